Source: an optimization exercise on an open RTL-to-GDS flow (aim: small area, a short achievable clock period and few clock cycles per item). Production flows keep margins and buffers that such runs may drop. RTL that was checked went through simulation tests only; none was proved equivalent to the original. Order is by start time. A run may have started before the one above it ended, and the first run may already hold edits. Not every run is shown, and edits may drop behaviour that the tests do not exercise. Only the layout flow was run in runs 3 to 10, 21, 22 and 25 to 28; the RTL was not checked for function there.

==> flow/design.v <==
module cordic_final (
    input  wire        clk,
    input  wire        rst_n,
    input  wire        start,
    input  wire [31:0] x_in,
    input  wire        func_select,
    output wire        busy,
    output reg         done,
    output wire [32:0] result
);
    assign busy = 1'b0;
    reg [15:0] xr; reg fs0;
    always @(posedge clk) begin xr <= x_in[15:0]; fs0 <= func_select; end
    wire signed [15:0] z0 = fs0 ? xr : {xr[15], xr[15:1]};
    wire d0 = ~z0[15];
    reg d1;
    always @(*) begin
        case ({d0})
            1'd0: d1 = (z0 >= -16'sd9000);
            1'd1: d1 = (z0 >= 16'sd9000);
        endcase
    end
    reg d2;
    always @(*) begin
        case ({d0,d1})
            2'd0: d2 = (z0 >= -16'sd13185);
            2'd1: d2 = (z0 >= -16'sd4815);
            2'd2: d2 = (z0 >= 16'sd4815);
            2'd3: d2 = (z0 >= 16'sd13185);
        endcase
    end
    reg d3;
    always @(*) begin
        case ({d0,d1,d2})
            3'd0: d3 = (z0 >= -16'sd15244);
            3'd1: d3 = (z0 >= -16'sd11126);
            3'd2: d3 = (z0 >= -16'sd6874);
            3'd3: d3 = (z0 >= -16'sd2756);
            3'd4: d3 = (z0 >= 16'sd2756);
            3'd5: d3 = (z0 >= 16'sd6874);
            3'd6: d3 = (z0 >= 16'sd11126);
            3'd7: d3 = (z0 >= 16'sd15244);
        endcase
    end
    reg signed [16:0] t4;
    always @(*) begin
        case ({d0,d1,d2,d3})
            4'd0: t4 = 17'sd16269;
            4'd1: t4 = 17'sd14219;
            4'd2: t4 = 17'sd12151;
            4'd3: t4 = 17'sd10101;
            4'd4: t4 = 17'sd7899;
            4'd5: t4 = 17'sd5849;
            4'd6: t4 = 17'sd3781;
            4'd7: t4 = 17'sd1731;
            4'd8: t4 = -17'sd1731;
            4'd9: t4 = -17'sd3781;
            4'd10: t4 = -17'sd5849;
            4'd11: t4 = -17'sd7899;
            4'd12: t4 = -17'sd10101;
            4'd13: t4 = -17'sd12151;
            4'd14: t4 = -17'sd14219;
            4'd15: t4 = -17'sd16269;
        endcase
    end
    wire signed [16:0] z4 = z0 + t4;
    reg signed [16:0] z4r; reg [3:0] da; reg signed [15:0] z0r; reg fs1;
    always @(posedge clk) begin z4r <= z4; da <= {d0,d1,d2,d3}; z0r <= z0; fs1 <= fs0; end
    wire d4 = ~z4r[16];
    wire signed [16:0] W = z4r + (d4 ? -17'sd1 : 17'sd2049);
    wire wneg = W[16];
    wire wbig = ~W[16] & (|W[15:11]);
    reg [2:0] dl;
    always @(*) begin
        case (W[2:0])
            3'd0: dl = 3'b001;
            3'd1: dl = 3'b001;
            3'd2: dl = 3'b010;
            3'd3: dl = 3'b010;
            3'd4: dl = 3'b101;
            3'd5: dl = 3'b101;
            3'd6: dl = 3'b110;
            3'd7: dl = 3'b110;
        endcase
    end
    wire [10:0] dr = wneg ? 11'd0 : wbig ? 11'h7ff : {W[10:3], dl};    
    wire [15:0] dall = {da, d4, dr};   
    reg [14:0] xt; reg signed [15:0] yt;
    always @(*) begin
        case (dall[15:11])
            5'd0: begin xt = 15'd26410; yt = -16'sd20702; end
            5'd1: begin xt = 15'd24018; yt = -16'sd17552; end
            5'd2: begin xt = 15'd24018; yt = -16'sd17551; end
            5'd3: begin xt = 15'd22002; yt = -16'sd14675; end
            5'd4: begin xt = 15'd21990; yt = -16'sd14653; end
            5'd5: begin xt = 15'd20322; yt = -16'sd12009; end
            5'd6: begin xt = 15'd20322; yt = -16'sd12009; end
            5'd7: begin xt = 15'd18974; yt = -16'sd9553; end
            5'd8: begin xt = 15'd18890; yt = -16'sd9377; end
            5'd9: begin xt = 15'd17860; yt = -16'sd7081; end
            5'd10: begin xt = 15'd17860; yt = -16'sd7081; end
            5'd11: begin xt = 15'd17110; yt = -16'sd4897; end
            5'd12: begin xt = 15'd17106; yt = -16'sd4880; end
            5'd13: begin xt = 15'd16626; yt = -16'sd2772; end
            5'd14: begin xt = 15'd16627; yt = -16'sd2772; end
            5'd15: begin xt = 15'd16409; yt = -16'sd708; end
            5'd16: begin xt = 15'd16412; yt = 16'sd708; end
            5'd17: begin xt = 15'd16628; yt = 16'sd2772; end
            5'd18: begin xt = 15'd16627; yt = 16'sd2772; end
            5'd19: begin xt = 15'd17105; yt = 16'sd4880; end
            5'd20: begin xt = 15'd17111; yt = 16'sd4897; end
            5'd21: begin xt = 15'd17859; yt = 16'sd7081; end
            5'd22: begin xt = 15'd17859; yt = 16'sd7081; end
            5'd23: begin xt = 15'd18887; yt = 16'sd9377; end
            5'd24: begin xt = 15'd18977; yt = 16'sd9553; end
            5'd25: begin xt = 15'd20323; yt = 16'sd12009; end
            5'd26: begin xt = 15'd20323; yt = 16'sd12009; end
            5'd27: begin xt = 15'd21989; yt = 16'sd14653; end
            5'd28: begin xt = 15'd22003; yt = 16'sd14676; end
            5'd29: begin xt = 15'd24017; yt = 16'sd17552; end
            5'd30: begin xt = 15'd24017; yt = 16'sd17551; end
            5'd31: begin xt = 15'd26407; yt = 16'sd20701; end
        endcase
    end
    wire signed [31:0] S = z0r * z0r;
    reg [30:0] Sr;
    always @(posedge clk) Sr <= S[30:0];
    wire [45:0] Sc = Sr * 15'd23900;
    wire signed [15:0] om = 16'sd16384 - $signed({1'b0, Sc[44:30]});
    wire [14:0] x6; wire signed [15:0] y6;
    assign x6 = dall[10] ? $signed({1'b0, xt}) + (yt >>> 5) : $signed({1'b0, xt}) - (yt >>> 5);
    assign y6 = dall[10] ? yt + $signed({1'b0, xt >> 5}) : yt - $signed({1'b0, xt >> 5});
    reg [14:0] xs3; reg signed [15:0] ys3; reg [15:0] dq3; reg fs3;
    always @(posedge clk) begin xs3 <= x6; ys3 <= y6; dq3 <= dall; fs3 <= fs1; end
    wire [14:0] x7; wire signed [15:0] y7;
    assign x7 = dq3[9] ? $signed({1'b0, xs3}) + (ys3 >>> 6) : $signed({1'b0, xs3}) - (ys3 >>> 6);
    assign y7 = dq3[9] ? ys3 + $signed({1'b0, xs3 >> 6}) : ys3 - $signed({1'b0, xs3 >> 6});
    wire [14:0] x8; wire signed [15:0] y8;
    assign x8 = dq3[8] ? $signed({1'b0, x7}) + (y7 >>> 7) : $signed({1'b0, x7}) - (y7 >>> 7);
    assign y8 = dq3[8] ? y7 + $signed({1'b0, x7 >> 7}) : y7 - $signed({1'b0, x7 >> 7});
    reg [14:0] xs4; reg signed [15:0] ys4; reg [15:0] dq4; reg fs4;
    always @(posedge clk) begin xs4 <= x8; ys4 <= y8; dq4 <= dq3; fs4 <= fs3; end
    reg signed [15:0] omr4;
    always @(posedge clk) omr4 <= om;
    wire [14:0] x9; wire signed [15:0] y9;
    assign x9 = dq4[7] ? $signed({1'b0, xs4}) + (ys4 >>> 8) : $signed({1'b0, xs4}) - (ys4 >>> 8);
    assign y9 = dq4[7] ? ys4 + $signed({1'b0, xs4 >> 8}) : ys4 - $signed({1'b0, xs4 >> 8});
    wire [14:0] x10; wire signed [15:0] y10;
    assign x10 = dq4[6] ? $signed({1'b0, x9}) + (y9 >>> 9) : $signed({1'b0, x9}) - (y9 >>> 9);
    assign y10 = dq4[6] ? y9 + $signed({1'b0, x9 >> 9}) : y9 - $signed({1'b0, x9 >> 9});
    reg [14:0] xs5; reg signed [15:0] ys5; reg [15:0] dq5; reg fs5;
    always @(posedge clk) begin xs5 <= x10; ys5 <= y10; dq5 <= dq4; fs5 <= fs4; end
    reg signed [15:0] omr5;
    always @(posedge clk) omr5 <= omr4;
    wire [14:0] x11; wire signed [15:0] y11;
    assign x11 = dq5[5] ? $signed({1'b0, xs5}) + (ys5 >>> 10) : $signed({1'b0, xs5}) - (ys5 >>> 10);
    assign y11 = dq5[5] ? ys5 + $signed({1'b0, xs5 >> 10}) : ys5 - $signed({1'b0, xs5 >> 10});
    wire [14:0] x12; wire signed [15:0] y12;
    assign x12 = dq5[4] ? $signed({1'b0, x11}) + (y11 >>> 11) : $signed({1'b0, x11}) - (y11 >>> 11);
    assign y12 = dq5[4] ? y11 + $signed({1'b0, x11 >> 11}) : y11 - $signed({1'b0, x11 >> 11});
    reg [14:0] xs6; reg signed [15:0] ys6; reg [15:0] dq6; reg fs6;
    always @(posedge clk) begin xs6 <= x12; ys6 <= y12; dq6 <= dq5; fs6 <= fs5; end
    reg signed [15:0] omr6;
    always @(posedge clk) omr6 <= omr5;
    wire [14:0] x13; wire signed [15:0] y13;
    assign x13 = dq6[3] ? $signed({1'b0, xs6}) + (ys6 >>> 12) : $signed({1'b0, xs6}) - (ys6 >>> 12);
    assign y13 = dq6[3] ? ys6 + $signed({1'b0, xs6 >> 12}) : ys6 - $signed({1'b0, xs6 >> 12});
    wire [14:0] x14; wire signed [15:0] y14;
    assign x14 = dq6[2] ? $signed({1'b0, x13}) + (y13 >>> 13) : $signed({1'b0, x13}) - (y13 >>> 13);
    assign y14 = dq6[2] ? y13 + $signed({1'b0, x13 >> 13}) : y13 - $signed({1'b0, x13 >> 13});
    reg [14:0] xs7; reg signed [15:0] ys7; reg [15:0] dq7; reg fs7;
    always @(posedge clk) begin xs7 <= x14; ys7 <= y14; dq7 <= dq6; fs7 <= fs6; end
    reg signed [15:0] omr7;
    always @(posedge clk) omr7 <= omr6;
    wire [14:0] x15; wire signed [15:0] y15;
    assign x15 = dq7[1] ? $signed({1'b0, xs7}) + (ys7 >>> 13) : $signed({1'b0, xs7}) - (ys7 >>> 13);
    assign y15 = dq7[1] ? ys7 + $signed({1'b0, xs7 >> 13}) : ys7 - $signed({1'b0, xs7 >> 13});
    wire [14:0] x16; wire signed [15:0] y16;
    assign x16 = dq7[0] ? $signed({1'b0, x15}) + (y15 >>> 14) : $signed({1'b0, x15}) - (y15 >>> 14);
    assign y16 = dq7[0] ? y15 + $signed({1'b0, x15 >> 14}) : y15 - $signed({1'b0, x15 >> 14});
    reg [14:0] xs8; reg signed [15:0] ys8; reg [15:0] dq8; reg fs8;
    always @(posedge clk) begin xs8 <= x16; ys8 <= y16; dq8 <= dq7; fs8 <= fs7; end
    reg signed [15:0] omr8;
    always @(posedge clk) omr8 <= omr7;
    wire signed [31:0] fp = ys8 * omr8 + (fs8 ? 32'sd0 : 32'sd268435456);
    wire [14:0] rr = fs8 ? fp[28:14] : fp[29:15];
    reg [14:0] res;
    always @(posedge clk) res <= rr;
    assign result = {{18{res[14]}}, res};
    reg [7:0] vq;
    always @(posedge clk or negedge rst_n) begin
        if (!rst_n) begin vq <= 0; done <= 1'b0; end
        else begin vq <= {vq[6:0], start}; done <= vq[7]; end
    end
endmodule
==> flow/run.sh <==
#!/bin/bash
# synth_recipe.tcl (not shown) runs the flow's synth.tcl, then flattens the netlist and writes it again
# the make line also repeats each setting of config.mk as NAME=value (left out here)
make -C /OpenROAD-flow-scripts/flow DESIGN_CONFIG=/design/flow/config.mk WORK_HOME=/design/flow/orfs CLKGATE_MAP_FILE= SYNTH_SCRIPT=/design/flow/synth_recipe.tcl finish
==> flow/config.mk <==
export PLATFORM = sky130hd
export DESIGN_NAME = cordic_final
export DESIGN_NICKNAME = cordic_final
export VERILOG_FILES = /design/flow/design.v
export SDC_FILE = /design/flow/constraint.sdc
export NUM_CORES = 4
export LEC_CHECK = 0
export CAP_MARGIN = 20
export CORE_MARGIN = 2
export CORE_UTILIZATION = 40
export SLEW_MARGIN = 20
==> flow/constraint.sdc <==
create_clock -name core_clock -period 12.0 [get_ports {clk}]
set_input_delay 2.4000 -clock core_clock [delete_from_list [all_inputs] [get_ports {clk}]]
set_output_delay 2.4000 -clock core_clock [all_outputs]
set_load 0.01 [all_outputs]
==> results_dict.tcl, run 1 <==
set metrics [dict create \
    path_clk_slew_ns 0.06 \
    cp_slowest_stage_delay_ns 0.82 \
    first_global_vias 39400 \
    syn_avg_cell_area_um2 8.87 \
    crit_fanout 17 \
    hp-class "reg2reg" \
    rsz0062_at_grt "false" \
    n_antenna_cell 0 \
    cts_resized 0 \
    clock_sinks 396 \
    worst_ep_arrival_time_ns 8.60 \
    first_pass_iters 5 \
    grt_pass1_wl_um 190000 \
    drt_iter0_markers 1611 \
    yosysSeqAreaShare_pct 15.1 \
    cts_tree "yes" \
    fp-row-count 133 \
    synth_warnings 1 \
    worst-setup-path-type "reg2reg" \
    setup_viol 0 \
    fin_area_mm2 0.0567 \
    fillCellCount 13000 \
    yosys.cell_count.top_type "inv_1" \
    die_y_um 367 \
    wirelength_um 111000 \
    vias 38000 \
    hpwl_um 93200 \
    final_cells 7725 \
    drc 0 \
    layout-drive-gt1-share_pct 3.08 \
    outcome "timing/DRC/antenna clean" \
    layout.nets 7353 \
    antenna_found_initial 1 \
    postCtsHoldBufs 0 \
    skew_ns 0.0484 \
    synth_top_area_share_pct 26.2 \
    grt_max_degree 54 \
    routed_via_density 4.92 \
    finalHoldViolCount 0 \
    ys_types 90 \
    die_x_um 367 \
    htreeDepth 2 \
    die-area_mm2 0.135 \
    synthCells 5947 \
    root_buffer "clkbuf_16" \
    clk-insertion-delay-late_ns 0.66 \
    post-route-period-util_pct 67.3 \
    yosysTopAreaCell "fa_1" \
    period_needed_ns 8.08 \
    relSlewSlack_pct 37.1 \
    syn2layout_area_growth_pct 7.55 \
    wl_per_cell_um 14.4 \
    synth_ff_type "dfxtp_1" \
    gr-usage-all-layers_pct 16.8 \
    start_util_pct 40.2 \
    cts-buffers-inserted 48 \
    async_reset_ff_share_pct 2.27 \
    tns_ns 0 \
    ios 71 \
    synth_edf_count 0 \
    dp_cells 7638 \
    ys_ff_latch 396 \
    post-cts-setup-buffers 0 \
    drv_slew 0 \
    detail-route-antenna-nets 0 \
    max-cap-violations 0 \
    clockBufferDepth 3 \
    io_buffers 53 \
    dpl_cell_area_mm2 0.0550 \
    core_area_mm2 0.131 \
    netlist_top_cells_count "1151 x inv_1, 693 x ha_1, 691 x fa_1, 417 x nand2_1, 387 x dfxtp_1" \
    cp_num_buf_inv 3 \
    fmax_mhz 124 \
    slowest_stage "dfxtp_1" \
    crit_path_end_kind "flip-flop" \
    tightest_slew_ns 0.941 \
    grt.overflow.total 0 \
    gp_congestion 0.880 \
    setup.worst_path.start_class "flip-flop" \
    cp.required_ns 12.52 \
    cp_common_cell "o21ai_0" \
    crit_family "compound AO/OA/AOI/OAI gates" \
    synth_area_leaders "fa_1 26%, ha_1 16%, dfxtp_1 15%" \
    synth.cell_area_mm2 0.0527 \
]
cell families (layout without fill, tap and decap cells):
group                      count (synthesis)  in the layout  synth area share, %
adders and majority gates               1384           1384                 42.7
other                                      2              4               0.0142
muxes                                     51             51                 1.04
AOI/OAI and AO/OA                        994            994                 11.9
and+or+nand+nor                         1401           1401                 12.8
DFF                                      396            396                 15.1
xor gates and xnor gates                 426            426                 7.10
buffers and inverters                   1293           1314                 9.34
registers in the layout, indices dropped and copies added, names as in the netlist, 16 cells and up:
| signal | flops |
|---|---|
| ys4 | 16 |
| Sr | 30 |
| ys5 | 16 |
| ys3 | 16 |
| omr8 | 16 |
| z0r | 16 |
| omr4 | 16 |
| z4r | 17 |
| ys7 | 16 |
| xr | 16 |
| ys8 | 16 |
| omr6 | 16 |
| omr7 | 16 |
| ys6 | 16 |
| omr5 | 16 |
cells in the final DEF, fill, tap and decap left out, types with 48 or more instances in the layout:
cell type | synthesis | layout
dfxtp_1 | 387 | 387
and2_1 | 161 | 161
xor2_1 | 111 | 111
nand2b_1 | 60 | 60
fa_1 | 691 | 691
o21ai_0 | 205 | 205
clkdlybuf4s50_1 | 0 | 53
clkbuf_16 | 0 | 48
inv_1 | 1151 | 1151
nor2b_1 | 63 | 63
nor3_1 | 121 | 121
ha_1 | 693 | 693
nor2_1 | 338 | 337
a21oi_1 | 327 | 327
xnor2_1 | 314 | 314
nand3_1 | 63 | 63
a21o_1 | 82 | 82
a31oi_1 | 50 | 50
nand2_1 | 417 | 417
path summary, 6_finish.rpt:
check | from | end | slack (ns) | cells after the start
setup / recovery | fs0$_DFF_P_ | z4r[16]$_DFF_P_ | 3.92 | 31
min in group asynchronous | rst_n | vq[1]$_DFF_PN0_ | 2.07 | 1
max in group asynchronous | rst_n | done$_DFF_PN0_ | 9.65 | 1
hold reg to reg | dq4[2]$_DFF_P_ | dq5[2]$_DFF_P_ | 0.31 | 0
setup reg to reg | fs0$_DFF_P_ | z4r[16]$_DFF_P_ | 3.92 | 31
hold / removal | dq4[2]$_DFF_P_ | dq5[2]$_DFF_P_ | 0.31 | 0
worst reg2reg max path: cells and delay by family (launching register included):
kind / cells / cell delay [ns]
AO/OA/AOI/OAI: 17 / 3.16
multiplexers: 1 / 0.64
flip-flops: 1 / 0.82
buffers and inverters: 3 / 0.68
adder cells (fa/ha/maj): 3 / 1.02
AND/OR/NAND/NOR: 6 / 1.43
XOR/XNOR: 1 / 0.23
routing by layer:
metal / part of all wire, % / global-route usage (%)
met3: 3.3 / 2.06
met1: 47 / 22.0
met2: 47 / 29.0
met4: 2.3 / 4.48
met5: 0 / 0
final cells by class:
class	instances	area (um2)	share of cell area, %
Clock buffer	62	1320	2.33
Clock inverter	25	364	0.642
Inverter	1156	4340	7.65
Multi-Input combinational cell	4260	39800	70.3
Sequential cell	396	7970	14.1
Tap cell	1755	2200	3.87
Timing Repair Buffer	71	666	1.17
stage by stage:
stage / hold slack, ns / worst slack, ns / util (%)
6_report: 0.315 / 3.92 / 43.2
5_1_grt: 0.325 / 3.10 / 43.2
4_1_cts: 0.310 / 4.04 / 43.2
3_5_place_dp: 0.312 / 4.08 / 42.0
3_3_place_gp: 0.310 / 4.19 / 42.0
2_1_floorplan: 0.310 / 5.38 / -
Testbench counts, summed over its fixed seeds: cycles 2,120, items 2,048.
Power of run 1 is left out: the tool's default activity adds up to more than one toggle a clock period on the data nets, which glitch-free logic cannot reach.
==> run 2, diff against run 1 <==
--- a/flow/config.mk
+++ b/flow/config.mk
@@ -10,2 +10,3 @@
 export CORE_UTILIZATION = 40
+export SETUP_SLACK_MARGIN = 5
 export SLEW_MARGIN = 20
==> results_dict.tcl, run 2 <==
set metrics [dict create \
    clockBufferDepth 3 \
    yosysSeqAreaShare_pct 15.1 \
    synth_warnings 1 \
    synthCells 5947 \
    synth_area_leaders "fa_1 26%, ha_1 16%, dfxtp_1 15%" \
    start_util_pct 40.2 \
    netlist_top_cells_count "1151 x inv_1, 693 x ha_1, 691 x fa_1, 417 x nand2_1, 387 x dfxtp_1" \
    wirelength_um 111000 \
    drc 0 \
    grt_pass1_wl_um 190000 \
    routed_via_density 4.92 \
    yosysTopAreaCell "fa_1" \
    ys_ff_latch 396 \
    crit_path_end_kind "flip-flop" \
    crit_chain "and2_1, fa_1, fa_1, fa_1, fa_1, fa_1, fa_1, ha_1, a21o_1, a21o_1, a21o_1, a21o_1, a21oi_1, o21ai_0, a2111oi_0, buf_4, nor2_1, or3_1, a21oi_1, nor4_1" \
    synth_ff_type "dfxtp_1" \
    post-route-period-util_pct 56.2 \
    largest_reg_flops 30 \
    drt_iter0_markers 1551 \
    worst-setup-path-type "reg2reg" \
    cp_slowest_stage_delay_ns 0.72 \
    hpwl_um 93200 \
    crit_family "adder cells" \
    final_common_cell "inv_1" \
    setup_viol 0 \
    relSlewSlack_pct 37.0 \
    mostFrequentLayoutCells "1148 x inv_1, 693 x ha_1, 689 x fa_1, 416 x nand2_1, 347 x dfxtp_1" \
    finalHoldViolCount 0 \
    clock_sinks 396 \
    layout.nets 7366 \
    synth.cell_area_mm2 0.0527 \
    detail-route-antenna-nets 0 \
    postCtsHoldBufs 0 \
    top_layer_used "met4" \
    cts-buffers-inserted 48 \
    hp-class "reg2reg" \
    core_area_mm2 0.131 \
    skew_ns 0.0495 \
    drv_slew 0 \
    max-cap-violations 0 \
    slowest_stage "dfxtp_1" \
    grt.overflow.total 0 \
    antenna_found_initial 1 \
    async_reset_ff_share_pct 2.27 \
    n_antenna_cell 0 \
    first_pass_iters 6 \
    grt_max_degree 54 \
    fmax_mhz 148 \
    gp_congestion 0.880 \
    vias 38100 \
    wl_met1_um 52000 \
    tightest_slew_ns 0.938 \
    die_y_um 367 \
    root_buffer "clkbuf_16" \
    worst_ep_arrival_time_ns 7.24 \
    tns_ns 0 \
    ys_types 90 \
    yosys.cell_count.top_type "inv_1" \
    first_global_vias 39400 \
    largest_register "Sr" \
    clk-insertion-delay-late_ns 0.66 \
    synth_top_area_share_pct 26.2 \
    ios 71 \
    htreeDepth 2 \
    syn2layout_area_growth_pct 8.38 \
    cp.required_ns 12.50 \
    layout-drive-gt1-share_pct 4.71 \
    rsz0062_at_grt "true" \
    path_clk_slew_ns 0.06 \
    dr_wl_met3_um 3950 \
    die-area_mm2 0.135 \
    syn_avg_cell_area_um2 8.87 \
    wl_per_cell_um 14.4 \
    die_x_um 367 \
    fp-row-count 133 \
    cts_tree "yes" \
    cp_common_cell "fa_1" \
    synth_edf_count 0 \
    crit_fanout 16 \
    dr_wl_met2_um 52900 \
    outcome "timing/DRC/antenna clean" \
    reg.largest.list "Sr x30, z4r x17" \
    setup.worst_path.start_class "flip-flop" \
    io_buffers 53 \
    gr-usage-all-layers_pct 16.8 \
    cp_num_buf_inv 1 \
    period_needed_ns 6.74 \
]
==> run 2: cell count changes in the layout (fill, tap and decap cells not counted), moves of 7 or more <==
cell / delta
a21boi_0: -7
buf_4: +11
dfxtp_4: +8
o21ai_1: +8
a21boi_1: +7
dfxtp_1: -40
dfxtp_2: +32
o21ai_0: -8
==> run 2: per-stage QoR <==
stage                     worst slack [ns]  cell area [um2]  utilization (%)  cells  hold WS (ns)
after global placement                4.19            55000             42.0   7638         0.310
after detailed placement              4.08            55000             42.0   7638         0.312
after CTS                             5.01            56800             43.3   7725         0.310
final                                 5.26            57100             43.6   7738         0.315
after global routing                  4.90            57100             43.6   7738         0.325
after floorplan                       5.38            52700                -   5949         0.310
==> run 2: per-layer routing <==
layer / vias to the layer above / global-route usage [%]
li1: 19200 / -
met3: 151 / 2.06
met2: 567 / 29.0
met1: 18200 / 22.0
met4: 0 / 4.48
met5: - / 0
==> run 2: repair_timing <==
action                     CTS  global route
resized for setup           18           105
setup endpoints to repair   20            49
buffers inserted             0            13
pin swaps                    0            13
==> run 2: final cells by class <==
| type | instances | area [um2] |
|---|---|---|
| clock buffer | 62 | 1320 |
| fill | 13000 | 74000 |
| inverter | 1156 | 4350 |
| clock inverter | 25 | 364 |
| multi-input combinational | 4260 | 40100 |
| tap | 1755 | 2200 |
| timing repair buffer | 84 | 773 |
| sequential | 396 | 8040 |
==> run 2: cells by family after synthesis <==
logic type / synth area share, %
adder cells (fa/ha/maj): 42.7
XOR/XNOR: 7.10
flip-flops: 15.1
AO/OA/AOI/OAI: 11.9
buffers and inverters: 9.34
other: 0.0142
AND/OR/NAND/NOR: 12.8
multiplexers: 1.04
==> run 2: worst reg2reg max path: cells and delay by family (launching register included) <==
| family | cells | cell delay (ns) |
|---|---|---|
| adder cells (fa/ha/maj) | 7 | 3.43 |
| AND/OR/NAND/NOR | 4 | 0.70 |
| flip-flops | 1 | 0.72 |
| buffers and inverters | 1 | 0.21 |
| AO/OA/AOI/OAI | 8 | 1.56 |
==> run 2: final timing paths <==
kind	from	to	slack, ns	cells past startpoint
max	omr8[11]$_DFF_P_	res[13]$_DFF_P_	5.26	20
min	dq4[2]$_DFF_P_	dq5[2]$_DFF_P_	0.32	0
max reg2reg	omr8[11]$_DFF_P_	res[13]$_DFF_P_	5.26	20
min reg2reg	dq4[2]$_DFF_P_	dq5[2]$_DFF_P_	0.32	0
max in group asynchronous	rst_n	done$_DFF_PN0_	9.65	1
min in group asynchronous	rst_n	vq[1]$_DFF_PN0_	2.07	1
Power of run 2 is left out for the same reason.
==> run 3, diff against run 2 <==
==> flow/design.v (replaced) <==
module cordic_final (
    input  wire        clk,
    input  wire        rst_n,
    input  wire        start,
    input  wire [31:0] x_in,
    input  wire        func_select,
    output wire        busy,
    output reg         done,
    output wire [32:0] result
);
    assign busy = 1'b0;
    reg [15:0] xr; reg fs0;
    always @(posedge clk) begin xr <= x_in[15:0]; fs0 <= func_select; end
    wire signed [15:0] z0 = fs0 ? xr : {xr[15], xr[15:1]};
    wire d0 = ~z0[15];
    reg d1;
    always @(*) begin
        case ({d0})
            1'd0: d1 = (z0 >= -16'sd9000);
            1'd1: d1 = (z0 >= 16'sd9000);
        endcase
    end
    reg d2;
    always @(*) begin
        case ({d0,d1})
            2'd0: d2 = (z0 >= -16'sd13185);
            2'd1: d2 = (z0 >= -16'sd4815);
            2'd2: d2 = (z0 >= 16'sd4815);
            2'd3: d2 = (z0 >= 16'sd13185);
        endcase
    end
    reg d3;
    always @(*) begin
        case ({d0,d1,d2})
            3'd0: d3 = (z0 >= -16'sd15244);
            3'd1: d3 = (z0 >= -16'sd11126);
            3'd2: d3 = (z0 >= -16'sd6874);
            3'd3: d3 = (z0 >= -16'sd2756);
            3'd4: d3 = (z0 >= 16'sd2756);
            3'd5: d3 = (z0 >= 16'sd6874);
            3'd6: d3 = (z0 >= 16'sd11126);
            3'd7: d3 = (z0 >= 16'sd15244);
        endcase
    end
    reg signed [16:0] t4;
    always @(*) begin
        case ({d0,d1,d2,d3})
            4'd0: t4 = 17'sd16269;
            4'd1: t4 = 17'sd14219;
            4'd2: t4 = 17'sd12151;
            4'd3: t4 = 17'sd10101;
            4'd4: t4 = 17'sd7899;
            4'd5: t4 = 17'sd5849;
            4'd6: t4 = 17'sd3781;
            4'd7: t4 = 17'sd1731;
            4'd8: t4 = -17'sd1731;
            4'd9: t4 = -17'sd3781;
            4'd10: t4 = -17'sd5849;
            4'd11: t4 = -17'sd7899;
            4'd12: t4 = -17'sd10101;
            4'd13: t4 = -17'sd12151;
            4'd14: t4 = -17'sd14219;
            4'd15: t4 = -17'sd16269;
        endcase
    end
    wire signed [16:0] z4 = z0 + t4;    
    wire zs = z0[15];
    wire [14:0] zv = z0[14:0] ^ {15{zs}};
    reg signed [16:0] z4r; reg [3:0] da; reg [14:0] vr; reg sr; reg fs1;
    always @(posedge clk) begin z4r <= z4; da <= {d0,d1,d2,d3}; vr <= zv; sr <= zs; fs1 <= fs0; end
    wire d4 = ~z4r[16];
    wire signed [16:0] W = z4r + (d4 ? -17'sd1 : 17'sd2049);
    wire wneg = W[16];
    wire wbig = ~W[16] & (|W[15:11]);
    reg [2:0] dl;
    always @(*) begin
        case (W[2:0])
            3'd0: dl = 3'b001;
            3'd1: dl = 3'b001;
            3'd2: dl = 3'b010;
            3'd3: dl = 3'b010;
            3'd4: dl = 3'b101;
            3'd5: dl = 3'b101;
            3'd6: dl = 3'b110;
            3'd7: dl = 3'b110;
        endcase
    end
    wire [10:0] dr = wneg ? 11'd0 : wbig ? 11'h7ff : {W[10:3], dl};
    wire [15:0] dall = {da, d4, dr};   
    reg [14:0] xt; reg signed [15:0] yt;
    always @(*) begin
        case (dall[15:11])
            5'd0: begin xt = 15'd26410; yt = -16'sd20702; end
            5'd1: begin xt = 15'd24018; yt = -16'sd17552; end
            5'd2: begin xt = 15'd24018; yt = -16'sd17551; end
            5'd3: begin xt = 15'd22002; yt = -16'sd14675; end
            5'd4: begin xt = 15'd21990; yt = -16'sd14653; end
            5'd5: begin xt = 15'd20322; yt = -16'sd12009; end
            5'd6: begin xt = 15'd20322; yt = -16'sd12009; end
            5'd7: begin xt = 15'd18974; yt = -16'sd9553; end
            5'd8: begin xt = 15'd18890; yt = -16'sd9377; end
            5'd9: begin xt = 15'd17860; yt = -16'sd7081; end
            5'd10: begin xt = 15'd17860; yt = -16'sd7081; end
            5'd11: begin xt = 15'd17110; yt = -16'sd4897; end
            5'd12: begin xt = 15'd17106; yt = -16'sd4880; end
            5'd13: begin xt = 15'd16626; yt = -16'sd2772; end
            5'd14: begin xt = 15'd16627; yt = -16'sd2772; end
            5'd15: begin xt = 15'd16409; yt = -16'sd708; end
            5'd16: begin xt = 15'd16412; yt = 16'sd708; end
            5'd17: begin xt = 15'd16628; yt = 16'sd2772; end
            5'd18: begin xt = 15'd16627; yt = 16'sd2772; end
            5'd19: begin xt = 15'd17105; yt = 16'sd4880; end
            5'd20: begin xt = 15'd17111; yt = 16'sd4897; end
            5'd21: begin xt = 15'd17859; yt = 16'sd7081; end
            5'd22: begin xt = 15'd17859; yt = 16'sd7081; end
            5'd23: begin xt = 15'd18887; yt = 16'sd9377; end
            5'd24: begin xt = 15'd18977; yt = 16'sd9553; end
            5'd25: begin xt = 15'd20323; yt = 16'sd12009; end
            5'd26: begin xt = 15'd20323; yt = 16'sd12009; end
            5'd27: begin xt = 15'd21989; yt = 16'sd14653; end
            5'd28: begin xt = 15'd22003; yt = 16'sd14676; end
            5'd29: begin xt = 15'd24017; yt = 16'sd17552; end
            5'd30: begin xt = 15'd24017; yt = 16'sd17551; end
            5'd31: begin xt = 15'd26407; yt = 16'sd20701; end
        endcase
    end
    wire sq_1 = vr[0] & vr[1];
    wire sq_2 = vr[0] & vr[2];
    wire sq_3 = vr[0] & vr[3];
    wire sq_4 = vr[0] & vr[4];
    wire sq_5 = vr[0] & vr[5];
    wire sq_6 = vr[0] & vr[6];
    wire sq_7 = vr[0] & vr[7];
    wire sq_8 = vr[0] & vr[8];
    wire sq_9 = vr[0] & vr[9];
    wire sq_10 = vr[0] & vr[10];
    wire sq_11 = vr[0] & vr[11];
    wire sq_12 = vr[0] & vr[12];
    wire sq_13 = vr[0] & vr[13];
    wire sq_14 = vr[0] & vr[14];
    wire sq_15 = sr & vr[0];
    wire sq_16 = vr[1] & vr[2];
    wire sq_17 = vr[1] & vr[3];
    wire sq_18 = vr[1] & vr[4];
    wire sq_19 = vr[1] & vr[5];
    wire sq_20 = vr[1] & vr[6];
    wire sq_21 = vr[1] & vr[7];
    wire sq_22 = vr[1] & vr[8];
    wire sq_23 = vr[1] & vr[9];
    wire sq_24 = vr[1] & vr[10];
    wire sq_25 = vr[1] & vr[11];
    wire sq_26 = vr[1] & vr[12];
    wire sq_27 = vr[1] & vr[13];
    wire sq_28 = vr[1] & vr[14];
    wire sq_29 = sr & vr[1];
    wire sq_30 = vr[2] & vr[3];
    wire sq_31 = vr[2] & vr[4];
    wire sq_32 = vr[2] & vr[5];
    wire sq_33 = vr[2] & vr[6];
    wire sq_34 = vr[2] & vr[7];
    wire sq_35 = vr[2] & vr[8];
    wire sq_36 = vr[2] & vr[9];
    wire sq_37 = vr[2] & vr[10];
    wire sq_38 = vr[2] & vr[11];
    wire sq_39 = vr[2] & vr[12];
    wire sq_40 = vr[2] & vr[13];
    wire sq_41 = vr[2] & vr[14];
    wire sq_42 = sr & vr[2];
    wire sq_43 = vr[3] & vr[4];
    wire sq_44 = vr[3] & vr[5];
    wire sq_45 = vr[3] & vr[6];
    wire sq_46 = vr[3] & vr[7];
    wire sq_47 = vr[3] & vr[8];
    wire sq_48 = vr[3] & vr[9];
    wire sq_49 = vr[3] & vr[10];
    wire sq_50 = vr[3] & vr[11];
    wire sq_51 = vr[3] & vr[12];
    wire sq_52 = vr[3] & vr[13];
    wire sq_53 = vr[3] & vr[14];
    wire sq_54 = sr & vr[3];
    wire sq_55 = vr[4] & vr[5];
    wire sq_56 = vr[4] & vr[6];
    wire sq_57 = vr[4] & vr[7];
    wire sq_58 = vr[4] & vr[8];
    wire sq_59 = vr[4] & vr[9];
    wire sq_60 = vr[4] & vr[10];
    wire sq_61 = vr[4] & vr[11];
    wire sq_62 = vr[4] & vr[12];
    wire sq_63 = vr[4] & vr[13];
    wire sq_64 = vr[4] & vr[14];
    wire sq_65 = sr & vr[4];
    wire sq_66 = vr[5] & vr[6];
    wire sq_67 = vr[5] & vr[7];
    wire sq_68 = vr[5] & vr[8];
    wire sq_69 = vr[5] & vr[9];
    wire sq_70 = vr[5] & vr[10];
    wire sq_71 = vr[5] & vr[11];
    wire sq_72 = vr[5] & vr[12];
    wire sq_73 = vr[5] & vr[13];
    wire sq_74 = vr[5] & vr[14];
    wire sq_75 = sr & vr[5];
    wire sq_76 = vr[6] & vr[7];
    wire sq_77 = vr[6] & vr[8];
    wire sq_78 = vr[6] & vr[9];
    wire sq_79 = vr[6] & vr[10];
    wire sq_80 = vr[6] & vr[11];
    wire sq_81 = vr[6] & vr[12];
    wire sq_82 = vr[6] & vr[13];
    wire sq_83 = vr[6] & vr[14];
    wire sq_84 = sr & vr[6];
    wire sq_85 = vr[7] & vr[8];
    wire sq_86 = vr[7] & vr[9];
    wire sq_87 = vr[7] & vr[10];
    wire sq_88 = vr[7] & vr[11];
    wire sq_89 = vr[7] & vr[12];
    wire sq_90 = vr[7] & vr[13];
    wire sq_91 = vr[7] & vr[14];
    wire sq_92 = sr & vr[7];
    wire sq_93 = vr[8] & vr[9];
    wire sq_94 = vr[8] & vr[10];
    wire sq_95 = vr[8] & vr[11];
    wire sq_96 = vr[8] & vr[12];
    wire sq_97 = vr[8] & vr[13];
    wire sq_98 = vr[8] & vr[14];
    wire sq_99 = sr & vr[8];
    wire sq_100 = vr[9] & vr[10];
    wire sq_101 = vr[9] & vr[11];
    wire sq_102 = vr[9] & vr[12];
    wire sq_103 = vr[9] & vr[13];
    wire sq_104 = vr[9] & vr[14];
    wire sq_105 = sr & vr[9];
    wire sq_106 = vr[10] & vr[11];
    wire sq_107 = vr[10] & vr[12];
    wire sq_108 = vr[10] & vr[13];
    wire sq_109 = vr[10] & vr[14];
    wire sq_110 = sr & vr[10];
    wire sq_111 = vr[11] & vr[12];
    wire sq_112 = vr[11] & vr[13];
    wire sq_113 = vr[11] & vr[14];
    wire sq_114 = sr & vr[11];
    wire sq_115 = vr[12] & vr[13];
    wire sq_116 = vr[12] & vr[14];
    wire sq_117 = sr & vr[12];
    wire sq_118 = vr[13] & vr[14];
    wire sq_119 = sr & vr[13];
    wire sq_120 = sr & vr[14];
    wire sq_121 = sq_9 ^ sq_22;
    wire sq_122 = sq_9 & sq_22;
    wire sq_123 = sq_10 ^ sq_23;
    wire sq_124 = sq_10 & sq_23;
    wire sq_125s, sq_125c;
    cf_fa u_sq_125 (.a(sq_11), .b(sq_24), .c(sq_36), .s(sq_125s), .co(sq_125c));
    wire sq_126 = sq_47 ^ sq_57;
    wire sq_127 = sq_47 & sq_57;
    wire sq_128s, sq_128c;
    cf_fa u_sq_128 (.a(sq_12), .b(sq_25), .c(sq_37), .s(sq_128s), .co(sq_128c));
    wire sq_129 = sq_48 ^ sq_58;
    wire sq_130 = sq_48 & sq_58;
    wire sq_131s, sq_131c;
    cf_fa u_sq_131 (.a(sq_13), .b(sq_26), .c(sq_38), .s(sq_131s), .co(sq_131c));
    wire sq_132s, sq_132c;
    cf_fa u_sq_132 (.a(sq_49), .b(sq_59), .c(sq_68), .s(sq_132s), .co(sq_132c));
    wire sq_133 = sq_76 ^ vr[7];
    wire sq_134 = sq_76 & vr[7];
    wire sq_135s, sq_135c;
    cf_fa u_sq_135 (.a(sq_14), .b(sq_27), .c(sq_39), .s(sq_135s), .co(sq_135c));
    wire sq_136s, sq_136c;
    cf_fa u_sq_136 (.a(sq_50), .b(sq_60), .c(sq_69), .s(sq_136s), .co(sq_136c));
    wire sq_137 = sq_77 ^ sq_120;
    wire sq_138 = sq_77 & sq_120;
    wire sq_139s, sq_139c;
    cf_fa u_sq_139 (.a(sq_28), .b(sq_40), .c(sq_51), .s(sq_139s), .co(sq_139c));
    wire sq_140s, sq_140c;
    cf_fa u_sq_140 (.a(sq_61), .b(sq_70), .c(sq_78), .s(sq_140s), .co(sq_140c));
    wire sq_141 = sq_85 ^ vr[8];
    wire sq_142 = sq_85 & vr[8];
    wire sq_143s, sq_143c;
    cf_fa u_sq_143 (.a(sq_41), .b(sq_52), .c(sq_62), .s(sq_143s), .co(sq_143c));
    wire sq_144 = sq_71 ^ sq_79;
    wire sq_145 = sq_71 & sq_79;
    wire sq_146s, sq_146c;
    cf_fa u_sq_146 (.a(sq_53), .b(sq_63), .c(sq_72), .s(sq_146s), .co(sq_146c));
    wire sq_147 = sq_80 ^ sq_87;
    wire sq_148 = sq_80 & sq_87;
    wire sq_149 = sq_64 ^ sq_73;
    wire sq_150 = sq_64 & sq_73;
    wire sq_151 = sq_74 ^ sq_82;
    wire sq_152 = sq_74 & sq_82;
    wire sq_153 = sq_5 ^ sq_18;
    wire sq_154 = sq_5 & sq_18;
    wire sq_155 = sq_6 ^ sq_19;
    wire sq_156 = sq_6 & sq_19;
    wire sq_157s, sq_157c;
    cf_fa u_sq_157 (.a(sq_7), .b(sq_20), .c(sq_32), .s(sq_157s), .co(sq_157c));
    wire sq_158 = sq_43 ^ vr[4];
    wire sq_159 = sq_43 & vr[4];
    wire sq_160s, sq_160c;
    cf_fa u_sq_160 (.a(sq_8), .b(sq_21), .c(sq_33), .s(sq_160s), .co(sq_160c));
    wire sq_161 = sq_44 ^ sq_99;
    wire sq_162 = sq_44 & sq_99;
    wire sq_163s, sq_163c;
    cf_fa u_sq_163 (.a(sq_121), .b(sq_34), .c(sq_45), .s(sq_163s), .co(sq_163c));
    wire sq_164s, sq_164c;
    cf_fa u_sq_164 (.a(sq_55), .b(vr[5]), .c(sq_105), .s(sq_164s), .co(sq_164c));
    wire sq_165s, sq_165c;
    cf_fa u_sq_165 (.a(sq_122), .b(sq_123), .c(sq_35), .s(sq_165s), .co(sq_165c));
    wire sq_166s, sq_166c;
    cf_fa u_sq_166 (.a(sq_46), .b(sq_56), .c(sq_110), .s(sq_166s), .co(sq_166c));
    wire sq_167s, sq_167c;
    cf_fa u_sq_167 (.a(sq_124), .b(sq_125s), .c(sq_126), .s(sq_167s), .co(sq_167c));
    wire sq_168s, sq_168c;
    cf_fa u_sq_168 (.a(sq_66), .b(vr[6]), .c(sq_114), .s(sq_168s), .co(sq_168c));
    wire sq_169s, sq_169c;
    cf_fa u_sq_169 (.a(sq_125c), .b(sq_127), .c(sq_128s), .s(sq_169s), .co(sq_169c));
    wire sq_170s, sq_170c;
    cf_fa u_sq_170 (.a(sq_129), .b(sq_67), .c(sq_117), .s(sq_170s), .co(sq_170c));
    wire sq_171s, sq_171c;
    cf_fa u_sq_171 (.a(sq_128c), .b(sq_130), .c(sq_131s), .s(sq_171s), .co(sq_171c));
    wire sq_172s, sq_172c;
    cf_fa u_sq_172 (.a(sq_132s), .b(sq_133), .c(sq_119), .s(sq_172s), .co(sq_172c));
    wire sq_173s, sq_173c;
    cf_fa u_sq_173 (.a(sq_131c), .b(sq_132c), .c(sq_134), .s(sq_173s), .co(sq_173c));
    wire sq_174s, sq_174c;
    cf_fa u_sq_174 (.a(sq_135s), .b(sq_136s), .c(sq_137), .s(sq_174s), .co(sq_174c));
    wire sq_175s, sq_175c;
    cf_fa u_sq_175 (.a(sq_135c), .b(sq_136c), .c(sq_138), .s(sq_175s), .co(sq_175c));
    wire sq_176s, sq_176c;
    cf_fa u_sq_176 (.a(sq_139s), .b(sq_140s), .c(sq_141), .s(sq_176s), .co(sq_176c));
    wire sq_177s, sq_177c;
    cf_fa u_sq_177 (.a(sq_139c), .b(sq_140c), .c(sq_142), .s(sq_177s), .co(sq_177c));
    wire sq_178s, sq_178c;
    cf_fa u_sq_178 (.a(sq_143s), .b(sq_144), .c(sq_86), .s(sq_178s), .co(sq_178c));
    wire sq_179s, sq_179c;
    cf_fa u_sq_179 (.a(sq_143c), .b(sq_145), .c(sq_146s), .s(sq_179s), .co(sq_179c));
    wire sq_180s, sq_180c;
    cf_fa u_sq_180 (.a(sq_147), .b(sq_93), .c(vr[9]), .s(sq_180s), .co(sq_180c));
    wire sq_181s, sq_181c;
    cf_fa u_sq_181 (.a(sq_146c), .b(sq_148), .c(sq_149), .s(sq_181s), .co(sq_181c));
    wire sq_182s, sq_182c;
    cf_fa u_sq_182 (.a(sq_81), .b(sq_88), .c(sq_94), .s(sq_182s), .co(sq_182c));
    wire sq_183s, sq_183c;
    cf_fa u_sq_183 (.a(sq_150), .b(sq_151), .c(sq_89), .s(sq_183s), .co(sq_183c));
    wire sq_184s, sq_184c;
    cf_fa u_sq_184 (.a(sq_95), .b(sq_100), .c(vr[10]), .s(sq_184s), .co(sq_184c));
    wire sq_185s, sq_185c;
    cf_fa u_sq_185 (.a(sq_152), .b(sq_83), .c(sq_90), .s(sq_185s), .co(sq_185c));
    wire sq_186 = sq_96 ^ sq_101;
    wire sq_187 = sq_96 & sq_101;
    wire sq_188s, sq_188c;
    cf_fa u_sq_188 (.a(sq_91), .b(sq_97), .c(sq_102), .s(sq_188s), .co(sq_188c));
    wire sq_189 = sq_106 ^ vr[11];
    wire sq_190 = sq_106 & vr[11];
    wire sq_191 = sq_98 ^ sq_103;
    wire sq_192 = sq_98 & sq_103;
    wire sq_193 = sq_104 ^ sq_108;
    wire sq_194 = sq_104 & sq_108;
    wire sq_195 = sq_3 ^ sq_16;
    wire sq_196 = sq_3 & sq_16;
    wire sq_197 = sq_4 ^ sq_17;
    wire sq_198 = sq_4 & sq_17;
    wire sq_199s, sq_199c;
    cf_fa u_sq_199 (.a(sq_153), .b(sq_30), .c(vr[3]), .s(sq_199s), .co(sq_199c));
    wire sq_200s, sq_200c;
    cf_fa u_sq_200 (.a(sq_154), .b(sq_155), .c(sq_31), .s(sq_200s), .co(sq_200c));
    wire sq_201s, sq_201c;
    cf_fa u_sq_201 (.a(sq_156), .b(sq_157s), .c(sq_158), .s(sq_201s), .co(sq_201c));
    wire sq_202s, sq_202c;
    cf_fa u_sq_202 (.a(sq_157c), .b(sq_159), .c(sq_160s), .s(sq_202s), .co(sq_202c));
    wire sq_203s, sq_203c;
    cf_fa u_sq_203 (.a(sq_160c), .b(sq_162), .c(sq_163s), .s(sq_203s), .co(sq_203c));
    wire sq_204s, sq_204c;
    cf_fa u_sq_204 (.a(sq_163c), .b(sq_164c), .c(sq_165s), .s(sq_204s), .co(sq_204c));
    wire sq_205s, sq_205c;
    cf_fa u_sq_205 (.a(sq_165c), .b(sq_166c), .c(sq_167s), .s(sq_205s), .co(sq_205c));
    wire sq_206s, sq_206c;
    cf_fa u_sq_206 (.a(sq_167c), .b(sq_168c), .c(sq_169s), .s(sq_206s), .co(sq_206c));
    wire sq_207s, sq_207c;
    cf_fa u_sq_207 (.a(sq_169c), .b(sq_170c), .c(sq_171s), .s(sq_207s), .co(sq_207c));
    wire sq_208s, sq_208c;
    cf_fa u_sq_208 (.a(sq_171c), .b(sq_172c), .c(sq_173s), .s(sq_208s), .co(sq_208c));
    wire sq_209s, sq_209c;
    cf_fa u_sq_209 (.a(sq_173c), .b(sq_174c), .c(sq_175s), .s(sq_209s), .co(sq_209c));
    wire sq_210s, sq_210c;
    cf_fa u_sq_210 (.a(sq_175c), .b(sq_176c), .c(sq_177s), .s(sq_210s), .co(sq_210c));
    wire sq_211s, sq_211c;
    cf_fa u_sq_211 (.a(sq_177c), .b(sq_178c), .c(sq_179s), .s(sq_211s), .co(sq_211c));
    wire sq_212s, sq_212c;
    cf_fa u_sq_212 (.a(sq_179c), .b(sq_180c), .c(sq_181s), .s(sq_212s), .co(sq_212c));
    wire sq_213s, sq_213c;
    cf_fa u_sq_213 (.a(sq_181c), .b(sq_182c), .c(sq_183s), .s(sq_213s), .co(sq_213c));
    wire sq_214s, sq_214c;
    cf_fa u_sq_214 (.a(sq_183c), .b(sq_184c), .c(sq_185s), .s(sq_214s), .co(sq_214c));
    wire sq_215s, sq_215c;
    cf_fa u_sq_215 (.a(sq_185c), .b(sq_187), .c(sq_188s), .s(sq_215s), .co(sq_215c));
    wire sq_216s, sq_216c;
    cf_fa u_sq_216 (.a(sq_188c), .b(sq_190), .c(sq_191), .s(sq_216s), .co(sq_216c));
    wire sq_217s, sq_217c;
    cf_fa u_sq_217 (.a(sq_192), .b(sq_193), .c(sq_111), .s(sq_217s), .co(sq_217c));
    wire sq_218 = sq_194 ^ sq_109;
    wire sq_219 = sq_194 & sq_109;
    wire sq_220 = sq_113 ^ sq_115;
    wire sq_221 = sq_113 & sq_115;
    wire sq_222 = sq_1 ^ vr[1];
    wire sq_223 = sq_1 & vr[1];
    wire sq_224 = sq_2 ^ sq_42;
    wire sq_225 = sq_2 & sq_42;
    wire sq_226s, sq_226c;
    cf_fa u_sq_226 (.a(sq_195), .b(vr[2]), .c(sq_54), .s(sq_226s), .co(sq_226c));
    wire sq_227s, sq_227c;
    cf_fa u_sq_227 (.a(sq_196), .b(sq_197), .c(sq_65), .s(sq_227s), .co(sq_227c));
    wire sq_228s, sq_228c;
    cf_fa u_sq_228 (.a(sq_198), .b(sq_199s), .c(sq_75), .s(sq_228s), .co(sq_228c));
    wire sq_229s, sq_229c;
    cf_fa u_sq_229 (.a(sq_199c), .b(sq_200s), .c(sq_84), .s(sq_229s), .co(sq_229c));
    wire sq_230s, sq_230c;
    cf_fa u_sq_230 (.a(sq_200c), .b(sq_201s), .c(sq_92), .s(sq_230s), .co(sq_230c));
    wire sq_231s, sq_231c;
    cf_fa u_sq_231 (.a(sq_201c), .b(sq_202s), .c(sq_161), .s(sq_231s), .co(sq_231c));
    wire sq_232s, sq_232c;
    cf_fa u_sq_232 (.a(sq_202c), .b(sq_203s), .c(sq_164s), .s(sq_232s), .co(sq_232c));
    wire sq_233s, sq_233c;
    cf_fa u_sq_233 (.a(sq_203c), .b(sq_204s), .c(sq_166s), .s(sq_233s), .co(sq_233c));
    wire sq_234s, sq_234c;
    cf_fa u_sq_234 (.a(sq_204c), .b(sq_205s), .c(sq_168s), .s(sq_234s), .co(sq_234c));
    wire sq_235s, sq_235c;
    cf_fa u_sq_235 (.a(sq_205c), .b(sq_206s), .c(sq_170s), .s(sq_235s), .co(sq_235c));
    wire sq_236s, sq_236c;
    cf_fa u_sq_236 (.a(sq_206c), .b(sq_207s), .c(sq_172s), .s(sq_236s), .co(sq_236c));
    wire sq_237s, sq_237c;
    cf_fa u_sq_237 (.a(sq_207c), .b(sq_208s), .c(sq_174s), .s(sq_237s), .co(sq_237c));
    wire sq_238s, sq_238c;
    cf_fa u_sq_238 (.a(sq_208c), .b(sq_209s), .c(sq_176s), .s(sq_238s), .co(sq_238c));
    wire sq_239s, sq_239c;
    cf_fa u_sq_239 (.a(sq_209c), .b(sq_210s), .c(sq_178s), .s(sq_239s), .co(sq_239c));
    wire sq_240s, sq_240c;
    cf_fa u_sq_240 (.a(sq_210c), .b(sq_211s), .c(sq_180s), .s(sq_240s), .co(sq_240c));
    wire sq_241s, sq_241c;
    cf_fa u_sq_241 (.a(sq_211c), .b(sq_212s), .c(sq_182s), .s(sq_241s), .co(sq_241c));
    wire sq_242s, sq_242c;
    cf_fa u_sq_242 (.a(sq_212c), .b(sq_213s), .c(sq_184s), .s(sq_242s), .co(sq_242c));
    wire sq_243s, sq_243c;
    cf_fa u_sq_243 (.a(sq_213c), .b(sq_214s), .c(sq_186), .s(sq_243s), .co(sq_243c));
    wire sq_244s, sq_244c;
    cf_fa u_sq_244 (.a(sq_214c), .b(sq_215s), .c(sq_189), .s(sq_244s), .co(sq_244c));
    wire sq_245s, sq_245c;
    cf_fa u_sq_245 (.a(sq_215c), .b(sq_216s), .c(sq_107), .s(sq_245s), .co(sq_245c));
    wire sq_246s, sq_246c;
    cf_fa u_sq_246 (.a(sq_216c), .b(sq_217s), .c(vr[12]), .s(sq_246s), .co(sq_246c));
    wire sq_247s, sq_247c;
    cf_fa u_sq_247 (.a(sq_217c), .b(sq_218), .c(sq_112), .s(sq_247s), .co(sq_247c));
    wire sq_248s, sq_248c;
    cf_fa u_sq_248 (.a(sq_219), .b(sq_220), .c(vr[13]), .s(sq_248s), .co(sq_248c));
    wire sq_249 = sq_221 ^ sq_116;
    wire sq_250 = sq_221 & sq_116;
    wire sq_251 = sq_118 ^ vr[14];
    wire sq_252 = sq_118 & vr[14];
    wire [30:0] S = {1'b0, sq_252, sq_250, sq_248c, sq_247c, sq_246c, sq_245c, sq_244c, sq_243c, sq_242c, sq_241c, sq_240c, sq_239c, sq_238c, sq_237c, sq_236c, sq_235c, sq_234c, sq_233c, sq_232c, sq_231c, sq_230c, sq_229c, sq_228c, sq_227c, sq_226c, sq_225, sq_223, sq_222, sq_15, vr[0]} + {1'b0, 1'b0, sq_251, sq_249, sq_248s, sq_247s, sq_246s, sq_245s, sq_244s, sq_243s, sq_242s, sq_241s, sq_240s, sq_239s, sq_238s, sq_237s, sq_236s, sq_235s, sq_234s, sq_233s, sq_232s, sq_231s, sq_230s, sq_229s, sq_228s, sq_227s, sq_226s, sq_224, sq_29, 1'b0, sr};
    reg [30:0] Sr;
    always @(posedge clk) Sr <= S;
    wire cm_1 = ~Sr[0];
    wire cm_2 = ~Sr[1];
    wire cm_3 = ~Sr[2];
    wire cm_4 = ~Sr[3];
    wire cm_5 = ~Sr[4];
    wire cm_6 = ~Sr[5];
    wire cm_7 = ~Sr[6];
    wire cm_8 = ~Sr[7];
    wire cm_9 = ~Sr[8];
    wire cm_10 = ~Sr[9];
    wire cm_11 = ~Sr[10];
    wire cm_12 = ~Sr[11];
    wire cm_13 = ~Sr[12];
    wire cm_14 = ~Sr[13];
    wire cm_15 = ~Sr[14];
    wire cm_16 = ~Sr[15];
    wire cm_17 = ~Sr[16];
    wire cm_18 = ~Sr[17];
    wire cm_19 = ~Sr[18];
    wire cm_20 = ~Sr[19];
    wire cm_21 = ~Sr[20];
    wire cm_22 = ~Sr[21];
    wire cm_23 = ~Sr[22];
    wire cm_24 = ~Sr[23];
    wire cm_25 = ~Sr[24];
    wire cm_26 = ~Sr[25];
    wire cm_27 = ~Sr[26];
    wire cm_28 = ~Sr[27];
    wire cm_29 = ~Sr[28];
    wire cm_30 = ~Sr[29];
    wire cm_31 = ~Sr[30];
    wire cm_32 = ~Sr[8];
    wire cm_33 = ~Sr[9];
    wire cm_34 = ~Sr[10];
    wire cm_35 = ~Sr[11];
    wire cm_36 = ~Sr[12];
    wire cm_37 = ~Sr[13];
    wire cm_38 = ~Sr[14];
    wire cm_39 = ~Sr[15];
    wire cm_40 = ~Sr[16];
    wire cm_41 = ~Sr[17];
    wire cm_42 = ~Sr[18];
    wire cm_43 = ~Sr[19];
    wire cm_44 = ~Sr[20];
    wire cm_45 = ~Sr[21];
    wire cm_46 = ~Sr[22];
    wire cm_47 = ~Sr[23];
    wire cm_48 = ~Sr[24];
    wire cm_49 = ~Sr[25];
    wire cm_50 = ~Sr[26];
    wire cm_51 = ~Sr[27];
    wire cm_52 = ~Sr[28];
    wire cm_53 = ~Sr[29];
    wire cm_54 = ~Sr[30];
    wire cm_55 = Sr[0] ^ Sr[1];
    wire cm_56 = Sr[0] & Sr[1];
    wire cm_57s, cm_57c;
    cf_fa u_cm_57 (.a(Sr[1]), .b(Sr[2]), .c(cm_6), .s(cm_57s), .co(cm_57c));
    wire cm_58s, cm_58c;
    cf_fa u_cm_58 (.a(Sr[2]), .b(Sr[3]), .c(cm_7), .s(cm_58s), .co(cm_58c));
    wire cm_59s, cm_59c;
    cf_fa u_cm_59 (.a(Sr[3]), .b(Sr[4]), .c(cm_8), .s(cm_59s), .co(cm_59c));
    wire cm_60s, cm_60c;
    cf_fa u_cm_60 (.a(Sr[4]), .b(Sr[5]), .c(cm_9), .s(cm_60s), .co(cm_60c));
    wire cm_61s, cm_61c;
    cf_fa u_cm_61 (.a(Sr[5]), .b(Sr[6]), .c(cm_10), .s(cm_61s), .co(cm_61c));
    wire cm_62s, cm_62c;
    cf_fa u_cm_62 (.a(Sr[6]), .b(Sr[7]), .c(cm_11), .s(cm_62s), .co(cm_62c));
    wire cm_63s, cm_63c;
    cf_fa u_cm_63 (.a(Sr[7]), .b(Sr[8]), .c(cm_12), .s(cm_63s), .co(cm_63c));
    wire cm_64s, cm_64c;
    cf_fa u_cm_64 (.a(Sr[8]), .b(Sr[9]), .c(cm_13), .s(cm_64s), .co(cm_64c));
    wire cm_65s, cm_65c;
    cf_fa u_cm_65 (.a(Sr[9]), .b(Sr[10]), .c(cm_14), .s(cm_65s), .co(cm_65c));
    wire cm_66s, cm_66c;
    cf_fa u_cm_66 (.a(Sr[10]), .b(Sr[11]), .c(cm_15), .s(cm_66s), .co(cm_66c));
    wire cm_67s, cm_67c;
    cf_fa u_cm_67 (.a(Sr[11]), .b(Sr[12]), .c(cm_16), .s(cm_67s), .co(cm_67c));
    wire cm_68s, cm_68c;
    cf_fa u_cm_68 (.a(Sr[12]), .b(Sr[13]), .c(cm_17), .s(cm_68s), .co(cm_68c));
    wire cm_69s, cm_69c;
    cf_fa u_cm_69 (.a(Sr[13]), .b(Sr[14]), .c(cm_18), .s(cm_69s), .co(cm_69c));
    wire cm_70s, cm_70c;
    cf_fa u_cm_70 (.a(Sr[14]), .b(Sr[15]), .c(cm_19), .s(cm_70s), .co(cm_70c));
    wire cm_71s, cm_71c;
    cf_fa u_cm_71 (.a(Sr[15]), .b(Sr[16]), .c(cm_20), .s(cm_71s), .co(cm_71c));
    wire cm_72s, cm_72c;
    cf_fa u_cm_72 (.a(Sr[16]), .b(Sr[17]), .c(cm_21), .s(cm_72s), .co(cm_72c));
    wire cm_73s, cm_73c;
    cf_fa u_cm_73 (.a(Sr[17]), .b(Sr[18]), .c(cm_22), .s(cm_73s), .co(cm_73c));
    wire cm_74s, cm_74c;
    cf_fa u_cm_74 (.a(Sr[18]), .b(Sr[19]), .c(cm_23), .s(cm_74s), .co(cm_74c));
    wire cm_75s, cm_75c;
    cf_fa u_cm_75 (.a(Sr[19]), .b(Sr[20]), .c(cm_24), .s(cm_75s), .co(cm_75c));
    wire cm_76s, cm_76c;
    cf_fa u_cm_76 (.a(Sr[20]), .b(Sr[21]), .c(cm_25), .s(cm_76s), .co(cm_76c));
    wire cm_77s, cm_77c;
    cf_fa u_cm_77 (.a(Sr[21]), .b(Sr[22]), .c(cm_26), .s(cm_77s), .co(cm_77c));
    wire cm_78 = Sr[22] ^ Sr[23];
    wire cm_79 = Sr[22] & Sr[23];
    wire cm_80s, cm_80c;
    cf_fa u_cm_80 (.a(cm_1), .b(Sr[2]), .c(Sr[4]), .s(cm_80s), .co(cm_80c));
    wire cm_81s, cm_81c;
    cf_fa u_cm_81 (.a(cm_2), .b(Sr[3]), .c(Sr[5]), .s(cm_81s), .co(cm_81c));
    wire cm_82s, cm_82c;
    cf_fa u_cm_82 (.a(cm_3), .b(Sr[4]), .c(Sr[6]), .s(cm_82s), .co(cm_82c));
    wire cm_83 = Sr[7] ^ cm_34;
    wire cm_84 = Sr[7] & cm_34;
    wire cm_85s, cm_85c;
    cf_fa u_cm_85 (.a(Sr[0]), .b(cm_4), .c(Sr[5]), .s(cm_85s), .co(cm_85c));
    wire cm_86s, cm_86c;
    cf_fa u_cm_86 (.a(Sr[7]), .b(Sr[8]), .c(cm_35), .s(cm_86s), .co(cm_86c));
    wire cm_87s, cm_87c;
    cf_fa u_cm_87 (.a(cm_55), .b(cm_5), .c(Sr[6]), .s(cm_87s), .co(cm_87c));
    wire cm_88s, cm_88c;
    cf_fa u_cm_88 (.a(Sr[8]), .b(Sr[9]), .c(cm_36), .s(cm_88s), .co(cm_88c));
    wire cm_89s, cm_89c;
    cf_fa u_cm_89 (.a(cm_56), .b(cm_57s), .c(Sr[7]), .s(cm_89s), .co(cm_89c));
    wire cm_90s, cm_90c;
    cf_fa u_cm_90 (.a(Sr[9]), .b(Sr[10]), .c(cm_37), .s(cm_90s), .co(cm_90c));
    wire cm_91s, cm_91c;
    cf_fa u_cm_91 (.a(cm_57c), .b(cm_58s), .c(Sr[8]), .s(cm_91s), .co(cm_91c));
    wire cm_92s, cm_92c;
    cf_fa u_cm_92 (.a(Sr[10]), .b(Sr[11]), .c(cm_38), .s(cm_92s), .co(cm_92c));
    wire cm_93s, cm_93c;
    cf_fa u_cm_93 (.a(cm_58c), .b(cm_59s), .c(Sr[9]), .s(cm_93s), .co(cm_93c));
    wire cm_94s, cm_94c;
    cf_fa u_cm_94 (.a(Sr[11]), .b(Sr[12]), .c(cm_39), .s(cm_94s), .co(cm_94c));
    wire cm_95s, cm_95c;
    cf_fa u_cm_95 (.a(cm_59c), .b(cm_60s), .c(Sr[10]), .s(cm_95s), .co(cm_95c));
    wire cm_96s, cm_96c;
    cf_fa u_cm_96 (.a(Sr[12]), .b(Sr[13]), .c(cm_40), .s(cm_96s), .co(cm_96c));
    wire cm_97s, cm_97c;
    cf_fa u_cm_97 (.a(cm_60c), .b(cm_61s), .c(Sr[11]), .s(cm_97s), .co(cm_97c));
    wire cm_98s, cm_98c;
    cf_fa u_cm_98 (.a(Sr[13]), .b(Sr[14]), .c(cm_41), .s(cm_98s), .co(cm_98c));
    wire cm_99s, cm_99c;
    cf_fa u_cm_99 (.a(cm_61c), .b(cm_62s), .c(Sr[12]), .s(cm_99s), .co(cm_99c));
    wire cm_100s, cm_100c;
    cf_fa u_cm_100 (.a(Sr[14]), .b(Sr[15]), .c(cm_42), .s(cm_100s), .co(cm_100c));
    wire cm_101s, cm_101c;
    cf_fa u_cm_101 (.a(cm_62c), .b(cm_63s), .c(Sr[13]), .s(cm_101s), .co(cm_101c));
    wire cm_102s, cm_102c;
    cf_fa u_cm_102 (.a(Sr[15]), .b(Sr[16]), .c(cm_43), .s(cm_102s), .co(cm_102c));
    wire cm_103s, cm_103c;
    cf_fa u_cm_103 (.a(cm_63c), .b(cm_64s), .c(Sr[14]), .s(cm_103s), .co(cm_103c));
    wire cm_104s, cm_104c;
    cf_fa u_cm_104 (.a(Sr[16]), .b(Sr[17]), .c(cm_44), .s(cm_104s), .co(cm_104c));
    wire cm_105s, cm_105c;
    cf_fa u_cm_105 (.a(cm_64c), .b(cm_65s), .c(Sr[15]), .s(cm_105s), .co(cm_105c));
    wire cm_106s, cm_106c;
    cf_fa u_cm_106 (.a(Sr[17]), .b(Sr[18]), .c(cm_45), .s(cm_106s), .co(cm_106c));
    wire cm_107s, cm_107c;
    cf_fa u_cm_107 (.a(cm_65c), .b(cm_66s), .c(Sr[16]), .s(cm_107s), .co(cm_107c));
    wire cm_108s, cm_108c;
    cf_fa u_cm_108 (.a(Sr[18]), .b(Sr[19]), .c(cm_46), .s(cm_108s), .co(cm_108c));
    wire cm_109s, cm_109c;
    cf_fa u_cm_109 (.a(cm_66c), .b(cm_67s), .c(Sr[17]), .s(cm_109s), .co(cm_109c));
    wire cm_110s, cm_110c;
    cf_fa u_cm_110 (.a(Sr[19]), .b(Sr[20]), .c(cm_47), .s(cm_110s), .co(cm_110c));
    wire cm_111s, cm_111c;
    cf_fa u_cm_111 (.a(cm_67c), .b(cm_68s), .c(Sr[18]), .s(cm_111s), .co(cm_111c));
    wire cm_112s, cm_112c;
    cf_fa u_cm_112 (.a(Sr[20]), .b(Sr[21]), .c(cm_48), .s(cm_112s), .co(cm_112c));
    wire cm_113s, cm_113c;
    cf_fa u_cm_113 (.a(cm_68c), .b(cm_69s), .c(Sr[19]), .s(cm_113s), .co(cm_113c));
    wire cm_114s, cm_114c;
    cf_fa u_cm_114 (.a(Sr[21]), .b(Sr[22]), .c(cm_49), .s(cm_114s), .co(cm_114c));
    wire cm_115s, cm_115c;
    cf_fa u_cm_115 (.a(cm_69c), .b(cm_70s), .c(Sr[20]), .s(cm_115s), .co(cm_115c));
    wire cm_116s, cm_116c;
    cf_fa u_cm_116 (.a(Sr[22]), .b(Sr[23]), .c(cm_50), .s(cm_116s), .co(cm_116c));
    wire cm_117s, cm_117c;
    cf_fa u_cm_117 (.a(cm_70c), .b(cm_71s), .c(Sr[21]), .s(cm_117s), .co(cm_117c));
    wire cm_118s, cm_118c;
    cf_fa u_cm_118 (.a(Sr[23]), .b(Sr[24]), .c(cm_51), .s(cm_118s), .co(cm_118c));
    wire cm_119s, cm_119c;
    cf_fa u_cm_119 (.a(cm_71c), .b(cm_72s), .c(Sr[22]), .s(cm_119s), .co(cm_119c));
    wire cm_120s, cm_120c;
    cf_fa u_cm_120 (.a(Sr[24]), .b(Sr[25]), .c(cm_52), .s(cm_120s), .co(cm_120c));
    wire cm_121s, cm_121c;
    cf_fa u_cm_121 (.a(cm_72c), .b(cm_73s), .c(Sr[23]), .s(cm_121s), .co(cm_121c));
    wire cm_122s, cm_122c;
    cf_fa u_cm_122 (.a(Sr[25]), .b(Sr[26]), .c(cm_53), .s(cm_122s), .co(cm_122c));
    wire cm_123s, cm_123c;
    cf_fa u_cm_123 (.a(cm_73c), .b(cm_74s), .c(Sr[24]), .s(cm_123s), .co(cm_123c));
    wire cm_124s, cm_124c;
    cf_fa u_cm_124 (.a(Sr[26]), .b(Sr[27]), .c(cm_54), .s(cm_124s), .co(cm_124c));
    wire cm_125s, cm_125c;
    cf_fa u_cm_125 (.a(cm_74c), .b(cm_75s), .c(Sr[25]), .s(cm_125s), .co(cm_125c));
    wire cm_126 = ~(Sr[27] ^ Sr[28]);
    wire cm_127 = Sr[27] | Sr[28];
    wire cm_128s, cm_128c;
    cf_fa u_cm_128 (.a(cm_75c), .b(cm_76s), .c(Sr[26]), .s(cm_128s), .co(cm_128c));
    wire cm_129 = ~(Sr[28] ^ Sr[29]);
    wire cm_130 = Sr[28] | Sr[29];
    wire cm_131s, cm_131c;
    cf_fa u_cm_131 (.a(cm_76c), .b(cm_77s), .c(Sr[27]), .s(cm_131s), .co(cm_131c));
    wire cm_132 = ~(Sr[29] ^ Sr[30]);
    wire cm_133 = Sr[29] | Sr[30];
    wire cm_134s, cm_134c;
    cf_fa u_cm_134 (.a(cm_77c), .b(cm_78), .c(cm_27), .s(cm_134s), .co(cm_134c));
    wire cm_135 = ~(Sr[28] ^ Sr[30]);
    wire cm_136 = Sr[28] | Sr[30];
    wire cm_137s, cm_137c;
    cf_fa u_cm_137 (.a(cm_79), .b(Sr[23]), .c(Sr[24]), .s(cm_137s), .co(cm_137c));
    wire cm_138 = ~(cm_28 ^ Sr[29]);
    wire cm_139 = cm_28 | Sr[29];
    wire cm_140s, cm_140c;
    cf_fa u_cm_140 (.a(Sr[24]), .b(Sr[25]), .c(cm_29), .s(cm_140s), .co(cm_140c));
    wire cm_141 = Sr[30] ^ 1'b1;
    wire cm_142 = Sr[30] & 1'b1;
    wire cm_143s, cm_143c;
    cf_fa u_cm_143 (.a(Sr[25]), .b(Sr[26]), .c(cm_30), .s(cm_143s), .co(cm_143c));
    wire cm_144 = Sr[26] ^ Sr[27];
    wire cm_145 = Sr[26] & Sr[27];
    wire cm_146 = cm_80s ^ Sr[5];
    wire cm_147 = cm_80s & Sr[5];
    wire cm_148s, cm_148c;
    cf_fa u_cm_148 (.a(cm_80c), .b(cm_81s), .c(Sr[6]), .s(cm_148s), .co(cm_148c));
    wire cm_149s, cm_149c;
    cf_fa u_cm_149 (.a(cm_81c), .b(cm_82s), .c(cm_83), .s(cm_149s), .co(cm_149c));
    wire cm_150s, cm_150c;
    cf_fa u_cm_150 (.a(cm_82c), .b(cm_84), .c(cm_85s), .s(cm_150s), .co(cm_150c));
    wire cm_151s, cm_151c;
    cf_fa u_cm_151 (.a(cm_85c), .b(cm_86c), .c(cm_87s), .s(cm_151s), .co(cm_151c));
    wire cm_152s, cm_152c;
    cf_fa u_cm_152 (.a(cm_87c), .b(cm_88c), .c(cm_89s), .s(cm_152s), .co(cm_152c));
    wire cm_153s, cm_153c;
    cf_fa u_cm_153 (.a(cm_89c), .b(cm_90c), .c(cm_91s), .s(cm_153s), .co(cm_153c));
    wire cm_154s, cm_154c;
    cf_fa u_cm_154 (.a(cm_91c), .b(cm_92c), .c(cm_93s), .s(cm_154s), .co(cm_154c));
    wire cm_155s, cm_155c;
    cf_fa u_cm_155 (.a(cm_93c), .b(cm_94c), .c(cm_95s), .s(cm_155s), .co(cm_155c));
    wire cm_156s, cm_156c;
    cf_fa u_cm_156 (.a(cm_95c), .b(cm_96c), .c(cm_97s), .s(cm_156s), .co(cm_156c));
    wire cm_157s, cm_157c;
    cf_fa u_cm_157 (.a(cm_97c), .b(cm_98c), .c(cm_99s), .s(cm_157s), .co(cm_157c));
    wire cm_158s, cm_158c;
    cf_fa u_cm_158 (.a(cm_99c), .b(cm_100c), .c(cm_101s), .s(cm_158s), .co(cm_158c));
    wire cm_159s, cm_159c;
    cf_fa u_cm_159 (.a(cm_101c), .b(cm_102c), .c(cm_103s), .s(cm_159s), .co(cm_159c));
    wire cm_160s, cm_160c;
    cf_fa u_cm_160 (.a(cm_103c), .b(cm_104c), .c(cm_105s), .s(cm_160s), .co(cm_160c));
    wire cm_161s, cm_161c;
    cf_fa u_cm_161 (.a(cm_105c), .b(cm_106c), .c(cm_107s), .s(cm_161s), .co(cm_161c));
    wire cm_162s, cm_162c;
    cf_fa u_cm_162 (.a(cm_107c), .b(cm_108c), .c(cm_109s), .s(cm_162s), .co(cm_162c));
    wire cm_163s, cm_163c;
    cf_fa u_cm_163 (.a(cm_109c), .b(cm_110c), .c(cm_111s), .s(cm_163s), .co(cm_163c));
    wire cm_164s, cm_164c;
    cf_fa u_cm_164 (.a(cm_111c), .b(cm_112c), .c(cm_113s), .s(cm_164s), .co(cm_164c));
    wire cm_165s, cm_165c;
    cf_fa u_cm_165 (.a(cm_113c), .b(cm_114c), .c(cm_115s), .s(cm_165s), .co(cm_165c));
    wire cm_166s, cm_166c;
    cf_fa u_cm_166 (.a(cm_115c), .b(cm_116c), .c(cm_117s), .s(cm_166s), .co(cm_166c));
    wire cm_167s, cm_167c;
    cf_fa u_cm_167 (.a(cm_117c), .b(cm_118c), .c(cm_119s), .s(cm_167s), .co(cm_167c));
    wire cm_168s, cm_168c;
    cf_fa u_cm_168 (.a(cm_119c), .b(cm_120c), .c(cm_121s), .s(cm_168s), .co(cm_168c));
    wire cm_169s, cm_169c;
    cf_fa u_cm_169 (.a(cm_121c), .b(cm_122c), .c(cm_123s), .s(cm_169s), .co(cm_169c));
    wire cm_170s, cm_170c;
    cf_fa u_cm_170 (.a(cm_123c), .b(cm_124c), .c(cm_125s), .s(cm_170s), .co(cm_170c));
    wire cm_171s, cm_171c;
    cf_fa u_cm_171 (.a(cm_125c), .b(cm_127), .c(cm_128s), .s(cm_171s), .co(cm_171c));
    wire cm_172s, cm_172c;
    cf_fa u_cm_172 (.a(cm_128c), .b(cm_130), .c(cm_131s), .s(cm_172s), .co(cm_172c));
    wire cm_173s, cm_173c;
    cf_fa u_cm_173 (.a(cm_131c), .b(cm_133), .c(cm_134s), .s(cm_173s), .co(cm_173c));
    wire cm_174s, cm_174c;
    cf_fa u_cm_174 (.a(cm_134c), .b(cm_136), .c(cm_137s), .s(cm_174s), .co(cm_174c));
    wire cm_175s, cm_175c;
    cf_fa u_cm_175 (.a(cm_137c), .b(cm_139), .c(cm_140s), .s(cm_175s), .co(cm_175c));
    wire cm_176s, cm_176c;
    cf_fa u_cm_176 (.a(cm_140c), .b(cm_142), .c(cm_143s), .s(cm_176s), .co(cm_176c));
    wire cm_177s, cm_177c;
    cf_fa u_cm_177 (.a(cm_143c), .b(cm_144), .c(cm_31), .s(cm_177s), .co(cm_177c));
    wire cm_178 = cm_145 ^ Sr[27];
    wire cm_179 = cm_145 & Sr[27];
    wire cm_180 = Sr[28] ^ Sr[29];
    wire cm_181 = Sr[28] & Sr[29];
    wire cm_182 = Sr[29] ^ Sr[30];
    wire cm_183 = Sr[29] & Sr[30];
    wire cm_184 = cm_146 ^ cm_32;
    wire cm_185 = cm_146 & cm_32;
    wire cm_186s, cm_186c;
    cf_fa u_cm_186 (.a(cm_147), .b(cm_148s), .c(cm_33), .s(cm_186s), .co(cm_186c));
    wire cm_187 = ~(cm_148c ^ cm_149s);
    wire cm_188 = cm_148c | cm_149s;
    wire cm_189s, cm_189c;
    cf_fa u_cm_189 (.a(cm_149c), .b(cm_150s), .c(cm_86s), .s(cm_189s), .co(cm_189c));
    wire cm_190s, cm_190c;
    cf_fa u_cm_190 (.a(cm_150c), .b(cm_151s), .c(cm_88s), .s(cm_190s), .co(cm_190c));
    wire cm_191s, cm_191c;
    cf_fa u_cm_191 (.a(cm_151c), .b(cm_152s), .c(cm_90s), .s(cm_191s), .co(cm_191c));
    wire cm_192s, cm_192c;
    cf_fa u_cm_192 (.a(cm_152c), .b(cm_153s), .c(cm_92s), .s(cm_192s), .co(cm_192c));
    wire cm_193s, cm_193c;
    cf_fa u_cm_193 (.a(cm_153c), .b(cm_154s), .c(cm_94s), .s(cm_193s), .co(cm_193c));
    wire cm_194s, cm_194c;
    cf_fa u_cm_194 (.a(cm_154c), .b(cm_155s), .c(cm_96s), .s(cm_194s), .co(cm_194c));
    wire cm_195s, cm_195c;
    cf_fa u_cm_195 (.a(cm_155c), .b(cm_156s), .c(cm_98s), .s(cm_195s), .co(cm_195c));
    wire cm_196s, cm_196c;
    cf_fa u_cm_196 (.a(cm_156c), .b(cm_157s), .c(cm_100s), .s(cm_196s), .co(cm_196c));
    wire cm_197s, cm_197c;
    cf_fa u_cm_197 (.a(cm_157c), .b(cm_158s), .c(cm_102s), .s(cm_197s), .co(cm_197c));
    wire cm_198s, cm_198c;
    cf_fa u_cm_198 (.a(cm_158c), .b(cm_159s), .c(cm_104s), .s(cm_198s), .co(cm_198c));
    wire cm_199s, cm_199c;
    cf_fa u_cm_199 (.a(cm_159c), .b(cm_160s), .c(cm_106s), .s(cm_199s), .co(cm_199c));
    wire cm_200s, cm_200c;
    cf_fa u_cm_200 (.a(cm_160c), .b(cm_161s), .c(cm_108s), .s(cm_200s), .co(cm_200c));
    wire cm_201s, cm_201c;
    cf_fa u_cm_201 (.a(cm_161c), .b(cm_162s), .c(cm_110s), .s(cm_201s), .co(cm_201c));
    wire cm_202s, cm_202c;
    cf_fa u_cm_202 (.a(cm_162c), .b(cm_163s), .c(cm_112s), .s(cm_202s), .co(cm_202c));
    wire cm_203s, cm_203c;
    cf_fa u_cm_203 (.a(cm_163c), .b(cm_164s), .c(cm_114s), .s(cm_203s), .co(cm_203c));
    wire cm_204s, cm_204c;
    cf_fa u_cm_204 (.a(cm_164c), .b(cm_165s), .c(cm_116s), .s(cm_204s), .co(cm_204c));
    wire cm_205s, cm_205c;
    cf_fa u_cm_205 (.a(cm_165c), .b(cm_166s), .c(cm_118s), .s(cm_205s), .co(cm_205c));
    wire cm_206s, cm_206c;
    cf_fa u_cm_206 (.a(cm_166c), .b(cm_167s), .c(cm_120s), .s(cm_206s), .co(cm_206c));
    wire cm_207s, cm_207c;
    cf_fa u_cm_207 (.a(cm_167c), .b(cm_168s), .c(cm_122s), .s(cm_207s), .co(cm_207c));
    wire cm_208s, cm_208c;
    cf_fa u_cm_208 (.a(cm_168c), .b(cm_169s), .c(cm_124s), .s(cm_208s), .co(cm_208c));
    wire cm_209s, cm_209c;
    cf_fa u_cm_209 (.a(cm_169c), .b(cm_170s), .c(cm_126), .s(cm_209s), .co(cm_209c));
    wire cm_210s, cm_210c;
    cf_fa u_cm_210 (.a(cm_170c), .b(cm_171s), .c(cm_129), .s(cm_210s), .co(cm_210c));
    wire cm_211s, cm_211c;
    cf_fa u_cm_211 (.a(cm_171c), .b(cm_172s), .c(cm_132), .s(cm_211s), .co(cm_211c));
    wire cm_212s, cm_212c;
    cf_fa u_cm_212 (.a(cm_172c), .b(cm_173s), .c(cm_135), .s(cm_212s), .co(cm_212c));
    wire cm_213s, cm_213c;
    cf_fa u_cm_213 (.a(cm_173c), .b(cm_174s), .c(cm_138), .s(cm_213s), .co(cm_213c));
    wire cm_214s, cm_214c;
    cf_fa u_cm_214 (.a(cm_174c), .b(cm_175s), .c(cm_141), .s(cm_214s), .co(cm_214c));
    wire cm_215 = ~(cm_175c ^ cm_176s);
    wire cm_216 = cm_175c | cm_176s;
    wire cm_217 = ~(cm_176c ^ cm_177s);
    wire cm_218 = cm_176c | cm_177s;
    wire cm_219s, cm_219c;
    cf_fa u_cm_219 (.a(cm_177c), .b(cm_178), .c(Sr[28]), .s(cm_219s), .co(cm_219c));
    wire cm_220 = ~(cm_179 ^ cm_180);
    wire cm_221 = cm_179 | cm_180;
    wire cm_222 = ~(cm_181 ^ cm_182);
    wire cm_223 = cm_181 | cm_182;
    wire cm_224 = ~(cm_183 ^ Sr[30]);
    wire cm_225 = cm_183 | Sr[30];
    wire [42:0] V = {cm_223, cm_221, cm_219c, cm_218, cm_216, cm_214c, cm_213c, cm_212c, cm_211c, cm_210c, cm_209c, cm_208c, cm_207c, cm_206c, cm_205c, cm_204c, cm_203c, cm_202c, cm_201c, cm_200c, cm_199c, cm_198c, cm_197c, cm_196c, cm_195c, cm_194c, cm_193c, cm_192c, cm_191c, cm_190c, cm_189c, cm_188, cm_186c, cm_185, cm_184, 1'b0, 1'b0, 1'b0, 1'b0, 1'b0, 1'b0, 1'b0, 1'b0} + {cm_224, cm_222, cm_220, cm_219s, cm_217, cm_215, cm_214s, cm_213s, cm_212s, cm_211s, cm_210s, cm_209s, cm_208s, cm_207s, cm_206s, cm_205s, cm_204s, cm_203s, cm_202s, cm_201s, cm_200s, cm_199s, cm_198s, cm_197s, cm_196s, cm_195s, cm_194s, cm_193s, cm_192s, cm_191s, cm_190s, cm_189s, cm_187, cm_186s, 1'b1, 1'b0, 1'b0, 1'b0, 1'b0, 1'b0, 1'b0, 1'b0, 1'b0};
    wire [14:0] coeff = V[42:28];
    wire signed [15:0] ysh5 = $signed(yt) >>> 5;
    wire [15:0] xsh5 = {1'b0, xt} >> 5;
    wire [15:0] xn6 = {1'b0, xt} + (ysh5 ^ {16{~dall[10]}}) + {15'd0, ~dall[10]};
    wire [15:0] yn6 = yt + (xsh5 ^ {16{~dall[10]}}) + {15'd0, ~dall[10]};
    reg [14:0] xs3; reg [15:0] ys3; reg [15:0] dq3; reg fs3;
    always @(posedge clk) begin xs3 <= xn6[14:0]; ys3 <= yn6; dq3 <= dall; fs3 <= fs1; end
    wire signed [15:0] ysh6 = $signed(ys3) >>> 6;
    wire [15:0] xsh6 = {1'b0, xs3} >> 6;
    wire [15:0] xn7 = {1'b0, xs3} + (ysh6 ^ {16{~dq3[9]}}) + {15'd0, ~dq3[9]};
    wire [15:0] yn7 = ys3 + (xsh6 ^ {16{~dq3[9]}}) + {15'd0, ~dq3[9]};
    wire signed [15:0] ysh7 = $signed(yn7) >>> 7;
    wire [15:0] xsh7 = {1'b0, xn7[14:0]} >> 7;
    wire [15:0] xn8 = {1'b0, xn7[14:0]} + (ysh7 ^ {16{~dq3[8]}}) + {15'd0, ~dq3[8]};
    wire [15:0] yn8 = yn7 + (xsh7 ^ {16{~dq3[8]}}) + {15'd0, ~dq3[8]};
    reg [14:0] xs4; reg [15:0] ys4; reg [15:0] dq4; reg fs4;
    always @(posedge clk) begin xs4 <= xn8[14:0]; ys4 <= yn8; dq4 <= dq3; fs4 <= fs3; end
    reg [14:0] cf4;
    always @(posedge clk) cf4 <= coeff;
    wire signed [15:0] ysh8 = $signed(ys4) >>> 8;
    wire [15:0] xsh8 = {1'b0, xs4} >> 8;
    wire [15:0] xn9 = {1'b0, xs4} + (ysh8 ^ {16{~dq4[7]}}) + {15'd0, ~dq4[7]};
    wire [15:0] yn9 = ys4 + (xsh8 ^ {16{~dq4[7]}}) + {15'd0, ~dq4[7]};
    wire signed [15:0] ysh9 = $signed(yn9) >>> 9;
    wire [15:0] xsh9 = {1'b0, xn9[14:0]} >> 9;
    wire [15:0] xn10 = {1'b0, xn9[14:0]} + (ysh9 ^ {16{~dq4[6]}}) + {15'd0, ~dq4[6]};
    wire [15:0] yn10 = yn9 + (xsh9 ^ {16{~dq4[6]}}) + {15'd0, ~dq4[6]};
    reg [14:0] xs5; reg [15:0] ys5; reg [15:0] dq5; reg fs5;
    always @(posedge clk) begin xs5 <= xn10[14:0]; ys5 <= yn10; dq5 <= dq4; fs5 <= fs4; end
    reg [14:0] cf5;
    always @(posedge clk) cf5 <= cf4;
    wire signed [15:0] ysh10 = $signed(ys5) >>> 10;
    wire [15:0] xsh10 = {1'b0, xs5} >> 10;
    wire [15:0] xn11 = {1'b0, xs5} + (ysh10 ^ {16{~dq5[5]}}) + {15'd0, ~dq5[5]};
    wire [15:0] yn11 = ys5 + (xsh10 ^ {16{~dq5[5]}}) + {15'd0, ~dq5[5]};
    wire signed [15:0] ysh11 = $signed(yn11) >>> 11;
    wire [15:0] xsh11 = {1'b0, xn11[14:0]} >> 11;
    wire [15:0] xn12 = {1'b0, xn11[14:0]} + (ysh11 ^ {16{~dq5[4]}}) + {15'd0, ~dq5[4]};
    wire [15:0] yn12 = yn11 + (xsh11 ^ {16{~dq5[4]}}) + {15'd0, ~dq5[4]};
    reg [14:0] xs6; reg [15:0] ys6; reg [15:0] dq6; reg fs6;
    always @(posedge clk) begin xs6 <= xn12[14:0]; ys6 <= yn12; dq6 <= dq5; fs6 <= fs5; end
    reg [14:0] cf6;
    always @(posedge clk) cf6 <= cf5;
    wire signed [15:0] ysh12 = $signed(ys6) >>> 12;
    wire [15:0] xsh12 = {1'b0, xs6} >> 12;
    wire [15:0] xn13 = {1'b0, xs6} + (ysh12 ^ {16{~dq6[3]}}) + {15'd0, ~dq6[3]};
    wire [15:0] yn13 = ys6 + (xsh12 ^ {16{~dq6[3]}}) + {15'd0, ~dq6[3]};
    wire signed [15:0] ysh13 = $signed(yn13) >>> 13;
    wire [15:0] xsh13 = {1'b0, xn13[14:0]} >> 13;
    wire [15:0] xn14 = {1'b0, xn13[14:0]} + (ysh13 ^ {16{~dq6[2]}}) + {15'd0, ~dq6[2]};
    wire [15:0] yn14 = yn13 + (xsh13 ^ {16{~dq6[2]}}) + {15'd0, ~dq6[2]};
    reg [14:0] xs7; reg [15:0] ys7; reg [15:0] dq7; reg fs7;
    always @(posedge clk) begin xs7 <= xn14[14:0]; ys7 <= yn14; dq7 <= dq6; fs7 <= fs6; end
    reg [14:0] cf7;
    always @(posedge clk) cf7 <= cf6;
    wire signed [15:0] ysh14 = $signed(ys7) >>> 13;
    wire [15:0] xsh14 = {1'b0, xs7} >> 13;
    wire [15:0] xn15 = {1'b0, xs7} + (ysh14 ^ {16{~dq7[1]}}) + {15'd0, ~dq7[1]};
    wire [15:0] yn15 = ys7 + (xsh14 ^ {16{~dq7[1]}}) + {15'd0, ~dq7[1]};
    wire signed [15:0] ysh15 = $signed(yn15) >>> 14;
    wire [15:0] xsh15 = {1'b0, xn15[14:0]} >> 14;
    wire [15:0] xn16 = {1'b0, xn15[14:0]} + (ysh15 ^ {16{~dq7[0]}}) + {15'd0, ~dq7[0]};
    wire [15:0] yn16 = yn15 + (xsh15 ^ {16{~dq7[0]}}) + {15'd0, ~dq7[0]};
    reg [14:0] xs8; reg [15:0] ys8; reg [15:0] dq8; reg fs8;
    always @(posedge clk) begin xs8 <= xn16[14:0]; ys8 <= yn16; dq8 <= dq7; fs8 <= fs7; end
    reg [14:0] cf8;
    always @(posedge clk) cf8 <= cf7;
    wire mu_1 = cf8[0] ^ 1'b0;
    wire mu_2 = (cf8[1] & ~cf8[0] & ~1'b0) | (~cf8[1] & cf8[0] & 1'b0);
    wire mu_3 = ~cf8[1];
    wire mu_4 = (((mu_1 & ys8[0]) | (mu_2 & 1'b0)) ^ mu_3);
    wire mu_5 = (((mu_1 & ys8[1]) | (mu_2 & ys8[0])) ^ mu_3);
    wire mu_6 = (((mu_1 & ys8[2]) | (mu_2 & ys8[1])) ^ mu_3);
    wire mu_7 = (((mu_1 & ys8[3]) | (mu_2 & ys8[2])) ^ mu_3);
    wire mu_8 = (((mu_1 & ys8[4]) | (mu_2 & ys8[3])) ^ mu_3);
    wire mu_9 = (((mu_1 & ys8[5]) | (mu_2 & ys8[4])) ^ mu_3);
    wire mu_10 = (((mu_1 & ys8[6]) | (mu_2 & ys8[5])) ^ mu_3);
    wire mu_11 = (((mu_1 & ys8[7]) | (mu_2 & ys8[6])) ^ mu_3);
    wire mu_12 = (((mu_1 & ys8[8]) | (mu_2 & ys8[7])) ^ mu_3);
    wire mu_13 = (((mu_1 & ys8[9]) | (mu_2 & ys8[8])) ^ mu_3);
    wire mu_14 = (((mu_1 & ys8[10]) | (mu_2 & ys8[9])) ^ mu_3);
    wire mu_15 = (((mu_1 & ys8[11]) | (mu_2 & ys8[10])) ^ mu_3);
    wire mu_16 = (((mu_1 & ys8[12]) | (mu_2 & ys8[11])) ^ mu_3);
    wire mu_17 = (((mu_1 & ys8[13]) | (mu_2 & ys8[12])) ^ mu_3);
    wire mu_18 = (((mu_1 & ys8[14]) | (mu_2 & ys8[13])) ^ mu_3);
    wire mu_19 = (((mu_1 & ys8[15]) | (mu_2 & ys8[14])) ^ mu_3);
    wire mu_20 = (((mu_1 & ys8[15]) | (mu_2 & ys8[15])) ^ mu_3);
    wire mu_21 = ~mu_20;
    wire mu_22 = cf8[2] ^ cf8[1];
    wire mu_23 = (cf8[3] & ~cf8[2] & ~cf8[1]) | (~cf8[3] & cf8[2] & cf8[1]);
    wire mu_24 = ~cf8[3];
    wire mu_25 = (((mu_22 & ys8[0]) | (mu_23 & 1'b0)) ^ mu_24);
    wire mu_26 = (((mu_22 & ys8[1]) | (mu_23 & ys8[0])) ^ mu_24);
    wire mu_27 = (((mu_22 & ys8[2]) | (mu_23 & ys8[1])) ^ mu_24);
    wire mu_28 = (((mu_22 & ys8[3]) | (mu_23 & ys8[2])) ^ mu_24);
    wire mu_29 = (((mu_22 & ys8[4]) | (mu_23 & ys8[3])) ^ mu_24);
    wire mu_30 = (((mu_22 & ys8[5]) | (mu_23 & ys8[4])) ^ mu_24);
    wire mu_31 = (((mu_22 & ys8[6]) | (mu_23 & ys8[5])) ^ mu_24);
    wire mu_32 = (((mu_22 & ys8[7]) | (mu_23 & ys8[6])) ^ mu_24);
    wire mu_33 = (((mu_22 & ys8[8]) | (mu_23 & ys8[7])) ^ mu_24);
    wire mu_34 = (((mu_22 & ys8[9]) | (mu_23 & ys8[8])) ^ mu_24);
    wire mu_35 = (((mu_22 & ys8[10]) | (mu_23 & ys8[9])) ^ mu_24);
    wire mu_36 = (((mu_22 & ys8[11]) | (mu_23 & ys8[10])) ^ mu_24);
    wire mu_37 = (((mu_22 & ys8[12]) | (mu_23 & ys8[11])) ^ mu_24);
    wire mu_38 = (((mu_22 & ys8[13]) | (mu_23 & ys8[12])) ^ mu_24);
    wire mu_39 = (((mu_22 & ys8[14]) | (mu_23 & ys8[13])) ^ mu_24);
    wire mu_40 = (((mu_22 & ys8[15]) | (mu_23 & ys8[14])) ^ mu_24);
    wire mu_41 = (((mu_22 & ys8[15]) | (mu_23 & ys8[15])) ^ mu_24);
    wire mu_42 = ~mu_41;
    wire mu_43 = cf8[4] ^ cf8[3];
    wire mu_44 = (cf8[5] & ~cf8[4] & ~cf8[3]) | (~cf8[5] & cf8[4] & cf8[3]);
    wire mu_45 = ~cf8[5];
    wire mu_46 = (((mu_43 & ys8[0]) | (mu_44 & 1'b0)) ^ mu_45);
    wire mu_47 = (((mu_43 & ys8[1]) | (mu_44 & ys8[0])) ^ mu_45);
    wire mu_48 = (((mu_43 & ys8[2]) | (mu_44 & ys8[1])) ^ mu_45);
    wire mu_49 = (((mu_43 & ys8[3]) | (mu_44 & ys8[2])) ^ mu_45);
    wire mu_50 = (((mu_43 & ys8[4]) | (mu_44 & ys8[3])) ^ mu_45);
    wire mu_51 = (((mu_43 & ys8[5]) | (mu_44 & ys8[4])) ^ mu_45);
    wire mu_52 = (((mu_43 & ys8[6]) | (mu_44 & ys8[5])) ^ mu_45);
    wire mu_53 = (((mu_43 & ys8[7]) | (mu_44 & ys8[6])) ^ mu_45);
    wire mu_54 = (((mu_43 & ys8[8]) | (mu_44 & ys8[7])) ^ mu_45);
    wire mu_55 = (((mu_43 & ys8[9]) | (mu_44 & ys8[8])) ^ mu_45);
    wire mu_56 = (((mu_43 & ys8[10]) | (mu_44 & ys8[9])) ^ mu_45);
    wire mu_57 = (((mu_43 & ys8[11]) | (mu_44 & ys8[10])) ^ mu_45);
    wire mu_58 = (((mu_43 & ys8[12]) | (mu_44 & ys8[11])) ^ mu_45);
    wire mu_59 = (((mu_43 & ys8[13]) | (mu_44 & ys8[12])) ^ mu_45);
    wire mu_60 = (((mu_43 & ys8[14]) | (mu_44 & ys8[13])) ^ mu_45);
    wire mu_61 = (((mu_43 & ys8[15]) | (mu_44 & ys8[14])) ^ mu_45);
    wire mu_62 = (((mu_43 & ys8[15]) | (mu_44 & ys8[15])) ^ mu_45);
    wire mu_63 = ~mu_62;
    wire mu_64 = cf8[6] ^ cf8[5];
    wire mu_65 = (cf8[7] & ~cf8[6] & ~cf8[5]) | (~cf8[7] & cf8[6] & cf8[5]);
    wire mu_66 = ~cf8[7];
    wire mu_67 = (((mu_64 & ys8[0]) | (mu_65 & 1'b0)) ^ mu_66);
    wire mu_68 = (((mu_64 & ys8[1]) | (mu_65 & ys8[0])) ^ mu_66);
    wire mu_69 = (((mu_64 & ys8[2]) | (mu_65 & ys8[1])) ^ mu_66);
    wire mu_70 = (((mu_64 & ys8[3]) | (mu_65 & ys8[2])) ^ mu_66);
    wire mu_71 = (((mu_64 & ys8[4]) | (mu_65 & ys8[3])) ^ mu_66);
    wire mu_72 = (((mu_64 & ys8[5]) | (mu_65 & ys8[4])) ^ mu_66);
    wire mu_73 = (((mu_64 & ys8[6]) | (mu_65 & ys8[5])) ^ mu_66);
    wire mu_74 = (((mu_64 & ys8[7]) | (mu_65 & ys8[6])) ^ mu_66);
    wire mu_75 = (((mu_64 & ys8[8]) | (mu_65 & ys8[7])) ^ mu_66);
    wire mu_76 = (((mu_64 & ys8[9]) | (mu_65 & ys8[8])) ^ mu_66);
    wire mu_77 = (((mu_64 & ys8[10]) | (mu_65 & ys8[9])) ^ mu_66);
    wire mu_78 = (((mu_64 & ys8[11]) | (mu_65 & ys8[10])) ^ mu_66);
    wire mu_79 = (((mu_64 & ys8[12]) | (mu_65 & ys8[11])) ^ mu_66);
    wire mu_80 = (((mu_64 & ys8[13]) | (mu_65 & ys8[12])) ^ mu_66);
    wire mu_81 = (((mu_64 & ys8[14]) | (mu_65 & ys8[13])) ^ mu_66);
    wire mu_82 = (((mu_64 & ys8[15]) | (mu_65 & ys8[14])) ^ mu_66);
    wire mu_83 = (((mu_64 & ys8[15]) | (mu_65 & ys8[15])) ^ mu_66);
    wire mu_84 = ~mu_83;
    wire mu_85 = cf8[8] ^ cf8[7];
    wire mu_86 = (cf8[9] & ~cf8[8] & ~cf8[7]) | (~cf8[9] & cf8[8] & cf8[7]);
    wire mu_87 = ~cf8[9];
    wire mu_88 = (((mu_85 & ys8[0]) | (mu_86 & 1'b0)) ^ mu_87);
    wire mu_89 = (((mu_85 & ys8[1]) | (mu_86 & ys8[0])) ^ mu_87);
    wire mu_90 = (((mu_85 & ys8[2]) | (mu_86 & ys8[1])) ^ mu_87);
    wire mu_91 = (((mu_85 & ys8[3]) | (mu_86 & ys8[2])) ^ mu_87);
    wire mu_92 = (((mu_85 & ys8[4]) | (mu_86 & ys8[3])) ^ mu_87);
    wire mu_93 = (((mu_85 & ys8[5]) | (mu_86 & ys8[4])) ^ mu_87);
    wire mu_94 = (((mu_85 & ys8[6]) | (mu_86 & ys8[5])) ^ mu_87);
    wire mu_95 = (((mu_85 & ys8[7]) | (mu_86 & ys8[6])) ^ mu_87);
    wire mu_96 = (((mu_85 & ys8[8]) | (mu_86 & ys8[7])) ^ mu_87);
    wire mu_97 = (((mu_85 & ys8[9]) | (mu_86 & ys8[8])) ^ mu_87);
    wire mu_98 = (((mu_85 & ys8[10]) | (mu_86 & ys8[9])) ^ mu_87);
    wire mu_99 = (((mu_85 & ys8[11]) | (mu_86 & ys8[10])) ^ mu_87);
    wire mu_100 = (((mu_85 & ys8[12]) | (mu_86 & ys8[11])) ^ mu_87);
    wire mu_101 = (((mu_85 & ys8[13]) | (mu_86 & ys8[12])) ^ mu_87);
    wire mu_102 = (((mu_85 & ys8[14]) | (mu_86 & ys8[13])) ^ mu_87);
    wire mu_103 = (((mu_85 & ys8[15]) | (mu_86 & ys8[14])) ^ mu_87);
    wire mu_104 = (((mu_85 & ys8[15]) | (mu_86 & ys8[15])) ^ mu_87);
    wire mu_105 = ~mu_104;
    wire mu_106 = cf8[10] ^ cf8[9];
    wire mu_107 = (cf8[11] & ~cf8[10] & ~cf8[9]) | (~cf8[11] & cf8[10] & cf8[9]);
    wire mu_108 = ~cf8[11];
    wire mu_109 = (((mu_106 & ys8[0]) | (mu_107 & 1'b0)) ^ mu_108);
    wire mu_110 = (((mu_106 & ys8[1]) | (mu_107 & ys8[0])) ^ mu_108);
    wire mu_111 = (((mu_106 & ys8[2]) | (mu_107 & ys8[1])) ^ mu_108);
    wire mu_112 = (((mu_106 & ys8[3]) | (mu_107 & ys8[2])) ^ mu_108);
    wire mu_113 = (((mu_106 & ys8[4]) | (mu_107 & ys8[3])) ^ mu_108);
    wire mu_114 = (((mu_106 & ys8[5]) | (mu_107 & ys8[4])) ^ mu_108);
    wire mu_115 = (((mu_106 & ys8[6]) | (mu_107 & ys8[5])) ^ mu_108);
    wire mu_116 = (((mu_106 & ys8[7]) | (mu_107 & ys8[6])) ^ mu_108);
    wire mu_117 = (((mu_106 & ys8[8]) | (mu_107 & ys8[7])) ^ mu_108);
    wire mu_118 = (((mu_106 & ys8[9]) | (mu_107 & ys8[8])) ^ mu_108);
    wire mu_119 = (((mu_106 & ys8[10]) | (mu_107 & ys8[9])) ^ mu_108);
    wire mu_120 = (((mu_106 & ys8[11]) | (mu_107 & ys8[10])) ^ mu_108);
    wire mu_121 = (((mu_106 & ys8[12]) | (mu_107 & ys8[11])) ^ mu_108);
    wire mu_122 = (((mu_106 & ys8[13]) | (mu_107 & ys8[12])) ^ mu_108);
    wire mu_123 = (((mu_106 & ys8[14]) | (mu_107 & ys8[13])) ^ mu_108);
    wire mu_124 = (((mu_106 & ys8[15]) | (mu_107 & ys8[14])) ^ mu_108);
    wire mu_125 = (((mu_106 & ys8[15]) | (mu_107 & ys8[15])) ^ mu_108);
    wire mu_126 = ~mu_125;
    wire mu_127 = cf8[12] ^ cf8[11];
    wire mu_128 = (cf8[13] & ~cf8[12] & ~cf8[11]) | (~cf8[13] & cf8[12] & cf8[11]);
    wire mu_129 = ~cf8[13];
    wire mu_130 = (((mu_127 & ys8[0]) | (mu_128 & 1'b0)) ^ mu_129);
    wire mu_131 = (((mu_127 & ys8[1]) | (mu_128 & ys8[0])) ^ mu_129);
    wire mu_132 = (((mu_127 & ys8[2]) | (mu_128 & ys8[1])) ^ mu_129);
    wire mu_133 = (((mu_127 & ys8[3]) | (mu_128 & ys8[2])) ^ mu_129);
    wire mu_134 = (((mu_127 & ys8[4]) | (mu_128 & ys8[3])) ^ mu_129);
    wire mu_135 = (((mu_127 & ys8[5]) | (mu_128 & ys8[4])) ^ mu_129);
    wire mu_136 = (((mu_127 & ys8[6]) | (mu_128 & ys8[5])) ^ mu_129);
    wire mu_137 = (((mu_127 & ys8[7]) | (mu_128 & ys8[6])) ^ mu_129);
    wire mu_138 = (((mu_127 & ys8[8]) | (mu_128 & ys8[7])) ^ mu_129);
    wire mu_139 = (((mu_127 & ys8[9]) | (mu_128 & ys8[8])) ^ mu_129);
    wire mu_140 = (((mu_127 & ys8[10]) | (mu_128 & ys8[9])) ^ mu_129);
    wire mu_141 = (((mu_127 & ys8[11]) | (mu_128 & ys8[10])) ^ mu_129);
    wire mu_142 = (((mu_127 & ys8[12]) | (mu_128 & ys8[11])) ^ mu_129);
    wire mu_143 = (((mu_127 & ys8[13]) | (mu_128 & ys8[12])) ^ mu_129);
    wire mu_144 = (((mu_127 & ys8[14]) | (mu_128 & ys8[13])) ^ mu_129);
    wire mu_145 = (((mu_127 & ys8[15]) | (mu_128 & ys8[14])) ^ mu_129);
    wire mu_146 = (((mu_127 & ys8[15]) | (mu_128 & ys8[15])) ^ mu_129);
    wire mu_147 = ~mu_146;
    wire mu_148 = cf8[14] ^ cf8[13];
    wire mu_149 = (1'b0 & ~cf8[14] & ~cf8[13]) | (~1'b0 & cf8[14] & cf8[13]);
    wire mu_150 = ~1'b0;
    wire mu_151 = (((mu_148 & ys8[0]) | (mu_149 & 1'b0)) ^ mu_150);
    wire mu_152 = (((mu_148 & ys8[1]) | (mu_149 & ys8[0])) ^ mu_150);
    wire mu_153 = (((mu_148 & ys8[2]) | (mu_149 & ys8[1])) ^ mu_150);
    wire mu_154 = (((mu_148 & ys8[3]) | (mu_149 & ys8[2])) ^ mu_150);
    wire mu_155 = (((mu_148 & ys8[4]) | (mu_149 & ys8[3])) ^ mu_150);
    wire mu_156 = (((mu_148 & ys8[5]) | (mu_149 & ys8[4])) ^ mu_150);
    wire mu_157 = (((mu_148 & ys8[6]) | (mu_149 & ys8[5])) ^ mu_150);
    wire mu_158 = (((mu_148 & ys8[7]) | (mu_149 & ys8[6])) ^ mu_150);
    wire mu_159 = (((mu_148 & ys8[8]) | (mu_149 & ys8[7])) ^ mu_150);
    wire mu_160 = (((mu_148 & ys8[9]) | (mu_149 & ys8[8])) ^ mu_150);
    wire mu_161 = (((mu_148 & ys8[10]) | (mu_149 & ys8[9])) ^ mu_150);
    wire mu_162 = (((mu_148 & ys8[11]) | (mu_149 & ys8[10])) ^ mu_150);
    wire mu_163 = (((mu_148 & ys8[12]) | (mu_149 & ys8[11])) ^ mu_150);
    wire mu_164 = (((mu_148 & ys8[13]) | (mu_149 & ys8[12])) ^ mu_150);
    wire mu_165 = (((mu_148 & ys8[14]) | (mu_149 & ys8[13])) ^ mu_150);
    wire mu_166 = (((mu_148 & ys8[15]) | (mu_149 & ys8[14])) ^ mu_150);
    wire mu_167 = (((mu_148 & ys8[15]) | (mu_149 & ys8[15])) ^ mu_150);
    wire mu_168 = ~mu_167;
    wire mu_169 = ~ys8[15];
    wire mu_170 = ~fs8;
    wire mu_171 = mu_18 ^ mu_37;
    wire mu_172 = mu_18 & mu_37;
    wire mu_173 = mu_19 ^ mu_38;
    wire mu_174 = mu_19 & mu_38;
    wire mu_175s, mu_175c;
    cf_fa u_mu_175 (.a(mu_21), .b(mu_39), .c(mu_58), .s(mu_175s), .co(mu_175c));
    wire mu_176 = mu_40 ^ mu_59;
    wire mu_177 = mu_40 & mu_59;
    wire mu_178 = mu_14 ^ mu_33;
    wire mu_179 = mu_14 & mu_33;
    wire mu_180 = mu_15 ^ mu_34;
    wire mu_181 = mu_15 & mu_34;
    wire mu_182s, mu_182c;
    cf_fa u_mu_182 (.a(mu_16), .b(mu_35), .c(mu_54), .s(mu_182s), .co(mu_182c));
    wire mu_183 = mu_73 ^ mu_92;
    wire mu_184 = mu_73 & mu_92;
    wire mu_185s, mu_185c;
    cf_fa u_mu_185 (.a(mu_17), .b(mu_36), .c(mu_55), .s(mu_185s), .co(mu_185c));
    wire mu_186 = mu_74 ^ mu_93;
    wire mu_187 = mu_74 & mu_93;
    wire mu_188s, mu_188c;
    cf_fa u_mu_188 (.a(mu_171), .b(mu_56), .c(mu_75), .s(mu_188s), .co(mu_188c));
    wire mu_189s, mu_189c;
    cf_fa u_mu_189 (.a(mu_94), .b(mu_113), .c(mu_132), .s(mu_189s), .co(mu_189c));
    wire mu_190 = mu_151 ^ mu_150;
    wire mu_191 = mu_151 & mu_150;
    wire mu_192s, mu_192c;
    cf_fa u_mu_192 (.a(mu_172), .b(mu_173), .c(mu_57), .s(mu_192s), .co(mu_192c));
    wire mu_193s, mu_193c;
    cf_fa u_mu_193 (.a(mu_76), .b(mu_95), .c(mu_114), .s(mu_193s), .co(mu_193c));
    wire mu_194s, mu_194c;
    cf_fa u_mu_194 (.a(mu_133), .b(mu_152), .c(ys8[1]), .s(mu_194s), .co(mu_194c));
    wire mu_195s, mu_195c;
    cf_fa u_mu_195 (.a(mu_174), .b(mu_175s), .c(mu_77), .s(mu_195s), .co(mu_195c));
    wire mu_196s, mu_196c;
    cf_fa u_mu_196 (.a(mu_96), .b(mu_115), .c(mu_134), .s(mu_196s), .co(mu_196c));
    wire mu_197 = ~(mu_153 ^ ys8[2]);
    wire mu_198 = mu_153 | ys8[2];
    wire mu_199s, mu_199c;
    cf_fa u_mu_199 (.a(mu_175c), .b(mu_176), .c(mu_78), .s(mu_199s), .co(mu_199c));
    wire mu_200s, mu_200c;
    cf_fa u_mu_200 (.a(mu_97), .b(mu_116), .c(mu_135), .s(mu_200s), .co(mu_200c));
    wire mu_201 = ~(mu_154 ^ ys8[3]);
    wire mu_202 = mu_154 | ys8[3];
    wire mu_203s, mu_203c;
    cf_fa u_mu_203 (.a(mu_177), .b(mu_42), .c(mu_60), .s(mu_203s), .co(mu_203c));
    wire mu_204s, mu_204c;
    cf_fa u_mu_204 (.a(mu_79), .b(mu_98), .c(mu_117), .s(mu_204s), .co(mu_204c));
    wire mu_205s, mu_205c;
    cf_fa u_mu_205 (.a(mu_136), .b(mu_155), .c(ys8[4]), .s(mu_205s), .co(mu_205c));
    wire mu_206s, mu_206c;
    cf_fa u_mu_206 (.a(mu_61), .b(mu_80), .c(mu_99), .s(mu_206s), .co(mu_206c));
    wire mu_207s, mu_207c;
    cf_fa u_mu_207 (.a(mu_118), .b(mu_137), .c(mu_156), .s(mu_207s), .co(mu_207c));
    wire mu_208 = ys8[5] ^ 1'b1;
    wire mu_209 = ys8[5] & 1'b1;
    wire mu_210s, mu_210c;
    cf_fa u_mu_210 (.a(mu_63), .b(mu_81), .c(mu_100), .s(mu_210s), .co(mu_210c));
    wire mu_211s, mu_211c;
    cf_fa u_mu_211 (.a(mu_119), .b(mu_138), .c(mu_157), .s(mu_211s), .co(mu_211c));
    wire mu_212s, mu_212c;
    cf_fa u_mu_212 (.a(mu_82), .b(mu_101), .c(mu_120), .s(mu_212s), .co(mu_212c));
    wire mu_213 = mu_139 ^ mu_158;
    wire mu_214 = mu_139 & mu_158;
    wire mu_215s, mu_215c;
    cf_fa u_mu_215 (.a(mu_84), .b(mu_102), .c(mu_121), .s(mu_215s), .co(mu_215c));
    wire mu_216 = mu_103 ^ mu_122;
    wire mu_217 = mu_103 & mu_122;
    wire mu_218 = mu_10 ^ mu_29;
    wire mu_219 = mu_10 & mu_29;
    wire mu_220 = mu_11 ^ mu_30;
    wire mu_221 = mu_11 & mu_30;
    wire mu_222s, mu_222c;
    cf_fa u_mu_222 (.a(mu_12), .b(mu_31), .c(mu_50), .s(mu_222s), .co(mu_222c));
    wire mu_223 = mu_69 ^ mu_88;
    wire mu_224 = mu_69 & mu_88;
    wire mu_225s, mu_225c;
    cf_fa u_mu_225 (.a(mu_13), .b(mu_32), .c(mu_51), .s(mu_225s), .co(mu_225c));
    wire mu_226 = mu_70 ^ mu_89;
    wire mu_227 = mu_70 & mu_89;
    wire mu_228s, mu_228c;
    cf_fa u_mu_228 (.a(mu_178), .b(mu_52), .c(mu_71), .s(mu_228s), .co(mu_228c));
    wire mu_229s, mu_229c;
    cf_fa u_mu_229 (.a(mu_90), .b(mu_109), .c(mu_108), .s(mu_229s), .co(mu_229c));
    wire mu_230s, mu_230c;
    cf_fa u_mu_230 (.a(mu_179), .b(mu_180), .c(mu_53), .s(mu_230s), .co(mu_230c));
    wire mu_231s, mu_231c;
    cf_fa u_mu_231 (.a(mu_72), .b(mu_91), .c(mu_110), .s(mu_231s), .co(mu_231c));
    wire mu_232s, mu_232c;
    cf_fa u_mu_232 (.a(mu_181), .b(mu_182s), .c(mu_183), .s(mu_232s), .co(mu_232c));
    wire mu_233s, mu_233c;
    cf_fa u_mu_233 (.a(mu_111), .b(mu_130), .c(mu_129), .s(mu_233s), .co(mu_233c));
    wire mu_234s, mu_234c;
    cf_fa u_mu_234 (.a(mu_182c), .b(mu_184), .c(mu_185s), .s(mu_234s), .co(mu_234c));
    wire mu_235s, mu_235c;
    cf_fa u_mu_235 (.a(mu_186), .b(mu_112), .c(mu_131), .s(mu_235s), .co(mu_235c));
    wire mu_236s, mu_236c;
    cf_fa u_mu_236 (.a(mu_185c), .b(mu_187), .c(mu_188s), .s(mu_236s), .co(mu_236c));
    wire mu_237s, mu_237c;
    cf_fa u_mu_237 (.a(mu_189s), .b(mu_190), .c(ys8[0]), .s(mu_237s), .co(mu_237c));
    wire mu_238s, mu_238c;
    cf_fa u_mu_238 (.a(mu_188c), .b(mu_189c), .c(mu_191), .s(mu_238s), .co(mu_238c));
    wire mu_239s, mu_239c;
    cf_fa u_mu_239 (.a(mu_192s), .b(mu_193s), .c(mu_194s), .s(mu_239s), .co(mu_239c));
    wire mu_240s, mu_240c;
    cf_fa u_mu_240 (.a(mu_192c), .b(mu_193c), .c(mu_194c), .s(mu_240s), .co(mu_240c));
    wire mu_241s, mu_241c;
    cf_fa u_mu_241 (.a(mu_195s), .b(mu_196s), .c(mu_197), .s(mu_241s), .co(mu_241c));
    wire mu_242s, mu_242c;
    cf_fa u_mu_242 (.a(mu_195c), .b(mu_196c), .c(mu_198), .s(mu_242s), .co(mu_242c));
    wire mu_243s, mu_243c;
    cf_fa u_mu_243 (.a(mu_199s), .b(mu_200s), .c(mu_201), .s(mu_243s), .co(mu_243c));
    wire mu_244s, mu_244c;
    cf_fa u_mu_244 (.a(mu_199c), .b(mu_200c), .c(mu_202), .s(mu_244s), .co(mu_244c));
    wire mu_245s, mu_245c;
    cf_fa u_mu_245 (.a(mu_203s), .b(mu_204s), .c(mu_205s), .s(mu_245s), .co(mu_245c));
    wire mu_246s, mu_246c;
    cf_fa u_mu_246 (.a(mu_203c), .b(mu_204c), .c(mu_205c), .s(mu_246s), .co(mu_246c));
    wire mu_247s, mu_247c;
    cf_fa u_mu_247 (.a(mu_206s), .b(mu_207s), .c(mu_208), .s(mu_247s), .co(mu_247c));
    wire mu_248s, mu_248c;
    cf_fa u_mu_248 (.a(mu_206c), .b(mu_207c), .c(mu_209), .s(mu_248s), .co(mu_248c));
    wire mu_249s, mu_249c;
    cf_fa u_mu_249 (.a(mu_210s), .b(mu_211s), .c(ys8[6]), .s(mu_249s), .co(mu_249c));
    wire mu_250s, mu_250c;
    cf_fa u_mu_250 (.a(mu_210c), .b(mu_211c), .c(mu_212s), .s(mu_250s), .co(mu_250c));
    wire mu_251 = ~(mu_213 ^ ys8[7]);
    wire mu_252 = mu_213 | ys8[7];
    wire mu_253s, mu_253c;
    cf_fa u_mu_253 (.a(mu_212c), .b(mu_214), .c(mu_215s), .s(mu_253s), .co(mu_253c));
    wire mu_254s, mu_254c;
    cf_fa u_mu_254 (.a(mu_140), .b(mu_159), .c(ys8[8]), .s(mu_254s), .co(mu_254c));
    wire mu_255s, mu_255c;
    cf_fa u_mu_255 (.a(mu_215c), .b(mu_216), .c(mu_141), .s(mu_255s), .co(mu_255c));
    wire mu_256 = ~(mu_160 ^ ys8[9]);
    wire mu_257 = mu_160 | ys8[9];
    wire mu_258s, mu_258c;
    cf_fa u_mu_258 (.a(mu_217), .b(mu_105), .c(mu_123), .s(mu_258s), .co(mu_258c));
    wire mu_259s, mu_259c;
    cf_fa u_mu_259 (.a(mu_142), .b(mu_161), .c(ys8[10]), .s(mu_259s), .co(mu_259c));
    wire mu_260s, mu_260c;
    cf_fa u_mu_260 (.a(mu_124), .b(mu_143), .c(mu_162), .s(mu_260s), .co(mu_260c));
    wire mu_261 = ys8[11] ^ 1'b1;
    wire mu_262 = ys8[11] & 1'b1;
    wire mu_263s, mu_263c;
    cf_fa u_mu_263 (.a(mu_126), .b(mu_144), .c(mu_163), .s(mu_263s), .co(mu_263c));
    wire mu_264 = mu_145 ^ mu_164;
    wire mu_265 = mu_145 & mu_164;
    wire mu_266 = mu_147 ^ mu_165;
    wire mu_267 = mu_147 & mu_165;
    wire mu_268 = mu_8 ^ mu_27;
    wire mu_269 = mu_8 & mu_27;
    wire mu_270 = mu_9 ^ mu_28;
    wire mu_271 = mu_9 & mu_28;
    wire mu_272s, mu_272c;
    cf_fa u_mu_272 (.a(mu_218), .b(mu_48), .c(mu_67), .s(mu_272s), .co(mu_272c));
    wire mu_273s, mu_273c;
    cf_fa u_mu_273 (.a(mu_219), .b(mu_220), .c(mu_49), .s(mu_273s), .co(mu_273c));
    wire mu_274s, mu_274c;
    cf_fa u_mu_274 (.a(mu_221), .b(mu_222s), .c(mu_223), .s(mu_274s), .co(mu_274c));
    wire mu_275s, mu_275c;
    cf_fa u_mu_275 (.a(mu_222c), .b(mu_224), .c(mu_225s), .s(mu_275s), .co(mu_275c));
    wire mu_276s, mu_276c;
    cf_fa u_mu_276 (.a(mu_225c), .b(mu_227), .c(mu_228s), .s(mu_276s), .co(mu_276c));
    wire mu_277s, mu_277c;
    cf_fa u_mu_277 (.a(mu_228c), .b(mu_229c), .c(mu_230s), .s(mu_277s), .co(mu_277c));
    wire mu_278s, mu_278c;
    cf_fa u_mu_278 (.a(mu_230c), .b(mu_231c), .c(mu_232s), .s(mu_278s), .co(mu_278c));
    wire mu_279s, mu_279c;
    cf_fa u_mu_279 (.a(mu_232c), .b(mu_233c), .c(mu_234s), .s(mu_279s), .co(mu_279c));
    wire mu_280s, mu_280c;
    cf_fa u_mu_280 (.a(mu_234c), .b(mu_235c), .c(mu_236s), .s(mu_280s), .co(mu_280c));
    wire mu_281s, mu_281c;
    cf_fa u_mu_281 (.a(mu_236c), .b(mu_237c), .c(mu_238s), .s(mu_281s), .co(mu_281c));
    wire mu_282s, mu_282c;
    cf_fa u_mu_282 (.a(mu_238c), .b(mu_239c), .c(mu_240s), .s(mu_282s), .co(mu_282c));
    wire mu_283s, mu_283c;
    cf_fa u_mu_283 (.a(mu_240c), .b(mu_241c), .c(mu_242s), .s(mu_283s), .co(mu_283c));
    wire mu_284s, mu_284c;
    cf_fa u_mu_284 (.a(mu_242c), .b(mu_243c), .c(mu_244s), .s(mu_284s), .co(mu_284c));
    wire mu_285s, mu_285c;
    cf_fa u_mu_285 (.a(mu_244c), .b(mu_245c), .c(mu_246s), .s(mu_285s), .co(mu_285c));
    wire mu_286s, mu_286c;
    cf_fa u_mu_286 (.a(mu_246c), .b(mu_247c), .c(mu_248s), .s(mu_286s), .co(mu_286c));
    wire mu_287s, mu_287c;
    cf_fa u_mu_287 (.a(mu_248c), .b(mu_249c), .c(mu_250s), .s(mu_287s), .co(mu_287c));
    wire mu_288s, mu_288c;
    cf_fa u_mu_288 (.a(mu_250c), .b(mu_252), .c(mu_253s), .s(mu_288s), .co(mu_288c));
    wire mu_289s, mu_289c;
    cf_fa u_mu_289 (.a(mu_253c), .b(mu_254c), .c(mu_255s), .s(mu_289s), .co(mu_289c));
    wire mu_290s, mu_290c;
    cf_fa u_mu_290 (.a(mu_255c), .b(mu_257), .c(mu_258s), .s(mu_290s), .co(mu_290c));
    wire mu_291s, mu_291c;
    cf_fa u_mu_291 (.a(mu_258c), .b(mu_259c), .c(mu_260s), .s(mu_291s), .co(mu_291c));
    wire mu_292s, mu_292c;
    cf_fa u_mu_292 (.a(mu_260c), .b(mu_262), .c(mu_263s), .s(mu_292s), .co(mu_292c));
    wire mu_293s, mu_293c;
    cf_fa u_mu_293 (.a(mu_263c), .b(mu_264), .c(ys8[13]), .s(mu_293s), .co(mu_293c));
    wire mu_294s, mu_294c;
    cf_fa u_mu_294 (.a(mu_265), .b(mu_266), .c(ys8[14]), .s(mu_294s), .co(mu_294c));
    wire mu_295 = mu_267 ^ mu_166;
    wire mu_296 = mu_267 & mu_166;
    wire mu_297 = mu_6 ^ mu_25;
    wire mu_298 = mu_6 & mu_25;
    wire mu_299 = mu_7 ^ mu_26;
    wire mu_300 = mu_7 & mu_26;
    wire mu_301s, mu_301c;
    cf_fa u_mu_301 (.a(mu_268), .b(mu_46), .c(mu_45), .s(mu_301s), .co(mu_301c));
    wire mu_302s, mu_302c;
    cf_fa u_mu_302 (.a(mu_269), .b(mu_270), .c(mu_47), .s(mu_302s), .co(mu_302c));
    wire mu_303s, mu_303c;
    cf_fa u_mu_303 (.a(mu_271), .b(mu_272s), .c(mu_66), .s(mu_303s), .co(mu_303c));
    wire mu_304s, mu_304c;
    cf_fa u_mu_304 (.a(mu_272c), .b(mu_273s), .c(mu_68), .s(mu_304s), .co(mu_304c));
    wire mu_305s, mu_305c;
    cf_fa u_mu_305 (.a(mu_273c), .b(mu_274s), .c(mu_87), .s(mu_305s), .co(mu_305c));
    wire mu_306s, mu_306c;
    cf_fa u_mu_306 (.a(mu_274c), .b(mu_275s), .c(mu_226), .s(mu_306s), .co(mu_306c));
    wire mu_307s, mu_307c;
    cf_fa u_mu_307 (.a(mu_275c), .b(mu_276s), .c(mu_229s), .s(mu_307s), .co(mu_307c));
    wire mu_308s, mu_308c;
    cf_fa u_mu_308 (.a(mu_276c), .b(mu_277s), .c(mu_231s), .s(mu_308s), .co(mu_308c));
    wire mu_309s, mu_309c;
    cf_fa u_mu_309 (.a(mu_277c), .b(mu_278s), .c(mu_233s), .s(mu_309s), .co(mu_309c));
    wire mu_310s, mu_310c;
    cf_fa u_mu_310 (.a(mu_278c), .b(mu_279s), .c(mu_235s), .s(mu_310s), .co(mu_310c));
    wire mu_311s, mu_311c;
    cf_fa u_mu_311 (.a(mu_279c), .b(mu_280s), .c(mu_237s), .s(mu_311s), .co(mu_311c));
    wire mu_312s, mu_312c;
    cf_fa u_mu_312 (.a(mu_280c), .b(mu_281s), .c(mu_239s), .s(mu_312s), .co(mu_312c));
    wire mu_313s, mu_313c;
    cf_fa u_mu_313 (.a(mu_281c), .b(mu_282s), .c(mu_241s), .s(mu_313s), .co(mu_313c));
    wire mu_314s, mu_314c;
    cf_fa u_mu_314 (.a(mu_282c), .b(mu_283s), .c(mu_243s), .s(mu_314s), .co(mu_314c));
    wire mu_315s, mu_315c;
    cf_fa u_mu_315 (.a(mu_283c), .b(mu_284s), .c(mu_245s), .s(mu_315s), .co(mu_315c));
    wire mu_316s, mu_316c;
    cf_fa u_mu_316 (.a(mu_284c), .b(mu_285s), .c(mu_247s), .s(mu_316s), .co(mu_316c));
    wire mu_317s, mu_317c;
    cf_fa u_mu_317 (.a(mu_285c), .b(mu_286s), .c(mu_249s), .s(mu_317s), .co(mu_317c));
    wire mu_318s, mu_318c;
    cf_fa u_mu_318 (.a(mu_286c), .b(mu_287s), .c(mu_251), .s(mu_318s), .co(mu_318c));
    wire mu_319s, mu_319c;
    cf_fa u_mu_319 (.a(mu_287c), .b(mu_288s), .c(mu_254s), .s(mu_319s), .co(mu_319c));
    wire mu_320s, mu_320c;
    cf_fa u_mu_320 (.a(mu_288c), .b(mu_289s), .c(mu_256), .s(mu_320s), .co(mu_320c));
    wire mu_321s, mu_321c;
    cf_fa u_mu_321 (.a(mu_289c), .b(mu_290s), .c(mu_259s), .s(mu_321s), .co(mu_321c));
    wire mu_322s, mu_322c;
    cf_fa u_mu_322 (.a(mu_290c), .b(mu_291s), .c(mu_261), .s(mu_322s), .co(mu_322c));
    wire mu_323s, mu_323c;
    cf_fa u_mu_323 (.a(mu_291c), .b(mu_292s), .c(ys8[12]), .s(mu_323s), .co(mu_323c));
    wire mu_324 = ~(mu_292c ^ mu_293s);
    wire mu_325 = mu_292c | mu_293s;
    wire mu_326s, mu_326c;
    cf_fa u_mu_326 (.a(mu_293c), .b(mu_294s), .c(mu_170), .s(mu_326s), .co(mu_326c));
    wire mu_327s, mu_327c;
    cf_fa u_mu_327 (.a(mu_294c), .b(mu_295), .c(mu_169), .s(mu_327s), .co(mu_327c));
    wire [29:0] fp = {mu_326c, mu_325, mu_323c, mu_322c, mu_321c, mu_320c, mu_319c, mu_318c, mu_317c, mu_316c, mu_315c, mu_314c, mu_313c, mu_312c, mu_311c, mu_310c, mu_309c, mu_308c, mu_307c, mu_306c, mu_305c, mu_304c, mu_303c, mu_302c, mu_301c, mu_300, mu_298, mu_297, mu_5, mu_4} + {mu_327s, mu_326s, mu_324, mu_323s, mu_322s, mu_321s, mu_320s, mu_319s, mu_318s, mu_317s, mu_316s, mu_315s, mu_314s, mu_313s, mu_312s, mu_311s, mu_310s, mu_309s, mu_308s, mu_307s, mu_306s, mu_305s, mu_304s, mu_303s, mu_302s, mu_301s, mu_299, mu_24, 1'b0, mu_3};
    wire [14:0] rr = fs8 ? fp[28:14] : fp[29:15];
    reg [14:0] res;
    always @(posedge clk) res <= rr;
    assign result = {{18{res[14]}}, res};
    reg [7:0] vq;
    always @(posedge clk or negedge rst_n) begin
        if (!rst_n) begin vq <= 0; done <= 1'b0; end
        else begin vq <= {vq[6:0], start}; done <= vq[7]; end
    end
endmodule
(* keep_hierarchy = "yes" *)
module cf_fa (input wire a, input wire b, input wire c, output wire s, output wire co);
    assign s = a ^ b ^ c;
    assign co = (a & b) | (a & c) | (b & c);
endmodule
(* keep_hierarchy = "yes" *)
module cf_ha (input wire a, input wire b, output wire s, output wire co);
    assign s = a ^ b;
    assign co = a & b;
endmodule
--- a/flow/config.mk
+++ b/flow/config.mk
@@ -10,3 +10,2 @@
 export CORE_UTILIZATION = 40
-export SETUP_SLACK_MARGIN = 5
 export SLEW_MARGIN = 20
==> results_dict.tcl, run 3 <==
set metrics [dict create \
    drt_iter0_markers 1783 \
    die_x_um 321 \
    worst-setup-path-type "reg2reg" \
    whs_endpoint "dq4[1]$_DFF_P_" \
    die-area_mm2 0.103 \
    wl_per_cell_um 15.9 \
    reg.largest.list "Sr x30, z4r x17" \
    r2r-start "fs0$_DFF_P_" \
    r2r_setup_slack_ns 4.23 \
    synth_edf_count 0 \
    first_global_vias 30400 \
    fmax_mhz 129 \
    hpwl_um 71800 \
    path_clk_slew_ns 0.06 \
    crit_path_end_kind "flip-flop" \
    detail-route-antenna-nets 0 \
    root_buffer "clkbuf_16" \
    yosysTopAreaCell "dfxtp_1" \
    gp_congestion 0.870 \
    rsz0062_at_grt "false" \
    relSlewSlack_pct 37.5 \
    vias 31000 \
    post-route-period-util_pct 64.8 \
    setup.worst_path.start_class "flip-flop" \
    r2r_cells 31 \
    cp.required_ns 12.52 \
    yosysSeqAreaShare_pct 19.5 \
    yosys.cell_count.top_type "ha_1" \
    cts_tree "yes" \
    mostFrequentLayoutCells "475 x ha_1, 381 x dfxtp_1, 346 x fa_1, 315 x nand2_1, 312 x a21oi_1" \
    synth_area_leaders "dfxtp_1 19%, fa_1 17%, ha_1 15%" \
    drc 0 \
    max-cap-violations 0 \
    grt.overflow.total 0 \
    synth_warnings 1 \
    largest_reg_flops 30 \
    synth_top_area_share_pct 19.0 \
    io_buffers 53 \
    slowest_stage "dfxtp_1" \
    htreeDepth 2 \
    n_antenna_cell 0 \
    async_reset_ff_share_pct 2.30 \
    cp_slowest_stage_delay_ns 0.87 \
    period_needed_ns 7.77 \
    worst_ep_arrival_time_ns 8.30 \
    netlist_top_cells_count "475 x ha_1, 382 x dfxtp_1, 346 x fa_1, 315 x nand2_1, 312 x a21oi_1" \
    layout-drive-gt1-share_pct 3.87 \
    die_y_um 321 \
    cts-buffers-inserted 47 \
    clockBufferDepth 3 \
    synthCells 4507 \
    cp_common_cell "o21ai_0" \
    final_common_cell "ha_1" \
    postCtsHoldBufs 0 \
    syn2layout_area_growth_pct 8.29 \
    worstHoldPathCells 0 \
    clock_sinks 391 \
    crit_fanout 19 \
    antenna_found_initial 0 \
    largest_register "Sr" \
    ys_types 98 \
    synth.cell_area_mm2 0.0403 \
    wirelength_um 91900 \
    min_from "dq3[1]$_SDFF_PP0_" \
    fin_area_mm2 0.0436 \
    dpl_cell_area_mm2 0.0419 \
    core_area_mm2 0.100 \
    grt_max_degree 67 \
    routed_via_density 5.35 \
    tightest_slew_ns 0.936 \
    grt_pass1_wl_um 154000 \
    synth_ff_type "dfxtp_1" \
    clk-insertion-delay-late_ns 0.62 \
    syn_avg_cell_area_um2 8.93 \
    gr-usage-all-layers_pct 17.9 \
    crit_start "fs0$_DFF_P_" \
    ios 71 \
    layout.nets 5315 \
    hp-class "reg2reg" \
    cp_num_buf_inv 3 \
    start_util_pct 40.3 \
    drv_slew 0 \
    tns_ns 0 \
    cts_resized 0 \
    post-cts-setup-buffers 0 \
    fp-row-count 116 \
    crit_family "compound AO/OA/AOI/OAI gates" \
    outcome "timing/DRC/antenna clean" \
    skew_ns 0.0466 \
    first_pass_iters 6 \
    ys_ff_latch 391 \
    finalHoldViolCount 0 \
    reg2reg_to "z4r[14]$_DFF_P_" \
    setup_viol 0 \
]
run 3: changes by cell type in the layout (fill, tap and decap cells not counted), moves of 43 or more:
cell / delta
inv_1: -849
fa_1: -343
ha_1: -218
nand2_1: -101
a22oi_1: +88
o21ai_0: +80
nor2_1: -46
a211oi_1: +43
nor3_1: -43
run 3: cell families after synthesis:
group	after synthesis	share of synthesized area (%)
compound gates	1253	20.5
xor+xnor	380	8.30
fa+ha+maj	851	32.7
buf+inv	501	4.89
flops	391	19.5
mux	44	1.12
other cells	2	0.0186
simple gates	1085	12.9
run 3: per-stage QoR:
step	util (%)	setup WS, ns	hold slack, ns	std cells
2_1_floorplan	-	5.37	0.310	4509
4_1_cts	43.6	4.21	0.326	5794
3_3_place_gp	41.9	4.24	0.310	5707
6_report	43.6	4.23	0.324	5794
3_5_place_dp	41.9	4.23	0.312	5707
5_1_grt	43.6	3.29	0.329	5794
run 3: cell type report:
class                      count  area, um2
timing repair buffer          92        823
fill                        9716      56400
clock inverter                19        325
multi-input combinational   3617      30400
tap                         1298       1620
sequential                   391       7870
clock buffer                  68       1360
inverter                     309       1160
run 3: how the worst max path moves through the flow:
stage | to | slack, ns | cells after the start
after detailed placement | z4r[14]$_DFF_P_ | 4.23 | 31
after global routing | z4r[14]$_DFF_P_ | 3.29 | 31
after floorplan | z4r[14]$_DFF_P_ | 5.37 | 33
final | z4r[14]$_DFF_P_ | 4.23 | 31
after global placement | z4r[14]$_DFF_P_ | 4.24 | 31
after CTS | z4r[14]$_DFF_P_ | 4.21 | 31
run 3: per-module statistics from Yosys, one instance, submodules excluded:
module	cells	copies in the design	cell area [um2]	flip-flops and latches
cordic_final	4199	1	34100	391
cf_fa	1	308	20.0	0
run 3: metal layers:
metal  global-route usage [%]  vias to the layer above  share of wire [%]
li1                         -                    15700                  -
met1                     23.4                    14600                 46
met3                     2.22                      122                3.9
met2                     31.1                      552                 48
met5                        0                        -                  0
met4                     4.34                        0                2.3
Power of run 3 is left out for the same reason.
==> run 4, diff against run 3 <==
--- a/flow/config.mk
+++ b/flow/config.mk
@@ -10,2 +10,3 @@
 export CORE_UTILIZATION = 40
+export SETUP_SLACK_MARGIN = 5
 export SLEW_MARGIN = 20
==> results_dict.tcl, run 4 <==
set metrics [dict create \
    outcome "timing/DRC/antenna clean" \
    met1_usage_pct 23.5 \
    max-cap-violations 0 \
    syn2layout_area_growth_pct 9.52 \
    synth.cell_area_mm2 0.0403 \
    start_util_pct 40.3 \
    vias 31200 \
    htreeDepth 2 \
    rsz0062_at_grt "true" \
    busiest_layer "met2" \
    layout-drive-gt1-share_pct 5.74 \
    hpwl_um 71800 \
    synth_ff_type "dfxtp_1" \
    clockBufferDepth 3 \
    crit_chain "clkinvlp_4, buf_4, o311a_1, o22ai_1, fa_1, fa_1, fa_1, fa_1, fa_1, ha_1, inv_1, a21oi_1, o21a_1, o221ai_2, o211ai_1, a31oi_2, o21bai_1, a21oi_2, or2_2, o221a_2" \
    mostFrequentLayoutCells "472 x ha_1, 371 x dfxtp_1, 346 x fa_1, 314 x nand2_1, 303 x a21oi_1" \
    fp-row-count 116 \
    io_buffers 53 \
    post-route-period-util_pct 55.0 \
    worst-setup-path-type "reg2reg" \
    wl_per_cell_um 15.9 \
    synth_warnings 1 \
    reg.largest.list "Sr x30, z4r x17" \
    core_area_mm2 0.100 \
    fin_util_pct 44.1 \
    clock_sinks 391 \
    async_reset_ff_share_pct 2.30 \
    netlist_top_cells_count "475 x ha_1, 382 x dfxtp_1, 346 x fa_1, 315 x nand2_1, 312 x a21oi_1" \
    drc 0 \
    gr-usage-all-layers_pct 17.9 \
    synth_top_area_share_pct 19.0 \
    relSlewSlack_pct 34.4 \
    die-area_mm2 0.103 \
    fmax_mhz 152 \
    root_buffer "clkbuf_16" \
    hp-class "reg2reg" \
    die_x_um 321 \
    period_needed_ns 6.59 \
    yosysTopAreaCell "dfxtp_1" \
    worst_ep_arrival_time_ns 7.07 \
    grt_pass1_wl_um 154000 \
    final_common_cell "ha_1" \
    cp_common_cell "fa_1" \
    first_global_vias 30400 \
    yosys.cell_count.top_type "ha_1" \
    holdWs_ns 0.324 \
    largest_reg_flops 30 \
    die_y_um 321 \
    synth_edf_count 0 \
    synthCells 4507 \
    fillCellCount 9680 \
    cp.required_ns 12.48 \
    crit_fanout 23 \
    wirelength_um 92400 \
    tns_ns 0 \
    tightest_slew_ns 0.958 \
    grt.overflow.total 0 \
    yosysSeqAreaShare_pct 19.5 \
    layout.nets 5346 \
    setup.worst_path.start_class "flip-flop" \
    ys_ff_latch 391 \
    largest_register "Sr" \
    skew_ns 0.0478 \
    crit_family "adder cells" \
    drv_slew 0 \
    ios 71 \
    detail-route-antenna-nets 0 \
    first_pass_iters 5 \
    setup_viol 0 \
    finalHoldViolCount 0 \
    grt_util_met2_pct 31.1 \
    drt_iter0_markers 1686 \
    gp_congestion 0.870 \
    cp_num_buf_inv 3 \
    syn_avg_cell_area_um2 8.93 \
    antenna_found_initial 0 \
    clk-insertion-delay-late_ns 0.63 \
    postCtsHoldBufs 0 \
    cts-buffers-inserted 47 \
    crit_path_end_kind "flip-flop" \
    cp_slowest_stage_delay_ns 0.64 \
    synth_area_leaders "dfxtp_1 19%, fa_1 17%, ha_1 15%" \
    cts_tree "yes" \
    ys_types 98 \
    routed_via_density 5.36 \
    n_antenna_cell 0 \
    gr-usage-met3_pct 2.22 \
    grt_max_degree 67 \
    path_clk_slew_ns 0.06 \
    slowest_stage "dfxtp_2" \
]
-- run 4: final timing paths --
path	from	end	slack, ns	cells after the start
worst min register to register	dq4[5]$_DFF_P_	dq5[5]$_DFF_P_	0.32	0
worst min-delay path	dq4[5]$_DFF_P_	dq5[5]$_DFF_P_	0.32	0
worst max register to register	cf8[2]$_DFF_P_	res[14]$_DFF_P_	5.41	20
worst max-delay path	cf8[2]$_DFF_P_	res[14]$_DFF_P_	5.41	20
max in group asynchronous	rst_n	vq[1]$_DFF_PN0_	9.61	1
min in group asynchronous	rst_n	vq[4]$_DFF_PN0_	2.11	1
-- run 4: final cells by class --
class / count / area [um2] / share of cell area, %
Tap cell: 1298 / 1620 / 3.68
Inverter: 309 / 1190 / 2.70
Sequential cell: 391 / 7900 / 17.9
Multi-Input combinational cell: 3617 / 30600 / 69.5
Timing Repair Buffer: 123 / 1070 / 2.43
Clock inverter: 19 / 325 / 0.738
Clock buffer: 68 / 1360 / 3.08
-- run 4: cell families after synthesis --
| logic type | count (synthesis) | share of synthesized area, % |
|---|---|---|
| AO/OA/AOI/OAI | 1253 | 20.5 |
| XOR/XNOR | 380 | 8.30 |
| adder cells (fa/ha/maj) | 851 | 32.7 |
| buffers and inverters | 501 | 4.89 |
| flip-flops | 391 | 19.5 |
| multiplexers | 44 | 1.12 |
| other | 2 | 0.0186 |
| AND/OR/NAND/NOR | 1085 | 12.9 |
-- run 4: stage by stage --
step                      worst slack (ns)  area [um2]  cells
after detailed placement              4.23       41900   5707
final                                 5.41       44100   5825
after global routing                  4.91       44100   5825
after floorplan                       5.37       40300   4509
after CTS                             4.91       43700   5795
after global placement                4.24       41900   5707
-- run 4: metal layers --
metal / part of all wire, % / wire length [um]
met5: 0 / 0
met4: 2.2 / 2010
met3: 4.0 / 3670
met2: 48 / 44400
met1: 46 / 42300
-- run 4: worst reg2reg max path: stages, from the launching register on --
cell	delay, ns
dfxtp_2	0.64
clkinvlp_4	0.25
buf_4	0.22
o311a_1	0.34
o22ai_1	0.22
fa_1	0.49
fa_1	0.53
fa_1	0.46
fa_1	0.60
fa_1	0.44
ha_1	0.36
inv_1	0.08
a21oi_1	0.12
o21a_1	0.16
o221ai_2	0.13
o211ai_1	0.34
a31oi_2	0.20
o21bai_1	0.34
a21oi_2	0.14
or2_2	0.30
o221a_2	0.12
-- run 4: Yosys stat by module (local to each module, per instance) --
module        cell area [um2]  flops+latches  cells inside
cordic_final            34100            391          4199
cf_fa                    20.0              0             1
-- run 4: repair_timing --
action,4_1_cts,5_1_grt
setup buffers,1,30
resized for setup,22,81
cloned,0,0
setup endpoints to repair,17,28
pin swaps,0,4
Power of run 4 is left out for the same reason.
==> run 5, diff against run 4 <==
==> flow/flow/run.sh (new file) <==
#!/bin/bash
set -euo pipefail
bash standard.sh SETUP_SLACK_MARGIN=8 finish > standard_flow.log 2>&1
==> flow/standard.sh (new file) <==
#!/bin/bash
# synth_recipe.tcl (not shown) runs the flow's synth.tcl, then flattens the netlist and writes it again
# the make line also repeats each setting of config.mk as NAME=value (left out here)
make -C /OpenROAD-flow-scripts/flow DESIGN_CONFIG=/design/flow/config.mk WORK_HOME=/design/flow/orfs CLKGATE_MAP_FILE= SYNTH_SCRIPT=/design/flow/synth_recipe.tcl "${@:-finish}"
--- a/flow/config.mk
+++ b/flow/config.mk
@@ -10,3 +10,2 @@
 export CORE_UTILIZATION = 40
-export SETUP_SLACK_MARGIN = 5
 export SLEW_MARGIN = 20
removed: flow/run.sh
==> results_dict.tcl, run 5 <==
set metrics [dict create \
    outcome "timing/DRC/antenna clean" \
    multi_input_area_mm2 0.0357 \
    max-cap-violations 0 \
    cp_common_cell "o21ai_2" \
    cp.required_ns 12.53 \
    relSlewSlack_pct 18.2 \
    die_x_um 321 \
    routed_via_density 5.43 \
    syn_avg_cell_area_um2 8.93 \
    worst_ep_arrival_time_ns 6.70 \
    fin_ws_ns 5.84 \
    setup.worst_path.start_class "flip-flop" \
    gr-usage-all-layers_pct 20.7 \
    fp-row-count 116 \
    crit_path_end_kind "flip-flop" \
    postCtsHoldBufs 0 \
    grt_max_degree 53 \
    finalHoldViolCount 0 \
    mostFrequentLayoutCells "516 x buf_4, 354 x ha_1, 323 x dfxtp_1, 295 x fa_1, 287 x nand2_1" \
    final_common_cell "buf_4" \
    root_buffer "clkbuf_16" \
    synthCells 4507 \
    clock_sinks 391 \
    ios 71 \
    yosys.cell_count.top_type "ha_1" \
    grt.overflow.total 0 \
    wl_per_cell_um 17.4 \
    drv_slew 0 \
    detail-route-antenna-nets 0 \
    min_from "cf4[3]$_DFF_P_" \
    clk-insertion-delay-late_ns 0.65 \
    cts_tree "yes" \
    ys_ff_latch 391 \
    ys_types 98 \
    reg.largest.list "Sr x30, z4r x17" \
    skew_ns 0.0628 \
    rsz0062_at_grt "true" \
    vias 35300 \
    largest_register "Sr" \
    hpwl_um 73500 \
    clockBufferDepth 3 \
    htreeDepth 2 \
    register_area_mm2 0.00805 \
    tightest_slew_ns 1.23 \
    drc 0 \
    layout-drive-gt1-share_pct 33.9 \
    hp-class "reg2reg" \
    post-route-period-util_pct 51.4 \
    yosysTopAreaCell "dfxtp_1" \
    io_buffers 53 \
    drt_iter0_markers 1902 \
    async_reset_ff_share_pct 2.30 \
    core_area_mm2 0.100 \
    synth.cell_area_mm2 0.0403 \
    cp_slowest_stage_delay_ns 0.36 \
    path_clk_slew_ns 0.08 \
    die_y_um 321 \
    die-area_mm2 0.103 \
    layout.nets 6026 \
    crit_start "fs0$_DFF_P_" \
    synth_edf_count 0 \
    netlist_top_cells_count "475 x ha_1, 382 x dfxtp_1, 346 x fa_1, 315 x nand2_1, 312 x a21oi_1" \
    synth_ff_type "dfxtp_1" \
    pre_cts_ws_ns 4.74 \
    antenna_found_initial 0 \
    wirelength_um 114000 \
    yosysSeqAreaShare_pct 19.5 \
    first_pass_iters 8 \
    setup_viol 0 \
    dpl_cell_area_mm2 0.0437 \
    syn2layout_area_growth_pct 38.3 \
    fillCellCount 8335 \
    gp_congestion 0.880 \
    first_global_vias 34900 \
    synth_top_area_share_pct 19.0 \
    n_antenna_cell 0 \
    fin_area_mm2 0.0557 \
    start_util_pct 40.3 \
    slowest_stage "fa_2" \
    synth_warnings 1 \
    fmax_mhz 162 \
    tns_ns 0 \
    crit_fanout 9 \
    worst-setup-path-type "reg2reg" \
    synth_area_leaders "dfxtp_1 19%, fa_1 17%, ha_1 15%" \
    grt_pass1_wl_um 176000 \
    r2r-start "fs0$_DFF_P_" \
    largest_reg_flops 30 \
    cts-buffers-inserted 48 \
    period_needed_ns 6.16 \
]
-- run 5: layer usage --
layer	track usage [%]	up-vias	share of wire, %
met5	0	-	0
met4	6.74	0	3.4
met3	2.57	231	4.3
met2	36.8	900	50
met1	25.9	17100	42
li1	-	17100	-
-- run 5: final timing paths --
path | endpoint | slack, ns | depth (start not counted)
setup / recovery | z4r[14]$_DFF_P_ | 5.84 | 34
min in group asynchronous | done$_DFF_PN0_ | 2.06 | 1
setup reg to reg | z4r[14]$_DFF_P_ | 5.84 | 34
hold reg to reg | cf5[3]$_DFF_P_ | 0.30 | 0
hold / removal | cf5[3]$_DFF_P_ | 0.30 | 0
max in group asynchronous | vq[0]$_DFF_PN0_ | 9.67 | 1
-- run 5: Yosys stat by module (local to each module, per instance) --
module | cells | area [um2]
cf_fa | 1 | 20.0
cordic_final | 4199 | 34100
-- run 5: per-stage QoR --
step                utilization (%)  hold WS [ns]  instances
floorplan                         -         0.310       4509
global placement               43.7         0.309       5703
detailed placement             43.7         0.312       5703
CTS                            52.5         0.303       6353
global route                   55.7         0.316       6505
finish                         55.7         0.300       6505
-- run 5: critical path: cells and delay by family, from the launching register on --
family	cells	cell delay, ns
flip-flops	1	0.35
AO/OA/AOI/OAI	20	3.40
adder cells (fa/ha/maj)	3	0.77
buffers and inverters	4	0.39
AND/OR/NAND/NOR	4	0.45
XOR/XNOR	1	0.19
multiplexers	2	0.47
-- run 5: cells by family after synthesis --
logic type	Yosys count	synth area share (%)
mux	44	1.12
other cells	2	0.0186
simple gates	1085	12.9
flops	391	19.5
compound gates	1253	20.5
buf+inv	501	4.89
xor+xnor	380	8.30
fa+ha+maj	851	32.7
-- run 5: area by class of cell --
| type | instances | share of cell area, % |
|---|---|---|
| tap | 1298 | 2.92 |
| inverter | 309 | 2.32 |
| timing repair buffer | 802 | 13.3 |
| clock inverter | 20 | 0.384 |
| sequential | 391 | 14.5 |
| multi-input combinational | 3617 | 64.1 |
| clock buffer | 68 | 2.49 |
-- run 5: timing repair --
| item | CTS | global route |
|---|---|---|
| setup endpoints to repair | 228 | 209 |
| pin swaps | 475 | 411 |
| gates resized for setup | 648 | 418 |
| cloned | 8 | 1 |
| setup buffers | 554 | 151 |
Power of run 5 is left out for the same reason.
## Run 6: large edit since run 5, in outline
flow/design.v: 1330 -> 1470 lines; modules unchanged: 2
  cordic_final: edited, 1320 -> 1460 lines, shown in part
==> module cordic_final, changes in run 6, first 47 of 1108 lines <==
@@ -11,5 +11,7 @@
     assign busy = 1'b0;
-    reg [15:0] xr; reg fs0;
-    always @(posedge clk) begin xr <= x_in[15:0]; fs0 <= func_select; end
-    wire signed [15:0] z0 = fs0 ? xr : {xr[15], xr[15:1]};
+    reg [15:0] z0r;
+    always @(posedge clk) z0r <= func_select ? x_in[15:0] : {x_in[15], x_in[15:1]};
+    reg [0:0] fsr;
+    always @(posedge clk) fsr <= func_select;
+    wire signed [15:0] z0 = z0r;
     wire d0 = ~z0[15];
@@ -44,30 +46,65 @@
     end
-    reg signed [16:0] t4;
+    reg d4;
     always @(*) begin
         case ({d0,d1,d2,d3})
-            4'd0: t4 = 17'sd16269;
-            4'd1: t4 = 17'sd14219;
-            4'd2: t4 = 17'sd12151;
-            4'd3: t4 = 17'sd10101;
-            4'd4: t4 = 17'sd7899;
-            4'd5: t4 = 17'sd5849;
-            4'd6: t4 = 17'sd3781;
-            4'd7: t4 = 17'sd1731;
-            4'd8: t4 = -17'sd1731;
-            4'd9: t4 = -17'sd3781;
-            4'd10: t4 = -17'sd5849;
-            4'd11: t4 = -17'sd7899;
-            4'd12: t4 = -17'sd10101;
-            4'd13: t4 = -17'sd12151;
-            4'd14: t4 = -17'sd14219;
-            4'd15: t4 = -17'sd16269;
+            4'd0: d4 = (z0 >= -16'sd16269);
+            4'd1: d4 = (z0 >= -16'sd14219);
+            4'd2: d4 = (z0 >= -16'sd12151);
+            4'd3: d4 = (z0 >= -16'sd10101);
+            4'd4: d4 = (z0 >= -16'sd7899);
+            4'd5: d4 = (z0 >= -16'sd5849);
+            4'd6: d4 = (z0 >= -16'sd3781);
+            4'd7: d4 = (z0 >= -16'sd1731);
+            4'd8: d4 = (z0 >= 16'sd1731);
+            4'd9: d4 = (z0 >= 16'sd3781);
+            4'd10: d4 = (z0 >= 16'sd5849);
+            4'd11: d4 = (z0 >= 16'sd7899);
+            4'd12: d4 = (z0 >= 16'sd10101);
+            4'd13: d4 = (z0 >= 16'sd12151);
removed: flow/flow/run.sh
removed: flow/standard.sh
==> flow/run.sh (new file) <==
#!/bin/bash
# synth_recipe.tcl (not shown) runs the flow's synth.tcl, then flattens the netlist and writes it again
# the make line also repeats each setting of config.mk as NAME=value (left out here)
make -C /OpenROAD-flow-scripts/flow DESIGN_CONFIG=/design/flow/config.mk WORK_HOME=/design/flow/orfs CLKGATE_MAP_FILE= SYNTH_SCRIPT=/design/flow/synth_recipe.tcl finish
==> results_dict.tcl, run 6 <==
set metrics [dict create \
    outcome "timing/DRC/antenna clean" \
    core_area_mm2 0.126 \
    min_from "dq_p10[0]$_DFF_P_" \
    grt_pass1_wl_um 187000 \
    grt_max_degree 66 \
    cts_tree "yes" \
    clock_sinks 815 \
    syn_avg_cell_area_um2 9.70 \
    synth_area_leaders "dfxtp_1 32%, fa_1 13%, ha_1 12%" \
    layout.nets 6014 \
    synth.cell_area_mm2 0.0506 \
    postCtsHoldBufs 0 \
    layout-drive-gt1-share_pct 5.59 \
    synth_edf_count 0 \
    final_common_cell "dfxtp_1" \
    grt.overflow.total 0 \
    synth_fa_ha_area_share_pct 26.0 \
    path_clk_slew_ns 0.06 \
    async_reset_ff_share_pct 1.96 \
    htreeDepth 3 \
    tns_ns 0 \
    mostFrequentLayoutCells "794 x dfxtp_1, 484 x ha_1, 394 x nor2_1, 330 x fa_1, 289 x a21oi_1" \
    synthMuxAreaShare_pct 0.682 \
    hp-class "reg2reg" \
    reg2reg_to "t5[14]$_DFF_P_" \
    largest_register "Sr" \
    crit_path_end_kind "flip-flop" \
    die_y_um 360 \
    n_antenna_cell 0 \
    drt_iter0_markers 2922 \
    ios 71 \
    first_pass_iters 6 \
    drv_slew 0 \
    period_needed_ns 6.06 \
    yosys.cell_count.top_type "dfxtp_1" \
    synth_warnings 1 \
    whs_endpoint "dq_p11[0]$_DFF_P_" \
    gp_congestion 0.888 \
    worst-setup-path-type "reg2reg" \
    io_buffers 53 \
    netlist_top_cells_count "799 x dfxtp_1, 484 x ha_1, 394 x nor2_1, 330 x fa_1, 289 x a21oi_1" \
    relSlewSlack_pct 31.0 \
    antenna_found_initial 3 \
    cts_resized 0 \
    synth_top_area_share_pct 31.6 \
    synth_xor_area_share_pct 6.66 \
    clockBufferDepth 3 \
    fp-row-count 130 \
    r2r-start "z0r[15]$_DFF_P_" \
    first_global_vias 36200 \
    synthCells 5216 \
    worstHoldPathCells 0 \
    die-area_mm2 0.129 \
    routed_via_density 5.39 \
    finalHoldViolCount 0 \
    detail-route-antenna-nets 0 \
    max-cap-violations 0 \
    root_buffer "clkbuf_16" \
    hpwl_um 84900 \
    worst_ep_arrival_time_ns 6.64 \
    rsz0062_at_grt "false" \
    tightest_slew_ns 1.03 \
    yosysSeqAreaShare_pct 32.4 \
    post-cts-setup-buffers 0 \
    start_util_pct 40.3 \
    post-route-period-util_pct 50.5 \
    ys_types 96 \
    synth_top_family_by_area "adder cells" \
    synth_ff_type "dfxtp_1" \
    skew_ns 0.0255 \
    cts-buffers-inserted 91 \
    synth_compound_area_share_pct 17.5 \
    reg.largest.list "Sr x31, mra x30, sqa x30" \
    fmax_mhz 165 \
    r2r_setup_slack_ns 5.94 \
    crit_fanout 42 \
    r2r_cells 22 \
    cp.required_ns 12.58 \
    die_x_um 360 \
    ys_ff_latch 815 \
    syn2layout_area_growth_pct 10.1 \
    clk-insertion-delay-late_ns 0.70 \
    fillCellCount 12000 \
    gr-usage-all-layers_pct 17.4 \
    wirelength_um 113000 \
    wl_per_cell_um 16.5 \
    setup_viol 0 \
    drc 0 \
    setup.worst_path.start_class "flip-flop" \
    vias 37100 \
    yosysTopAreaCell "dfxtp_1" \
    yosys.area_share.simple_pct 12.7 \
    largest_reg_flops 31 \
]
==> run 6: cell count changes after synthesis, moves of 34 or more <==
cell,previous run,this run
dfxtp_1,382,799
nor2_1,287,394
and2_1,140,57
nand3_1,45,103
o21ai_0,277,228
nand2_1,315,270
nor3_1,75,117
a21o_1,95,61
==> run 6: cell families after synthesis <==
| logic type | count (synthesis) |
|---|---|
| simple gates | 1315 |
| buf+inv | 514 |
| mux | 31 |
| compound gates | 1293 |
| flops | 815 |
| other cells | 1 |
| fa+ha+maj | 862 |
| xor+xnor | 385 |
==> run 6: area by class of cell <==
cell class              count  area, um2  share of cell area (%)
clock buffers             126       2630                    4.72
clock inverters            43        624                    1.12
inverters                 283       1060                    1.91
multi-input cells        3887      32200                    57.7
flip-flops and latches    815      16400                    29.4
well taps                1650       2060                    3.70
repair buffers             86        778                    1.40
==> run 6: layer usage <==
| metal | vias up | track usage (%) | share of wire, % |
|---|---|---|---|
| met3 | 235 | 2.82 | 5.1 |
| met5 | - | 0 | 0 |
| li1 | 18400 | - | - |
| met4 | 0 | 6.07 | 3.3 |
| met2 | 954 | 28.6 | 46 |
| met1 | 17500 | 23.0 | 46 |
==> run 6: per-stage QoR <==
step                      cells  util (%)  setup slack (ns)  instance area [um2]  hold slack [ns]
after floorplan            5216         -              7.20                50600            0.310
after global placement     6721      41.8              6.07                52500            0.310
after detailed placement   6721      41.8              6.10                52500            0.312
after CTS                  6890      44.4              6.06                55700            0.293
after global routing       6890      44.4              5.60                55700            0.299
final                      6890      44.4              5.94                55700            0.304
==> run 6: worst max-delay path: stages, from the launching register on <==
cell      delay (ns)
dfxtp_1         0.30
buf_4           0.43
clkinv_1        0.54
ha_1            0.48
inv_1           0.18
nor3_2          0.10
o311ai_1        0.14
a211oi_1        0.15
o21ai_1         0.44
nand2_4         0.21
inv_2           0.24
ha_1            0.26
a21oi_1         0.06
o21ai_1         0.10
a221oi_2        0.08
a311oi_2        0.37
or2_4           0.28
mux4_2          0.57
o21ai_2         0.15
and4_1          0.23
ha_1            0.23
a31oi_1         0.12
a31o_2          0.24
==> run 6: per-module statistics from Yosys (local to each module, per instance) <==
module / flops+latches / cells inside / cell area [um2] / copies in the design
cf_fa: 0 / 1 / 20.0 / 308
cordic_final: 815 / 4908 / 44400 / 1
==> run 6: how the worst max path moves through the flow <==
stage / from / end / slack, ns / cells past startpoint
after floorplan: z0r[15]$_DFF_P_ / t5[14]$_DFF_P_ / 7.20 / 21
after global placement: z0r[15]$_DFF_P_ / t5[14]$_DFF_P_ / 6.07 / 22
after detailed placement: z0r[15]$_DFF_P_ / t5[14]$_DFF_P_ / 6.10 / 22
after CTS: z0r[15]$_DFF_P_ / t5[14]$_DFF_P_ / 6.06 / 22
after global routing: z0r[15]$_DFF_P_ / t5[2]$_DFF_P_ / 5.60 / 23
final: z0r[15]$_DFF_P_ / t5[14]$_DFF_P_ / 5.94 / 22
Power of run 6 is left out for the same reason.
==> run 7, diff against run 6 <==
--- a/flow/design.v
+++ b/flow/design.v
@@ -172,12 +172,6 @@
     wire [15:0] yn6 = yq + (xsh5 ^ {16{~dq[10]}}) + {15'd0, ~dq[10]};
-    reg [14:0] xs6;
-    always @(posedge clk) xs6 <= xn6[14:0];
-    reg [15:0] ys6;
-    always @(posedge clk) ys6 <= yn6;
-    reg [10:0] dq_p4;
-    always @(posedge clk) dq_p4 <= dq;
-    wire signed [15:0] ysh6 = $signed(ys6) >>> 6;
-    wire [15:0] xsh6 = {1'b0, xs6} >> 6;
-    wire [15:0] xn7 = {1'b0, xs6} + (ysh6 ^ {16{~dq_p4[9]}}) + {15'd0, ~dq_p4[9]};
-    wire [15:0] yn7 = ys6 + (xsh6 ^ {16{~dq_p4[9]}}) + {15'd0, ~dq_p4[9]};
+    wire signed [15:0] ysh6 = $signed(yn6) >>> 6;
+    wire [15:0] xsh6 = {1'b0, xn6[14:0]} >> 6;
+    wire [15:0] xn7 = {1'b0, xn6[14:0]} + (ysh6 ^ {16{~dq[9]}}) + {15'd0, ~dq[9]};
+    wire [15:0] yn7 = yn6 + (xsh6 ^ {16{~dq[9]}}) + {15'd0, ~dq[9]};
     reg [14:0] xs7;
@@ -186,18 +180,12 @@
     always @(posedge clk) ys7 <= yn7;
-    reg [10:0] dq_p5;
-    always @(posedge clk) dq_p5 <= dq_p4;
+    reg [10:0] dq_p4;
+    always @(posedge clk) dq_p4 <= dq;
     wire signed [15:0] ysh7 = $signed(ys7) >>> 7;
     wire [15:0] xsh7 = {1'b0, xs7} >> 7;
-    wire [15:0] xn8 = {1'b0, xs7} + (ysh7 ^ {16{~dq_p5[8]}}) + {15'd0, ~dq_p5[8]};
-    wire [15:0] yn8 = ys7 + (xsh7 ^ {16{~dq_p5[8]}}) + {15'd0, ~dq_p5[8]};
-    reg [14:0] xs8;
-    always @(posedge clk) xs8 <= xn8[14:0];
-    reg [15:0] ys8;
-    always @(posedge clk) ys8 <= yn8;
-    reg [10:0] dq_p6;
-    always @(posedge clk) dq_p6 <= dq_p5;
-    wire signed [15:0] ysh8 = $signed(ys8) >>> 8;
-    wire [15:0] xsh8 = {1'b0, xs8} >> 8;
-    wire [15:0] xn9 = {1'b0, xs8} + (ysh8 ^ {16{~dq_p6[7]}}) + {15'd0, ~dq_p6[7]};
-    wire [15:0] yn9 = ys8 + (xsh8 ^ {16{~dq_p6[7]}}) + {15'd0, ~dq_p6[7]};
+    wire [15:0] xn8 = {1'b0, xs7} + (ysh7 ^ {16{~dq_p4[8]}}) + {15'd0, ~dq_p4[8]};
+    wire [15:0] yn8 = ys7 + (xsh7 ^ {16{~dq_p4[8]}}) + {15'd0, ~dq_p4[8]};
+    wire signed [15:0] ysh8 = $signed(yn8) >>> 8;
+    wire [15:0] xsh8 = {1'b0, xn8[14:0]} >> 8;
+    wire [15:0] xn9 = {1'b0, xn8[14:0]} + (ysh8 ^ {16{~dq_p4[7]}}) + {15'd0, ~dq_p4[7]};
+    wire [15:0] yn9 = yn8 + (xsh8 ^ {16{~dq_p4[7]}}) + {15'd0, ~dq_p4[7]};
     reg [14:0] xs9;
@@ -206,18 +194,12 @@
     always @(posedge clk) ys9 <= yn9;
-    reg [10:0] dq_p7;
-    always @(posedge clk) dq_p7 <= dq_p6;
+    reg [10:0] dq_p5;
+    always @(posedge clk) dq_p5 <= dq_p4;
     wire signed [15:0] ysh9 = $signed(ys9) >>> 9;
     wire [15:0] xsh9 = {1'b0, xs9} >> 9;
-    wire [15:0] xn10 = {1'b0, xs9} + (ysh9 ^ {16{~dq_p7[6]}}) + {15'd0, ~dq_p7[6]};
-    wire [15:0] yn10 = ys9 + (xsh9 ^ {16{~dq_p7[6]}}) + {15'd0, ~dq_p7[6]};
-    reg [14:0] xs10;
-    always @(posedge clk) xs10 <= xn10[14:0];
-    reg [15:0] ys10;
-    always @(posedge clk) ys10 <= yn10;
-    reg [10:0] dq_p8;
-    always @(posedge clk) dq_p8 <= dq_p7;
-    wire signed [15:0] ysh10 = $signed(ys10) >>> 10;
-    wire [15:0] xsh10 = {1'b0, xs10} >> 10;
-    wire [15:0] xn11 = {1'b0, xs10} + (ysh10 ^ {16{~dq_p8[5]}}) + {15'd0, ~dq_p8[5]};
-    wire [15:0] yn11 = ys10 + (xsh10 ^ {16{~dq_p8[5]}}) + {15'd0, ~dq_p8[5]};
+    wire [15:0] xn10 = {1'b0, xs9} + (ysh9 ^ {16{~dq_p5[6]}}) + {15'd0, ~dq_p5[6]};
+    wire [15:0] yn10 = ys9 + (xsh9 ^ {16{~dq_p5[6]}}) + {15'd0, ~dq_p5[6]};
+    wire signed [15:0] ysh10 = $signed(yn10) >>> 10;
+    wire [15:0] xsh10 = {1'b0, xn10[14:0]} >> 10;
+    wire [15:0] xn11 = {1'b0, xn10[14:0]} + (ysh10 ^ {16{~dq_p5[5]}}) + {15'd0, ~dq_p5[5]};
+    wire [15:0] yn11 = yn10 + (xsh10 ^ {16{~dq_p5[5]}}) + {15'd0, ~dq_p5[5]};
     reg [14:0] xs11;
@@ -226,18 +208,12 @@
     always @(posedge clk) ys11 <= yn11;
-    reg [10:0] dq_p9;
-    always @(posedge clk) dq_p9 <= dq_p8;
+    reg [10:0] dq_p6;
+    always @(posedge clk) dq_p6 <= dq_p5;
     wire signed [15:0] ysh11 = $signed(ys11) >>> 11;
     wire [15:0] xsh11 = {1'b0, xs11} >> 11;
-    wire [15:0] xn12 = {1'b0, xs11} + (ysh11 ^ {16{~dq_p9[4]}}) + {15'd0, ~dq_p9[4]};
-    wire [15:0] yn12 = ys11 + (xsh11 ^ {16{~dq_p9[4]}}) + {15'd0, ~dq_p9[4]};
-    reg [14:0] xs12;
-    always @(posedge clk) xs12 <= xn12[14:0];
-    reg [15:0] ys12;
-    always @(posedge clk) ys12 <= yn12;
-    reg [10:0] dq_p10;
-    always @(posedge clk) dq_p10 <= dq_p9;
-    wire signed [15:0] ysh12 = $signed(ys12) >>> 12;
-    wire [15:0] xsh12 = {1'b0, xs12} >> 12;
-    wire [15:0] xn13 = {1'b0, xs12} + (ysh12 ^ {16{~dq_p10[3]}}) + {15'd0, ~dq_p10[3]};
-    wire [15:0] yn13 = ys12 + (xsh12 ^ {16{~dq_p10[3]}}) + {15'd0, ~dq_p10[3]};
+    wire [15:0] xn12 = {1'b0, xs11} + (ysh11 ^ {16{~dq_p6[4]}}) + {15'd0, ~dq_p6[4]};
+    wire [15:0] yn12 = ys11 + (xsh11 ^ {16{~dq_p6[4]}}) + {15'd0, ~dq_p6[4]};
+    wire signed [15:0] ysh12 = $signed(yn12) >>> 12;
+    wire [15:0] xsh12 = {1'b0, xn12[14:0]} >> 12;
+    wire [15:0] xn13 = {1'b0, xn12[14:0]} + (ysh12 ^ {16{~dq_p6[3]}}) + {15'd0, ~dq_p6[3]};
+    wire [15:0] yn13 = yn12 + (xsh12 ^ {16{~dq_p6[3]}}) + {15'd0, ~dq_p6[3]};
     reg [14:0] xs13;
@@ -246,18 +222,12 @@
     always @(posedge clk) ys13 <= yn13;
-    reg [10:0] dq_p11;
-    always @(posedge clk) dq_p11 <= dq_p10;
+    reg [10:0] dq_p7;
+    always @(posedge clk) dq_p7 <= dq_p6;
     wire signed [15:0] ysh13 = $signed(ys13) >>> 13;
     wire [15:0] xsh13 = {1'b0, xs13} >> 13;
-    wire [15:0] xn14 = {1'b0, xs13} + (ysh13 ^ {16{~dq_p11[2]}}) + {15'd0, ~dq_p11[2]};
-    wire [15:0] yn14 = ys13 + (xsh13 ^ {16{~dq_p11[2]}}) + {15'd0, ~dq_p11[2]};
-    reg [14:0] xs14;
-    always @(posedge clk) xs14 <= xn14[14:0];
-    reg [15:0] ys14;
-    always @(posedge clk) ys14 <= yn14;
-    reg [10:0] dq_p12;
-    always @(posedge clk) dq_p12 <= dq_p11;
-    wire signed [15:0] ysh14 = $signed(ys14) >>> 13;
-    wire [15:0] xsh14 = {1'b0, xs14} >> 13;
-    wire [15:0] xn15 = {1'b0, xs14} + (ysh14 ^ {16{~dq_p12[1]}}) + {15'd0, ~dq_p12[1]};
-    wire [15:0] yn15 = ys14 + (xsh14 ^ {16{~dq_p12[1]}}) + {15'd0, ~dq_p12[1]};
+    wire [15:0] xn14 = {1'b0, xs13} + (ysh13 ^ {16{~dq_p7[2]}}) + {15'd0, ~dq_p7[2]};
+    wire [15:0] yn14 = ys13 + (xsh13 ^ {16{~dq_p7[2]}}) + {15'd0, ~dq_p7[2]};
+    wire signed [15:0] ysh14 = $signed(yn14) >>> 13;
+    wire [15:0] xsh14 = {1'b0, xn14[14:0]} >> 13;
+    wire [15:0] xn15 = {1'b0, xn14[14:0]} + (ysh14 ^ {16{~dq_p7[1]}}) + {15'd0, ~dq_p7[1]};
+    wire [15:0] yn15 = yn14 + (xsh14 ^ {16{~dq_p7[1]}}) + {15'd0, ~dq_p7[1]};
     reg [14:0] xs15;
@@ -266,7 +236,7 @@
     always @(posedge clk) ys15 <= yn15;
-    reg [10:0] dq_p13;
-    always @(posedge clk) dq_p13 <= dq_p12;
+    reg [10:0] dq_p8;
+    always @(posedge clk) dq_p8 <= dq_p7;
     wire signed [15:0] ysh15 = $signed(ys15) >>> 14;
     wire [15:0] xsh15 = {1'b0, xs15} >> 14;
-    wire [15:0] yn16 = ys15 + (xsh15 ^ {16{~dq_p13[0]}}) + {15'd0, ~dq_p13[0]};
+    wire [15:0] yn16 = ys15 + (xsh15 ^ {16{~dq_p8[0]}}) + {15'd0, ~dq_p8[0]};
     reg [15:0] ys16;
@@ -605,7 +575,3 @@
     wire sq_252 = sq_118 & zv[14];
-    reg [30:0] sqa;
-    always @(posedge clk) sqa <= {1'b0, sq_252, sq_250, sq_248c, sq_247c, sq_246c, sq_245c, sq_244c, sq_243c, sq_242c, sq_241c, sq_240c, sq_239c, sq_238c, sq_237c, sq_236c, sq_235c, sq_234c, sq_233c, sq_232c, sq_231c, sq_230c, sq_229c, sq_228c, sq_227c, sq_226c, sq_225, sq_223, sq_222, sq_15, zv[0]};
-    reg [30:0] sqb;
-    always @(posedge clk) sqb <= {1'b0, 1'b0, sq_251, sq_249, sq_248s, sq_247s, sq_246s, sq_245s, sq_244s, sq_243s, sq_242s, sq_241s, sq_240s, sq_239s, sq_238s, sq_237s, sq_236s, sq_235s, sq_234s, sq_233s, sq_232s, sq_231s, sq_230s, sq_229s, sq_228s, sq_227s, sq_226s, sq_224, sq_29, 1'b0, zs};
-    wire [30:0] S = sqa + sqb;
+    wire [30:0] S = {1'b0, sq_252, sq_250, sq_248c, sq_247c, sq_246c, sq_245c, sq_244c, sq_243c, sq_242c, sq_241c, sq_240c, sq_239c, sq_238c, sq_237c, sq_236c, sq_235c, sq_234c, sq_233c, sq_232c, sq_231c, sq_230c, sq_229c, sq_228c, sq_227c, sq_226c, sq_225, sq_223, sq_222, sq_15, zv[0]} + {1'b0, 1'b0, sq_251, sq_249, sq_248s, sq_247s, sq_246s, sq_245s, sq_244s, sq_243s, sq_242s, sq_241s, sq_240s, sq_239s, sq_238s, sq_237s, sq_236s, sq_235s, sq_234s, sq_233s, sq_232s, sq_231s, sq_230s, sq_229s, sq_228s, sq_227s, sq_226s, sq_224, sq_29, 1'b0, zs};
     reg [30:0] Sr;
@@ -969,4 +935,6 @@
     always @(posedge clk) cf <= V[42:28];
+    reg [14:0] cf_p4;
+    always @(posedge clk) cf_p4 <= cf;
     reg [14:0] cf_p5;
-    always @(posedge clk) cf_p5 <= cf;
+    always @(posedge clk) cf_p5 <= cf_p4;
     reg [14:0] cf_p6;
@@ -979,12 +947,2 @@
     always @(posedge clk) cf_p9 <= cf_p8;
-    reg [14:0] cf_p10;
-    always @(posedge clk) cf_p10 <= cf_p9;
-    reg [14:0] cf_p11;
-    always @(posedge clk) cf_p11 <= cf_p10;
-    reg [14:0] cf_p12;
-    always @(posedge clk) cf_p12 <= cf_p11;
-    reg [14:0] cf_p13;
-    always @(posedge clk) cf_p13 <= cf_p12;
-    reg [14:0] cf_p14;
-    always @(posedge clk) cf_p14 <= cf_p13;
     reg [0:0] fsr_p2;
@@ -1005,15 +963,5 @@
     always @(posedge clk) fsr_p9 <= fsr_p8;
-    reg [0:0] fsr_p10;
-    always @(posedge clk) fsr_p10 <= fsr_p9;
-    reg [0:0] fsr_p11;
-    always @(posedge clk) fsr_p11 <= fsr_p10;
-    reg [0:0] fsr_p12;
-    always @(posedge clk) fsr_p12 <= fsr_p11;
-    reg [0:0] fsr_p13;
-    always @(posedge clk) fsr_p13 <= fsr_p12;
-    reg [0:0] fsr_p14;
-    always @(posedge clk) fsr_p14 <= fsr_p13;
-    wire mu_1 = cf_p14[0] ^ 1'b0;
-    wire mu_2 = (cf_p14[1] & ~cf_p14[0] & ~1'b0) | (~cf_p14[1] & cf_p14[0] & 1'b0);
-    wire mu_3 = ~cf_p14[1];
+    wire mu_1 = cf_p9[0] ^ 1'b0;
+    wire mu_2 = (cf_p9[1] & ~cf_p9[0] & ~1'b0) | (~cf_p9[1] & cf_p9[0] & 1'b0);
+    wire mu_3 = ~cf_p9[1];
     wire mu_4 = (((mu_1 & ys16[0]) | (mu_2 & 1'b0)) ^ mu_3);
@@ -1036,5 +984,5 @@
     wire mu_21 = ~mu_20;
-    wire mu_22 = cf_p14[2] ^ cf_p14[1];
-    wire mu_23 = (cf_p14[3] & ~cf_p14[2] & ~cf_p14[1]) | (~cf_p14[3] & cf_p14[2] & cf_p14[1]);
-    wire mu_24 = ~cf_p14[3];
+    wire mu_22 = cf_p9[2] ^ cf_p9[1];
+    wire mu_23 = (cf_p9[3] & ~cf_p9[2] & ~cf_p9[1]) | (~cf_p9[3] & cf_p9[2] & cf_p9[1]);
+    wire mu_24 = ~cf_p9[3];
     wire mu_25 = (((mu_22 & ys16[0]) | (mu_23 & 1'b0)) ^ mu_24);
@@ -1057,5 +1005,5 @@
     wire mu_42 = ~mu_41;
-    wire mu_43 = cf_p14[4] ^ cf_p14[3];
-    wire mu_44 = (cf_p14[5] & ~cf_p14[4] & ~cf_p14[3]) | (~cf_p14[5] & cf_p14[4] & cf_p14[3]);
-    wire mu_45 = ~cf_p14[5];
+    wire mu_43 = cf_p9[4] ^ cf_p9[3];
+    wire mu_44 = (cf_p9[5] & ~cf_p9[4] & ~cf_p9[3]) | (~cf_p9[5] & cf_p9[4] & cf_p9[3]);
+    wire mu_45 = ~cf_p9[5];
     wire mu_46 = (((mu_43 & ys16[0]) | (mu_44 & 1'b0)) ^ mu_45);
@@ -1078,5 +1026,5 @@
     wire mu_63 = ~mu_62;
-    wire mu_64 = cf_p14[6] ^ cf_p14[5];
-    wire mu_65 = (cf_p14[7] & ~cf_p14[6] & ~cf_p14[5]) | (~cf_p14[7] & cf_p14[6] & cf_p14[5]);
-    wire mu_66 = ~cf_p14[7];
+    wire mu_64 = cf_p9[6] ^ cf_p9[5];
+    wire mu_65 = (cf_p9[7] & ~cf_p9[6] & ~cf_p9[5]) | (~cf_p9[7] & cf_p9[6] & cf_p9[5]);
+    wire mu_66 = ~cf_p9[7];
     wire mu_67 = (((mu_64 & ys16[0]) | (mu_65 & 1'b0)) ^ mu_66);
@@ -1099,5 +1047,5 @@
     wire mu_84 = ~mu_83;
-    wire mu_85 = cf_p14[8] ^ cf_p14[7];
-    wire mu_86 = (cf_p14[9] & ~cf_p14[8] & ~cf_p14[7]) | (~cf_p14[9] & cf_p14[8] & cf_p14[7]);
-    wire mu_87 = ~cf_p14[9];
+    wire mu_85 = cf_p9[8] ^ cf_p9[7];
+    wire mu_86 = (cf_p9[9] & ~cf_p9[8] & ~cf_p9[7]) | (~cf_p9[9] & cf_p9[8] & cf_p9[7]);
+    wire mu_87 = ~cf_p9[9];
     wire mu_88 = (((mu_85 & ys16[0]) | (mu_86 & 1'b0)) ^ mu_87);
@@ -1120,5 +1068,5 @@
     wire mu_105 = ~mu_104;
-    wire mu_106 = cf_p14[10] ^ cf_p14[9];
-    wire mu_107 = (cf_p14[11] & ~cf_p14[10] & ~cf_p14[9]) | (~cf_p14[11] & cf_p14[10] & cf_p14[9]);
-    wire mu_108 = ~cf_p14[11];
+    wire mu_106 = cf_p9[10] ^ cf_p9[9];
+    wire mu_107 = (cf_p9[11] & ~cf_p9[10] & ~cf_p9[9]) | (~cf_p9[11] & cf_p9[10] & cf_p9[9]);
+    wire mu_108 = ~cf_p9[11];
     wire mu_109 = (((mu_106 & ys16[0]) | (mu_107 & 1'b0)) ^ mu_108);
@@ -1141,5 +1089,5 @@
     wire mu_126 = ~mu_125;
-    wire mu_127 = cf_p14[12] ^ cf_p14[11];
-    wire mu_128 = (cf_p14[13] & ~cf_p14[12] & ~cf_p14[11]) | (~cf_p14[13] & cf_p14[12] & cf_p14[11]);
-    wire mu_129 = ~cf_p14[13];
+    wire mu_127 = cf_p9[12] ^ cf_p9[11];
+    wire mu_128 = (cf_p9[13] & ~cf_p9[12] & ~cf_p9[11]) | (~cf_p9[13] & cf_p9[12] & cf_p9[11]);
+    wire mu_129 = ~cf_p9[13];
     wire mu_130 = (((mu_127 & ys16[0]) | (mu_128 & 1'b0)) ^ mu_129);
@@ -1162,4 +1110,4 @@
     wire mu_147 = ~mu_146;
-    wire mu_148 = cf_p14[14] ^ cf_p14[13];
-    wire mu_149 = (1'b0 & ~cf_p14[14] & ~cf_p14[13]) | (~1'b0 & cf_p14[14] & cf_p14[13]);
+    wire mu_148 = cf_p9[14] ^ cf_p9[13];
+    wire mu_149 = (1'b0 & ~cf_p9[14] & ~cf_p9[13]) | (~1'b0 & cf_p9[14] & cf_p9[13]);
     wire mu_150 = ~1'b0;
@@ -1184,3 +1132,3 @@
     wire mu_169 = ~ys16[15];
-    wire mu_170 = ~fsr_p14;
+    wire mu_170 = ~fsr_p9;
     wire mu_171 = mu_18 ^ mu_37;
@@ -1443,10 +1391,4 @@
     cf_fa u_mu_327 (.a(mu_294c), .b(mu_295), .c(mu_169), .s(mu_327s), .co(mu_327c));
-    reg [29:0] mra;
-    always @(posedge clk) mra <= {mu_326c, mu_325, mu_323c, mu_322c, mu_321c, mu_320c, mu_319c, mu_318c, mu_317c, mu_316c, mu_315c, mu_314c, mu_313c, mu_312c, mu_311c, mu_310c, mu_309c, mu_308c, mu_307c, mu_306c, mu_305c, mu_304c, mu_303c, mu_302c, mu_301c, mu_300, mu_298, mu_297, mu_5, mu_4};
-    reg [29:0] mrb;
-    always @(posedge clk) mrb <= {mu_327s, mu_326s, mu_324, mu_323s, mu_322s, mu_321s, mu_320s, mu_319s, mu_318s, mu_317s, mu_316s, mu_315s, mu_314s, mu_313s, mu_312s, mu_311s, mu_310s, mu_309s, mu_308s, mu_307s, mu_306s, mu_305s, mu_304s, mu_303s, mu_302s, mu_301s, mu_299, mu_24, 1'b0, mu_3};
-    reg [0:0] fsr_p15;
-    always @(posedge clk) fsr_p15 <= fsr_p14;
-    wire [29:0] fp = mra + mrb;
-    wire [14:0] rr = fsr_p15 ? fp[28:14] : fp[29:15];
+    wire [29:0] fp = {mu_326c, mu_325, mu_323c, mu_322c, mu_321c, mu_320c, mu_319c, mu_318c, mu_317c, mu_316c, mu_315c, mu_314c, mu_313c, mu_312c, mu_311c, mu_310c, mu_309c, mu_308c, mu_307c, mu_306c, mu_305c, mu_304c, mu_303c, mu_302c, mu_301c, mu_300, mu_298, mu_297, mu_5, mu_4} + {mu_327s, mu_326s, mu_324, mu_323s, mu_322s, mu_321s, mu_320s, mu_319s, mu_318s, mu_317s, mu_316s, mu_315s, mu_314s, mu_313s, mu_312s, mu_311s, mu_310s, mu_309s, mu_308s, mu_307s, mu_306s, mu_305s, mu_304s, mu_303s, mu_302s, mu_301s, mu_299, mu_24, 1'b0, mu_3};
+    wire [14:0] rr = fsr_p9 ? fp[28:14] : fp[29:15];
     reg [14:0] res;
@@ -1454,6 +1396,6 @@
     assign result = {{18{res[14]}}, res};
-    reg [14:0] vq;
+    reg [8:0] vq;
     always @(posedge clk or negedge rst_n) begin
         if (!rst_n) begin vq <= 0; done <= 1'b0; end
-        else begin vq <= {vq[13:0], start}; done <= vq[14]; end
+        else begin vq <= {vq[7:0], start}; done <= vq[8]; end
     end
==> results_dict.tcl, run 7 <==
set metrics [dict create \
    final_cells 6198 \
    cts_tree "yes" \
    finalHoldViolCount 0 \
    max-cap-violations 0 \
    crit_chain "buf_4, clkinv_1, nor2_1, a22oi_1, o221ai_1, fa_1, fa_1, fa_1, fa_1, ha_1, nand3_1, nor2_1, a21oi_1, a21oi_1, o2111ai_1, a31oi_1, a21oi_2, o21ai_1, or3_1, and3_1" \
    outcome "timing/DRC/antenna clean" \
    netlist_top_cells_count "483 x ha_1, 431 x dfxtp_1, 401 x nor2_1, 354 x a21oi_1, 330 x fa_1" \
    synth_area_leaders "dfxtp_1 20%, fa_1 15%, ha_1 14%" \
    period_needed_ns 7.27 \
    register_area_mm2 0.00888 \
    synthCells 4842 \
    routed_via_density 5.45 \
    root_buffer "clkbuf_16" \
    cp_num_buf_inv 2 \
    r2r-start "cf_p9[5]$_DFF_P_" \
    first_pass_iters 6 \
    synth_xor_area_share_pct 8.04 \
    setup_viol 0 \
    dp_cells 6102 \
    clock_sinks 441 \
    worst_ep_arrival_time_ns 7.77 \
    final_common_cell "ha_1" \
    synth_compound_area_share_pct 21.2 \
    reg2reg_to "res[14]$_DFF_P_" \
    worstHoldPathCells 0 \
    path_clk_slew_ns 0.06 \
    first_global_vias 32400 \
    post-cts-setup-buffers 0 \
    cp_slowest_stage_delay_ns 0.77 \
    skew_ns 0.0369 \
    post-route-period-util_pct 60.6 \
    crit_fanout 60 \
    clockBufferDepth 3 \
    yosys.cell_count.top_type "ha_1" \
    gp_congestion 0.930 \
    async_reset_ff_share_pct 2.27 \
    holdWs_ns 0.304 \
    relSlewSlack_pct 21.7 \
    ys_types 99 \
    core_area_mm2 0.106 \
    fmax_mhz 137 \
    synth_top_area_share_pct 20.2 \
    r2r_cells 20 \
    vias 33800 \
    grt_max_degree 68 \
    clk-insertion-delay-late_ns 0.63 \
    die-area_mm2 0.109 \
    tightest_slew_ns 1.17 \
    synth_warnings 1 \
    io_buffers 53 \
    drc 0 \
    pre_cts_ws_ns 4.82 \
    slowest_stage "nor2_1" \
    r2r_setup_slack_ns 4.73 \
    detail-route-antenna-nets 0 \
    wirelength_um 99600 \
    min_from "dq[6]$_SDFF_PN0_" \
    cp_common_cell "fa_1" \
    mostFrequentLayoutCells "483 x ha_1, 426 x dfxtp_1, 401 x nor2_1, 354 x a21oi_1, 330 x fa_1" \
    synth_ff_type "dfxtp_1" \
    die_x_um 331 \
    start_util_pct 40.5 \
    yosys.area_share.simple_pct 13.7 \
    fp-row-count 119 \
    cp.required_ns 12.50 \
    ys_ff_latch 441 \
    gr-usage-all-layers_pct 18.0 \
    whs_endpoint "dq_p4[6]$_DFF_P_" \
    tns_ns 0 \
    grt_pass1_wl_um 164000 \
    drt_iter0_markers 2185 \
    crit_family "adder cells" \
    cts-buffers-inserted 51 \
    yosysSeqAreaShare_pct 20.8 \
    synth.cell_area_mm2 0.0427 \
    layout.nets 5613 \
    worst-setup-path-type "reg2reg" \
    setup.worst_path.start_class "flip-flop" \
    multi_input_area_mm2 0.0319 \
    antenna_found_initial 0 \
    synth_top_family_by_area "adder cells" \
    ios 71 \
    fillCellCount 10300 \
    hp-class "reg2reg" \
    wl_per_cell_um 16.1 \
    synth_fa_ha_area_share_pct 30.6 \
    htreeDepth 2 \
    postCtsHoldBufs 0 \
    layout-drive-gt1-share_pct 4.26 \
    largest_reg_flops 30 \
    grt.overflow.total 0 \
    yosysTopAreaCell "dfxtp_1" \
    rsz0062_at_grt "false" \
    synthMuxAreaShare_pct 1.01 \
    die_y_um 331 \
    largest_register "Sr" \
    synth_edf_count 0 \
    hpwl_um 76400 \
    crit_path_end_kind "flip-flop" \
    cts_resized 0 \
    syn2layout_area_growth_pct 7.85 \
    drv_slew 0 \
    fin_ws_ns 4.73 \
    n_antenna_cell 0 \
    syn_avg_cell_area_um2 8.82 \
]
[run 7: kinds of logic (layout without fill, tap and decap cells)]
| family | after synthesis | in the layout |
|---|---|---|
| adder cells (fa/ha/maj) | 855 | 855 |
| other | 2 | 4 |
| flip-flops | 441 | 441 |
| AO/OA/AOI/OAI | 1368 | 1368 |
| XOR/XNOR | 389 | 389 |
| multiplexers | 41 | 41 |
| AND/OR/NAND/NOR | 1248 | 1248 |
| buffers and inverters | 498 | 461 |
[run 7: worst reg2reg max path, delay by kind of cell (launching register included)]
family	cells	cell delay [ns]
buf+inv	2	0.99
flops	1	0.31
fa+ha+maj	5	2.29
simple gates	5	1.40
compound gates	8	2.17
[run 7: modules after synthesis, one instance, submodules excluded]
module        cells  times used  flip-flops and latches  area [um2]
cordic_final   4534           1                     441       36600
cf_fa             1         308                       0        20.0
[run 7: metrics by stage]
step	area [um2]	util (%)
after floorplan	42700	-
after global placement	44400	42.0
after detailed placement	44400	42.0
after CTS	46100	43.6
after global routing	46100	43.6
final	46100	43.6
[run 7: per-layer routing]
metal  GRT usage, %  vias up  part of all wire, %  routed length [um]
met5              0        -                    0                   0
met4           5.36        0                  2.5                2500
met3           1.82      147                  4.3                4320
met2           30.1      753                   46               46000
met1           24.6    15800                   47               46800
li1               -    17000                    -                   -
[run 7: worst max-delay path by stage]
| stage | startpoint | to | slack [ns] | cells past startpoint |
|---|---|---|---|---|
| 2_1_floorplan | z0r[15]$_DFF_P_ | Sr[20]$_DFF_P_ | 5.97 | 20 |
| 3_3_place_gp | ys16[7]$_DFF_P_ | res[14]$_DFF_P_ | 4.90 | 20 |
| 3_5_place_dp | ys16[7]$_DFF_P_ | res[14]$_DFF_P_ | 4.82 | 20 |
| 4_1_cts | ys16[7]$_DFF_P_ | res[14]$_DFF_P_ | 4.77 | 20 |
| 5_1_grt | cf_p9[4]$_DFF_P_ | res[14]$_DFF_P_ | 4.31 | 19 |
| 6_report | cf_p9[5]$_DFF_P_ | res[14]$_DFF_P_ | 4.73 | 20 |
[run 7: cell type report]
class                      instances  share of cell area (%)
timing repair buffer              96                    1.85
tap                             1391                    3.78
sequential                       441                    19.3
clock inverter                    30                   0.584
inverter                         269                    2.19
clock buffer                      66                    3.16
multi-input combinational       3905                    69.2
Power of run 7 is left out for the same reason.
--- run 8: outline of the changes from run 7 ---
flow/design.v: 1412 -> 1365 lines; modules unchanged: 2
  cordic_final: edited, 1402 -> 1355 lines, shown in part
==> module cordic_final as of run 8, first 44 of 1355 lines <==
module cordic_final (
    input  wire        clk,
    input  wire        rst_n,
    input  wire        start,
    input  wire [31:0] x_in,
    input  wire        func_select,
    output wire        busy,
    output reg         done,
    output wire [32:0] result
);
    assign busy = 1'b0;
    reg [15:0] z0r;
    always @(posedge clk) z0r <= func_select ? x_in[15:0] : {x_in[15], x_in[15:1]};
    reg [0:0] fsr;
    always @(posedge clk) fsr <= func_select;
    wire zs = z0r[15];
    wire [14:0] zv = z0r[14:0] ^ {15{zs}};
    wire [15:1] tq;
    assign tq[1] = (zv >= 15'd1731);
    assign tq[2] = (zv >= 15'd2756);
    assign tq[3] = (zv >= 15'd3781);
    assign tq[4] = (zv >= 15'd4815);
    assign tq[5] = (zv >= 15'd5849);
    assign tq[6] = (zv >= 15'd6874);
    assign tq[7] = (zv >= 15'd7899);
    assign tq[8] = (zv >= 15'd9000);
    assign tq[9] = (zv >= 15'd10101);
    assign tq[10] = (zv >= 15'd11126);
    assign tq[11] = (zv >= 15'd12151);
    assign tq[12] = (zv >= 15'd13185);
    assign tq[13] = (zv >= 15'd14219);
    assign tq[14] = (zv >= 15'd15244);
    assign tq[15] = (zv >= 15'd16269);
    wire [3:0] cnt;
    assign cnt[3] = tq[8];
    assign cnt[2] = (tq[4] & ~tq[8]) | tq[12];
    assign cnt[1] = (tq[2] & ~tq[4]) | (tq[6] & ~tq[8]) | (tq[10] & ~tq[12]) | tq[14];
    assign cnt[0] = (tq[1] & ~tq[2]) | (tq[3] & ~tq[4]) | (tq[5] & ~tq[6]) | (tq[7] & ~tq[8]) | (tq[9] & ~tq[10]) | (tq[11] & ~tq[12]) | (tq[13] & ~tq[14]) | tq[15];
    reg [3:0] cq;
    always @(posedge clk) cq <= cnt;
    reg [0:0] sq;
    always @(posedge clk) sq <= zs;
    reg [14:0] vq;
    always @(posedge clk) vq <= zv;
==> results_dict.tcl, run 8 <==
set metrics [dict create \
    r2r_setup_slack_ns 7.63 \
    io_buffers 53 \
    gr-usage-all-layers_pct 15.3 \
    reg2reg_to "dq[5]$_DFF_P_" \
    layout-drive-gt1-share_pct 5.69 \
    yosysTopAreaCell "dfxtp_1" \
    antenna_found_initial 2 \
    clk-insertion-delay-late_ns 0.66 \
    grt_pass1_wl_um 152000 \
    root_buffer "clkbuf_16" \
    detail-route-antenna-nets 0 \
    synth_area_leaders "dfxtp_1 36%, fa_1 14%, ha_1 13%" \
    setup_viol 0 \
    largest_register "cma" \
    dp_cells 5871 \
    hpwl_um 68800 \
    layout.nets 5283 \
    drc 0 \
    syn2layout_area_growth_pct 11.0 \
    clock_sinks 863 \
    grt.overflow.total 0 \
    tns_ns 0 \
    worst_ep_arrival_time_ns 4.86 \
    relSlewSlack_pct 28.2 \
    crit_chain "buf_4, inv_1, nor2_1, o31ai_1, ha_1, a21o_1, a21oi_1, o21ai_0, a21oi_1, o21bai_1, a41oi_1, and4b_1, nor3_1, nor4_1, buf_4, a21oi_1, xor2_1" \
    fillCellCount 10900 \
    synth_ff_type "dfxtp_1" \
    outcome "timing/DRC/antenna clean" \
    drt_iter0_markers 1418 \
    reg.largest.list "cma x35, cmb x34, Sr x31" \
    yosysSeqAreaShare_pct 37.0 \
    gp_congestion 0.857 \
    r2r-start "cq[3]$_DFF_P_" \
    tightest_slew_ns 1.08 \
    core_area_mm2 0.116 \
    synth_top_area_share_pct 36.2 \
    cp.required_ns 12.49 \
    crit_path_end_kind "flip-flop" \
    period_needed_ns 4.37 \
    crit_family "compound AO/OA/AOI/OAI gates" \
    post-cts-setup-buffers 0 \
    fmax_mhz 229 \
    crit_fanout 42 \
    hp-class "reg2reg" \
    yosys.cell_count.top_type "dfxtp_1" \
    mostFrequentLayoutCells "846 x dfxtp_1, 478 x ha_1, 418 x xnor2_1, 329 x fa_1, 300 x nor2_1" \
    path_clk_slew_ns 0.06 \
    whs_endpoint "dq_p5[4]$_DFF_P_" \
    r2r_cells 17 \
    min_from "dq_p4[4]$_DFF_P_" \
    synthCells 4438 \
    largest_reg_flops 35 \
    cp_slowest_stage_delay_ns 0.46 \
    cts_resized 0 \
    start_util_pct 40.3 \
    cp_common_cell "a21oi_1" \
    post-route-period-util_pct 36.4 \
    async_reset_ff_share_pct 1.85 \
    max-cap-violations 0 \
    ys_ff_latch 863 \
    fp-row-count 125 \
    htreeDepth 3 \
    cp_num_buf_inv 3 \
    die-area_mm2 0.120 \
    finalHoldViolCount 0 \
    netlist_top_cells_count "847 x dfxtp_1, 478 x ha_1, 418 x xnor2_1, 329 x fa_1, 300 x nor2_1" \
    vias 29900 \
    worst-setup-path-type "reg2reg" \
    die_x_um 346 \
    multi_input_area_mm2 0.0277 \
    syn_avg_cell_area_um2 10.6 \
    worstHoldPathCells 0 \
    cts-buffers-inserted 91 \
    die_y_um 346 \
    postCtsHoldBufs 0 \
    skew_ns 0.0258 \
    clockBufferDepth 3 \
    synth_warnings 1 \
    cts_tree "yes" \
    first_pass_iters 5 \
    synth_edf_count 0 \
    wirelength_um 91700 \
    first_global_vias 30400 \
    final_common_cell "dfxtp_1" \
    grt_max_degree 70 \
    rsz0062_at_grt "false" \
    ios 71 \
    drv_slew 0 \
    wl_per_cell_um 15.2 \
    ys_types 72 \
    slowest_stage "inv_1" \
    routed_via_density 4.94 \
    final_cells 6043 \
    setup.worst_path.start_class "flip-flop" \
    register_area_mm2 0.0174 \
    synth.cell_area_mm2 0.0469 \
]
run 8: cell count changes after synthesis, sizes merged, moves of 40 or more:
cell / delta
xnor2: +138
a211oi: -65
maj3: -42
inv: +40
nor2b: -85
nand2: -197
a21o: -40
o21ai: -164
dfxtp: +416
a21oi: -74
a22oi: +58
nor2: -101
clkbuf: -56
o21bai: +43
run 8: area by class of cell:
type / count / share of cell area, %
antenna: 3 / 0.0144
clock buffer: 127 / 5.10
inverter: 299 / 2.16
multi-input combinational: 3112 / 53.2
timing repair buffer: 73 / 1.31
tap: 1524 / 3.67
sequential: 863 / 33.4
clock inverter: 42 / 1.14
run 8: routing by layer:
layer / GRT usage [%] / share of wire (%) / vias to the layer above
met2: 26.3 / 47 / 488
li1: - / - / 15200
met3: 2.30 / 3.5 / 139
met4: 4.65 / 2.6 / 0
met1: 19.7 / 46 / 14000
met5: 0 / 0 / -
run 8: cells by family after synthesis:
kind of cell / share of synthesized area, %
AOI/OAI and AO/OA: 13.3
xor gates and xnor gates: 10.5
adders and majority gates: 26.8
buffers and inverters: 3.87
DFF: 37.0
muxes: 0.646
other: 0.00800
and+or+nand+nor: 7.85
run 8: how the worst max path moves through the flow:
| stage | startpoint | end | slack, ns | cells after the start |
|---|---|---|---|---|
| floorplan | cq[3]$_DFF_P_ | dq[3]$_DFF_P_ | 8.10 | 18 |
| global placement | dq_p5[8]$_DFF_P_ | xs8[14]$_DFF_P_ | 7.68 | 14 |
| detailed placement | dq_p5[8]$_DFF_P_ | xs8[14]$_DFF_P_ | 7.67 | 14 |
| CTS | res[14]$_DFF_P_ | result[29] | 7.61 | 1 |
| global route | cq[3]$_DFF_P_ | dq[5]$_DFF_P_ | 7.29 | 17 |
| finish | cq[3]$_DFF_P_ | dq[5]$_DFF_P_ | 7.63 | 17 |
run 8: through the flow:
stage / instance area, um2 / hold slack, ns / util [%] / setup slack (ns)
global route: 52000 / 0.320 / 44.8 / 7.29
detailed placement: 48800 / 0.312 / 42.0 / 7.67
global placement: 48800 / 0.310 / 42.0 / 7.68
finish: 52000 / 0.313 / 44.8 / 7.63
floorplan: 46900 / 0.310 / - / 8.10
CTS: 52000 / 0.311 / 44.8 / 7.61
run 8: per-module statistics from Yosys, one instance, submodules excluded:
| module | times used | cells inside | area [um2] | flops+latches |
|---|---|---|---|---|
| cf_fa | 308 | 1 | 20.0 | 0 |
| cordic_final | 1 | 4130 | 40700 | 863 |
Power of run 8 is left out for the same reason.
==> run 9, diff against run 8 <==
==> flow/flow/run.sh (new file) <==
#!/bin/bash
set -euo pipefail
bash standard.sh SETUP_SLACK_MARGIN=7.8 finish > standard_flow.log 2>&1
==> flow/standard.sh (new file) <==
#!/bin/bash
# synth_recipe.tcl (not shown) runs the flow's synth.tcl, then flattens the netlist and writes it again
# the make line also repeats each setting of config.mk as NAME=value (left out here)
make -C /OpenROAD-flow-scripts/flow DESIGN_CONFIG=/design/flow/config.mk WORK_HOME=/design/flow/orfs CLKGATE_MAP_FILE= SYNTH_SCRIPT=/design/flow/synth_recipe.tcl "${@:-finish}"
removed: flow/run.sh
==> results_dict.tcl, run 9 <==
set metrics [dict create \
    max-cap-violations 0 \
    netlist_top_cells_count "847 x dfxtp_1, 478 x ha_1, 418 x xnor2_1, 329 x fa_1, 300 x nor2_1" \
    grt_max_degree 70 \
    root_buffer "clkbuf_16" \
    worst-setup-path-type "reg2out" \
    drv_slew 0 \
    async_reset_ff_share_pct 1.85 \
    grt.overflow.total 0 \
    cp.required_ns 9.60 \
    die-area_mm2 0.120 \
    antenna_found_initial 2 \
    register_area_mm2 0.0174 \
    tns_ns 0 \
    ys_types 72 \
    outcome "timing/DRC/antenna clean" \
    crit_fanout 19 \
    reg.largest.list "cma x35, cmb x34, Sr x31" \
    first_global_vias 30400 \
    drc 0 \
    yosys.cell_count.top_type "dfxtp_1" \
    first_pass_iters 6 \
    worst_ep_arrival_time_ns 1.64 \
    tightest_slew_ns 1.08 \
    ios 71 \
    syn2layout_area_growth_pct 11.2 \
    htreeDepth 3 \
    multi_input_area_mm2 0.0277 \
    cts-buffers-inserted 91 \
    synth_top_area_share_pct 36.2 \
    core_area_mm2 0.116 \
    die_y_um 346 \
    synthCells 4438 \
    wirelength_um 91600 \
    synth.cell_area_mm2 0.0469 \
    ys_ff_latch 863 \
    vias 29900 \
    cp_num_buf_inv 1 \
    path_clk_slew_ns 0.06 \
    dpl_cell_area_mm2 0.0488 \
    layout-drive-gt1-share_pct 6.10 \
    drt_iter0_markers 1347 \
    cts_tree "yes" \
    hp-class "reg2reg" \
    fp-row-count 125 \
    layout.nets 5289 \
    synth_ff_type "dfxtp_1" \
    die_x_um 346 \
    gr-usage-all-layers_pct 15.3 \
    syn_avg_cell_area_um2 10.6 \
    gp_congestion 0.857 \
    detail-route-antenna-nets 0 \
    wl_per_cell_um 15.2 \
    final_common_cell "dfxtp_1" \
    largest_reg_flops 35 \
    relSlewSlack_pct 27.8 \
    grt_pass1_wl_um 152000 \
    setup_viol 0 \
    routed_via_density 4.94 \
    clk-insertion-delay-late_ns 0.66 \
    post-route-period-util_pct 33.7 \
    slowest_stage "clkdlybuf4s50_1" \
    setup.worst_path.start_class "flip-flop" \
    largest_register "cma" \
    r2r_setup_slack_ns 8.04 \
    crit_family "buffers and inverters" \
    rsz0062_at_grt "false" \
    crit_path_end_kind "output pin" \
    period_needed_ns 4.04 \
    synth_warnings 1 \
    finalHoldViolCount 0 \
    crit_chain "clkdlybuf4s50_1" \
    fin_area_mm2 0.0521 \
    fin_ws_ns 7.96 \
    fillCellCount 10900 \
    hpwl_um 68800 \
    skew_ns 0.0248 \
    start_util_pct 40.3 \
    pre_cts_ws_ns 7.67 \
    yosysTopAreaCell "dfxtp_1" \
    synth_area_leaders "dfxtp_1 36%, fa_1 14%, ha_1 13%" \
    clockBufferDepth 3 \
    synth_edf_count 0 \
    holdWs_ns 0.313 \
    clock_sinks 863 \
    io_buffers 53 \
    postCtsHoldBufs 0 \
    mostFrequentLayoutCells "840 x dfxtp_1, 478 x ha_1, 418 x xnor2_1, 329 x fa_1, 300 x nor2_1" \
    fmax_mhz 248 \
    yosysSeqAreaShare_pct 37.0 \
    cp_slowest_stage_delay_ns 0.56 \
]
[run 9: changes by cell type in the layout (fill, tap and decap cells not counted), sizes merged]
| cell | change |
|---|---|
| clkinvlp | +4 |
| buf | +6 |
| inv | -4 |
[run 9: metrics by stage]
step | utilization (%) | cells
6_report | 44.8 | 6049
5_1_grt | 44.8 | 6049
4_1_cts | 44.8 | 6041
3_5_place_dp | 42.0 | 5871
3_3_place_gp | 42.0 | 5871
2_1_floorplan | - | 4438
[run 9: per-module statistics from Yosys, one instance, submodules excluded]
module / copies in the design / cell area, um2 / cells
cordic_final: 1 / 40700 / 4130
cf_fa: 308 / 20.0 / 1
[run 9: metal layers]
metal / part of all wire [%] / vias up / track usage [%] / wire, um
li1: - / 15200 / - / -
met1: 46 / 14000 / 19.7 / 42400
met5: 0 / - / 0 / 0
met3: 3.8 / 137 / 2.30 / 3450
met4: 2.6 / 0 / 4.65 / 2340
met2: 47 / 513 / 26.3 / 43400
[run 9: area by class of cell]
class,instances,area share [%]
multi-input combinational,3112,53.2
clock inverter,42,1.13
clock buffer,127,5.09
inverter,299,2.18
antenna,3,0.0144
tap,1524,3.66
sequential,863,33.3
timing repair buffer,79,1.39
[run 9: kinds of logic after synthesis]
group           synth area share (%)
compound gates                  13.3
flops                           37.0
fa+ha+maj                       26.8
simple gates                    7.85
xor+xnor                        10.5
buf+inv                         3.87
mux                            0.646
other cells                  0.00800
[run 9: final timing paths]
path                                         from           endpoint  cells after the start
min in group asynchronous                   rst_n   vld[4]$_DFF_PN0_                      1
max in group asynchronous                   rst_n  vld[14]$_DFF_PN0_                      1
worst max register to register  dq_p10[3]$_DFF_P_   xs13[14]$_DFF_P_                     14
worst min-delay path               fsr_p2$_DFF_P_     fsr_p3$_DFF_P_                      0
worst max-delay path              res[14]$_DFF_P_         result[29]                      1
worst min register to register     fsr_p2$_DFF_P_     fsr_p3$_DFF_P_                      0
[run 9: repair_timing]
item,CTS,global route
endpoints found under the hold margin,0,0
resized for setup,4,11
buffers inserted,1,5
setup endpoints to repair,32,39
Power of run 9 is left out for the same reason.
==> run 10, diff against run 9 <==
--- a/flow/design.v
+++ b/flow/design.v
@@ -58,7 +58,7 @@
     reg [15:0] yq;
-    always @(posedge clk) yq <= yt;
+    always @(posedge clk) yq <= yt ^ {16{~dr[10]}};
     wire [15:0] ysh5 = {{5{yq[15]}}, yq[15:5]};
     wire [15:0] xsh5 = {6'd0, xq[14:5]};
-    wire [15:0] xn6 = {1'b0, xq} + (ysh5 ^ {16{~dq[10]}}) + {15'd0, ~dq[10]};
-    wire [15:0] yn6 = yq + (xsh5 ^ {16{~dq[10]}}) + {15'd0, ~dq[10]};
+    wire [15:0] xn6 = {1'b0, xq} + ysh5 + {15'd0, ~dq[10]};
+    wire [15:0] yn6 = (yq + xsh5) ^ {16{dq[10] ^ dq[9]}};
     reg [14:0] xs6;
@@ -71,4 +71,4 @@
     wire [15:0] xsh6 = {7'd0, xs6[14:6]};
-    wire [15:0] xn7 = {1'b0, xs6} + (ysh6 ^ {16{~dq_p4[9]}}) + {15'd0, ~dq_p4[9]};
-    wire [15:0] yn7 = ys6 + (xsh6 ^ {16{~dq_p4[9]}}) + {15'd0, ~dq_p4[9]};
+    wire [15:0] xn7 = {1'b0, xs6} + ysh6 + {15'd0, ~dq_p4[9]};
+    wire [15:0] yn7 = (ys6 + xsh6) ^ {16{dq_p4[9] ^ dq_p4[8]}};
     reg [14:0] xs7;
@@ -81,4 +81,4 @@
     wire [15:0] xsh7 = {8'd0, xs7[14:7]};
-    wire [15:0] xn8 = {1'b0, xs7} + (ysh7 ^ {16{~dq_p5[8]}}) + {15'd0, ~dq_p5[8]};
-    wire [15:0] yn8 = ys7 + (xsh7 ^ {16{~dq_p5[8]}}) + {15'd0, ~dq_p5[8]};
+    wire [15:0] xn8 = {1'b0, xs7} + ysh7 + {15'd0, ~dq_p5[8]};
+    wire [15:0] yn8 = (ys7 + xsh7) ^ {16{dq_p5[8] ^ dq_p5[7]}};
     reg [14:0] xs8;
@@ -91,4 +91,4 @@
     wire [15:0] xsh8 = {9'd0, xs8[14:8]};
-    wire [15:0] xn9 = {1'b0, xs8} + (ysh8 ^ {16{~dq_p6[7]}}) + {15'd0, ~dq_p6[7]};
-    wire [15:0] yn9 = ys8 + (xsh8 ^ {16{~dq_p6[7]}}) + {15'd0, ~dq_p6[7]};
+    wire [15:0] xn9 = {1'b0, xs8} + ysh8 + {15'd0, ~dq_p6[7]};
+    wire [15:0] yn9 = (ys8 + xsh8) ^ {16{dq_p6[7] ^ dq_p6[6]}};
     reg [14:0] xs9;
@@ -101,4 +101,4 @@
     wire [15:0] xsh9 = {10'd0, xs9[14:9]};
-    wire [15:0] xn10 = {1'b0, xs9} + (ysh9 ^ {16{~dq_p7[6]}}) + {15'd0, ~dq_p7[6]};
-    wire [15:0] yn10 = ys9 + (xsh9 ^ {16{~dq_p7[6]}}) + {15'd0, ~dq_p7[6]};
+    wire [15:0] xn10 = {1'b0, xs9} + ysh9 + {15'd0, ~dq_p7[6]};
+    wire [15:0] yn10 = (ys9 + xsh9) ^ {16{dq_p7[6] ^ dq_p7[5]}};
     reg [14:0] xs10;
@@ -111,4 +111,4 @@
     wire [15:0] xsh10 = {11'd0, xs10[14:10]};
-    wire [15:0] xn11 = {1'b0, xs10} + (ysh10 ^ {16{~dq_p8[5]}}) + {15'd0, ~dq_p8[5]};
-    wire [15:0] yn11 = ys10 + (xsh10 ^ {16{~dq_p8[5]}}) + {15'd0, ~dq_p8[5]};
+    wire [15:0] xn11 = {1'b0, xs10} + ysh10 + {15'd0, ~dq_p8[5]};
+    wire [15:0] yn11 = (ys10 + xsh10) ^ {16{dq_p8[5] ^ dq_p8[4]}};
     reg [14:0] xs11;
@@ -121,4 +121,4 @@
     wire [15:0] xsh11 = {12'd0, xs11[14:11]};
-    wire [15:0] xn12 = {1'b0, xs11} + (ysh11 ^ {16{~dq_p9[4]}}) + {15'd0, ~dq_p9[4]};
-    wire [15:0] yn12 = ys11 + (xsh11 ^ {16{~dq_p9[4]}}) + {15'd0, ~dq_p9[4]};
+    wire [15:0] xn12 = {1'b0, xs11} + ysh11 + {15'd0, ~dq_p9[4]};
+    wire [15:0] yn12 = (ys11 + xsh11) ^ {16{dq_p9[4] ^ dq_p9[3]}};
     reg [14:0] xs12;
@@ -131,4 +131,4 @@
     wire [15:0] xsh12 = {13'd0, xs12[14:12]};
-    wire [15:0] xn13 = {1'b0, xs12} + (ysh12 ^ {16{~dq_p10[3]}}) + {15'd0, ~dq_p10[3]};
-    wire [15:0] yn13 = ys12 + (xsh12 ^ {16{~dq_p10[3]}}) + {15'd0, ~dq_p10[3]};
+    wire [15:0] xn13 = {1'b0, xs12} + ysh12 + {15'd0, ~dq_p10[3]};
+    wire [15:0] yn13 = (ys12 + xsh12) ^ {16{dq_p10[3] ^ dq_p10[2]}};
     reg [14:0] xs13;
@@ -141,4 +141,4 @@
     wire [15:0] xsh13 = {14'd0, xs13[14:13]};
-    wire [15:0] xn14 = {1'b0, xs13} + (ysh13 ^ {16{~dq_p11[2]}}) + {15'd0, ~dq_p11[2]};
-    wire [15:0] yn14 = ys13 + (xsh13 ^ {16{~dq_p11[2]}}) + {15'd0, ~dq_p11[2]};
+    wire [15:0] xn14 = {1'b0, xs13} + ysh13 + {15'd0, ~dq_p11[2]};
+    wire [15:0] yn14 = (ys13 + xsh13) ^ {16{dq_p11[2] ^ dq_p11[1]}};
     reg [14:0] xs14;
@@ -151,4 +151,4 @@
     wire [15:0] xsh14 = {14'd0, xs14[14:13]};
-    wire [15:0] xn15 = {1'b0, xs14} + (ysh14 ^ {16{~dq_p12[1]}}) + {15'd0, ~dq_p12[1]};
-    wire [15:0] yn15 = ys14 + (xsh14 ^ {16{~dq_p12[1]}}) + {15'd0, ~dq_p12[1]};
+    wire [15:0] xn15 = {1'b0, xs14} + ysh14 + {15'd0, ~dq_p12[1]};
+    wire [15:0] yn15 = (ys14 + xsh14) ^ {16{dq_p12[1] ^ dq_p12[0]}};
     reg [14:0] xs15;
@@ -161,3 +161,3 @@
     wire [15:0] xsh15 = {15'd0, xs15[14:14]};
-    wire [15:0] yn16 = ys15 + (xsh15 ^ {16{~dq_p13[0]}}) + {15'd0, ~dq_p13[0]};
+    wire [15:0] yn16 = (ys15 + xsh15) ^ {16{~dq_p13[0]}};
     reg [15:0] ys16;
==> results_dict.tcl, run 10 <==
set metrics [dict create \
    largest_register "cma" \
    die-area_mm2 0.116 \
    grt.overflow.total 0 \
    worst_ep_arrival_time_ns 1.65 \
    wirelength_um 86300 \
    mostFrequentLayoutCells "845 x dfxtp_1, 493 x xnor2_1, 382 x ha_1, 338 x fa_1, 233 x nor2_1" \
    ios 71 \
    fin_ws_ns 7.95 \
    worstSetupEndpoint "result[32]" \
    cp_slowest_stage_delay_ns 0.57 \
    synth_top_area_share_pct 37.4 \
    synth_top_family_by_area "adder cells" \
    async_reset_ff_share_pct 1.85 \
    pre_cts_ws_ns 7.24 \
    layout.nets 4929 \
    cp.required_ns 9.60 \
    crit_path_end_kind "output pin" \
    synth_area_leaders "dfxtp_1 37%, fa_1 15%, ha_1 11%" \
    synth_edf_count 0 \
    hpwl_um 65000 \
    tns_ns 0 \
    clockBufferDepth 3 \
    yosysTopAreaCell "dfxtp_1" \
    skew_ns 0.0212 \
    htreeDepth 3 \
    reg2reg_to "mrb[17]$_DFF_P_" \
    fp-row-count 123 \
    crit_family "buffers and inverters" \
    clk-insertion-delay-late_ns 0.66 \
    start_util_pct 40.3 \
    r2r-start "ys16[13]$_DFF_P_" \
    die_y_um 341 \
    worst-setup-path-type "reg2out" \
    ys_types 70 \
    finalHoldViolCount 0 \
    synth_warnings 1 \
    tightest_slew_ns 1.09 \
    drv_slew 0 \
    vias 28100 \
    fillCellCount 10400 \
    outcome "timing/DRC/antenna clean" \
    wl_per_cell_um 15.0 \
    clock_sinks 863 \
    final_cells 5744 \
    cts-buffers-inserted 87 \
    io_buffers 53 \
    grt_max_degree 46 \
    crit_fanout 19 \
    grt_pass1_wl_um 144000 \
    antenna_found_initial 0 \
    fin_util_pct 44.9 \
    crit_chain "clkdlybuf4s50_1" \
    setup.worst_path.start_class "flip-flop" \
    gp_congestion 0.835 \
    n_antenna_cell 0 \
    yosys.cell_count.top_type "dfxtp_1" \
    die_x_um 341 \
    syn2layout_area_growth_pct 11.3 \
    fmax_mhz 247 \
    root_buffer "clkbuf_16" \
    synth_fa_ha_area_share_pct 25.5 \
    rsz0062_at_grt "false" \
    synth_compound_area_share_pct 11.2 \
    cts_tree "yes" \
    dp_cells 5580 \
    yosysSeqAreaShare_pct 38.3 \
    setup_viol 0 \
    slowest_stage "clkdlybuf4s50_1" \
    layout-drive-gt1-share_pct 5.61 \
    drt_iter0_markers 1436 \
    reg.largest.list "cma x35, cmb x34, Sr x31" \
    cp_num_buf_inv 1 \
    final_common_cell "dfxtp_1" \
    r2r_setup_slack_ns 8.07 \
    period_needed_ns 4.05 \
    core_area_mm2 0.112 \
    path_depth 1 \
    synthCells 4183 \
    post-route-period-util_pct 33.8 \
    gr-usage-all-layers_pct 14.9 \
    synth.cell_area_mm2 0.0453 \
    crit_start "res[14]$_DFF_P_" \
    first_global_vias 28600 \
    synth_ff_type "dfxtp_1" \
    ys_ff_latch 863 \
    relSlewSlack_pct 27.2 \
    max-cap-violations 0 \
    synthMuxAreaShare_pct 0.682 \
    synth_xor_area_share_pct 13.1 \
    drc 0 \
    path_clk_slew_ns 0.06 \
    detail-route-antenna-nets 0 \
    hp-class "reg2reg" \
    routed_via_density 4.90 \
    netlist_top_cells_count "847 x dfxtp_1, 494 x xnor2_1, 382 x ha_1, 338 x fa_1, 235 x nor2_1" \
    r2r_cells 7 \
    yosys.area_share.simple_pct 7.98 \
    largest_reg_flops 35 \
    first_pass_iters 5 \
    syn_avg_cell_area_um2 10.8 \
]
-- run 10: what timing repair did --
item                                   4_1_cts  5_1_grt
pin swaps                                    1        0
gates cloned                                 0        0
endpoints found under the hold margin        0        0
buffers inserted                             3        0
resized for setup                            5        6
hold buffers                                 0        0
setup endpoints to repair                   46       27
-- run 10: worst min path at each step --
stage	depth (start not counted)	to	from	slack, ns
after floorplan	0	cf_p10[0]$_DFF_P_	cf_p9[0]$_DFF_P_	0.31
after global placement	0	cf_p11[6]$_DFF_P_	cf_p10[6]$_DFF_P_	0.31
after detailed placement	0	cf_p10[10]$_DFF_P_	cf_p9[10]$_DFF_P_	0.31
after CTS	0	fsr_p4$_DFF_P_	fsr_p3$_DFF_P_	0.31
after global routing	0	dq_p10[1]$_DFF_P_	dq_p9[1]$_DFF_P_	0.31
final	0	fsr_p4$_DFF_P_	fsr_p3$_DFF_P_	0.31
-- run 10: cell type report --
| cell class | instances | area [um2] | share of cell area (%) |
|---|---|---|---|
| multi-input combinational | 2947 | 26600 | 52.8 |
| sequential | 863 | 17400 | 34.4 |
| clock buffer | 112 | 2440 | 4.84 |
| tap | 1500 | 1880 | 3.72 |
| inverter | 208 | 788 | 1.56 |
| clock inverter | 48 | 694 | 1.38 |
| timing repair buffer | 66 | 654 | 1.30 |
-- run 10: cells by family after synthesis --
logic type / Yosys count
flops: 863
compound gates: 763
simple gates: 761
fa+ha+maj: 720
xor+xnor: 676
buf+inv: 373
mux: 26
other cells: 1
-- run 10: per-layer routing --
layer	wire [um]	track usage (%)	up-vias	part of all wire, %
met3	2930	1.99	157	3.4
li1	-	-	14200	-
met5	0	0	-	0
met2	41100	25.7	461	48
met4	2240	4.65	0	2.6
met1	40000	19.4	13300	46
-- run 10: metrics by stage --
step / hold slack (ns) / instance area (um2)
2_1_floorplan: 0.310 / 45300
3_3_place_gp: 0.310 / 47200
3_5_place_dp: 0.312 / 47200
4_1_cts: 0.314 / 50400
5_1_grt: 0.308 / 50500
6_report: 0.309 / 50500
-- run 10: per-module statistics from Yosys (local to each module, per instance) --
module | times used | cells | flip-flops and latches | area (um2)
cordic_final | 1 | 3875 | 863 | 39200
cf_fa | 308 | 1 | 0 | 20.0
Power of run 10 is left out for the same reason.
==> run 11, diff against run 10 <==
--- a/flow/design.v
+++ b/flow/design.v
@@ -58,7 +58,7 @@
     reg [15:0] yq;
-    always @(posedge clk) yq <= yt ^ {16{~dr[10]}};
+    always @(posedge clk) yq <= yt;
     wire [15:0] ysh5 = {{5{yq[15]}}, yq[15:5]};
     wire [15:0] xsh5 = {6'd0, xq[14:5]};
-    wire [15:0] xn6 = {1'b0, xq} + ysh5 + {15'd0, ~dq[10]};
-    wire [15:0] yn6 = (yq + xsh5) ^ {16{dq[10] ^ dq[9]}};
+    wire [15:0] xn6 = {1'b0, xq} + (ysh5 ^ {16{~dq[10]}}) + {15'd0, ~dq[10]};
+    wire [15:0] yn6 = yq + (xsh5 ^ {16{~dq[10]}}) + {15'd0, ~dq[10]};
     reg [14:0] xs6;
@@ -71,4 +71,4 @@
     wire [15:0] xsh6 = {7'd0, xs6[14:6]};
-    wire [15:0] xn7 = {1'b0, xs6} + ysh6 + {15'd0, ~dq_p4[9]};
-    wire [15:0] yn7 = (ys6 + xsh6) ^ {16{dq_p4[9] ^ dq_p4[8]}};
+    wire [15:0] xn7 = {1'b0, xs6} + (ysh6 ^ {16{~dq_p4[9]}}) + {15'd0, ~dq_p4[9]};
+    wire [15:0] yn7 = ys6 + (xsh6 ^ {16{~dq_p4[9]}}) + {15'd0, ~dq_p4[9]};
     reg [14:0] xs7;
@@ -81,4 +81,4 @@
     wire [15:0] xsh7 = {8'd0, xs7[14:7]};
-    wire [15:0] xn8 = {1'b0, xs7} + ysh7 + {15'd0, ~dq_p5[8]};
-    wire [15:0] yn8 = (ys7 + xsh7) ^ {16{dq_p5[8] ^ dq_p5[7]}};
+    wire [15:0] xn8 = {1'b0, xs7} + (ysh7 ^ {16{~dq_p5[8]}}) + {15'd0, ~dq_p5[8]};
+    wire [15:0] yn8 = ys7 + (xsh7 ^ {16{~dq_p5[8]}}) + {15'd0, ~dq_p5[8]};
     reg [14:0] xs8;
@@ -91,4 +91,4 @@
     wire [15:0] xsh8 = {9'd0, xs8[14:8]};
-    wire [15:0] xn9 = {1'b0, xs8} + ysh8 + {15'd0, ~dq_p6[7]};
-    wire [15:0] yn9 = (ys8 + xsh8) ^ {16{dq_p6[7] ^ dq_p6[6]}};
+    wire [15:0] xn9 = {1'b0, xs8} + (ysh8 ^ {16{~dq_p6[7]}}) + {15'd0, ~dq_p6[7]};
+    wire [15:0] yn9 = ys8 + (xsh8 ^ {16{~dq_p6[7]}}) + {15'd0, ~dq_p6[7]};
     reg [14:0] xs9;
@@ -101,4 +101,4 @@
     wire [15:0] xsh9 = {10'd0, xs9[14:9]};
-    wire [15:0] xn10 = {1'b0, xs9} + ysh9 + {15'd0, ~dq_p7[6]};
-    wire [15:0] yn10 = (ys9 + xsh9) ^ {16{dq_p7[6] ^ dq_p7[5]}};
+    wire [15:0] xn10 = {1'b0, xs9} + (ysh9 ^ {16{~dq_p7[6]}}) + {15'd0, ~dq_p7[6]};
+    wire [15:0] yn10 = ys9 + (xsh9 ^ {16{~dq_p7[6]}}) + {15'd0, ~dq_p7[6]};
     reg [14:0] xs10;
@@ -111,4 +111,4 @@
     wire [15:0] xsh10 = {11'd0, xs10[14:10]};
-    wire [15:0] xn11 = {1'b0, xs10} + ysh10 + {15'd0, ~dq_p8[5]};
-    wire [15:0] yn11 = (ys10 + xsh10) ^ {16{dq_p8[5] ^ dq_p8[4]}};
+    wire [15:0] xn11 = {1'b0, xs10} + (ysh10 ^ {16{~dq_p8[5]}}) + {15'd0, ~dq_p8[5]};
+    wire [15:0] yn11 = ys10 + (xsh10 ^ {16{~dq_p8[5]}}) + {15'd0, ~dq_p8[5]};
     reg [14:0] xs11;
@@ -121,4 +121,4 @@
     wire [15:0] xsh11 = {12'd0, xs11[14:11]};
-    wire [15:0] xn12 = {1'b0, xs11} + ysh11 + {15'd0, ~dq_p9[4]};
-    wire [15:0] yn12 = (ys11 + xsh11) ^ {16{dq_p9[4] ^ dq_p9[3]}};
+    wire [15:0] xn12 = {1'b0, xs11} + (ysh11 ^ {16{~dq_p9[4]}}) + {15'd0, ~dq_p9[4]};
+    wire [15:0] yn12 = ys11 + (xsh11 ^ {16{~dq_p9[4]}}) + {15'd0, ~dq_p9[4]};
     reg [14:0] xs12;
@@ -131,4 +131,4 @@
     wire [15:0] xsh12 = {13'd0, xs12[14:12]};
-    wire [15:0] xn13 = {1'b0, xs12} + ysh12 + {15'd0, ~dq_p10[3]};
-    wire [15:0] yn13 = (ys12 + xsh12) ^ {16{dq_p10[3] ^ dq_p10[2]}};
+    wire [15:0] xn13 = {1'b0, xs12} + (ysh12 ^ {16{~dq_p10[3]}}) + {15'd0, ~dq_p10[3]};
+    wire [15:0] yn13 = ys12 + (xsh12 ^ {16{~dq_p10[3]}}) + {15'd0, ~dq_p10[3]};
     reg [14:0] xs13;
@@ -141,4 +141,4 @@
     wire [15:0] xsh13 = {14'd0, xs13[14:13]};
-    wire [15:0] xn14 = {1'b0, xs13} + ysh13 + {15'd0, ~dq_p11[2]};
-    wire [15:0] yn14 = (ys13 + xsh13) ^ {16{dq_p11[2] ^ dq_p11[1]}};
+    wire [15:0] xn14 = {1'b0, xs13} + (ysh13 ^ {16{~dq_p11[2]}}) + {15'd0, ~dq_p11[2]};
+    wire [15:0] yn14 = ys13 + (xsh13 ^ {16{~dq_p11[2]}}) + {15'd0, ~dq_p11[2]};
     reg [14:0] xs14;
@@ -151,4 +151,4 @@
     wire [15:0] xsh14 = {14'd0, xs14[14:13]};
-    wire [15:0] xn15 = {1'b0, xs14} + ysh14 + {15'd0, ~dq_p12[1]};
-    wire [15:0] yn15 = (ys14 + xsh14) ^ {16{dq_p12[1] ^ dq_p12[0]}};
+    wire [15:0] xn15 = {1'b0, xs14} + (ysh14 ^ {16{~dq_p12[1]}}) + {15'd0, ~dq_p12[1]};
+    wire [15:0] yn15 = ys14 + (xsh14 ^ {16{~dq_p12[1]}}) + {15'd0, ~dq_p12[1]};
     reg [14:0] xs15;
@@ -161,3 +161,3 @@
     wire [15:0] xsh15 = {15'd0, xs15[14:14]};
-    wire [15:0] yn16 = (ys15 + xsh15) ^ {16{~dq_p13[0]}};
+    wire [15:0] yn16 = ys15 + (xsh15 ^ {16{~dq_p13[0]}}) + {15'd0, ~dq_p13[0]};
     reg [15:0] ys16;
@@ -1355,3 +1355,3 @@
 endmodule
-(* keep_hierarchy = "yes" *)
+(* keep_hierarchy = "yes", use_dsp = "yes" *)
 module cf_fa (input wire a, input wire b, input wire c, output wire s, output wire co);
@@ -1360,3 +1360,3 @@
 endmodule
-(* keep_hierarchy = "yes" *)
+(* keep_hierarchy = "yes", use_dsp = "yes" *)
 module cf_ha (input wire a, input wire b, output wire s, output wire co);
==> results_dict.tcl, run 11 <==
set metrics [dict create \
    cp_num_buf_inv 1 \
    synth_edf_count 0 \
    reg.largest.list "cma x35, cmb x34, Sr x31" \
    crit_chain "clkdlybuf4s50_1" \
    worstHoldPathCells 0 \
    period_needed_ns 4.04 \
    cts-buffers-inserted 91 \
    ios 71 \
    syn2layout_area_growth_pct 11.2 \
    clk-insertion-delay-late_ns 0.66 \
    yosysTopAreaCell "dfxtp_1" \
    synth_ff_type "dfxtp_1" \
    fin_ws_ns 7.96 \
    clock_sinks 863 \
    path_depth 1 \
    pre_cts_ws_ns 7.67 \
    relSlewSlack_pct 27.8 \
    dpl_cell_area_mm2 0.0488 \
    cts_tree "yes" \
    skew_ns 0.0248 \
    r2r_cells 14 \
    first_global_vias 30400 \
    synth.cell_area_mm2 0.0469 \
    clockBufferDepth 3 \
    postCtsHoldBufs 0 \
    finalHoldViolCount 0 \
    final_cells 6049 \
    detail-route-antenna-nets 0 \
    crit_path_end_kind "output pin" \
    drv_slew 0 \
    wirelength_um 91600 \
    tightest_slew_ns 1.08 \
    die_y_um 346 \
    outcome "timing/DRC/antenna clean" \
    root_buffer "clkbuf_16" \
    gp_congestion 0.857 \
    io_buffers 53 \
    grt.overflow.total 0 \
    max-cap-violations 0 \
    final_common_cell "dfxtp_1" \
    die-area_mm2 0.120 \
    cp_slowest_stage_delay_ns 0.56 \
    dp_cells 5871 \
    vias 29900 \
    grt_pass1_wl_um 152000 \
    worst-setup-path-type "reg2out" \
    first_pass_iters 6 \
    tns_ns 0 \
    fin_area_mm2 0.0521 \
    gr-usage-all-layers_pct 15.3 \
    cp.required_ns 9.60 \
    worst_ep_arrival_time_ns 1.64 \
    antenna_found_initial 2 \
    ys_ff_latch 863 \
    yosysSeqAreaShare_pct 37.0 \
    hp-class "reg2reg" \
    drt_iter0_markers 1347 \
    mostFrequentLayoutCells "840 x dfxtp_1, 478 x ha_1, 418 x xnor2_1, 329 x fa_1, 300 x nor2_1" \
    slowest_stage "clkdlybuf4s50_1" \
    synth_warnings 1 \
    wl_per_cell_um 15.2 \
    drc 0 \
    netlist_top_cells_count "847 x dfxtp_1, 478 x ha_1, 418 x xnor2_1, 329 x fa_1, 300 x nor2_1" \
    setup.worst_path.start_class "flip-flop" \
    layout-drive-gt1-share_pct 6.10 \
    path_clk_slew_ns 0.06 \
    synthCells 4438 \
    core_area_mm2 0.116 \
    crit_fanout 19 \
    largest_register "cma" \
    start_util_pct 40.3 \
    setup_viol 0 \
    grt_max_degree 70 \
    ys_types 72 \
    synth_top_area_share_pct 36.2 \
    async_reset_ff_share_pct 1.85 \
    die_x_um 346 \
    routed_via_density 4.94 \
    synth_area_leaders "dfxtp_1 36%, fa_1 14%, ha_1 13%" \
    rsz0062_at_grt "false" \
    layout.nets 5289 \
    hpwl_um 68800 \
    largest_reg_flops 35 \
    htreeDepth 3 \
    fmax_mhz 248 \
    crit_family "buffers and inverters" \
    fp-row-count 125 \
    yosys.cell_count.top_type "dfxtp_1" \
    post-route-period-util_pct 33.7 \
    syn_avg_cell_area_um2 10.6 \
]
## run 11: changes by cell type after synthesis, moves of 28 or more
cell	before	now
a21oi_1	176	279
ha_1	382	478
inv_1	206	299
xnor2_1	494	418
nor2_1	235	300
o21bai_1	27	91
and3_1	50	4
a31o_2	3	46
nand2b_1	30	68
xor2_1	181	143
a31oi_1	57	25
a21o_1	97	69
## run 11: kinds of logic after synthesis
group	count (synthesis)	share of synthesized area [%]
flip-flops	863	37.0
multiplexers	27	0.646
AO/OA/AOI/OAI	936	13.3
other	1	0.00800
adder cells (fa/ha/maj)	807	26.8
buffers and inverters	463	3.87
AND/OR/NAND/NOR	780	7.85
XOR/XNOR	561	10.5
## run 11: worst paths after layout
path                                     endpoint         startpoint  slack (ns)
worst max-delay path                   result[29]    res[14]$_DFF_P_        7.96
worst min-delay path               fsr_p3$_DFF_P_     fsr_p2$_DFF_P_        0.31
worst max register to register   xs13[14]$_DFF_P_  dq_p10[3]$_DFF_P_        8.04
worst min register to register     fsr_p3$_DFF_P_     fsr_p2$_DFF_P_        0.31
max in group asynchronous       vld[14]$_DFF_PN0_              rst_n        9.37
min in group asynchronous        vld[4]$_DFF_PN0_              rst_n        2.17
## run 11: what timing repair did
action	4_1_cts	5_1_grt
gates resized for setup	4	11
cloned	0	0
buffers inserted	1	5
setup endpoints to repair	32	39
## run 11: area by class of cell
type                            instances  area, um2
Inverter                              299       1140
Sequential cell                       863      17400
Timing Repair Buffer                   79        726
Antenna cell                            3       7.51
Clock inverter                         42        591
Fill cell                           10900      64100
Clock buffer                          127       2650
Tap cell                             1524       1910
Multi-Input combinational cell       3112      27700
## run 11: modules after synthesis, one instance, submodules excluded
module        cell area [um2]  flops+latches
cordic_final            40700            863
cf_fa                    20.0              0
## run 11: layer usage
| layer | GRT usage, % | up-vias | wire length, um |
|---|---|---|---|
| met5 | 0 | - | 0 |
| met4 | 4.65 | 0 | 2340 |
| met3 | 2.30 | 137 | 3450 |
| met2 | 26.3 | 513 | 43400 |
| met1 | 19.7 | 14000 | 42400 |
| li1 | - | 15200 | - |
## run 11: metrics by stage
step	utilization, %	hold slack, ns
4_1_cts	44.8	0.311
2_1_floorplan	-	0.310
6_report	44.8	0.313
3_5_place_dp	42.0	0.312
3_3_place_gp	42.0	0.310
5_1_grt	44.8	0.320
Testbench counts for the RTL of run 11, summed over its fixed seeds: cycles 2,176, items 2,048.
Power of run 11 is left out for the same reason.
==> run 12, diff against run 11 <==
--- a/flow/design.v
+++ b/flow/design.v
@@ -58,7 +58,7 @@
     reg [15:0] yq;
-    always @(posedge clk) yq <= yt;
+    always @(posedge clk) yq <= yt ^ {16{~dr[10]}};
     wire [15:0] ysh5 = {{5{yq[15]}}, yq[15:5]};
     wire [15:0] xsh5 = {6'd0, xq[14:5]};
-    wire [15:0] xn6 = {1'b0, xq} + (ysh5 ^ {16{~dq[10]}}) + {15'd0, ~dq[10]};
-    wire [15:0] yn6 = yq + (xsh5 ^ {16{~dq[10]}}) + {15'd0, ~dq[10]};
+    wire [15:0] xn6 = {1'b0, xq} + ysh5 + {15'd0, ~dq[10]};
+    wire [15:0] yn6 = (yq + xsh5) ^ {16{dq[10] ^ dq[9]}};
     reg [14:0] xs6;
@@ -71,4 +71,4 @@
     wire [15:0] xsh6 = {7'd0, xs6[14:6]};
-    wire [15:0] xn7 = {1'b0, xs6} + (ysh6 ^ {16{~dq_p4[9]}}) + {15'd0, ~dq_p4[9]};
-    wire [15:0] yn7 = ys6 + (xsh6 ^ {16{~dq_p4[9]}}) + {15'd0, ~dq_p4[9]};
+    wire [15:0] xn7 = {1'b0, xs6} + ysh6 + {15'd0, ~dq_p4[9]};
+    wire [15:0] yn7 = (ys6 + xsh6) ^ {16{dq_p4[9] ^ dq_p4[8]}};
     reg [14:0] xs7;
@@ -81,4 +81,4 @@
     wire [15:0] xsh7 = {8'd0, xs7[14:7]};
-    wire [15:0] xn8 = {1'b0, xs7} + (ysh7 ^ {16{~dq_p5[8]}}) + {15'd0, ~dq_p5[8]};
-    wire [15:0] yn8 = ys7 + (xsh7 ^ {16{~dq_p5[8]}}) + {15'd0, ~dq_p5[8]};
+    wire [15:0] xn8 = {1'b0, xs7} + ysh7 + {15'd0, ~dq_p5[8]};
+    wire [15:0] yn8 = (ys7 + xsh7) ^ {16{dq_p5[8] ^ dq_p5[7]}};
     reg [14:0] xs8;
@@ -91,4 +91,4 @@
     wire [15:0] xsh8 = {9'd0, xs8[14:8]};
-    wire [15:0] xn9 = {1'b0, xs8} + (ysh8 ^ {16{~dq_p6[7]}}) + {15'd0, ~dq_p6[7]};
-    wire [15:0] yn9 = ys8 + (xsh8 ^ {16{~dq_p6[7]}}) + {15'd0, ~dq_p6[7]};
+    wire [15:0] xn9 = {1'b0, xs8} + ysh8 + {15'd0, ~dq_p6[7]};
+    wire [15:0] yn9 = (ys8 + xsh8) ^ {16{dq_p6[7] ^ dq_p6[6]}};
     reg [14:0] xs9;
@@ -101,4 +101,4 @@
     wire [15:0] xsh9 = {10'd0, xs9[14:9]};
-    wire [15:0] xn10 = {1'b0, xs9} + (ysh9 ^ {16{~dq_p7[6]}}) + {15'd0, ~dq_p7[6]};
-    wire [15:0] yn10 = ys9 + (xsh9 ^ {16{~dq_p7[6]}}) + {15'd0, ~dq_p7[6]};
+    wire [15:0] xn10 = {1'b0, xs9} + ysh9 + {15'd0, ~dq_p7[6]};
+    wire [15:0] yn10 = (ys9 + xsh9) ^ {16{dq_p7[6] ^ dq_p7[5]}};
     reg [14:0] xs10;
@@ -111,4 +111,4 @@
     wire [15:0] xsh10 = {11'd0, xs10[14:10]};
-    wire [15:0] xn11 = {1'b0, xs10} + (ysh10 ^ {16{~dq_p8[5]}}) + {15'd0, ~dq_p8[5]};
-    wire [15:0] yn11 = ys10 + (xsh10 ^ {16{~dq_p8[5]}}) + {15'd0, ~dq_p8[5]};
+    wire [15:0] xn11 = {1'b0, xs10} + ysh10 + {15'd0, ~dq_p8[5]};
+    wire [15:0] yn11 = (ys10 + xsh10) ^ {16{dq_p8[5] ^ dq_p8[4]}};
     reg [14:0] xs11;
@@ -121,4 +121,4 @@
     wire [15:0] xsh11 = {12'd0, xs11[14:11]};
-    wire [15:0] xn12 = {1'b0, xs11} + (ysh11 ^ {16{~dq_p9[4]}}) + {15'd0, ~dq_p9[4]};
-    wire [15:0] yn12 = ys11 + (xsh11 ^ {16{~dq_p9[4]}}) + {15'd0, ~dq_p9[4]};
+    wire [15:0] xn12 = {1'b0, xs11} + ysh11 + {15'd0, ~dq_p9[4]};
+    wire [15:0] yn12 = (ys11 + xsh11) ^ {16{dq_p9[4] ^ dq_p9[3]}};
     reg [14:0] xs12;
@@ -131,4 +131,4 @@
     wire [15:0] xsh12 = {13'd0, xs12[14:12]};
-    wire [15:0] xn13 = {1'b0, xs12} + (ysh12 ^ {16{~dq_p10[3]}}) + {15'd0, ~dq_p10[3]};
-    wire [15:0] yn13 = ys12 + (xsh12 ^ {16{~dq_p10[3]}}) + {15'd0, ~dq_p10[3]};
+    wire [15:0] xn13 = {1'b0, xs12} + ysh12 + {15'd0, ~dq_p10[3]};
+    wire [15:0] yn13 = (ys12 + xsh12) ^ {16{dq_p10[3] ^ dq_p10[2]}};
     reg [14:0] xs13;
@@ -141,4 +141,4 @@
     wire [15:0] xsh13 = {14'd0, xs13[14:13]};
-    wire [15:0] xn14 = {1'b0, xs13} + (ysh13 ^ {16{~dq_p11[2]}}) + {15'd0, ~dq_p11[2]};
-    wire [15:0] yn14 = ys13 + (xsh13 ^ {16{~dq_p11[2]}}) + {15'd0, ~dq_p11[2]};
+    wire [15:0] xn14 = {1'b0, xs13} + ysh13 + {15'd0, ~dq_p11[2]};
+    wire [15:0] yn14 = (ys13 + xsh13) ^ {16{dq_p11[2] ^ dq_p11[1]}};
     reg [14:0] xs14;
@@ -151,4 +151,4 @@
     wire [15:0] xsh14 = {14'd0, xs14[14:13]};
-    wire [15:0] xn15 = {1'b0, xs14} + (ysh14 ^ {16{~dq_p12[1]}}) + {15'd0, ~dq_p12[1]};
-    wire [15:0] yn15 = ys14 + (xsh14 ^ {16{~dq_p12[1]}}) + {15'd0, ~dq_p12[1]};
+    wire [15:0] xn15 = {1'b0, xs14} + ysh14 + {15'd0, ~dq_p12[1]};
+    wire [15:0] yn15 = (ys14 + xsh14) ^ {16{dq_p12[1] ^ dq_p12[0]}};
     reg [14:0] xs15;
@@ -161,3 +161,3 @@
     wire [15:0] xsh15 = {15'd0, xs15[14:14]};
-    wire [15:0] yn16 = ys15 + (xsh15 ^ {16{~dq_p13[0]}}) + {15'd0, ~dq_p13[0]};
+    wire [15:0] yn16 = (ys15 + xsh15) ^ {16{~dq_p13[0]}};
     reg [15:0] ys16;
==> results_dict.tcl, run 12 <==
set metrics [dict create \
    wirelength_um 86300 \
    synth_area_leaders "dfxtp_1 37%, fa_1 15%, ha_1 11%" \
    drc 0 \
    die_x_um 341 \
    crit_family "buffers and inverters" \
    layout-drive-gt1-share_pct 5.61 \
    cts-buffers-inserted 87 \
    syn2layout_area_growth_pct 11.3 \
    first_pass_iters 5 \
    root_buffer "clkbuf_16" \
    ys_ff_latch 863 \
    crit_chain "clkdlybuf4s50_1" \
    synth_ff_type "dfxtp_1" \
    rsz0062_at_grt "false" \
    grt_max_degree 46 \
    tightest_slew_ns 1.09 \
    grt.overflow.total 0 \
    fin_ws_ns 7.95 \
    yosys.cell_count.top_type "dfxtp_1" \
    die-area_mm2 0.116 \
    drv_slew 0 \
    clk-insertion-delay-late_ns 0.66 \
    start_util_pct 40.3 \
    finalHoldViolCount 0 \
    gr-usage-all-layers_pct 14.9 \
    synth.cell_area_mm2 0.0453 \
    yosysTopAreaCell "dfxtp_1" \
    htreeDepth 3 \
    cp_num_buf_inv 1 \
    layout.nets 4929 \
    skew_ns 0.0212 \
    wl_per_cell_um 15.0 \
    drt_iter0_markers 1436 \
    tns_ns 0 \
    fmax_mhz 247 \
    hpwl_um 65000 \
    final_common_cell "dfxtp_1" \
    core_area_mm2 0.112 \
    cp_slowest_stage_delay_ns 0.57 \
    async_reset_ff_share_pct 1.85 \
    cts_tree "yes" \
    setup_viol 0 \
    path_clk_slew_ns 0.06 \
    ios 71 \
    holdWs_ns 0.309 \
    mostFrequentLayoutCells "845 x dfxtp_1, 493 x xnor2_1, 382 x ha_1, 338 x fa_1, 233 x nor2_1" \
    synthCells 4183 \
    slowest_stage "clkdlybuf4s50_1" \
    largest_reg_flops 35 \
    crit_path_end_kind "output pin" \
    fp-row-count 123 \
    synth_warnings 1 \
    io_buffers 53 \
    n_antenna_cell 0 \
    pre_cts_ws_ns 7.24 \
    setup.worst_path.start_class "flip-flop" \
    postCtsHoldBufs 0 \
    synth_top_area_share_pct 37.4 \
    crit_fanout 19 \
    period_needed_ns 4.05 \
    first_global_vias 28600 \
    syn_avg_cell_area_um2 10.8 \
    clock_sinks 863 \
    post-route-period-util_pct 33.8 \
    detail-route-antenna-nets 0 \
    gp_congestion 0.835 \
    netlist_top_cells_count "847 x dfxtp_1, 494 x xnor2_1, 382 x ha_1, 338 x fa_1, 235 x nor2_1" \
    ys_types 70 \
    grt_pass1_wl_um 144000 \
    max-cap-violations 0 \
    antenna_found_initial 0 \
    largest_register "cma" \
    worst_ep_arrival_time_ns 1.65 \
    vias 28100 \
    die_y_um 341 \
    hp-class "reg2reg" \
    routed_via_density 4.90 \
    synth_edf_count 0 \
    clockBufferDepth 3 \
    worst-setup-path-type "reg2out" \
    outcome "timing/DRC/antenna clean" \
    r2r_setup_slack_ns 8.07 \
    yosysSeqAreaShare_pct 38.3 \
    reg.largest.list "cma x35, cmb x34, Sr x31" \
    relSlewSlack_pct 27.2 \
    cp.required_ns 9.60 \
]
## run 12: logic make-up after synthesis
family | Yosys count | share of synthesized area (%)
simple gates | 761 | 7.98
compound gates | 763 | 11.2
xor+xnor | 676 | 13.1
other cells | 1 | 0.00827
buf+inv | 373 | 3.27
fa+ha+maj | 720 | 25.5
mux | 26 | 0.682
flops | 863 | 38.3
## run 12: area by class of cell
class	instances	area [um2]
Clock buffer	112	2440
Clock inverter	48	694
Fill cell	10400	62000
Inverter	208	788
Multi-Input combinational cell	2947	26600
Sequential cell	863	17400
Tap cell	1500	1880
Timing Repair Buffer	66	654
## run 12: per-module statistics from Yosys (local to each module, per instance)
module | cells inside | times used
cordic_final | 3875 | 1
cf_fa | 1 | 308
## run 12: metrics by stage
| step | std cells | area [um2] | utilization (%) |
|---|---|---|---|
| 2_1_floorplan | 4183 | 45300 | - |
| 3_3_place_gp | 5580 | 47200 | 41.9 |
| 5_1_grt | 5744 | 50500 | 44.9 |
| 6_report | 5744 | 50500 | 44.9 |
| 3_5_place_dp | 5580 | 47200 | 41.9 |
| 4_1_cts | 5743 | 50400 | 44.8 |
## run 12: what timing repair did
item	CTS	global route
setup buffers	3	0
pin swaps	1	0
resized for setup	5	6
setup endpoints to repair	46	27
## run 12: final timing paths
path	to	start	cells after the start
hold / removal	fsr_p4$_DFF_P_	fsr_p3$_DFF_P_	0
hold reg to reg	fsr_p4$_DFF_P_	fsr_p3$_DFF_P_	0
setup reg to reg	mrb[17]$_DFF_P_	ys16[13]$_DFF_P_	7
max in group asynchronous	vld[10]$_DFF_PN0_	rst_n	1
min in group asynchronous	vld[3]$_DFF_PN0_	rst_n	1
setup / recovery	result[32]	res[14]$_DFF_P_	1
## run 12: per-layer routing
| layer | GRT usage, % | share of wire (%) |
|---|---|---|
| met5 | 0 | 0 |
| met3 | 1.99 | 3.4 |
| met1 | 19.4 | 46 |
| met4 | 4.65 | 2.6 |
| met2 | 25.7 | 48 |
Testbench counts for the RTL of run 12, summed over its fixed seeds: cycles 2,176, items 2,048.
Power of run 12 is left out for the same reason.
==> run 13, diff against run 12 <==
==> flow/flow/run.sh (replaced) <==
#!/bin/bash
set -euo pipefail
bash standard.sh SETUP_SLACK_MARGIN=8.5 finish > standard_flow.log 2>&1
==> results_dict.tcl, run 13 <==
set metrics [dict create \
    outcome "timing/DRC/antenna clean" \
    syn2layout_area_growth_pct 12.8 \
    reg.largest.list "cma x35, cmb x34, Sr x31" \
    grt_max_degree 40 \
    postCtsHoldBufs 0 \
    start_util_pct 40.3 \
    synth_warnings 1 \
    tightest_slew_ns 1.05 \
    core_area_mm2 0.112 \
    dp_cells 5579 \
    rsz0062_at_grt "true" \
    final_common_cell "dfxtp_1" \
    first_global_vias 28700 \
    detail-route-antenna-nets 0 \
    yosysTopAreaCell "dfxtp_1" \
    synth_edf_count 0 \
    worstHoldPathCells 0 \
    synth_area_leaders "dfxtp_1 37%, fa_1 15%, ha_1 11%" \
    ys_ff_latch 863 \
    wl_per_cell_um 15.1 \
    hpwl_um 65000 \
    gp_congestion 0.837 \
    synth.cell_area_mm2 0.0453 \
    io_buffers 53 \
    clk-insertion-delay-late_ns 0.66 \
    hp-class "reg2reg" \
    antenna_found_initial 0 \
    synthCells 4183 \
    yosysSeqAreaShare_pct 38.3 \
    die-area_mm2 0.116 \
    fp-row-count 123 \
    reg2reg_to "yq[2]$_DFF_P_" \
    finalHoldViolCount 0 \
    whs_endpoint "cf_p13[7]$_DFF_P_" \
    drc 0 \
    ios 71 \
    clock_sinks 863 \
    layout-drive-gt1-share_pct 8.50 \
    clockBufferDepth 3 \
    grt_pass1_wl_um 144000 \
    htreeDepth 3 \
    skew_ns 0.0246 \
    setup_viol 0 \
    ys_types 70 \
    worst_ep_arrival_time_ns 1.29 \
    gr-usage-all-layers_pct 15.0 \
    async_reset_ff_share_pct 1.85 \
    yosys.cell_count.top_type "dfxtp_1" \
    largest_register "cma" \
    drv_slew 0 \
    r2r_cells 18 \
    setup.worst_path.start_class "flip-flop" \
    root_buffer "clkbuf_16" \
    path_clk_slew_ns 0.07 \
    crit_fanout 7 \
    post-route-period-util_pct 30.7 \
    cp.required_ns 9.60 \
    routed_via_density 4.89 \
    netlist_top_cells_count "847 x dfxtp_1, 494 x xnor2_1, 382 x ha_1, 338 x fa_1, 235 x nor2_1" \
    tns_ns 0 \
    cts_tree "yes" \
    vias 28200 \
    first_pass_iters 5 \
    r2r-start "cq[2]$_DFF_P_" \
    crit_path_end_kind "output pin" \
    max-cap-violations 0 \
    relSlewSlack_pct 30.2 \
    crit_start "res[14]$_DFF_P_" \
    period_needed_ns 3.69 \
    n_antenna_cell 0 \
    drt_iter0_markers 1508 \
    cts-buffers-inserted 90 \
    die_y_um 341 \
    worst-setup-path-type "reg2out" \
    r2r_setup_slack_ns 8.58 \
    mostFrequentLayoutCells "818 x dfxtp_1, 493 x xnor2_1, 364 x ha_1, 335 x fa_1, 232 x nor2_1" \
    syn_avg_cell_area_um2 10.8 \
    largest_reg_flops 35 \
    layout.nets 4954 \
    wirelength_um 87000 \
    fmax_mhz 271 \
    synth_ff_type "dfxtp_1" \
    synth_top_area_share_pct 37.4 \
    grt.overflow.total 0 \
    min_from "cf_p12[7]$_DFF_P_" \
    final_cells 5771 \
    die_x_um 341 \
]
## run 13: changes by cell type in the layout (fill, tap and decap cells not counted), sizes merged
cell	delta
bufinv	+1
clkinv	-5
buf	+52
clkdlybuf4s50	-34
bufbuf	+5
clkbuf	-2
clkinvlp	+4
inv	+6
## run 13: routing by layer
metal	track usage [%]	vias to the layer above	part of all wire (%)
li1	-	14300	-
met1	19.3	13200	46
met2	25.7	576	47
met3	2.32	166	4.2
met4	4.82	0	2.7
met5	0	-	0
## run 13: logic make-up after synthesis
family | synth area share [%]
muxes | 0.682
AOI/OAI and AO/OA | 11.2
DFF | 38.3
and+or+nand+nor | 7.98
other | 0.00827
xor gates and xnor gates | 13.1
buffers and inverters | 3.27
adders and majority gates | 25.5
## run 13: Yosys stat by module, one instance, submodules excluded
module | times used | flops+latches | cells | area [um2]
cordic_final | 1 | 863 | 3875 | 39200
cf_fa | 308 | 0 | 1 | 20.0
## run 13: layout make-up
| type | instances | area (um2) |
|---|---|---|
| Inverter | 208 | 788 |
| Clock buffer | 111 | 2490 |
| Tap cell | 1500 | 1880 |
| Sequential cell | 863 | 17400 |
| Fill cell | 10400 | 61400 |
| Multi-Input combinational cell | 2947 | 26800 |
| Timing Repair Buffer | 88 | 981 |
| Clock inverter | 54 | 751 |
## run 13: metrics by stage
stage	utilization (%)	hold slack, ns	cell area (um2)	worst slack (ns)
floorplan	-	0.310	45300	8.49
CTS	45.1	0.310	50800	8.26
detailed placement	41.9	0.312	47200	7.27
global route	45.5	0.312	51100	8.24
global placement	41.9	0.310	47200	7.37
finish	45.5	0.316	51100	8.31
## run 13: critical path, stage by stage (launching register included)
cell and delay, ns:
dfxtp_4 0.39, buf_6 0.14, buf_6 0.10
## run 13: what timing repair did
item,4_1_cts,5_1_grt
hold endpoints to repair,0,0
setup buffers,11,10
setup endpoints to repair,98,92
pin swaps,8,15
gates cloned,6,0
gates resized for setup,208,63
## run 13: how the worst max path moves through the flow
stage                     slack, ns              to  depth (start not counted)
after floorplan                8.49  dq[10]$_DFF_P_                         16
after global placement         7.37   yq[0]$_DFF_P_                         15
after detailed placement       7.27   yq[0]$_DFF_P_                         15
after CTS                      8.26      result[27]                          2
after global routing           8.24      result[27]                          2
final                          8.31      result[27]                          2
Power of run 13 is left out for the same reason.
==> run 14, diff against run 13 <==
==> flow/flow/run.sh (replaced) <==
#!/bin/bash
set -euo pipefail
bash standard.sh SETUP_SLACK_MARGIN=8.35 finish > standard_flow.log 2>&1
==> results_dict.tcl, run 14 <==
set metrics [dict create \
    outcome "timing/DRC/antenna clean" \
    worst-setup-path-type "reg2out" \
    grt_pass1_wl_um 144000 \
    grt_max_degree 44 \
    clock_sinks 863 \
    skew_ns 0.0301 \
    synthCells 4183 \
    finalHoldViolCount 0 \
    mostFrequentLayoutCells "831 x dfxtp_1, 493 x xnor2_1, 370 x ha_1, 337 x fa_1, 233 x nor2_1" \
    antenna_found_initial 0 \
    cp_common_cell "buf_6" \
    gr-usage-all-layers_pct 14.9 \
    root_buffer "clkbuf_16" \
    cp.required_ns 9.60 \
    htreeDepth 3 \
    layout.nets 4947 \
    crit_chain "buf_6, buf_6" \
    tightest_slew_ns 1.13 \
    r2r_setup_slack_ns 8.46 \
    grt.overflow.total 0 \
    yosysSeqAreaShare_pct 38.3 \
    rsz0062_at_grt "true" \
    cts_tree "yes" \
    vias 28300 \
    clockBufferDepth 3 \
    clk-insertion-delay-late_ns 0.66 \
    reg.largest.list "cma x35, cmb x34, Sr x31" \
    cp_slowest_stage_delay_ns 0.39 \
    die_x_um 341 \
    largest_register "cma" \
    post-route-period-util_pct 30.6 \
    synth_edf_count 0 \
    worstHoldPathCells 0 \
    yosys.cell_count.top_type "dfxtp_1" \
    detail-route-antenna-nets 0 \
    fp-row-count 123 \
    wl_per_cell_um 15.1 \
    postCtsHoldBufs 0 \
    synth_ff_type "dfxtp_1" \
    ios 71 \
    ys_ff_latch 863 \
    die-area_mm2 0.116 \
    first_global_vias 28700 \
    relSlewSlack_pct 24.3 \
    drc 0 \
    start_util_pct 40.3 \
    crit_fanout 8 \
    first_pass_iters 5 \
    largest_reg_flops 35 \
    fmax_mhz 272 \
    drv_slew 0 \
    tns_ns 0 \
    holdWs_ns 0.313 \
    final_common_cell "dfxtp_1" \
    core_area_mm2 0.112 \
    setup.worst_path.start_class "flip-flop" \
    hp-class "reg2reg" \
    r2r_cells 16 \
    slowest_stage "dfxtp_4" \
    max-cap-violations 0 \
    cts-buffers-inserted 88 \
    synth_top_area_share_pct 37.4 \
    yosysTopAreaCell "dfxtp_1" \
    fin_ws_ns 8.32 \
    n_antenna_cell 0 \
    crit_path_end_kind "output pin" \
    async_reset_ff_share_pct 1.85 \
    drt_iter0_markers 1452 \
    gp_congestion 0.839 \
    path_clk_slew_ns 0.06 \
    ys_types 70 \
    synth_area_leaders "dfxtp_1 37%, fa_1 15%, ha_1 11%" \
    setup_viol 0 \
    io_buffers 53 \
    worst_ep_arrival_time_ns 1.28 \
    syn_avg_cell_area_um2 10.8 \
    routed_via_density 4.92 \
    die_y_um 341 \
    pre_cts_ws_ns 7.28 \
    synth_warnings 1 \
    synth.cell_area_mm2 0.0453 \
    layout-drive-gt1-share_pct 7.49 \
    hpwl_um 65100 \
    syn2layout_area_growth_pct 12.1 \
    wirelength_um 87100 \
    period_needed_ns 3.68 \
    netlist_top_cells_count "847 x dfxtp_1, 494 x xnor2_1, 382 x ha_1, 338 x fa_1, 235 x nor2_1" \
]
[run 14: cell types whose count changed in the layout (fill, tap and decap cells not counted), moves of 4 or more]
cell        before  now
ha_1           364  370
clkbuf_2         0    6
buf_12           8    4
ha_2            16   11
buf_4           17   12
dfxtp_1        818  831
bufbuf_16        5    1
clkinvlp_4      11    7
dfxtp_4         13    4
buf_2           17    9
dfxtp_2         16   12
[run 14: kinds of logic after synthesis]
logic type	Yosys count	share of synthesized area [%]
adders and majority gates	720	25.5
AOI/OAI and AO/OA	763	11.2
buffers and inverters	373	3.27
and+or+nand+nor	761	7.98
xor gates and xnor gates	676	13.1
other	1	0.00827
muxes	26	0.682
DFF	863	38.3
[run 14: final timing paths]
kind                                      endpoint          startpoint
worst min register to register  cf_p12[10]$_DFF_P_  cf_p11[10]$_DFF_P_
worst max-delay path                    result[14]     res[14]$_DFF_P_
max in group asynchronous        vld[11]$_DFF_PN0_               rst_n
min in group asynchronous           done$_DFF_PN0_               rst_n
worst max register to register      dq[10]$_DFF_P_       cq[3]$_DFF_P_
worst min-delay path            cf_p12[10]$_DFF_P_  cf_p11[10]$_DFF_P_
[run 14: critical path, delay by kind of cell, from the launching register on]
family / cells / cell delay [ns]
DFF: 1 / 0.39
buffers and inverters: 2 / 0.23
[run 14: final cells by class]
| class | count | area (um2) |
|---|---|---|
| fillers | 10400 | 61700 |
| multi-input cells | 2947 | 26800 |
| flip-flops and latches | 863 | 17400 |
| clock buffers | 113 | 2480 |
| well taps | 1500 | 1880 |
| repair buffers | 83 | 897 |
| inverters | 208 | 788 |
| clock inverters | 44 | 612 |
[run 14: layer usage]
metal,GRT usage [%],up-vias,wire [um]
met5,0,-,0
met4,5.07,0,2650
met3,2.30,165,3630
met2,25.5,593,41400
met1,19.2,13300,39400
li1,-,14300,-
[run 14: stage by stage]
stage / cells / util [%] / area, um2
final: 5758 / 45.2 / 50800
after global routing: 5758 / 45.2 / 50800
after CTS: 5745 / 44.8 / 50400
after detailed placement: 5580 / 41.9 / 47200
after global placement: 5580 / 41.9 / 47200
after floorplan: 4183 / - / 45300
[run 14: repair_timing]
action / CTS / global route
buffers inserted: 6 / 8
endpoints found under the setup margin: 89 / 57
cloned: 2 / 5
gates resized for setup: 161 / 46
pin swaps: 2 / 10
[run 14: Yosys stat by module, one instance, submodules excluded]
module	cells inside	copies in the design	area (um2)
cf_fa	1	308	20.0
cordic_final	3875	1	39200
Power of run 14 is left out for the same reason.
==> run 15, diff against run 14 <==
==> flow/flow/run.sh (replaced) <==
#!/bin/bash
set -euo pipefail
bash standard.sh SETUP_SLACK_MARGIN=8.0 finish > standard_flow.log 2>&1
==> results_dict.tcl, run 15 <==
set metrics [dict create \
    outcome "timing/DRC/antenna clean" \
    drc 0 \
    yosysTopAreaCell "dfxtp_1" \
    path_clk_slew_ns 0.06 \
    largest_register "cma" \
    wl_per_cell_um 15.0 \
    crit_chain "clkdlybuf4s50_1" \
    die_x_um 341 \
    gr-usage-all-layers_pct 14.9 \
    largest_reg_flops 35 \
    rsz0062_at_grt "false" \
    tightest_slew_ns 1.12 \
    start_util_pct 40.3 \
    relSlewSlack_pct 25.4 \
    fin_ws_ns 8.08 \
    post-route-period-util_pct 32.6 \
    crit_family "buffers and inverters" \
    synthCells 4183 \
    worst-setup-path-type "reg2out" \
    crit_fanout 1 \
    cts_tree "yes" \
    slowest_stage "clkdlybuf4s50_1" \
    drt_iter0_markers 1491 \
    final_common_cell "dfxtp_1" \
    cp_num_buf_inv 1 \
    synth_ff_type "dfxtp_1" \
    clk-insertion-delay-late_ns 0.66 \
    antenna_found_initial 0 \
    r2r_cells 5 \
    holdWs_ns 0.310 \
    syn_avg_cell_area_um2 10.8 \
    skew_ns 0.0215 \
    mostFrequentLayoutCells "841 x dfxtp_1, 493 x xnor2_1, 381 x ha_1, 338 x fa_1, 233 x nor2_1" \
    core_area_mm2 0.112 \
    cts-buffers-inserted 87 \
    n_antenna_cell 0 \
    grt.overflow.total 0 \
    vias 28100 \
    hp-class "reg2reg" \
    worst_ep_arrival_time_ns 1.52 \
    grt_max_degree 46 \
    netlist_top_cells_count "847 x dfxtp_1, 494 x xnor2_1, 382 x ha_1, 338 x fa_1, 235 x nor2_1" \
    layout-drive-gt1-share_pct 5.79 \
    finalHoldViolCount 0 \
    gp_congestion 0.835 \
    crit_start "res[13]$_DFF_P_" \
    detail-route-antenna-nets 0 \
    tns_ns 0 \
    max-cap-violations 0 \
    die-area_mm2 0.116 \
    synth_edf_count 0 \
    synth_top_area_share_pct 37.4 \
    first_pass_iters 5 \
    grt_pass1_wl_um 144000 \
    synth.cell_area_mm2 0.0453 \
    clockBufferDepth 3 \
    period_needed_ns 3.92 \
    synth_area_leaders "dfxtp_1 37%, fa_1 15%, ha_1 11%" \
    reg2reg_to "sqb[21]$_DFF_P_" \
    crit_path_end_kind "output pin" \
    routed_via_density 4.90 \
    die_y_um 341 \
    cp_slowest_stage_delay_ns 0.56 \
    syn2layout_area_growth_pct 11.5 \
    r2r_setup_slack_ns 8.18 \
    synth_warnings 1 \
    htreeDepth 3 \
    drv_slew 0 \
    worstSetupEndpoint "result[13]" \
    reg.largest.list "cma x35, cmb x34, Sr x31" \
    r2r-start "z0r[15]$_DFF_P_" \
    layout.nets 4931 \
    hpwl_um 65000 \
    ys_types 70 \
    setup.worst_path.start_class "flip-flop" \
    path_depth 1 \
    pre_cts_ws_ns 7.24 \
    fmax_mhz 255 \
    ios 71 \
    clock_sinks 863 \
    io_buffers 53 \
    root_buffer "clkbuf_16" \
    wirelength_um 86300 \
    first_global_vias 28600 \
    async_reset_ff_share_pct 1.85 \
    ys_ff_latch 863 \
    yosys.cell_count.top_type "dfxtp_1" \
    setup_viol 0 \
    fp-row-count 123 \
    yosysSeqAreaShare_pct 38.3 \
    cp.required_ns 9.60 \
]
run 15: cell counts after synthesis:
Identical to the previous run, type by type.
run 15: how the worst min path moves through the flow:
stage	startpoint	end	slack, ns	cells past startpoint
finish	fsr_p3$_DFF_P_	fsr_p4$_DFF_P_	0.31	0
global route	dq_p9[1]$_DFF_P_	dq_p10[1]$_DFF_P_	0.31	0
CTS	fsr_p3$_DFF_P_	fsr_p4$_DFF_P_	0.31	0
detailed placement	cf_p9[10]$_DFF_P_	cf_p10[10]$_DFF_P_	0.31	0
global placement	cf_p10[6]$_DFF_P_	cf_p11[6]$_DFF_P_	0.31	0
floorplan	cf_p9[0]$_DFF_P_	cf_p10[0]$_DFF_P_	0.31	0
run 15: cell families (layout without fill, tap and decap cells):
family                   after synthesis  after routing  share of synthesized area, %
AO/OA/AOI/OAI                        763            763                          11.2
XOR/XNOR                             676            676                          13.1
adder cells (fa/ha/maj)              720            720                          25.5
buffers and inverters                373            436                          3.27
flip-flops                           863            863                          38.3
multiplexers                          26             26                         0.682
other                                  1              1                       0.00827
AND/OR/NAND/NOR                      761            761                          7.98
run 15: area by class of cell:
class                      count  area, um2
clock inverter                48        694
multi-input combinational   2947      26700
fill                       10400      61900
clock buffer                 112       2440
tap                         1500       1880
inverter                     208        788
sequential                   863      17400
timing repair buffer          68        732
run 15: per-stage QoR:
stage / area (um2) / std cells / utilization (%)
2_1_floorplan: 45300 / 4183 / -
3_3_place_gp: 47200 / 5580 / 41.9
3_5_place_dp: 47200 / 5580 / 41.9
4_1_cts: 50400 / 5743 / 44.8
5_1_grt: 50600 / 5746 / 44.9
6_report: 50600 / 5746 / 44.9
run 15: metal layers:
layer	track usage, %	wire [um]	vias to the layer above	share of wire [%]
met2	25.7	41000	465	48
met5	0	0	-	0
met3	1.99	2970	165	3.4
met4	4.63	2300	0	2.7
met1	19.4	40000	13300	46
li1	-	-	14200	-
run 15: modules after synthesis (local to each module, per instance):
module        cells  cell area (um2)  times used
cf_fa             1             20.0         308
cordic_final   3875            39200           1
run 15: timing repair:
action,in CTS,in global routing
setup endpoints to repair,46,52
endpoints found under the hold margin,0,0
pin swaps,1,1
buffers inserted,3,2
hold buffers,0,0
resized for setup,9,31
Power of run 15 is left out for the same reason.
==> run 16, diff against run 15 <==
==> flow/flow/run.sh (replaced) <==
#!/bin/bash
set -euo pipefail
bash standard.sh SETUP_SLACK_MARGIN=8.2 finish > standard_flow.log 2>&1
==> results_dict.tcl, run 16 <==
set metrics [dict create \
    synthCells 4183 \
    reg.largest.list "cma x35, cmb x34, Sr x31" \
    antenna_found_initial 0 \
    cts_tree "yes" \
    gr-usage-all-layers_pct 15.0 \
    largest_reg_flops 35 \
    synth.cell_area_mm2 0.0453 \
    post-route-period-util_pct 30.7 \
    clock_sinks 863 \
    grt_pass1_wl_um 145000 \
    mostFrequentLayoutCells "831 x dfxtp_1, 493 x xnor2_1, 374 x ha_1, 338 x fa_1, 233 x nor2_1" \
    fmax_mhz 271 \
    syn_avg_cell_area_um2 10.8 \
    ios 71 \
    root_buffer "clkbuf_16" \
    start_util_pct 40.3 \
    synth_ff_type "dfxtp_1" \
    gp_congestion 0.835 \
    fin_ws_ns 8.31 \
    dp_cells 5580 \
    r2r_cells 16 \
    outcome "timing/DRC/antenna clean" \
    clk-insertion-delay-late_ns 0.66 \
    tns_ns 0 \
    die_y_um 341 \
    largest_register "cma" \
    first_global_vias 28700 \
    reg2reg_to "yq[2]$_DFF_P_" \
    syn2layout_area_growth_pct 11.7 \
    r2r_setup_slack_ns 8.41 \
    drv_slew 0 \
    synth_area_leaders "dfxtp_1 37%, fa_1 15%, ha_1 11%" \
    max-cap-violations 0 \
    layout.nets 4940 \
    fillCellCount 10400 \
    setup_viol 0 \
    yosys.cell_count.top_type "dfxtp_1" \
    htreeDepth 3 \
    fin_util_pct 45.0 \
    fp-row-count 123 \
    register_area_mm2 0.0174 \
    grt_max_degree 46 \
    worstSetupEndpoint "result[32]" \
    drt_iter0_markers 1467 \
    vias 28300 \
    worst-setup-path-type "reg2out" \
    tightest_slew_ns 1.09 \
    drc 0 \
    cp.required_ns 9.60 \
    synth_warnings 1 \
    relSlewSlack_pct 27.1 \
    die-area_mm2 0.116 \
    core_area_mm2 0.112 \
    yosysSeqAreaShare_pct 38.3 \
    hpwl_um 65000 \
    hp-class "reg2reg" \
    worst_ep_arrival_time_ns 1.29 \
    synth_edf_count 0 \
    ys_types 70 \
    wl_per_cell_um 15.2 \
    multi_input_area_mm2 0.0267 \
    yosysTopAreaCell "dfxtp_1" \
    crit_path_end_kind "output pin" \
    crit_fanout 9 \
    crit_start "res[14]$_DFF_P_" \
    detail-route-antenna-nets 0 \
    async_reset_ff_share_pct 1.85 \
    r2r-start "cq[3]$_DFF_P_" \
    path_clk_slew_ns 0.06 \
    synth_top_area_share_pct 37.4 \
    cts-buffers-inserted 87 \
    final_cells 5755 \
    io_buffers 53 \
    clockBufferDepth 3 \
    wirelength_um 87300 \
    crit_chain "buf_4, buf_2" \
    netlist_top_cells_count "847 x dfxtp_1, 494 x xnor2_1, 382 x ha_1, 338 x fa_1, 235 x nor2_1" \
    cp_slowest_stage_delay_ns 0.35 \
    rsz0062_at_grt "true" \
    period_needed_ns 3.69 \
    first_pass_iters 5 \
    layout-drive-gt1-share_pct 6.89 \
    die_x_um 341 \
    skew_ns 0.0217 \
    finalHoldViolCount 0 \
    slowest_stage "dfxtp_4" \
    pre_cts_ws_ns 7.24 \
    ys_ff_latch 863 \
    setup.worst_path.start_class "flip-flop" \
    final_common_cell "dfxtp_1" \
    routed_via_density 4.92 \
    grt.overflow.total 0 \
    n_antenna_cell 0 \
]
## run 16: per-stage QoR
stage	area, um2	hold WS, ns
4_1_cts	50400	0.314
3_5_place_dp	47200	0.312
5_1_grt	50600	0.308
3_3_place_gp	47200	0.310
2_1_floorplan	45300	0.310
6_report	50600	0.310
## run 16: layout make-up
cell class                 instances  share of cell area (%)
timing repair buffer              76                    1.41
sequential                       863                    34.4
tap                             1500                    3.71
clock inverter                    48                    1.37
inverter                         208                    1.56
multi-input combinational       2948                    52.8
clock buffer                     112                    4.83
## run 16: cells by family (layout without fill, tap and decap cells)
logic type	after synthesis	in the layout	synth area share [%]
buf+inv	373	444	3.27
fa+ha+maj	720	720	25.5
compound gates	763	764	11.2
mux	26	26	0.682
xor+xnor	676	676	13.1
simple gates	761	761	7.98
other cells	1	1	0.00827
flops	863	863	38.3
## run 16: metal layers
metal	vias up	global-route usage, %	wire length [um]
met5	-	0	0
met4	0	4.65	2370
met3	179	1.99	3170
met2	536	25.8	41500
met1	13300	19.5	40300
li1	14200	-	-
## run 16: worst min path at each step
stage / from / to / slack [ns] / cells past startpoint
2_1_floorplan: cf_p9[0]$_DFF_P_ / cf_p10[0]$_DFF_P_ / 0.31 / 0
3_3_place_gp: cf_p10[6]$_DFF_P_ / cf_p11[6]$_DFF_P_ / 0.31 / 0
3_5_place_dp: cf_p9[10]$_DFF_P_ / cf_p10[10]$_DFF_P_ / 0.31 / 0
4_1_cts: fsr_p3$_DFF_P_ / fsr_p4$_DFF_P_ / 0.31 / 0
5_1_grt: dq_p9[1]$_DFF_P_ / dq_p10[1]$_DFF_P_ / 0.31 / 0
6_report: fsr_p3$_DFF_P_ / fsr_p4$_DFF_P_ / 0.31 / 0
## run 16: per-module statistics from Yosys, one instance, submodules excluded
module / times used / cells
cf_fa: 308 / 1
cordic_final: 1 / 3875
## run 16: critical path, delay by kind of cell (launching register included)
family / cells / cell delay, ns
DFF: 1 / 0.35
buffers and inverters: 2 / 0.29
## run 16: what timing repair did
action | 4_1_cts | 5_1_grt
setup endpoints to repair | 69 | 68
cloned | 1 | 4
hold buffers | 0 | 0
hold endpoints to repair | 0 | 0
setup buffers | 8 | 1
resized for setup | 80 | 46
pin swaps | 4 | 3
Power of run 16 is left out for the same reason.
==> run 17, diff against run 16 <==
--- a/flow/config.mk
+++ b/flow/config.mk
@@ -10,2 +10,4 @@
 export CORE_UTILIZATION = 40
+export CTS_CLUSTER_DIAMETER = 80
+export CTS_CLUSTER_SIZE = 35
 export SLEW_MARGIN = 20
==> results_dict.tcl, run 17 <==
set metrics [dict create \
    gp_congestion 0.835 \
    yosysTopAreaCell "dfxtp_1" \
    synth.cell_area_mm2 0.0453 \
    reg.largest.list "cma x35, cmb x34, Sr x31" \
    n_antenna_cell 0 \
    ios 71 \
    layout.nets 4885 \
    drt_iter0_markers 1418 \
    synth_area_leaders "dfxtp_1 37%, fa_1 15%, ha_1 11%" \
    drv_slew 0 \
    grt_max_degree 46 \
    r2r_setup_slack_ns 8.38 \
    ys_ff_latch 863 \
    skew_ns 0.0216 \
    fp-row-count 123 \
    post-route-period-util_pct 31.1 \
    yosys.cell_count.top_type "dfxtp_1" \
    synth_edf_count 0 \
    wirelength_um 85200 \
    gr-usage-all-layers_pct 14.7 \
    clockBufferDepth 3 \
    setup.worst_path.start_class "flip-flop" \
    dp_cells 5580 \
    cts_tree "yes" \
    crit_fanout 10 \
    die-area_mm2 0.116 \
    ys_types 70 \
    routed_via_density 4.90 \
    detail-route-antenna-nets 0 \
    rsz0062_at_grt "true" \
    netlist_top_cells_count "847 x dfxtp_1, 494 x xnor2_1, 382 x ha_1, 338 x fa_1, 235 x nor2_1" \
    synth_compound_area_share_pct 11.2 \
    finalHoldViolCount 0 \
    grt.overflow.total 0 \
    period_needed_ns 3.73 \
    final_common_cell "dfxtp_1" \
    io_buffers 53 \
    synth_fa_ha_area_share_pct 25.5 \
    htreeDepth 2 \
    synth_warnings 1 \
    crit_path_end_kind "output pin" \
    first_global_vias 28100 \
    synth_ff_type "dfxtp_1" \
    reg2reg_to "dq[5]$_DFF_P_" \
    tns_ns 0 \
    first_pass_iters 6 \
    mostFrequentLayoutCells "832 x dfxtp_1, 493 x xnor2_1, 374 x ha_1, 338 x fa_1, 233 x nor2_1" \
    largest_register "cma" \
    hpwl_um 65000 \
    async_reset_ff_share_pct 1.85 \
    synth_top_area_share_pct 37.4 \
    postCtsHoldBufs 0 \
    wl_per_cell_um 15.1 \
    outcome "timing/DRC/antenna clean" \
    worstHoldPathCells 0 \
    path_clk_slew_ns 0.11 \
    largest_reg_flops 35 \
    final_cells 5653 \
    crit_chain "buf_12, clkdlybuf4s15_1" \
    r2r_cells 16 \
    die_y_um 341 \
    cp.required_ns 9.60 \
    die_x_um 341 \
    core_area_mm2 0.112 \
    synth_top_family_by_area "adder cells" \
    worst_ep_arrival_time_ns 1.33 \
    min_from "cf[11]$_DFF_P_" \
    slowest_stage "dfxtp_4" \
    fillCellCount 10600 \
    hp-class "reg2reg" \
    cts-buffers-inserted 38 \
    vias 27700 \
    max-cap-violations 0 \
    worst-setup-path-type "reg2out" \
    root_buffer "clkbuf_16" \
    antenna_found_initial 0 \
    setup_viol 0 \
    clock_sinks 863 \
    start_util_pct 40.3 \
    syn_avg_cell_area_um2 10.8 \
    synth_xor_area_share_pct 13.1 \
    relSlewSlack_pct 27.2 \
    yosys.area_share.simple_pct 7.98 \
    whs_endpoint "cf_p6[11]$_DFF_P_" \
    r2r-start "cq[2]$_DFF_P_" \
    drc 0 \
    yosysSeqAreaShare_pct 38.3 \
    grt_pass1_wl_um 142000 \
    clk-insertion-delay-late_ns 0.62 \
    syn2layout_area_growth_pct 7.65 \
    cp_slowest_stage_delay_ns 0.37 \
    fmax_mhz 268 \
    fin_util_pct 43.4 \
    synthCells 4183 \
    tightest_slew_ns 1.09 \
    synthMuxAreaShare_pct 0.682 \
    layout-drive-gt1-share_pct 4.65 \
]
==> run 17: cell counts after synthesis <==
Identical to the previous run, type by type.
==> run 17: worst max-delay path: cells and delay by family (launching register included) <==
kind,cells,cell delay (ns)
buffers and inverters,2,0.35
DFF,1,0.37
==> run 17: what timing repair did <==
| action | CTS | global route |
|---|---|---|
| endpoints found under the setup margin | 68 | 63 |
| pin swaps | 2 | 1 |
| endpoints found under the hold margin | 0 | 0 |
| buffers inserted | 6 | 1 |
| cloned | 0 | 1 |
| gates resized for setup | 90 | 30 |
==> run 17: area by class of cell <==
| cell class | count | area [um2] | area share, % |
|---|---|---|---|
| tap | 1500 | 1880 | 3.85 |
| clock inverter | 24 | 397 | 0.813 |
| clock buffer | 40 | 980 | 2.01 |
| inverter | 208 | 788 | 1.62 |
| sequential | 863 | 17400 | 35.6 |
| timing repair buffer | 71 | 661 | 1.35 |
| multi-input combinational | 2947 | 26700 | 54.7 |
==> run 17: cells by family after synthesis <==
| group | after synthesis |
|---|---|
| buf+inv | 373 |
| compound gates | 763 |
| xor+xnor | 676 |
| mux | 26 |
| other cells | 1 |
| fa+ha+maj | 720 |
| simple gates | 761 |
| flops | 863 |
==> run 17: per-module statistics from Yosys (local to each module, per instance) <==
module | times used | flops+latches
cordic_final | 1 | 863
cf_fa | 308 | 0
==> run 17: how the worst max path moves through the flow <==
stage	startpoint	to	slack (ns)	cells past startpoint
final	res[14]$_DFF_P_	result[32]	8.27	2
after global routing	res[14]$_DFF_P_	result[32]	8.19	2
after CTS	res[14]$_DFF_P_	result[32]	8.21	2
after detailed placement	cq[2]$_DFF_P_	yq[0]$_DFF_P_	7.24	15
after global placement	cq[2]$_DFF_P_	yq[0]$_DFF_P_	7.36	15
after floorplan	cq[3]$_DFF_P_	dq[10]$_DFF_P_	8.30	16
==> run 17: metrics by stage <==
stage / hold slack, ns / setup WS (ns) / instance area, um2
6_report: 0.323 / 8.27 / 48800
5_1_grt: 0.325 / 8.19 / 48800
4_1_cts: 0.326 / 8.21 / 48600
3_5_place_dp: 0.312 / 7.24 / 47200
3_3_place_gp: 0.310 / 7.36 / 47200
2_1_floorplan: 0.310 / 8.30 / 45300
==> run 17: routing by layer <==
metal	share of wire, %	GRT usage, %
met5	0	0
met4	2.1	3.80
met3	3.2	1.47
met2	48	25.7
met1	47	19.3
Power of run 17 is left out for the same reason.
==> run 18, diff against run 17 <==
--- a/flow/config.mk
+++ b/flow/config.mk
@@ -11,3 +11,3 @@
 export CTS_CLUSTER_DIAMETER = 80
-export CTS_CLUSTER_SIZE = 35
+export CTS_CLUSTER_SIZE = 28
 export SLEW_MARGIN = 20
==> results_dict.tcl, run 18 <==
set metrics [dict create \
    setup.worst_path.start_class "flip-flop" \
    crit_path_end_kind "output pin" \
    worst_ep_arrival_time_ns 1.33 \
    cp_num_buf_inv 2 \
    antenna_found_initial 0 \
    drt_iter0_markers 1470 \
    cp_slowest_stage_delay_ns 0.37 \
    crit_fanout 10 \
    cts-buffers-inserted 43 \
    detail-route-antenna-nets 0 \
    pre_cts_ws_ns 7.24 \
    relSlewSlack_pct 25.9 \
    outcome "timing/DRC/antenna clean" \
    synthCells 4183 \
    r2r-start "cq[2]$_DFF_P_" \
    fin_ws_ns 8.27 \
    yosysSeqAreaShare_pct 38.3 \
    io_buffers 53 \
    path_clk_slew_ns 0.10 \
    synth_edf_count 0 \
    cts_tree "yes" \
    mostFrequentLayoutCells "832 x dfxtp_1, 493 x xnor2_1, 374 x ha_1, 338 x fa_1, 233 x nor2_1" \
    synth_ff_type "dfxtp_1" \
    rsz0062_at_grt "true" \
    yosys.cell_count.top_type "dfxtp_1" \
    worst-setup-path-type "reg2out" \
    cp.required_ns 9.60 \
    ys_types 70 \
    skew_ns 0.0232 \
    tightest_slew_ns 1.11 \
    fp-row-count 123 \
    synth_warnings 1 \
    syn_avg_cell_area_um2 10.8 \
    netlist_top_cells_count "847 x dfxtp_1, 494 x xnor2_1, 382 x ha_1, 338 x fa_1, 235 x nor2_1" \
    largest_reg_flops 35 \
    first_pass_iters 5 \
    htreeDepth 2 \
    syn2layout_area_growth_pct 7.94 \
    r2r_setup_slack_ns 8.36 \
    async_reset_ff_share_pct 1.85 \
    crit_family "flip-flops" \
    clk-insertion-delay-late_ns 0.62 \
    final_common_cell "dfxtp_1" \
    layout.nets 4890 \
    reg2reg_to "dq[5]$_DFF_P_" \
    worstHoldPathCells 0 \
    largest_register "cma" \
    clockBufferDepth 3 \
    hpwl_um 65000 \
    hp-class "reg2reg" \
    root_buffer "clkbuf_16" \
    vias 27800 \
    tns_ns 0 \
    setup_viol 0 \
    wl_per_cell_um 15.1 \
    ios 71 \
    reg.largest.list "cma x35, cmb x34, Sr x31" \
    start_util_pct 40.3 \
    finalHoldViolCount 0 \
    wirelength_um 85300 \
    die_x_um 341 \
    ys_ff_latch 863 \
    fmax_mhz 268 \
    grt.overflow.total 0 \
    gp_congestion 0.835 \
    clock_sinks 863 \
    r2r_cells 16 \
    synth_area_leaders "dfxtp_1 37%, fa_1 15%, ha_1 11%" \
    layout-drive-gt1-share_pct 4.55 \
    die_y_um 341 \
    core_area_mm2 0.112 \
    max-cap-violations 0 \
    grt_max_degree 46 \
    routed_via_density 4.92 \
    die-area_mm2 0.116 \
    post-route-period-util_pct 31.1 \
    yosysTopAreaCell "dfxtp_1" \
    n_antenna_cell 0 \
    whs_endpoint "dq_p6[1]$_DFF_P_" \
    grt_pass1_wl_um 142000 \
    drv_slew 0 \
    period_needed_ns 3.73 \
    synth.cell_area_mm2 0.0453 \
    synth_top_area_share_pct 37.4 \
    slowest_stage "dfxtp_4" \
    drc 0 \
    gr-usage-all-layers_pct 14.7 \
    min_from "dq_p5[1]$_DFF_P_" \
    crit_chain "buf_12, clkdlybuf4s15_1" \
    first_global_vias 28100 \
]
## run 18: changes by cell type in the layout (fill, tap and decap cells not counted), sizes merged
cell           delta
clkbuf           +11
clkdlybuf4s15    +11
buf               -8
clkinv            -8
clkinvlp          -2
bufinv            +1
## run 18: worst max-delay path by stage
stage,startpoint,to,slack (ns),cells after the start
floorplan,cq[3]$_DFF_P_,dq[10]$_DFF_P_,8.30,16
CTS,res[14]$_DFF_P_,result[19],8.19,2
global route,cq[2]$_DFF_P_,yq[5]$_DFF_P_,8.16,15
global placement,cq[2]$_DFF_P_,yq[0]$_DFF_P_,7.36,15
detailed placement,cq[2]$_DFF_P_,yq[0]$_DFF_P_,7.24,15
finish,res[14]$_DFF_P_,result[32],8.27,2
## run 18: logic make-up after synthesis
kind of cell | Yosys count | synth area share, %
flops | 863 | 38.3
fa+ha+maj | 720 | 25.5
compound gates | 763 | 11.2
mux | 26 | 0.682
other cells | 1 | 0.00827
simple gates | 761 | 7.98
xor+xnor | 676 | 13.1
buf+inv | 373 | 3.27
## run 18: layout make-up
class / instances / area (um2)
Sequential cell: 863 / 17400
Fill cell: 10500 / 63600
Timing Repair Buffer: 71 / 727
Multi-Input combinational cell: 2947 / 26700
Tap cell: 1500 / 1880
Clock inverter: 15 / 241
Inverter: 208 / 788
Clock buffer: 54 / 1210
## run 18: metrics by stage
stage | cell area, um2 | instances | util [%] | hold slack, ns
2_1_floorplan | 45300 | 4183 | - | 0.310
3_3_place_gp | 47200 | 5580 | 41.9 | 0.310
3_5_place_dp | 47200 | 5580 | 41.9 | 0.312
4_1_cts | 48800 | 5655 | 43.3 | 0.326
5_1_grt | 48900 | 5658 | 43.5 | 0.330
6_report | 48900 | 5658 | 43.5 | 0.326
## run 18: timing repair
item,4_1_cts,5_1_grt
setup buffers,6,1
resized for setup,78,28
pin swaps,2,1
hold buffers,0,0
endpoints found under the setup margin,68,66
gates cloned,0,1
## run 18: per-module statistics from Yosys, one instance, submodules excluded
module,area (um2),times used
cordic_final,39200,1
cf_fa,20.0,308
## run 18: metal layers
layer  track usage, %  vias up  wire length, um
met1             19.3    13200            39900
met5                0        -                0
met4             3.76        0             1880
met2             25.7      451            40900
met3             1.49      118             2670
li1                 -    14100                -
Power of run 18 is left out for the same reason.
==> run 19, diff against run 18 <==
--- a/flow/config.mk
+++ b/flow/config.mk
@@ -9,3 +9,3 @@
 export CORE_MARGIN = 2
-export CORE_UTILIZATION = 40
+export CORE_UTILIZATION = 55
 export CTS_CLUSTER_DIAMETER = 80
==> results_dict.tcl, run 19 <==
set metrics [dict create \
    ys_ff_latch 863 \
    die_x_um 291 \
    syn_avg_cell_area_um2 10.8 \
    n_antenna_cell 0 \
    wl_per_cell_um 16.6 \
    dpl_cell_area_mm2 0.0467 \
    htreeDepth 2 \
    antenna_found_initial 0 \
    worst_ep_arrival_time_ns 1.33 \
    worst-setup-path-type "reg2out" \
    relSlewSlack_pct 29.3 \
    final_common_cell "dfxtp_1" \
    min_from "cf_p12[5]$_DFF_P_" \
    fp-row-count 105 \
    first_pass_iters 5 \
    wirelength_um 86700 \
    synth.cell_area_mm2 0.0453 \
    first_global_vias 28200 \
    core_area_mm2 0.0818 \
    grt_pass1_wl_um 145000 \
    whs_endpoint "cf_p13[5]$_DFF_P_" \
    start_util_pct 55.4 \
    r2r_setup_slack_ns 8.36 \
    post-route-period-util_pct 31.1 \
    outcome "timing/DRC/antenna clean" \
    synth_edf_count 0 \
    yosysTopAreaCell "dfxtp_1" \
    cp.required_ns 9.60 \
    clock_sinks 863 \
    die_y_um 291 \
    largest_register "cma" \
    synthCells 4183 \
    hpwl_um 67200 \
    skew_ns 0.0196 \
    routed_via_density 5.30 \
    max-cap-violations 0 \
    rsz0062_at_grt "false" \
    fin_util_pct 59.1 \
    crit_family "flip-flops" \
    yosysSeqAreaShare_pct 38.3 \
    synth_area_leaders "dfxtp_1 37%, fa_1 15%, ha_1 11%" \
    synth_ff_type "dfxtp_1" \
    gr-usage-all-layers_pct 20.8 \
    netlist_top_cells_count "847 x dfxtp_1, 494 x xnor2_1, 382 x ha_1, 338 x fa_1, 235 x nor2_1" \
    tightest_slew_ns 1.06 \
    io_buffers 53 \
    cp_num_buf_inv 2 \
    mostFrequentLayoutCells "826 x dfxtp_1, 493 x xnor2_1, 375 x ha_1, 338 x fa_1, 233 x nor2_1" \
    gp_congestion 0.855 \
    die-area_mm2 0.0847 \
    ys_types 70 \
    finalHoldViolCount 0 \
    tns_ns 0 \
    async_reset_ff_share_pct 1.85 \
    largest_reg_flops 35 \
    fmax_mhz 268 \
    reg.largest.list "cma x35, cmb x34, Sr x31" \
    layout-drive-gt1-share_pct 4.90 \
    drt_iter0_markers 1176 \
    layout.nets 4893 \
    setup.worst_path.start_class "flip-flop" \
    clockBufferDepth 3 \
    crit_chain "buf_12, clkdlybuf4s15_1" \
    cts-buffers-inserted 43 \
    setup_viol 0 \
    path_clk_slew_ns 0.10 \
    synth_top_area_share_pct 37.4 \
    slowest_stage "dfxtp_4" \
    grt.overflow.total 0 \
    r2r_cells 16 \
    hp-class "reg2reg" \
    ios 71 \
    drc 0 \
    clk-insertion-delay-late_ns 0.62 \
    synth_warnings 1 \
    crit_fanout 10 \
    vias 27700 \
    period_needed_ns 3.73 \
    fin_area_mm2 0.0484 \
    r2r-start "cq[2]$_DFF_P_" \
    root_buffer "clkbuf_16" \
    cts_tree "yes" \
    worstHoldPathCells 0 \
    cp_slowest_stage_delay_ns 0.36 \
    drv_slew 0 \
    reg2reg_to "dq[2]$_DFF_P_" \
    grt_max_degree 46 \
    detail-route-antenna-nets 0 \
    syn2layout_area_growth_pct 6.71 \
    yosys.cell_count.top_type "dfxtp_1" \
    crit_path_end_kind "output pin" \
]
==> run 19: cell families (layout without fill, tap and decap cells) <==
family / count (synthesis) / after routing / synth area share (%)
adders and majority gates: 720 / 720 / 25.5
muxes: 26 / 26 / 0.682
and+or+nand+nor: 761 / 761 / 7.98
other: 1 / 1 / 0.00827
xor gates and xnor gates: 676 / 676 / 13.1
DFF: 863 / 863 / 38.3
AOI/OAI and AO/OA: 763 / 763 / 11.2
buffers and inverters: 373 / 354 / 3.27
==> run 19: worst max-delay path by stage <==
stage	cells after the start	endpoint	slack, ns	start
CTS	2	result[24]	8.20	res[14]$_DFF_P_
detailed placement	15	yq[1]$_DFF_P_	7.14	cq[2]$_DFF_P_
finish	2	result[15]	8.27	res[14]$_DFF_P_
global route	15	yq[13]$_DFF_P_	8.17	cq[2]$_DFF_P_
global placement	15	yq[1]$_DFF_P_	7.26	cq[2]$_DFF_P_
floorplan	16	dq[10]$_DFF_P_	8.30	cq[3]$_DFF_P_
==> run 19: final cells by class <==
cell class / instances / area (um2)
well taps: 1070 / 1340
clock buffers: 48 / 1150
multi-input cells: 2947 / 26700
fillers: 7083 / 33500
clock inverters: 24 / 302
flip-flops and latches: 863 / 17400
repair buffers: 74 / 713
inverters: 208 / 788
==> run 19: per-layer routing <==
| metal | vias to the layer above | routed length [um] | GRT usage, % |
|---|---|---|---|
| met5 | - | 0 | 0 |
| met4 | 0 | 2770 | 6.39 |
| met3 | 111 | 2830 | 2.27 |
| met2 | 426 | 42100 | 36.4 |
| met1 | 13100 | 39000 | 27.0 |
| li1 | 14100 | - | - |
==> run 19: per-stage QoR <==
step	hold WS (ns)	cells	worst slack, ns
3_3_place_gp	0.310	5153	7.26
4_1_cts	0.330	5231	8.20
6_report	0.323	5234	8.27
5_1_grt	0.334	5234	8.17
2_1_floorplan	0.310	4183	8.30
3_5_place_dp	0.312	5153	7.14
==> run 19: worst register-to-register path, cell delays in order, from the launching register on <==
cell and delay (ns):
dfxtp_2 0.43, buf_12 0.20, clkinvlp_4 0.18, nor2_4 0.17, nor2_1 0.10, xor2_1 0.19, ha_1 0.25, fa_1 0.41
a21o_1 0.19, a21oi_2 0.17, nand2b_4 0.16, a21oi_1 0.11, and4_1 0.22, o2111a_2 0.28, buf_4 0.18, a31oi_1 0.20
xnor2_1 0.16
==> run 19: timing repair <==
item / 4_1_cts / 5_1_grt
cloned: 0 / 2
endpoints found under the setup margin: 65 / 59
pin swaps: 2 / 0
hold buffers: 0 / 0
setup buffers: 6 / 0
resized for setup: 73 / 38
==> run 19: modules after synthesis, one instance, submodules excluded <==
module / flip-flops and latches / times used
cordic_final: 863 / 1
cf_fa: 0 / 308
Power of run 19 is left out for the same reason.
==> run 20, diff against run 19 <==
--- a/flow/config.mk
+++ b/flow/config.mk
@@ -9,3 +9,3 @@
 export CORE_MARGIN = 2
-export CORE_UTILIZATION = 55
+export CORE_UTILIZATION = 70
 export CTS_CLUSTER_DIAMETER = 80
==> results_dict.tcl, run 20 <==
set metrics [dict create \
    io_buffers 53 \
    netlist_top_cells_count "847 x dfxtp_1, 494 x xnor2_1, 382 x ha_1, 338 x fa_1, 235 x nor2_1" \
    ys_ff_latch 863 \
    tightest_slew_ns 1.12 \
    root_buffer "clkbuf_16" \
    cp_num_buf_inv 2 \
    async_reset_ff_share_pct 1.85 \
    layout-drive-gt1-share_pct 4.45 \
    clk-insertion-delay-late_ns 0.61 \
    syn_avg_cell_area_um2 10.8 \
    dr_wl_met2_um 39800 \
    yosysTopAreaCell "dfxtp_1" \
    dr_wl_met3_um 3270 \
    routed_via_density 5.64 \
    wl_met1_um 35500 \
    grt.overflow.total 0 \
    detail-route-antenna-nets 0 \
    synth_warnings 1 \
    ios 71 \
    drt_iter0_markers 1664 \
    hp-class "reg2reg" \
    fp-row-count 93 \
    period_needed_ns 3.76 \
    antenna_found_initial 0 \
    gp_congestion 0.891 \
    reg.largest.list "cma x35, cmb x34, Sr x31" \
    crit_path_end_kind "output pin" \
    syn2layout_area_growth_pct 5.89 \
    finalHoldViolCount 0 \
    synth.cell_area_mm2 0.0453 \
    crit_start "res[14]$_DFF_P_" \
    top_layer_used "met4" \
    worstHoldPathCells 0 \
    synthCells 4183 \
    crit_family "buffers and inverters" \
    fillCellCount 4562 \
    vias 28300 \
    grt_max_degree 46 \
    synth_ff_type "dfxtp_1" \
    fmax_mhz 266 \
    setup.worst_path.start_class "flip-flop" \
    synth_edf_count 0 \
    htreeDepth 2 \
    crit_chain "buf_12, dlygate4sd2_1" \
    core_area_mm2 0.0642 \
    worst-setup-path-type "reg2out" \
    wirelength_um 80500 \
    whs_endpoint "fsr_p13$_DFF_P_" \
    synth_top_area_share_pct 37.4 \
    outcome "timing/DRC/antenna clean" \
    largest_reg_flops 35 \
    wl_per_cell_um 16.1 \
    synth_area_leaders "dfxtp_1 37%, fa_1 15%, ha_1 11%" \
    post-route-period-util_pct 31.4 \
    largest_register "cma" \
    min_from "fsr_p12$_DFF_P_" \
    die_y_um 258 \
    ys_types 70 \
    mostFrequentLayoutCells "830 x dfxtp_1, 493 x xnor2_1, 379 x ha_1, 338 x fa_1, 233 x nor2_1" \
    cp_slowest_stage_delay_ns 0.37 \
    crit_fanout 10 \
    setup_viol 0 \
    max-cap-violations 0 \
    rsz0062_at_grt "true" \
    hpwl_um 61200 \
    r2r_setup_slack_ns 8.36 \
    yosys.cell_count.top_type "dfxtp_1" \
    skew_ns 0.0222 \
    r2r-start "btwo[0]$_DFF_P_" \
    gr-usage-all-layers_pct 24.6 \
    cts_tree "yes" \
    drc 0 \
    slowest_stage "dfxtp_4" \
    die-area_mm2 0.0668 \
    relSlewSlack_pct 25.4 \
    layout.nets 4887 \
    r2r_cells 7 \
    clock_sinks 863 \
    n_antenna_cell 0 \
    reg2reg_to "mrb[17]$_DFF_P_" \
    tns_ns 0 \
    cp.required_ns 9.60 \
    start_util_pct 70.6 \
    die_x_um 258 \
    yosysSeqAreaShare_pct 38.3 \
    final_common_cell "dfxtp_1" \
    grt_pass1_wl_um 137000 \
    path_clk_slew_ns 0.09 \
    cts-buffers-inserted 42 \
    worst_ep_arrival_time_ns 1.36 \
    first_global_vias 28700 \
    drv_slew 0 \
    first_pass_iters 5 \
    clockBufferDepth 3 \
]
run 20: cell count changes in the layout (fill, tap and decap cells not counted), sizes merged:
cell,change
clkdlybuf4s15,-9
dlygate4sd2,+9
buf,-5
clkinv,-2
inv,-2
bufinv,+1
clkbuf,-1
clkinvlp,+1
run 20: how the worst max path moves through the flow:
stage                     endpoint  slack, ns  depth (start not counted)
floorplan           dq[10]$_DFF_P_       8.30                         16
global placement     yq[4]$_DFF_P_       7.37                         15
detailed placement  yq[11]$_DFF_P_       7.36                         15
CTS                     result[22]       8.20                          2
global route            result[22]       8.18                          2
finish                  result[30]       8.24                          2
run 20: layout make-up:
type	count	area [um2]	share of cell area [%]
Clock buffer	47	1120	2.34
Clock inverter	22	294	0.613
Inverter	208	788	1.64
Multi-Input combinational cell	2947	26700	55.6
Sequential cell	863	17400	36.2
Tap cell	855	1070	2.23
Timing Repair Buffer	69	668	1.39
run 20: cell families after synthesis:
logic type	count (synthesis)	share of synthesized area [%]
flops	863	38.3
compound gates	763	11.2
simple gates	761	7.98
fa+ha+maj	720	25.5
xor+xnor	676	13.1
buf+inv	373	3.27
mux	26	0.682
other cells	1	0.00827
run 20: per-module statistics from Yosys (local to each module, per instance):
module / cell area, um2 / times used / flip-flops and latches
cf_fa: 20.0 / 308 / 0
cordic_final: 39200 / 1 / 863
run 20: per-layer routing:
metal,vias to the layer above,GRT usage (%)
li1,14100,-
met2,579,43.5
met5,-,0
met1,13500,31.9
met4,0,7.08
met3,132,3.00
run 20: per-stage QoR:
step	instances	hold WS [ns]	util, %	area, um2	worst slack, ns
6_report	5011	0.325	74.7	48000	8.24
5_1_grt	5011	0.333	74.7	48000	8.18
4_1_cts	5008	0.326	74.5	47900	8.20
3_5_place_dp	4932	0.312	72.2	46300	7.36
3_3_place_gp	4932	0.310	72.2	46300	7.37
2_1_floorplan	4183	0.310	-	45300	8.30
run 20: what timing repair did:
item / 4_1_cts / 5_1_grt
setup endpoints to repair: 63 / 72
gates cloned: 0 / 2
gates resized for setup: 60 / 29
setup buffers: 7 / 0
hold buffers: 0 / 0
pin swaps: 2 / 1
Power of run 20 is left out for the same reason.
## Run 21: large edit since run 20, in outline
flow/design.v: 1365 -> 1335 lines; modules unchanged: 2
  cordic_final: edited, 1355 -> 1325 lines, shown in part
==> module cordic_final, changes in run 21, first 45 of 472 lines <==
@@ -58,7 +58,10 @@
     reg [15:0] yq;
-    always @(posedge clk) yq <= yt ^ {16{~dr[10]}};
+    always @(posedge clk) yq <= yt;
     wire [15:0] ysh5 = {{5{yq[15]}}, yq[15:5]};
     wire [15:0] xsh5 = {6'd0, xq[14:5]};
-    wire [15:0] xn6 = {1'b0, xq} + ysh5 + {15'd0, ~dq[10]};
-    wire [15:0] yn6 = (yq + xsh5) ^ {16{dq[10] ^ dq[9]}};
+    wire [15:0] yh5 = yq ^ {16{~dq[10]}};
+    wire [15:0] yhs5 = {{5{yh5[15]}}, yh5[15:5]};
+    wire [15:0] xn6 = {1'b0, xq} + yhs5 + {15'd0, ~dq[10]};
+    wire [15:0] yn6p = yq + (xsh5 ^ {16{~dq[10]}}) + {15'd0, ~dq[10]};
+    wire [15:0] yn6 = yn6p ^ {16{~dq[9]}};
     reg [14:0] xs6;
@@ -925,5 +928,5 @@
     wire bn6 = ~cf_p13[13];
-    wire bo7 = cf_p13[14] ^ cf_p13[13];
-    wire bt7 = (1'b0 & ~cf_p13[14] & ~cf_p13[13]) | (~1'b0 & cf_p13[14] & cf_p13[13]);
-    wire bn7 = ~1'b0;
+    wire bo7 = ~(cf_p13[14] ^ cf_p13[13]);    
+    wire bt7 = 1'b0;
+    wire bn7 = cf_p13[14] & cf_p13[13];
     reg [7:0] bone;
@@ -1078,266 +1081,233 @@
     wire mu_144 = ~mu_143;
-    wire mu_145 = ~ys16[15];
-    wire mu_146 = ~fsr_p14;
-    wire mu_147 = mu_15 ^ mu_31;
-    wire mu_148 = mu_15 & mu_31;
-    wire mu_149 = mu_16 ^ mu_32;
-    wire mu_150 = mu_16 & mu_32;
-    wire mu_151s, mu_151c;
-    cf_fa u_mu_151 (.a(mu_18), .b(mu_33), .c(mu_49), .s(mu_151s), .co(mu_151c));
-    wire mu_152 = mu_34 ^ mu_50;
-    wire mu_153 = mu_34 & mu_50;
-    wire mu_154 = mu_11 ^ mu_27;
-    wire mu_155 = mu_11 & mu_27;
-    wire mu_156 = mu_12 ^ mu_28;
-    wire mu_157 = mu_12 & mu_28;
-    wire mu_158s, mu_158c;
-    cf_fa u_mu_158 (.a(mu_13), .b(mu_29), .c(mu_45), .s(mu_158s), .co(mu_158c));
-    wire mu_159 = mu_61 ^ mu_77;
-    wire mu_160 = mu_61 & mu_77;
+    wire mu_145 = ~fsr_p14;
+    wire mu_146 = mu_11 ^ mu_27;
==> flow/flow/run.sh (replaced) <==
#!/bin/bash
set -euo pipefail
bash standard.sh SETUP_SLACK_MARGIN=8.5 finish > standard_flow.log 2>&1
--- a/flow/config.mk
+++ b/flow/config.mk
@@ -9,3 +9,3 @@
 export CORE_MARGIN = 2
-export CORE_UTILIZATION = 70
+export CORE_UTILIZATION = 40
 export CTS_CLUSTER_DIAMETER = 80
==> results_dict.tcl, run 21 <==
set metrics [dict create \
    outcome "timing/DRC/antenna clean" \
    htreeDepth 2 \
    setup_viol 0 \
    crit_fanout 10 \
    max-cap-violations 0 \
    wl_per_cell_um 15.0 \
    async_reset_ff_share_pct 1.85 \
    relSlewSlack_pct 31.1 \
    skew_ns 0.0235 \
    synth_top_area_share_pct 37.4 \
    detail-route-antenna-nets 0 \
    syn2layout_area_growth_pct 8.91 \
    ys_types 79 \
    rsz0062_at_grt "true" \
    reg.largest.list "cma x35, cmb x34, Sr x31" \
    tns_ns 0 \
    fp-row-count 123 \
    synth_warnings 1 \
    tightest_slew_ns 1.03 \
    synthCells 4221 \
    period_needed_ns 3.63 \
    largest_reg_flops 35 \
    worst-setup-path-type "reg2out" \
    yosysSeqAreaShare_pct 38.3 \
    gp_congestion 0.853 \
    hpwl_um 65100 \
    ys_ff_latch 863 \
    grt_pass1_wl_um 143000 \
    wirelength_um 85700 \
    die_x_um 341 \
    drc 0 \
    die-area_mm2 0.116 \
    root_buffer "clkbuf_16" \
    fillCellCount 10600 \
    setup.worst_path.start_class "flip-flop" \
    largest_register "cma" \
    core_area_mm2 0.112 \
    layout.nets 4934 \
    final_common_cell "dfxtp_1" \
    yosys.cell_count.top_type "dfxtp_1" \
    drt_iter0_markers 1395 \
    path_clk_slew_ns 0.10 \
    vias 27900 \
    start_util_pct 40.3 \
    grt_max_degree 61 \
    synth_ff_type "dfxtp_1" \
    synth.cell_area_mm2 0.0454 \
    mostFrequentLayoutCells "825 x dfxtp_1, 504 x xnor2_1, 371 x ha_1, 320 x fa_1, 259 x nor2_1" \
    drv_slew 0 \
    routed_via_density 4.88 \
    worst_ep_arrival_time_ns 1.23 \
    cp.required_ns 9.60 \
    cts-buffers-inserted 44 \
    hp-class "reg2reg" \
    finalHoldViolCount 0 \
    die_y_um 341 \
    cts_tree "yes" \
    syn_avg_cell_area_um2 10.7 \
    antenna_found_initial 4 \
    io_buffers 53 \
    synth_edf_count 0 \
    fmax_mhz 275 \
    postCtsHoldBufs 0 \
    yosysTopAreaCell "dfxtp_1" \
    ios 71 \
    clk-insertion-delay-late_ns 0.63 \
    grt.overflow.total 0 \
    synth_area_leaders "dfxtp_1 37%, fa_1 14%, ha_1 11%" \
    first_global_vias 28200 \
    gr-usage-all-layers_pct 14.8 \
    crit_path_end_kind "output pin" \
    clock_sinks 863 \
    netlist_top_cells_count "847 x dfxtp_1, 507 x xnor2_1, 387 x ha_1, 321 x fa_1, 260 x nor2_1" \
    clockBufferDepth 3 \
    layout-drive-gt1-share_pct 6.34 \
    first_pass_iters 5 \
    post-route-period-util_pct 30.3 \
]
## run 21: changes by cell type in the layout (fill, tap and decap cells not counted), sizes merged, moves of 11 or more
cell,before,now
buf,14,58
a211oi,27,15
nor2,235,260
xnor2,494,507
a31oi,58,43
o21a,22,33
fa,338,321
a22oi,120,107
dlygate4sd2,24,0
nand2,153,178
## run 21: per-module statistics from Yosys, one instance, submodules excluded
| module | cells inside | area [um2] |
|---|---|---|
| cordic_final | 3928 | 39500 |
| cf_fa | 1 | 20.0 |
## run 21: layout make-up
cell class / instances / area (um2) / share of cell area (%)
Antenna cell: 3 / 7.51 / 0.0152
Clock buffer: 50 / 1180 / 2.40
Clock inverter: 20 / 305 / 0.618
Inverter: 200 / 759 / 1.54
Multi-Input combinational cell: 3000 / 27100 / 54.8
Sequential cell: 863 / 17400 / 35.2
Tap cell: 1500 / 1880 / 3.80
Timing Repair Buffer: 81 / 826 / 1.67
## run 21: path summary, 6_finish.rpt
kind | depth (start not counted) | slack (ns) | to | startpoint
worst max-delay path | 2 | 8.37 | result[24] | res[14]$_DFF_P_
worst min-delay path | 0 | 0.32 | dq_p5[6]$_DFF_P_ | dq_p4[6]$_DFF_P_
worst max register to register | 16 | 8.59 | dq[0]$_DFF_P_ | cq[0]$_DFF_P_
worst min register to register | 0 | 0.32 | dq_p5[6]$_DFF_P_ | dq_p4[6]$_DFF_P_
max in group asynchronous | 1 | 9.39 | vld[14]$_DFF_PN0_ | rst_n
min in group asynchronous | 1 | 2.19 | done$_DFF_PN0_ | rst_n
## run 21: timing repair
action,in CTS,in global routing
setup endpoints to repair,67,72
setup buffers,5,8
gates cloned,1,4
pin swaps,7,17
gates resized for setup,204,58
## run 21: metal layers
layer	part of all wire, %	up-vias	GRT usage, %
met4	2.8	0	4.95
met3	4.4	123	2.17
li1	-	14200	-
met2	46	510	24.5
met5	0	-	0
met1	46	13100	19.8
## run 21: cells by family after synthesis
family	synth area share [%]
AO/OA/AOI/OAI	11.0
AND/OR/NAND/NOR	8.61
multiplexers	0.670
adder cells (fa/ha/maj)	24.8
flip-flops	38.3
XOR/XNOR	13.5
other	0.00826
buffers and inverters	3.14
## run 21: metrics by stage
stage	util [%]	hold slack (ns)	area, um2	worst slack [ns]	std cells
6_report	43.9	0.324	49400	8.37	5717
5_1_grt	43.9	0.338	49400	8.30	5717
4_1_cts	43.4	0.326	48900	8.30	5699
3_5_place_dp	42.0	0.312	47200	7.78	5623
3_3_place_gp	42.0	0.310	47200	7.76	5623
2_1_floorplan	-	0.310	45400	8.50	4221
## run 21: critical path, stage by stage, from the launching register on
cell and delay [ns]:
dfxtp_4 0.36, buf_12 0.14, buf_6 0.12
Power of run 21 is left out for the same reason.
==> run 22, diff against run 21 <==
==> flow/flow/run.sh (replaced) <==
#!/bin/bash
set -euo pipefail
bash standard.sh SETUP_SLACK_MARGIN=8.2 finish > standard_flow.log 2>&1
==> results_dict.tcl, run 22 <==
set metrics [dict create \
    relSlewSlack_pct 25.0 \
    fmax_mhz 268 \
    async_reset_ff_share_pct 1.85 \
    grt_max_degree 61 \
    skew_ns 0.0301 \
    netlist_top_cells_count "847 x dfxtp_1, 507 x xnor2_1, 387 x ha_1, 321 x fa_1, 260 x nor2_1" \
    reg.largest.list "cma x35, cmb x34, Sr x31" \
    largest_reg_flops 35 \
    core_area_mm2 0.112 \
    reg2reg_to "dq[5]$_DFF_P_" \
    drv_slew 0 \
    synthCells 4221 \
    r2r_setup_slack_ns 8.36 \
    synth_ff_type "dfxtp_1" \
    r2r-start "cq[1]$_DFF_P_" \
    tightest_slew_ns 1.12 \
    worst_ep_arrival_time_ns 1.33 \
    setup_viol 0 \
    first_pass_iters 5 \
    antenna_found_initial 3 \
    min_from "fsr_p4$_DFF_P_" \
    max-cap-violations 0 \
    wl_per_cell_um 14.9 \
    holdWs_ns 0.329 \
    layout-drive-gt1-share_pct 4.90 \
    cts-buffers-inserted 46 \
    slowest_stage "dfxtp_4" \
    synth.cell_area_mm2 0.0454 \
    synth_top_area_share_pct 37.4 \
    clk-insertion-delay-late_ns 0.64 \
    die_x_um 341 \
    die-area_mm2 0.116 \
    layout.nets 4920 \
    cp_slowest_stage_delay_ns 0.36 \
    ys_ff_latch 863 \
    post-route-period-util_pct 31.1 \
    yosys.cell_count.top_type "dfxtp_1" \
    fin_util_pct 43.6 \
    setup.worst_path.start_class "flip-flop" \
    synth_warnings 1 \
    yosysTopAreaCell "dfxtp_1" \
    final_common_cell "dfxtp_1" \
    finalHoldViolCount 0 \
    clockBufferDepth 3 \
    synth_edf_count 0 \
    tns_ns 0 \
    crit_fanout 10 \
    clock_sinks 863 \
    outcome "timing/DRC/antenna clean" \
    mostFrequentLayoutCells "840 x dfxtp_1, 505 x xnor2_1, 374 x ha_1, 321 x fa_1, 260 x nor2_1" \
    syn2layout_area_growth_pct 8.06 \
    root_buffer "clkbuf_16" \
    io_buffers 53 \
    r2r_cells 16 \
    largest_register "cma" \
    die_y_um 341 \
    yosysSeqAreaShare_pct 38.3 \
    synth_area_leaders "dfxtp_1 37%, fa_1 14%, ha_1 11%" \
    routed_via_density 4.89 \
    first_global_vias 28100 \
    crit_start "res[14]$_DFF_P_" \
    whs_endpoint "fsr_p5$_DFF_P_" \
    detail-route-antenna-nets 0 \
    crit_chain "buf_12, clkdlybuf4s15_2" \
    cts_tree "yes" \
    ys_types 79 \
    wirelength_um 85300 \
    fp-row-count 123 \
    drt_iter0_markers 1475 \
    vias 27900 \
    crit_path_end_kind "output pin" \
    path_clk_slew_ns 0.10 \
    htreeDepth 2 \
    cp.required_ns 9.60 \
    ios 71 \
    gp_congestion 0.846 \
    drc 0 \
    postCtsHoldBufs 0 \
    syn_avg_cell_area_um2 10.7 \
    hp-class "reg2reg" \
    worstHoldPathCells 0 \
    start_util_pct 40.3 \
    grt.overflow.total 0 \
    gr-usage-all-layers_pct 14.7 \
    grt_pass1_wl_um 143000 \
    period_needed_ns 3.73 \
    worst-setup-path-type "reg2out" \
    hpwl_um 64900 \
    rsz0062_at_grt "false" \
]
run 22: per-module statistics from Yosys (local to each module, per instance):
| module | times used | area, um2 | cells |
|---|---|---|---|
| cordic_final | 1 | 39500 | 3928 |
| cf_fa | 293 | 20.0 | 1 |
run 22: metrics by stage:
step                instances  instance area (um2)  worst slack, ns
floorplan                4221                45400             8.33
global placement         5620                47200             7.71
detailed placement       5620                47200             7.70
CTS                      5698                48800             8.14
global route             5706                49000             8.16
finish                   5706                49000             8.27
run 22: layout make-up:
cell class	instances	area, um2
fillers	10700	63500
multi-input cells	3000	26900
flip-flops and latches	863	17400
well taps	1500	1880
clock buffers	50	1210
inverters	200	759
repair buffers	65	559
clock inverters	25	397
diodes	3	7.51
run 22: cells by family after synthesis:
family | count (synthesis) | share of synthesized area, %
compound gates | 739 | 11.0
flops | 863 | 38.3
mux | 27 | 0.670
xor+xnor | 698 | 13.5
fa+ha+maj | 708 | 24.8
other cells | 1 | 0.00826
simple gates | 826 | 8.61
buf+inv | 359 | 3.14
run 22: what timing repair did:
item,in CTS,in global routing
setup endpoints to repair,45,41
pin swaps,0,5
gates resized for setup,90,51
buffers inserted,3,4
gates cloned,0,1
run 22: worst max path at each step:
stage	cells after the start	end
after floorplan	9	sqb[13]$_DFF_P_
after global placement	14	dq[3]$_DFF_P_
after detailed placement	15	dq[2]$_DFF_P_
after CTS	2	result[31]
after global routing	16	dq[5]$_DFF_P_
final	2	result[27]
run 22: worst max-delay path: cells and delay by family (launching register included):
family                 cells  cell delay (ns)
DFF                        1             0.36
buffers and inverters      2             0.35
run 22: routing by layer:
metal | track usage (%) | routed length, um
met3 | 1.95 | 3230
met1 | 19.7 | 40300
met4 | 4.38 | 2260
met2 | 24.9 | 39500
met5 | 0 | 0
Power of run 22 is left out for the same reason.
==> run 23, diff against run 22 <==
--- a/flow/design.v
+++ b/flow/design.v
@@ -11,8 +11,11 @@
     assign busy = 1'b0;
-    reg [15:0] z0r;
-    always @(posedge clk) z0r <= func_select ? x_in[15:0] : {x_in[15], x_in[15:1]};
+    wire [15:0] z0i = func_select ? x_in[15:0] : {x_in[15], x_in[15:1]};
+    reg [14:0] v0r;
+    always @(posedge clk) v0r <= z0i[14:0] ^ {15{z0i[15]}};
+    reg [0:0] s0r;
+    always @(posedge clk) s0r <= z0i[15];
     reg [0:0] fsr;
     always @(posedge clk) fsr <= func_select;
-    wire zs = z0r[15];
-    wire [14:0] zv = z0r[14:0] ^ {15{zs}};
+    wire zs = s0r;
+    wire [14:0] zv = v0r;
     wire [15:1] tq;
@@ -49,3 +52,5 @@
     wire [2:0] dl = (W[2] ? (W[1] ? 3'd6 : 3'd5) : (W[1] ? 3'd2 : 3'd1));
-    wire [10:0] dr = (wneg ? 11'd0 : wbig ? 11'h7ff : {W[10:3], dl}) ^ {11{sq}};   
+    wire [10:0] dr = {W[10:3], dl} ^ {11{sq}};   
+    wire sat = wneg | wbig;
+    wire st = wbig ^ sq;
     wire [4:0] d04 = {~sq, cq ^ {4{sq}}};
@@ -55,2 +60,6 @@
     always @(posedge clk) dq <= dr;
+    reg [0:0] satq;
+    always @(posedge clk) satq <= sat;
+    reg [0:0] stq;
+    always @(posedge clk) stq <= st;
     reg [14:0] xq;
@@ -59,9 +68,11 @@
     always @(posedge clk) yq <= yt;
+    wire d5s3 = satq ? stq : dq[10];
     wire [15:0] ysh5 = {{5{yq[15]}}, yq[15:5]};
     wire [15:0] xsh5 = {6'd0, xq[14:5]};
-    wire [15:0] yh5 = yq ^ {16{~dq[10]}};
+    wire [15:0] yh5 = yq ^ {16{~d5s3}};
     wire [15:0] yhs5 = {{5{yh5[15]}}, yh5[15:5]};
-    wire [15:0] xn6 = {1'b0, xq} + yhs5 + {15'd0, ~dq[10]};
-    wire [15:0] yn6p = yq + (xsh5 ^ {16{~dq[10]}}) + {15'd0, ~dq[10]};
-    wire [15:0] yn6 = yn6p ^ {16{~dq[9]}};
+    wire [15:0] xn6 = {1'b0, xq} + yhs5 + {15'd0, ~d5s3};
+    wire [15:0] yn6p = yq + (xsh5 ^ {16{~d5s3}}) + {15'd0, ~d5s3};
+    wire d6s3 = satq ? stq : dq[9];
+    wire [15:0] yn6 = yn6p ^ {16{~d6s3}};
     reg [14:0] xs6;
@@ -72,6 +83,12 @@
     always @(posedge clk) dq_p4 <= dq;
+    reg [0:0] satq_p4;
+    always @(posedge clk) satq_p4 <= satq;
+    reg [0:0] stq_p4;
+    always @(posedge clk) stq_p4 <= stq;
+    wire d6s4 = satq_p4 ? stq_p4 : dq_p4[9];
     wire [15:0] ysh6 = {{6{ys6[15]}}, ys6[15:6]};
     wire [15:0] xsh6 = {7'd0, xs6[14:6]};
-    wire [15:0] xn7 = {1'b0, xs6} + ysh6 + {15'd0, ~dq_p4[9]};
-    wire [15:0] yn7 = (ys6 + xsh6) ^ {16{dq_p4[9] ^ dq_p4[8]}};
+    wire [15:0] xn7 = {1'b0, xs6} + ysh6 + {15'd0, ~d6s4};
+    wire d7s4 = satq_p4 ? stq_p4 : dq_p4[8];
+    wire [15:0] yn7 = (ys6 + xsh6) ^ {16{d6s4 ^ d7s4}};
     reg [14:0] xs7;
@@ -82,6 +99,12 @@
     always @(posedge clk) dq_p5 <= dq_p4;
+    reg [0:0] satq_p5;
+    always @(posedge clk) satq_p5 <= satq_p4;
+    reg [0:0] stq_p5;
+    always @(posedge clk) stq_p5 <= stq_p4;
+    wire d7s5 = satq_p5 ? stq_p5 : dq_p5[8];
     wire [15:0] ysh7 = {{7{ys7[15]}}, ys7[15:7]};
     wire [15:0] xsh7 = {8'd0, xs7[14:7]};
-    wire [15:0] xn8 = {1'b0, xs7} + ysh7 + {15'd0, ~dq_p5[8]};
-    wire [15:0] yn8 = (ys7 + xsh7) ^ {16{dq_p5[8] ^ dq_p5[7]}};
+    wire [15:0] xn8 = {1'b0, xs7} + ysh7 + {15'd0, ~d7s5};
+    wire d8s5 = satq_p5 ? stq_p5 : dq_p5[7];
+    wire [15:0] yn8 = (ys7 + xsh7) ^ {16{d7s5 ^ d8s5}};
     reg [14:0] xs8;
@@ -92,6 +115,12 @@
     always @(posedge clk) dq_p6 <= dq_p5;
+    reg [0:0] satq_p6;
+    always @(posedge clk) satq_p6 <= satq_p5;
+    reg [0:0] stq_p6;
+    always @(posedge clk) stq_p6 <= stq_p5;
+    wire d8s6 = satq_p6 ? stq_p6 : dq_p6[7];
     wire [15:0] ysh8 = {{8{ys8[15]}}, ys8[15:8]};
     wire [15:0] xsh8 = {9'd0, xs8[14:8]};
-    wire [15:0] xn9 = {1'b0, xs8} + ysh8 + {15'd0, ~dq_p6[7]};
-    wire [15:0] yn9 = (ys8 + xsh8) ^ {16{dq_p6[7] ^ dq_p6[6]}};
+    wire [15:0] xn9 = {1'b0, xs8} + ysh8 + {15'd0, ~d8s6};
+    wire d9s6 = satq_p6 ? stq_p6 : dq_p6[6];
+    wire [15:0] yn9 = (ys8 + xsh8) ^ {16{d8s6 ^ d9s6}};
     reg [14:0] xs9;
@@ -102,6 +131,12 @@
     always @(posedge clk) dq_p7 <= dq_p6;
+    reg [0:0] satq_p7;
+    always @(posedge clk) satq_p7 <= satq_p6;
+    reg [0:0] stq_p7;
+    always @(posedge clk) stq_p7 <= stq_p6;
+    wire d9s7 = satq_p7 ? stq_p7 : dq_p7[6];
     wire [15:0] ysh9 = {{9{ys9[15]}}, ys9[15:9]};
     wire [15:0] xsh9 = {10'd0, xs9[14:9]};
-    wire [15:0] xn10 = {1'b0, xs9} + ysh9 + {15'd0, ~dq_p7[6]};
-    wire [15:0] yn10 = (ys9 + xsh9) ^ {16{dq_p7[6] ^ dq_p7[5]}};
+    wire [15:0] xn10 = {1'b0, xs9} + ysh9 + {15'd0, ~d9s7};
+    wire d10s7 = satq_p7 ? stq_p7 : dq_p7[5];
+    wire [15:0] yn10 = (ys9 + xsh9) ^ {16{d9s7 ^ d10s7}};
     reg [14:0] xs10;
@@ -112,6 +147,12 @@
     always @(posedge clk) dq_p8 <= dq_p7;
+    reg [0:0] satq_p8;
+    always @(posedge clk) satq_p8 <= satq_p7;
+    reg [0:0] stq_p8;
+    always @(posedge clk) stq_p8 <= stq_p7;
+    wire d10s8 = satq_p8 ? stq_p8 : dq_p8[5];
     wire [15:0] ysh10 = {{10{ys10[15]}}, ys10[15:10]};
     wire [15:0] xsh10 = {11'd0, xs10[14:10]};
-    wire [15:0] xn11 = {1'b0, xs10} + ysh10 + {15'd0, ~dq_p8[5]};
-    wire [15:0] yn11 = (ys10 + xsh10) ^ {16{dq_p8[5] ^ dq_p8[4]}};
+    wire [15:0] xn11 = {1'b0, xs10} + ysh10 + {15'd0, ~d10s8};
+    wire d11s8 = satq_p8 ? stq_p8 : dq_p8[4];
+    wire [15:0] yn11 = (ys10 + xsh10) ^ {16{d10s8 ^ d11s8}};
     reg [14:0] xs11;
@@ -122,6 +163,12 @@
     always @(posedge clk) dq_p9 <= dq_p8;
+    reg [0:0] satq_p9;
+    always @(posedge clk) satq_p9 <= satq_p8;
+    reg [0:0] stq_p9;
+    always @(posedge clk) stq_p9 <= stq_p8;
+    wire d11s9 = satq_p9 ? stq_p9 : dq_p9[4];
     wire [15:0] ysh11 = {{11{ys11[15]}}, ys11[15:11]};
     wire [15:0] xsh11 = {12'd0, xs11[14:11]};
-    wire [15:0] xn12 = {1'b0, xs11} + ysh11 + {15'd0, ~dq_p9[4]};
-    wire [15:0] yn12 = (ys11 + xsh11) ^ {16{dq_p9[4] ^ dq_p9[3]}};
+    wire [15:0] xn12 = {1'b0, xs11} + ysh11 + {15'd0, ~d11s9};
+    wire d12s9 = satq_p9 ? stq_p9 : dq_p9[3];
+    wire [15:0] yn12 = (ys11 + xsh11) ^ {16{d11s9 ^ d12s9}};
     reg [14:0] xs12;
@@ -132,6 +179,12 @@
     always @(posedge clk) dq_p10 <= dq_p9;
+    reg [0:0] satq_p10;
+    always @(posedge clk) satq_p10 <= satq_p9;
+    reg [0:0] stq_p10;
+    always @(posedge clk) stq_p10 <= stq_p9;
+    wire d12s10 = satq_p10 ? stq_p10 : dq_p10[3];
     wire [15:0] ysh12 = {{12{ys12[15]}}, ys12[15:12]};
     wire [15:0] xsh12 = {13'd0, xs12[14:12]};
-    wire [15:0] xn13 = {1'b0, xs12} + ysh12 + {15'd0, ~dq_p10[3]};
-    wire [15:0] yn13 = (ys12 + xsh12) ^ {16{dq_p10[3] ^ dq_p10[2]}};
+    wire [15:0] xn13 = {1'b0, xs12} + ysh12 + {15'd0, ~d12s10};
+    wire d13s10 = satq_p10 ? stq_p10 : dq_p10[2];
+    wire [15:0] yn13 = (ys12 + xsh12) ^ {16{d12s10 ^ d13s10}};
     reg [14:0] xs13;
@@ -142,6 +195,12 @@
     always @(posedge clk) dq_p11 <= dq_p10;
+    reg [0:0] satq_p11;
+    always @(posedge clk) satq_p11 <= satq_p10;
+    reg [0:0] stq_p11;
+    always @(posedge clk) stq_p11 <= stq_p10;
+    wire d13s11 = satq_p11 ? stq_p11 : dq_p11[2];
     wire [15:0] ysh13 = {{13{ys13[15]}}, ys13[15:13]};
     wire [15:0] xsh13 = {14'd0, xs13[14:13]};
-    wire [15:0] xn14 = {1'b0, xs13} + ysh13 + {15'd0, ~dq_p11[2]};
-    wire [15:0] yn14 = (ys13 + xsh13) ^ {16{dq_p11[2] ^ dq_p11[1]}};
+    wire [15:0] xn14 = {1'b0, xs13} + ysh13 + {15'd0, ~d13s11};
+    wire d14s11 = satq_p11 ? stq_p11 : dq_p11[1];
+    wire [15:0] yn14 = (ys13 + xsh13) ^ {16{d13s11 ^ d14s11}};
     reg [14:0] xs14;
@@ -152,6 +211,12 @@
     always @(posedge clk) dq_p12 <= dq_p11;
+    reg [0:0] satq_p12;
+    always @(posedge clk) satq_p12 <= satq_p11;
+    reg [0:0] stq_p12;
+    always @(posedge clk) stq_p12 <= stq_p11;
+    wire d14s12 = satq_p12 ? stq_p12 : dq_p12[1];
     wire [15:0] ysh14 = {{13{ys14[15]}}, ys14[15:13]};
     wire [15:0] xsh14 = {14'd0, xs14[14:13]};
-    wire [15:0] xn15 = {1'b0, xs14} + ysh14 + {15'd0, ~dq_p12[1]};
-    wire [15:0] yn15 = (ys14 + xsh14) ^ {16{dq_p12[1] ^ dq_p12[0]}};
+    wire [15:0] xn15 = {1'b0, xs14} + ysh14 + {15'd0, ~d14s12};
+    wire d15s12 = satq_p12 ? stq_p12 : dq_p12[0];
+    wire [15:0] yn15 = (ys14 + xsh14) ^ {16{d14s12 ^ d15s12}};
     reg [14:0] xs15;
@@ -162,5 +227,10 @@
     always @(posedge clk) dq_p13 <= dq_p12;
+    reg [0:0] satq_p13;
+    always @(posedge clk) satq_p13 <= satq_p12;
+    reg [0:0] stq_p13;
+    always @(posedge clk) stq_p13 <= stq_p12;
+    wire d15s13 = satq_p13 ? stq_p13 : dq_p13[0];
     wire [15:0] ysh15 = {{14{ys15[15]}}, ys15[15:14]};
     wire [15:0] xsh15 = {15'd0, xs15[14:14]};
-    wire [15:0] yn16 = (ys15 + xsh15) ^ {16{~dq_p13[0]}};
+    wire [15:0] yn16 = (ys15 + xsh15) ^ {16{~d15s13}};
     reg [15:0] ys16;
@@ -1318,3 +1388,7 @@
     always @(posedge clk) res <= rr;
-    assign result = {{18{res[14]}}, res};
+    reg [0:0] rsa;
+    always @(posedge clk) rsa <= fsr_p15 & fp[28];
+    reg [0:0] rsb;
+    always @(posedge clk) rsb <= fsr_p15 & fp[29];
+    assign result = {{6{rsb}}, {6{rsa}}, {7{res[14]}}, res[13:0]};
     reg [14:0] vld;
==> flow/flow/run.sh (replaced) <==
#!/bin/bash
set -euo pipefail
bash standard.sh SETUP_SLACK_MARGIN=8.7 finish > standard_flow.log 2>&1
==> results_dict.tcl, run 23 <==
set metrics [dict create \
    yosys.cell_count.top_type "dfxtp_1" \
    async_reset_ff_share_pct 1.80 \
    yosysTopAreaCell "dfxtp_1" \
    layout.nets 4975 \
    mostFrequentLayoutCells "820 x dfxtp_1, 510 x xnor2_1, 365 x ha_1, 318 x fa_1, 190 x xor2_1" \
    htreeDepth 2 \
    root_buffer "clkbuf_16" \
    path_clk_slew_ns 0.10 \
    final_common_cell "dfxtp_1" \
    die_x_um 343 \
    yosys.area_share.simple_pct 8.51 \
    period_needed_ns 3.56 \
    ios 71 \
    synthMuxAreaShare_pct 0.840 \
    cts_tree "yes" \
    cp_slowest_stage_delay_ns 0.39 \
    gr-usage-met3_pct 2.21 \
    r2r_cells 13 \
    antenna_found_initial 0 \
    fmax_mhz 281 \
    crit_fanout 6 \
    pre_cts_ws_ns 7.39 \
    core_area_mm2 0.114 \
    setup.worst_path.start_class "flip-flop" \
    finalHoldViolCount 0 \
    synth_top_family_by_area "adder cells" \
    yosysSeqAreaShare_pct 38.8 \
    synth_area_leaders "dfxtp_1 38%, fa_1 14%, ha_1 10%" \
    worst_ep_arrival_time_ns 1.16 \
    grt_max_degree 64 \
    die_y_um 343 \
    ys_types 81 \
    worst-setup-path-type "reg2out" \
    grt.overflow.total 0 \
    reg2reg_to "ys6[15]$_DFF_P_" \
    tns_ns 0 \
    r2r-start "satq$_DFF_P_" \
    start_util_pct 40.3 \
    synth_fa_ha_area_share_pct 24.1 \
    fp-row-count 124 \
    post-route-period-util_pct 29.7 \
    die-area_mm2 0.118 \
    synth_compound_area_share_pct 11.5 \
    netlist_top_cells_count "871 x dfxtp_1, 511 x xnor2_1, 371 x ha_1, 321 x fa_1, 203 x a21oi_1" \
    holdWs_ns 0.327 \
    cts-buffers-inserted 50 \
    relSlewSlack_pct 30.5 \
    fin_ws_ns 8.44 \
    dpl_cell_area_mm2 0.0480 \
    setup_viol 0 \
    drv_slew 0 \
    syn_avg_cell_area_um2 10.9 \
    max-cap-violations 0 \
    wirelength_um 83300 \
    wl_per_cell_um 14.4 \
    largest_register "cma" \
    synth_edf_count 0 \
    synth_warnings 1 \
    io_buffers 53 \
    slowest_stage "dfxtp_4" \
    first_pass_iters 5 \
    n_antenna_cell 0 \
    synth_ff_type "dfxtp_1" \
    layout-drive-gt1-share_pct 7.78 \
    synth_xor_area_share_pct 13.4 \
    fin_area_mm2 0.0505 \
    clk-insertion-delay-late_ns 0.67 \
    met1_usage_pct 17.6 \
    clockBufferDepth 3 \
    busiest_layer "met2" \
    synth.cell_area_mm2 0.0460 \
    skew_ns 0.0309 \
    syn2layout_area_growth_pct 9.86 \
    vias 28300 \
    rsz0062_at_grt "true" \
    crit_path_end_kind "output pin" \
    gr-usage-all-layers_pct 14.2 \
    hp-class "reg2reg" \
    tightest_slew_ns 1.04 \
    clock_sinks 887 \
    reg.largest.list "cma x35, cmb x34, Sr x31" \
    cp.required_ns 9.60 \
    min_from "cf_p9[9]$_DFF_P_" \
    drt_iter0_markers 1259 \
    ys_ff_latch 887 \
    gp_congestion 0.816 \
    grt_util_met2_pct 25.4 \
    detail-route-antenna-nets 0 \
    whs_endpoint "cf_p10[9]$_DFF_P_" \
    r2r_setup_slack_ns 8.58 \
    first_global_vias 28400 \
    hpwl_um 61600 \
    drc 0 \
    grt_pass1_wl_um 139000 \
    crit_start "rsb$_DFF_P_" \
    synth_top_area_share_pct 37.9 \
    worstHoldPathCells 0 \
    routed_via_density 4.88 \
    crit_family "flip-flops" \
    synthCells 4222 \
    largest_reg_flops 35 \
    outcome "timing/DRC/antenna clean" \
    cp_num_buf_inv 1 \
    crit_chain "buf_2" \
]
run 23: cell count changes in the layout (fill, tap and decap cells not counted), sizes merged, moves of 24 or more:
cell and delta:
o211ai +24, dfxtp +24, nor2 -84, mux2i +28, and2 +124, buf +77, a21o +25, nand2 -28
run 23: layout make-up:
cell class	count	area [um2]
inverters	184	699
well taps	1512	1890
clock buffers	55	1330
repair buffers	124	1080
fillers	10800	63600
flip-flops and latches	887	17900
multi-input cells	3000	27100
clock inverters	31	497
run 23: how the worst max path moves through the flow:
stage	depth (start not counted)	end
after detailed placement	15	stq$_DFF_P_
after CTS	1	result[24]
final	1	result[28]
after global routing	1	result[24]
after floorplan	13	ys6[15]$_DFF_P_
after global placement	15	stq$_DFF_P_
run 23: what timing repair did:
action | CTS | global route
hold buffers | 0 | 0
cloned | 3 | 0
resized for setup | 194 | 85
setup buffers | 27 | 21
endpoints found under the setup margin | 83 | 96
pin swaps | 10 | 37
run 23: logic make-up after synthesis:
logic type / count (synthesis)
XOR/XNOR: 703
flip-flops: 887
adder cells (fa/ha/maj): 692
other: 1
multiplexers: 38
AND/OR/NAND/NOR: 781
AO/OA/AOI/OAI: 784
buffers and inverters: 336
run 23: per-module statistics from Yosys, one instance, submodules excluded:
module	times used	cells inside
cf_fa	293	1
cordic_final	1	3929
run 23: per-stage QoR:
stage	utilization, %	std cells
6_report	44.3	5793
3_3_place_gp	42.0	5656
3_5_place_dp	42.0	5656
2_1_floorplan	-	4222
4_1_cts	43.9	5772
5_1_grt	44.3	5793
run 23: per-layer routing:
metal,share of wire (%),wire length (um),vias to the layer above
li1,-,-,14400
met1,45,37700,13400
met2,49,40700,406
met3,3.6,3010,124
met4,2.2,1860,0
met5,0,0,-
Testbench counts for the RTL of run 23, summed over its fixed seeds: cycles 2,176, items 2,048.
Power of run 23 is left out for the same reason.
==> run 24, diff against run 23 <==
==> flow/flow/run.sh (replaced) <==
#!/bin/bash
set -euo pipefail
bash standard.sh SETUP_SLACK_MARGIN=8.5 finish > standard_flow.log 2>&1
==> results_dict.tcl, run 24 <==
set metrics [dict create \
    outcome "timing/DRC/antenna clean" \
    ys_ff_latch 887 \
    synth_ff_type "dfxtp_1" \
    crit_chain "buf_2" \
    vias 28000 \
    drv_slew 0 \
    async_reset_ff_share_pct 1.80 \
    fillCellCount 10800 \
    yosysSeqAreaShare_pct 38.8 \
    io_buffers 53 \
    ios 71 \
    cp_num_buf_inv 1 \
    detail-route-antenna-nets 0 \
    r2r_cells 14 \
    wl_per_cell_um 14.2 \
    drc 0 \
    die_x_um 343 \
    post-route-period-util_pct 29.5 \
    mostFrequentLayoutCells "856 x dfxtp_1, 510 x xnor2_1, 367 x ha_1, 320 x fa_1, 199 x a21oi_1" \
    path_clk_slew_ns 0.10 \
    clk-insertion-delay-late_ns 0.66 \
    clockBufferDepth 3 \
    antenna_found_initial 0 \
    synth_warnings 1 \
    routed_via_density 4.85 \
    worst_ep_arrival_time_ns 1.14 \
    dp_cells 5661 \
    layout-drive-gt1-share_pct 5.62 \
    netlist_top_cells_count "871 x dfxtp_1, 511 x xnor2_1, 371 x ha_1, 321 x fa_1, 203 x a21oi_1" \
    ys_types 81 \
    core_area_mm2 0.114 \
    grt_pass1_wl_um 139000 \
    slowest_stage "dfxtp_4" \
    relSlewSlack_pct 32.5 \
    setup.worst_path.start_class "flip-flop" \
    largest_reg_flops 35 \
    setup_viol 0 \
    register_area_mm2 0.0179 \
    drt_iter0_markers 1349 \
    grt_max_degree 64 \
    cp.required_ns 9.60 \
    largest_register "cma" \
    grt.overflow.total 0 \
    holdWs_ns 0.326 \
    htreeDepth 2 \
    fin_ws_ns 8.46 \
    gp_congestion 0.827 \
    syn_avg_cell_area_um2 10.9 \
    pre_cts_ws_ns 7.23 \
    yosysTopAreaCell "dfxtp_1" \
    period_needed_ns 3.54 \
    final_cells 5761 \
    die-area_mm2 0.118 \
    fmax_mhz 282 \
    finalHoldViolCount 0 \
    cts_tree "yes" \
    n_antenna_cell 0 \
    path_depth 1 \
    max-cap-violations 0 \
    multi_input_area_mm2 0.0270 \
    hpwl_um 61300 \
    worst-setup-path-type "reg2out" \
    crit_family "flip-flops" \
    final_common_cell "dfxtp_1" \
    hp-class "reg2reg" \
    synth_area_leaders "dfxtp_1 38%, fa_1 14%, ha_1 10%" \
    r2r_setup_slack_ns 8.58 \
    syn2layout_area_growth_pct 8.72 \
    synthCells 4222 \
    rsz0062_at_grt "true" \
    layout.nets 4946 \
    wirelength_um 81800 \
    synth_edf_count 0 \
    start_util_pct 40.3 \
    crit_path_end_kind "output pin" \
    skew_ns 0.0304 \
    tns_ns 0 \
    synth_top_area_share_pct 37.9 \
    tightest_slew_ns 1.01 \
    yosys.cell_count.top_type "dfxtp_1" \
    root_buffer "clkbuf_16" \
    synth.cell_area_mm2 0.0460 \
    gr-usage-all-layers_pct 14.1 \
    first_global_vias 28500 \
    fp-row-count 124 \
    first_pass_iters 5 \
    cp_slowest_stage_delay_ns 0.38 \
    worstHoldPathCells 0 \
    reg.largest.list "cma x35, cmb x34, Sr x31" \
    clock_sinks 887 \
    crit_fanout 6 \
    die_y_um 343 \
    cts-buffers-inserted 48 \
]
-- run 24: cell counts after synthesis --
Identical to the previous run, type by type.
-- run 24: layout make-up --
cell class                 count  share of cell area (%)
clock inverter                30                   0.833
tap                         1512                    3.78
sequential                   887                    35.7
timing repair buffer          98                    1.81
inverter                     184                    1.41
clock buffer                  51                    2.51
multi-input combinational   2999                    53.9
-- run 24: per-stage QoR --
stage	area [um2]	utilization, %
6_report	50000	43.8
5_1_grt	50000	43.8
4_1_cts	49800	43.6
3_5_place_dp	48000	42.0
3_3_place_gp	48000	42.0
2_1_floorplan	46000	-
-- run 24: cells by family (layout without fill, tap and decap cells) --
family / after synthesis / in the layout / synth area share, %
simple gates: 781 / 781 / 8.51
buf+inv: 336 / 363 / 2.90
fa+ha+maj: 692 / 692 / 24.1
flops: 887 / 887 / 38.8
compound gates: 784 / 784 / 11.5
other cells: 1 / 1 / 0.00815
mux: 38 / 38 / 0.840
xor+xnor: 703 / 703 / 13.4
-- run 24: repair_timing --
action / in CTS / in global routing
resized for setup: 176 / 31
gates cloned: 5 / 0
pin swaps: 4 / 7
endpoints found under the hold margin: 0 / 0
buffers inserted: 8 / 6
hold buffers: 0 / 0
setup endpoints to repair: 40 / 48
-- run 24: routing by layer --
layer | track usage (%) | vias up | share of wire (%)
li1 | - | 14300 | -
met1 | 17.4 | 13100 | 45
met2 | 25.3 | 402 | 49
met3 | 2.06 | 130 | 3.6
met4 | 4.51 | 0 | 2.5
met5 | 0 | - | 0
-- run 24: worst paths after layout --
check	start	endpoint
worst max-delay path	rsa$_DFF_P_	result[22]
max in group asynchronous	rst_n	vld[11]$_DFF_PN0_
min in group asynchronous	rst_n	vld[7]$_DFF_PN0_
worst min register to register	fsr_p6$_DFF_P_	fsr_p7$_DFF_P_
worst min-delay path	fsr_p6$_DFF_P_	fsr_p7$_DFF_P_
worst max register to register	cq[1]$_DFF_P_	stq$_DFF_P_
-- run 24: modules after synthesis (local to each module, per instance) --
module	cell area, um2	cells inside	flip-flops and latches	copies in the design
cf_fa	20.0	1	0	293
cordic_final	40100	3929	887	1
Power of run 24 is left out for the same reason.
==> run 25, diff against run 24 <==
--- a/flow/design.v
+++ b/flow/design.v
@@ -56,4 +56,4 @@
     wire [4:0] d04 = {~sq, cq ^ {4{sq}}};
-    wire [14:0] xt = (d04[4] ? (d04[3] ? (d04[2] ? (d04[1] ? (d04[0] ? 15'd26407 : 15'd24017) : (d04[0] ? 15'd24017 : 15'd22003)) : (d04[1] ? (d04[0] ? 15'd21989 : 15'd20323) : (d04[0] ? 15'd20323 : 15'd18977))) : (d04[2] ? (d04[1] ? (d04[0] ? 15'd18887 : 15'd17859) : (d04[0] ? 15'd17859 : 15'd17111)) : (d04[1] ? (d04[0] ? 15'd17105 : 15'd16627) : (d04[0] ? 15'd16628 : 15'd16412)))) : (d04[3] ? (d04[2] ? (d04[1] ? (d04[0] ? 15'd16409 : 15'd16627) : (d04[0] ? 15'd16626 : 15'd17106)) : (d04[1] ? (d04[0] ? 15'd17110 : 15'd17860) : (d04[0] ? 15'd17860 : 15'd18890))) : (d04[2] ? (d04[1] ? (d04[0] ? 15'd18974 : 15'd20322) : (d04[0] ? 15'd20322 : 15'd21990)) : (d04[1] ? (d04[0] ? 15'd22002 : 15'd24018) : (d04[0] ? 15'd24018 : 15'd26410)))));
-    wire [15:0] yt = (d04[4] ? (d04[3] ? (d04[2] ? (d04[1] ? (d04[0] ? 16'd20701 : 16'd17551) : (d04[0] ? 16'd17552 : 16'd14676)) : (d04[1] ? (d04[0] ? 16'd14653 : 16'd12009) : (d04[0] ? 16'd12009 : 16'd9553))) : (d04[2] ? (d04[1] ? (d04[0] ? 16'd9377 : 16'd7081) : (d04[0] ? 16'd7081 : 16'd4897)) : (d04[1] ? (d04[0] ? 16'd4880 : 16'd2772) : (d04[0] ? 16'd2772 : 16'd708)))) : (d04[3] ? (d04[2] ? (d04[1] ? (d04[0] ? 16'd64828 : 16'd62764) : (d04[0] ? 16'd62764 : 16'd60656)) : (d04[1] ? (d04[0] ? 16'd60639 : 16'd58455) : (d04[0] ? 16'd58455 : 16'd56159))) : (d04[2] ? (d04[1] ? (d04[0] ? 16'd55983 : 16'd53527) : (d04[0] ? 16'd53527 : 16'd50883)) : (d04[1] ? (d04[0] ? 16'd50861 : 16'd47985) : (d04[0] ? 16'd47984 : 16'd44834)))));
+    reg [4:0] dtq;
+    always @(posedge clk) dtq <= d04;
     reg [10:0] dq;
@@ -64,19 +64,11 @@
     always @(posedge clk) stq <= st;
-    reg [14:0] xq;
-    always @(posedge clk) xq <= xt;
-    reg [15:0] yq;
-    always @(posedge clk) yq <= yt;
     wire d5s3 = satq ? stq : dq[10];
-    wire [15:0] ysh5 = {{5{yq[15]}}, yq[15:5]};
-    wire [15:0] xsh5 = {6'd0, xq[14:5]};
-    wire [15:0] yh5 = yq ^ {16{~d5s3}};
-    wire [15:0] yhs5 = {{5{yh5[15]}}, yh5[15:5]};
-    wire [15:0] xn6 = {1'b0, xq} + yhs5 + {15'd0, ~d5s3};
-    wire [15:0] yn6p = yq + (xsh5 ^ {16{~d5s3}}) + {15'd0, ~d5s3};
-    wire d6s3 = satq ? stq : dq[9];
-    wire [15:0] yn6 = yn6p ^ {16{~d6s3}};
+    wire [5:0] d05 = {d5s3, dtq};
+    wire [14:0] xt6 = (d05[5] ? (d05[4] ? (d05[3] ? (d05[2] ? (d05[1] ? (d05[0] ? 15'd27053 : 15'd24565) : (d05[0] ? 15'd24565 : 15'd22461)) : (d05[1] ? (d05[0] ? 15'd22446 : 15'd20698) : (d05[0] ? 15'd20698 : 15'd19275))) : (d05[2] ? (d05[1] ? (d05[0] ? 15'd19180 : 15'd18080) : (d05[0] ? 15'd18080 : 15'd17264)) : (d05[1] ? (d05[0] ? 15'd17257 : 15'd16713) : (d05[0] ? 15'd16714 : 15'd16434)))) : (d05[3] ? (d05[2] ? (d05[1] ? (d05[0] ? 15'd16386 : 15'd16540) : (d05[0] ? 15'd16539 : 15'd16953)) : (d05[1] ? (d05[0] ? 15'd16956 : 15'd17638) : (d05[0] ? 15'd17638 : 15'd18596))) : (d05[2] ? (d05[1] ? (d05[0] ? 15'd18675 : 15'd19946) : (d05[0] ? 15'd19946 : 15'd21532)) : (d05[1] ? (d05[0] ? 15'd21543 : 15'd23469) : (d05[0] ? 15'd23469 : 15'd25763))))) : (d05[4] ? (d05[3] ? (d05[2] ? (d05[1] ? (d05[0] ? 15'd25761 : 15'd23469) : (d05[0] ? 15'd23469 : 15'd21545)) : (d05[1] ? (d05[0] ? 15'd21532 : 15'd19948) : (d05[0] ? 15'd19948 : 15'd18679))) : (d05[2] ? (d05[1] ? (d05[0] ? 15'd18594 : 15'd17638) : (d05[0] ? 15'd17638 : 15'd16958)) : (d05[1] ? (d05[0] ? 15'd16953 : 15'd16541) : (d05[0] ? 15'd16542 : 15'd16390)))) : (d05[3] ? (d05[2] ? (d05[1] ? (d05[0] ? 15'd16432 : 15'd16714) : (d05[0] ? 15'd16713 : 15'd17259)) : (d05[1] ? (d05[0] ? 15'd17264 : 15'd18082) : (d05[0] ? 15'd18082 : 15'd19184))) : (d05[2] ? (d05[1] ? (d05[0] ? 15'd19273 : 15'd20698) : (d05[0] ? 15'd20698 : 15'd22448)) : (d05[1] ? (d05[0] ? 15'd22461 : 15'd24567) : (d05[0] ? 15'd24567 : 15'd27057))))));
+    wire [15:0] yt6 = (d05[5] ? (d05[4] ? (d05[3] ? (d05[2] ? (d05[1] ? (d05[0] ? 16'd21526 : 16'd18301) : (d05[0] ? 16'd18302 : 16'd15363)) : (d05[1] ? (d05[0] ? 16'd15340 : 16'd12644) : (d05[0] ? 16'd12644 : 16'd10146))) : (d05[2] ? (d05[1] ? (d05[0] ? 16'd9967 : 16'd7639) : (d05[0] ? 16'd7639 : 16'd5431)) : (d05[1] ? (d05[0] ? 16'd5414 : 16'd3291) : (d05[0] ? 16'd3291 : 16'd1220)))) : (d05[3] ? (d05[2] ? (d05[1] ? (d05[0] ? 16'd65340 : 16'd63283) : (d05[0] ? 16'd63283 : 16'd61190)) : (d05[1] ? (d05[0] ? 16'd61173 : 16'd59013) : (d05[0] ? 16'd59013 : 16'd56749))) : (d05[2] ? (d05[1] ? (d05[0] ? 16'd56575 : 16'd54162) : (d05[0] ? 16'd54162 : 16'd51570)) : (d05[1] ? (d05[0] ? 16'd51548 : 16'd48735) : (d05[0] ? 16'd48734 : 16'd45659))))) : (d05[4] ? (d05[3] ? (d05[2] ? (d05[1] ? (d05[0] ? 16'd19876 : 16'd16801) : (d05[0] ? 16'd16802 : 16'd13989)) : (d05[1] ? (d05[0] ? 16'd13966 : 16'd11374) : (d05[0] ? 16'd11374 : 16'd8960))) : (d05[2] ? (d05[1] ? (d05[0] ? 16'd8787 : 16'd6523) : (d05[0] ? 16'd6523 : 16'd4363)) : (d05[1] ? (d05[0] ? 16'd4346 : 16'd2253) : (d05[0] ? 16'd2253 : 16'd196)))) : (d05[3] ? (d05[2] ? (d05[1] ? (d05[0] ? 16'd64316 : 16'd62245) : (d05[0] ? 16'd62245 : 16'd60122)) : (d05[1] ? (d05[0] ? 16'd60105 : 16'd57897) : (d05[0] ? 16'd57897 : 16'd55569))) : (d05[2] ? (d05[1] ? (d05[0] ? 16'd55391 : 16'd52892) : (d05[0] ? 16'd52892 : 16'd50196)) : (d05[1] ? (d05[0] ? 16'd50174 : 16'd47235) : (d05[0] ? 16'd47234 : 16'd44009))))));
     reg [14:0] xs6;
-    always @(posedge clk) xs6 <= xn6[14:0];
+    always @(posedge clk) xs6 <= xt6;
+    wire d6s3 = satq ? stq : dq[9];
     reg [15:0] ys6;
-    always @(posedge clk) ys6 <= yn6;
+    always @(posedge clk) ys6 <= yt6 ^ {16{~d6s3}};
     reg [10:0] dq_p4;
==> results_dict.tcl, run 25 <==
set metrics [dict create \
    reg.largest.list "cma x35, cmb x34, Sr x31" \
    setup_viol 0 \
    crit_path_end_kind "output pin" \
    gp_congestion 0.832 \
    cts-buffers-inserted 47 \
    relSlewSlack_pct 27.2 \
    cts_tree "yes" \
    crit_fanout 7 \
    reg2reg_to "mrb[20]$_DFF_P_" \
    pre_cts_ws_ns 8.00 \
    whs_endpoint "dq_p5[2]$_DFF_P_" \
    synth_edf_count 0 \
    setup.worst_path.start_class "flip-flop" \
    fin_ws_ns 8.48 \
    clk-insertion-delay-late_ns 0.63 \
    synth.cell_area_mm2 0.0453 \
    synth_warnings 1 \
    synth_area_leaders "dfxtp_1 37%, fa_1 14%, xnor2_1 9.7%" \
    largest_register "cma" \
    worst_ep_arrival_time_ns 1.12 \
    skew_ns 0.0239 \
    first_pass_iters 5 \
    hp-class "reg2reg" \
    gr-usage-all-layers_pct 14.0 \
    layout.nets 4887 \
    min_from "dq_p4[2]$_DFF_P_" \
    drv_slew 0 \
    core_area_mm2 0.112 \
    syn_avg_cell_area_um2 10.7 \
    fp-row-count 123 \
    antenna_found_initial 0 \
    ios 71 \
    clockBufferDepth 3 \
    grt.overflow.total 0 \
    root_buffer "clkbuf_16" \
    synth_ff_type "dfxtp_1" \
    worstHoldPathCells 0 \
    first_global_vias 28100 \
    multi_input_area_mm2 0.0266 \
    detail-route-antenna-nets 0 \
    tns_ns 0 \
    period_needed_ns 3.52 \
    ys_types 90 \
    start_util_pct 40.3 \
    hpwl_um 61300 \
    die_y_um 341 \
    crit_family "flip-flops" \
    cp_slowest_stage_delay_ns 0.37 \
    crit_chain "buf_2" \
    htreeDepth 2 \
    rsz0062_at_grt "true" \
    final_cells 5716 \
    yosysTopAreaCell "dfxtp_1" \
    clock_sinks 861 \
    routed_via_density 4.89 \
    max-cap-violations 0 \
    largest_reg_flops 35 \
    r2r_cells 5 \
    wl_per_cell_um 14.3 \
    die-area_mm2 0.116 \
    slowest_stage "dfxtp_4" \
    final_common_cell "dfxtp_1" \
    fmax_mhz 284 \
    grt_max_degree 84 \
    register_area_mm2 0.0173 \
    r2r-start "bneg[2]$_DFF_P_" \
    fillCellCount 10600 \
    vias 28000 \
    async_reset_ff_share_pct 1.86 \
    cp_num_buf_inv 1 \
    layout-drive-gt1-share_pct 4.67 \
    path_clk_slew_ns 0.09 \
    dp_cells 5637 \
    worst-setup-path-type "reg2out" \
    finalHoldViolCount 0 \
    yosys.cell_count.top_type "dfxtp_1" \
    netlist_top_cells_count "845 x dfxtp_1, 504 x xnor2_1, 346 x ha_1, 319 x fa_1, 203 x a21oi_1" \
    ys_ff_latch 861 \
    post-route-period-util_pct 29.4 \
    syn2layout_area_growth_pct 7.41 \
    tightest_slew_ns 1.09 \
    r2r_setup_slack_ns 8.60 \
    synthCells 4235 \
    yosysSeqAreaShare_pct 38.2 \
    outcome "timing/DRC/antenna clean" \
    io_buffers 53 \
    postCtsHoldBufs 0 \
    wirelength_um 81700 \
    cp.required_ns 9.60 \
    mostFrequentLayoutCells "835 x dfxtp_1, 504 x xnor2_1, 346 x ha_1, 319 x fa_1, 202 x a21oi_1" \
    drt_iter0_markers 1467 \
    grt_pass1_wl_um 137000 \
    synth_top_area_share_pct 37.3 \
    drc 0 \
    die_x_um 341 \
]
==> run 25: changes by cell type after synthesis, moves of 16 or more <==
cell      delta
o21bai_1    -17
xor2_1      -23
ha_1        -25
a211oi_1    +33
o21ai_0     +20
dfxtp_1     -26
nand2_1     +46
a21o_1      -16
==> run 25: metal layers <==
layer  part of all wire (%)  global-route usage [%]  vias up
li1                       -                       -    14300
met1                     45                    17.4    13000
met2                     49                    25.2      481
met3                    3.8                    1.72      132
met4                    2.5                    4.41        0
met5                      0                       0        -
==> run 25: area by class of cell <==
class	count	area share [%]
Multi-Input combinational cell	3025	54.7
Sequential cell	861	35.6
Tap cell	1500	3.86
Clock buffer	47	2.42
Inverter	175	1.35
Timing Repair Buffer	76	1.13
Clock inverter	31	0.925
Antenna cell	1	0.00514
==> run 25: worst max path at each step <==
stage | start | to | slack (ns) | depth (start not counted)
floorplan | func_select | v0r[10]$_DFF_P_ | 8.60 | 4
global placement | func_select | v0r[0]$_DFF_P_ | 8.01 | 3
detailed placement | func_select | v0r[10]$_DFF_P_ | 8.00 | 3
CTS | res[14]$_DFF_P_ | result[15] | 8.40 | 1
global route | rsb$_DFF_P_ | result[27] | 8.40 | 1
finish | res[14]$_DFF_P_ | result[15] | 8.48 | 1
==> run 25: cells by family (layout without fill, tap and decap cells) <==
family                     after synthesis  after routing  synth area share, %
adders and majority gates              665            665                 23.6
buffers and inverters                  349            329                 3.08
AOI/OAI and AO/OA                      822            822                 12.2
xor gates and xnor gates               673            673                 13.0
DFF                                    861            861                 38.2
other                                    1              2              0.00827
muxes                                   34             34                0.817
and+or+nand+nor                        830            830                 9.07
==> run 25: stage by stage <==
stage / hold WS (ns) / area [um2] / util [%]
after floorplan: 0.310 / 45300 / -
after global placement: 0.310 / 47200 / 41.9
after detailed placement: 0.312 / 47200 / 41.9
after CTS: 0.328 / 48700 / 43.2
after global routing: 0.338 / 48700 / 43.3
final: 0.330 / 48700 / 43.3
==> run 25: what timing repair did <==
| action | 4_1_cts | 5_1_grt |
|---|---|---|
| cloned | 0 | 0 |
| setup buffers | 0 | 0 |
| gates resized for setup | 145 | 4 |
| endpoints found under the setup margin | 34 | 36 |
==> run 25: Yosys stat by module (local to each module, per instance) <==
module | cells inside | copies in the design | cell area [um2] | flip-flops and latches
cf_fa | 1 | 293 | 20.0 | 0
cordic_final | 3942 | 1 | 39500 | 861
Power of run 25 is left out for the same reason.
==> run 26, diff against run 25 <==
--- a/flow/design.v
+++ b/flow/design.v
@@ -75,12 +75,9 @@
     always @(posedge clk) dq_p4 <= dq;
-    reg [0:0] satq_p4;
-    always @(posedge clk) satq_p4 <= satq;
-    reg [0:0] stq_p4;
-    always @(posedge clk) stq_p4 <= stq;
-    wire d6s4 = satq_p4 ? stq_p4 : dq_p4[9];
+    wire [10:0] dsat = satq ? {11{stq}} : dq;
+    reg [10:0] dqs;
+    always @(posedge clk) dqs <= dsat;
     wire [15:0] ysh6 = {{6{ys6[15]}}, ys6[15:6]};
     wire [15:0] xsh6 = {7'd0, xs6[14:6]};
-    wire [15:0] xn7 = {1'b0, xs6} + ysh6 + {15'd0, ~d6s4};
-    wire d7s4 = satq_p4 ? stq_p4 : dq_p4[8];
-    wire [15:0] yn7 = (ys6 + xsh6) ^ {16{d6s4 ^ d7s4}};
+    wire [15:0] xn7 = {1'b0, xs6} + ysh6 + {15'd0, ~dqs[9]};
+    wire [15:0] yn7 = (ys6 + xsh6) ^ {16{dqs[9] ^ dqs[8]}};
     reg [14:0] xs7;
@@ -91,12 +88,8 @@
     always @(posedge clk) dq_p5 <= dq_p4;
-    reg [0:0] satq_p5;
-    always @(posedge clk) satq_p5 <= satq_p4;
-    reg [0:0] stq_p5;
-    always @(posedge clk) stq_p5 <= stq_p4;
-    wire d7s5 = satq_p5 ? stq_p5 : dq_p5[8];
+    reg [10:0] dqs_p5;
+    always @(posedge clk) dqs_p5 <= dqs;
     wire [15:0] ysh7 = {{7{ys7[15]}}, ys7[15:7]};
     wire [15:0] xsh7 = {8'd0, xs7[14:7]};
-    wire [15:0] xn8 = {1'b0, xs7} + ysh7 + {15'd0, ~d7s5};
-    wire d8s5 = satq_p5 ? stq_p5 : dq_p5[7];
-    wire [15:0] yn8 = (ys7 + xsh7) ^ {16{d7s5 ^ d8s5}};
+    wire [15:0] xn8 = {1'b0, xs7} + ysh7 + {15'd0, ~dqs_p5[8]};
+    wire [15:0] yn8 = (ys7 + xsh7) ^ {16{dqs_p5[8] ^ dqs_p5[7]}};
     reg [14:0] xs8;
@@ -107,12 +100,8 @@
     always @(posedge clk) dq_p6 <= dq_p5;
-    reg [0:0] satq_p6;
-    always @(posedge clk) satq_p6 <= satq_p5;
-    reg [0:0] stq_p6;
-    always @(posedge clk) stq_p6 <= stq_p5;
-    wire d8s6 = satq_p6 ? stq_p6 : dq_p6[7];
+    reg [10:0] dqs_p6;
+    always @(posedge clk) dqs_p6 <= dqs_p5;
     wire [15:0] ysh8 = {{8{ys8[15]}}, ys8[15:8]};
     wire [15:0] xsh8 = {9'd0, xs8[14:8]};
-    wire [15:0] xn9 = {1'b0, xs8} + ysh8 + {15'd0, ~d8s6};
-    wire d9s6 = satq_p6 ? stq_p6 : dq_p6[6];
-    wire [15:0] yn9 = (ys8 + xsh8) ^ {16{d8s6 ^ d9s6}};
+    wire [15:0] xn9 = {1'b0, xs8} + ysh8 + {15'd0, ~dqs_p6[7]};
+    wire [15:0] yn9 = (ys8 + xsh8) ^ {16{dqs_p6[7] ^ dqs_p6[6]}};
     reg [14:0] xs9;
@@ -123,12 +112,8 @@
     always @(posedge clk) dq_p7 <= dq_p6;
-    reg [0:0] satq_p7;
-    always @(posedge clk) satq_p7 <= satq_p6;
-    reg [0:0] stq_p7;
-    always @(posedge clk) stq_p7 <= stq_p6;
-    wire d9s7 = satq_p7 ? stq_p7 : dq_p7[6];
+    reg [10:0] dqs_p7;
+    always @(posedge clk) dqs_p7 <= dqs_p6;
     wire [15:0] ysh9 = {{9{ys9[15]}}, ys9[15:9]};
     wire [15:0] xsh9 = {10'd0, xs9[14:9]};
-    wire [15:0] xn10 = {1'b0, xs9} + ysh9 + {15'd0, ~d9s7};
-    wire d10s7 = satq_p7 ? stq_p7 : dq_p7[5];
-    wire [15:0] yn10 = (ys9 + xsh9) ^ {16{d9s7 ^ d10s7}};
+    wire [15:0] xn10 = {1'b0, xs9} + ysh9 + {15'd0, ~dqs_p7[6]};
+    wire [15:0] yn10 = (ys9 + xsh9) ^ {16{dqs_p7[6] ^ dqs_p7[5]}};
     reg [14:0] xs10;
@@ -139,12 +124,8 @@
     always @(posedge clk) dq_p8 <= dq_p7;
-    reg [0:0] satq_p8;
-    always @(posedge clk) satq_p8 <= satq_p7;
-    reg [0:0] stq_p8;
-    always @(posedge clk) stq_p8 <= stq_p7;
-    wire d10s8 = satq_p8 ? stq_p8 : dq_p8[5];
+    reg [10:0] dqs_p8;
+    always @(posedge clk) dqs_p8 <= dqs_p7;
     wire [15:0] ysh10 = {{10{ys10[15]}}, ys10[15:10]};
     wire [15:0] xsh10 = {11'd0, xs10[14:10]};
-    wire [15:0] xn11 = {1'b0, xs10} + ysh10 + {15'd0, ~d10s8};
-    wire d11s8 = satq_p8 ? stq_p8 : dq_p8[4];
-    wire [15:0] yn11 = (ys10 + xsh10) ^ {16{d10s8 ^ d11s8}};
+    wire [15:0] xn11 = {1'b0, xs10} + ysh10 + {15'd0, ~dqs_p8[5]};
+    wire [15:0] yn11 = (ys10 + xsh10) ^ {16{dqs_p8[5] ^ dqs_p8[4]}};
     reg [14:0] xs11;
@@ -155,12 +136,8 @@
     always @(posedge clk) dq_p9 <= dq_p8;
-    reg [0:0] satq_p9;
-    always @(posedge clk) satq_p9 <= satq_p8;
-    reg [0:0] stq_p9;
-    always @(posedge clk) stq_p9 <= stq_p8;
-    wire d11s9 = satq_p9 ? stq_p9 : dq_p9[4];
+    reg [10:0] dqs_p9;
+    always @(posedge clk) dqs_p9 <= dqs_p8;
     wire [15:0] ysh11 = {{11{ys11[15]}}, ys11[15:11]};
     wire [15:0] xsh11 = {12'd0, xs11[14:11]};
-    wire [15:0] xn12 = {1'b0, xs11} + ysh11 + {15'd0, ~d11s9};
-    wire d12s9 = satq_p9 ? stq_p9 : dq_p9[3];
-    wire [15:0] yn12 = (ys11 + xsh11) ^ {16{d11s9 ^ d12s9}};
+    wire [15:0] xn12 = {1'b0, xs11} + ysh11 + {15'd0, ~dqs_p9[4]};
+    wire [15:0] yn12 = (ys11 + xsh11) ^ {16{dqs_p9[4] ^ dqs_p9[3]}};
     reg [14:0] xs12;
@@ -171,12 +148,8 @@
     always @(posedge clk) dq_p10 <= dq_p9;
-    reg [0:0] satq_p10;
-    always @(posedge clk) satq_p10 <= satq_p9;
-    reg [0:0] stq_p10;
-    always @(posedge clk) stq_p10 <= stq_p9;
-    wire d12s10 = satq_p10 ? stq_p10 : dq_p10[3];
+    reg [10:0] dqs_p10;
+    always @(posedge clk) dqs_p10 <= dqs_p9;
     wire [15:0] ysh12 = {{12{ys12[15]}}, ys12[15:12]};
     wire [15:0] xsh12 = {13'd0, xs12[14:12]};
-    wire [15:0] xn13 = {1'b0, xs12} + ysh12 + {15'd0, ~d12s10};
-    wire d13s10 = satq_p10 ? stq_p10 : dq_p10[2];
-    wire [15:0] yn13 = (ys12 + xsh12) ^ {16{d12s10 ^ d13s10}};
+    wire [15:0] xn13 = {1'b0, xs12} + ysh12 + {15'd0, ~dqs_p10[3]};
+    wire [15:0] yn13 = (ys12 + xsh12) ^ {16{dqs_p10[3] ^ dqs_p10[2]}};
     reg [14:0] xs13;
@@ -187,12 +160,8 @@
     always @(posedge clk) dq_p11 <= dq_p10;
-    reg [0:0] satq_p11;
-    always @(posedge clk) satq_p11 <= satq_p10;
-    reg [0:0] stq_p11;
-    always @(posedge clk) stq_p11 <= stq_p10;
-    wire d13s11 = satq_p11 ? stq_p11 : dq_p11[2];
+    reg [10:0] dqs_p11;
+    always @(posedge clk) dqs_p11 <= dqs_p10;
     wire [15:0] ysh13 = {{13{ys13[15]}}, ys13[15:13]};
     wire [15:0] xsh13 = {14'd0, xs13[14:13]};
-    wire [15:0] xn14 = {1'b0, xs13} + ysh13 + {15'd0, ~d13s11};
-    wire d14s11 = satq_p11 ? stq_p11 : dq_p11[1];
-    wire [15:0] yn14 = (ys13 + xsh13) ^ {16{d13s11 ^ d14s11}};
+    wire [15:0] xn14 = {1'b0, xs13} + ysh13 + {15'd0, ~dqs_p11[2]};
+    wire [15:0] yn14 = (ys13 + xsh13) ^ {16{dqs_p11[2] ^ dqs_p11[1]}};
     reg [14:0] xs14;
@@ -203,12 +172,8 @@
     always @(posedge clk) dq_p12 <= dq_p11;
-    reg [0:0] satq_p12;
-    always @(posedge clk) satq_p12 <= satq_p11;
-    reg [0:0] stq_p12;
-    always @(posedge clk) stq_p12 <= stq_p11;
-    wire d14s12 = satq_p12 ? stq_p12 : dq_p12[1];
+    reg [10:0] dqs_p12;
+    always @(posedge clk) dqs_p12 <= dqs_p11;
     wire [15:0] ysh14 = {{13{ys14[15]}}, ys14[15:13]};
     wire [15:0] xsh14 = {14'd0, xs14[14:13]};
-    wire [15:0] xn15 = {1'b0, xs14} + ysh14 + {15'd0, ~d14s12};
-    wire d15s12 = satq_p12 ? stq_p12 : dq_p12[0];
-    wire [15:0] yn15 = (ys14 + xsh14) ^ {16{d14s12 ^ d15s12}};
+    wire [15:0] xn15 = {1'b0, xs14} + ysh14 + {15'd0, ~dqs_p12[1]};
+    wire [15:0] yn15 = (ys14 + xsh14) ^ {16{dqs_p12[1] ^ dqs_p12[0]}};
     reg [14:0] xs15;
@@ -219,10 +184,7 @@
     always @(posedge clk) dq_p13 <= dq_p12;
-    reg [0:0] satq_p13;
-    always @(posedge clk) satq_p13 <= satq_p12;
-    reg [0:0] stq_p13;
-    always @(posedge clk) stq_p13 <= stq_p12;
-    wire d15s13 = satq_p13 ? stq_p13 : dq_p13[0];
+    reg [10:0] dqs_p13;
+    always @(posedge clk) dqs_p13 <= dqs_p12;
     wire [15:0] ysh15 = {{14{ys15[15]}}, ys15[15:14]};
     wire [15:0] xsh15 = {15'd0, xs15[14:14]};
-    wire [15:0] yn16 = (ys15 + xsh15) ^ {16{~d15s13}};
+    wire [15:0] yn16 = (ys15 + xsh15) ^ {16{~dqs_p13[0]}};
     reg [15:0] ys16;
==> results_dict.tcl, run 26 <==
set metrics [dict create \
    mostFrequentLayoutCells "807 x dfxtp_1, 504 x xnor2_1, 344 x ha_1, 318 x fa_1, 226 x a21oi_1" \
    die-area_mm2 0.114 \
    rsz0062_at_grt "true" \
    antenna_found_initial 1 \
    ios 71 \
    io_buffers 53 \
    grt_pass1_wl_um 137000 \
    final_common_cell "dfxtp_1" \
    syn_avg_cell_area_um2 10.7 \
    postCtsHoldBufs 0 \
    finalHoldViolCount 0 \
    period_needed_ns 3.54 \
    netlist_top_cells_count "825 x dfxtp_1, 506 x xnor2_1, 346 x ha_1, 319 x fa_1, 227 x a21oi_1" \
    synth_top_area_share_pct 37.0 \
    cts_tree "yes" \
    synth_warnings 1 \
    routed_via_density 4.91 \
    wl_met1_um 36100 \
    largest_register "cma" \
    yosys.cell_count.top_type "dfxtp_1" \
    layout-drive-gt1-share_pct 5.00 \
    crit_path_end_kind "output pin" \
    grt_max_degree 88 \
    drv_slew 0 \
    crit_chain "buf_2" \
    yosysSeqAreaShare_pct 37.9 \
    drt_iter0_markers 1348 \
    crit_fanout 6 \
    async_reset_ff_share_pct 1.90 \
    detail-route-antenna-nets 0 \
    grt.overflow.total 0 \
    clockBufferDepth 3 \
    post-route-period-util_pct 29.5 \
    wirelength_um 81600 \
    dr_wl_met2_um 40400 \
    cp.required_ns 9.60 \
    clk-insertion-delay-late_ns 0.66 \
    first_global_vias 27900 \
    max-cap-violations 0 \
    worst_ep_arrival_time_ns 1.14 \
    relSlewSlack_pct 27.9 \
    path_clk_slew_ns 0.10 \
    dr_wl_met3_um 2870 \
    start_util_pct 40.3 \
    gp_congestion 0.874 \
    multi_input_area_mm2 0.0264 \
    crit_family "flip-flops" \
    largest_reg_flops 35 \
    clock_sinks 841 \
    htreeDepth 2 \
    core_area_mm2 0.111 \
    slowest_stage "dfxtp_4" \
    skew_ns 0.0364 \
    layout.nets 4827 \
    cp_num_buf_inv 1 \
    worst-setup-path-type "reg2out" \
    fillCellCount 10500 \
    root_buffer "clkbuf_16" \
    reg.largest.list "cma x35, cmb x34, Sr x31" \
    synth_ff_type "dfxtp_1" \
    fmax_mhz 282 \
    synth_area_leaders "dfxtp_1 37%, fa_1 14%, xnor2_1 9.9%" \
    yosysTopAreaCell "dfxtp_1" \
    register_area_mm2 0.0169 \
    synth_edf_count 0 \
    ys_ff_latch 841 \
    synth.cell_area_mm2 0.0447 \
    gr-usage-all-layers_pct 14.2 \
    hpwl_um 61600 \
    first_pass_iters 5 \
    n_antenna_cell 0 \
    drc 0 \
    syn2layout_area_growth_pct 8.09 \
    hp-class "reg2reg" \
    tightest_slew_ns 1.08 \
    setup_viol 0 \
    fp-row-count 122 \
    ys_types 79 \
    wl_per_cell_um 14.5 \
    vias 27800 \
    die_y_um 338 \
    top_layer_used "met4" \
    synthCells 4178 \
    tns_ns 0 \
    setup.worst_path.start_class "flip-flop" \
    cp_slowest_stage_delay_ns 0.39 \
    outcome "timing/DRC/antenna clean" \
    cts-buffers-inserted 46 \
    die_x_um 338 \
]
[run 26: changes by cell type after synthesis, moves of 14 or more]
| cell | delta |
|---|---|
| nor2_1 | -33 |
| nand2_1 | -30 |
| inv_1 | +29 |
| a211oi_1 | -26 |
| a21oi_1 | +24 |
| dfxtp_1 | -20 |
| clkbuf_1 | +16 |
| o211ai_1 | +15 |
| a31oi_1 | -14 |
| and3_1 | +14 |
| o21ai_0 | +14 |
[run 26: kinds of logic (layout without fill, tap and decap cells)]
logic type | Yosys count | in the layout | synth area share [%]
compound gates | 829 | 829 | 12.3
xor+xnor | 673 | 673 | 13.2
fa+ha+maj | 665 | 665 | 24.0
buf+inv | 374 | 355 | 3.30
flops | 841 | 841 | 37.9
mux | 26 | 26 | 0.642
other cells | 1 | 1 | 0.00840
simple gates | 769 | 769 | 8.69
[run 26: cell type report]
cell class	count	share of cell area, %
sequential	841	35.1
clock inverter	30	0.871
clock buffer	51	2.60
tap	1488	3.86
inverter	203	1.58
timing repair buffer	71	1.18
multi-input combinational	2963	54.8
[run 26: stage by stage]
stage,setup slack (ns),instances,util (%),cell area [um2],hold slack (ns)
final,8.46,5647,43.6,48300,0.327
after global routing,8.39,5647,43.6,48300,0.336
after CTS,8.39,5645,43.5,48100,0.310
after detailed placement,7.98,5559,42.0,46500,0.312
after global placement,7.99,5559,42.0,46500,0.310
after floorplan,8.58,4178,-,44700,0.310
[run 26: metal layers]
layer / vias to the layer above / global-route usage, %
met5: - / 0
met4: 0 / 4.99
met3: 127 / 1.67
met2: 441 / 25.4
met1: 13100 / 17.6
li1: 14100 / -
[run 26: per-module statistics from Yosys, one instance, submodules excluded]
module	flip-flops and latches	area [um2]	cells	times used
cf_fa	0	20.0	1	293
cordic_final	841	38800	3885	1
[run 26: path summary, 6_finish.rpt]
kind / end / slack, ns / start / cells after the start
max: result[29] / 8.46 / rsb$_DFF_P_ / 1
min: dqs_p11[1]$_DFF_P_ / 0.33 / dqs_p10[1]$_DFF_P_ / 0
max reg2reg: stq$_DFF_P_ / 8.65 / cq[0]$_DFF_P_ / 15
min reg2reg: dqs_p11[1]$_DFF_P_ / 0.33 / dqs_p10[1]$_DFF_P_ / 0
max in group asynchronous: vld[10]$_DFF_PN0_ / 9.40 / rst_n / 1
min in group asynchronous: done$_DFF_PN0_ / 2.17 / rst_n / 1
[run 26: timing repair]
action	4_1_cts	5_1_grt
setup endpoints to repair	38	43
setup buffers	5	2
pin swaps	5	7
resized for setup	157	21
Power of run 26 is left out for the same reason.
--- run 27: outline of the changes from run 26 ---
flow/design.v: 1363 -> 1348 lines; modules unchanged: 2
  cordic_final: edited, 1353 -> 1338 lines, shown in part
==> module cordic_final, changes in run 27, first 5 of 263 lines <==
@@ -64,11 +64,12 @@
     always @(posedge clk) stq <= st;
-    wire d5s3 = satq ? stq : dq[10];
-    wire [5:0] d05 = {d5s3, dtq};
-    wire [14:0] xt6 = (d05[5] ? (d05[4] ? (d05[3] ? (d05[2] ? (d05[1] ? (d05[0] ? 15'd27053 : 15'd24565) : (d05[0] ? 15'd24565 : 15'd22461)) : (d05[1] ? (d05[0] ? 15'd22446 : 15'd20698) : (d05[0] ? 15'd20698 : 15'd19275))) : (d05[2] ? (d05[1] ? (d05[0] ? 15'd19180 : 15'd18080) : (d05[0] ? 15'd18080 : 15'd17264)) : (d05[1] ? (d05[0] ? 15'd17257 : 15'd16713) : (d05[0] ? 15'd16714 : 15'd16434)))) : (d05[3] ? (d05[2] ? (d05[1] ? (d05[0] ? 15'd16386 : 15'd16540) : (d05[0] ? 15'd16539 : 15'd16953)) : (d05[1] ? (d05[0] ? 15'd16956 : 15'd17638) : (d05[0] ? 15'd17638 : 15'd18596))) : (d05[2] ? (d05[1] ? (d05[0] ? 15'd18675 : 15'd19946) : (d05[0] ? 15'd19946 : 15'd21532)) : (d05[1] ? (d05[0] ? 15'd21543 : 15'd23469) : (d05[0] ? 15'd23469 : 15'd25763))))) : (d05[4] ? (d05[3] ? (d05[2] ? (d05[1] ? (d05[0] ? 15'd25761 : 15'd23469) : (d05[0] ? 15'd23469 : 15'd21545)) : (d05[1] ? (d05[0] ? 15'd21532 : 15'd19948) : (d05[0] ? 15'd19948 : 15'd18679))) : (d05[2] ? (d05[1] ? (d05[0] ? 15'd18594 : 15'd17638) : (d05[0] ? 15'd17638 : 15'd16958)) : (d05[1] ? (d05[0] ? 15'd16953 : 15'd16541) : (d05[0] ? 15'd16542 : 15'd16390)))) : (d05[3] ? (d05[2] ? (d05[1] ? (d05[0] ? 15'd16432 : 15'd16714) : (d05[0] ? 15'd16713 : 15'd17259)) : (d05[1] ? (d05[0] ? 15'd17264 : 15'd18082) : (d05[0] ? 15'd18082 : 15'd19184))) : (d05[2] ? (d05[1] ? (d05[0] ? 15'd19273 : 15'd20698) : (d05[0] ? 15'd20698 : 15'd22448)) : (d05[1] ? (d05[0] ? 15'd22461 : 15'd24567) : (d05[0] ? 15'd24567 : 15'd27057))))));
==> results_dict.tcl, run 27 <==
set metrics [dict create \
    syn_avg_cell_area_um2 10.2 \
    grt_max_degree 95 \
    die_y_um 336 \
    core_area_mm2 0.109 \
    setup_viol 0 \
    outcome "timing/DRC/antenna clean" \
    finalHoldViolCount 0 \
    grt_pass1_wl_um 149000 \
    synthCells 4319 \
    htreeDepth 2 \
    hpwl_um 67400 \
    setup.worst_path.start_class "flip-flop" \
    wl_per_cell_um 15.8 \
    rsz0062_at_grt "true" \
    tightest_slew_ns 1.09 \
    routed_via_density 5.09 \
    io_buffers 53 \
    crit_fanout 6 \
    layout-drive-gt1-share_pct 6.12 \
    final_common_cell "dfxtp_1" \
    first_global_vias 29100 \
    synth_ff_type "dfxtp_1" \
    ys_ff_latch 784 \
    clock_sinks 784 \
    reg.largest.list "cma x35, cmb x34, Sr x31" \
    r2r_cells 9 \
    drc 0 \
    die_x_um 336 \
    synth_warnings 1 \
    gp_congestion 0.956 \
    yosys.cell_count.top_type "dfxtp_1" \
    synth_area_leaders "dfxtp_1 35%, fa_1 14%, ha_1 9.3%" \
    worst_ep_arrival_time_ns 1.23 \
    drv_slew 0 \
    relSlewSlack_pct 27.2 \
    postCtsHoldBufs 0 \
    whs_endpoint "dqs_p6[2]$_DFF_P_" \
    crit_path_end_kind "output pin" \
    gr-usage-all-layers_pct 16.0 \
    worst-setup-path-type "reg2out" \
    fp-row-count 121 \
    cts_tree "yes" \
    clk-insertion-delay-late_ns 0.63 \
    mostFrequentLayoutCells "745 x dfxtp_1, 463 x xnor2_1, 324 x ha_1, 314 x fa_1, 222 x a21oi_1" \
    fillCellCount 10400 \
    root_buffer "clkbuf_16" \
    yosysSeqAreaShare_pct 35.8 \
    synth_top_area_share_pct 34.9 \
    worstHoldPathCells 0 \
    synth_edf_count 0 \
    yosysTopAreaCell "dfxtp_1" \
    r2r-start "dtq[1]$_DFF_P_" \
    skew_ns 0.0290 \
    wirelength_um 90900 \
    fmax_mhz 275 \
    fin_ws_ns 8.37 \
    path_clk_slew_ns 0.10 \
    grt.overflow.total 0 \
    fin_area_mm2 0.0478 \
    clockBufferDepth 3 \
    die-area_mm2 0.113 \
    cp.required_ns 9.60 \
    period_needed_ns 3.63 \
    syn2layout_area_growth_pct 8.33 \
    min_from "dqs_p5[2]$_DFF_P_" \
    dpl_cell_area_mm2 0.0458 \
    r2r_setup_slack_ns 8.58 \
    hp-class "reg2reg" \
    async_reset_ff_share_pct 1.91 \
    netlist_top_cells_count "769 x dfxtp_1, 464 x xnor2_1, 328 x ha_1, 316 x fa_1, 226 x a21oi_1" \
    first_pass_iters 5 \
    antenna_found_initial 0 \
    layout.nets 4920 \
    detail-route-antenna-nets 0 \
    post-route-period-util_pct 30.3 \
    vias 29200 \
    largest_register "cma" \
    largest_reg_flops 35 \
    tns_ns 0 \
    drt_iter0_markers 1723 \
    max-cap-violations 0 \
    reg2reg_to "ys7[1]$_DFF_P_" \
    ys_types 80 \
    synth.cell_area_mm2 0.0441 \
    start_util_pct 40.4 \
    pre_cts_ws_ns 7.93 \
    ios 71 \
    cts-buffers-inserted 45 \
]
==> run 27: cell types whose count changed after synthesis, sizes merged, moves of 19 or more <==
cell    before  now
dfxtp      825  769
o21ai      146  177
xnor2      506  464
clkbuf     142  173
nand2      166  223
inv        201  179
buf         29   48
a31oi       14   49
nor2       153  205
==> run 27: worst max-delay path, cell delays in order, from the launching register on <==
cell and delay [ns]:
dfxtp_4 0.38, buf_6 0.12, buf_6 0.11
==> run 27: cells by family after synthesis <==
family | share of synthesized area, %
fa+ha+maj | 23.7
buf+inv | 3.62
other cells | 0.00851
flops | 35.8
mux | 0.636
simple gates | 10.5
xor+xnor | 12.6
compound gates | 13.2
==> run 27: layout make-up <==
type	count	area (um2)	area share [%]
multi-input combinational	3134	26900	56.4
sequential	784	15800	33.1
tap	1476	1850	3.87
clock buffer	47	1160	2.44
timing repair buffer	94	836	1.75
inverter	180	683	1.43
clock inverter	28	488	1.02
timing repair inverter	1	5.00	0.0105
antenna	1	2.50	0.00524
==> run 27: worst max path at each step <==
stage               startpoint               to  slack (ns)  depth (start not counted)
2_1_floorplan      func_select  v0r[10]$_DFF_P_        8.58                          4
3_3_place_gp    dtq[2]$_DFF_P_   ys7[4]$_DFF_P_        7.88                          9
3_5_place_dp    dtq[1]$_DFF_P_   ys7[2]$_DFF_P_        7.93                         12
4_1_cts        res[14]$_DFF_P_       result[20]        8.24                          1
5_1_grt            rsb$_DFF_P_       result[29]        8.30                          2
6_report           rsb$_DFF_P_       result[32]        8.37                          2
==> run 27: through the flow <==
step | util (%) | hold WS [ns] | cells
floorplan | - | 0.310 | 4319
global placement | 42.0 | 0.310 | 5653
detailed placement | 42.0 | 0.312 | 5653
CTS | 43.6 | 0.306 | 5737
global route | 43.8 | 0.316 | 5744
finish | 43.8 | 0.309 | 5745
==> run 27: repair_timing <==
action	in CTS	in global routing
buffers inserted	8	7
resized for setup	174	41
setup endpoints to repair	66	62
cloned	1	0
pin swaps	3	7
==> run 27: routing by layer <==
metal / global-route usage (%) / share of wire (%) / vias up
li1: - / - / 14600
met2: 28.0 / 48 / 727
met1: 20.2 / 44 / 13700
met5: 0 / 0 / -
met4: 5.92 / 3.3 / 0
met3: 2.07 / 5.0 / 172
==> run 27: modules after synthesis (local to each module, per instance) <==
module        copies in the design  flip-flops and latches  area (um2)  cells inside
cordic_final                     1                     784       38200          4026
cf_fa                          293                       0        20.0             1
Power of run 27 is left out for the same reason.
==> run 28, diff against run 27 <==
--- a/flow/design.v
+++ b/flow/design.v
@@ -1317,9 +1317,15 @@
     wire mu_285 = mu_252 | mu_142;
-    reg [29:0] mra;
-    always @(posedge clk) mra <= {mu_283c, mu_282, mu_280c, mu_279, mu_277c, mu_276c, mu_275c, mu_274c, mu_273c, mu_272c, mu_271c, mu_270c, mu_269c, mu_268c, mu_267c, mu_266c, mu_265c, mu_264c, mu_263c, mu_262c, mu_261c, mu_260c, mu_259c, mu_258c, mu_257c, mu_256, mu_254, mu_253, mu_2, mu_1};
-    reg [29:0] mrb;
-    always @(posedge clk) mrb <= {mu_284, mu_283s, mu_281, mu_280s, mu_278, mu_277s, mu_276s, mu_275s, mu_274s, mu_273s, mu_272s, mu_271s, mu_270s, mu_269s, mu_268s, mu_267s, mu_266s, mu_265s, mu_264s, mu_263s, mu_262s, mu_261s, mu_260s, mu_259s, mu_258s, mu_257s, mu_255, bneg[1], 1'b0, bneg[0]};
+    wire [9:0] mla = {mu_261c, mu_260c, mu_259c, mu_258c, mu_257c, mu_256, mu_254, mu_253, mu_2, mu_1};
+    wire [9:0] mlb = {mu_262s, mu_261s, mu_260s, mu_259s, mu_258s, mu_257s, mu_255, bneg[1], 1'b0, bneg[0]};
+    wire [10:0] mls = {1'b0, mla} + {1'b0, mlb};    
+    reg [19:0] mra;
+    always @(posedge clk) mra <= {mu_283c, mu_282, mu_280c, mu_279, mu_277c, mu_276c, mu_275c, mu_274c, mu_273c, mu_272c, mu_271c, mu_270c, mu_269c, mu_268c, mu_267c, mu_266c, mu_265c, mu_264c, mu_263c, mu_262c};
+    reg [19:0] mrb;
+    always @(posedge clk) mrb <= {mu_284, mu_283s, mu_281, mu_280s, mu_278, mu_277s, mu_276s, mu_275s, mu_274s, mu_273s, mu_272s, mu_271s, mu_270s, mu_269s, mu_268s, mu_267s, mu_266s, mu_265s, mu_264s, mu_263s};
+    reg [0:0] mrc;
+    always @(posedge clk) mrc <= mls[10];
     reg [0:0] fsr_p14;
     always @(posedge clk) fsr_p14 <= fsr_p13;
-    wire [29:0] fp = mra + mrb;
+    wire [19:0] fph = mra + mrb + {19'd0, mrc};
+    wire [29:0] fp = {fph, 10'd0};
     wire [14:0] rr = fsr_p14 ? fp[28:14] : fp[29:15];
==> results_dict.tcl, run 28 <==
set metrics [dict create \
    outcome "timing/DRC/antenna clean" \
    io_buffers 53 \
    mostFrequentLayoutCells "720 x dfxtp_1, 451 x xnor2_1, 325 x ha_1, 315 x fa_1, 244 x a21oi_1" \
    cp_common_cell "buf_6" \
    worst-setup-path-type "reg2out" \
    grt_pass1_wl_um 150000 \
    skew_ns 0.0367 \
    post-route-period-util_pct 30.3 \
    synth_top_area_share_pct 34.4 \
    setup.worst_path.start_class "flip-flop" \
    clock_sinks 766 \
    cts-buffers-inserted 45 \
    hp-class "reg2reg" \
    ys_types 83 \
    wirelength_um 91100 \
    die-area_mm2 0.112 \
    root_buffer "clkbuf_16" \
    vias 29100 \
    antenna_found_initial 0 \
    max-cap-violations 0 \
    layout.nets 4888 \
    hpwl_um 66800 \
    r2r_cells 7 \
    fp-row-count 121 \
    crit_fanout 7 \
    ys_ff_latch 766 \
    syn2layout_area_growth_pct 7.97 \
    die_y_um 335 \
    fmax_mhz 275 \
    gp_congestion 0.925 \
    busiest_layer "met2" \
    detail-route-antenna-nets 0 \
    drv_slew 0 \
    slowest_stage "dfxtp_4" \
    synth.cell_area_mm2 0.0438 \
    finalHoldViolCount 0 \
    crit_path_end_kind "output pin" \
    tightest_slew_ns 1.07 \
    synthCells 4285 \
    whs_endpoint "fsr_p9$_DFF_P_" \
    synth_edf_count 0 \
    setup_viol 0 \
    gr-usage-met3_pct 2.46 \
    largest_reg_flops 35 \
    drt_iter0_markers 1749 \
    final_common_cell "dfxtp_1" \
    yosysTopAreaCell "dfxtp_1" \
    netlist_top_cells_count "751 x dfxtp_1, 451 x xnor2_1, 328 x ha_1, 316 x fa_1, 247 x a21oi_1" \
    synth_area_leaders "dfxtp_1 34%, fa_1 14%, ha_1 9.4%" \
    start_util_pct 40.3 \
    crit_chain "buf_6, buf_6" \
    tns_ns 0 \
    rsz0062_at_grt "true" \
    grt.overflow.total 0 \
    min_from "fsr_p8$_DFF_P_" \
    relSlewSlack_pct 28.8 \
    core_area_mm2 0.109 \
    clk-insertion-delay-late_ns 0.66 \
    reg.largest.list "cma x35, cmb x34, Sr x31" \
    worstHoldPathCells 0 \
    routed_via_density 5.15 \
    largest_register "cma" \
    period_needed_ns 3.64 \
    first_global_vias 29200 \
    r2r_setup_slack_ns 8.61 \
    drc 0 \
    gr-usage-all-layers_pct 16.1 \
    path_clk_slew_ns 0.10 \
    die_x_um 335 \
    grt_max_degree 85 \
    cp_slowest_stage_delay_ns 0.38 \
    synth_ff_type "dfxtp_1" \
    postCtsHoldBufs 0 \
    syn_avg_cell_area_um2 10.2 \
    wl_per_cell_um 16.1 \
    n_antenna_cell 0 \
    first_pass_iters 8 \
    htreeDepth 2 \
    grt_util_met2_pct 28.1 \
    ios 71 \
    synth_warnings 1 \
    cp.required_ns 9.60 \
    r2r-start "dtq[2]$_DFF_P_" \
    cts_tree "yes" \
    layout-drive-gt1-share_pct 5.78 \
    yosysSeqAreaShare_pct 35.2 \
    clockBufferDepth 3 \
    reg2reg_to "ys7[2]$_DFF_P_" \
    met1_usage_pct 20.3 \
    yosys.cell_count.top_type "dfxtp_1" \
    worst_ep_arrival_time_ns 1.24 \
    async_reset_ff_share_pct 1.96 \
]
[run 28: cell types whose count changed in the layout (fill, tap and decap cells not counted), sizes merged, moves of 12 or more]
cell,previous run,this run
a2111oi,1,15
a21o,90,103
dfxtp,769,751
xnor2,464,451
a21oi,227,247
a31oi,49,28
nand3,93,78
or2,27,12
inv,194,182
or3,24,11
nor2,205,191
o211ai,17,30
[run 28: metal layers]
metal | wire [um] | share of wire (%)
met2 | 43600 | 48
met1 | 40200 | 44
met4 | 2800 | 3.1
met5 | 0 | 0
met3 | 4480 | 4.9
[run 28: worst max-delay path, delay by kind of cell, from the launching register on]
kind,cells,cell delay [ns]
buf+inv,2,0.22
flops,1,0.38
[run 28: logic make-up (layout without fill, tap and decap cells)]
kind of cell               count (synthesis)  in the layout  share of synthesized area, %
xor gates and xnor gates                 616            616                          12.3
DFF                                      766            766                          35.2
buffers and inverters                    384            336                          3.47
adders and majority gates                644            644                          23.8
muxes                                     31             31                         0.866
other                                      1              1                       0.00857
and+or+nand+nor                          896            896                          10.1
AOI/OAI and AO/OA                        947            947                          14.2
[run 28: cell type report]
| class | count | area, um2 |
|---|---|---|
| Multi-Input combinational cell | 3135 | 27000 |
| Fill cell | 10400 | 61500 |
| Clock inverter | 26 | 415 |
| Timing Repair Buffer | 89 | 752 |
| Inverter | 171 | 646 |
| Clock buffer | 50 | 1170 |
| Tap cell | 1414 | 1770 |
| Sequential cell | 766 | 15500 |
[run 28: what timing repair did]
item / in CTS / in global routing
pin swaps: 0 / 5
gates cloned: 0 / 0
resized for setup: 147 / 62
buffers inserted: 6 / 4
setup endpoints to repair: 46 / 58
[run 28: per-stage QoR]
step	util [%]	hold slack (ns)	setup WS, ns	cell area (um2)	std cells
after floorplan	-	0.310	8.58	43800	4285
after global placement	41.8	0.310	8.02	45500	5565
after detailed placement	41.8	0.312	7.97	45500	5565
after CTS	43.3	0.331	8.25	47000	5647
after global routing	43.5	0.337	8.29	47200	5651
final	43.5	0.326	8.36	47200	5651
[run 28: worst max-delay path by stage]
stage,startpoint,to,slack (ns),depth (start not counted)
finish,res[14]$_DFF_P_,result[15],8.36,2
global route,res[14]$_DFF_P_,result[15],8.29,2
CTS,res[14]$_DFF_P_,result[17],8.25,1
detailed placement,func_select,v0r[8]$_DFF_P_,7.97,3
global placement,func_select,v0r[11]$_DFF_P_,8.02,3
floorplan,func_select,v0r[10]$_DFF_P_,8.58,4
[run 28: per-module statistics from Yosys (local to each module, per instance)]
module | flops+latches | cell area, um2 | copies in the design
cordic_final | 766 | 37900 | 1
cf_fa | 0 | 20.0 | 293
Power of run 28 is left out for the same reason.
==> run 29, diff against run 28 <==
--- a/flow/design.v
+++ b/flow/design.v
@@ -1337,3 +1337,7 @@
     always @(posedge clk) rsb <= fsr_p14 & fp[29];
-    assign result = {{6{rsb}}, {6{rsa}}, {7{res[14]}}, res[13:0]};
+    reg [0:0] rsc;
+    always @(posedge clk) rsc <= fsr_p14 & fp[28] & fp[29];
+    reg [0:0] rsd;
+    always @(posedge clk) rsd <= fsr_p14 & (fp[28] | fp[29]);
+    assign result = {{5{rsd}}, {5{rsc}}, {4{rsb}}, {4{rsa}}, res};
     reg [13:0] vld;
==> results_dict.tcl, run 29 <==
set metrics [dict create \
    reg.largest.list "cma x35, cmb x34, Sr x31" \
    fillCellCount 10500 \
    tightest_slew_ns 1.13 \
    worst-setup-path-type "reg2out" \
    die_y_um 335 \
    drv_slew 0 \
    ys_ff_latch 768 \
    crit_start "rsc$_DFF_P_" \
    r2r-start "dtq[0]$_DFF_P_" \
    period_needed_ns 3.51 \
    synthCells 4313 \
    clk-insertion-delay-late_ns 0.62 \
    cp_num_buf_inv 1 \
    path_clk_slew_ns 0.09 \
    fmax_mhz 285 \
    finalHoldViolCount 0 \
    synth_warnings 1 \
    synth.cell_area_mm2 0.0437 \
    postCtsHoldBufs 0 \
    core_area_mm2 0.109 \
    antenna_found_initial 0 \
    die_x_um 335 \
    final_common_cell "dfxtp_1" \
    htreeDepth 2 \
    wl_met1_um 39800 \
    tns_ns 0 \
    r2r_cells 13 \
    crit_chain "buf_6" \
    mostFrequentLayoutCells "736 x dfxtp_1, 458 x xnor2_1, 326 x ha_1, 316 x fa_1, 233 x nand2_1" \
    largest_reg_flops 35 \
    start_util_pct 40.2 \
    cts-buffers-inserted 43 \
    crit_fanout 5 \
    fp-row-count 121 \
    grt.overflow.total 0 \
    fin_ws_ns 8.49 \
    multi_input_area_mm2 0.0269 \
    rsz0062_at_grt "true" \
    synth_edf_count 0 \
    ios 71 \
    yosys.area_share.simple_pct 10.4 \
    setup_viol 0 \
    crit_family "flip-flops" \
    synth_compound_area_share_pct 13.6 \
    synth_top_family_by_area "adder cells" \
    r2r_setup_slack_ns 8.54 \
    dr_wl_met2_um 43700 \
    cp.required_ns 9.60 \
    wl_per_cell_um 16.0 \
    yosysSeqAreaShare_pct 35.3 \
    synth_fa_ha_area_share_pct 23.8 \
    grt_pass1_wl_um 150000 \
    synth_area_leaders "dfxtp_1 34%, fa_1 14%, ha_1 9.4%" \
    outcome "timing/DRC/antenna clean" \
    slowest_stage "dfxtp_4" \
    max-cap-violations 0 \
    grt_max_degree 96 \
    clockBufferDepth 3 \
    netlist_top_cells_count "753 x dfxtp_1, 458 x xnor2_1, 328 x ha_1, 316 x fa_1, 233 x nand2_1" \
    reg2reg_to "ys7[5]$_DFF_P_" \
    gp_congestion 0.934 \
    register_area_mm2 0.0155 \
    synth_xor_area_share_pct 12.6 \
    cp_slowest_stage_delay_ns 0.40 \
    setup.worst_path.start_class "flip-flop" \
    worst_ep_arrival_time_ns 1.11 \
    drc 0 \
    ys_types 74 \
    vias 29300 \
    syn2layout_area_growth_pct 7.64 \
    layout-drive-gt1-share_pct 4.84 \
    clock_sinks 768 \
    post-route-period-util_pct 29.3 \
    crit_path_end_kind "output pin" \
    n_antenna_cell 0 \
    top_layer_used "met4" \
    gr-usage-all-layers_pct 16.2 \
    detail-route-antenna-nets 0 \
    synthMuxAreaShare_pct 0.741 \
    hpwl_um 67100 \
    routed_via_density 5.17 \
    synth_top_area_share_pct 34.5 \
    yosysTopAreaCell "dfxtp_1" \
    dr_wl_met3_um 4110 \
    pre_cts_ws_ns 8.01 \
    hp-class "reg2reg" \
    fin_util_pct 43.3 \
    wirelength_um 90800 \
    async_reset_ff_share_pct 1.95 \
    yosys.cell_count.top_type "dfxtp_1" \
    io_buffers 53 \
    drt_iter0_markers 1890 \
    relSlewSlack_pct 23.6 \
    cts_tree "yes" \
    largest_register "cma" \
    first_pass_iters 7 \
    root_buffer "clkbuf_16" \
    die-area_mm2 0.112 \
    skew_ns 0.0290 \
    layout.nets 4908 \
    path_depth 1 \
    holdWs_ns 0.321 \
    syn_avg_cell_area_um2 10.1 \
    worstSetupEndpoint "result[26]" \
    first_global_vias 29000 \
    synth_ff_type "dfxtp_1" \
]
==> run 29: changes by cell type after synthesis, sizes merged, moves of 12 or more <==
cell	change
nor2	+28
a21oi	-20
a31oi	+17
nand2b	-17
or3	+17
or2	+13
o21ai	+12
==> run 29: logic make-up (layout without fill, tap and decap cells) <==
logic type | count (synthesis) | count (layout)
fa+ha+maj | 644 | 644
xor+xnor | 628 | 628
buf+inv | 395 | 337
compound gates | 917 | 917
other cells | 1 | 1
mux | 27 | 27
simple gates | 933 | 933
flops | 768 | 768
==> run 29: Yosys stat by module, one instance, submodules excluded <==
module	flops+latches	cell area (um2)	cells inside	times used
cf_fa	0	20.0	1	293
cordic_final	768	37900	4020	1
==> run 29: how the worst min path moves through the flow <==
stage	from	to	cells past startpoint
2_1_floorplan	cf_p9[0]$_DFF_P_	cf_p10[0]$_DFF_P_	0
3_3_place_gp	cf[9]$_DFF_P_	cf_p6[9]$_DFF_P_	0
3_5_place_dp	cf_p9[6]$_DFF_P_	cf_p10[6]$_DFF_P_	0
4_1_cts	dqs_p9[1]$_DFF_P_	dqs_p10[1]$_DFF_P_	0
5_1_grt	cf_p8[0]$_DFF_P_	cf_p9[0]$_DFF_P_	0
6_report	cf_p8[0]$_DFF_P_	cf_p9[0]$_DFF_P_	0
==> run 29: repair_timing <==
action | CTS | global route
gates cloned | 0 | 1
endpoints found under the setup margin | 53 | 46
buffers inserted | 0 | 3
resized for setup | 153 | 34
==> run 29: metal layers <==
| metal | GRT usage, % | vias up |
|---|---|---|
| met5 | 0 | - |
| met2 | 28.3 | 699 |
| met1 | 20.4 | 13800 |
| met4 | 5.89 | 0 |
| met3 | 1.89 | 185 |
| li1 | - | 14600 |
==> run 29: cell type report <==
| type | count | area share (%) |
|---|---|---|
| multi-input combinational | 3150 | 57.0 |
| sequential | 768 | 32.9 |
| clock buffer | 45 | 2.39 |
| timing repair inverter | 1 | 0.0106 |
| inverter | 181 | 1.45 |
| tap | 1414 | 3.76 |
| clock inverter | 27 | 0.925 |
| timing repair buffer | 83 | 1.53 |
==> run 29: metrics by stage <==
step,cells,cell area (um2)
detailed placement,5593,45500
floorplan,4313,43700
finish,5669,47100
global route,5669,47100
global placement,5593,45500
CTS,5665,46900
Testbench counts for the RTL of run 29, summed over its fixed seeds: cycles 2,168, items 2,048.
Power of run 29 is left out for the same reason.
==> run 30, diff against run 29 <==
==> flow/flow/run.sh (replaced) <==
#!/bin/bash
set -euo pipefail
bash standard.sh SETUP_SLACK_MARGIN=8.4 finish > standard_flow.log 2>&1
==> results_dict.tcl, run 30 <==
set metrics [dict create \
    outcome "timing/DRC/antenna clean" \
    synth_top_area_share_pct 34.5 \
    antenna_found_initial 1 \
    detail-route-antenna-nets 0 \
    crit_start "rsc$_DFF_P_" \
    grt_max_degree 79 \
    ys_types 74 \
    synth_edf_count 0 \
    path_clk_slew_ns 0.10 \
    postCtsHoldBufs 0 \
    max-cap-violations 0 \
    synthCells 4313 \
    clock_sinks 768 \
    min_from "cf_p10[14]$_DFF_P_" \
    clockBufferDepth 3 \
    setup_viol 0 \
    mostFrequentLayoutCells "741 x dfxtp_1, 458 x xnor2_1, 325 x ha_1, 316 x fa_1, 233 x nand2_1" \
    largest_register "cma" \
    crit_path_end_kind "output pin" \
    hp-class "reg2reg" \
    syn_avg_cell_area_um2 10.1 \
    ys_ff_latch 768 \
    grt_pass1_wl_um 150000 \
    synth_warnings 1 \
    layout.nets 4915 \
    routed_via_density 5.14 \
    cp.required_ns 9.60 \
    wl_per_cell_um 16.0 \
    first_global_vias 29300 \
    gp_congestion 0.936 \
    period_needed_ns 3.57 \
    rsz0062_at_grt "true" \
    synth_area_leaders "dfxtp_1 34%, fa_1 14%, ha_1 9.4%" \
    post-route-period-util_pct 29.8 \
    die_y_um 335 \
    synth_ff_type "dfxtp_1" \
    first_pass_iters 6 \
    cts_tree "yes" \
    syn2layout_area_growth_pct 7.83 \
    synth.cell_area_mm2 0.0437 \
    yosysTopAreaCell "dfxtp_1" \
    start_util_pct 40.2 \
    gr-usage-all-layers_pct 16.1 \
    vias 29200 \
    wirelength_um 90700 \
    yosysSeqAreaShare_pct 35.3 \
    netlist_top_cells_count "753 x dfxtp_1, 458 x xnor2_1, 328 x ha_1, 316 x fa_1, 233 x nand2_1" \
    io_buffers 53 \
    r2r-start "dtq[2]$_DFF_P_" \
    fin_util_pct 43.4 \
    relSlewSlack_pct 29.6 \
    root_buffer "clkbuf_16" \
    reg.largest.list "cma x35, cmb x34, Sr x31" \
    crit_fanout 3 \
    worst_ep_arrival_time_ns 1.17 \
    final_common_cell "dfxtp_1" \
    htreeDepth 2 \
    setup.worst_path.start_class "flip-flop" \
    die-area_mm2 0.112 \
    hpwl_um 67600 \
    clk-insertion-delay-late_ns 0.62 \
    drv_slew 0 \
    skew_ns 0.0284 \
    cts-buffers-inserted 46 \
    grt.overflow.total 0 \
    yosys.cell_count.top_type "dfxtp_1" \
    async_reset_ff_share_pct 1.95 \
    drt_iter0_markers 1720 \
    core_area_mm2 0.109 \
    layout-drive-gt1-share_pct 5.06 \
    drc 0 \
    finalHoldViolCount 0 \
    die_x_um 335 \
    fmax_mhz 280 \
    tightest_slew_ns 1.06 \
    tns_ns 0 \
    worst-setup-path-type "reg2out" \
    fp-row-count 121 \
    ios 71 \
    largest_reg_flops 35 \
    n_antenna_cell 0 \
]
[run 30: timing repair]
action	in CTS	in global routing
resized for setup	121	29
hold endpoints to repair	0	0
cloned	0	1
pin swaps	0	0
buffers inserted	2	0
endpoints found under the setup margin	46	34
[run 30: modules after synthesis (local to each module, per instance)]
module | copies in the design | flops+latches | cell area [um2]
cordic_final | 1 | 768 | 37900
cf_fa | 293 | 0 | 20.0
[run 30: worst max-delay path, cell delays in order (launching register included)]
cell and delay, ns:
dfxtp_2 0.34, buf_6 0.12, buf_6 0.11
[run 30: kinds of logic after synthesis]
kind of cell / count (synthesis) / synth area share, %
muxes: 27 / 0.741
and+or+nand+nor: 933 / 10.4
xor gates and xnor gates: 628 / 12.6
other: 1 / 0.00857
AOI/OAI and AO/OA: 917 / 13.6
DFF: 768 / 35.3
buffers and inverters: 395 / 3.55
adders and majority gates: 644 / 23.8
[run 30: per-stage QoR]
stage          instance area [um2]  cells  hold WS (ns)  worst slack, ns
2_1_floorplan                43700   4313         0.310             8.41
3_3_place_gp                 45500   5597         0.310             8.05
3_5_place_dp                 45500   5598         0.312             8.04
4_1_cts                      47100   5680         0.324             8.30
5_1_grt                      47200   5681         0.327             8.31
6_report                     47200   5681         0.326             8.43
[run 30: layout make-up]
cell class	instances	area, um2
tap	1414	1770
fill	10400	61500
timing repair inverter	1	5.00
timing repair buffer	87	699
inverter	181	683
multi-input combinational	3150	26900
clock inverter	30	447
sequential	768	15500
clock buffer	50	1240
[run 30: path summary, 6_finish.rpt]
path | slack, ns | endpoint | cells past startpoint
min in group asynchronous | 2.19 | done$_DFF_PN0_ | 1
worst min register to register | 0.33 | cf_p11[14]$_DFF_P_ | 0
max in group asynchronous | 9.40 | vld[0]$_DFF_PN0_ | 1
worst max register to register | 8.57 | xs7[5]$_DFF_P_ | 9
worst max-delay path | 8.43 | result[26] | 2
worst min-delay path | 0.33 | cf_p11[14]$_DFF_P_ | 0
[run 30: per-layer routing]
layer | routed length (um) | vias up | track usage (%)
li1 | - | 14600 | -
met3 | 4220 | 191 | 1.95
met1 | 39700 | 13800 | 20.3
met4 | 2850 | 2 | 5.30
met5 | 12 | - | 0
met2 | 44000 | 657 | 28.6
Power of run 30 is left out for the same reason.
==> run 31, diff against run 30 <==
==> flow/flow/run.sh (replaced) <==
#!/bin/bash
set -euo pipefail
bash standard.sh SETUP_SLACK_MARGIN=8.65 finish > standard_flow.log 2>&1
==> results_dict.tcl, run 31 <==
set metrics [dict create \
    hpwl_um 67400 \
    routed_via_density 5.14 \
    clock_sinks 768 \
    yosysSeqAreaShare_pct 35.3 \
    grt_pass1_wl_um 150000 \
    gp_congestion 0.926 \
    fmax_mhz 284 \
    ys_ff_latch 768 \
    fillCellCount 10400 \
    finalHoldViolCount 0 \
    die_x_um 335 \
    die-area_mm2 0.112 \
    core_area_mm2 0.109 \
    crit_chain "buf_6" \
    post-cts-setup-buffers 0 \
    max-cap-violations 0 \
    antenna_found_initial 0 \
    tns_ns 0 \
    syn2layout_area_growth_pct 7.53 \
    layout-drive-gt1-share_pct 5.74 \
    synth_warnings 1 \
    layout.nets 4903 \
    rsz0062_at_grt "true" \
    synth_ff_type "dfxtp_1" \
    wl_per_cell_um 16.1 \
    path_clk_slew_ns 0.10 \
    worst-setup-path-type "reg2out" \
    netlist_top_cells_count "753 x dfxtp_1, 458 x xnor2_1, 328 x ha_1, 316 x fa_1, 233 x nand2_1" \
    relSlewSlack_pct 29.5 \
    setup_viol 0 \
    outcome "timing/DRC/antenna clean" \
    cp_slowest_stage_delay_ns 0.39 \
    gr-usage-all-layers_pct 16.2 \
    wirelength_um 91000 \
    n_antenna_cell 0 \
    multi_input_area_mm2 0.0269 \
    detail-route-antenna-nets 0 \
    yosys.cell_count.top_type "dfxtp_1" \
    dp_cells 5593 \
    drt_iter0_markers 1649 \
    first_pass_iters 5 \
    ys_types 74 \
    clk-insertion-delay-late_ns 0.63 \
    grt_max_degree 85 \
    reg.largest.list "cma x35, cmb x34, Sr x31" \
    synth_area_leaders "dfxtp_1 34%, fa_1 14%, ha_1 9.4%" \
    drc 0 \
    fin_area_mm2 0.0470 \
    start_util_pct 40.2 \
    largest_reg_flops 35 \
    clockBufferDepth 3 \
    grt.overflow.total 0 \
    crit_family "flip-flops" \
    final_cells 5666 \
    drv_slew 0 \
    cp.required_ns 9.60 \
    dpl_cell_area_mm2 0.0455 \
    ios 71 \
    crit_path_end_kind "output pin" \
    cts-buffers-inserted 42 \
    register_area_mm2 0.0155 \
    io_buffers 53 \
    vias 29200 \
    post-route-period-util_pct 29.3 \
    async_reset_ff_share_pct 1.95 \
    largest_register "cma" \
    worst_ep_arrival_time_ns 1.12 \
    die_y_um 335 \
    cp_num_buf_inv 1 \
    yosysTopAreaCell "dfxtp_1" \
    htreeDepth 2 \
    hp-class "reg2reg" \
    synth_top_area_share_pct 34.5 \
    slowest_stage "dfxtp_4" \
    cts_tree "yes" \
    fp-row-count 121 \
    setup.worst_path.start_class "flip-flop" \
    synthCells 4313 \
    period_needed_ns 3.52 \
    syn_avg_cell_area_um2 10.1 \
    root_buffer "clkbuf_16" \
    crit_fanout 5 \
    holdWs_ns 0.319 \
    first_global_vias 29000 \
    skew_ns 0.0224 \
    mostFrequentLayoutCells "707 x dfxtp_1, 458 x xnor2_1, 326 x ha_1, 314 x fa_1, 233 x nand2_1" \
    synth.cell_area_mm2 0.0437 \
    synth_edf_count 0 \
    final_common_cell "dfxtp_1" \
    tightest_slew_ns 1.06 \
]
run 31: changes by cell type in the layout (fill, tap and decap cells not counted), moves of 6 or more:
cell / previous run / this run
dfxtp_1: 741 / 707
dfxtp_2: 10 / 39
buf_6: 6 / 18
clkbuf_2: 9 / 0
buf_4: 31 / 25
clkbuf_16: 49 / 43
run 31: cells by family (layout without fill, tap and decap cells):
| logic type | count (synthesis) | in the layout | share of synthesized area [%] |
|---|---|---|---|
| simple gates | 933 | 933 | 10.4 |
| compound gates | 917 | 917 | 13.6 |
| flops | 768 | 768 | 35.3 |
| fa+ha+maj | 644 | 644 | 23.8 |
| xor+xnor | 628 | 628 | 12.6 |
| buf+inv | 395 | 334 | 3.55 |
| mux | 27 | 27 | 0.741 |
| other cells | 1 | 1 | 0.00857 |
run 31: final cells by class:
class | instances | area share (%)
clock buffer | 46 | 2.33
sequential | 768 | 33.0
timing repair buffer | 80 | 1.43
clock inverter | 27 | 0.806
inverter | 181 | 1.46
multi-input combinational | 3150 | 57.2
tap | 1414 | 3.76
run 31: metrics by stage:
| step | worst slack, ns | util [%] |
|---|---|---|
| final | 8.48 | 43.3 |
| after global routing | 8.40 | 43.3 |
| after CTS | 8.41 | 43.1 |
| after detailed placement | 8.02 | 41.8 |
| after global placement | 8.04 | 41.8 |
| after floorplan | 8.67 | - |
run 31: what timing repair did:
| item | 4_1_cts | 5_1_grt |
|---|---|---|
| endpoints found under the setup margin | 70 | 94 |
| resized for setup | 159 | 71 |
| pin swaps | 1 | 3 |
| hold buffers | 0 | 0 |
run 31: worst paths after layout:
check,end,slack (ns),cells after the start,startpoint
setup reg to reg,xs7[5]$_DFF_P_,8.66,9,dtq[2]$_DFF_P_
hold reg to reg,dqs_p6[1]$_DFF_P_,0.32,0,dqs_p5[1]$_DFF_P_
max in group asynchronous,vld[7]$_DFF_PN0_,9.44,1,rst_n
min in group asynchronous,vld[2]$_DFF_PN0_,2.15,1,rst_n
setup / recovery,result[24],8.48,1,rsc$_DFF_P_
hold / removal,dqs_p6[1]$_DFF_P_,0.32,0,dqs_p5[1]$_DFF_P_
run 31: Yosys stat by module (local to each module, per instance):
module        copies in the design  area (um2)
cordic_final                     1       37900
cf_fa                          293        20.0
run 31: routing by layer:
layer | up-vias | part of all wire [%] | global-route usage (%)
met1 | 13600 | 44 | 20.5
met3 | 180 | 4.8 | 2.00
met5 | - | 0 | 0
li1 | 14600 | - | -
met2 | 772 | 48 | 28.1
met4 | 0 | 3.4 | 5.97
Power of run 31 is left out for the same reason.
==> run 32, diff against run 31 <==
--- a/flow/config.mk
+++ b/flow/config.mk
@@ -11,3 +11,3 @@
 export CTS_CLUSTER_DIAMETER = 80
-export CTS_CLUSTER_SIZE = 28
+export CTS_CLUSTER_SIZE = 35
 export SLEW_MARGIN = 20
==> results_dict.tcl, run 32 <==
set metrics [dict create \
    outcome "timing/DRC/antenna clean" \
    layout-drive-gt1-share_pct 5.83 \
    worst-setup-path-type "reg2out" \
    grt.overflow.total 0 \
    cts-buffers-inserted 41 \
    setup_viol 0 \
    gp_congestion 0.926 \
    hp-class "reg2reg" \
    wl_per_cell_um 16.1 \
    yosysSeqAreaShare_pct 35.3 \
    tns_ns 0 \
    first_pass_iters 5 \
    antenna_found_initial 0 \
    n_antenna_cell 0 \
    slowest_stage "dfxtp_4" \
    fillCellCount 10400 \
    tightest_slew_ns 1.05 \
    start_util_pct 40.2 \
    setup.worst_path.start_class "flip-flop" \
    finalHoldViolCount 0 \
    reg.largest.list "cma x35, cmb x34, Sr x31" \
    drv_slew 0 \
    ys_types 74 \
    yosysTopAreaCell "dfxtp_1" \
    cp_slowest_stage_delay_ns 0.40 \
    grt_max_degree 85 \
    die_y_um 335 \
    crit_path_end_kind "output pin" \
    cp.required_ns 9.60 \
    io_buffers 53 \
    syn_avg_cell_area_um2 10.1 \
    fp-row-count 121 \
    wirelength_um 91100 \
    crit_family "flip-flops" \
    die-area_mm2 0.112 \
    relSlewSlack_pct 29.0 \
    period_needed_ns 3.53 \
    netlist_top_cells_count "753 x dfxtp_1, 458 x xnor2_1, 328 x ha_1, 316 x fa_1, 233 x nand2_1" \
    worst_ep_arrival_time_ns 1.13 \
    async_reset_ff_share_pct 1.95 \
    yosys.cell_count.top_type "dfxtp_1" \
    worstHoldPathCells 0 \
    gr-usage-all-layers_pct 16.2 \
    max-cap-violations 0 \
    r2r_cells 9 \
    synthCells 4313 \
    grt_pass1_wl_um 150000 \
    first_global_vias 29000 \
    routed_via_density 5.14 \
    rsz0062_at_grt "true" \
    detail-route-antenna-nets 0 \
    layout.nets 4902 \
    syn2layout_area_growth_pct 7.97 \
    skew_ns 0.0318 \
    clockBufferDepth 3 \
    ys_ff_latch 768 \
    post-route-period-util_pct 29.4 \
    root_buffer "clkbuf_16" \
    ios 71 \
    hpwl_um 67400 \
    final_common_cell "dfxtp_1" \
    synth_area_leaders "dfxtp_1 34%, fa_1 14%, ha_1 9.4%" \
    htreeDepth 2 \
    r2r_setup_slack_ns 8.63 \
    fin_ws_ns 8.47 \
    synth.cell_area_mm2 0.0437 \
    synth_warnings 1 \
    vias 29100 \
    synth_edf_count 0 \
    synth_top_area_share_pct 34.5 \
    holdWs_ns 0.316 \
    drc 0 \
    mostFrequentLayoutCells "707 x dfxtp_1, 458 x xnor2_1, 325 x ha_1, 315 x fa_1, 233 x nand2_1" \
    fmax_mhz 283 \
    path_depth 1 \
    cp_num_buf_inv 1 \
    path_clk_slew_ns 0.11 \
    crit_fanout 5 \
    largest_reg_flops 35 \
    cts_tree "yes" \
    core_area_mm2 0.109 \
    drt_iter0_markers 1610 \
    clk-insertion-delay-late_ns 0.62 \
    pre_cts_ws_ns 8.02 \
    synth_ff_type "dfxtp_1" \
    largest_register "cma" \
    fin_util_pct 43.5 \
    clock_sinks 768 \
    crit_chain "buf_6" \
    die_x_um 335 \
]
run 32: cell counts after synthesis:
No cell type changed its count.
run 32: timing repair:
action / in CTS / in global routing
pin swaps: 2 / 3
setup buffers: 0 / 0
hold buffers: 0 / 0
endpoints found under the setup margin: 72 / 90
resized for setup: 157 / 69
run 32: logic make-up (layout without fill, tap and decap cells):
| family | count (synthesis) | after routing | synth area share [%] |
|---|---|---|---|
| flops | 768 | 768 | 35.3 |
| xor+xnor | 628 | 628 | 12.6 |
| buf+inv | 395 | 335 | 3.55 |
| other cells | 1 | 1 | 0.00857 |
| mux | 27 | 27 | 0.741 |
| fa+ha+maj | 644 | 644 | 23.8 |
| compound gates | 917 | 917 | 13.6 |
| simple gates | 933 | 933 | 10.4 |
run 32: layer usage:
layer	up-vias	GRT usage (%)	share of wire (%)	routed length, um
met5	-	0	0	0
met4	0	6.05	3.5	3150
met3	176	1.93	4.6	4210
met2	714	28.1	48	43700
met1	13700	20.5	44	40100
li1	14600	-	-	-
run 32: per-stage QoR:
| stage | cells | cell area (um2) |
|---|---|---|
| global route | 5667 | 47200 |
| global placement | 5593 | 45500 |
| CTS | 5667 | 47000 |
| detailed placement | 5593 | 45500 |
| floorplan | 4313 | 43800 |
| finish | 5667 | 47200 |
run 32: layout make-up:
class,count,area (um2),share of cell area [%]
inverter,181,687,1.45
clock inverter,31,628,1.33
tap,1414,1770,3.75
multi-input combinational,3150,26900,57.0
clock buffer,43,1050,2.23
sequential,768,15500,32.9
timing repair buffer,80,642,1.36
run 32: final timing paths:
kind | startpoint | end
worst max-delay path | rsc$_DFF_P_ | result[24]
worst min-delay path | cf_p6[5]$_DFF_P_ | cf_p7[5]$_DFF_P_
worst max register to register | dtq[2]$_DFF_P_ | xs7[5]$_DFF_P_
worst min register to register | cf_p6[5]$_DFF_P_ | cf_p7[5]$_DFF_P_
max in group asynchronous | rst_n | vld[7]$_DFF_PN0_
min in group asynchronous | rst_n | vld[2]$_DFF_PN0_
run 32: per-module statistics from Yosys, one instance, submodules excluded:
module	times used	cells inside	flip-flops and latches	area, um2
cf_fa	293	1	0	20.0
cordic_final	1	4020	768	37900
Power of run 32 is left out for the same reason.
==> run 33, diff against run 32 <==
--- a/flow/config.mk
+++ b/flow/config.mk
@@ -11,3 +11,3 @@
 export CTS_CLUSTER_DIAMETER = 80
-export CTS_CLUSTER_SIZE = 35
+export CTS_CLUSTER_SIZE = 22
 export SLEW_MARGIN = 20
==> results_dict.tcl, run 33 <==
set metrics [dict create \
    htreeDepth 2 \
    n_antenna_cell 0 \
    period_needed_ns 3.51 \
    die-area_mm2 0.112 \
    busiest_layer "met2" \
    gr-usage-met3_pct 1.95 \
    reg.largest.list "cma x35, cmb x34, Sr x31" \
    whs_endpoint "fsr_p8$_DFF_P_" \
    grt_pass1_wl_um 150000 \
    grt_util_met2_pct 28.1 \
    skew_ns 0.0193 \
    fillCellCount 10400 \
    drt_iter0_markers 1620 \
    largest_register "cma" \
    synthCells 4313 \
    path_depth 1 \
    clockBufferDepth 3 \
    yosysSeqAreaShare_pct 35.3 \
    wirelength_um 91200 \
    crit_path_end_kind "output pin" \
    fmax_mhz 285 \
    core_area_mm2 0.109 \
    routed_via_density 5.15 \
    yosys.cell_count.top_type "dfxtp_1" \
    syn_avg_cell_area_um2 10.1 \
    relSlewSlack_pct 28.8 \
    cp_num_buf_inv 1 \
    die_x_um 335 \
    grt.overflow.total 0 \
    io_buffers 53 \
    cts-buffers-inserted 47 \
    setup_viol 0 \
    synth_warnings 1 \
    ios 71 \
    max-cap-violations 0 \
    worstHoldPathCells 0 \
    gp_congestion 0.926 \
    synth_edf_count 0 \
    outcome "timing/DRC/antenna clean" \
    rsz0062_at_grt "true" \
    crit_chain "buf_2" \
    synth.cell_area_mm2 0.0437 \
    antenna_found_initial 0 \
    slowest_stage "dfxtp_4" \
    hp-class "reg2reg" \
    mostFrequentLayoutCells "711 x dfxtp_1, 458 x xnor2_1, 325 x ha_1, 314 x fa_1, 233 x nand2_1" \
    crit_fanout 5 \
    layout.nets 4908 \
    tns_ns 0 \
    clk-insertion-delay-late_ns 0.61 \
    path_clk_slew_ns 0.08 \
    root_buffer "clkbuf_16" \
    synth_top_area_share_pct 34.5 \
    drc 0 \
    synth_area_leaders "dfxtp_1 34%, fa_1 14%, ha_1 9.4%" \
    netlist_top_cells_count "753 x dfxtp_1, 458 x xnor2_1, 328 x ha_1, 316 x fa_1, 233 x nand2_1" \
    finalHoldViolCount 0 \
    first_global_vias 29100 \
    gr-usage-all-layers_pct 16.1 \
    cp.required_ns 9.60 \
    largest_reg_flops 35 \
    clock_sinks 768 \
    syn2layout_area_growth_pct 7.74 \
    crit_family "flip-flops" \
    synth_ff_type "dfxtp_1" \
    min_from "fsr_p7$_DFF_P_" \
    cts_tree "yes" \
    reg2reg_to "xs7[5]$_DFF_P_" \
    fp-row-count 121 \
    detail-route-antenna-nets 0 \
    r2r_cells 9 \
    cp_slowest_stage_delay_ns 0.37 \
    final_common_cell "dfxtp_1" \
    worst-setup-path-type "reg2out" \
    ys_ff_latch 768 \
    layout-drive-gt1-share_pct 5.74 \
    async_reset_ff_share_pct 1.95 \
    met1_usage_pct 20.4 \
    vias 29200 \
    tightest_slew_ns 1.06 \
    die_y_um 335 \
    worst_ep_arrival_time_ns 1.11 \
    drv_slew 0 \
    r2r_setup_slack_ns 8.63 \
    start_util_pct 40.2 \
    r2r-start "dtq[2]$_DFF_P_" \
    grt_max_degree 85 \
    first_pass_iters 5 \
    post-route-period-util_pct 29.2 \
    ys_types 74 \
    hpwl_um 67400 \
    setup.worst_path.start_class "flip-flop" \
    wl_per_cell_um 16.1 \
    yosysTopAreaCell "dfxtp_1" \
]
[run 33: area by class of cell]
class	count	area (um2)	share of cell area [%]
clock buffers	56	1290	2.74
multi-input cells	3150	26900	57.1
flip-flops and latches	768	15500	32.9
inverters	181	687	1.46
well taps	1414	1770	3.75
repair buffers	80	673	1.43
clock inverters	19	256	0.544
[run 33: cell families after synthesis]
| group | after synthesis | share of synthesized area [%] |
|---|---|---|
| muxes | 27 | 0.741 |
| AOI/OAI and AO/OA | 917 | 13.6 |
| xor gates and xnor gates | 628 | 12.6 |
| buffers and inverters | 395 | 3.55 |
| other | 1 | 0.00857 |
| adders and majority gates | 644 | 23.8 |
| and+or+nand+nor | 933 | 10.4 |
| DFF | 768 | 35.3 |
[run 33: how the worst max path moves through the flow]
stage / end / slack (ns) / from
floorplan: mrb[5]$_DFF_P_ / 8.67 / bneg[4]$_DFF_P_
global placement: v0r[14]$_DFF_P_ / 8.04 / x_in[15]
detailed placement: v0r[6]$_DFF_P_ / 8.02 / func_select
CTS: result[32] / 8.43 / rsd$_DFF_P_
global route: result[23] / 8.43 / rsc$_DFF_P_
finish: result[28] / 8.49 / rsd$_DFF_P_
[run 33: through the flow]
| stage | instance area (um2) | instances | setup WS [ns] | hold slack (ns) | util [%] |
|---|---|---|---|---|---|
| 2_1_floorplan | 43800 | 4313 | 8.67 | 0.310 | - |
| 3_5_place_dp | 45500 | 5593 | 8.02 | 0.312 | 41.8 |
| 6_report | 47100 | 5668 | 8.49 | 0.327 | 43.4 |
| 3_3_place_gp | 45500 | 5593 | 8.04 | 0.310 | 41.8 |
| 4_1_cts | 46900 | 5668 | 8.43 | 0.321 | 43.1 |
| 5_1_grt | 47100 | 5668 | 8.43 | 0.329 | 43.4 |
[run 33: repair_timing]
action | 4_1_cts | 5_1_grt
pin swaps | 2 | 3
cloned | 0 | 0
resized for setup | 159 | 70
hold buffers | 0 | 0
buffers inserted | 0 | 0
endpoints found under the setup margin | 70 | 92
[run 33: layer usage]
| metal | wire length (um) | share of wire (%) |
|---|---|---|
| met2 | 43600 | 48 |
| met1 | 40200 | 44 |
| met4 | 3210 | 3.5 |
| met3 | 4160 | 4.6 |
| met5 | 0 | 0 |
[run 33: Yosys stat by module, one instance, submodules excluded]
| module | cell area, um2 | cells inside |
|---|---|---|
| cordic_final | 37900 | 4020 |
| cf_fa | 20.0 | 1 |
Power of run 33 is left out for the same reason.
==> run 34, diff against run 33 <==
--- a/flow/config.mk
+++ b/flow/config.mk
@@ -10,2 +10,3 @@
 export CORE_UTILIZATION = 40
+export CTS_BUF_LIST = sky130_fd_sc_hd__clkbuf_8 sky130_fd_sc_hd__clkbuf_16
 export CTS_CLUSTER_DIAMETER = 80
==> results_dict.tcl, run 34 <==
set metrics [dict create \
    die_x_um 335 \
    worstHoldPathCells 0 \
    skew_ns 0.0192 \
    path_depth 1 \
    r2r-start "dtq[2]$_DFF_P_" \
    outcome "timing/DRC/antenna clean" \
    wl_per_cell_um 16.1 \
    ys_ff_latch 768 \
    worst-setup-path-type "reg2out" \
    busiest_layer "met2" \
    post-cts-setup-buffers 0 \
    n_antenna_cell 0 \
    finalHoldViolCount 0 \
    grt.overflow.total 0 \
    reg.largest.list "cma x35, cmb x34, Sr x31" \
    max-cap-violations 0 \
    synth_edf_count 0 \
    grt_max_degree 85 \
    syn_avg_cell_area_um2 10.1 \
    clockBufferDepth 3 \
    htreeDepth 2 \
    synth_top_area_share_pct 34.5 \
    largest_reg_flops 35 \
    largest_register "cma" \
    routed_via_density 5.15 \
    drv_slew 0 \
    yosysSeqAreaShare_pct 35.3 \
    detail-route-antenna-nets 0 \
    path_clk_slew_ns 0.08 \
    synth_warnings 1 \
    relSlewSlack_pct 28.8 \
    first_pass_iters 5 \
    setup.worst_path.start_class "flip-flop" \
    reg2reg_to "xs7[5]$_DFF_P_" \
    grt_util_met2_pct 28.1 \
    cts-buffers-inserted 47 \
    first_global_vias 29100 \
    crit_start "rsd$_DFF_P_" \
    gr-usage-met3_pct 1.95 \
    yosysTopAreaCell "dfxtp_1" \
    root_buffer "clkbuf_16" \
    worstSetupEndpoint "result[28]" \
    cp_num_buf_inv 1 \
    core_area_mm2 0.109 \
    tightest_slew_ns 1.06 \
    async_reset_ff_share_pct 1.95 \
    r2r_setup_slack_ns 8.63 \
    vias 29200 \
    io_buffers 53 \
    layout-drive-gt1-share_pct 5.74 \
    gr-usage-all-layers_pct 16.1 \
    yosys.cell_count.top_type "dfxtp_1" \
    netlist_top_cells_count "753 x dfxtp_1, 458 x xnor2_1, 328 x ha_1, 316 x fa_1, 233 x nand2_1" \
    grt_pass1_wl_um 150000 \
    die-area_mm2 0.112 \
    drc 0 \
    fp-row-count 121 \
    worst_ep_arrival_time_ns 1.11 \
    crit_path_end_kind "output pin" \
    gp_congestion 0.926 \
    cp.required_ns 9.60 \
    drt_iter0_markers 1622 \
    cts_tree "yes" \
    start_util_pct 40.2 \
    clk-insertion-delay-late_ns 0.61 \
    crit_family "flip-flops" \
    met1_usage_pct 20.4 \
    die_y_um 335 \
    clock_sinks 768 \
    hp-class "reg2reg" \
    mostFrequentLayoutCells "711 x dfxtp_1, 458 x xnor2_1, 325 x ha_1, 314 x fa_1, 233 x nand2_1" \
    crit_chain "buf_2" \
    synth.cell_area_mm2 0.0437 \
    tns_ns 0 \
    ios 71 \
    synth_area_leaders "dfxtp_1 34%, fa_1 14%, ha_1 9.4%" \
    r2r_cells 9 \
    crit_fanout 5 \
    postCtsHoldBufs 0 \
    wirelength_um 91200 \
    setup_viol 0 \
    period_needed_ns 3.51 \
    hpwl_um 67400 \
    fmax_mhz 285 \
    post-route-period-util_pct 29.2 \
    layout.nets 4908 \
    final_common_cell "dfxtp_1" \
    slowest_stage "dfxtp_4" \
    syn2layout_area_growth_pct 7.74 \
    synthCells 4313 \
    ys_types 74 \
    antenna_found_initial 0 \
    cp_slowest_stage_delay_ns 0.37 \
    rsz0062_at_grt "true" \
    synth_ff_type "dfxtp_1" \
]
## run 34: per-stage QoR
stage | worst slack (ns) | utilization, % | instances | hold WS (ns) | instance area, um2
final | 8.49 | 43.4 | 5668 | 0.327 | 47100
after global routing | 8.43 | 43.4 | 5668 | 0.329 | 47100
after CTS | 8.43 | 43.1 | 5668 | 0.321 | 46900
after detailed placement | 8.02 | 41.8 | 5593 | 0.312 | 45500
after global placement | 8.04 | 41.8 | 5593 | 0.310 | 45500
after floorplan | 8.67 | - | 4313 | 0.310 | 43800
## run 34: per-module statistics from Yosys (local to each module, per instance)
module        area (um2)  flops+latches  copies in the design
cordic_final       37900            768                     1
cf_fa               20.0              0                   293
## run 34: timing repair
item / CTS / global route
resized for setup: 159 / 70
pin swaps: 2 / 3
cloned: 0 / 0
endpoints found under the setup margin: 70 / 92
## run 34: worst reg2reg max path, cell delays in order, from the launching register on
cell and delay (ns):
dfxtp_2 0.32, buf_4 0.33, clkinvlp_4 0.55, ha_1 0.61
nor2_1 0.31, nand2_1 0.16, a21oi_1 0.26, a311oi_1 0.08
a2111oi_0 0.42, a41oi_1 0.14
## run 34: worst min path at each step
stage	startpoint	endpoint	slack, ns
floorplan	cf_p9[0]$_DFF_P_	cf_p10[0]$_DFF_P_	0.31
finish	fsr_p7$_DFF_P_	fsr_p8$_DFF_P_	0.33
global route	fsr_p7$_DFF_P_	fsr_p8$_DFF_P_	0.33
detailed placement	cf_p9[14]$_DFF_P_	cf_p10[14]$_DFF_P_	0.31
CTS	dqs_p5[1]$_DFF_P_	dqs_p6[1]$_DFF_P_	0.32
global placement	cf_p10[1]$_DFF_P_	cf_p11[1]$_DFF_P_	0.31
## run 34: layer usage
metal,part of all wire (%),up-vias,routed length [um]
met5,0,-,0
met4,3.5,0,3210
met3,4.6,189,4160
met2,48,718,43600
met1,44,13700,40200
li1,-,14600,-
## run 34: layout make-up
class / count / area, um2
inverters: 181 / 687
clock inverters: 22 / 268
flip-flops and latches: 768 / 15500
fillers: 10400 / 61600
clock buffers: 53 / 1280
well taps: 1414 / 1770
repair buffers: 80 / 673
multi-input cells: 3150 / 26900
## run 34: logic make-up after synthesis
| group | share of synthesized area, % |
|---|---|
| muxes | 0.741 |
| xor gates and xnor gates | 12.6 |
| DFF | 35.3 |
| AOI/OAI and AO/OA | 13.6 |
| adders and majority gates | 23.8 |
| other | 0.00857 |
| and+or+nand+nor | 10.4 |
| buffers and inverters | 3.55 |
Power of run 34 is left out for the same reason.
==> run 35, diff against run 34 <==
--- a/flow/config.mk
+++ b/flow/config.mk
@@ -10,5 +10,5 @@
 export CORE_UTILIZATION = 40
-export CTS_BUF_LIST = sky130_fd_sc_hd__clkbuf_8 sky130_fd_sc_hd__clkbuf_16
-export CTS_CLUSTER_DIAMETER = 80
-export CTS_CLUSTER_SIZE = 22
+export CTS_BUF_LIST = sky130_fd_sc_hd__clkbuf_8
+export CTS_CLUSTER_DIAMETER = 60
+export CTS_CLUSTER_SIZE = 14
 export SLEW_MARGIN = 20
==> results_dict.tcl, run 35 <==
set metrics [dict create \
    outcome "timing/DRC/antenna clean" \
    mostFrequentLayoutCells "711 x dfxtp_1, 458 x xnor2_1, 325 x ha_1, 314 x fa_1, 233 x nand2_1" \
    setup.worst_path.start_class "flip-flop" \
    layout-drive-gt1-share_pct 6.74 \
    worst_ep_arrival_time_ns 1.21 \
    grt.overflow.total 0 \
    gr-usage-all-layers_pct 16.3 \
    skew_ns 0.0367 \
    die-area_mm2 0.112 \
    grt_pass1_wl_um 151000 \
    ios 71 \
    core_area_mm2 0.109 \
    cp_num_buf_inv 1 \
    postCtsHoldBufs 0 \
    synthCells 4313 \
    worst-setup-path-type "reg2out" \
    async_reset_ff_share_pct 1.95 \
    hpwl_um 67400 \
    path_clk_slew_ns 0.08 \
    wl_per_cell_um 16.0 \
    max-cap-violations 0 \
    setup_viol 0 \
    period_needed_ns 3.61 \
    slowest_stage "dfxtp_4" \
    htreeDepth 3 \
    syn2layout_area_growth_pct 7.93 \
    gp_congestion 0.926 \
    detail-route-antenna-nets 0 \
    cts-buffers-inserted 77 \
    io_buffers 53 \
    clockBufferDepth 3 \
    tightest_slew_ns 1.06 \
    synth_edf_count 0 \
    crit_family "flip-flops" \
    crit_chain "buf_6" \
    fillCellCount 10400 \
    ys_ff_latch 768 \
    grt_max_degree 85 \
    routed_via_density 5.14 \
    synth_top_area_share_pct 34.5 \
    synth_ff_type "dfxtp_1" \
    tns_ns 0 \
    antenna_found_initial 2 \
    reg.largest.list "cma x35, cmb x34, Sr x31" \
    first_pass_iters 7 \
    start_util_pct 40.2 \
    clock_sinks 768 \
    die_y_um 335 \
    ys_types 74 \
    crit_fanout 5 \
    fp-row-count 121 \
    dp_cells 5593 \
    first_global_vias 29200 \
    synth_area_leaders "dfxtp_1 34%, fa_1 14%, ha_1 9.4%" \
    relSlewSlack_pct 29.4 \
    hp-class "reg2reg" \
    cp.required_ns 9.60 \
    root_buffer "clkbuf_8" \
    synth_warnings 1 \
    vias 29400 \
    crit_path_end_kind "output pin" \
    final_cells 5716 \
    rsz0062_at_grt "true" \
    drv_slew 0 \
    synth.cell_area_mm2 0.0437 \
    largest_register "cma" \
    post-route-period-util_pct 30.1 \
    yosys.cell_count.top_type "dfxtp_1" \
    wirelength_um 91700 \
    drc 0 \
    yosysTopAreaCell "dfxtp_1" \
    cts_tree "yes" \
    clk-insertion-delay-late_ns 0.72 \
    layout.nets 4938 \
    finalHoldViolCount 0 \
    largest_reg_flops 35 \
    die_x_um 335 \
    netlist_top_cells_count "753 x dfxtp_1, 458 x xnor2_1, 328 x ha_1, 316 x fa_1, 233 x nand2_1" \
    yosysSeqAreaShare_pct 35.3 \
    fmax_mhz 277 \
    final_common_cell "dfxtp_1" \
    syn_avg_cell_area_um2 10.1 \
    drt_iter0_markers 1614 \
    cp_slowest_stage_delay_ns 0.39 \
]
## run 35: cell count changes in the layout (fill, tap and decap cells not counted), sizes merged
cell and change:
inv +6, clkdlybuf4s50 +1, clkinv +5, dlymetal6s2s -1, bufinv +4, clkbuf +33
diode +1, clkinvlp -1
## run 35: timing repair
| action | 4_1_cts | 5_1_grt |
|---|---|---|
| buffers inserted | 0 | 0 |
| resized for setup | 161 | 66 |
| pin swaps | 3 | 3 |
| setup endpoints to repair | 67 | 85 |
## run 35: area by class of cell
class	count	area, um2	share of cell area (%)
multi-input combinational	3150	26900	57.1
sequential	768	15500	32.9
tap	1414	1770	3.75
clock buffer	86	1180	2.51
inverter	181	687	1.45
timing repair buffer	80	667	1.41
clock inverter	36	448	0.949
antenna	1	2.50	0.00530
## run 35: per-stage QoR
stage	cell area [um2]	hold WS (ns)	setup slack, ns	utilization [%]
global route	47200	0.318	8.28	43.4
detailed placement	45500	0.312	8.02	41.8
floorplan	43800	0.310	8.67	-
CTS	47000	0.316	8.30	43.2
finish	47200	0.319	8.39	43.4
global placement	45500	0.310	8.04	41.8
## run 35: worst paths after layout
kind,start,to,slack [ns],cells after the start
setup reg to reg,dtq[2]$_DFF_P_,xs7[5]$_DFF_P_,8.66,9
min in group asynchronous,rst_n,vld[2]$_DFF_PN0_,2.07,1
max in group asynchronous,rst_n,vld[7]$_DFF_PN0_,9.53,1
setup / recovery,rsd$_DFF_P_,result[32],8.39,1
hold reg to reg,dqs_p6[0]$_DFF_P_,dqs_p7[0]$_DFF_P_,0.32,0
hold / removal,dqs_p6[0]$_DFF_P_,dqs_p7[0]$_DFF_P_,0.32,0
## run 35: kinds of logic (layout without fill, tap and decap cells)
logic type / Yosys count / in the layout / synth area share (%)
xor gates and xnor gates: 628 / 628 / 12.6
adders and majority gates: 644 / 644 / 23.8
other: 1 / 2 / 0.00857
buffers and inverters: 395 / 383 / 3.55
DFF: 768 / 768 / 35.3
AOI/OAI and AO/OA: 917 / 917 / 13.6
and+or+nand+nor: 933 / 933 / 10.4
muxes: 27 / 27 / 0.741
## run 35: per-module statistics from Yosys (local to each module, per instance)
module        area [um2]  flip-flops and latches  cells inside  copies in the design
cordic_final       37900                     768          4020                     1
cf_fa               20.0                       0             1                   293
## run 35: routing by layer
layer / vias to the layer above / wire (um) / global-route usage, %
met3: 200 / 4540 / 2.48
met5: - / 0 / 0
met2: 769 / 43500 / 27.9
met1: 13700 / 40200 / 20.5
met4: 0 / 3370 / 6.45
li1: 14700 / - / -
## run 35: worst register-to-register path: cells and delay by family (launching register included)
| family | cells | cell delay [ns] |
|---|---|---|
| adder cells (fa/ha/maj) | 1 | 0.62 |
| buffers and inverters | 2 | 0.87 |
| flip-flops | 1 | 0.32 |
| AO/OA/AOI/OAI | 4 | 0.89 |
| AND/OR/NAND/NOR | 2 | 0.47 |
Power of run 35 is left out for the same reason.

afterwards: timing with drivers on the ports:
No port has a modelled driver above. Below, the same layouts with a new extraction and two added sets of constraints.
Step 1, drivers: a clkbuf_16 drives clk and a buf_2 each remaining input, both assumed.
Step 2 moves the port delays by t, midway between the first and last clock arrival at a register: inputs arrive t later, outputs are due t later. That takes back most of the time a late clock gives input paths.
Slacks: no drivers / after step 1 / after step 2; pairs: no drivers / after step 1.
run | shift t [ns] | setup WS [ns] | worst hold slack (ns) | worst slew at a driven data input, ns
run 1 | 0.709 | 3.919 / 3.919 / 3.919 | 0.315 / 0.315 / 0.315 | 0.04
run 2 | 0.711 | 5.261 / 5.261 / 5.261 | 0.315 / 0.315 / 0.315 | 0.04
run 3 | 0.668 | 4.226 / 4.226 / 4.226 | 0.324 / 0.324 / 0.324 | 0.03
run 4 | 0.668 | 5.406 / 5.406 / 5.406 | 0.324 / 0.324 / 0.324 | 0.03
run 5 | 0.683 | 5.836 / 5.836 / 5.836 | 0.300 / 0.300 / 0.300 | 0.04
run 6 | 0.766 | 5.942 / 5.942 / 5.942 | 0.304 / 0.304 / 0.304 | 0.10
run 7 | 0.676 | 4.726 / 4.726 / 4.726 | 0.304 / 0.304 / 0.304 | 0.04
run 8 | 0.713 | 7.631 / 7.631 / 7.631 | 0.313 / 0.313 / 0.313 | 0.12
run 9 | 0.713 | 7.962 / 7.893 / 8.045 | 0.313 / 0.313 / 0.313 | 0.12
run 10 | 0.712 | 7.950 / 7.887 / 8.071 | 0.309 / 0.309 / 0.309 | 0.09
run 11 | 0.713 | 7.962 / 7.893 / 8.045 | 0.313 / 0.313 / 0.313 | 0.12
run 12 | 0.712 | 7.950 / 7.887 / 8.071 | 0.309 / 0.309 / 0.309 | 0.09
run 13 | 0.703 | 8.311 / 8.252 / 8.186 | 0.316 / 0.316 / 0.316 | 0.10
run 14 | 0.704 | 8.323 / 8.261 / 8.189 | 0.313 / 0.313 / 0.313 | 0.10
run 15 | 0.713 | 8.084 / 8.021 / 8.155 | 0.310 / 0.310 / 0.310 | 0.09
run 16 | 0.712 | 8.311 / 8.249 / 8.156 | 0.310 / 0.310 / 0.310 | 0.09
run 17 | 0.673 | 8.269 / 8.210 / 8.176 | 0.323 / 0.323 / 0.323 | 0.09
run 18 | 0.672 | 8.265 / 8.204 / 8.171 | 0.326 / 0.326 / 0.326 | 0.09
run 19 | 0.673 | 8.269 / 8.205 / 8.084 | 0.323 / 0.323 / 0.323 | 0.04
run 20 | 0.660 | 8.236 / 8.170 / 8.144 | 0.325 / 0.325 / 0.325 | 0.04
run 21 | 0.689 | 8.368 / 8.300 / 8.212 | 0.324 / 0.324 / 0.324 | 0.12
run 22 | 0.690 | 8.272 / 8.208 / 8.186 | 0.329 / 0.329 / 0.329 | 0.13
run 23 | 0.720 | 8.436 / 8.367 / 8.149 | 0.327 / 0.327 / 0.327 | 0.04
run 24 | 0.703 | 8.455 / 8.391 / 8.060 | 0.326 / 0.326 / 0.326 | 0.04
run 25 | 0.684 | 8.477 / 8.415 / 8.045 | 0.330 / 0.330 / 0.330 | 0.05
run 26 | 0.693 | 8.459 / 8.395 / 8.037 | 0.327 / 0.327 / 0.327 | 0.04
run 27 | 0.672 | 8.366 / 8.305 / 8.056 | 0.309 / 0.309 / 0.309 | 0.03
run 28 | 0.703 | 8.359 / 8.296 / 8.012 | 0.326 / 0.326 / 0.326 | 0.03
run 29 | 0.671 | 8.487 / 8.423 / 8.058 | 0.321 / 0.321 / 0.321 | 0.05
run 30 | 0.661 | 8.428 / 8.369 / 8.054 | 0.326 / 0.326 / 0.326 | 0.04
run 31 | 0.678 | 8.479 / 8.411 / 8.099 | 0.319 / 0.319 / 0.319 | 0.05
run 32 | 0.683 | 8.473 / 8.404 / 8.098 | 0.316 / 0.316 / 0.316 | 0.05
run 33 | 0.665 | 8.492 / 8.430 / 8.094 | 0.327 / 0.327 / 0.327 | 0.05
run 34 | 0.665 | 8.492 / 8.430 / 8.094 | 0.327 / 0.327 / 0.327 | 0.05
run 35 | 0.756 | 8.392 / 8.334 / 8.033 | 0.319 / 0.319 / 0.319 | 0.05
After both steps setup and hold are still met in every run listed. For run 25, which loses most, drivers alone change the setup slack by -0.062 ns; drivers and shift together by -0.432 ns.
